What follows belongs to an exercise in optimizing a design on an open flow for small area; a production flow would make more cautious choices. At most, simulation tests tie the RTL to the original design; equivalence was not proved. The runs stand in the order in which they began. Some may have run side by side, so a run need not build on the results above it, and the first need not be the original design. Not every run is shown, and edits may drop behaviour that the tests do not exercise. No functional check of the RTL was part of runs 3 and 6. In runs 7 to 18 the design's own scripts or RTL, not TritonCTS, make the clock network. The clock port is modelled as an ideal driver, which makes a skipped or thinned clock tree look cheaper than it is; a real chip needs a root buffer or a tree. Power and IR drop assume default switching activity.

`flow/run.sh`:
```
#!/bin/bash
# synth_recipe.tcl (not shown) runs the flow's synth.tcl, then flattens the netlist and writes it again
# the make line also repeats each setting of config.mk as NAME=value (left out here)
make -C /OpenROAD-flow-scripts/flow DESIGN_CONFIG=/design/flow/config.mk WORK_HOME=/design/flow/orfs CLKGATE_MAP_FILE= SYNTH_SCRIPT=/design/flow/synth_recipe.tcl finish
```
`flow/design.v`:
```
module com_ser(
	input [55:0] data_in,
	input clk,
	input rst,
	input n_det, 
	output end_trs,
	output tx_on,
	output Tx
    );
	 reg [2:0] state;
	 reg [11:0] count;
	 reg reg_Tx;
	 reg [7:0] d_shift;
	 reg [3:0] nr_bit;
	 wire [271:0] afis = 272'h4d617375726120756e676869756c756920657374652064653a202E67726164650a0d;
	 reg [271:0] text;
	 reg [55:0] same_d;
	 reg ok;
	 reg reg_end_trs;
	 reg reg_tx_on;
	 reg [5:0] nr_pachet;
	 reg [15:0] delay;
	 parameter stop_begin = 3'b0; 
	 parameter idle = 3'b01;
	 parameter start = 3'b010;
	 parameter trs_state = 3'b011;
	 parameter final_st = 3'b100;
	 assign Tx = reg_Tx;
	 assign end_trs = reg_end_trs;
	 assign tx_on = reg_tx_on;
	 always @(posedge clk) begin
			if (rst) begin
				state <= stop_begin;
				reg_Tx <= 1'b1;
				reg_end_trs <= 1'b0;
				reg_tx_on <= 1'b0;
			end else
			case (state)
				stop_begin: begin
					reg_Tx<=1'b1;
					count <=12'b0;
					nr_pachet<=0;
					delay<=0;
					text <= afis;
					d_shift <=0;
					nr_bit <=0;
					same_d <= data_in;
					reg_end_trs <= 1'b0;
					reg_tx_on <=1'b0;
					if (rst)
						state <=stop_begin;
					else if ((~rst) && (n_det))
						state <= idle;		
				end
				idle: begin
					reg_tx_on <=1'b1;
					state <= start;
					if ((nr_pachet == 6'b11010) || (nr_pachet == 6'b11011) || (nr_pachet == 6'b11100) || (nr_pachet == 6'd30) || (nr_pachet == 6'd31)|| (nr_pachet == 6'd32) || (nr_pachet == 6'd33))  begin
						if (nr_pachet == 6'b11010) begin
							d_shift <= data_in[55:48];
							nr_pachet <= nr_pachet+1'b1;
						end else if (nr_pachet == 6'b11011) begin
							d_shift <= data_in[47:40];
							nr_pachet <= nr_pachet+1'b1;
						end else if (nr_pachet == 6'b11100) begin
							d_shift <= data_in[39:32];
							nr_pachet <= nr_pachet+1'b1;
						end else if (nr_pachet == 6'd30) begin
							d_shift <= data_in[31:24];
							nr_pachet <= nr_pachet+1'b1;
						end else if (nr_pachet == 6'd31) begin
							d_shift <= data_in[23:16];
							nr_pachet <= nr_pachet+1'b1;
						end else if (nr_pachet == 6'd32) begin
							d_shift <= data_in[15:8];
							nr_pachet <= nr_pachet+1'b1;
						end else if (nr_pachet == 6'd33) begin
							d_shift <= data_in[7:0];
							nr_pachet <= nr_pachet+1'b1;
						end
					end else begin
						text <= {text[263:0],8'b0};
						d_shift <= text[271:264];
						nr_pachet <= nr_pachet+1'b1;
					end
				end
				start: begin
					if (count == 12'h363) begin	
						state <= trs_state;
						count <= 12'b0;
						reg_Tx <= d_shift[0] ;
						d_shift <= {1'b0,d_shift[7:1]};
						nr_bit <= nr_bit + 1'b1;
					end else begin
						state <= start;
						count <= count + 1'b1;
						reg_Tx <= 1'b0;
					end
				end
				trs_state: begin
					if(count == 12'h363)
						if ( nr_bit > 4'd7) begin
							state <= final_st;
							count <= 12'b0;
							nr_bit <= 4'b0;
						end else begin
							count <= 12'b0;
							reg_Tx <= d_shift[0] ;
							d_shift <= {1'b0,d_shift[7:1]};
							nr_bit <= nr_bit + 1'b1;
							state <= trs_state;
						end
					else
						count <= count + 1'b1;
				end
				final_st : begin
					reg_Tx <= 1'b1;
					if(nr_pachet > 6'd40) begin
						if(delay==16'h1)
							reg_end_trs <= 1'b1;
						else
							reg_end_trs <= 1'b0;
						if ( delay == 16'hf) begin
							delay <= 16'b0;
							state <= stop_begin;
							text <= afis;
						end else
							delay <= delay+1'b1;					
					end else if ( nr_pachet <= 6'd40) begin
						if ( delay == 16'hffff)
							delay <= 16'b0;
						else
							delay <= delay+1'b1;
						state <= (delay == 16'hffff) ? idle : final_st;	
					end
				end
			endcase
	 end
endmodule
module no_signal(
	input clk,
	input rst,
	input n_det, 
	output end_trs,
	output Tx
    );
	 reg [2:0] state;
	 reg [11:0] count;
	 reg reg_Tx;
	 reg [7:0] d_shift;
	 reg [3:0] nr_bit;
	 wire [151:0] nedetectat = 152'h53656d6e616c206e6564657465637461740a0d;
	 reg [151:0] ned_text;
	 reg ok;
	 reg reg_end_trs;
	 reg [5:0] nr_pachet;
	 reg [15:0] delay;
	 parameter stop_begin = 3'b0; 
	 parameter idle = 3'b01;
	 parameter start = 3'b010;
	 parameter trs_state = 3'b011;
	 parameter final_st = 3'b100;
	 assign Tx = reg_Tx;
	 assign end_trs = reg_end_trs;
	 always @(posedge clk) begin
			if (rst) begin
				state <= stop_begin;
				reg_Tx <= 1'b1;
				reg_end_trs <= 1'b0;
			end else
			case (state)
				stop_begin: begin
					reg_Tx<=1'b1;
					count <=12'b0;
					nr_pachet<=0;
					delay<=0;
					ned_text <= nedetectat;
					d_shift <=0;
					nr_bit <=0;
					reg_end_trs <= 1'b0;
					if(rst)
						state<=stop_begin;
					else if((~rst) && (n_det))
						state <= idle;		
				end
				idle: begin
					state <= start;
					ned_text <= {ned_text[143:0],8'b0};
					d_shift <= ned_text[151:144];
					nr_pachet <= nr_pachet+1'b1;	
				end
				start: begin
					if (count == 12'h363) begin	
						state <= trs_state;
						count <= 12'b0;
						reg_Tx <= d_shift[0] ;
						d_shift <= {1'b0,d_shift[7:1]};
						nr_bit <= nr_bit + 1'b1;
					end else begin
						state <= start;
						count <= count + 1'b1;
						reg_Tx <= 1'b0;
					end
				end
				trs_state: begin
					if(count == 12'h363)
						if ( nr_bit > 4'd7) begin
							state <= final_st;
							count <= 12'b0;
							nr_bit <= 4'b0;
						end else begin
							count <= 12'b0;
							reg_Tx <= d_shift[0] ;
							d_shift <= {1'b0,d_shift[7:1]};
							nr_bit <= nr_bit + 1'b1;
							state <= trs_state;
						end
					else
						count <= count + 1'b1;
				end
				final_st : begin
					reg_Tx <= 1'b1;
					if (nr_pachet > 6'd19) begin
						reg_end_trs <= 1'b1;
						state <=stop_begin;
					end
					if (nr_pachet <= 6'd19) begin
						if ( delay == 16'hffff)
							delay <= 16'b0;
						else
							delay <= delay+1'b1;
						state <= (delay == 16'hffff) ? idle : final_st;	
					end
				end	
			endcase
	 end
endmodule
module report_tx(
	input clk,
	input rst,
	input [55:0] frame,
	input send_frame,
	input send_nosig,
	output tx,
	output frame_done,
	output nosig_done
    );
	 wire Tx_on, Tx_off;
	 wire tx_on;
	 assign tx = (tx_on) ? Tx_on : Tx_off;
	 com_ser EMISIE(.clk(clk),.rst(rst),.data_in(frame),.n_det(send_frame),.Tx(Tx_on),.end_trs(frame_done),.tx_on(tx_on));
	 no_signal No_signal(.clk(clk),.rst(rst),.n_det(send_nosig),.Tx(Tx_off),.end_trs(nosig_done));
endmodule
```
`flow/constraint.sdc`:
```
create_clock -name core_clock -period 10.0 [get_ports {clk}]
set_input_delay 2.0000 -clock core_clock [delete_from_list [all_inputs] [get_ports {clk}]]
set_output_delay 2.0000 -clock core_clock [all_outputs]
set_load 0.01 [all_outputs]
```
`flow/config.mk`:
```
export PLATFORM = sky130hd
export DESIGN_NAME = report_tx
export DESIGN_NICKNAME = report_tx
export VERILOG_FILES = /design/flow/design.v
export SDC_FILE = /design/flow/constraint.sdc
export NUM_CORES = 8
export LEC_CHECK = 0
export CAP_MARGIN = 20
export CORE_MARGIN = 2
export CORE_UTILIZATION = 40
export SLEW_MARGIN = 20
```
==> results of run 1 <==
worst max-delay path, cell delays in order:
cell and delay (ns):
clkdlybuf4s50_1 0.42, buf_4 0.23, nor3_4 0.13, buf_4 0.38
buf_4 0.89
synthesized netlist by cell type (all sizes together), types with 2 or more instances:
| cell | number |
|---|---|
| and3 | 70 |
| or3b | 2 |
| o211a | 7 |
| nand2 | 53 |
| a22o | 6 |
| o22ai | 8 |
| nand4 | 10 |
| nand2b | 61 |
| edfxtp | 414 |
| a41oi | 3 |
| a31oi | 3 |
| a221oi | 8 |
| a22oi | 7 |
| inv | 19 |
| mux2 | 3 |
| nand3 | 34 |
| or3 | 115 |
| o211ai | 3 |
| nor4 | 7 |
| xor2 | 31 |
| xnor2 | 27 |
| mux2i | 7 |
| o21ai | 25 |
| a311o | 8 |
| or4b | 2 |
| dfxtp | 11 |
| a211o | 2 |
| a21oi | 11 |
| clkbuf | 68 |
| a211oi | 6 |
| nor2b | 3 |
| or2 | 3 |
| nor2 | 91 |
| buf | 12 |
| nand3b | 5 |
| and2 | 108 |
| ha | 12 |
| a2111oi | 3 |
| nor3 | 17 |
routing by layer:
metal | wire length [um] | vias to the layer above | global-route usage
met4 | 673 | 0 | 0.0439
li1 | - | 4874 | -
met1 | 14800 | 4960 | 0.187
met2 | 13200 | 164 | 0.192
met3 | 1210 | 44 | 0.0237
met5 | 0 | - | 0
through the flow:
stage                     cell area (um2)  utilization  worst slack, ns  hold slack, ns  total power [mW]
final                               20600        0.466             6.04           0.490              4.69
after global placement              19100        0.433             5.51           0.472              3.10
after global routing                20600        0.466             5.91           0.506              4.93
after floorplan                     17900            -            0.214           0.431              2.95
after detailed placement            19100        0.433             5.49           0.478              3.13
after CTS                           20600        0.465             6.05           0.486              4.76
cells by family (layout without fill, tap and decap cells):
family / count (synthesis) / in the layout / synth area share
fa+ha+maj: 12 / 12 / 0.00838
xor+xnor: 58 / 58 / 0.0284
buf+inv: 100 / 182 / 0.0223
mux: 10 / 10 / 0.00601
compound gates: 106 / 106 / 0.0433
simple gates: 586 / 586 / 0.185
flops: 425 / 425 / 0.706
final timing paths:
path | cells past startpoint | end | slack (ns)
setup / recovery | 5 | No_signal.ned_text[91] | 6.04
hold / removal | 2 | EMISIE.reg_tx_on | 0.49
setup reg to reg | 8 | EMISIE.text[89] | 6.22
hold reg to reg | 2 | EMISIE.reg_tx_on | 0.49
registers in the layout, summed over array words and instances (netlist names), 3 cells and up:
register / cells
No_signal.nr_bit: 4
EMISIE.delay: 16
EMISIE.d_shift: 8
EMISIE.nr_bit: 4
EMISIE.count: 12
No_signal.nr_pachet: 6
No_signal.d_shift: 7
No_signal.state: 3
No_signal.delay: 16
EMISIE.state: 3
EMISIE.text: 213
No_signal.count: 12
No_signal.ned_text: 110
EMISIE.nr_pachet: 6
final cells by class:
type	count	area share
inverter	20	0.00364
tap	592	0.0359
clock inverter	35	0.0145
multi-input combinational	772	0.239
clock buffer	49	0.0554
sequential	425	0.614
timing repair buffer	78	0.0375
where the power goes:
part           total, mW  leakage [nW]  internal [mW]  switching (mW)
combinational      0.664          2.20          0.238           0.425
sequential          2.42          3.77           2.31           0.109
clock               1.61         0.701          0.934           0.680
==> metrics.yaml, run 1 <==
setup_violations: 0
hpwl_um: 15900
grt_util_all_layers: 0.128
insertion_delay_ns: 0.55
power_density_nw_per_um2: 228
clk_pin_slew_ns: 0.06
routedWlPerCell_um: 15.2
die_w_um: 216
max_freq_mhz: 252
rsz0062_at_grt: "false"
synth.area.top_cells: "edfxtp_1 (69%), or3_1 (4.0%), and2_1 (3.8%)"
areaGrowthSynthToFinish_pct: 15.0
die_area_um2: 46500
drt_iter0_drc: 867
fin_crit_ns: 3.96
status: "complete, no violations"
finalMaxSlewViolations: 0
startpoint: "rst"
post-cts-setup-buffers: 0
cts_num_sinks: 425
syn_inst: 1297
synth_area_um2: 17900
synth_largest_area_cell: "edfxtp_1"
tightestPinTransition_ns: 1.08
tritoncts: "built"
antenna_found_initial: 0
fin_skew_ns: 0.0156
wirelength_um: 29900
drive_gt1_frac: 0.0776
placed_cells: 1886
dr.pass1.iters: 5
core_um2: 44200
grt_max_degree: 214
synth_top_flop_cell: "edfxtp_1"
synth_edf_count: 414
hold_start: "EMISIE.reg_tx_on"
ant_nets: 0
rr_startpoint: "EMISIE.nr_pachet[0]"
numPortBuffers: 62
gp_congestion: 0.810
grt_pass1_wl_um: 49900
startpoint_type: "primary input"
ys_ff_latch: 425
stdcell_count: 1971
die_h_um: 216
fill_cells: 3869
num_vias: 10000
crit_arrival_ns: 4.12
mostFrequentLayoutCells: "edfxtp_1 (414), or3_1 (115), and2_1 (107), nor2_1 (90), and3_1 (70)"
htree_num_levels: 2
start_util: 0.405
peakVddDrop_v: 0.000125
power_leakage_nw: 6.67
fin_crit_sh: 0.396
final.setup.tns_ns: 0
path_class: "in2reg"
viasPerCell: 5.09
multi_input_area_um2: 4920
yosysUniqueCellTypes: 64
avgSynthCellArea_um2: 13.8
n_antenna_cell: 0
async_reset_ff_frac: 0
end_kind: "flop"
synth_fp_nets: 1369
overflow: 0
hold_viol: 0
hold_buffers: 0
grt_pass1_vias: 9737
drc: 0
clk_root_buffer_cell: "clkbuf_16"
critical_path_peak_fanout: 87
min_path_type: "reg2reg"
num_rows: 77
layout_commonest_cell: "edfxtp_1"
maxCapViolations: 0
synth_top_area_frac: 0.694
clockBufferDepth: 3
ys_seq_area_frac: 0.706
regArea_um2: 12700
nets: 1414
ios: 63
cts_resized: 0
required_ns: 10.16
cts_made_buffers: 45
ys_warn_count: 2
slew_headroom: 0.279
==> run 2: changes to the inputs <==
==> flow/design.v (replaced) <==
module report_tx(
	input clk,
	input rst,
	input [55:0] frame,
	input send_frame,
	input send_nosig,
	output tx,
	output frame_done,
	output nosig_done
    );
	reg act;
	reg [5:0] b;
	reg [6:0] s;
	reg [9:0] p;
	wire gap = s[6] | s[5] | s[4];
	wire pre = (s == 7'd6);
	wire st  = (s == 7'd7);
	wire dat = (s[6:3] == 4'b0001);
	wire d7  = (s == 7'd15);
	wire h   = p[9] & p[8] & p[6] & p[5];
	wire wrap = pre | (st & h & p[1]) | (dat & ~d7 & h & p[1] & p[0]) |
	            (d7 & h & p[2]) | (gap & (&p));
	reg [7:0] t;
	always @(*) begin
		case (b)
		6'd0: t = 8'h74;
		6'd1: t = 8'h0a;
		6'd2: t = 8'h0d;
		6'd3: t = 8'h00;
		6'd6: t = 8'h4d;
		6'd7: t = 8'h61;
		6'd8: t = 8'h73;
		6'd9: t = 8'h75;
		6'd10: t = 8'h72;
		6'd11: t = 8'h61;
		6'd12: t = 8'h20;
		6'd13: t = 8'h75;
		6'd14: t = 8'h6e;
		6'd15: t = 8'h67;
		6'd16: t = 8'h68;
		6'd17: t = 8'h69;
		6'd18: t = 8'h75;
		6'd19: t = 8'h6c;
		6'd20: t = 8'h75;
		6'd21: t = 8'h69;
		6'd22: t = 8'h20;
		6'd23: t = 8'h65;
		6'd24: t = 8'h73;
		6'd25: t = 8'h74;
		6'd26: t = 8'h65;
		6'd27: t = 8'h20;
		6'd28: t = 8'h64;
		6'd29: t = 8'h65;
		6'd30: t = 8'h3a;
		6'd31: t = 8'h20;
		6'd32: t = 8'h00;
		6'd33: t = 8'h00;
		6'd34: t = 8'h00;
		6'd35: t = 8'h2e;
		6'd36: t = 8'h00;
		6'd37: t = 8'h00;
		6'd38: t = 8'h00;
		6'd39: t = 8'h00;
		6'd40: t = 8'h67;
		6'd41: t = 8'h72;
		6'd42: t = 8'h61;
		6'd43: t = 8'h64;
		6'd44: t = 8'h65;
		6'd45: t = 8'h0a;
		6'd46: t = 8'h0d;
		6'd48: t = 8'h53;
		6'd49: t = 8'h65;
		6'd50: t = 8'h6d;
		6'd51: t = 8'h6e;
		6'd52: t = 8'h61;
		6'd53: t = 8'h6c;
		6'd54: t = 8'h20;
		6'd55: t = 8'h6e;
		6'd56: t = 8'h65;
		6'd57: t = 8'h64;
		6'd58: t = 8'h65;
		6'd59: t = 8'h74;
		6'd60: t = 8'h65;
		6'd61: t = 8'h63;
		6'd62: t = 8'h74;
		6'd63: t = 8'h61;
		default: t = 8'h00;
		endcase
	end
	reg [7:0] fbyte;
	always @(*) begin
		case (b[2:0])
		3'd0: fbyte = frame[55:48];
		3'd1: fbyte = frame[47:40];
		3'd2: fbyte = frame[39:32];
		3'd3: fbyte = 8'h2e;
		3'd4: fbyte = frame[31:24];
		3'd5: fbyte = frame[23:16];
		3'd6: fbyte = frame[15:8];
		default: fbyte = frame[7:0];
		endcase
	end
	wire [7:0] byte_v = (b[5:3] == 3'b100) ? fbyte : t;
	wire bitv = byte_v[s[2:0]];
	assign frame_done = act & (b == 6'd47) & p[0];
	assign nosig_done = act & (b == 6'd4);
	assign tx = ~act | pre | gap | (dat & bitv);
	always @(posedge clk) begin
		if (rst)
			act <= 1'b0;
		else if (act)
			act <= ~(frame_done | nosig_done);
		else
			act <= send_frame | send_nosig;
		if (~act) begin
			s <= 7'd79;
			p <= 10'd1023;
			b <= send_frame ? 6'd6 : 6'd48;
		end else begin
			if (wrap) begin
				p <= 10'd0;
				s <= (s == 7'd79) ? 7'd6 : s + 1'b1;
			end else
				p <= p + 1'b1;
			if (wrap & d7)
				b <= b + 1'b1;
		end
	end
endmodule
==> run 2 against run 1 <==
Core utilization is 4.3 points higher. Synthesized area is 83% lower. First-iteration DRC count is 70% lower. Largest power group is now combinational logic. Global-route usage is 8.9 points higher. Critical path type is now in2out. Die area is 82% lower. Critical path depth is 3 higher. Hold slack better by 0.081 ns. Still clean. Setup slack worse by 2.2 ns. Critical endpoint is now tx. Fmax is 36% lower.
==> metrics.yaml, run 2 <==
synth_fp_nets: 448  # -67%
start_util: 0.413  # +0.00757
nets: 490  # -65%
synth-adder-area-share: 0.0627  # +0.0543
synthSimpleGateAreaFrac: 0.237  # +0.0513
hpwl_um: 6480  # -59%
path_class: "in2out"
power_leakage_nw: 1.37  # -80%
startpoint_type: "primary input"
fill_cells: 698  # -82%
synth_compound_area_frac: 0.297  # +0.254
rrSetupSlack_ns: 6.10  # -0.12 ns
n_antenna_cell: 0  # unchanged
setup_violations: 0  # unchanged
gp_congestion: 0.906  # +12%
min_path_type: "reg2reg"
grt_pass1_wl_um: 14700  # -71%
max_freq_mhz: 161  # -36%
synth_top_area_frac: 0.167  # -0.527
async_reset_ff_frac: 0  # unchanged
wirelength_um: 8950  # -70%
drive_gt1_frac: 0.0817  # +0.00414
required_ns: 8.00  # -2.16 ns
routedWlPerCell_um: 17.4  # +15%
grt_util_all_layers: 0.217  # +0.0890
crit_end: "tx"
dr.pass1.iters: 5  # unchanged
ys_warn_count: 1  # -1
clk_root_buffer_cell: "clkbuf_8"
grt_pass1_vias: 2862  # -71%
rr_startpoint: "s[0]"
num_rows: 31  # -60%
core_um2: 7250  # -84%
peakVddDrop_v: 0.0000956  # -24%
clockBufferDepth: 2  # -1
die_h_um: 90.5  # -58%
num_vias: 3142  # -69%
die_w_um: 90.5  # -58%
rr_endpoint: "t[4]"
tritoncts: "built"
intPower_mw: 0.459  # -87%
areaGrowthSynthToFinish_pct: 23.2
synth_top_family_by_area: "compound AO/OA/AOI/OAI gates"
r2r_cells: 10  # +2
power_density_nw_per_um2: 235  # +3.0%
hold_buffers: 0  # unchanged
die_area_um2: 8190  # -82%
top_register: "p"
post-route-util: 0.509  # +0.0425
slew_headroom: 0.497  # +0.217
antenna_found_initial: 0  # unchanged
crit_arrival_ns: 4.20  # +0.08 ns
ios: 63  # unchanged
startpoint: "frame[14]"
fin_crit_sh: 0.620  # +0.223
cts_resized: 0  # unchanged
avgSynthCellArea_um2: 8.02  # -42%
clockPowerShare: 0.130  # -0.214
end_kind: "output port"
ys_ff_latch: 31  # -93%
status: "complete, no violations"
synth_top_flop_cell: "dfxtp_1"
switching_share: 0.470  # +0.211
viasPerCell: 6.10  # +20%
overflow: 0  # unchanged
layout_commonest_cell: "clkdlybuf4s50_1"
drc: 0  # unchanged
stdcell_count: 515  # -74%
numPortBuffers: 62  # unchanged
synthMostInstantiatedCell: "nand2_1"
power_frac_comb: 0.595  # +0.454
fin_crit_ns: 6.20  # +2.23 ns
post-cts-setup-buffers: 0  # unchanged
final.setup.tns_ns: 0  # unchanged
p_sw_mw: 0.407  # -67%
rsz0062_at_grt: "false"
maxCapViolations: 0  # unchanged
clk_pin_slew_ns: 0.07  # about the same
synth.area.top_cells: "dfxtp_1 (17%), ha_1 (6.3%), edfxtp_1 (6.0%)"
synth.mux.area_fraction: 0.0690  # +0.0630
synth_area_um2: 2990  # -83%
p_seq_frac: 0.276  # -0.239
synth_largest_area_cell: "dfxtp_1"
tightestPinTransition_ns: 0.755  # -0.326 ns
synthXorXnorAreaFrac: 0.0351  # +0.00676
cts_num_sinks: 31  # -93%
syn_inst: 373  # -71%
finalMaxSlewViolations: 0  # unchanged
placed_cells: 507  # -73%
hold_viol: 0  # unchanged
yosysUniqueCellTypes: 68  # +6.3%
critical_path_peak_fanout: 1  # -99%
cts_made_buffers: 5  # -89%
synthTopCellsByCount: "nand2_1 (38), dfxtp_1 (25), nor2_1 (25), o21ai_0 (21), clkbuf_1 (19)"
largest_reg_flops: 10  # -95%
hold_depth: 2  # unchanged
mostFrequentLayoutCells: "clkdlybuf4s50_1 (62), nand2_1 (38), nor2_1 (25), dfxtp_1 (25), o21ai_0 (21)"
fin_skew_ns: 0.00616  # -0.00945 ns
grt_max_degree: 38  # -82%
insertion_delay_ns: 0.28  # -0.27 ns
drt_iter0_drc: 264  # -70%
synth_edf_count: 6  # -99%
ant_nets: 0  # unchanged
htree_num_levels: 2  # unchanged
ys_seq_area_frac: 0.227  # -0.479
[run 2: cell count changes after synthesis, sizes merged, moves of 22 or more]
cell    delta
and2     -100
nand2b    -55
xor2      -24
xnor2     -22
nor2      -66
clkbuf    -49
or3      -108
edfxtp   -408
and3      -66
[run 2: final cells by class]
class,instances,area [um2],share of cell area
Inverter,13,48.8,0.0132
Sequential cell,31,681,0.185
Tap cell,99,124,0.0336
Clock buffer,7,96.3,0.0261
Multi-Input combinational cell,300,2100,0.569
Timing Repair Buffer,64,636,0.172
Clock inverter,1,6.26,0.00170
[run 2: per-layer routing]
layer,track usage,up-vias,share of wire
met4,0.0731,0,0.015
met3,0.0476,14,0.090
met1,0.301,1468,0.46
li1,-,1518,-
met2,0.333,142,0.44
met5,0,-,0
[run 2: cells by family (layout without fill, tap and decap cells)]
group	after synthesis	after routing
mux	15	15
fa+ha+maj	15	15
compound gates	119	119
buf+inv	42	85
flops	31	31
xor+xnor	12	12
simple gates	139	139
[run 2: how the worst min path moves through the flow]
stage | startpoint | end | slack [ns]
floorplan | p[0] | p[0] | 0.50
global placement | p[4] | p[4] | 0.54
detailed placement | s[4] | s[4] | 0.56
CTS | s[4] | s[4] | 0.57
global route | p[0] | p[0] | 0.62
finish | s[4] | s[4] | 0.57
[run 2: power by group through the flow]
| stage | logic, mW | registers [mW] | clock network [mW] |
|---|---|---|---|
| 3_3_place_gp | 0.507 | 0.240 | 0 |
| 5_1_grt | 0.572 | 0.250 | 0.120 |
| 3_5_place_dp | 0.508 | 0.242 | 0 |
| 4_1_cts | 0.512 | 0.239 | 0.115 |
| 2_1_floorplan | 0.438 | 0.204 | 0 |
| 6_report | 0.515 | 0.239 | 0.112 |
[run 2: worst max-delay path, stage by stage]
cell	delay (ns)
clkdlybuf4s50_1	0.47
a222oi_1	0.09
mux4_2	0.52
nand2_1	0.08
o21ai_0	0.10
a221o_1	0.32
nand3_1	0.09
clkdlybuf4s50_1	0.54
[run 2: through the flow]
step / hold WS [ns] / worst slack [ns] / total power [mW] / area, um2
3_5_place_dp: 0.558 / 3.81 / 0.750 / 3590
2_1_floorplan: 0.504 / 4.91 / 0.643 / 2990
5_1_grt: 0.622 / 3.74 / 0.943 / 3690
6_report: 0.571 / 3.80 / 0.866 / 3690
3_3_place_gp: 0.544 / 3.86 / 0.747 / 3590
4_1_cts: 0.568 / 3.81 / 0.865 / 3690
==> run 3: changes to the inputs <==
==> flow/design.v (replaced) <==
module report_tx(
	input clk,
	input rst,
	input [55:0] frame,
	input send_frame,
	input send_nosig,
	output tx,
	output frame_done,
	output nosig_done
    );
	reg act;
	reg [5:0] b;
	reg [6:0] s;
	reg [9:0] p;
	wire gap = s[6] | s[5] | s[4];
	wire pre = (s == 7'd6);
	wire st  = (s == 7'd7);
	wire dat = (s[6:3] == 4'b0001);
	wire d7  = (s == 7'd15);
	wire h   = p[9] & p[8] & p[6] & p[5];
	wire wrap = pre | (st & h & p[1]) | (dat & ~d7 & h & p[1] & p[0]) |
	            (d7 & h & p[2]) | (gap & (&p));
	wire [511:0] text = 512'h61746365746564656e206c616e6d6553000d0a6564617267000000002e000000203a656420657473652069756c756968676e752061727573614d0000000d0a74;
	wire [7:0] t = text[{b, 3'd0} +: 8];
	reg [7:0] fbyte;
	always @(*) begin
		case (b[2:0])
		3'd0: fbyte = frame[55:48];
		3'd1: fbyte = frame[47:40];
		3'd2: fbyte = frame[39:32];
		3'd3: fbyte = 8'h2e;
		3'd4: fbyte = frame[31:24];
		3'd5: fbyte = frame[23:16];
		3'd6: fbyte = frame[15:8];
		default: fbyte = frame[7:0];
		endcase
	end
	wire [7:0] byte_v = (b[5:3] == 3'b100) ? fbyte : t;
	wire bitv = byte_v[s[2:0]];
	assign frame_done = act & (b == 6'd47) & p[0];
	assign nosig_done = act & (b == 6'd4);
	assign tx = ~act | pre | gap | (dat & bitv);
	always @(posedge clk) begin
		if (rst)
			act <= 1'b0;
		else if (act)
			act <= ~(frame_done | nosig_done);
		else
			act <= send_frame | send_nosig;
		if (~act) begin
			s <= 7'd79;
			p <= 10'd1023;
			b <= send_frame ? 6'd6 : 6'd48;
		end else begin
			if (wrap) begin
				p <= 10'd0;
				s <= (s == 7'd79) ? 7'd6 : s + 1'b1;
			end else
				p <= p + 1'b1;
			if (wrap & d7)
				b <= b + 1'b1;
		end
	end
endmodule
==> flow/flow/run.sh (new file) <==
#!/bin/bash
# Layout flow: the standard flow (standard.sh), with two changes:
#  - synthesis maps the logic with an area-oriented ABC script (flow/abc.script)
#  - port buffers are the smallest buffer cell (buf_1)
set -euo pipefail
W=$PWD
rm -rf "$W/scripts"
cp -r "$FLOW_HOME/scripts" "$W/scripts"
cp "$W/flow/abc.script" "$W/scripts/abc_speed.script"
cp "$W/flow/abc.script" "$W/scripts/abc_area.script"
bash standard.sh synth SCRIPTS_DIR="$W/scripts" > "$W/synth.log" 2>&1
bash standard.sh finish SCRIPTS_DIR="$W/scripts" \
  BUFFER_PORTS_ARGS="-buffer_cell sky130_fd_sc_hd__buf_1" > "$W/layout.log" 2>&1
==> flow/flow/abc.script (new file) <==
strash
balance -l
resub -K 6 -l
rewrite -l
resub -K 6 -N 2 -l
refactor -l
resub -K 8 -l
balance -l
resub -K 8 -N 2 -l
rewrite -l
resub -K 10 -l
rewrite -z -l
resub -K 10 -N 2 -l
balance -l
resub -K 12 -l
refactor -z -l
resub -K 12 -N 2 -l
rewrite -z -l
balance -l
dch -f
amap
topo
==> flow/standard.sh (new file) <==
#!/bin/bash
# synth_recipe.tcl (not shown) runs the flow's synth.tcl, then flattens the netlist and writes it again
# the make line also repeats each setting of config.mk as NAME=value (left out here)
make -C /OpenROAD-flow-scripts/flow DESIGN_CONFIG=/design/flow/config.mk WORK_HOME=/design/flow/orfs CLKGATE_MAP_FILE= SYNTH_SCRIPT=/design/flow/synth_recipe.tcl "${@:-finish}"
removed: flow/run.sh
==> run 3 against run 2 <==
Still clean. Final cell count shrank 13%. Synthesized area shrank 29%. Core utilization shrank 1.8 points. Global-route usage grew 0.20 points. Synthesized cell count shrank 16%. Largest power group unchanged.
==> metrics.yaml, run 3 <==
numPortBuffers: 62  # unchanged
die_w_um: 76.7  # -15%
setup_violations: 0  # unchanged
maxCapViolations: 0  # unchanged
drive_gt1_frac: 0.0106  # -0.0711
synthTopCellsByCount: "nor2_1 (56), clkinv_1 (43), o21ai_0 (37), nand2_1 (30), dfxtp_1 (18)"
post-route-util: 0.491  # -0.0178
htree_num_levels: 1  # -1
areaGrowthSynthToFinish_pct: 18.5
required_ns: 8.00  # about the same
synth_area_um2: 2110  # -29%
hpwl_um: 5200  # -20%
synth.area.top_cells: "dfxtp_1 (17%), nor2_1 (9.9%), o21ai_0 (8.8%)"
slew_headroom: 0.462  # -0.0342
status: "complete, no violations"
tritoncts: "built"
peakVddDrop_v: 0.000166  # +73%
cts_num_sinks: 24  # -23%
min_path_type: "reg2reg"
fin_skew_ns: 0.00159  # -0.00457 ns
ys_ff_latch: 24  # -23%
wirelength_um: 6710  # -25%
hold_start: "s[5]"
critical_path_peak_fanout: 11  # +10
top_register: "p"
n_antenna_cell: 0  # unchanged
mostFrequentLayoutCells: "buf_1 (62), nor2_1 (56), clkinv_1 (43), o21ai_0 (37), nand2_1 (30)"
die_area_um2: 5880  # -28%
grt_pass1_vias: 2340  # -18%
ys_warn_count: 1  # unchanged
critPathSlowestCell: "nor2_1"
path_class: "reg2out"
power_density_nw_per_um2: 209  # -11%
hold_viol: 0  # unchanged
avgSynthCellArea_um2: 6.78  # -16%
end_kind: "output port"
insertion_delay_ns: 0.27  # about the same
rsz0062_at_grt: "false"
start_util: 0.414  # +0.00139
pre_cts_slack_ns: 4.04  # +0.225 ns
slowest_delay_ns: 0.64  # +0.10 ns
power_leakage_nw: 0.856  # -37%
largest_reg_flops: 10  # unchanged
design_area_um2: 2510  # -32%
antenna_found_initial: 0  # unchanged
cts_made_buffers: 3  # -2
num_vias: 2611  # -17%
syn_inst: 312  # -16%
fin_crit_sh: 0.612  # -0.00734
crit_path_frequent_cell: "nor2_1"
hold_buffers: 0  # unchanged
die_h_um: 76.7  # -15%
grt_util_all_layers: 0.219  # +0.00196
startpoint_type: "flop"
stdcell_count: 448  # -13%
clk_root_buffer_cell: "clkbuf_8"
hold_depth: 1  # -1
drc: 0  # unchanged
rr_startpoint: "p[0]"
synth_top_flop_cell: "dfxtp_1"
nets: 450  # -8.2%
layout_commonest_cell: "buf_1"
grt_max_degree: 21  # -45%
final.setup.tns_ns: 0  # unchanged
path_cells: "clkinv_1 -> ha_1 -> clkinv_1 -> nor2_1 -> nor2_1 -> nand2_1 -> clkinv_1 -> o22ai_1 -> nand2_1 -> a31oi_1 -> nor4_1 -> nor2_1 -> nor2_1 -> nor2_1 -> o21a_1 -> nor3_1 -> nor2b_1 -> or3_1 -> buf_1"
ant_nets: 0  # unchanged
dr.pass1.iters: 5  # unchanged
cts_resized: 0  # unchanged
startpoint: "b[0]"
viasPerCell: 5.83  # -4.5%
finalMaxSlewViolations: 0  # unchanged
routedWlPerCell_um: 15.0  # -14%
post-cts-setup-buffers: 0  # unchanged
clockBufferDepth: 2  # unchanged
yosysUniqueCellTypes: 36  # -47%
grt_pass1_wl_um: 10700  # -27%
r2r_cells: 12  # +2
synth_largest_area_cell: "dfxtp_1"
fin_ws_ns: 3.88  # +0.0734 ns
core_um2: 5110  # -30%
num_rows: 26  # -16%
ios: 63  # unchanged
placed_cells: 444  # -12%
synthMostInstantiatedCell: "nor2_1"
crit_arrival_ns: 4.12  # -0.08 ns
synth_edf_count: 6  # unchanged
tightestPinTransition_ns: 0.798  # +0.0429 ns
drt_iter0_drc: 325  # +23%
dpl_cell_area_um2: 2430  # -32%
async_reset_ff_frac: 0  # unchanged
ys_seq_area_frac: 0.256  # +0.0282
fin_crit_ns: 6.12  # -0.0734 ns
synth_top_area_frac: 0.170  # +0.00319
max_freq_mhz: 163  # +1.2%
overflow: 0  # unchanged
clk_pin_slew_ns: 0.08  # about the same
synth_fp_nets: 383  # -15%
gp_congestion: 0.948  # +4.7%
## run 3: cell type report
type | instances | area (um2)
Clock inverter | 1 | 30.0
Tap cell | 70 | 87.6
Multi-Input combinational cell | 245 | 1410
Inverter | 43 | 161
Clock buffer | 3 | 41.3
Sequential cell | 24 | 541
Timing Repair Buffer | 62 | 233
Fill cell | 551 | 2600
## run 3: through the flow
| step | power [mW] | hold WS [ns] |
|---|---|---|
| floorplan | 0.363 | 0.452 |
| global placement | 0.438 | 0.473 |
| detailed placement | 0.437 | 0.484 |
| CTS | 0.523 | 0.507 |
| global route | 0.575 | 0.535 |
| finish | 0.523 | 0.500 |
## run 3: metal layers
| layer | GRT usage | part of all wire |
|---|---|---|
| met2 | 0.375 | 0.45 |
| met4 | 0.0927 | 0.034 |
| met3 | 0.0247 | 0.086 |
| met1 | 0.278 | 0.43 |
| met5 | 0 | 0 |
## run 3: worst paths after layout
| path | slack, ns | end |
|---|---|---|
| min reg2reg | 0.50 | s[5] |
| max | 3.88 | tx |
| max reg2reg | 6.84 | b[0] |
| min | 0.50 | s[5] |
## run 3: report_power, final
group / switching, mW / internal [mW]
registers: 0.0325 / 0.129
clock network: 0.0313 / 0.0535
logic: 0.175 / 0.102
total: 0.239 / 0.284
## run 3: cells by family (layout without fill, tap and decap cells)
group | count (synthesis) | count (layout) | share of synthesized area
AND/OR/NAND/NOR | 127 | 127 | 0.262
AO/OA/AOI/OAI | 107 | 107 | 0.341
buffers and inverters | 43 | 109 | 0.0763
flip-flops | 24 | 24 | 0.256
adder cells (fa/ha/maj) | 11 | 11 | 0.0651
## run 3: critical path: cells and delay by family, from the launching register on
family	cells	cell delay, ns
adders and majority gates	1	0.17
and+or+nand+nor	11	1.91
AOI/OAI and AO/OA	3	0.52
buffers and inverters	4	0.72
DFF	1	0.52
==> run 4: changes to the inputs <==
--- a/flow/design.v
+++ b/flow/design.v
@@ -10,2 +10,7 @@
     );
+	localparam [9:0] P_END   = 10'd358;   
+	localparam [9:0] P_START = 10'd1;     
+	localparam [9:0] P_LAST  = 10'd512;   
+	localparam [9:0] P_PRE   = 10'd928;   
+	localparam [9:0] P_IDLE  = 10'd691;   
 	reg act;
@@ -16,8 +21,4 @@
 	wire pre = (s == 7'd6);
-	wire st  = (s == 7'd7);
 	wire dat = (s[6:3] == 4'b0001);
-	wire d7  = (s == 7'd15);
-	wire h   = p[9] & p[8] & p[6] & p[5];
-	wire wrap = pre | (st & h & p[1]) | (dat & ~d7 & h & p[1] & p[0]) |
-	            (d7 & h & p[2]) | (gap & (&p));
+	wire wrap = (p == P_END);
 	wire [511:0] text = 512'h61746365746564656e206c616e6d6553000d0a6564617267000000002e000000203a656420657473652069756c756968676e752061727573614d0000000d0a74;
@@ -50,14 +51,13 @@
 		if (~act) begin
-			s <= 7'd79;
-			p <= 10'd1023;
+			s <= 7'd6;
+			p <= P_IDLE;
 			b <= send_frame ? 6'd6 : 6'd48;
-		end else begin
-			if (wrap) begin
-				p <= 10'd0;
-				s <= (s == 7'd79) ? 7'd6 : s + 1'b1;
-			end else
-				p <= p + 1'b1;
-			if (wrap & d7)
+		end else if (wrap) begin
+			s <= (s == 7'd90) ? 7'd6 : s + 1'b1;
+			p <= (s == 7'd6) ? P_START : (s == 7'd14) ? P_LAST :
+			     (s == 7'd90) ? P_PRE : 10'd0;
+			if (s == 7'd15)
 				b <= b + 1'b1;
-		end
+		end else
+			p <= {p[8:0], ~(p[9] ^ p[6])};
 	end
==> flow/flow/run.sh (replaced) <==
#!/bin/bash
# Layout flow: the standard flow (standard.sh), with these changes:
#  - synthesis maps the logic with an area-oriented ABC script (flow/abc.script)
#    and leaves adders to ABC (no ADDER_MAP_FILE); registers are unchanged
#  - port buffers are the smallest buffer cell (buf_1)
# Each step's full output goes to a log file in this folder.
set -euo pipefail
W=$PWD
rm -rf "$W/scripts"
cp -r "$FLOW_HOME/scripts" "$W/scripts"
cp "$W/flow/abc.script" "$W/scripts/abc_speed.script"
cp "$W/flow/abc.script" "$W/scripts/abc_area.script"
bash standard.sh synth SCRIPTS_DIR="$W/scripts" ADDER_MAP_FILE= > "$W/synth.log" 2>&1
bash standard.sh finish SCRIPTS_DIR="$W/scripts" ADDER_MAP_FILE= \
  BUFFER_PORTS_ARGS="-buffer_cell sky130_fd_sc_hd__buf_1" > "$W/layout.log" 2>&1
--- a/flow/flow/abc.script
+++ b/flow/flow/abc.script
@@ -20,3 +20,3 @@
 dch -f
-amap
+map -a
 topo
==> run 4 against run 3 <==
Sequential cell count is the same. Count of clock-buffer cells in the layout grew 1. Routed wire length shrank 8.9%. Global-route usage grew 2.3 points. Synthesized cell count shrank 11%. Largest cell class unchanged.
==> metrics.yaml, run 4 <==
synth_top_family_by_area: "compound AO/OA/AOI/OAI gates"
grt_pass1_wl_um: 9990  # -6.7%
max_freq_mhz: 179  # +9.9%
peakVddDrop_v: 0.0000682  # -59%
drive_gt1_frac: 0.0262  # +0.0157
rr_startpoint: "b[2]"
synth_area_um2: 1820  # -14%
drc: 0  # unchanged
grt_pass1_vias: 2132  # -8.9%
die_area_um2: 5110  # -13%
ant_nets: 0  # unchanged
grt_max_degree: 17  # -19%
synthTopCellsByCount: "nor2_1 (54), clkinv_1 (41), o21ai_0 (26), nand2_1 (24), a21oi_1 (23)"
rrSetupSlack_ns: 7.13  # +0.29 ns
status: "complete, no violations"
avgSynthCellArea_um2: 6.58  # -2.9%
die_h_um: 71.5  # -6.8%
ys_ff_latch: 24  # unchanged
setup_violations: 0  # unchanged
finalMaxSlewViolations: 0  # unchanged
synth.mux.area_fraction: 0  # unchanged
top_register: "p"
antenna_found_initial: 0  # unchanged
wirelength_um: 6110  # -8.9%
synthXorXnorAreaFrac: 0.00480  # +0.00480
die_w_um: 71.5  # -6.8%
drt_iter0_drc: 255  # -22%
htree_num_levels: 1  # unchanged
hold_viol: 0  # unchanged
rsz0062_at_grt: "false"
num_vias: 2325  # -11%
overflow: 0  # unchanged
synth_fp_nets: 337  # -12%
synthSimpleGateAreaFrac: 0.266  # +0.00476
hpwl_um: 4760  # -8.3%
power_leakage_nw: 0.705  # -18%
fin_skew_ns: 0.00352  # +0.00192 ns
end_kind: "output port"
clk_pin_slew_ns: 0.08  # about the same
placed_cells: 391  # -12%
post-cts-setup-buffers: 0  # unchanged
required_ns: 8.00  # about the same
synth.area.top_cells: "dfxtp_1 (20%), nor2_1 (11%), edfxtp_1 (9.9%)"
rr_endpoint: "act"
numPortBuffers: 62  # unchanged
fin_ws_ns: 4.43  # +0.551 ns
grt_util_all_layers: 0.242  # +0.0232
pre_cts_slack_ns: 4.54  # +0.507 ns
power_density_nw_per_um2: 135  # -35%
async_reset_ff_frac: 0  # unchanged
fill_cells: 462  # -16%
maxCapViolations: 0  # unchanged
viasPerCell: 5.89  # +0.99%
synth_top_flop_cell: "dfxtp_1"
nets: 404  # -10%
gp_congestion: 0.975  # +2.9%
insertion_delay_ns: 0.26  # about the same
clk_root_buffer_cell: "clkbuf_8"
tightestPinTransition_ns: 0.982  # +0.184 ns
yosysUniqueCellTypes: 31  # -14%
synth-adder-area-share: 0  # -0.0651
clockBufferDepth: 2  # unchanged
whs_endpoint: "p[3]"
areaGrowthSynthToFinish_pct: 18.8
startpoint_type: "flop"
hold_buffers: 0  # unchanged
tritoncts: "built"
start_util: 0.416  # +0.00180
syn_inst: 277  # -11%
n_antenna_cell: 0  # unchanged
dr.pass1.iters: 5  # unchanged
core_um2: 4380  # -14%
ys_seq_area_frac: 0.296  # +0.0409
hold_depth: 2  # +1
ios: 63  # unchanged
mostFrequentLayoutCells: "buf_1 (62), nor2_1 (54), clkinv_1 (41), o21ai_0 (26), nand2_1 (24)"
synth_compound_area_frac: 0.348  # +0.00656
fin_crit_sh: 0.557  # -0.0551
final.setup.tns_ns: 0  # unchanged
stdcell_count: 395  # -12%
r2r_cells: 9  # -3
num_rows: 24  # -7.7%
layout_commonest_cell: "buf_1"
total_power_mw: 0.292  # -44%
largest_reg_flops: 10  # unchanged
cts_resized: 0  # unchanged
fin_crit_ns: 5.57  # -0.551 ns
cts_num_sinks: 24  # unchanged
synth_largest_area_cell: "dfxtp_1"
cts_made_buffers: 3  # unchanged
synthMostInstantiatedCell: "nor2_1"
ys_warn_count: 1  # unchanged
min_path_type: "reg2reg"
slew_headroom: 0.340  # -0.123
hold_start: "p[2]"
path_class: "reg2out"
synth_edf_count: 6  # unchanged
critical_path_peak_fanout: 11  # unchanged
routedWlPerCell_um: 15.5  # +3.3%
synth_top_area_frac: 0.198  # +0.0273
crit_arrival_ns: 3.57  # -0.55 ns
==> run 4: worst max path at each step <==
stage | start | end | depth (start not counted)
4_1_cts | b[2] | tx | 15
3_3_place_gp | frame[25] | tx | 10
5_1_grt | b[2] | tx | 15
2_1_floorplan | frame[25] | tx | 8
6_report | b[0] | tx | 14
3_5_place_dp | frame[25] | tx | 10
==> run 4: layer usage <==
metal,routed length [um],global-route usage
met2,2730,0.385
met4,153,0.0650
met1,2860,0.343
met5,0,0
met3,369,0.0380
==> run 4: power by group <==
| part | internal [mW] | leakage, nW | switching, mW |
|---|---|---|---|
| Combinational | 0.0401 | 0.474 | 0.0722 |
| Sequential | 0.109 | 0.208 | 0.0128 |
| Clock | 0.0284 | 0.0228 | 0.0295 |
| Total | 0.177 | 0.705 | 0.115 |
==> run 4: cell type report <==
cell class | count | area (um2) | share of cell area
inverters | 41 | 154 | 0.0711
well taps | 52 | 65.1 | 0.0300
multi-input cells | 212 | 1130 | 0.521
flip-flops and latches | 24 | 541 | 0.250
clock buffers | 4 | 45.0 | 0.0208
repair buffers | 62 | 233 | 0.107
==> run 4: cell families (layout without fill, tap and decap cells) <==
| group | count (synthesis) | after routing |
|---|---|---|
| buffers and inverters | 41 | 107 |
| DFF | 24 | 24 |
| xor gates and xnor gates | 1 | 1 |
| and+or+nand+nor | 112 | 112 |
| AOI/OAI and AO/OA | 99 | 99 |
==> run 4: per-stage QoR <==
step                 util  hold WS [ns]  cell area, um2
global route        0.494         0.447            2170
floorplan               -         0.403            1820
finish              0.494         0.432            2170
global placement    0.484         0.412            2120
detailed placement  0.484         0.417            2120
CTS                 0.494         0.428            2170
==> run 4: critical path, stage by stage (launching register included) <==
cell and delay (ns):
edfxtp_1 0.60, clkinv_1 0.23, nor2_1 0.55, o21ai_0 0.29
a21oi_1 0.31, o21ai_0 0.23, clkinv_1 0.08, o211ai_1 0.09
a22oi_1 0.26, nor2_1 0.07, nor2_1 0.09, a21oi_1 0.07
o21ai_0 0.17, nand4_1 0.11, buf_1 0.16
==> run 5: changes to the inputs <==
--- a/flow/config.mk
+++ b/flow/config.mk
@@ -10,2 +10,3 @@
 export CORE_UTILIZATION = 40
+export CTS_BUF_LIST = sky130_fd_sc_hd__clkbuf_4 sky130_fd_sc_hd__clkbuf_8
 export SLEW_MARGIN = 20
==> run 5 against run 4 <==
Still clean on timing, DRC and antenna. Synthesized area is the same. Global-route usage is the same. Power grew 0.87%. Sequential share of layout area is essentially flat. Hold slack gained 0.0033 ns. Core utilization grew 0.086 points. Sequential cell count is the same. Critical path type unchanged. Critical endpoint unchanged.
==> metrics.yaml, run 5 <==
mostFrequentLayoutCells: "buf_1 (62), nor2_1 (54), clkinv_1 (41), o21ai_0 (26), nand2_1 (24)"
end_kind: "output port"
gp_congestion: 0.975  # unchanged
synthMostInstantiatedCell: "nor2_1"
wirelength_um: 6110  # about the same
intPower_mw: 0.180  # +1.5%
core_um2: 4380  # unchanged
grt_pass1_wl_um: 9990  # unchanged
dr.pass1.iters: 6  # +1
tritoncts: "built"
die_h_um: 71.5  # unchanged
post-route-util: 0.495  # +0.000856
grt_max_degree: 17  # unchanged
hold_start: "p[2]"
required_ns: 8.00  # about the same
drc: 0  # unchanged
async_reset_ff_frac: 0  # unchanged
num_rows: 24  # unchanged
rr_endpoint: "act"
crit_arrival_ns: 3.55  # -0.02 ns
ys_warn_count: 1  # unchanged
overflow: 0  # unchanged
slew_headroom: 0.336  # -0.00372
die_area_um2: 5110  # unchanged
largest_reg_flops: 10  # unchanged
crit_family: "compound AO/OA/AOI/OAI gates"
fill_cells: 462  # unchanged
antenna_found_initial: 0  # unchanged
rr_startpoint: "b[2]"
n_antenna_cell: 0  # unchanged
slowest_delay_ns: 0.60  # about the same
clk_root_buffer_cell: "clkbuf_8"
viasPerCell: 5.84  # -0.82%
maxCapViolations: 0  # unchanged
routedWlPerCell_um: 15.5  # about the same
clk_pin_slew_ns: 0.08  # about the same
min_path_type: "reg2reg"
top_register: "p"
setup_violations: 0  # unchanged
ios: 63  # unchanged
finalMaxSlewViolations: 0  # unchanged
hold_viol: 0  # unchanged
ys_seq_area_frac: 0.296  # unchanged
avgSynthCellArea_um2: 6.58  # unchanged
drive_gt1_frac: 0.0292  # +0.00292
layout_commonest_cell: "buf_1"
cts_resized: 0  # unchanged
synth_largest_area_cell: "dfxtp_1"
power_leakage_nw: 0.709  # +0.48%
status: "complete, no violations"
synth_top_flop_cell: "dfxtp_1"
synth_area_um2: 1820  # unchanged
fin_skew_ns: 0.00254  # -0.000979 ns
synthTopCellsByCount: "nor2_1 (54), clkinv_1 (41), o21ai_0 (26), nand2_1 (24), a21oi_1 (23)"
max_freq_mhz: 180  # +0.48%
numPortBuffers: 62  # unchanged
path_class: "reg2out"
path_buf_inv: 3  # unchanged
htree_num_levels: 1  # unchanged
cts_num_sinks: 24  # unchanged
p_seq_frac: 0.413  # -0.004
rrSetupSlack_ns: 7.15  # +0.02 ns
grt_util_all_layers: 0.242  # unchanged
fin_ws_ns: 4.45  # +0.0267 ns
fin_crit_sh: 0.555  # -0.00267
synth_edf_count: 6  # unchanged
start_util: 0.416  # unchanged
areaGrowthSynthToFinish_pct: 19.0
whs_endpoint: "p[3]"
r2r_cells: 9  # unchanged
synth_fp_nets: 337  # unchanged
nets: 404  # unchanged
power_frac_comb: 0.379  # -0.006
startpoint_type: "flop"
post-cts-setup-buffers: 0  # unchanged
yosysUniqueCellTypes: 31  # unchanged
die_w_um: 71.5  # unchanged
p_sw_mw: 0.114  # -0.17%
insertion_delay_ns: 0.26  # about the same
cts_made_buffers: 3  # unchanged
grt_pass1_vias: 2132  # unchanged
pre_cts_slack_ns: 4.54  # unchanged
power_density_nw_per_um2: 136  # +0.69%
synth_top_area_frac: 0.198  # unchanged
syn_inst: 277  # unchanged
switching_share: 0.389  # -0.00403
tightestPinTransition_ns: 0.987  # +0.00554 ns
clockBufferDepth: 2  # unchanged
hpwl_um: 4760  # unchanged
ys_ff_latch: 24  # unchanged
clockPowerShare: 0.207  # +0.008
rsz0062_at_grt: "false"
path_cells: "clkinv_1 -> nor2_1 -> o21ai_0 -> a21oi_1 -> o21ai_0 -> clkinv_1 -> o211ai_1 -> a22oi_1 -> nor2_1 -> nor2_1 -> a21oi_1 -> o21ai_0 -> nand4_1 -> buf_1"
synth.area.top_cells: "dfxtp_1 (20%), nor2_1 (11%), edfxtp_1 (9.9%)"
critPathSlowestCell: "edfxtp_1"
drt_iter0_drc: 255  # unchanged
ant_nets: 0  # unchanged
num_vias: 2306  # -0.82%
critical_path_peak_fanout: 11  # unchanged
hold_depth: 2  # unchanged
fin_crit_ns: 5.55  # -0.0267 ns
hold_buffers: 0  # unchanged
peakVddDrop_v: 0.0000698  # +2.4%
final.setup.tns_ns: 0  # unchanged
## run 5: changes by cell type in the layout (fill, tap and decap cells not counted)
cell,delta
clkbuf_1,-1
clkbuf_4,+1
## run 5: worst reg2reg max path, stage by stage (launching register included)
cell and delay (ns):
edfxtp_1 0.50, clkinv_1 0.24, nor2_1 0.29, clkinv_1 0.21, nor2_1 0.31, clkinv_1 0.34
nor2_1 0.27, o21ai_0 0.15, nor4_1 0.32, nor4_1 0.10
## run 5: area by class of cell
type,count,area [um2],share of cell area
clock buffer,4,48.8,0.0225
inverter,41,154,0.0709
multi-input combinational,212,1130,0.520
sequential,24,541,0.249
tap,52,65.1,0.0300
timing repair buffer,62,233,0.107
## run 5: metal layers
metal	track usage	vias to the layer above	part of all wire
li1	-	1151	-
met1	0.343	1040	0.46
met2	0.385	99	0.45
met3	0.0380	16	0.067
met4	0.0650	0	0.015
met5	0	-	0
## run 5: worst max path at each step
| stage | startpoint | to | slack [ns] | cells after the start |
|---|---|---|---|---|
| final | b[0] | tx | 4.45 | 14 |
| after global routing | b[2] | tx | 4.07 | 15 |
| after CTS | b[2] | tx | 4.50 | 15 |
| after detailed placement | frame[25] | tx | 4.54 | 10 |
| after global placement | frame[25] | tx | 4.56 | 10 |
| after floorplan | frame[25] | tx | 4.89 | 8 |
## run 5: kinds of logic (layout without fill, tap and decap cells)
group / Yosys count / in the layout / share of synthesized area
simple gates: 112 / 112 / 0.266
flops: 24 / 24 / 0.297
compound gates: 99 / 99 / 0.348
buf+inv: 41 / 107 / 0.0844
xor+xnor: 1 / 1 / 0.00481
## run 5: per-stage QoR
step	total power, mW	cells	hold slack, ns	area (um2)
final	0.294	395	0.435	2170
after detailed placement	0.232	391	0.417	2120
after global placement	0.235	391	0.412	2120
after global routing	0.313	395	0.447	2170
after floorplan	0.195	277	0.403	1820
after CTS	0.292	395	0.428	2170
## run 5: power by group through the flow
stage / Sequential, mW / Combinational, mW / Clock [mW]
2_1_floorplan: 0.119 / 0.0763 / 0
3_3_place_gp: 0.124 / 0.111 / 0
3_5_place_dp: 0.124 / 0.109 / 0
4_1_cts: 0.121 / 0.109 / 0.0614
5_1_grt: 0.123 / 0.125 / 0.0658
6_report: 0.122 / 0.112 / 0.0611
==> run 6: changes to the inputs <==
==> flow/design.v (replaced) <==
module report_tx_logic(input rst, input [55:0] frame, input send_frame, input send_nosig, input act, input [5:0] b, input [6:0] s, input [9:0] p, output act_d, output [5:0] b_d, output [6:0] s_d, output [9:0] p_d, output tx, output frame_done, output nosig_done);
  wire new_n111, new_n112, new_n113, new_n114, new_n115, new_n116, new_n117,
    new_n118, new_n119, new_n120, new_n121, new_n122, new_n123, new_n124,
    new_n125, new_n126, new_n127, new_n128, new_n129, new_n130, new_n131,
    new_n132, new_n133, new_n134, new_n135, new_n136, new_n137, new_n138,
    new_n139, new_n140, new_n141, new_n142, new_n144, new_n145, new_n146,
    new_n147, new_n149, new_n150, new_n151, new_n152, new_n154, new_n155,
    new_n156, new_n157, new_n158, new_n159, new_n160, new_n161, new_n162,
    new_n163, new_n164, new_n165, new_n166, new_n167, new_n168, new_n169,
    new_n170, new_n171, new_n172, new_n174, new_n175, new_n176, new_n177,
    new_n179, new_n180, new_n181, new_n182, new_n183, new_n185, new_n186,
    new_n187, new_n189, new_n190, new_n191, new_n192, new_n194, new_n195,
    new_n196, new_n197, new_n199, new_n200, new_n201, new_n202, new_n203,
    new_n204, new_n205, new_n206, new_n207, new_n208, new_n210, new_n211,
    new_n213, new_n214, new_n216, new_n217, new_n219, new_n220, new_n221,
    new_n223, new_n224, new_n225, new_n227, new_n228, new_n229, new_n231,
    new_n232, new_n233, new_n234, new_n235, new_n236, new_n237, new_n238,
    new_n246, new_n248, new_n250, new_n251, new_n252, new_n253, new_n255,
    new_n256, new_n257, new_n258, new_n259, new_n260, new_n261, new_n262,
    new_n263, new_n264, new_n265, new_n266, new_n267, new_n268, new_n269,
    new_n270, new_n271, new_n272, new_n273, new_n274, new_n275, new_n276,
    new_n277, new_n278, new_n279, new_n280, new_n281, new_n282, new_n283,
    new_n284, new_n285, new_n286, new_n287, new_n288, new_n289, new_n290,
    new_n291, new_n292, new_n293, new_n294, new_n295, new_n296, new_n297,
    new_n298, new_n299, new_n300, new_n301, new_n302, new_n303, new_n304,
    new_n305, new_n306, new_n307, new_n308, new_n309, new_n310, new_n311,
    new_n312, new_n313, new_n314, new_n315, new_n316, new_n317, new_n318,
    new_n319, new_n320, new_n321, new_n322, new_n323, new_n324, new_n325,
    new_n326, new_n327, new_n328, new_n329, new_n330, new_n331, new_n332,
    new_n333, new_n334, new_n335, new_n336, new_n337, new_n338, new_n339,
    new_n340, new_n341, new_n342, new_n343, new_n344, new_n345, new_n346,
    new_n347, new_n348, new_n349, new_n350, new_n351, new_n352, new_n353,
    new_n354, new_n355, new_n356, new_n357, new_n358, new_n359, new_n360,
    new_n361, new_n362, new_n363, new_n364, new_n365, new_n366, new_n367,
    new_n368, new_n369, new_n370, new_n371, new_n372, new_n373, new_n374,
    new_n375, new_n376, new_n377, new_n378, new_n379, new_n380, new_n381,
    new_n382, new_n383, new_n384, new_n385, new_n386, new_n387, new_n388,
    new_n389, new_n390, new_n391, new_n392, new_n393, new_n394, new_n395,
    new_n396, new_n397, new_n398, new_n399, new_n400, new_n401, new_n402,
    new_n403, new_n404, new_n405, new_n406, new_n407, new_n408, new_n409,
    new_n410, new_n411, new_n412, new_n413, new_n414, new_n415, new_n416,
    new_n417, new_n418, new_n419, new_n420, new_n421, new_n422, new_n423,
    new_n424, new_n425, new_n426, new_n427, new_n428, new_n429, new_n430,
    new_n431, new_n432, new_n433, new_n434, new_n435, new_n436, new_n437,
    new_n438, new_n439, new_n440, new_n441, new_n442, new_n443, new_n444,
    new_n445, new_n446, new_n447, new_n448, new_n449, new_n450, new_n451,
    new_n452, new_n453, new_n454, new_n455, new_n456, new_n457, new_n458,
    new_n459, new_n460, new_n461, new_n462, new_n463, new_n464, new_n465,
    new_n466, new_n467, new_n468, new_n469, new_n470, new_n471, new_n472,
    new_n473, new_n474, new_n475, new_n476, new_n477, new_n478, new_n479,
    new_n480, new_n481, new_n482, new_n483, new_n484, new_n485, new_n486,
    new_n487, new_n488, new_n489, new_n490;
  assign new_n111 = b[0] & b[2];
  assign new_n112 = b[3] & new_n111;
  assign new_n113 = ~b[0] & ~b[3];
  assign new_n114 = b[5] & ~new_n113;
  assign new_n115 = ~new_n112 & new_n114;
  assign new_n116 = ~b[3] & ~b[4];
  assign new_n117 = b[5] & new_n116;
  assign new_n118 = b[0] & b[1];
  assign new_n119 = ~b[3] & b[4];
  assign new_n120 = new_n118 & new_n119;
  assign new_n121 = b[0] & ~b[1];
  assign new_n122 = b[3] & ~b[5];
  assign new_n123 = new_n121 & new_n122;
  assign new_n124 = ~new_n120 & ~new_n123;
  assign new_n125 = ~new_n117 & new_n124;
  assign new_n126 = ~new_n115 & new_n125;
  assign new_n127 = ~b[1] & b[2];
  assign new_n128 = ~b[0] & new_n116;
  assign new_n129 = b[3] & ~b[4];
  assign new_n130 = b[2] & ~b[5];
  assign new_n131 = new_n129 & new_n130;
  assign new_n132 = ~new_n128 & ~new_n131;
  assign new_n133 = ~new_n127 & ~new_n132;
  assign new_n134 = ~b[0] & b[1];
  assign new_n135 = ~b[2] & new_n134;
  assign new_n136 = ~b[0] & ~b[1];
  assign new_n137 = new_n130 & new_n136;
  assign new_n138 = ~new_n135 & ~new_n137;
  assign new_n139 = b[4] & ~new_n138;
  assign new_n140 = ~new_n133 & ~new_n139;
  assign new_n141 = new_n126 & new_n140;
  assign new_n142 = act & new_n128;
  assign nosig_done = new_n141 & new_n142;
  assign new_n144 = b[2] & b[5];
  assign new_n145 = new_n129 & new_n144;
  assign new_n146 = act & p[0];
  assign new_n147 = new_n118 & new_n146;
  assign frame_done = new_n145 & new_n147;
  assign new_n149 = ~send_frame & ~act;
  assign new_n150 = ~send_nosig & new_n149;
  assign new_n151 = ~rst & ~new_n150;
  assign new_n152 = ~frame_done & new_n151;
  assign act_d = ~nosig_done & new_n152;
  assign new_n154 = ~s[4] & ~s[5];
  assign new_n155 = ~s[6] & new_n154;
  assign new_n156 = ~p[4] & p[5];
  assign new_n157 = ~p[7] & p[8];
  assign new_n158 = new_n156 & new_n157;
  assign new_n159 = p[6] & ~p[9];
  assign new_n160 = ~p[0] & p[1];
  assign new_n161 = p[2] & ~p[3];
  assign new_n162 = new_n160 & new_n161;
  assign new_n163 = new_n159 & new_n162;
  assign new_n164 = new_n158 & new_n163;
  assign new_n165 = s[0] & new_n164;
  assign new_n166 = s[1] & new_n165;
  assign new_n167 = s[2] & new_n166;
  assign new_n168 = s[3] & new_n167;
  assign new_n169 = new_n155 & new_n168;
  assign new_n170 = ~b[0] & ~new_n169;
  assign new_n171 = b[0] & new_n169;
  assign new_n172 = act & ~new_n171;
  assign b_d[0] = ~new_n170 & new_n172;
  assign new_n174 = ~b[1] & ~new_n171;
  assign new_n175 = new_n118 & new_n169;
  assign new_n176 = ~new_n174 & ~new_n175;
  assign new_n177 = act & ~new_n176;
  assign b_d[1] = ~new_n149 & ~new_n177;
  assign new_n179 = ~b[2] & ~new_n175;
  assign new_n180 = b[2] & new_n118;
  assign new_n181 = new_n169 & new_n180;
  assign new_n182 = ~new_n179 & ~new_n181;
  assign new_n183 = act & ~new_n182;
  assign b_d[2] = ~new_n149 & ~new_n183;
  assign new_n185 = ~b[3] & ~new_n181;
  assign new_n186 = b[3] & new_n181;
  assign new_n187 = act & ~new_n186;
  assign b_d[3] = ~new_n185 & new_n187;
  assign new_n189 = ~b[4] & ~new_n186;
  assign new_n190 = b[4] & new_n186;
  assign new_n191 = act & ~new_n190;
  assign new_n192 = ~new_n189 & new_n191;
  assign b_d[4] = new_n149 | new_n192;
  assign new_n194 = ~b[5] & ~new_n190;
  assign new_n195 = b[5] & new_n190;
  assign new_n196 = act & ~new_n195;
  assign new_n197 = ~new_n194 & new_n196;
  assign b_d[5] = new_n149 | new_n197;
  assign new_n199 = s[4] & ~s[5];
  assign new_n200 = s[6] & new_n199;
  assign new_n201 = ~s[2] & s[3];
  assign new_n202 = ~s[0] & s[1];
  assign new_n203 = new_n201 & new_n202;
  assign new_n204 = new_n200 & new_n203;
  assign new_n205 = new_n164 & new_n204;
  assign new_n206 = act & ~new_n205;
  assign new_n207 = ~s[0] & ~new_n164;
  assign new_n208 = ~new_n165 & ~new_n207;
  assign s_d[0] = new_n206 & new_n208;
  assign new_n210 = ~s[1] & ~new_n165;
  assign new_n211 = ~new_n166 & ~new_n210;
  assign s_d[1] = ~act | new_n211;
  assign new_n213 = ~s[2] & ~new_n166;
  assign new_n214 = ~new_n167 & ~new_n213;
  assign s_d[2] = ~new_n206 | new_n214;
  assign new_n216 = ~s[3] & ~new_n167;
  assign new_n217 = ~new_n168 & new_n206;
  assign s_d[3] = ~new_n216 & new_n217;
  assign new_n219 = ~s[4] & ~new_n168;
  assign new_n220 = s[4] & new_n168;
  assign new_n221 = new_n206 & ~new_n220;
  assign s_d[4] = ~new_n219 & new_n221;
  assign new_n223 = ~s[5] & ~new_n220;
  assign new_n224 = s[5] & new_n220;
  assign new_n225 = act & ~new_n224;
  assign s_d[5] = ~new_n223 & new_n225;
  assign new_n227 = s[6] & new_n224;
  assign new_n228 = ~s[6] & ~new_n224;
  assign new_n229 = new_n206 & ~new_n228;
  assign s_d[6] = ~new_n227 & new_n229;
  assign new_n231 = act & ~new_n164;
  assign new_n232 = new_n155 & new_n202;
  assign new_n233 = s[2] & ~s[3];
  assign new_n234 = new_n232 & new_n233;
  assign new_n235 = act & ~new_n234;
  assign new_n236 = ~new_n231 & ~new_n235;
  assign new_n237 = ~p[6] & p[9];
  assign new_n238 = ~new_n159 & ~new_n237;
  assign p_d[0] = new_n236 | new_n238;
  assign p_d[1] = ~act | p[0];
  assign p_d[2] = p[1] & new_n231;
  assign p_d[3] = p[2] & new_n231;
  assign p_d[4] = ~act | p[3];
  assign p_d[5] = p[4] | ~new_n206;
  assign p_d[6] = p[5] & new_n231;
  assign new_n246 = p[6] & ~new_n164;
  assign p_d[7] = ~new_n206 | new_n246;
  assign new_n248 = ~p[7] & ~new_n205;
  assign p_d[8] = act & ~new_n248;
  assign new_n250 = s[2] & s[3];
  assign new_n251 = new_n232 & new_n250;
  assign new_n252 = new_n164 & ~new_n251;
  assign new_n253 = p[8] & ~new_n252;
  assign p_d[9] = ~new_n206 | new_n253;
  assign new_n255 = ~b[5] & new_n116;
  assign new_n256 = ~new_n145 & ~new_n255;
  assign new_n257 = ~new_n130 & ~new_n256;
  assign new_n258 = ~new_n136 & new_n257;
  assign new_n259 = ~b[1] & ~b[2];
  assign new_n260 = b[5] & new_n259;
  assign new_n261 = new_n126 & new_n260;
  assign new_n262 = ~s[1] & ~new_n261;
  assign new_n263 = b[1] & b[2];
  assign new_n264 = ~frame[13] & new_n263;
  assign new_n265 = ~b[0] & ~new_n264;
  assign new_n266 = ~frame[29] & new_n127;
  assign new_n267 = b[1] & ~b[2];
  assign new_n268 = ~frame[37] & new_n267;
  assign new_n269 = ~frame[53] & new_n259;
  assign new_n270 = ~new_n268 & ~new_n269;
  assign new_n271 = ~new_n266 & new_n270;
  assign new_n272 = new_n265 & new_n271;
  assign new_n273 = ~frame[21] & new_n127;
  assign new_n274 = b[0] & ~new_n273;
  assign new_n275 = ~frame[5] & new_n263;
  assign new_n276 = ~frame[45] & new_n259;
  assign new_n277 = ~new_n275 & ~new_n276;
  assign new_n278 = new_n274 & new_n277;
  assign new_n279 = new_n117 & ~new_n278;
  assign new_n280 = ~new_n272 & new_n279;
  assign new_n281 = b[2] & ~new_n118;
  assign new_n282 = new_n255 & new_n281;
  assign new_n283 = ~new_n280 & ~new_n282;
  assign new_n284 = new_n262 & new_n283;
  assign new_n285 = ~b[1] & b[4];
  assign new_n286 = new_n281 & ~new_n285;
  assign new_n287 = new_n141 & new_n286;
  assign new_n288 = ~frame[30] & new_n136;
  assign new_n289 = b[2] & ~new_n288;
  assign new_n290 = ~frame[22] & new_n121;
  assign new_n291 = ~frame[6] & new_n118;
  assign new_n292 = ~frame[14] & new_n134;
  assign new_n293 = ~new_n291 & ~new_n292;
  assign new_n294 = ~new_n290 & new_n293;
  assign new_n295 = new_n289 & new_n294;
  assign new_n296 = frame[54] & new_n136;
  assign new_n297 = frame[38] & new_n134;
  assign new_n298 = frame[46] & new_n121;
  assign new_n299 = ~new_n297 & ~new_n298;
  assign new_n300 = ~new_n296 & new_n299;
  assign new_n301 = ~b[2] & ~new_n300;
  assign new_n302 = new_n117 & ~new_n301;
  assign new_n303 = ~new_n295 & new_n302;
  assign new_n304 = b[3] & b[4];
  assign new_n305 = new_n118 & new_n304;
  assign new_n306 = ~b[5] & new_n305;
  assign new_n307 = ~s[0] & ~new_n306;
  assign new_n308 = ~new_n303 & new_n307;
  assign new_n309 = ~new_n287 & new_n308;
  assign new_n310 = ~new_n284 & ~new_n309;
  assign new_n311 = ~new_n258 & ~new_n310;
  assign new_n312 = ~s[0] & ~s[1];
  assign new_n313 = frame[15] & new_n134;
  assign new_n314 = b[2] & ~new_n313;
  assign new_n315 = frame[31] & new_n136;
  assign new_n316 = frame[23] & new_n121;
  assign new_n317 = frame[7] & new_n118;
  assign new_n318 = ~new_n316 & ~new_n317;
  assign new_n319 = ~new_n315 & new_n318;
  assign new_n320 = new_n314 & new_n319;
  assign new_n321 = frame[55] & new_n136;
  assign new_n322 = ~b[2] & ~new_n321;
  assign new_n323 = frame[39] & new_n134;
  assign new_n324 = frame[47] & new_n121;
  assign new_n325 = ~new_n323 & ~new_n324;
  assign new_n326 = new_n322 & new_n325;
  assign new_n327 = s[0] & s[1];
  assign new_n328 = new_n117 & new_n327;
  assign new_n329 = ~new_n326 & new_n328;
  assign new_n330 = ~new_n320 & new_n329;
  assign new_n331 = ~new_n312 & ~new_n330;
  assign new_n332 = ~new_n311 & new_n331;
  assign new_n333 = b[2] & new_n134;
  assign new_n334 = frame[12] & new_n333;
  assign new_n335 = b[0] & new_n259;
  assign new_n336 = frame[44] & new_n335;
  assign new_n337 = ~new_n334 & ~new_n336;
  assign new_n338 = frame[36] & new_n135;
  assign new_n339 = frame[4] & new_n180;
  assign new_n340 = ~new_n338 & ~new_n339;
  assign new_n341 = b[2] & new_n121;
  assign new_n342 = frame[20] & new_n341;
  assign new_n343 = ~b[0] & new_n127;
  assign new_n344 = frame[28] & new_n343;
  assign new_n345 = ~new_n342 & ~new_n344;
  assign new_n346 = new_n340 & new_n345;
  assign new_n347 = new_n337 & new_n346;
  assign new_n348 = new_n117 & ~new_n347;
  assign new_n349 = ~b[1] & b[3];
  assign new_n350 = ~b[0] & ~new_n285;
  assign new_n351 = ~new_n349 & ~new_n350;
  assign new_n352 = ~new_n119 & ~new_n129;
  assign new_n353 = b[1] & new_n352;
  assign new_n354 = ~new_n351 & ~new_n353;
  assign new_n355 = ~b[5] & ~new_n354;
  assign new_n356 = ~frame[52] & ~b[4];
  assign new_n357 = ~b[1] & new_n113;
  assign new_n358 = ~new_n356 & new_n357;
  assign new_n359 = b[5] & ~new_n305;
  assign new_n360 = ~new_n358 & new_n359;
  assign new_n361 = ~b[2] & ~new_n360;
  assign new_n362 = ~new_n355 & new_n361;
  assign new_n363 = new_n304 & new_n333;
  assign new_n364 = new_n312 & ~new_n363;
  assign new_n365 = new_n119 & new_n137;
  assign new_n366 = new_n129 & ~new_n144;
  assign new_n367 = new_n121 & new_n366;
  assign new_n368 = ~new_n365 & ~new_n367;
  assign new_n369 = new_n364 & new_n368;
  assign new_n370 = ~new_n362 & new_n369;
  assign new_n371 = ~new_n348 & new_n370;
  assign new_n372 = new_n250 & ~new_n371;
  assign new_n373 = ~new_n332 & new_n372;
  assign new_n374 = frame[17] & new_n121;
  assign new_n375 = b[2] & ~new_n374;
  assign new_n376 = frame[9] & new_n134;
  assign new_n377 = frame[25] & new_n136;
  assign new_n378 = frame[1] & new_n118;
  assign new_n379 = ~new_n377 & ~new_n378;
  assign new_n380 = ~new_n376 & new_n379;
  assign new_n381 = new_n375 & new_n380;
  assign new_n382 = ~frame[33] & new_n135;
  assign new_n383 = new_n117 & ~new_n382;
  assign new_n384 = ~b[0] & new_n259;
  assign new_n385 = ~frame[49] & new_n384;
  assign new_n386 = ~frame[41] & new_n335;
  assign new_n387 = ~new_n385 & ~new_n386;
  assign new_n388 = new_n383 & new_n387;
  assign new_n389 = ~new_n381 & new_n388;
  assign new_n390 = ~b[1] & new_n112;
  assign new_n391 = ~new_n120 & ~new_n390;
  assign new_n392 = b[5] & ~new_n391;
  assign new_n393 = b[3] & new_n384;
  assign new_n394 = ~b[5] & new_n393;
  assign new_n395 = ~new_n134 & ~new_n263;
  assign new_n396 = ~b[5] & ~new_n395;
  assign new_n397 = ~new_n260 & ~new_n396;
  assign new_n398 = new_n129 & ~new_n397;
  assign new_n399 = ~new_n394 & ~new_n398;
  assign new_n400 = ~new_n392 & new_n399;
  assign new_n401 = ~new_n389 & new_n400;
  assign new_n402 = new_n262 & new_n401;
  assign new_n403 = new_n134 & ~new_n256;
  assign new_n404 = ~frame[35] & new_n135;
  assign new_n405 = new_n117 & ~new_n404;
  assign new_n406 = ~frame[11] & new_n333;
  assign new_n407 = ~frame[3] & new_n180;
  assign new_n408 = ~new_n406 & ~new_n407;
  assign new_n409 = new_n405 & new_n408;
  assign new_n410 = ~new_n403 & ~new_n409;
  assign new_n411 = ~frame[27] & new_n343;
  assign new_n412 = ~frame[43] & new_n335;
  assign new_n413 = ~new_n411 & ~new_n412;
  assign new_n414 = ~frame[51] & new_n384;
  assign new_n415 = ~frame[19] & new_n341;
  assign new_n416 = ~new_n414 & ~new_n415;
  assign new_n417 = new_n413 & new_n416;
  assign new_n418 = ~new_n410 & new_n417;
  assign new_n419 = ~b[0] & b[2];
  assign new_n420 = new_n119 & ~new_n419;
  assign new_n421 = new_n397 & new_n420;
  assign new_n422 = s[1] & ~new_n421;
  assign new_n423 = ~new_n418 & new_n422;
  assign new_n424 = ~new_n402 & ~new_n423;
  assign new_n425 = new_n121 & new_n257;
  assign new_n426 = new_n122 & new_n333;
  assign new_n427 = s[0] & ~new_n426;
  assign new_n428 = ~new_n425 & new_n427;
  assign new_n429 = ~new_n424 & new_n428;
  assign new_n430 = ~frame[0] & new_n118;
  assign new_n431 = new_n116 & ~new_n430;
  assign new_n432 = ~frame[24] & new_n136;
  assign new_n433 = ~frame[16] & new_n121;
  assign new_n434 = ~frame[8] & new_n134;
  assign new_n435 = ~new_n433 & ~new_n434;
  assign new_n436 = ~new_n432 & new_n435;
  assign new_n437 = new_n431 & new_n436;
  assign new_n438 = ~new_n305 & ~new_n437;
  assign new_n439 = b[2] & ~new_n438;
  assign new_n440 = frame[48] & new_n259;
  assign new_n441 = frame[32] & new_n267;
  assign new_n442 = ~new_n129 & ~new_n285;
  assign new_n443 = ~new_n441 & new_n442;
  assign new_n444 = ~new_n440 & new_n443;
  assign new_n445 = ~b[0] & ~new_n444;
  assign new_n446 = frame[40] & new_n335;
  assign new_n447 = new_n443 & new_n446;
  assign new_n448 = ~new_n445 & ~new_n447;
  assign new_n449 = ~new_n439 & new_n448;
  assign new_n450 = b[5] & ~new_n449;
  assign new_n451 = ~new_n135 & ~new_n390;
  assign new_n452 = b[4] & ~new_n451;
  assign new_n453 = new_n116 & new_n396;
  assign new_n454 = new_n312 & ~new_n393;
  assign new_n455 = ~new_n453 & new_n454;
  assign new_n456 = ~new_n335 & ~new_n343;
  assign new_n457 = new_n119 & ~new_n456;
  assign new_n458 = ~new_n122 & ~new_n130;
  assign new_n459 = b[0] & ~new_n352;
  assign new_n460 = ~new_n458 & new_n459;
  assign new_n461 = ~new_n457 & ~new_n460;
  assign new_n462 = new_n455 & new_n461;
  assign new_n463 = ~new_n452 & new_n462;
  assign new_n464 = ~new_n450 & new_n463;
  assign new_n465 = frame[50] & new_n259;
  assign new_n466 = new_n113 & ~new_n465;
  assign new_n467 = frame[26] & new_n127;
  assign new_n468 = frame[10] & new_n263;
  assign new_n469 = frame[34] & new_n267;
  assign new_n470 = ~new_n468 & ~new_n469;
  assign new_n471 = ~new_n467 & new_n470;
  assign new_n472 = new_n466 & new_n471;
  assign new_n473 = ~new_n121 & ~new_n135;
  assign new_n474 = b[3] & ~new_n473;
  assign new_n475 = ~frame[42] & new_n335;
  assign new_n476 = ~frame[18] & new_n341;
  assign new_n477 = ~frame[2] & new_n180;
  assign new_n478 = ~new_n476 & ~new_n477;
  assign new_n479 = ~new_n475 & new_n478;
  assign new_n480 = ~new_n474 & new_n479;
  assign new_n481 = ~new_n472 & new_n480;
  assign new_n482 = ~b[4] & b[5];
  assign new_n483 = ~new_n481 & new_n482;
  assign new_n484 = ~new_n141 & ~new_n483;
  assign new_n485 = new_n202 & ~new_n484;
  assign new_n486 = new_n201 & ~new_n485;
  assign new_n487 = ~new_n464 & new_n486;
  assign new_n488 = ~new_n429 & new_n487;
  assign new_n489 = new_n155 & new_n235;
  assign new_n490 = ~new_n488 & new_n489;
  assign tx = new_n373 | ~new_n490;
endmodule
module report_tx(
	input clk,
	input rst,
	input [55:0] frame,
	input send_frame,
	input send_nosig,
	output tx,
	output frame_done,
	output nosig_done
    );
	reg act;
	reg [5:0] b;
	reg [6:0] s;
	reg [9:0] p;
	wire act_d;
	wire [5:0] b_d;
	wire [6:0] s_d;
	wire [9:0] p_d;
	report_tx_logic L(.rst(rst), .frame(frame), .send_frame(send_frame),
		.send_nosig(send_nosig), .act(act), .b(b), .s(s), .p(p),
		.act_d(act_d), .b_d(b_d), .s_d(s_d), .p_d(p_d),
		.tx(tx), .frame_done(frame_done), .nosig_done(nosig_done));
	always @(posedge clk) begin
		act <= act_d;
		b <= b_d;
		s <= s_d;
		p <= p_d;
	end
endmodule
==> flow/flow/run.sh (replaced) <==
#!/bin/bash
# Layout flow: the standard flow (standard.sh) with these changes:
#  - synthesis is run once per ABC mapping script in flow/abc_*.script
#    (area-oriented scripts; adders are left to ABC: no ADDER_MAP_FILE),
#    and the run with the smallest cell area is kept.  Only the mapping of
#    the combinational logic differs between runs; the registers are the
#    standard synthesis's.
#  - port buffers are the smallest buffer cell (buf_1)
# Each run's full output goes to a log file in this folder.
set -euo pipefail
W=$PWD
rm -rf "$W/scripts"
cp -r "$FLOW_HOME/scripts" "$W/scripts"
best=""
bestarea=""
for sc in "$W"/flow/abc_*.script; do
  n=$(basename "$sc" .script)
  cp "$sc" "$W/scripts/abc_speed.script"
  cp "$sc" "$W/scripts/abc_area.script"
  rm -rf "$W/orfs"
  if bash standard.sh synth SCRIPTS_DIR="$W/scripts" ADDER_MAP_FILE= > "$W/synth_$n.log" 2>&1; then
    a=$(grep -h "Chip area for module" "$W"/orfs/reports/*/*/*/synth_stat.txt | awk '{print $NF}')
    echo "$n $a" >> "$W/synth_areas.log"
    if [[ -z "$best" ]] || awk -v a="$a" -v b="$bestarea" 'BEGIN{exit !(a<b)}'; then
      best=$n; bestarea=$a
    fi
    rm -rf "$W/orfs_$n"; mv "$W/orfs" "$W/orfs_$n"
  fi
done
echo "best $best $bestarea" >> "$W/synth_areas.log"
rm -rf "$W/orfs"
mv "$W/orfs_$best" "$W/orfs"
cp "$W/flow/$best.script" "$W/scripts/abc_speed.script"
cp "$W/flow/$best.script" "$W/scripts/abc_area.script"
for d in "$W"/orfs_abc_*; do rm -rf "$d"; done
bash standard.sh finish SCRIPTS_DIR="$W/scripts" ADDER_MAP_FILE= \
  BUFFER_PORTS_ARGS="-buffer_cell sky130_fd_sc_hd__buf_1" > "$W/layout.log" 2>&1
==> flow/flow/abc_1.script (new file) <==
strash
dch -f
map -a
topo
==> flow/flow/abc_2.script (new file) <==
strash
&get -n
&dch -f
&nf -a -R 1000 -p -C 32
&put
topo
==> flow/flow/abc_3.script (new file) <==
strash
dc2
&get -n
&dch -f
&nf -a -R 1000 -p
&put
topo
==> flow/flow/abc_4.script (new file) <==
strash
balance -l
resub -K 6 -l
rewrite -l
resub -K 6 -N 2 -l
refactor -l
resub -K 8 -l
balance -l
resub -K 8 -N 2 -l
rewrite -l
resub -K 10 -l
rewrite -z -l
resub -K 10 -N 2 -l
balance -l
resub -K 12 -l
refactor -z -l
resub -K 12 -N 2 -l
rewrite -z -l
balance -l
dch -f
map -a
topo
==> flow/flow/abc_5.script (new file) <==
strash
balance -l
resub -K 6 -l
rewrite -l
resub -K 6 -N 2 -l
refactor -l
resub -K 8 -l
balance -l
resub -K 8 -N 2 -l
rewrite -l
resub -K 10 -l
rewrite -z -l
resub -K 10 -N 2 -l
balance -l
resub -K 12 -l
refactor -z -l
resub -K 12 -N 2 -l
rewrite -z -l
balance -l
balance -l
resub -K 6 -l
rewrite -l
resub -K 6 -N 2 -l
refactor -l
resub -K 8 -l
balance -l
resub -K 8 -N 2 -l
rewrite -l
resub -K 10 -l
rewrite -z -l
resub -K 10 -N 2 -l
balance -l
resub -K 12 -l
refactor -z -l
resub -K 12 -N 2 -l
rewrite -z -l
balance -l
dch -f
map -a
topo
==> flow/flow/abc_6.script (new file) <==
strash
dch -f
amap -m
topo
--- a/flow/config.mk
+++ b/flow/config.mk
@@ -10,3 +10,2 @@
 export CORE_UTILIZATION = 40
-export CTS_BUF_LIST = sky130_fd_sc_hd__clkbuf_4 sky130_fd_sc_hd__clkbuf_8
 export SLEW_MARGIN = 20
removed: flow/flow/abc.script
==> run 6 against run 5 <==
Via count decreased by 2.5%. Largest cell class unchanged. Critical path depth decreased by 5. Clock skew increased by 0.0012 ns. Sequential cell count unchanged. Count of clock-buffer cells in the layout unchanged. Final cell count decreased by 6.8%. Design area decreased by 3.9%. Routed wire length decreased by 4.4%. First-iteration DRC count decreased by 40%. Combinational power decreased by 31%. Non-clock buffer count increased by 2. Critical path type is now in2out.
==> metrics.yaml, run 6 <==
tritoncts: "built"
fin_skew_ns: 0.00377  # +0.00123 ns
startpoint_type: "primary input"
rr_endpoint: "b[5]"
hold_viol: 0  # unchanged
largest_reg_flops: 10  # unchanged
dpl_cell_area_um2: 2030  # -4.2%
rr_startpoint: "p[0]"
fin_crit_sh: 0.539  # -0.0155
critical_path_peak_fanout: 1  # -10
whs_endpoint: "p[4]"
grt_pass1_vias: 2135  # +0.14%
yosysUniqueCellTypes: 39  # +26%
power_density_nw_per_um2: 125  # -7.8%
post-cts-setup-buffers: 0  # unchanged
path_class: "in2out"
wirelength_um: 5840  # -4.4%
status: "complete, no violations"
num_rows: 23  # -4.2%
ys_warn_count: 1  # unchanged
overflow: 0  # unchanged
top_register: "p"
insertion_delay_ns: 0.27  # about the same
finalMaxSlewViolations: 0  # unchanged
maxCapViolations: 0  # unchanged
power_leakage_nw: 0.680  # -4.1%
cts_made_buffers: 3  # unchanged
mostFrequentLayoutCells: "buf_1 (62), nand2_1 (30), nor2_1 (30), a21oi_1 (24), dfxtp_1 (24)"
fin_crit_ns: 5.39  # -0.155 ns
gp_congestion: 0.947  # -2.9%
layout_commonest_cell: "buf_1"
viasPerCell: 6.11  # +4.6%
min_path_type: "reg2reg"
end_kind: "output port"
routedWlPerCell_um: 15.9  # +2.6%
cts_num_sinks: 24  # unchanged
drt_iter0_drc: 154  # -40%
r2r_cells: 9  # unchanged
ys_ff_latch: 24  # unchanged
rsz0062_at_grt: "false"
drive_gt1_frac: 0.0189  # -0.0103
drc: 0  # unchanged
synth_edf_count: 0  # -6
avgSynthCellArea_um2: 6.88  # +4.6%
synthTopCellsByCount: "nand2_1 (30), nor2_1 (30), a21oi_1 (24), dfxtp_1 (24)"
die_area_um2: 4840  # -5.3%
slew_headroom: 0.432  # +0.0959
dr.pass1.iters: 5  # -1
die_w_um: 69.6  # -2.7%
ant_nets: 0  # unchanged
clk_root_buffer_cell: "clkbuf_8"
peakVddDrop_v: 0.0000722  # +3.4%
grt_pass1_wl_um: 9870  # -1.2%
top_layer: "met4"
areaGrowthSynthToFinish_pct: 21.2
clockBufferDepth: 2  # unchanged
met2WireLength_um: 2570  # -7.2%
nets: 379  # -6.2%
drt-met1-wl_um: 2780  # -1.8%
hold_start: "p[3]"
fin_hold_ws_ns: 0.443  # +0.00828 ns
grt_util_all_layers: 0.246  # +0.00422
tightestPinTransition_ns: 0.846  # -0.142 ns
hold_depth: 1  # -1
setup_violations: 0  # unchanged
numPortBuffers: 62  # unchanged
n_antenna_cell: 0  # unchanged
hpwl_um: 4270  # -10%
rrSetupSlack_ns: 6.87  # -0.28 ns
synth.area.top_cells: "dfxtp_1 (28%), a21oi_1 (7.0%), nand2_1 (6.5%)"
synth_top_flop_cell: "dfxtp_1"
hold_buffers: 0  # unchanged
syn_inst: 250  # -9.7%
synth_area_um2: 1720  # -5.6%
synth_fp_nets: 310  # -8.0%
clk_pin_slew_ns: 0.09  # about the same
max_freq_mhz: 186  # +2.9%
wl_met3_um: 428  # +3.9%
grt_max_degree: 30  # +13
ys_seq_area_frac: 0.279  # -0.0172
ios: 63  # unchanged
required_ns: 8.00  # about the same
synth_top_area_frac: 0.279  # +0.0816
crit_arrival_ns: 3.39  # -0.16 ns
cts_resized: 0  # unchanged
die_h_um: 69.6  # -2.7%
async_reset_ff_frac: 0  # unchanged
num_vias: 2248  # -2.5%
final.setup.tns_ns: 0  # unchanged
start_util: 0.424  # +0.00818
core_um2: 4060  # -7.4%
design_area_um2: 2090  # -3.9%
antenna_found_initial: 0  # unchanged
htree_num_levels: 1  # unchanged
synth_largest_area_cell: "dfxtp_1"
[run 6: cells by family (layout without fill, tap and decap cells)]
kind of cell           Yosys count  count (layout)  share of synthesized area
AND/OR/NAND/NOR                129             129                      0.365
XOR/XNOR                         3               3                     0.0153
flip-flops                      24              24                      0.279
AO/OA/AOI/OAI                   89              89                      0.329
buffers and inverters            5              73                     0.0109
[run 6: worst max-delay path: stages]
cell	delay [ns]
buf_1	0.06
o22ai_1	0.08
nor3_1	0.24
nor3_1	0.10
nor4_1	0.24
o22ai_1	0.14
a211o_1	0.29
nand3_1	0.09
buf_1	0.15
[run 6: power breakdown]
part | switching [mW] | total [mW] | internal (mW)
Combinational | 0.0467 | 0.0778 | 0.0311
Clock | 0.0309 | 0.0661 | 0.0352
Sequential | 0.0139 | 0.117 | 0.103
[run 6: per-stage QoR]
stage / util / instances / power [mW] / setup WS (ns)
floorplan: - / 250 / 0.166 / 5.01
global placement: 0.500 / 364 / 0.195 / 4.62
detailed placement: 0.500 / 364 / 0.195 / 4.65
CTS: 0.514 / 368 / 0.260 / 4.65
global route: 0.514 / 368 / 0.277 / 4.46
finish: 0.514 / 368 / 0.261 / 4.61
[run 6: cell type report]
class	instances	area (um2)
Clock buffer	4	55.1
Fill cell	461	1970
Inverter	5	18.8
Multi-Input combinational cell	221	1220
Sequential cell	24	480
Tap cell	50	62.6
Timing Repair Buffer	64	248
[run 6: worst max path at each step]
stage | end | slack [ns] | start
4_1_cts | tx | 4.65 | frame[53]
3_3_place_gp | tx | 4.62 | frame[6]
2_1_floorplan | tx | 5.01 | frame[6]
6_report | tx | 4.61 | frame[6]
3_5_place_dp | tx | 4.65 | frame[6]
5_1_grt | tx | 4.46 | b[1]
[run 6: per-layer routing]
layer	GRT usage	vias to the layer above
met5	0	-
met3	0.0436	11
li1	-	1109
met4	0.0458	0
met1	0.351	1017
met2	0.392	111
==> run 7: changes to the inputs <==
==> flow/design.v (replaced) <==
module report_tx_logic(input rst, input [55:0] frame, input send_frame, input send_nosig, input act_q, input [5:0] b_q, input [6:0] s_q, input [9:0] p_q, output act_d, output [5:0] b_d, output [6:0] s_d, output [9:0] p_d, output tx, output frame_done, output nosig_done);
  wire new_n111, new_n112, new_n113, new_n114, new_n115, new_n116, new_n117,
    new_n118, new_n119, new_n120, new_n121, new_n122, new_n123, new_n125,
    new_n126, new_n127, new_n128, new_n129, new_n131, new_n132, new_n133,
    new_n134, new_n136, new_n137, new_n138, new_n139, new_n140, new_n141,
    new_n142, new_n143, new_n144, new_n145, new_n146, new_n147, new_n148,
    new_n149, new_n150, new_n151, new_n152, new_n153, new_n154, new_n156,
    new_n157, new_n158, new_n159, new_n161, new_n162, new_n163, new_n164,
    new_n166, new_n167, new_n168, new_n170, new_n171, new_n172, new_n173,
    new_n175, new_n176, new_n177, new_n178, new_n180, new_n181, new_n183,
    new_n184, new_n185, new_n186, new_n187, new_n188, new_n189, new_n190,
    new_n191, new_n192, new_n193, new_n194, new_n195, new_n197, new_n198,
    new_n200, new_n201, new_n202, new_n204, new_n205, new_n206, new_n208,
    new_n209, new_n212, new_n213, new_n215, new_n216, new_n217, new_n218,
    new_n220, new_n222, new_n224, new_n226, new_n228, new_n230, new_n232,
    new_n234, new_n236, new_n237, new_n238, new_n239, new_n240, new_n241,
    new_n242, new_n243, new_n244, new_n245, new_n246, new_n247, new_n248,
    new_n249, new_n250, new_n251, new_n252, new_n253, new_n254, new_n255,
    new_n256, new_n257, new_n258, new_n259, new_n260, new_n261, new_n262,
    new_n263, new_n264, new_n265, new_n266, new_n267, new_n268, new_n269,
    new_n270, new_n271, new_n272, new_n273, new_n274, new_n275, new_n276,
    new_n277, new_n278, new_n279, new_n280, new_n281, new_n282, new_n283,
    new_n284, new_n285, new_n286, new_n287, new_n288, new_n289, new_n290,
    new_n291, new_n292, new_n293, new_n294, new_n295, new_n296, new_n297,
    new_n298, new_n299, new_n300, new_n301, new_n302, new_n303, new_n304,
    new_n305, new_n306, new_n307, new_n308, new_n309, new_n310, new_n311,
    new_n312, new_n313, new_n314, new_n315, new_n316, new_n317, new_n318,
    new_n319, new_n320, new_n321, new_n322, new_n323, new_n324, new_n325,
    new_n326, new_n327, new_n328, new_n329, new_n330, new_n331, new_n332,
    new_n333, new_n334, new_n335, new_n336, new_n337, new_n338, new_n339,
    new_n340, new_n341, new_n342, new_n343, new_n344, new_n345, new_n346,
    new_n347, new_n348, new_n349, new_n350, new_n351, new_n352, new_n353,
    new_n354, new_n355, new_n356, new_n357, new_n358, new_n359, new_n360,
    new_n361, new_n362, new_n363, new_n364, new_n365, new_n366, new_n367,
    new_n368, new_n369, new_n370, new_n371, new_n372, new_n373, new_n374,
    new_n375, new_n376, new_n377, new_n378, new_n379, new_n380, new_n381,
    new_n382, new_n383, new_n384, new_n385, new_n386, new_n387, new_n388,
    new_n389, new_n390, new_n391, new_n392, new_n393, new_n394, new_n395,
    new_n396, new_n397, new_n398, new_n399, new_n400, new_n401, new_n402,
    new_n403, new_n404, new_n405, new_n406, new_n407, new_n408, new_n409,
    new_n410, new_n411, new_n412, new_n413, new_n414, new_n415, new_n416,
    new_n417, new_n418, new_n419, new_n420, new_n421, new_n422, new_n423,
    new_n424, new_n425, new_n426, new_n427, new_n428, new_n429, new_n430,
    new_n431, new_n432, new_n433, new_n434, new_n435, new_n436, new_n437,
    new_n438, new_n439, new_n440, new_n441, new_n442, new_n443, new_n444,
    new_n445, new_n446, new_n447, new_n448, new_n449, new_n450, new_n451,
    new_n452, new_n453, new_n454, new_n455, new_n456, new_n457, new_n458,
    new_n459, new_n460, new_n461, new_n462, new_n463, new_n464, new_n465,
    new_n466, new_n467, new_n468, new_n469, new_n470, new_n471, new_n472,
    new_n473, new_n474, new_n475, new_n476, new_n477, new_n478, new_n479,
    new_n480, new_n481, new_n482, new_n483, new_n484, new_n485, new_n486,
    new_n487, new_n488, new_n489;
  assign new_n111 = ~b_q[1] & ~b_q[2];
  assign new_n112 = ~b_q[0] & new_n111;
  assign new_n113 = ~b_q[3] & ~b_q[5];
  assign new_n114 = ~b_q[1] & b_q[2];
  assign new_n115 = ~b_q[0] & new_n114;
  assign new_n116 = b_q[3] & b_q[5];
  assign new_n117 = b_q[2] & new_n116;
  assign new_n118 = ~new_n115 & new_n117;
  assign new_n119 = ~new_n113 & ~new_n118;
  assign new_n120 = ~new_n112 & ~new_n119;
  assign new_n121 = ~b_q[0] & new_n120;
  assign new_n122 = ~b_q[1] & ~b_q[4];
  assign new_n123 = act_q & new_n122;
  assign nosig_done = new_n121 & new_n123;
  assign new_n125 = b_q[0] & new_n116;
  assign new_n126 = ~b_q[4] & new_n125;
  assign new_n127 = b_q[1] & b_q[2];
  assign new_n128 = act_q & p_q[1];
  assign new_n129 = new_n127 & new_n128;
  assign frame_done = new_n126 & new_n129;
  assign new_n131 = ~send_frame & ~act_q;
  assign new_n132 = ~send_nosig & new_n131;
  assign new_n133 = ~rst & ~new_n132;
  assign new_n134 = ~frame_done & new_n133;
  assign act_d = ~nosig_done & new_n134;
  assign new_n136 = s_q[4] & s_q[5];
  assign new_n137 = s_q[3] & new_n136;
  assign new_n138 = ~p_q[4] & ~p_q[5];
  assign new_n139 = ~p_q[7] & ~p_q[8];
  assign new_n140 = new_n138 & new_n139;
  assign new_n141 = ~p_q[6] & ~p_q[9];
  assign new_n142 = ~p_q[0] & ~p_q[1];
  assign new_n143 = ~p_q[2] & ~p_q[3];
  assign new_n144 = new_n142 & new_n143;
  assign new_n145 = new_n141 & new_n144;
  assign new_n146 = new_n140 & new_n145;
  assign new_n147 = s_q[0] & new_n146;
  assign new_n148 = s_q[1] & s_q[2];
  assign new_n149 = new_n147 & new_n148;
  assign new_n150 = new_n137 & new_n149;
  assign new_n151 = ~s_q[6] & new_n150;
  assign new_n152 = ~b_q[0] & ~new_n151;
  assign new_n153 = b_q[0] & new_n151;
  assign new_n154 = act_q & ~new_n153;
  assign b_d[0] = ~new_n152 & new_n154;
  assign new_n156 = b_q[1] & new_n153;
  assign new_n157 = ~b_q[1] & ~new_n153;
  assign new_n158 = ~new_n156 & ~new_n157;
  assign new_n159 = act_q & ~new_n158;
  assign b_d[1] = ~new_n131 & ~new_n159;
  assign new_n161 = ~b_q[2] & ~new_n156;
  assign new_n162 = new_n127 & new_n153;
  assign new_n163 = ~new_n161 & ~new_n162;
  assign new_n164 = act_q & ~new_n163;
  assign b_d[2] = ~new_n131 & ~new_n164;
  assign new_n166 = ~b_q[3] & ~new_n162;
  assign new_n167 = b_q[3] & new_n162;
  assign new_n168 = act_q & ~new_n167;
  assign b_d[3] = ~new_n166 & new_n168;
  assign new_n170 = ~b_q[4] & ~new_n167;
  assign new_n171 = b_q[4] & new_n167;
  assign new_n172 = act_q & ~new_n171;
  assign new_n173 = ~new_n170 & new_n172;
  assign b_d[4] = new_n131 | new_n173;
  assign new_n175 = ~b_q[5] & ~new_n171;
  assign new_n176 = b_q[5] & new_n171;
  assign new_n177 = act_q & ~new_n176;
  assign new_n178 = ~new_n175 & new_n177;
  assign b_d[5] = new_n131 | new_n178;
  assign new_n180 = ~s_q[0] & ~new_n146;
  assign new_n181 = act_q & ~new_n147;
  assign s_d[0] = ~new_n180 & new_n181;
  assign new_n183 = ~s_q[6] & ~new_n150;
  assign new_n184 = new_n146 & new_n183;
  assign new_n185 = s_q[6] & new_n150;
  assign new_n186 = ~new_n184 & ~new_n185;
  assign new_n187 = ~s_q[0] & new_n136;
  assign new_n188 = new_n148 & new_n187;
  assign new_n189 = ~s_q[3] & new_n188;
  assign new_n190 = ~s_q[6] & ~new_n189;
  assign new_n191 = ~new_n186 & ~new_n190;
  assign new_n192 = act_q & ~new_n191;
  assign new_n193 = s_q[1] & new_n147;
  assign new_n194 = ~s_q[1] & ~new_n147;
  assign new_n195 = ~new_n193 & ~new_n194;
  assign s_d[1] = ~new_n192 | new_n195;
  assign new_n197 = ~s_q[2] & ~new_n193;
  assign new_n198 = ~new_n149 & ~new_n197;
  assign s_d[2] = ~new_n192 | new_n198;
  assign new_n200 = ~s_q[3] & ~new_n149;
  assign new_n201 = s_q[3] & new_n149;
  assign new_n202 = act_q & ~new_n201;
  assign s_d[3] = ~new_n200 & new_n202;
  assign new_n204 = ~s_q[4] & ~new_n201;
  assign new_n205 = s_q[4] & new_n201;
  assign new_n206 = ~new_n204 & ~new_n205;
  assign s_d[4] = ~new_n192 | new_n206;
  assign new_n208 = ~s_q[5] & ~new_n205;
  assign new_n209 = ~new_n151 & ~new_n208;
  assign s_d[5] = ~act_q | new_n209;
  assign s_d[6] = ~new_n183 & new_n192;
  assign new_n212 = p_q[6] & p_q[9];
  assign new_n213 = ~new_n141 & ~new_n212;
  assign p_d[0] = act_q & ~new_n213;
  assign new_n215 = ~new_n186 & ~new_n189;
  assign new_n216 = new_n188 & new_n215;
  assign new_n217 = ~p_q[0] & new_n186;
  assign new_n218 = act_q & ~new_n217;
  assign p_d[1] = ~new_n216 & new_n218;
  assign new_n220 = ~p_q[1] & ~new_n191;
  assign p_d[2] = act_q & ~new_n220;
  assign new_n222 = ~p_q[2] & ~new_n216;
  assign p_d[3] = act_q & ~new_n222;
  assign new_n224 = ~p_q[3] & ~new_n215;
  assign p_d[4] = act_q & ~new_n224;
  assign new_n226 = ~p_q[4] & ~new_n184;
  assign p_d[5] = act_q & ~new_n226;
  assign new_n228 = ~p_q[5] & ~new_n184;
  assign p_d[6] = act_q & ~new_n228;
  assign new_n230 = ~p_q[6] & ~new_n184;
  assign p_d[7] = act_q & ~new_n230;
  assign new_n232 = ~p_q[7] & ~new_n184;
  assign p_d[8] = act_q & ~new_n232;
  assign new_n234 = act_q & ~p_q[8];
  assign p_d[9] = new_n184 | ~new_n234;
  assign new_n236 = ~b_q[0] & new_n127;
  assign new_n237 = b_q[4] & new_n236;
  assign new_n238 = ~b_q[3] & new_n237;
  assign new_n239 = b_q[2] & b_q[4];
  assign new_n240 = b_q[0] & b_q[4];
  assign new_n241 = ~new_n239 & ~new_n240;
  assign new_n242 = b_q[3] & ~b_q[5];
  assign new_n243 = b_q[1] & new_n242;
  assign new_n244 = ~new_n241 & new_n243;
  assign new_n245 = ~s_q[0] & ~new_n244;
  assign new_n246 = ~new_n238 & new_n245;
  assign new_n247 = new_n120 & new_n122;
  assign new_n248 = s_q[1] & ~new_n247;
  assign new_n249 = b_q[1] & ~b_q[2];
  assign new_n250 = frame[34] & new_n249;
  assign new_n251 = frame[26] & new_n114;
  assign new_n252 = frame[50] & new_n111;
  assign new_n253 = b_q[5] & ~new_n252;
  assign new_n254 = ~new_n251 & new_n253;
  assign new_n255 = ~b_q[4] & ~new_n254;
  assign new_n256 = ~new_n250 & ~new_n255;
  assign new_n257 = ~b_q[3] & ~new_n256;
  assign new_n258 = ~frame[10] & ~b_q[3];
  assign new_n259 = ~new_n249 & ~new_n258;
  assign new_n260 = ~b_q[4] & ~new_n259;
  assign new_n261 = ~b_q[5] & new_n239;
  assign new_n262 = ~b_q[1] & ~new_n116;
  assign new_n263 = ~new_n261 & new_n262;
  assign new_n264 = ~new_n260 & ~new_n263;
  assign new_n265 = ~new_n257 & ~new_n264;
  assign new_n266 = ~b_q[0] & ~new_n265;
  assign new_n267 = ~frame[18] & new_n114;
  assign new_n268 = b_q[5] & ~new_n267;
  assign new_n269 = frame[42] & ~b_q[3];
  assign new_n270 = new_n111 & ~new_n269;
  assign new_n271 = ~frame[2] & new_n127;
  assign new_n272 = ~new_n270 & ~new_n271;
  assign new_n273 = new_n268 & new_n272;
  assign new_n274 = new_n242 & ~new_n249;
  assign new_n275 = ~b_q[4] & ~new_n274;
  assign new_n276 = ~new_n273 & new_n275;
  assign new_n277 = b_q[1] & ~b_q[5];
  assign new_n278 = ~new_n119 & ~new_n277;
  assign new_n279 = b_q[0] & ~new_n278;
  assign new_n280 = ~new_n276 & new_n279;
  assign new_n281 = ~new_n266 & ~new_n280;
  assign new_n282 = new_n248 & ~new_n281;
  assign new_n283 = ~b_q[0] & ~b_q[4];
  assign new_n284 = new_n114 & new_n283;
  assign new_n285 = ~frame[24] & new_n284;
  assign new_n286 = ~frame[48] & new_n111;
  assign new_n287 = ~b_q[0] & ~new_n286;
  assign new_n288 = ~new_n285 & new_n287;
  assign new_n289 = ~frame[16] & new_n114;
  assign new_n290 = ~frame[0] & new_n127;
  assign new_n291 = ~new_n239 & ~new_n290;
  assign new_n292 = ~new_n289 & new_n291;
  assign new_n293 = b_q[5] & ~new_n292;
  assign new_n294 = ~b_q[2] & ~b_q[4];
  assign new_n295 = ~frame[40] & new_n294;
  assign new_n296 = ~new_n249 & ~new_n283;
  assign new_n297 = ~new_n295 & new_n296;
  assign new_n298 = ~new_n293 & new_n297;
  assign new_n299 = ~new_n288 & ~new_n298;
  assign new_n300 = b_q[4] & ~new_n112;
  assign new_n301 = ~new_n249 & new_n300;
  assign new_n302 = ~b_q[4] & new_n249;
  assign new_n303 = b_q[0] & new_n302;
  assign new_n304 = ~new_n277 & ~new_n303;
  assign new_n305 = ~new_n301 & new_n304;
  assign new_n306 = ~frame[8] & new_n236;
  assign new_n307 = ~frame[32] & new_n302;
  assign new_n308 = b_q[5] & ~new_n307;
  assign new_n309 = ~new_n306 & new_n308;
  assign new_n310 = new_n305 & ~new_n309;
  assign new_n311 = ~b_q[3] & ~new_n310;
  assign new_n312 = ~new_n299 & new_n311;
  assign new_n313 = b_q[1] & new_n283;
  assign new_n314 = ~new_n115 & ~new_n313;
  assign new_n315 = ~b_q[5] & ~new_n314;
  assign new_n316 = ~b_q[2] & new_n240;
  assign new_n317 = b_q[3] & ~new_n316;
  assign new_n318 = ~new_n315 & new_n317;
  assign new_n319 = ~new_n312 & ~new_n318;
  assign new_n320 = ~s_q[1] & ~new_n126;
  assign new_n321 = ~new_n237 & new_n320;
  assign new_n322 = ~new_n319 & new_n321;
  assign new_n323 = ~new_n282 & ~new_n322;
  assign new_n324 = new_n246 & ~new_n323;
  assign new_n325 = ~b_q[3] & b_q[5];
  assign new_n326 = ~new_n112 & ~new_n127;
  assign new_n327 = ~new_n313 & new_n326;
  assign new_n328 = ~new_n240 & ~new_n327;
  assign new_n329 = ~frame[1] & new_n328;
  assign new_n330 = ~frame[41] & new_n111;
  assign new_n331 = ~frame[17] & new_n114;
  assign new_n332 = ~b_q[1] & b_q[4];
  assign new_n333 = b_q[0] & ~new_n332;
  assign new_n334 = ~new_n331 & new_n333;
  assign new_n335 = ~new_n330 & new_n334;
  assign new_n336 = ~new_n329 & new_n335;
  assign new_n337 = ~frame[49] & ~b_q[4];
  assign new_n338 = new_n112 & ~new_n337;
  assign new_n339 = frame[25] & new_n284;
  assign new_n340 = ~new_n338 & ~new_n339;
  assign new_n341 = frame[33] & new_n302;
  assign new_n342 = frame[9] & new_n127;
  assign new_n343 = new_n283 & new_n342;
  assign new_n344 = ~new_n341 & ~new_n343;
  assign new_n345 = new_n340 & new_n344;
  assign new_n346 = ~new_n336 & new_n345;
  assign new_n347 = new_n325 & ~new_n346;
  assign new_n348 = ~b_q[4] & new_n111;
  assign new_n349 = ~new_n116 & ~new_n120;
  assign new_n350 = new_n348 & ~new_n349;
  assign new_n351 = new_n242 & new_n328;
  assign new_n352 = new_n114 & new_n125;
  assign new_n353 = b_q[4] & new_n127;
  assign new_n354 = ~b_q[5] & new_n122;
  assign new_n355 = s_q[1] & ~new_n354;
  assign new_n356 = ~new_n353 & new_n355;
  assign new_n357 = ~new_n352 & ~new_n356;
  assign new_n358 = ~new_n351 & new_n357;
  assign new_n359 = ~new_n350 & new_n358;
  assign new_n360 = ~new_n347 & new_n359;
  assign new_n361 = b_q[3] & ~new_n127;
  assign new_n362 = ~new_n283 & new_n325;
  assign new_n363 = ~new_n332 & new_n362;
  assign new_n364 = ~frame[19] & new_n114;
  assign new_n365 = ~frame[3] & new_n127;
  assign new_n366 = ~frame[43] & new_n111;
  assign new_n367 = ~new_n365 & ~new_n366;
  assign new_n368 = ~new_n364 & new_n367;
  assign new_n369 = new_n363 & new_n368;
  assign new_n370 = frame[27] & new_n114;
  assign new_n371 = frame[35] & new_n249;
  assign new_n372 = b_q[5] & ~new_n371;
  assign new_n373 = ~new_n370 & new_n372;
  assign new_n374 = new_n283 & ~new_n373;
  assign new_n375 = frame[51] & new_n283;
  assign new_n376 = b_q[5] & ~new_n375;
  assign new_n377 = new_n111 & ~new_n376;
  assign new_n378 = ~new_n111 & new_n240;
  assign new_n379 = ~frame[11] & ~b_q[3];
  assign new_n380 = new_n236 & ~new_n379;
  assign new_n381 = ~new_n378 & ~new_n380;
  assign new_n382 = ~new_n377 & new_n381;
  assign new_n383 = ~new_n374 & new_n382;
  assign new_n384 = ~new_n369 & new_n383;
  assign new_n385 = ~new_n361 & ~new_n384;
  assign new_n386 = new_n248 & ~new_n385;
  assign new_n387 = s_q[0] & ~new_n386;
  assign new_n388 = ~new_n360 & new_n387;
  assign new_n389 = ~s_q[2] & ~new_n388;
  assign new_n390 = ~new_n324 & new_n389;
  assign new_n391 = ~frame[21] & new_n114;
  assign new_n392 = b_q[0] & ~new_n391;
  assign new_n393 = ~frame[5] & new_n127;
  assign new_n394 = ~frame[45] & new_n111;
  assign new_n395 = ~new_n393 & ~new_n394;
  assign new_n396 = new_n392 & new_n395;
  assign new_n397 = frame[29] & new_n115;
  assign new_n398 = frame[13] & new_n236;
  assign new_n399 = frame[37] & new_n249;
  assign new_n400 = s_q[0] & new_n325;
  assign new_n401 = ~new_n399 & new_n400;
  assign new_n402 = ~new_n398 & new_n401;
  assign new_n403 = ~new_n397 & new_n402;
  assign new_n404 = ~new_n396 & new_n403;
  assign new_n405 = ~b_q[5] & new_n127;
  assign new_n406 = new_n120 & ~new_n405;
  assign new_n407 = ~new_n121 & ~new_n406;
  assign new_n408 = ~new_n404 & new_n407;
  assign new_n409 = frame[53] & ~b_q[4];
  assign new_n410 = new_n112 & new_n409;
  assign new_n411 = ~new_n300 & ~new_n410;
  assign new_n412 = ~new_n408 & new_n411;
  assign new_n413 = frame[12] & b_q[2];
  assign new_n414 = b_q[1] & ~new_n413;
  assign new_n415 = ~frame[28] & new_n114;
  assign new_n416 = ~new_n414 & ~new_n415;
  assign new_n417 = frame[36] & new_n294;
  assign new_n418 = ~new_n416 & ~new_n417;
  assign new_n419 = ~frame[52] & new_n348;
  assign new_n420 = new_n325 & ~new_n419;
  assign new_n421 = ~new_n418 & new_n420;
  assign new_n422 = ~b_q[0] & ~new_n421;
  assign new_n423 = frame[44] & new_n111;
  assign new_n424 = b_q[0] & ~b_q[3];
  assign new_n425 = ~new_n423 & new_n424;
  assign new_n426 = frame[20] & new_n114;
  assign new_n427 = frame[4] & new_n127;
  assign new_n428 = ~new_n426 & ~new_n427;
  assign new_n429 = new_n425 & new_n428;
  assign new_n430 = new_n305 & ~new_n429;
  assign new_n431 = ~new_n422 & new_n430;
  assign new_n432 = ~b_q[2] & ~b_q[5];
  assign new_n433 = new_n283 & new_n432;
  assign new_n434 = ~s_q[0] & ~new_n433;
  assign new_n435 = ~new_n431 & new_n434;
  assign new_n436 = ~new_n412 & ~new_n435;
  assign new_n437 = b_q[4] & ~new_n127;
  assign new_n438 = new_n121 & new_n437;
  assign new_n439 = ~b_q[5] & new_n111;
  assign new_n440 = ~new_n237 & ~new_n439;
  assign new_n441 = b_q[3] & ~new_n440;
  assign new_n442 = ~s_q[1] & s_q[2];
  assign new_n443 = ~new_n441 & new_n442;
  assign new_n444 = ~new_n438 & new_n443;
  assign new_n445 = ~new_n436 & new_n444;
  assign new_n446 = frame[23] & new_n114;
  assign new_n447 = b_q[0] & ~new_n446;
  assign new_n448 = frame[7] & new_n127;
  assign new_n449 = frame[47] & new_n111;
  assign new_n450 = ~new_n448 & ~new_n449;
  assign new_n451 = new_n447 & new_n450;
  assign new_n452 = ~frame[31] & new_n115;
  assign new_n453 = ~frame[39] & new_n249;
  assign new_n454 = ~b_q[4] & new_n325;
  assign new_n455 = ~new_n453 & new_n454;
  assign new_n456 = ~new_n452 & new_n455;
  assign new_n457 = ~frame[55] & new_n112;
  assign new_n458 = ~frame[15] & new_n236;
  assign new_n459 = ~new_n457 & ~new_n458;
  assign new_n460 = new_n456 & new_n459;
  assign new_n461 = ~new_n451 & new_n460;
  assign new_n462 = ~new_n246 & ~new_n461;
  assign new_n463 = frame[22] & new_n114;
  assign new_n464 = b_q[0] & ~new_n463;
  assign new_n465 = frame[6] & new_n127;
  assign new_n466 = frame[46] & new_n111;
  assign new_n467 = ~new_n465 & ~new_n466;
  assign new_n468 = new_n464 & new_n467;
  assign new_n469 = ~frame[14] & new_n236;
  assign new_n470 = ~frame[54] & new_n112;
  assign new_n471 = ~frame[38] & new_n249;
  assign new_n472 = ~new_n470 & ~new_n471;
  assign new_n473 = ~new_n469 & new_n472;
  assign new_n474 = ~new_n468 & new_n473;
  assign new_n475 = new_n246 & new_n325;
  assign new_n476 = ~new_n474 & new_n475;
  assign new_n477 = ~frame[30] & ~b_q[3];
  assign new_n478 = ~s_q[0] & new_n477;
  assign new_n479 = b_q[5] & ~new_n478;
  assign new_n480 = new_n115 & ~new_n479;
  assign new_n481 = ~new_n406 & ~new_n480;
  assign new_n482 = ~new_n476 & new_n481;
  assign new_n483 = ~b_q[4] & ~new_n482;
  assign new_n484 = ~new_n462 & ~new_n483;
  assign new_n485 = new_n148 & ~new_n484;
  assign new_n486 = new_n137 & ~new_n485;
  assign new_n487 = ~new_n445 & new_n486;
  assign new_n488 = ~new_n390 & new_n487;
  assign new_n489 = act_q & new_n190;
  assign tx = new_n488 | ~new_n489;
endmodule
module report_tx(
	input clk,
	input rst,
	input [55:0] frame,
	input send_frame,
	input send_nosig,
	output tx,
	output frame_done,
	output nosig_done
    );
	reg act_q;
	reg [5:0] b_q;
	reg [6:0] s_q;
	reg [9:0] p_q;
	wire act_d;
	wire [5:0] b_d;
	wire [6:0] s_d;
	wire [9:0] p_d;
	report_tx_logic L(.rst(rst), .frame(frame), .send_frame(send_frame),
		.send_nosig(send_nosig), .act_q(act_q), .b_q(b_q), .s_q(s_q), .p_q(p_q),
		.act_d(act_d), .b_d(b_d), .s_d(s_d), .p_d(p_d),
		.tx(tx), .frame_done(frame_done), .nosig_done(nosig_done));
	always @(posedge clk) begin
		act_q <= act_d;
		b_q <= b_d;
		s_q <= s_d;
		p_q <= p_d;
	end
endmodule
--- a/flow/flow/run.sh
+++ b/flow/flow/run.sh
@@ -8,2 +8,6 @@
 #  - port buffers are the smallest buffer cell (buf_1)
+#  - the clock tree is a single clock buffer (flow/my_clkbuf.tcl) placed
+#    at the centre of the registers, in place of clock_tree_synthesis; the
+#    clock port drives only this buffer, and every register gets the clock
+#    from it
 # Each run's full output goes to a log file in this folder.
@@ -13,2 +17,6 @@
 cp -r "$FLOW_HOME/scripts" "$W/scripts"
+cp "$W/flow/my_clkbuf.tcl" "$W/scripts/my_clkbuf.tcl"
+grep -q '^log_cmd clock_tree_synthesis {\*}$cts_args$' "$W/scripts/cts.tcl"
+sed -i 's|^log_cmd clock_tree_synthesis {\*}$cts_args$|source $::env(SCRIPTS_DIR)/my_clkbuf.tcl\nbench_single_clock_buffer sky130_fd_sc_hd__clkbuf_16|' "$W/scripts/cts.tcl"
+grep -q '^my_single_clock_buffer' "$W/scripts/cts.tcl"
 best=""
==> flow/flow/my_clkbuf.tcl (new file) <==
# Single clock buffer instead of a clock tree: the design has few registers,
# so one buffer drives all of them (the clock port drives only this buffer).
proc my_single_clock_buffer { cell } {
  set block [ord::get_db_block]
  set net [$block findNet clk]
  set sx 0; set sy 0; set n 0
  foreach iterm [$net getITerms] {
    set loc [[$iterm getInst] getLocation]
    set sx [expr {$sx + [lindex $loc 0]}]
    set sy [expr {$sy + [lindex $loc 1]}]
    incr n
  }
  set dbu [$block getDbUnitsPerMicron]
  set x [expr {double($sx) / $n / $dbu}]
  set y [expr {double($sy) / $n / $dbu}]
  set r [insert_buffer -buffer_cell $cell -net clk -location [list $x $y] \
    -buffer_name clkbuf_root -net_name clk_root]
  set buf [sta::sta_to_db_inst $r]
  if { $buf == "NULL" } { error "clock buffer not inserted" }
  [[$buf findITerm X] getNet] setSigType CLOCK
  $net setSigType CLOCK
}
==> run 7 against run 6 <==
Still clean on timing, DRC and antenna. Clock power down 36%. Via count decreased by 3.6%. Routed wire length decreased by 5.7%. Global-route usage is 1.7 points lower. Critical path type unchanged. Largest power group is now combinational logic.
==> metrics.yaml, run 7 <==
finalMaxSlewViolations: 0  # unchanged
required_ns: 8.00  # about the same
path_cells: "buf_1 -> o221ai_1 -> a2111oi_0 -> o22ai_1 -> o21a_1 -> o32ai_1 -> a211oi_1 -> o311ai_0 -> buf_1"
end_kind: "output port"
async_reset_ff_frac: 0  # unchanged
stdcell_count: 356  # -3.3%
max_freq_mhz: 173  # -6.6%
min_path_type: "reg2reg"
maxCapViolations: 0  # unchanged
intPower_mw: 0.198  # +17%
switching_share: 0.416  # +0.0654
synthTopCellsByCount: "nor2_1 (37), nand2_1 (30), o21ai_0 (25), dfxtp_1 (24), a21oi_1 (19)"
grt_max_degree: 28  # -6.7%
slew_headroom: 0.514  # +0.0821
largest_reg_flops: 10  # unchanged
setup_violations: 0  # unchanged
overflow: 0  # unchanged
viasPerCell: 6.09  # -0.31%
start_util: 0.416  # -0.00784
tightestPinTransition_ns: 0.728  # -0.118 ns
crit_path_frequent_cell: "buf_1"
n_antenna_cell: 0  # unchanged
die_area_um2: 4730  # -2.4%
die_h_um: 68.7  # -1.2%
synth.area.top_cells: "dfxtp_1 (29%), nor2_1 (8.3%), o21ai_0 (7.5%)"
synth_largest_area_cell: "dfxtp_1"
fin_crit_ns: 5.77  # +0.383 ns
routedWlPerCell_um: 15.5  # -2.5%
path_class: "in2out"
drc: 0  # unchanged
antenna_found_initial: 0  # unchanged
cts_resized: 0  # unchanged
ios: 63  # unchanged
power_density_nw_per_um2: 169  # +35%
ys_ff_latch: 24  # unchanged
p_sw_mw: 0.142  # +55%
synth_area_um2: 1680  # -2.5%
top_register: "p_q"
drt_iter0_drc: 216  # +40%
hold_depth: 1  # unchanged
hold_viol: 0  # unchanged
nets: 368  # -2.9%
slowest_delay_ns: 0.40  # +0.11 ns
synthMostInstantiatedCell: "nor2_1"
syn_inst: 241  # -3.6%
drive_gt1_frac: 0.00980  # -0.00906
core_um2: 4030  # -0.71%
grt_util_all_layers: 0.229  # -0.0175
status: "complete, no violations"
peakVddDrop_v: 0.000114  # +58%
r2r_cells: 11  # +2
startpoint_type: "primary input"
synth_fp_nets: 301  # -2.9%
avgSynthCellArea_um2: 6.96  # +1.1%
die_w_um: 68.7  # -1.2%
areaGrowthSynthToFinish_pct: 20.0
insertion_delay_ns: 0.15  # -0.12 ns
gp_congestion: 0.897  # -5.2%
path_buf_inv: 2  # unchanged
num_vias: 2168  # -3.6%
crit_arrival_ns: 3.77  # +0.38 ns
fin_skew_ns: 0.00172  # -0.00205 ns
dr.pass1.iters: 8  # +3
critical_path_peak_fanout: 1  # unchanged
layout_commonest_cell: "buf_1"
ys_seq_area_frac: 0.287  # +0.00729
ant_nets: 0  # unchanged
final.setup.tns_ns: 0  # unchanged
fill_cells: 442  # -4.1%
grt_pass1_wl_um: 8530  # -14%
num_rows: 23  # unchanged
power_frac_comb: 0.449  # +0.151
yosysUniqueCellTypes: 38  # -2.6%
mostFrequentLayoutCells: "buf_1 (62), nor2_1 (37), nand2_1 (30), o21ai_0 (25), dfxtp_1 (24)"
clk_pin_slew_ns: 0.09  # about the same
critPathSlowestCell: "a2111oi_0"
hpwl_um: 4020  # -6.0%
path_depth: 9  # unchanged
fin_hold_ws_ns: 0.452  # +0.00828 ns
grt_pass1_vias: 1827  # -14%
post-cts-setup-buffers: 0  # unchanged
crit_family: "compound AO/OA/AOI/OAI gates"
synth_top_area_frac: 0.287  # +0.00729
p_seq_frac: 0.427  # -0.022
wirelength_um: 5510  # -5.7%
placed_cells: 355  # -2.5%
fin_crit_sh: 0.577  # +0.0383
ys_warn_count: 1  # unchanged
synth_edf_count: 0  # unchanged
rsz0062_at_grt: "false"
clockPowerShare: 0.124  # -0.129
synth_top_flop_cell: "dfxtp_1"
power_leakage_nw: 0.670  # -1.4%
hold_buffers: 0  # unchanged
numPortBuffers: 62  # unchanged
## run 7: changes by cell type in the layout (fill, tap and decap cells not counted), moves of 4 or more
| cell | change |
|---|---|
| a21oi_1 | -5 |
| and3_1 | -6 |
| clkbuf_8 | -4 |
| clkinv_1 | -4 |
| nand2b_1 | -7 |
| nand3_1 | -6 |
| nor2_1 | +7 |
| nor3_1 | -7 |
| o21ai_0 | +8 |
## run 7: power groups by stage
stage / registers [mW] / logic, mW / clock network [mW]
floorplan: 0.141 / 0.109 / 0
global placement: 0.147 / 0.151 / 0
detailed placement: 0.147 / 0.150 / 0
CTS: 0.147 / 0.150 / 0.0325
global route: 0.149 / 0.170 / 0.0465
finish: 0.145 / 0.153 / 0.0421
## run 7: cell families after synthesis
family	Yosys count	share of synthesized area
flops	24	0.287
compound gates	96	0.364
simple gates	115	0.321
buf+inv	1	0.00224
xor+xnor	5	0.0261
## run 7: worst paths after layout
check	from	endpoint	slack, ns
worst max register to register	p_q[5]	b_q[5]	6.76
worst max-delay path	frame[0]	tx	4.23
worst min-delay path	p_q[8]	p_q[9]	0.45
worst min register to register	p_q[8]	p_q[9]	0.45
## run 7: through the flow
| step | total power, mW | area [um2] | utilization | setup slack [ns] |
|---|---|---|---|---|
| after floorplan | 0.250 | 1680 | - | 4.35 |
| after global placement | 0.298 | 1990 | 0.493 | 4.14 |
| after detailed placement | 0.297 | 1990 | 0.493 | 4.19 |
| after CTS | 0.330 | 2010 | 0.499 | 4.20 |
| after global routing | 0.365 | 2010 | 0.499 | 3.92 |
| final | 0.340 | 2010 | 0.499 | 4.23 |
## run 7: layout make-up, clock buffers not listed
class	instances	area (um2)	share of cell area
multi-input combinational	216	1190	0.593
sequential	24	480	0.239
timing repair buffer	64	248	0.123
tap	50	62.6	0.0311
inverter	1	3.75	0.00187
## run 7: worst reg2reg max path, stage by stage, from the launching register on
cell and delay (ns):
dfxtp_1 0.32, nor4_1 0.40, nand3_1 0.16, nor2b_1 0.32
nor2b_1 0.36, and3b_1 0.29, nor2b_1 0.35, nand2_1 0.14
nor2_1 0.27, nand3_1 0.16, xnor2_1 0.18, a21o_1 0.19
## run 7: layer usage
metal / part of all wire / global-route usage / vias to the layer above
met5: 0 / 0 / -
li1: - / - / 1061
met4: 0.010 / 0.0221 / 0
met1: 0.47 / 0.354 / 981
met3: 0.098 / 0.00974 / 8
met2: 0.42 / 0.362 / 118
==> run 8: changes to the inputs <==
--- a/flow/config.mk
+++ b/flow/config.mk
@@ -10,2 +10,3 @@
 export CORE_UTILIZATION = 40
+export GPL_TIMING_DRIVEN = 0
 export SLEW_MARGIN = 20
==> run 8 against run 7 <==
Still clean. Setup slack got worse by 0.11 ns. Global-route usage shrank 0.13 points. Sequential cell count unchanged. Routed wire length down 2.7%. Die area unchanged. Critical path depth did not move. Clock skew increased by 0.0014 ns. Sequential power rose by 3%. Sequential share of layout area increased by 0.18 points.
==> metrics.yaml, run 8 <==
insertion_delay_ns: 0.15  # about the same
grt_pass1_wl_um: 8410  # -1.4%
numPortBuffers: 62  # unchanged
ys_ff_latch: 24  # unchanged
crit_path_frequent_cell: "buf_1"
synth.area.top_cells: "dfxtp_1 (29%), nor2_1 (8.3%), o21ai_0 (7.5%)"
min_path_type: "reg2reg"
r2r_cells: 11  # unchanged
startpoint_type: "primary input"
fin_crit_sh: 0.588  # +0.0105
mostFrequentLayoutCells: "buf_1 (62), nor2_1 (37), nand2_1 (30), o21ai_0 (25), dfxtp_1 (24)"
drt_iter0_drc: 245  # +13%
overflow: 0  # unchanged
grt_util_all_layers: 0.227  # -0.00128
ant_nets: 0  # unchanged
end_kind: "output port"
hold_viol: 0  # unchanged
num_rows: 23  # unchanged
status: "complete, no violations"
slowest_delay_ns: 0.44  # +0.04 ns
areaGrowthSynthToFinish_pct: 19.1
synth_area_um2: 1680  # unchanged
antenna_found_initial: 0  # unchanged
routedWlPerCell_um: 15.1  # -2.1%
n_antenna_cell: 0  # unchanged
clk_pin_slew_ns: 0.09  # about the same
nets: 366  # -0.54%
hold_buffers: 0  # unchanged
syn_inst: 241  # unchanged
power_density_nw_per_um2: 170  # +0.43%
core_um2: 4030  # unchanged
ios: 63  # unchanged
die_w_um: 68.7  # unchanged
wirelength_um: 5360  # -2.7%
synth_top_area_frac: 0.287  # unchanged
final.setup.tns_ns: 0  # unchanged
drive_gt1_frac: 0.00329  # -0.00651
synth_top_flop_cell: "dfxtp_1"
fin_hold_ws_ns: 0.448  # -0.00400 ns
hpwl_um: 3880  # -3.3%
post-cts-setup-buffers: 0  # unchanged
rsz0062_at_grt: "false"
path_class: "in2out"
grtUsageMet2: 0.347  # -0.0144
gp_congestion: 0.857  # -4.5%
crit_arrival_ns: 3.88  # +0.11 ns
path_depth: 9  # unchanged
die_area_um2: 4730  # unchanged
layout_commonest_cell: "buf_1"
critical_path_peak_fanout: 1  # unchanged
synth_largest_area_cell: "dfxtp_1"
synth_edf_count: 0  # unchanged
start_util: 0.416  # unchanged
largest_reg_flops: 10  # unchanged
top_register: "p_q"
total_power_mw: 0.339  # -0.31%
fin_crit_ns: 5.88  # +0.105 ns
path_buf_inv: 2  # unchanged
maxCapViolations: 0  # unchanged
crit_family: "compound AO/OA/AOI/OAI gates"
cts_resized: 0  # unchanged
grt_max_degree: 29  # +3.6%
use_met1: 0.371  # +0.0172
async_reset_ff_frac: 0  # unchanged
hold_depth: 1  # unchanged
tightestPinTransition_ns: 0.937  # +0.209 ns
synth_fp_nets: 301  # unchanged
fin_skew_ns: 0.00316  # +0.00144 ns
fill_cells: 450  # +1.8%
peakVddDrop_v: 0.0000829  # -27%
dr.pass1.iters: 5  # -3
synthMostInstantiatedCell: "nor2_1"
critPathSlowestCell: "a2111oi_0"
num_vias: 2113  # -2.5%
drc: 0  # unchanged
avgSynthCellArea_um2: 6.96  # unchanged
ys_warn_count: 1  # unchanged
max_freq_mhz: 170  # -1.8%
synthTopCellsByCount: "nor2_1 (37), nand2_1 (30), o21ai_0 (25), dfxtp_1 (24), a21oi_1 (19)"
power_leakage_nw: 0.660  # -1.5%
path_cells: "buf_1 -> o221ai_1 -> a2111oi_0 -> o22ai_1 -> o21a_1 -> o32ai_1 -> a211oi_1 -> o311ai_0 -> buf_1"
ys_seq_area_frac: 0.287  # unchanged
yosysUniqueCellTypes: 38  # unchanged
slew_headroom: 0.374  # -0.140
rrSetupSlack_ns: 6.72  # -0.04 ns
required_ns: 8.00  # about the same
viasPerCell: 5.97  # -2.0%
grt_pass1_vias: 1739  # -4.8%
die_h_um: 68.7  # unchanged
grt_busiest_layer: "met1"
setup_violations: 0  # unchanged
gr-usage-met3: 0.00649  # -0.00325
finalMaxSlewViolations: 0  # unchanged
## run 8: cell types whose count changed in the layout (fill, tap and decap cells not counted)
cell / previous run / this run
buf_4: 2 / 0
## run 8: metal layers
| metal | routed length, um | vias to the layer above |
|---|---|---|
| li1 | - | 1057 |
| met1 | 2600 | 961 |
| met2 | 2300 | 93 |
| met3 | 437 | 2 |
| met4 | 19 | 0 |
| met5 | 0 | - |
## run 8: area by class of cell, clock buffers not listed
cell class	instances	area [um2]	area share
Sequential cell	24	480	0.241
Timing Repair Buffer	62	233	0.117
Tap cell	50	62.6	0.0313
Multi-Input combinational cell	216	1190	0.597
Inverter	1	3.75	0.00188
## run 8: where the power goes
group	switching (mW)	leakage (nW)	internal (mW)	total [mW]
logic	0.0873	0.451	0.0611	0.148
clock network	0.0235	0.0123	0.0183	0.0419
registers	0.0303	0.197	0.118	0.149
total	0.141	0.660	0.198	0.339
## run 8: final timing paths
| path | startpoint | end |
|---|---|---|
| max | frame[0] | tx |
| min | p_q[8] | p_q[9] |
| max reg2reg | p_q[5] | b_q[5] |
| min reg2reg | p_q[8] | p_q[9] |
## run 8: metrics by stage
step                      worst slack, ns  std cells   util  instance area, um2
final                                4.12        354  0.496                2000
after global routing                 4.00        354  0.496                2000
after CTS                            4.10        354  0.496                2000
after detailed placement             4.10        353  0.489                1970
after global placement               4.09        353  0.489                1970
after floorplan                      4.35        241      -                1680
## run 8: logic make-up (layout without fill, tap and decap cells)
family / after synthesis / after routing / synth area share
flops: 24 / 24 / 0.287
buf+inv: 1 / 64 / 0.00224
compound gates: 96 / 96 / 0.364
simple gates: 115 / 115 / 0.321
xor+xnor: 5 / 5 / 0.0261
## run 8: worst register-to-register path, delay by kind of cell, from the launching register on
kind / cells / cell delay, ns
and+or+nand+nor: 9 / 2.48
DFF: 1 / 0.32
AOI/OAI and AO/OA: 1 / 0.20
xor gates and xnor gates: 1 / 0.18
==> run 9: changes to the inputs <==
--- a/flow/config.mk
+++ b/flow/config.mk
@@ -7,6 +7,5 @@
 export LEC_CHECK = 0
-export CAP_MARGIN = 20
+export CAP_MARGIN = 0
 export CORE_MARGIN = 2
 export CORE_UTILIZATION = 40
-export GPL_TIMING_DRIVEN = 0
-export SLEW_MARGIN = 20
+export SLEW_MARGIN = 0
==> run 9 against run 8 <==
Still clean. Critical endpoint unchanged. Synthesized cell count unchanged. Fmax increased by 1.8%. Setup slack improved by 0.11 ns. Routed wire length increased by 2.7%. Sequential share of layout area decreased by 0.18 points. Highest routed layer unchanged.
==> metrics.yaml, run 9 <==
core_um2: 4030  # unchanged
async_reset_ff_frac: 0  # unchanged
p_seq_frac: 0.427  # -0.012
switching_share: 0.416  # about the same
dpl_cell_area_um2: 1990  # +0.76%
grt_util_all_layers: 0.229  # +0.00128
synth_fp_nets: 301  # unchanged
insertion_delay_ns: 0.15  # about the same
required_ns: 8.00  # about the same
avgSynthCellArea_um2: 6.96  # unchanged
viasPerCell: 6.09  # +2.0%
yosysUniqueCellTypes: 38  # unchanged
p_sw_mw: 0.142  # +0.33%
tightestPinTransition_ns: 0.728  # -0.209 ns
n_antenna_cell: 0  # unchanged
fin_ws_ns: 4.23  # +0.105 ns
start_util: 0.416  # unchanged
fin_skew_ns: 0.00172  # -0.00144 ns
finalMaxSlewViolations: 0  # unchanged
cts_resized: 0  # unchanged
gr-usage-met3: 0.00974  # +0.00325
power_leakage_nw: 0.670  # +1.6%
hold_viol: 0  # unchanged
routedWlPerCell_um: 15.5  # +2.2%
layout_commonest_cell: "buf_1"
hold_depth: 1  # unchanged
synth_top_flop_cell: "dfxtp_1"
num_vias: 2168  # +2.6%
die_area_um2: 4730  # unchanged
max_freq_mhz: 173  # +1.8%
grt_max_degree: 28  # -3.4%
overflow: 0  # unchanged
synth_area_um2: 1680  # unchanged
largest_reg_flops: 10  # unchanged
maxCapViolations: 0  # unchanged
use_met1: 0.354  # -0.0172
grt_pass1_vias: 1827  # +5.1%
wirelength_um: 5510  # +2.7%
die_h_um: 68.7  # unchanged
ant_nets: 0  # unchanged
min_path_type: "reg2reg"
ys_seq_area_frac: 0.287  # unchanged
synthTopCellsByCount: "nor2_1 (37), nand2_1 (30), o21ai_0 (25), dfxtp_1 (24), a21oi_1 (19)"
r2r_cells: 11  # unchanged
slew_headroom: 0.514  # +0.140
die_w_um: 68.7  # unchanged
fin_crit_sh: 0.577  # -0.0105
intPower_mw: 0.198  # +0.31%
rsz0062_at_grt: "false"
grt_busiest_layer: "met2"
ios: 63  # unchanged
gp_congestion: 0.897  # +4.8%
numPortBuffers: 62  # unchanged
drc: 0  # unchanged
peakVddDrop_v: 0.000114  # +37%
synthMostInstantiatedCell: "nor2_1"
top_register: "p_q"
hpwl_um: 4020  # +3.4%
hold_buffers: 0  # unchanged
synth_top_area_frac: 0.287  # unchanged
antenna_found_initial: 0  # unchanged
critical_path_peak_fanout: 1  # unchanged
num_rows: 23  # unchanged
final.setup.tns_ns: 0  # unchanged
synth_edf_count: 0  # unchanged
clk_pin_slew_ns: 0.09  # about the same
path_class: "in2out"
syn_inst: 241  # unchanged
power_frac_comb: 0.449  # +0.011
ys_warn_count: 1  # unchanged
nets: 368  # +0.55%
grt_pass1_wl_um: 8530  # +1.4%
areaGrowthSynthToFinish_pct: 20.0
end_kind: "output port"
mostFrequentLayoutCells: "buf_1 (62), nor2_1 (37), nand2_1 (30), o21ai_0 (25), dfxtp_1 (24)"
synth_largest_area_cell: "dfxtp_1"
fill_cells: 442  # -1.8%
drt_iter0_drc: 216  # -12%
fin_crit_ns: 5.77  # -0.105 ns
clockPowerShare: 0.124  # about the same
synth.area.top_cells: "dfxtp_1 (29%), nor2_1 (8.3%), o21ai_0 (7.5%)"
status: "complete, no violations"
power_density_nw_per_um2: 169  # -0.43%
crit_arrival_ns: 3.77  # -0.11 ns
setup_violations: 0  # unchanged
grtUsageMet2: 0.362  # +0.0144
design_area_um2: 2010  # +0.75%
startpoint_type: "primary input"
drive_gt1_frac: 0.00980  # +0.00651
dr.pass1.iters: 8  # +3
post-cts-setup-buffers: 0  # unchanged
pre_cts_slack_ns: 4.19  # +0.0863 ns
ys_ff_latch: 24  # unchanged
[run 9: changes by cell type in the layout (fill, tap and decap cells not counted), sizes merged]
cell,delta
buf,+2
[run 9: worst paths after layout]
check / from / end / slack (ns)
setup reg to reg: p_q[5] / b_q[5] / 6.76
setup / recovery: frame[0] / tx / 4.23
hold reg to reg: p_q[8] / p_q[9] / 0.45
hold / removal: p_q[8] / p_q[9] / 0.45
[run 9: area by class of cell, clock buffers not listed]
class                           count  area [um2]  area share
Sequential cell                    24         480       0.239
Tap cell                           50        62.6      0.0311
Timing Repair Buffer               64         248       0.123
Multi-Input combinational cell    216        1190       0.593
Inverter                            1        3.75     0.00187
[run 9: cells by family after synthesis]
| kind of cell | count (synthesis) | share of synthesized area |
|---|---|---|
| buf+inv | 1 | 0.00224 |
| xor+xnor | 5 | 0.0261 |
| flops | 24 | 0.287 |
| compound gates | 96 | 0.364 |
| simple gates | 115 | 0.321 |
[run 9: power groups by stage]
| stage | Clock, mW | Sequential, mW | Combinational [mW] |
|---|---|---|---|
| after detailed placement | 0 | 0.147 | 0.150 |
| after CTS | 0.0325 | 0.147 | 0.150 |
| final | 0.0421 | 0.145 | 0.153 |
| after floorplan | 0 | 0.141 | 0.109 |
| after global routing | 0.0465 | 0.149 | 0.170 |
| after global placement | 0 | 0.147 | 0.151 |
[run 9: critical path, stage by stage]
cell       delay [ns]
buf_1            0.07
o221ai_1         0.11
a2111oi_0        0.40
o22ai_1          0.14
o21a_1           0.19
o32ai_1          0.21
a211oi_1         0.10
o311ai_0         0.34
buf_1            0.19
[run 9: metal layers]
| metal | routed length, um | vias up |
|---|---|---|
| li1 | - | 1061 |
| met1 | 2590 | 981 |
| met2 | 2320 | 118 |
| met3 | 541 | 8 |
| met4 | 57 | 0 |
| met5 | 0 | - |
[run 9: through the flow]
stage	total power, mW	utilization	hold WS, ns	std cells
floorplan	0.250	-	0.417	241
detailed placement	0.297	0.493	0.427	355
global route	0.365	0.499	0.460	356
global placement	0.298	0.493	0.428	355
finish	0.340	0.499	0.452	356
CTS	0.330	0.499	0.427	356
==> run 10: changes to the inputs <==
--- a/flow/flow/run.sh
+++ b/flow/flow/run.sh
@@ -8,3 +8,3 @@
 #  - port buffers are the smallest buffer cell (buf_1)
-#  - the clock tree is a single clock buffer (flow/my_clkbuf.tcl) placed
+#  - the clock tree is a single buffer (buf_12) (flow/my_clkbuf.tcl) placed
 #    at the centre of the registers, in place of clock_tree_synthesis; the
@@ -19,3 +19,3 @@
 grep -q '^log_cmd clock_tree_synthesis {\*}$cts_args$' "$W/scripts/cts.tcl"
-sed -i 's|^log_cmd clock_tree_synthesis {\*}$cts_args$|source $::env(SCRIPTS_DIR)/my_clkbuf.tcl\nbench_single_clock_buffer sky130_fd_sc_hd__clkbuf_16|' "$W/scripts/cts.tcl"
+sed -i 's|^log_cmd clock_tree_synthesis {\*}$cts_args$|source $::env(SCRIPTS_DIR)/my_clkbuf.tcl\nbench_single_clock_buffer sky130_fd_sc_hd__buf_12|' "$W/scripts/cts.tcl"
 grep -q '^my_single_clock_buffer' "$W/scripts/cts.tcl"
--- a/flow/config.mk
+++ b/flow/config.mk
@@ -7,5 +7,6 @@
 export LEC_CHECK = 0
-export CAP_MARGIN = 0
+export CAP_MARGIN = 20
 export CORE_MARGIN = 2
 export CORE_UTILIZATION = 40
-export SLEW_MARGIN = 0
+export GPL_TIMING_DRIVEN = 0
+export SLEW_MARGIN = 20
==> run 10 against run 9 <==
Design area fell by 1.0%. Clock power is 5% lower. Combinational power fell by 3%. Die area is the same. Critical path depth did not move. Via count is 2.4% lower. Sequential share of layout area up 0.24 points. Synthesized area did not move. Setup slack got worse by 0.096 ns. Sequential power up 3%. Sequential cell count is the same. Final cell count shrank 0.56%.
==> metrics.yaml, run 10 <==
status: "complete, no violations"
synth.area.top_cells: "dfxtp_1 (29%), nor2_1 (8.3%), o21ai_0 (7.5%)"
maxCapViolations: 0  # unchanged
multi_input_area_um2: 1190  # unchanged
startpoint_type: "primary input"
rsz0062_at_grt: "false"
synthMostInstantiatedCell: "nor2_1"
ys_seq_area_frac: 0.287  # unchanged
overflow: 0  # unchanged
power_density_nw_per_um2: 169  # +0.10%
max_freq_mhz: 170  # -1.6%
top_register: "p_q"
power_leakage_nw: 0.657  # -2.0%
synth_edf_count: 0  # unchanged
critical_path_peak_fanout: 1  # unchanged
drt_iter0_drc: 258  # +19%
yosysUniqueCellTypes: 38  # unchanged
slowest_delay_ns: 0.44  # +0.04 ns
drc: 0  # unchanged
areaGrowthSynthToFinish_pct: 18.8
critPathSlowestCell: "a2111oi_0"
crit_family: "compound AO/OA/AOI/OAI gates"
numPortBuffers: 62  # unchanged
post-cts-setup-buffers: 0  # unchanged
hpwl_um: 3880  # -3.3%
grt_max_degree: 29  # +3.6%
setup_violations: 0  # unchanged
ant_nets: 0  # unchanged
start_util: 0.416  # unchanged
tightestPinTransition_ns: 0.931  # +0.203 ns
die_w_um: 68.7  # unchanged
async_reset_ff_frac: 0  # unchanged
crit_arrival_ns: 3.87  # +0.10 ns
dr.pass1.iters: 5  # -3
grt_pass1_wl_um: 8380  # -1.8%
die_area_um2: 4730  # unchanged
wirelength_um: 5340  # -3.0%
gp_congestion: 0.857  # -4.5%
n_antenna_cell: 0  # unchanged
layout_commonest_cell: "buf_1"
fin_skew_ns: 0.00213  # +0.000415 ns
synth_largest_area_cell: "dfxtp_1"
peakVddDrop_v: 0.000125  # +9.4%
ys_ff_latch: 24  # unchanged
synth_area_um2: 1680  # unchanged
crit_path_frequent_cell: "buf_1"
ios: 63  # unchanged
routedWlPerCell_um: 15.1  # -2.4%
regArea_um2: 480  # unchanged
dpl_cell_area_um2: 1970  # -0.76%
num_vias: 2117  # -2.4%
design_area_um2: 1990  # -1.0%
grt_pass1_vias: 1733  # -5.1%
synth_top_area_frac: 0.287  # unchanged
end_kind: "output port"
insertion_delay_ns: 0.13  # -0.02 ns
antenna_found_initial: 0  # unchanged
num_rows: 23  # unchanged
syn_inst: 241  # unchanged
hold_buffers: 0  # unchanged
synthTopCellsByCount: "nor2_1 (37), nand2_1 (30), o21ai_0 (25), dfxtp_1 (24), a21oi_1 (19)"
ys_warn_count: 1  # unchanged
core_um2: 4030  # unchanged
path_class: "in2out"
finalMaxSlewViolations: 0  # unchanged
final.setup.tns_ns: 0  # unchanged
clk_pin_slew_ns: 0.09  # about the same
slew_headroom: 0.378  # -0.136
hold_viol: 0  # unchanged
min_path_type: "reg2reg"
drive_gt1_frac: 0.00329  # -0.00651
die_h_um: 68.7  # unchanged
mostFrequentLayoutCells: "buf_1 (62), nor2_1 (37), nand2_1 (30), o21ai_0 (25), dfxtp_1 (24)"
required_ns: 8.00  # about the same
largest_reg_flops: 10  # unchanged
fill_cells: 451  # +2.0%
path_buf_inv: 2  # unchanged
avgSynthCellArea_um2: 6.96  # unchanged
grt_util_all_layers: 0.226  # -0.00264
path_cells: "buf_1 -> o221ai_1 -> a2111oi_0 -> o22ai_1 -> o21a_1 -> o32ai_1 -> a211oi_1 -> o311ai_0 -> buf_1"
fin_crit_ns: 5.87  # +0.0960 ns
nets: 366  # -0.54%
cts_resized: 0  # unchanged
synth_fp_nets: 301  # unchanged
viasPerCell: 5.98  # -1.8%
fin_crit_sh: 0.587  # +0.00960
synth_top_flop_cell: "dfxtp_1"
## run 10: logic make-up (layout without fill, tap and decap cells)
group | count (synthesis) | in the layout | share of synthesized area
DFF | 24 | 24 | 0.287
AOI/OAI and AO/OA | 96 | 96 | 0.364
buffers and inverters | 1 | 64 | 0.00224
and+or+nand+nor | 115 | 115 | 0.321
xor gates and xnor gates | 5 | 5 | 0.0261
## run 10: report_power, final
group	total [mW]	internal, mW	switching [mW]
registers	0.149	0.118	0.0305
logic	0.148	0.0611	0.0867
clock network	0.0402	0.0163	0.0239
total	0.337	0.196	0.141
## run 10: cell type report, clock buffers not listed
| class | instances | share of cell area |
|---|---|---|
| well taps | 50 | 0.0314 |
| inverters | 1 | 0.00188 |
| repair buffers | 62 | 0.117 |
| multi-input cells | 216 | 0.599 |
| flip-flops and latches | 24 | 0.241 |
## run 10: worst paths after layout
path | from | endpoint | slack (ns) | cells after the start
hold / removal | p_q[8] | p_q[9] | 0.45 | 1
hold reg to reg | p_q[8] | p_q[9] | 0.45 | 1
setup / recovery | frame[0] | tx | 4.13 | 9
setup reg to reg | p_q[5] | b_q[5] | 6.72 | 11
## run 10: routing by layer
metal	global-route usage	wire length (um)	share of wire
met1	0.371	2560	0.48
met2	0.346	2320	0.43
met3	0.00487	456	0.085
met4	0	0	0
met5	0	0	0
## run 10: per-stage QoR
stage	total power, mW	std cells	util	worst slack [ns]	hold WS [ns]
after floorplan	0.250	241	-	4.35	0.417
after global placement	0.297	353	0.489	4.09	0.431
after detailed placement	0.296	353	0.489	4.10	0.429
after CTS	0.328	354	0.494	4.10	0.429
after global routing	0.364	354	0.494	4.00	0.478
final	0.337	354	0.494	4.13	0.447
==> run 11: changes to the inputs <==
==> flow/design.v (replaced) <==
module report_tx_logic(input rst, input [55:0] frame, input send_frame, input send_nosig, input act_q, input [5:0] b_q, input [6:0] s_q, input [9:0] p_q, output act_d, output [5:0] b_d, output [6:0] s_d, output [9:0] p_d, output tx, output frame_done, output nosig_done);
  wire new_n111, new_n112, new_n113, new_n114, new_n115, new_n116, new_n117,
    new_n118, new_n119, new_n120, new_n121, new_n122, new_n123, new_n124,
    new_n125, new_n126, new_n128, new_n129, new_n130, new_n131, new_n132,
    new_n133, new_n135, new_n136, new_n137, new_n138, new_n140, new_n141,
    new_n142, new_n143, new_n144, new_n145, new_n146, new_n147, new_n148,
    new_n149, new_n150, new_n151, new_n152, new_n153, new_n154, new_n155,
    new_n156, new_n157, new_n158, new_n159, new_n160, new_n162, new_n163,
    new_n164, new_n166, new_n167, new_n168, new_n169, new_n170, new_n172,
    new_n173, new_n174, new_n176, new_n177, new_n178, new_n179, new_n180,
    new_n181, new_n183, new_n184, new_n185, new_n187, new_n188, new_n189,
    new_n191, new_n192, new_n193, new_n194, new_n195, new_n197, new_n198,
    new_n200, new_n201, new_n203, new_n204, new_n205, new_n207, new_n208,
    new_n210, new_n212, new_n213, new_n215, new_n216, new_n217, new_n218,
    new_n219, new_n220, new_n221, new_n222, new_n223, new_n225, new_n226,
    new_n227, new_n228, new_n230, new_n232, new_n233, new_n234, new_n236,
    new_n238, new_n240, new_n242, new_n244, new_n246, new_n247, new_n248,
    new_n249, new_n250, new_n251, new_n252, new_n253, new_n254, new_n255,
    new_n256, new_n257, new_n258, new_n259, new_n260, new_n261, new_n262,
    new_n263, new_n264, new_n265, new_n266, new_n267, new_n268, new_n269,
    new_n270, new_n271, new_n272, new_n273, new_n274, new_n275, new_n276,
    new_n277, new_n278, new_n279, new_n280, new_n281, new_n282, new_n283,
    new_n284, new_n285, new_n286, new_n287, new_n288, new_n289, new_n290,
    new_n291, new_n292, new_n293, new_n294, new_n295, new_n296, new_n297,
    new_n298, new_n299, new_n300, new_n301, new_n302, new_n303, new_n304,
    new_n305, new_n306, new_n307, new_n308, new_n309, new_n310, new_n311,
    new_n312, new_n313, new_n314, new_n315, new_n316, new_n317, new_n318,
    new_n319, new_n320, new_n321, new_n322, new_n323, new_n324, new_n325,
    new_n326, new_n327, new_n328, new_n329, new_n330, new_n331, new_n332,
    new_n333, new_n334, new_n335, new_n336, new_n337, new_n338, new_n339,
    new_n340, new_n341, new_n342, new_n343, new_n344, new_n345, new_n346,
    new_n347, new_n348, new_n349, new_n350, new_n351, new_n352, new_n353,
    new_n354, new_n355, new_n356, new_n357, new_n358, new_n359, new_n360,
    new_n361, new_n362, new_n363, new_n364, new_n365, new_n366, new_n367,
    new_n368, new_n369, new_n370, new_n371, new_n372, new_n373, new_n374,
    new_n375, new_n376, new_n377, new_n378, new_n379, new_n380, new_n381,
    new_n382, new_n383, new_n384, new_n385, new_n386, new_n387, new_n388,
    new_n389, new_n390, new_n391, new_n392, new_n393, new_n394, new_n395,
    new_n396, new_n397, new_n398, new_n399, new_n400, new_n401, new_n402,
    new_n403, new_n404, new_n405, new_n406, new_n407, new_n408, new_n409,
    new_n410, new_n411, new_n412, new_n413, new_n414, new_n415, new_n416,
    new_n417, new_n418, new_n419, new_n420, new_n421, new_n422, new_n423,
    new_n424, new_n425, new_n426, new_n427, new_n428, new_n429, new_n430,
    new_n431, new_n432, new_n433, new_n434, new_n435, new_n436, new_n437,
    new_n438, new_n439, new_n440, new_n441, new_n442, new_n443, new_n444,
    new_n445, new_n446, new_n447, new_n448, new_n449, new_n450, new_n451,
    new_n452, new_n453, new_n454, new_n455, new_n456, new_n457, new_n458,
    new_n459, new_n460, new_n461, new_n462, new_n463, new_n464, new_n465,
    new_n466, new_n467, new_n468, new_n469, new_n470, new_n471, new_n472,
    new_n473, new_n474, new_n475, new_n476, new_n477, new_n478, new_n479,
    new_n480, new_n481, new_n482, new_n483, new_n484, new_n485, new_n486,
    new_n487, new_n488, new_n489, new_n490, new_n491, new_n492, new_n493,
    new_n494;
  assign new_n111 = b_q[1] & b_q[2];
  assign new_n112 = b_q[3] & ~new_n111;
  assign new_n113 = ~b_q[1] & ~b_q[2];
  assign new_n114 = ~b_q[0] & new_n113;
  assign new_n115 = b_q[4] & ~b_q[5];
  assign new_n116 = ~new_n114 & new_n115;
  assign new_n117 = new_n112 & new_n116;
  assign new_n118 = b_q[1] & ~b_q[2];
  assign new_n119 = b_q[0] & new_n118;
  assign new_n120 = ~b_q[3] & ~new_n119;
  assign new_n121 = b_q[0] & b_q[2];
  assign new_n122 = ~b_q[1] & new_n121;
  assign new_n123 = b_q[3] & ~new_n122;
  assign new_n124 = ~new_n120 & ~new_n123;
  assign new_n125 = new_n117 & ~new_n124;
  assign new_n126 = act_q & b_q[2];
  assign nosig_done = new_n125 & new_n126;
  assign new_n128 = ~b_q[4] & ~b_q[5];
  assign new_n129 = ~b_q[0] & b_q[1];
  assign new_n130 = b_q[2] & new_n129;
  assign new_n131 = new_n128 & new_n130;
  assign new_n132 = act_q & ~b_q[3];
  assign new_n133 = p_q[1] & new_n132;
  assign frame_done = new_n131 & new_n133;
  assign new_n135 = ~send_frame & ~send_nosig;
  assign new_n136 = ~act_q & new_n135;
  assign new_n137 = ~rst & ~new_n136;
  assign new_n138 = ~frame_done & new_n137;
  assign act_d = ~nosig_done & new_n138;
  assign new_n140 = send_frame & ~act_q;
  assign new_n141 = s_q[0] & s_q[1];
  assign new_n142 = ~p_q[4] & ~p_q[5];
  assign new_n143 = ~p_q[7] & ~p_q[8];
  assign new_n144 = new_n142 & new_n143;
  assign new_n145 = ~p_q[6] & ~p_q[9];
  assign new_n146 = ~p_q[0] & ~p_q[1];
  assign new_n147 = ~p_q[2] & ~p_q[3];
  assign new_n148 = new_n146 & new_n147;
  assign new_n149 = new_n145 & new_n148;
  assign new_n150 = new_n144 & new_n149;
  assign new_n151 = new_n141 & new_n150;
  assign new_n152 = s_q[2] & new_n151;
  assign new_n153 = s_q[3] & new_n152;
  assign new_n154 = s_q[4] & s_q[5];
  assign new_n155 = ~s_q[6] & new_n154;
  assign new_n156 = new_n153 & new_n155;
  assign new_n157 = b_q[0] & new_n156;
  assign new_n158 = ~b_q[0] & ~new_n156;
  assign new_n159 = act_q & ~new_n158;
  assign new_n160 = ~new_n157 & new_n159;
  assign b_d[0] = new_n140 | new_n160;
  assign new_n162 = b_q[1] & new_n157;
  assign new_n163 = ~b_q[1] & ~new_n157;
  assign new_n164 = act_q & ~new_n163;
  assign b_d[1] = ~new_n162 & new_n164;
  assign new_n166 = ~b_q[2] & ~new_n162;
  assign new_n167 = b_q[1] & new_n121;
  assign new_n168 = new_n156 & new_n167;
  assign new_n169 = act_q & ~new_n168;
  assign new_n170 = ~new_n166 & new_n169;
  assign b_d[2] = new_n140 | new_n170;
  assign new_n172 = ~b_q[3] & new_n168;
  assign new_n173 = b_q[3] & ~new_n168;
  assign new_n174 = act_q & ~new_n173;
  assign b_d[3] = new_n172 | ~new_n174;
  assign new_n176 = b_q[3] & new_n111;
  assign new_n177 = new_n157 & new_n176;
  assign new_n178 = ~b_q[4] & ~new_n177;
  assign new_n179 = b_q[4] & new_n177;
  assign new_n180 = act_q & ~new_n179;
  assign new_n181 = ~new_n178 & new_n180;
  assign b_d[4] = new_n140 | new_n181;
  assign new_n183 = b_q[5] & new_n179;
  assign new_n184 = ~b_q[5] & ~new_n179;
  assign new_n185 = act_q & ~new_n184;
  assign b_d[5] = ~new_n183 & new_n185;
  assign new_n187 = ~s_q[0] & ~new_n150;
  assign new_n188 = s_q[0] & new_n150;
  assign new_n189 = act_q & ~new_n188;
  assign s_d[0] = ~new_n187 & new_n189;
  assign new_n191 = new_n153 & new_n154;
  assign new_n192 = s_q[6] & new_n191;
  assign new_n193 = act_q & ~new_n192;
  assign new_n194 = ~s_q[1] & ~new_n188;
  assign new_n195 = ~new_n151 & ~new_n194;
  assign s_d[1] = ~new_n193 | new_n195;
  assign new_n197 = ~s_q[2] & ~new_n151;
  assign new_n198 = ~new_n152 & ~new_n197;
  assign s_d[2] = ~new_n193 | new_n198;
  assign new_n200 = ~s_q[3] & ~new_n152;
  assign new_n201 = act_q & ~new_n153;
  assign s_d[3] = ~new_n200 & new_n201;
  assign new_n203 = s_q[4] & new_n153;
  assign new_n204 = ~s_q[4] & ~new_n153;
  assign new_n205 = ~new_n203 & ~new_n204;
  assign s_d[4] = ~new_n193 | new_n205;
  assign new_n207 = ~s_q[5] & ~new_n203;
  assign new_n208 = ~new_n156 & ~new_n207;
  assign s_d[5] = ~act_q | new_n208;
  assign new_n210 = ~s_q[6] & ~new_n191;
  assign s_d[6] = new_n193 & ~new_n210;
  assign new_n212 = p_q[6] & p_q[9];
  assign new_n213 = ~new_n145 & ~new_n212;
  assign p_d[0] = act_q & ~new_n213;
  assign new_n215 = new_n150 & new_n210;
  assign new_n216 = ~p_q[0] & ~new_n192;
  assign new_n217 = ~new_n215 & new_n216;
  assign new_n218 = ~s_q[0] & s_q[1];
  assign new_n219 = s_q[2] & new_n218;
  assign new_n220 = new_n155 & new_n219;
  assign new_n221 = s_q[3] & new_n220;
  assign new_n222 = new_n150 & new_n221;
  assign new_n223 = act_q & ~new_n222;
  assign p_d[1] = ~new_n217 & new_n223;
  assign new_n225 = ~s_q[3] & new_n220;
  assign new_n226 = new_n150 & new_n225;
  assign new_n227 = ~p_q[1] & ~new_n226;
  assign new_n228 = ~new_n192 & new_n227;
  assign p_d[2] = act_q & ~new_n228;
  assign new_n230 = ~p_q[2] & ~new_n222;
  assign p_d[3] = act_q & ~new_n230;
  assign new_n232 = new_n215 & ~new_n225;
  assign new_n233 = ~p_q[3] & ~new_n192;
  assign new_n234 = ~new_n232 & new_n233;
  assign p_d[4] = act_q & ~new_n234;
  assign new_n236 = ~p_q[4] & ~new_n215;
  assign p_d[5] = act_q & ~new_n236;
  assign new_n238 = ~p_q[5] & ~new_n215;
  assign p_d[6] = act_q & ~new_n238;
  assign new_n240 = ~p_q[6] & ~new_n215;
  assign p_d[7] = act_q & ~new_n240;
  assign new_n242 = ~p_q[7] & ~new_n215;
  assign p_d[8] = act_q & ~new_n242;
  assign new_n244 = act_q & ~p_q[8];
  assign p_d[9] = new_n215 | ~new_n244;
  assign new_n246 = b_q[4] & b_q[5];
  assign new_n247 = ~b_q[3] & b_q[4];
  assign new_n248 = ~new_n114 & ~new_n122;
  assign new_n249 = new_n247 & ~new_n248;
  assign new_n250 = b_q[1] & ~b_q[3];
  assign new_n251 = ~new_n249 & ~new_n250;
  assign new_n252 = new_n246 & ~new_n251;
  assign new_n253 = ~b_q[3] & new_n121;
  assign new_n254 = ~new_n112 & ~new_n129;
  assign new_n255 = ~new_n253 & new_n254;
  assign new_n256 = new_n246 & ~new_n255;
  assign new_n257 = ~b_q[0] & ~b_q[3];
  assign new_n258 = ~new_n249 & ~new_n257;
  assign new_n259 = new_n256 & new_n258;
  assign new_n260 = ~b_q[0] & new_n118;
  assign new_n261 = new_n123 & ~new_n260;
  assign new_n262 = ~b_q[4] & b_q[5];
  assign new_n263 = ~new_n257 & new_n262;
  assign new_n264 = ~new_n261 & new_n263;
  assign new_n265 = b_q[0] & b_q[3];
  assign new_n266 = ~new_n113 & new_n265;
  assign new_n267 = ~new_n111 & ~new_n257;
  assign new_n268 = ~new_n266 & new_n267;
  assign new_n269 = new_n128 & ~new_n268;
  assign new_n270 = b_q[3] & new_n129;
  assign new_n271 = ~new_n111 & new_n257;
  assign new_n272 = new_n115 & ~new_n121;
  assign new_n273 = ~new_n271 & new_n272;
  assign new_n274 = ~new_n270 & new_n273;
  assign new_n275 = ~new_n269 & ~new_n274;
  assign new_n276 = ~new_n264 & new_n275;
  assign new_n277 = ~new_n259 & new_n276;
  assign new_n278 = ~new_n252 & new_n277;
  assign new_n279 = frame[8] & new_n122;
  assign new_n280 = b_q[0] & new_n113;
  assign new_n281 = frame[32] & new_n280;
  assign new_n282 = ~b_q[0] & ~b_q[1];
  assign new_n283 = b_q[2] & new_n282;
  assign new_n284 = frame[16] & new_n283;
  assign new_n285 = ~new_n281 & ~new_n284;
  assign new_n286 = ~new_n279 & new_n285;
  assign new_n287 = frame[40] & new_n114;
  assign new_n288 = frame[48] & new_n167;
  assign new_n289 = ~new_n287 & ~new_n288;
  assign new_n290 = frame[0] & new_n130;
  assign new_n291 = frame[24] & new_n119;
  assign new_n292 = ~new_n290 & ~new_n291;
  assign new_n293 = new_n289 & new_n292;
  assign new_n294 = new_n286 & new_n293;
  assign new_n295 = new_n259 & ~new_n294;
  assign new_n296 = ~s_q[0] & ~new_n295;
  assign new_n297 = ~new_n278 & new_n296;
  assign new_n298 = frame[1] & new_n130;
  assign new_n299 = frame[25] & new_n119;
  assign new_n300 = frame[9] & new_n122;
  assign new_n301 = ~new_n299 & ~new_n300;
  assign new_n302 = ~new_n298 & new_n301;
  assign new_n303 = ~new_n167 & ~new_n260;
  assign new_n304 = frame[41] & new_n114;
  assign new_n305 = new_n303 & ~new_n304;
  assign new_n306 = frame[17] & new_n283;
  assign new_n307 = frame[33] & new_n280;
  assign new_n308 = ~new_n306 & ~new_n307;
  assign new_n309 = new_n305 & new_n308;
  assign new_n310 = new_n302 & new_n309;
  assign new_n311 = ~frame[49] & new_n167;
  assign new_n312 = new_n259 & ~new_n311;
  assign new_n313 = ~new_n310 & new_n312;
  assign new_n314 = b_q[3] & ~new_n167;
  assign new_n315 = b_q[4] & ~new_n280;
  assign new_n316 = ~b_q[5] & ~new_n315;
  assign new_n317 = new_n314 & ~new_n316;
  assign new_n318 = b_q[0] & b_q[1];
  assign new_n319 = ~new_n282 & ~new_n318;
  assign new_n320 = ~b_q[0] & b_q[3];
  assign new_n321 = b_q[2] & new_n320;
  assign new_n322 = ~new_n250 & ~new_n321;
  assign new_n323 = ~new_n319 & new_n322;
  assign new_n324 = new_n128 & ~new_n323;
  assign new_n325 = ~new_n122 & new_n247;
  assign new_n326 = ~new_n118 & new_n319;
  assign new_n327 = ~b_q[3] & new_n262;
  assign new_n328 = ~new_n326 & new_n327;
  assign new_n329 = ~new_n325 & ~new_n328;
  assign new_n330 = ~new_n324 & new_n329;
  assign new_n331 = ~new_n317 & new_n330;
  assign new_n332 = s_q[0] & ~new_n331;
  assign new_n333 = ~new_n313 & new_n332;
  assign new_n334 = ~new_n297 & ~new_n333;
  assign new_n335 = ~s_q[1] & ~new_n334;
  assign new_n336 = ~new_n253 & ~new_n261;
  assign new_n337 = new_n116 & ~new_n336;
  assign new_n338 = b_q[2] & ~b_q[3];
  assign new_n339 = ~new_n257 & ~new_n338;
  assign new_n340 = new_n303 & ~new_n339;
  assign new_n341 = b_q[3] & ~new_n121;
  assign new_n342 = ~new_n282 & new_n341;
  assign new_n343 = new_n262 & ~new_n342;
  assign new_n344 = ~new_n340 & new_n343;
  assign new_n345 = ~new_n118 & new_n128;
  assign new_n346 = ~new_n265 & new_n345;
  assign new_n347 = ~new_n122 & new_n346;
  assign new_n348 = ~new_n256 & ~new_n347;
  assign new_n349 = ~new_n344 & new_n348;
  assign new_n350 = ~new_n337 & new_n349;
  assign new_n351 = frame[18] & new_n283;
  assign new_n352 = frame[10] & new_n122;
  assign new_n353 = frame[26] & new_n119;
  assign new_n354 = ~new_n352 & ~new_n353;
  assign new_n355 = ~new_n351 & new_n354;
  assign new_n356 = frame[42] & new_n114;
  assign new_n357 = new_n303 & ~new_n356;
  assign new_n358 = frame[34] & new_n280;
  assign new_n359 = frame[2] & new_n130;
  assign new_n360 = ~new_n358 & ~new_n359;
  assign new_n361 = new_n357 & new_n360;
  assign new_n362 = new_n355 & new_n361;
  assign new_n363 = ~frame[50] & new_n167;
  assign new_n364 = new_n259 & ~new_n363;
  assign new_n365 = ~new_n362 & new_n364;
  assign new_n366 = new_n218 & ~new_n365;
  assign new_n367 = ~new_n350 & new_n366;
  assign new_n368 = ~frame[51] & new_n167;
  assign new_n369 = frame[11] & new_n122;
  assign new_n370 = frame[3] & new_n130;
  assign new_n371 = new_n303 & ~new_n370;
  assign new_n372 = ~new_n369 & new_n371;
  assign new_n373 = frame[43] & new_n114;
  assign new_n374 = frame[35] & new_n280;
  assign new_n375 = ~new_n373 & ~new_n374;
  assign new_n376 = frame[27] & new_n119;
  assign new_n377 = frame[19] & new_n283;
  assign new_n378 = ~new_n376 & ~new_n377;
  assign new_n379 = new_n375 & new_n378;
  assign new_n380 = new_n372 & new_n379;
  assign new_n381 = ~new_n368 & ~new_n380;
  assign new_n382 = new_n259 & new_n381;
  assign new_n383 = ~new_n113 & new_n322;
  assign new_n384 = new_n128 & ~new_n383;
  assign new_n385 = new_n112 & new_n319;
  assign new_n386 = new_n115 & ~new_n385;
  assign new_n387 = ~new_n111 & new_n320;
  assign new_n388 = b_q[5] & ~new_n253;
  assign new_n389 = ~new_n387 & new_n388;
  assign new_n390 = ~new_n386 & ~new_n389;
  assign new_n391 = ~new_n384 & new_n390;
  assign new_n392 = ~new_n259 & new_n391;
  assign new_n393 = new_n141 & ~new_n392;
  assign new_n394 = ~new_n382 & new_n393;
  assign new_n395 = ~s_q[2] & ~new_n394;
  assign new_n396 = ~new_n367 & new_n395;
  assign new_n397 = ~new_n335 & new_n396;
  assign new_n398 = new_n320 & new_n331;
  assign new_n399 = ~frame[53] & new_n167;
  assign new_n400 = frame[29] & new_n119;
  assign new_n401 = frame[13] & new_n122;
  assign new_n402 = frame[5] & new_n130;
  assign new_n403 = ~new_n401 & ~new_n402;
  assign new_n404 = ~new_n400 & new_n403;
  assign new_n405 = frame[45] & new_n114;
  assign new_n406 = new_n303 & ~new_n405;
  assign new_n407 = frame[37] & new_n280;
  assign new_n408 = frame[21] & new_n283;
  assign new_n409 = ~new_n407 & ~new_n408;
  assign new_n410 = new_n406 & new_n409;
  assign new_n411 = new_n404 & new_n410;
  assign new_n412 = ~new_n399 & ~new_n411;
  assign new_n413 = new_n259 & ~new_n412;
  assign new_n414 = new_n128 & new_n338;
  assign new_n415 = s_q[0] & ~new_n414;
  assign new_n416 = ~new_n117 & new_n415;
  assign new_n417 = ~new_n413 & new_n416;
  assign new_n418 = ~new_n398 & new_n417;
  assign new_n419 = ~b_q[4] & ~new_n320;
  assign new_n420 = ~new_n250 & new_n419;
  assign new_n421 = ~new_n122 & new_n420;
  assign new_n422 = b_q[5] & ~new_n249;
  assign new_n423 = ~new_n421 & new_n422;
  assign new_n424 = new_n115 & ~new_n130;
  assign new_n425 = new_n120 & new_n424;
  assign new_n426 = b_q[4] & ~new_n314;
  assign new_n427 = ~b_q[5] & ~new_n114;
  assign new_n428 = ~new_n426 & new_n427;
  assign new_n429 = ~new_n425 & ~new_n428;
  assign new_n430 = ~new_n423 & new_n429;
  assign new_n431 = ~frame[4] & ~b_q[0];
  assign new_n432 = new_n111 & ~new_n431;
  assign new_n433 = frame[12] & new_n122;
  assign new_n434 = ~new_n432 & ~new_n433;
  assign new_n435 = frame[28] & new_n119;
  assign new_n436 = frame[20] & new_n283;
  assign new_n437 = ~new_n435 & ~new_n436;
  assign new_n438 = frame[44] & new_n114;
  assign new_n439 = frame[36] & new_n280;
  assign new_n440 = ~new_n438 & ~new_n439;
  assign new_n441 = new_n437 & new_n440;
  assign new_n442 = new_n434 & new_n441;
  assign new_n443 = ~frame[52] & new_n167;
  assign new_n444 = new_n259 & ~new_n443;
  assign new_n445 = ~new_n442 & new_n444;
  assign new_n446 = ~new_n430 & ~new_n445;
  assign new_n447 = ~s_q[0] & ~new_n446;
  assign new_n448 = ~s_q[1] & ~new_n447;
  assign new_n449 = ~new_n418 & new_n448;
  assign new_n450 = frame[46] & new_n114;
  assign new_n451 = ~frame[6] & ~b_q[0];
  assign new_n452 = new_n111 & ~new_n451;
  assign new_n453 = ~new_n450 & ~new_n452;
  assign new_n454 = frame[22] & new_n283;
  assign new_n455 = frame[30] & new_n119;
  assign new_n456 = ~new_n454 & ~new_n455;
  assign new_n457 = frame[14] & new_n122;
  assign new_n458 = frame[38] & new_n280;
  assign new_n459 = ~new_n457 & ~new_n458;
  assign new_n460 = new_n456 & new_n459;
  assign new_n461 = new_n453 & new_n460;
  assign new_n462 = ~frame[54] & new_n167;
  assign new_n463 = new_n259 & ~new_n462;
  assign new_n464 = ~new_n461 & new_n463;
  assign new_n465 = ~new_n131 & ~new_n414;
  assign new_n466 = ~new_n125 & new_n465;
  assign new_n467 = new_n124 & new_n262;
  assign new_n468 = ~new_n256 & ~new_n467;
  assign new_n469 = new_n466 & new_n468;
  assign new_n470 = new_n218 & ~new_n469;
  assign new_n471 = ~new_n464 & new_n470;
  assign new_n472 = frame[7] & new_n130;
  assign new_n473 = frame[23] & new_n283;
  assign new_n474 = frame[31] & new_n119;
  assign new_n475 = ~new_n473 & ~new_n474;
  assign new_n476 = ~new_n472 & new_n475;
  assign new_n477 = frame[15] & new_n122;
  assign new_n478 = frame[47] & new_n114;
  assign new_n479 = ~new_n477 & ~new_n478;
  assign new_n480 = frame[55] & new_n167;
  assign new_n481 = frame[39] & new_n280;
  assign new_n482 = ~new_n480 & ~new_n481;
  assign new_n483 = new_n479 & new_n482;
  assign new_n484 = new_n476 & new_n483;
  assign new_n485 = new_n259 & ~new_n484;
  assign new_n486 = new_n141 & ~new_n485;
  assign new_n487 = s_q[2] & ~new_n486;
  assign new_n488 = ~new_n471 & new_n487;
  assign new_n489 = ~new_n449 & new_n488;
  assign new_n490 = ~new_n397 & ~new_n489;
  assign new_n491 = s_q[3] & new_n155;
  assign new_n492 = ~new_n490 & new_n491;
  assign new_n493 = act_q & ~s_q[6];
  assign new_n494 = ~new_n225 & new_n493;
  assign tx = new_n492 | ~new_n494;
endmodule
module report_tx(
	input clk,
	input rst,
	input [55:0] frame,
	input send_frame,
	input send_nosig,
	output tx,
	output frame_done,
	output nosig_done
    );
	reg act_q;
	reg [5:0] b_q;
	reg [6:0] s_q;
	reg [9:0] p_q;
	wire act_d;
	wire [5:0] b_d;
	wire [6:0] s_d;
	wire [9:0] p_d;
	report_tx_logic L(.rst(rst), .frame(frame), .send_frame(send_frame),
		.send_nosig(send_nosig), .act_q(act_q), .b_q(b_q), .s_q(s_q), .p_q(p_q),
		.act_d(act_d), .b_d(b_d), .s_d(s_d), .p_d(p_d),
		.tx(tx), .frame_done(frame_done), .nosig_done(nosig_done));
	always @(posedge clk) begin
		act_q <= act_d;
		b_q <= b_d;
		s_q <= s_d;
		p_q <= p_d;
	end
endmodule
==> run 11 against run 10 <==
Still clean on timing, DRC and antenna. Sequential power fell by 6%. Largest cell class unchanged. Setup slack improved by 0.29 ns. Clock power grew 1%.
==> metrics.yaml, run 11 <==
num_vias: 2096  # -0.99%
drt-met1-wl_um: 2400  # -6.5%
top_register: "p_q"
final.setup.tns_ns: 0  # unchanged
start_util: 0.417  # +0.000491
path_class: "in2out"
tightestPinTransition_ns: 0.888  # -0.0437 ns
drive_gt1_frac: 0.0100  # +0.00674
routedWlPerCell_um: 15.2  # +1.1%
antenna_found_initial: 0  # unchanged
fin_skew_ns: 0.00207  # -0.0000637 ns
avgSynthCellArea_um2: 7.06  # +1.5%
gp_congestion: 0.900  # +5.1%
drt_iter0_drc: 162  # -37%
hpwl_um: 3960  # +2.0%
pre_cts_slack_ns: 4.47  # +0.365 ns
ant_nets: 0  # unchanged
drc: 0  # unchanged
ys_ff_latch: 24  # unchanged
hold_viol: 0  # unchanged
grt_pass1_vias: 1764  # +1.8%
min_path_type: "reg2reg"
slew_headroom: 0.406  # +0.0278
core_um2: 4000  # -0.71%
nets: 361  # -1.4%
maxCapViolations: 0  # unchanged
synth_area_um2: 1670  # -0.60%
grt_max_degree: 25  # -14%
hold_depth: 1  # unchanged
dpl_cell_area_um2: 1970  # unchanged
n_antenna_cell: 0  # unchanged
synthMostInstantiatedCell: "nand2_1"
numPortBuffers: 62  # unchanged
grt_pass1_wl_um: 8050  # -3.9%
num_rows: 23  # unchanged
max_freq_mhz: 179  # +5.1%
yosysUniqueCellTypes: 39  # +2.6%
slowest_delay_ns: 0.30  # -0.14 ns
largest_reg_flops: 10  # unchanged
layout_commonest_cell: "buf_1"
synthTopCellsByCount: "nand2_1 (34), nor2_1 (33), dfxtp_1 (24), a21oi_1 (20), o21ai_0 (16)"
path_cells: "buf_1 -> a222oi_1 -> nand3_1 -> o21ai_0 -> nand2_1 -> nand4_1 -> a31oi_1 -> nor3_1 -> o31ai_1 -> o2111ai_1 -> nand3_1 -> buf_1"
ios: 63  # unchanged
rsz0062_at_grt: "false"
hold_buffers: 0  # unchanged
mostFrequentLayoutCells: "buf_1 (62), nand2_1 (34), nor2_1 (33), dfxtp_1 (24), a21oi_1 (20)"
met2WireLength_um: 2540  # +9.5%
syn_inst: 236  # -2.1%
end_kind: "output port"
wl_met3_um: 284  # -38%
required_ns: 8.00  # about the same
overflow: 0  # unchanged
viasPerCell: 6.01  # +0.43%
synth_top_area_frac: 0.288  # +0.00172
finalMaxSlewViolations: 0  # unchanged
async_reset_ff_frac: 0  # unchanged
r2r_cells: 10  # -1
fin_ws_ns: 4.42  # +0.287 ns
synth_largest_area_cell: "dfxtp_1"
peakVddDrop_v: 0.000149  # +20%
top_layer: "met4"
insertion_delay_ns: 0.13  # about the same
ys_seq_area_frac: 0.288  # +0.00172
critical_path_peak_fanout: 1  # unchanged
die_w_um: 68.6  # -0.28%
ys_warn_count: 1  # unchanged
synth.area.top_cells: "dfxtp_1 (29%), nand2_1 (7.7%), nor2_1 (7.4%)"
cts_resized: 0  # unchanged
post-cts-setup-buffers: 0  # unchanged
critPathSlowestCell: "a222oi_1"
startpoint_type: "primary input"
design_area_um2: 1990  # unchanged
crit_arrival_ns: 3.58  # -0.29 ns
dr.pass1.iters: 5  # unchanged
fin_crit_sh: 0.558  # -0.0287
synth_top_flop_cell: "dfxtp_1"
areaGrowthSynthToFinish_pct: 19.5
power_leakage_nw: 0.703  # +7.0%
wirelength_um: 5320  # -0.37%
die_area_um2: 4700  # -0.55%
setup_violations: 0  # unchanged
die_h_um: 68.6  # -0.28%
grt_util_all_layers: 0.217  # -0.00915
power_density_nw_per_um2: 152  # -10%
status: "complete, no violations"
fin_crit_ns: 5.58  # -0.287 ns
clk_pin_slew_ns: 0.10  # about the same
synth_fp_nets: 296  # -1.7%
synth_edf_count: 0  # unchanged
run 11: cells by family after synthesis:
group,after synthesis,synth area share
AOI/OAI and AO/OA,83,0.335
xor gates and xnor gates,5,0.0263
buffers and inverters,4,0.00901
DFF,24,0.288
and+or+nand+nor,120,0.342
run 11: worst paths after layout:
kind              startpoint     end  slack [ns]
setup / recovery   frame[45]      tx        4.42
hold / removal        p_q[8]  p_q[9]        0.45
setup reg to reg      p_q[1]  p_q[4]        7.18
hold reg to reg       p_q[8]  p_q[9]        0.45
run 11: layout make-up, clock buffers not listed:
class | instances | area, um2
tap | 50 | 62.6
sequential | 24 | 480
multi-input combinational | 208 | 1180
fill | 442 | 2010
timing repair buffer | 62 | 233
inverter | 4 | 15.0
run 11: power by group:
group          switching [mW]  internal, mW  leakage, nW  total, mW
clock network          0.0244        0.0163      0.00940     0.0407
logic                  0.0694        0.0527        0.497      0.122
registers              0.0229         0.117        0.196      0.140
total                   0.117         0.186        0.703      0.303
run 11: worst max-delay path: cells and delay by family:
kind / cells / cell delay [ns]
and+or+nand+nor: 5 / 0.69
AOI/OAI and AO/OA: 5 / 0.68
buffers and inverters: 2 / 0.22
run 11: metal layers:
layer	track usage	vias to the layer above
met2	0.377	90
li1	-	1035
met1	0.299	959
met5	0	-
met4	0.0500	0
met3	0.00325	12
run 11: metrics by stage:
| step | util | instances | power, mW | hold slack [ns] |
|---|---|---|---|---|
| after floorplan | - | 236 | 0.225 | 0.417 |
| after global placement | 0.490 | 348 | 0.263 | 0.435 |
| after detailed placement | 0.493 | 348 | 0.262 | 0.435 |
| after CTS | 0.498 | 349 | 0.294 | 0.435 |
| after global routing | 0.498 | 349 | 0.330 | 0.473 |
| final | 0.498 | 349 | 0.303 | 0.453 |
==> run 12: changes to the inputs <==
==> flow/design.v (replaced) <==
module report_tx_logic(input rst, input [55:0] frame, input send_frame, input send_nosig, input act_q, input [5:0] b_q, input [6:0] s_q, input [9:0] p_q, output act_d, output [5:0] b_d, output [6:0] s_d, output [9:0] p_d, output tx, output frame_done, output nosig_done);
  wire new_n111, new_n112, new_n113, new_n114, new_n115, new_n116, new_n117,
    new_n118, new_n119, new_n120, new_n121, new_n122, new_n123, new_n124,
    new_n125, new_n126, new_n128, new_n129, new_n130, new_n131, new_n132,
    new_n134, new_n135, new_n136, new_n137, new_n139, new_n140, new_n141,
    new_n142, new_n143, new_n144, new_n145, new_n146, new_n147, new_n148,
    new_n149, new_n150, new_n151, new_n152, new_n153, new_n154, new_n155,
    new_n157, new_n158, new_n159, new_n160, new_n162, new_n163, new_n164,
    new_n165, new_n167, new_n168, new_n169, new_n170, new_n172, new_n173,
    new_n174, new_n176, new_n177, new_n178, new_n179, new_n181, new_n182,
    new_n184, new_n185, new_n186, new_n187, new_n188, new_n189, new_n191,
    new_n192, new_n194, new_n195, new_n197, new_n198, new_n200, new_n201,
    new_n202, new_n203, new_n205, new_n207, new_n208, new_n210, new_n211,
    new_n212, new_n213, new_n214, new_n215, new_n216, new_n217, new_n218,
    new_n219, new_n221, new_n222, new_n224, new_n226, new_n227, new_n229,
    new_n231, new_n233, new_n235, new_n237, new_n239, new_n240, new_n241,
    new_n242, new_n243, new_n244, new_n245, new_n246, new_n247, new_n248,
    new_n249, new_n250, new_n251, new_n252, new_n253, new_n254, new_n255,
    new_n256, new_n257, new_n258, new_n259, new_n260, new_n261, new_n262,
    new_n263, new_n264, new_n265, new_n266, new_n267, new_n268, new_n269,
    new_n270, new_n271, new_n272, new_n273, new_n274, new_n275, new_n276,
    new_n277, new_n278, new_n279, new_n280, new_n281, new_n282, new_n283,
    new_n284, new_n285, new_n286, new_n287, new_n288, new_n289, new_n290,
    new_n291, new_n292, new_n293, new_n294, new_n295, new_n296, new_n297,
    new_n298, new_n299, new_n300, new_n301, new_n302, new_n303, new_n304,
    new_n305, new_n306, new_n307, new_n308, new_n309, new_n310, new_n311,
    new_n312, new_n313, new_n314, new_n315, new_n316, new_n317, new_n318,
    new_n319, new_n320, new_n321, new_n322, new_n323, new_n324, new_n325,
    new_n326, new_n327, new_n328, new_n329, new_n330, new_n331, new_n332,
    new_n333, new_n334, new_n335, new_n336, new_n337, new_n338, new_n339,
    new_n340, new_n341, new_n342, new_n343, new_n344, new_n345, new_n346,
    new_n347, new_n348, new_n349, new_n350, new_n351, new_n352, new_n353,
    new_n354, new_n355, new_n356, new_n357, new_n358, new_n359, new_n360,
    new_n361, new_n362, new_n363, new_n364, new_n365, new_n366, new_n367,
    new_n368, new_n369, new_n370, new_n371, new_n372, new_n373, new_n374,
    new_n375, new_n376, new_n377, new_n378, new_n379, new_n380, new_n381,
    new_n382, new_n383, new_n384, new_n385, new_n386, new_n387, new_n388,
    new_n389, new_n390, new_n391, new_n392, new_n393, new_n394, new_n395,
    new_n396, new_n397, new_n398, new_n399, new_n400, new_n401, new_n402,
    new_n403, new_n404, new_n405, new_n406, new_n407, new_n408, new_n409,
    new_n410, new_n411, new_n412, new_n413, new_n414, new_n415, new_n416,
    new_n417, new_n418, new_n419, new_n420, new_n421, new_n422, new_n423,
    new_n424, new_n425, new_n426, new_n427, new_n428, new_n429, new_n430,
    new_n431, new_n432, new_n433, new_n434, new_n435, new_n436, new_n437,
    new_n438, new_n439, new_n440, new_n441, new_n442, new_n443, new_n444,
    new_n445, new_n446, new_n447, new_n448, new_n449, new_n450, new_n451,
    new_n452, new_n453, new_n454, new_n455, new_n456, new_n457, new_n458,
    new_n459, new_n460, new_n461, new_n462, new_n463, new_n464, new_n465,
    new_n466, new_n467, new_n468, new_n469, new_n470, new_n471, new_n472,
    new_n473, new_n474, new_n475, new_n476, new_n477, new_n478, new_n479,
    new_n480, new_n481;
  assign new_n111 = ~b_q[0] & b_q[3];
  assign new_n112 = b_q[4] & b_q[5];
  assign new_n113 = b_q[2] & ~b_q[5];
  assign new_n114 = ~new_n112 & ~new_n113;
  assign new_n115 = ~new_n111 & ~new_n114;
  assign new_n116 = ~b_q[2] & ~b_q[3];
  assign new_n117 = b_q[1] & ~b_q[2];
  assign new_n118 = b_q[3] & ~new_n117;
  assign new_n119 = ~new_n116 & ~new_n118;
  assign new_n120 = ~b_q[5] & ~new_n116;
  assign new_n121 = ~b_q[0] & ~new_n120;
  assign new_n122 = ~new_n119 & new_n121;
  assign new_n123 = ~new_n115 & new_n122;
  assign new_n124 = ~b_q[1] & b_q[2];
  assign new_n125 = act_q & b_q[4];
  assign new_n126 = new_n124 & new_n125;
  assign nosig_done = new_n123 & new_n126;
  assign new_n128 = b_q[0] & new_n116;
  assign new_n129 = ~b_q[5] & new_n128;
  assign new_n130 = ~b_q[1] & b_q[4];
  assign new_n131 = act_q & p_q[1];
  assign new_n132 = new_n130 & new_n131;
  assign frame_done = new_n129 & new_n132;
  assign new_n134 = ~send_frame & ~act_q;
  assign new_n135 = ~send_nosig & new_n134;
  assign new_n136 = ~rst & ~new_n135;
  assign new_n137 = ~frame_done & new_n136;
  assign act_d = ~nosig_done & new_n137;
  assign new_n139 = ~p_q[4] & ~p_q[5];
  assign new_n140 = ~p_q[7] & ~p_q[8];
  assign new_n141 = new_n139 & new_n140;
  assign new_n142 = ~p_q[6] & ~p_q[9];
  assign new_n143 = ~p_q[0] & ~p_q[1];
  assign new_n144 = ~p_q[2] & ~p_q[3];
  assign new_n145 = new_n143 & new_n144;
  assign new_n146 = new_n142 & new_n145;
  assign new_n147 = new_n141 & new_n146;
  assign new_n148 = s_q[0] & new_n147;
  assign new_n149 = s_q[1] & new_n148;
  assign new_n150 = s_q[2] & new_n149;
  assign new_n151 = s_q[3] & new_n150;
  assign new_n152 = ~s_q[6] & new_n151;
  assign new_n153 = b_q[0] & ~new_n152;
  assign new_n154 = ~b_q[0] & new_n152;
  assign new_n155 = ~new_n153 & ~new_n154;
  assign b_d[0] = act_q & ~new_n155;
  assign new_n157 = b_q[1] & ~new_n154;
  assign new_n158 = ~b_q[1] & new_n154;
  assign new_n159 = act_q & ~new_n158;
  assign new_n160 = ~new_n157 & new_n159;
  assign b_d[1] = ~new_n134 & ~new_n160;
  assign new_n162 = b_q[2] & ~new_n158;
  assign new_n163 = ~b_q[1] & ~b_q[2];
  assign new_n164 = new_n154 & new_n163;
  assign new_n165 = ~new_n162 & ~new_n164;
  assign b_d[2] = act_q & ~new_n165;
  assign new_n167 = new_n116 & new_n158;
  assign new_n168 = b_q[3] & ~new_n164;
  assign new_n169 = act_q & ~new_n168;
  assign new_n170 = ~new_n167 & new_n169;
  assign b_d[3] = ~new_n134 & ~new_n170;
  assign new_n172 = b_q[4] & ~new_n167;
  assign new_n173 = ~b_q[4] & new_n167;
  assign new_n174 = act_q & ~new_n173;
  assign b_d[4] = new_n172 | ~new_n174;
  assign new_n176 = b_q[5] & ~new_n173;
  assign new_n177 = ~b_q[5] & new_n173;
  assign new_n178 = act_q & ~new_n177;
  assign new_n179 = ~new_n176 & new_n178;
  assign b_d[5] = ~new_n134 & ~new_n179;
  assign new_n181 = ~s_q[0] & ~new_n147;
  assign new_n182 = act_q & ~new_n148;
  assign s_d[0] = ~new_n181 & new_n182;
  assign new_n184 = s_q[4] & new_n151;
  assign new_n185 = s_q[5] & new_n184;
  assign new_n186 = s_q[6] & new_n185;
  assign new_n187 = act_q & ~new_n186;
  assign new_n188 = ~s_q[1] & ~new_n148;
  assign new_n189 = ~new_n149 & ~new_n188;
  assign s_d[1] = ~new_n187 | new_n189;
  assign new_n191 = ~s_q[2] & ~new_n149;
  assign new_n192 = ~new_n150 & ~new_n191;
  assign s_d[2] = ~new_n187 | new_n192;
  assign new_n194 = ~s_q[3] & ~new_n150;
  assign new_n195 = act_q & ~new_n151;
  assign s_d[3] = ~new_n194 & new_n195;
  assign new_n197 = ~s_q[4] & ~new_n151;
  assign new_n198 = ~new_n184 & ~new_n197;
  assign s_d[4] = ~new_n187 | new_n198;
  assign new_n200 = act_q & ~s_q[6];
  assign new_n201 = new_n185 & new_n200;
  assign new_n202 = act_q & ~s_q[5];
  assign new_n203 = ~new_n184 & new_n202;
  assign s_d[5] = ~new_n201 & ~new_n203;
  assign new_n205 = ~s_q[6] & ~new_n185;
  assign s_d[6] = new_n187 & ~new_n205;
  assign new_n207 = p_q[6] & p_q[9];
  assign new_n208 = ~new_n142 & ~new_n207;
  assign p_d[0] = act_q & ~new_n208;
  assign new_n210 = ~s_q[6] & new_n147;
  assign new_n211 = ~new_n151 & new_n210;
  assign new_n212 = ~new_n186 & ~new_n211;
  assign new_n213 = ~p_q[0] & new_n212;
  assign new_n214 = ~s_q[0] & ~s_q[3];
  assign new_n215 = new_n211 & ~new_n214;
  assign new_n216 = ~s_q[0] & s_q[1];
  assign new_n217 = s_q[2] & new_n216;
  assign new_n218 = new_n215 & new_n217;
  assign new_n219 = act_q & ~new_n218;
  assign p_d[1] = ~new_n213 & new_n219;
  assign new_n221 = ~new_n212 & ~new_n215;
  assign new_n222 = ~p_q[1] & ~new_n221;
  assign p_d[2] = act_q & ~new_n222;
  assign new_n224 = ~p_q[2] & ~new_n218;
  assign p_d[3] = act_q & ~new_n224;
  assign new_n226 = ~p_q[3] & ~new_n215;
  assign new_n227 = ~new_n186 & new_n226;
  assign p_d[4] = act_q & ~new_n227;
  assign new_n229 = ~p_q[4] & ~new_n211;
  assign p_d[5] = act_q & ~new_n229;
  assign new_n231 = ~p_q[5] & ~new_n211;
  assign p_d[6] = act_q & ~new_n231;
  assign new_n233 = ~p_q[6] & ~new_n211;
  assign p_d[7] = act_q & ~new_n233;
  assign new_n235 = ~p_q[7] & ~new_n211;
  assign p_d[8] = act_q & ~new_n235;
  assign new_n237 = act_q & ~p_q[8];
  assign p_d[9] = new_n211 | ~new_n237;
  assign new_n239 = ~frame[2] & s_q[1];
  assign new_n240 = ~frame[1] & s_q[0];
  assign new_n241 = ~new_n239 & ~new_n240;
  assign new_n242 = new_n163 & ~new_n241;
  assign new_n243 = ~s_q[0] & ~s_q[1];
  assign new_n244 = frame[16] & new_n117;
  assign new_n245 = b_q[1] & b_q[2];
  assign new_n246 = frame[40] & new_n245;
  assign new_n247 = frame[0] & new_n163;
  assign new_n248 = ~new_n246 & ~new_n247;
  assign new_n249 = ~new_n244 & new_n248;
  assign new_n250 = new_n243 & ~new_n249;
  assign new_n251 = ~frame[41] & new_n245;
  assign new_n252 = s_q[0] & ~s_q[1];
  assign new_n253 = ~frame[17] & new_n117;
  assign new_n254 = new_n252 & ~new_n253;
  assign new_n255 = ~new_n251 & new_n254;
  assign new_n256 = ~frame[42] & new_n245;
  assign new_n257 = ~frame[18] & new_n117;
  assign new_n258 = new_n216 & ~new_n257;
  assign new_n259 = ~new_n256 & new_n258;
  assign new_n260 = ~new_n255 & ~new_n259;
  assign new_n261 = ~new_n250 & new_n260;
  assign new_n262 = ~new_n242 & ~new_n261;
  assign new_n263 = s_q[0] & s_q[1];
  assign new_n264 = ~frame[19] & new_n117;
  assign new_n265 = new_n263 & ~new_n264;
  assign new_n266 = ~frame[43] & new_n245;
  assign new_n267 = ~frame[3] & new_n163;
  assign new_n268 = ~new_n266 & ~new_n267;
  assign new_n269 = new_n265 & new_n268;
  assign new_n270 = b_q[0] & ~new_n269;
  assign new_n271 = ~new_n262 & new_n270;
  assign new_n272 = frame[51] & new_n163;
  assign new_n273 = new_n263 & ~new_n272;
  assign new_n274 = frame[27] & new_n124;
  assign new_n275 = frame[11] & new_n117;
  assign new_n276 = frame[35] & new_n245;
  assign new_n277 = ~new_n275 & ~new_n276;
  assign new_n278 = ~new_n274 & new_n277;
  assign new_n279 = new_n273 & new_n278;
  assign new_n280 = frame[33] & new_n245;
  assign new_n281 = new_n252 & ~new_n280;
  assign new_n282 = frame[9] & new_n117;
  assign new_n283 = frame[49] & new_n163;
  assign new_n284 = frame[25] & new_n124;
  assign new_n285 = ~new_n283 & ~new_n284;
  assign new_n286 = ~new_n282 & new_n285;
  assign new_n287 = new_n281 & new_n286;
  assign new_n288 = ~new_n279 & ~new_n287;
  assign new_n289 = frame[8] & new_n117;
  assign new_n290 = new_n243 & ~new_n289;
  assign new_n291 = frame[32] & new_n245;
  assign new_n292 = frame[24] & new_n124;
  assign new_n293 = frame[48] & new_n163;
  assign new_n294 = ~new_n292 & ~new_n293;
  assign new_n295 = ~new_n291 & new_n294;
  assign new_n296 = new_n290 & new_n295;
  assign new_n297 = frame[10] & new_n117;
  assign new_n298 = new_n216 & ~new_n297;
  assign new_n299 = frame[34] & new_n245;
  assign new_n300 = frame[26] & new_n124;
  assign new_n301 = frame[50] & new_n163;
  assign new_n302 = ~new_n300 & ~new_n301;
  assign new_n303 = ~new_n299 & new_n302;
  assign new_n304 = new_n298 & new_n303;
  assign new_n305 = ~new_n296 & ~new_n304;
  assign new_n306 = new_n288 & new_n305;
  assign new_n307 = ~b_q[0] & ~new_n306;
  assign new_n308 = ~s_q[2] & ~new_n307;
  assign new_n309 = ~new_n271 & new_n308;
  assign new_n310 = ~frame[5] & new_n163;
  assign new_n311 = ~frame[21] & new_n117;
  assign new_n312 = ~frame[45] & new_n245;
  assign new_n313 = ~new_n311 & ~new_n312;
  assign new_n314 = ~new_n310 & new_n313;
  assign new_n315 = new_n252 & ~new_n314;
  assign new_n316 = frame[23] & new_n117;
  assign new_n317 = new_n263 & ~new_n316;
  assign new_n318 = frame[47] & new_n245;
  assign new_n319 = frame[7] & new_n163;
  assign new_n320 = ~new_n318 & ~new_n319;
  assign new_n321 = new_n317 & new_n320;
  assign new_n322 = b_q[0] & ~new_n321;
  assign new_n323 = frame[4] & new_n163;
  assign new_n324 = new_n243 & ~new_n323;
  assign new_n325 = frame[20] & new_n117;
  assign new_n326 = frame[44] & new_n245;
  assign new_n327 = ~new_n325 & ~new_n326;
  assign new_n328 = new_n324 & new_n327;
  assign new_n329 = frame[6] & new_n163;
  assign new_n330 = new_n216 & ~new_n329;
  assign new_n331 = frame[46] & new_n245;
  assign new_n332 = frame[22] & new_n117;
  assign new_n333 = ~new_n331 & ~new_n332;
  assign new_n334 = new_n330 & new_n333;
  assign new_n335 = ~new_n328 & ~new_n334;
  assign new_n336 = new_n322 & new_n335;
  assign new_n337 = ~new_n315 & new_n336;
  assign new_n338 = frame[15] & new_n117;
  assign new_n339 = new_n263 & ~new_n338;
  assign new_n340 = frame[39] & new_n245;
  assign new_n341 = frame[31] & new_n124;
  assign new_n342 = frame[55] & new_n163;
  assign new_n343 = ~new_n341 & ~new_n342;
  assign new_n344 = ~new_n340 & new_n343;
  assign new_n345 = new_n339 & new_n344;
  assign new_n346 = ~b_q[0] & ~new_n345;
  assign new_n347 = frame[13] & new_n117;
  assign new_n348 = new_n252 & ~new_n347;
  assign new_n349 = frame[37] & new_n245;
  assign new_n350 = frame[29] & new_n124;
  assign new_n351 = frame[53] & new_n163;
  assign new_n352 = ~new_n350 & ~new_n351;
  assign new_n353 = ~new_n349 & new_n352;
  assign new_n354 = new_n348 & new_n353;
  assign new_n355 = frame[30] & new_n124;
  assign new_n356 = new_n216 & ~new_n355;
  assign new_n357 = frame[38] & new_n245;
  assign new_n358 = frame[14] & new_n117;
  assign new_n359 = frame[54] & new_n163;
  assign new_n360 = ~new_n358 & ~new_n359;
  assign new_n361 = ~new_n357 & new_n360;
  assign new_n362 = new_n356 & new_n361;
  assign new_n363 = frame[36] & new_n245;
  assign new_n364 = new_n243 & ~new_n363;
  assign new_n365 = frame[52] & new_n163;
  assign new_n366 = frame[12] & new_n117;
  assign new_n367 = frame[28] & new_n124;
  assign new_n368 = ~new_n366 & ~new_n367;
  assign new_n369 = ~new_n365 & new_n368;
  assign new_n370 = new_n364 & new_n369;
  assign new_n371 = ~new_n362 & ~new_n370;
  assign new_n372 = ~new_n354 & new_n371;
  assign new_n373 = new_n346 & new_n372;
  assign new_n374 = ~new_n337 & ~new_n373;
  assign new_n375 = s_q[2] & ~new_n374;
  assign new_n376 = ~b_q[1] & ~b_q[4];
  assign new_n377 = b_q[5] & new_n376;
  assign new_n378 = ~b_q[0] & b_q[5];
  assign new_n379 = ~b_q[3] & new_n378;
  assign new_n380 = ~b_q[2] & new_n379;
  assign new_n381 = new_n377 & new_n380;
  assign new_n382 = b_q[0] & b_q[3];
  assign new_n383 = b_q[5] & ~new_n382;
  assign new_n384 = b_q[4] & ~b_q[5];
  assign new_n385 = ~new_n113 & ~new_n384;
  assign new_n386 = ~b_q[0] & ~new_n385;
  assign new_n387 = ~new_n383 & ~new_n386;
  assign new_n388 = new_n163 & ~new_n387;
  assign new_n389 = b_q[3] & new_n384;
  assign new_n390 = ~new_n388 & new_n389;
  assign new_n391 = ~new_n381 & ~new_n390;
  assign new_n392 = ~new_n375 & ~new_n391;
  assign new_n393 = ~new_n309 & new_n392;
  assign new_n394 = ~b_q[4] & ~new_n113;
  assign new_n395 = ~new_n382 & new_n394;
  assign new_n396 = b_q[1] & ~new_n115;
  assign new_n397 = ~new_n395 & new_n396;
  assign new_n398 = s_q[1] & ~new_n397;
  assign new_n399 = b_q[0] & ~b_q[3];
  assign new_n400 = b_q[1] & ~new_n383;
  assign new_n401 = new_n399 & new_n400;
  assign new_n402 = new_n252 & ~new_n379;
  assign new_n403 = ~new_n401 & new_n402;
  assign new_n404 = ~new_n388 & new_n403;
  assign new_n405 = ~new_n398 & ~new_n404;
  assign new_n406 = new_n377 & new_n399;
  assign new_n407 = ~s_q[0] & ~new_n406;
  assign new_n408 = b_q[2] & ~b_q[4];
  assign new_n409 = new_n111 & new_n408;
  assign new_n410 = ~new_n378 & ~new_n409;
  assign new_n411 = b_q[5] & new_n408;
  assign new_n412 = ~new_n410 & ~new_n411;
  assign new_n413 = new_n407 & ~new_n412;
  assign new_n414 = ~new_n130 & new_n382;
  assign new_n415 = ~b_q[2] & b_q[5];
  assign new_n416 = b_q[1] & ~b_q[4];
  assign new_n417 = ~new_n415 & ~new_n416;
  assign new_n418 = new_n414 & new_n417;
  assign new_n419 = ~new_n380 & ~new_n418;
  assign new_n420 = ~new_n413 & new_n419;
  assign new_n421 = ~new_n405 & new_n420;
  assign new_n422 = ~new_n128 & new_n130;
  assign new_n423 = ~new_n120 & new_n422;
  assign new_n424 = b_q[2] & b_q[4];
  assign new_n425 = ~b_q[5] & ~new_n424;
  assign new_n426 = new_n400 & ~new_n425;
  assign new_n427 = ~new_n129 & ~new_n426;
  assign new_n428 = ~new_n423 & new_n427;
  assign new_n429 = new_n216 & ~new_n428;
  assign new_n430 = ~b_q[4] & new_n245;
  assign new_n431 = ~b_q[1] & b_q[5];
  assign new_n432 = ~new_n430 & ~new_n431;
  assign new_n433 = ~b_q[5] & ~new_n128;
  assign new_n434 = ~b_q[4] & ~new_n433;
  assign new_n435 = ~s_q[0] & ~new_n434;
  assign new_n436 = new_n432 & ~new_n435;
  assign new_n437 = new_n112 & new_n399;
  assign new_n438 = ~s_q[1] & ~new_n111;
  assign new_n439 = ~new_n437 & new_n438;
  assign new_n440 = ~new_n386 & new_n439;
  assign new_n441 = ~s_q[0] & ~new_n399;
  assign new_n442 = new_n430 & new_n441;
  assign new_n443 = new_n118 & new_n415;
  assign new_n444 = ~new_n442 & ~new_n443;
  assign new_n445 = new_n440 & new_n444;
  assign new_n446 = ~new_n436 & new_n445;
  assign new_n447 = ~b_q[0] & ~s_q[0];
  assign new_n448 = b_q[1] & b_q[4];
  assign new_n449 = new_n447 & ~new_n448;
  assign new_n450 = ~b_q[3] & ~b_q[5];
  assign new_n451 = ~new_n163 & ~new_n408;
  assign new_n452 = ~new_n450 & new_n451;
  assign new_n453 = new_n449 & new_n452;
  assign new_n454 = ~s_q[2] & ~new_n453;
  assign new_n455 = ~new_n446 & new_n454;
  assign new_n456 = ~new_n429 & new_n455;
  assign new_n457 = ~new_n421 & new_n456;
  assign new_n458 = new_n399 & new_n408;
  assign new_n459 = new_n432 & new_n458;
  assign new_n460 = b_q[5] & new_n245;
  assign new_n461 = ~new_n442 & new_n460;
  assign new_n462 = ~new_n447 & new_n448;
  assign new_n463 = new_n243 & ~new_n462;
  assign new_n464 = ~new_n461 & new_n463;
  assign new_n465 = ~new_n459 & new_n464;
  assign new_n466 = ~new_n123 & new_n465;
  assign new_n467 = new_n407 & ~new_n453;
  assign new_n468 = s_q[1] & ~new_n467;
  assign new_n469 = ~new_n424 & ~new_n462;
  assign new_n470 = b_q[3] & ~new_n469;
  assign new_n471 = new_n116 & new_n384;
  assign new_n472 = ~new_n449 & new_n471;
  assign new_n473 = s_q[2] & ~new_n472;
  assign new_n474 = ~new_n470 & new_n473;
  assign new_n475 = ~new_n468 & new_n474;
  assign new_n476 = ~new_n466 & new_n475;
  assign new_n477 = new_n391 & ~new_n476;
  assign new_n478 = ~new_n457 & new_n477;
  assign new_n479 = s_q[3] & ~new_n478;
  assign new_n480 = ~new_n393 & new_n479;
  assign new_n481 = new_n200 & ~new_n214;
  assign tx = new_n480 | ~new_n481;
endmodule
module report_tx(
	input clk,
	input rst,
	input [55:0] frame,
	input send_frame,
	input send_nosig,
	output tx,
	output frame_done,
	output nosig_done
    );
	reg act_q;
	reg [5:0] b_q;
	reg [6:0] s_q;
	reg [9:0] p_q;
	wire act_d;
	wire [5:0] b_d;
	wire [6:0] s_d;
	wire [9:0] p_d;
	report_tx_logic L(.rst(rst), .frame(frame), .send_frame(send_frame),
		.send_nosig(send_nosig), .act_q(act_q), .b_q(b_q), .s_q(s_q), .p_q(p_q),
		.act_d(act_d), .b_d(b_d), .s_d(s_d), .p_d(p_d),
		.tx(tx), .frame_done(frame_done), .nosig_done(nosig_done));
	always @(posedge clk) begin
		act_q <= act_d;
		b_q <= b_d;
		s_q <= s_d;
		p_q <= p_d;
	end
endmodule
==> flow/flow/abc_10.script (new file) <==
strash
&get -n
&dch -f
&nf -a -R 1000 -p -C 32
&put
mfs3 -ae
topo
==> flow/flow/abc_11.script (new file) <==
strash
dch -f
map -a
mfs3 -ae -R 4
topo
==> flow/flow/abc_7.script (new file) <==
strash
&get -n
&dch -f
&nf -a -R 1000 -p -C 32
&put
mfs3 -ae -R 4
topo
==> flow/flow/abc_8.script (new file) <==
strash
dc2
&get -n
&dch -f
&nf -a -R 1000 -p
&put
mfs3 -ae -R 4
topo
==> flow/flow/abc_9.script (new file) <==
strash
&get -n
&dch -f
&nf -a -R 1000 -p -C 32
&put
mfs3 -ae -R 4 -K 8 -H 6
topo
==> run 12 against run 11 <==
Critical path depth stayed put. Routed wire length fell by 9.2%. Sequential cell count unchanged. Clock power decreased by 2%. Critical path type is now reg2out. Highest routed layer unchanged. Largest cell class unchanged. Fmax is 0.88% lower. Combinational power increased by 11%. Synthesized cell count down 5.5%. First-iteration DRC count rose by 30%. Still clean on timing, DRC and antenna.
==> metrics.yaml, run 12 <==
status: "complete, no violations"
p_sw_mw: 0.127  # +8.6%
rsz0062_at_grt: "false"
slowest_delay_ns: 0.80  # +0.50 ns
dpl_cell_area_um2: 1900  # -3.5%
hold_viol: 0  # unchanged
n_antenna_cell: 0  # unchanged
placed_cells: 335  # -3.7%
avgSynthCellArea_um2: 7.21  # +2.1%
rrSetupSlack_ns: 7.00  # -0.18 ns
synth.mux.area_fraction: 0  # unchanged
fin_skew_ns: 0.00146  # -0.000608 ns
stdcell_count: 336  # -3.7%
synth_compound_area_frac: 0.377  # +0.0418
synth.area.top_cells: "dfxtp_1 (30%), a21oi_1 (7.2%), nand2_1 (6.5%)"
yosysUniqueCellTypes: 40  # +2.6%
final.setup.tns_ns: 0  # unchanged
synth_edf_count: 0  # unchanged
min_path_type: "reg2reg"
synthSimpleGateAreaFrac: 0.287  # -0.0544
grt_pass1_vias: 1827  # +3.6%
async_reset_ff_frac: 0  # unchanged
switching_share: 0.396  # +0.0101
insertion_delay_ns: 0.13  # about the same
synth_top_family_by_area: "compound AO/OA/AOI/OAI gates"
finalMaxSlewViolations: 0  # unchanged
startpoint_type: "flop"
crit_arrival_ns: 3.63  # +0.05 ns
hold_buffers: 0  # unchanged
fill_cells: 415  # -6.1%
fin_crit_sh: 0.563  # +0.00498
critical_path_peak_fanout: 14  # +13
core_um2: 3940  # -1.4%
synth_area_um2: 1610  # -3.5%
synth_largest_area_cell: "dfxtp_1"
num_rows: 23  # unchanged
end_kind: "output port"
largest_reg_flops: 10  # unchanged
synth-adder-area-share: 0  # unchanged
required_ns: 8.00  # about the same
areaGrowthSynthToFinish_pct: 19.8
cts_resized: 0  # unchanged
start_util: 0.408  # -0.00883
layout_commonest_cell: "buf_1"
synthXorXnorAreaFrac: 0.0163  # -0.00993
grt_util_all_layers: 0.224  # +0.00702
intPower_mw: 0.194  # +4.0%
tightestPinTransition_ns: 0.991  # +0.104 ns
critPathSlowestCell: "nor2_1"
dr.pass1.iters: 5  # unchanged
max_freq_mhz: 178  # -0.88%
top_register: "p_q"
mostFrequentLayoutCells: "buf_1 (62), nand2_1 (28), dfxtp_1 (24), a21oi_1 (23), o21ai_0 (18)"
wirelength_um: 4830  # -9.2%
design_area_um2: 1930  # -3.3%
power_frac_comb: 0.426  # +0.023
ant_nets: 0  # unchanged
grt_max_degree: 25  # unchanged
grt_pass1_wl_um: 8200  # +1.9%
numPortBuffers: 62  # unchanged
routedWlPerCell_um: 14.4  # -5.7%
gp_congestion: 0.868  # -3.6%
setup_violations: 0  # unchanged
clk_pin_slew_ns: 0.09  # about the same
power_leakage_nw: 0.634  # -9.8%
synth_top_flop_cell: "dfxtp_1"
syn_inst: 223  # -5.5%
p_seq_frac: 0.450  # -0.013
slew_headroom: 0.334  # -0.0720
synth_fp_nets: 283  # -4.4%
antenna_found_initial: 0  # unchanged
crit_family: "simple AND/OR/NAND/NOR gates"
peakVddDrop_v: 0.000102  # -32%
path_buf_inv: 2  # unchanged
drive_gt1_frac: 0.00699  # -0.00304
drt_iter0_drc: 211  # +30%
ios: 63  # unchanged
die_area_um2: 4540  # -3.3%
hpwl_um: 3580  # -9.5%
ys_seq_area_frac: 0.299  # +0.0105
power_density_nw_per_um2: 166  # +9.4%
die_w_um: 67.4  # -1.7%
synthTopCellsByCount: "nand2_1 (28), dfxtp_1 (24), a21oi_1 (23), nor2_1 (18), o21ai_0 (18)"
synth_top_area_frac: 0.299  # +0.0105
drc: 0  # unchanged
num_vias: 1956  # -6.7%
total_power_mw: 0.320  # +5.8%
maxCapViolations: 0  # unchanged
clockPowerShare: 0.124  # -0.010
ys_warn_count: 1  # unchanged
path_class: "reg2out"
fin_crit_ns: 5.63  # +0.0498 ns
path_cells: "clkinv_1 -> nor2_1 -> nor3_1 -> a222oi_1 -> nand2_1 -> nand4_1 -> a21oi_1 -> nor3_1 -> a31oi_1 -> o211ai_1 -> o211ai_1 -> buf_1"
synthMostInstantiatedCell: "nand2_1"
overflow: 0  # unchanged
viasPerCell: 5.82  # -3.1%
die_h_um: 67.4  # -1.7%
nets: 348  # -3.6%
ys_ff_latch: 24  # unchanged
post-cts-setup-buffers: 0  # unchanged
==> run 12: cell count changes in the layout (fill, tap and decap cells not counted), moves of 5 or more <==
cell,before,now
nor2b_1,9,3
nor3_1,6,12
clkinv_1,4,9
nand2_1,34,28
nor2_1,33,17
a22oi_1,10,4
o21a_1,0,7
a222oi_1,3,8
==> run 12: stage by stage <==
step	hold slack [ns]	utilization	worst slack, ns
2_1_floorplan	0.413	-	4.96
3_3_place_gp	0.432	0.483	4.52
3_5_place_dp	0.430	0.483	4.51
4_1_cts	0.430	0.488	4.52
5_1_grt	0.483	0.488	3.96
6_report	0.450	0.488	4.37
==> run 12: final timing paths <==
check / start / to / cells past startpoint
worst max-delay path: b_q[1] / tx / 12
worst max register to register: b_q[1] / act_q / 8
worst min register to register: p_q[8] / p_q[9] / 2
worst min-delay path: p_q[8] / p_q[9] / 2
==> run 12: routing by layer <==
layer | wire [um] | global-route usage | up-vias
met5 | 0 | 0 | -
met4 | 13 | 0.0383 | 0
met3 | 195 | 0.0117 | 2
met2 | 2340 | 0.381 | 51
met1 | 2280 | 0.317 | 898
li1 | - | - | 1005
==> run 12: logic make-up (layout without fill, tap and decap cells) <==
group           Yosys count  in the layout
compound gates           91             91
xor+xnor                  3              3
buf+inv                   9             72
flops                    24             24
simple gates             96             96
==> run 12: tightest hold or removal path, stage by stage (launching register included) <==
cell and delay (ns):
dfxtp_1 0.34, nor2_1 0.05, nand2_1 0.04
==> run 12: power groups by stage <==
stage / combinational, mW / sequential [mW] / clock, mW
6_report: 0.136 / 0.144 / 0.0398
5_1_grt: 0.156 / 0.148 / 0.0443
3_5_place_dp: 0.135 / 0.146 / 0
2_1_floorplan: 0.103 / 0.138 / 0
3_3_place_gp: 0.135 / 0.146 / 0
4_1_cts: 0.136 / 0.146 / 0.0307
==> run 12: final cells by class, clock buffers not listed <==
cell class / instances / area (um2) / share of cell area
Multi-Input combinational cell: 190 / 1100 / 0.569
Timing Repair Buffer: 62 / 233 / 0.121
Sequential cell: 24 / 480 / 0.250
Inverter: 9 / 33.8 / 0.0175
Tap cell: 50 / 62.6 / 0.0325
==> run 13: changes to the inputs <==
==> flow/design.v (replaced) <==
module report_tx_logic(input rst, input [55:0] frame, input send_frame, input send_nosig, input act_q, input [5:0] b_q, input [6:0] s_q, input [9:0] p_q, output act_d, output [5:0] b_d, output [6:0] s_d, output [9:0] p_d, output tx, output frame_done, output nosig_done);
  wire new_n111, new_n112, new_n113, new_n114, new_n115, new_n116, new_n117,
    new_n118, new_n119, new_n120, new_n121, new_n122, new_n124, new_n126,
    new_n127, new_n128, new_n129, new_n131, new_n132, new_n133, new_n134,
    new_n135, new_n136, new_n137, new_n138, new_n139, new_n140, new_n141,
    new_n142, new_n143, new_n144, new_n145, new_n146, new_n147, new_n149,
    new_n150, new_n151, new_n152, new_n154, new_n155, new_n156, new_n158,
    new_n159, new_n160, new_n161, new_n163, new_n164, new_n165, new_n166,
    new_n168, new_n169, new_n170, new_n171, new_n173, new_n174, new_n176,
    new_n177, new_n178, new_n179, new_n180, new_n181, new_n183, new_n184,
    new_n186, new_n187, new_n189, new_n190, new_n192, new_n193, new_n194,
    new_n196, new_n198, new_n199, new_n201, new_n202, new_n203, new_n204,
    new_n205, new_n206, new_n207, new_n208, new_n210, new_n211, new_n212,
    new_n213, new_n215, new_n217, new_n218, new_n220, new_n222, new_n224,
    new_n226, new_n228, new_n230, new_n231, new_n232, new_n233, new_n234,
    new_n235, new_n236, new_n237, new_n238, new_n239, new_n240, new_n241,
    new_n242, new_n243, new_n244, new_n245, new_n246, new_n247, new_n248,
    new_n249, new_n250, new_n251, new_n252, new_n253, new_n254, new_n255,
    new_n256, new_n257, new_n258, new_n259, new_n260, new_n261, new_n262,
    new_n263, new_n264, new_n265, new_n266, new_n267, new_n268, new_n269,
    new_n270, new_n271, new_n272, new_n273, new_n274, new_n275, new_n276,
    new_n277, new_n278, new_n279, new_n280, new_n281, new_n282, new_n283,
    new_n284, new_n285, new_n286, new_n287, new_n288, new_n289, new_n290,
    new_n291, new_n292, new_n293, new_n294, new_n295, new_n296, new_n297,
    new_n298, new_n299, new_n300, new_n301, new_n302, new_n303, new_n304,
    new_n305, new_n306, new_n307, new_n308, new_n309, new_n310, new_n311,
    new_n312, new_n313, new_n314, new_n315, new_n316, new_n317, new_n318,
    new_n319, new_n320, new_n321, new_n322, new_n323, new_n324, new_n325,
    new_n326, new_n327, new_n328, new_n329, new_n330, new_n331, new_n332,
    new_n333, new_n334, new_n335, new_n336, new_n337, new_n338, new_n339,
    new_n340, new_n341, new_n342, new_n343, new_n344, new_n345, new_n346,
    new_n347, new_n348, new_n349, new_n350, new_n351, new_n352, new_n353,
    new_n354, new_n355, new_n356, new_n357, new_n358, new_n359, new_n360,
    new_n361, new_n362, new_n363, new_n364, new_n365, new_n366, new_n367,
    new_n368, new_n369, new_n370, new_n371, new_n372, new_n373, new_n374,
    new_n375, new_n376, new_n377, new_n378, new_n379, new_n380, new_n381,
    new_n382, new_n383, new_n384, new_n385, new_n386, new_n387, new_n388,
    new_n389, new_n390, new_n391, new_n392, new_n393, new_n394, new_n395,
    new_n396, new_n397, new_n398, new_n399, new_n400, new_n401, new_n402,
    new_n403, new_n404, new_n405, new_n406, new_n407, new_n408, new_n409,
    new_n410, new_n411, new_n412, new_n413, new_n414, new_n415, new_n416,
    new_n417, new_n418, new_n419, new_n420, new_n421, new_n422, new_n423,
    new_n424, new_n425, new_n426, new_n427, new_n428, new_n429, new_n430,
    new_n431, new_n432, new_n433, new_n434, new_n435, new_n436, new_n437,
    new_n438, new_n439, new_n440, new_n441, new_n442, new_n443, new_n444,
    new_n445, new_n446, new_n447, new_n448, new_n449, new_n450, new_n451,
    new_n452, new_n453, new_n454, new_n455, new_n456, new_n457, new_n458,
    new_n459, new_n460, new_n461, new_n462, new_n463, new_n464, new_n465,
    new_n466, new_n467, new_n468, new_n469, new_n470, new_n471, new_n472,
    new_n473, new_n474;
  assign new_n111 = ~b_q[2] & ~b_q[5];
  assign new_n112 = ~b_q[0] & ~b_q[1];
  assign new_n113 = new_n111 & ~new_n112;
  assign new_n114 = ~b_q[0] & ~b_q[2];
  assign new_n115 = ~b_q[1] & ~b_q[2];
  assign new_n116 = b_q[3] & ~new_n115;
  assign new_n117 = ~new_n114 & new_n116;
  assign new_n118 = ~new_n113 & ~new_n117;
  assign new_n119 = b_q[4] & ~new_n118;
  assign new_n120 = act_q & ~b_q[1];
  assign new_n121 = new_n119 & new_n120;
  assign new_n122 = ~b_q[0] & b_q[5];
  assign nosig_done = new_n121 & new_n122;
  assign new_n124 = ~b_q[3] & p_q[1];
  assign frame_done = new_n121 & new_n124;
  assign new_n126 = ~send_frame & ~act_q;
  assign new_n127 = ~send_nosig & new_n126;
  assign new_n128 = ~rst & ~new_n127;
  assign new_n129 = ~frame_done & new_n128;
  assign act_d = ~nosig_done & new_n129;
  assign new_n131 = ~p_q[4] & ~p_q[5];
  assign new_n132 = ~p_q[7] & ~p_q[8];
  assign new_n133 = new_n131 & new_n132;
  assign new_n134 = ~p_q[6] & ~p_q[9];
  assign new_n135 = ~p_q[0] & ~p_q[1];
  assign new_n136 = ~p_q[2] & ~p_q[3];
  assign new_n137 = new_n135 & new_n136;
  assign new_n138 = new_n134 & new_n137;
  assign new_n139 = new_n133 & new_n138;
  assign new_n140 = s_q[0] & new_n139;
  assign new_n141 = s_q[1] & new_n140;
  assign new_n142 = s_q[2] & new_n141;
  assign new_n143 = s_q[3] & new_n142;
  assign new_n144 = ~s_q[6] & new_n143;
  assign new_n145 = b_q[0] & ~new_n144;
  assign new_n146 = ~b_q[0] & new_n144;
  assign new_n147 = ~new_n145 & ~new_n146;
  assign b_d[0] = act_q & ~new_n147;
  assign new_n149 = b_q[1] & ~new_n146;
  assign new_n150 = ~b_q[1] & new_n146;
  assign new_n151 = act_q & ~new_n150;
  assign new_n152 = ~new_n149 & new_n151;
  assign b_d[1] = ~new_n126 & ~new_n152;
  assign new_n154 = b_q[2] & ~new_n150;
  assign new_n155 = new_n115 & new_n146;
  assign new_n156 = ~new_n154 & ~new_n155;
  assign b_d[2] = act_q & ~new_n156;
  assign new_n158 = b_q[3] & ~new_n155;
  assign new_n159 = ~b_q[3] & new_n155;
  assign new_n160 = act_q & ~new_n159;
  assign new_n161 = ~new_n158 & new_n160;
  assign b_d[3] = ~new_n126 & ~new_n161;
  assign new_n163 = b_q[4] & ~new_n159;
  assign new_n164 = ~b_q[3] & ~b_q[4];
  assign new_n165 = new_n155 & new_n164;
  assign new_n166 = act_q & ~new_n165;
  assign b_d[4] = new_n163 | ~new_n166;
  assign new_n168 = b_q[5] & ~new_n165;
  assign new_n169 = ~b_q[5] & new_n165;
  assign new_n170 = act_q & ~new_n169;
  assign new_n171 = ~new_n168 & new_n170;
  assign b_d[5] = ~new_n126 & ~new_n171;
  assign new_n173 = ~s_q[0] & ~new_n139;
  assign new_n174 = act_q & ~new_n140;
  assign s_d[0] = ~new_n173 & new_n174;
  assign new_n176 = s_q[4] & new_n143;
  assign new_n177 = s_q[5] & new_n176;
  assign new_n178 = s_q[6] & new_n177;
  assign new_n179 = act_q & ~new_n178;
  assign new_n180 = ~s_q[1] & ~new_n140;
  assign new_n181 = ~new_n141 & ~new_n180;
  assign s_d[1] = ~new_n179 | new_n181;
  assign new_n183 = ~s_q[2] & ~new_n141;
  assign new_n184 = ~new_n142 & ~new_n183;
  assign s_d[2] = ~new_n179 | new_n184;
  assign new_n186 = ~s_q[3] & ~new_n142;
  assign new_n187 = act_q & ~new_n143;
  assign s_d[3] = ~new_n186 & new_n187;
  assign new_n189 = ~s_q[4] & ~new_n143;
  assign new_n190 = ~new_n176 & ~new_n189;
  assign s_d[4] = ~new_n179 | new_n190;
  assign new_n192 = ~s_q[5] & ~new_n176;
  assign new_n193 = ~s_q[6] & new_n177;
  assign new_n194 = ~new_n192 & ~new_n193;
  assign s_d[5] = ~act_q | new_n194;
  assign new_n196 = ~s_q[6] & ~new_n177;
  assign s_d[6] = new_n179 & ~new_n196;
  assign new_n198 = p_q[6] & p_q[9];
  assign new_n199 = ~new_n134 & ~new_n198;
  assign p_d[0] = act_q & ~new_n199;
  assign new_n201 = ~s_q[6] & new_n139;
  assign new_n202 = ~new_n143 & new_n201;
  assign new_n203 = ~new_n178 & ~new_n202;
  assign new_n204 = ~p_q[0] & new_n203;
  assign new_n205 = s_q[1] & s_q[2];
  assign new_n206 = s_q[3] & new_n205;
  assign new_n207 = new_n202 & new_n206;
  assign new_n208 = act_q & ~new_n207;
  assign p_d[1] = ~new_n204 & new_n208;
  assign new_n210 = ~s_q[0] & ~s_q[3];
  assign new_n211 = ~s_q[6] & ~new_n210;
  assign new_n212 = ~new_n203 & ~new_n211;
  assign new_n213 = ~p_q[1] & ~new_n212;
  assign p_d[2] = act_q & ~new_n213;
  assign new_n215 = ~p_q[2] & ~new_n207;
  assign p_d[3] = act_q & ~new_n215;
  assign new_n217 = ~new_n203 & ~new_n210;
  assign new_n218 = ~p_q[3] & ~new_n217;
  assign p_d[4] = act_q & ~new_n218;
  assign new_n220 = ~p_q[4] & ~new_n202;
  assign p_d[5] = act_q & ~new_n220;
  assign new_n222 = ~p_q[5] & ~new_n202;
  assign p_d[6] = act_q & ~new_n222;
  assign new_n224 = ~p_q[6] & ~new_n202;
  assign p_d[7] = act_q & ~new_n224;
  assign new_n226 = ~p_q[7] & ~new_n202;
  assign p_d[8] = act_q & ~new_n226;
  assign new_n228 = act_q & ~p_q[8];
  assign p_d[9] = new_n202 | ~new_n228;
  assign new_n230 = b_q[0] & b_q[5];
  assign new_n231 = ~b_q[1] & new_n230;
  assign new_n232 = b_q[4] & new_n231;
  assign new_n233 = ~b_q[0] & ~b_q[5];
  assign new_n234 = ~b_q[3] & ~new_n233;
  assign new_n235 = b_q[1] & ~new_n230;
  assign new_n236 = new_n234 & ~new_n235;
  assign new_n237 = s_q[0] & ~new_n236;
  assign new_n238 = ~new_n232 & ~new_n237;
  assign new_n239 = b_q[1] & b_q[4];
  assign new_n240 = b_q[2] & ~new_n239;
  assign new_n241 = b_q[0] & b_q[2];
  assign new_n242 = ~new_n234 & ~new_n241;
  assign new_n243 = ~new_n240 & ~new_n242;
  assign new_n244 = ~b_q[4] & ~b_q[5];
  assign new_n245 = ~b_q[2] & ~new_n244;
  assign new_n246 = ~b_q[0] & ~new_n245;
  assign new_n247 = ~b_q[1] & ~new_n230;
  assign new_n248 = ~new_n246 & new_n247;
  assign new_n249 = ~new_n243 & ~new_n248;
  assign new_n250 = ~new_n238 & ~new_n249;
  assign new_n251 = b_q[0] & ~new_n250;
  assign new_n252 = b_q[2] & ~b_q[3];
  assign new_n253 = new_n239 & ~new_n252;
  assign new_n254 = ~new_n251 & new_n253;
  assign new_n255 = ~b_q[3] & new_n114;
  assign new_n256 = b_q[0] & b_q[3];
  assign new_n257 = ~b_q[4] & ~new_n115;
  assign new_n258 = new_n256 & new_n257;
  assign new_n259 = ~new_n255 & ~new_n258;
  assign new_n260 = b_q[5] & s_q[0];
  assign new_n261 = ~new_n259 & new_n260;
  assign new_n262 = ~b_q[1] & b_q[2];
  assign new_n263 = ~new_n114 & ~new_n241;
  assign new_n264 = ~new_n262 & ~new_n263;
  assign new_n265 = b_q[3] & ~b_q[5];
  assign new_n266 = ~new_n112 & new_n265;
  assign new_n267 = ~new_n264 & new_n266;
  assign new_n268 = s_q[1] & ~new_n267;
  assign new_n269 = ~new_n261 & new_n268;
  assign new_n270 = ~new_n254 & new_n269;
  assign new_n271 = ~s_q[2] & ~new_n270;
  assign new_n272 = new_n164 & ~new_n263;
  assign new_n273 = b_q[1] & ~b_q[2];
  assign new_n274 = ~b_q[4] & ~new_n273;
  assign new_n275 = ~new_n231 & ~new_n235;
  assign new_n276 = new_n274 & ~new_n275;
  assign new_n277 = new_n272 & ~new_n276;
  assign new_n278 = ~s_q[2] & ~new_n276;
  assign new_n279 = ~b_q[3] & new_n230;
  assign new_n280 = ~new_n265 & ~new_n279;
  assign new_n281 = new_n262 & new_n280;
  assign new_n282 = ~new_n262 & ~new_n280;
  assign new_n283 = ~new_n281 & ~new_n282;
  assign new_n284 = new_n278 & new_n283;
  assign new_n285 = ~b_q[0] & b_q[3];
  assign new_n286 = ~new_n239 & ~new_n285;
  assign new_n287 = ~new_n233 & ~new_n286;
  assign new_n288 = ~s_q[1] & ~new_n287;
  assign new_n289 = ~b_q[1] & new_n279;
  assign new_n290 = ~b_q[0] & new_n273;
  assign new_n291 = ~new_n289 & ~new_n290;
  assign new_n292 = ~new_n288 & new_n291;
  assign new_n293 = ~b_q[3] & b_q[4];
  assign new_n294 = new_n111 & new_n293;
  assign new_n295 = ~s_q[1] & ~new_n294;
  assign new_n296 = b_q[4] & ~new_n295;
  assign new_n297 = ~s_q[0] & ~new_n296;
  assign new_n298 = ~new_n292 & new_n297;
  assign new_n299 = ~new_n284 & ~new_n298;
  assign new_n300 = ~new_n277 & ~new_n299;
  assign new_n301 = b_q[4] & ~new_n262;
  assign new_n302 = new_n122 & ~new_n301;
  assign new_n303 = ~new_n274 & new_n302;
  assign new_n304 = ~s_q[0] & ~new_n303;
  assign new_n305 = b_q[4] & new_n116;
  assign new_n306 = new_n295 & ~new_n305;
  assign new_n307 = ~new_n304 & ~new_n306;
  assign new_n308 = ~new_n119 & ~new_n307;
  assign new_n309 = ~new_n300 & new_n308;
  assign new_n310 = ~new_n271 & ~new_n309;
  assign new_n311 = b_q[0] & new_n305;
  assign new_n312 = b_q[3] & new_n113;
  assign new_n313 = ~b_q[1] & b_q[5];
  assign new_n314 = new_n164 & new_n313;
  assign new_n315 = new_n256 & new_n262;
  assign new_n316 = ~new_n314 & ~new_n315;
  assign new_n317 = ~new_n312 & new_n316;
  assign new_n318 = b_q[4] & ~new_n230;
  assign new_n319 = new_n234 & new_n318;
  assign new_n320 = ~new_n272 & ~new_n319;
  assign new_n321 = new_n317 & new_n320;
  assign new_n322 = ~new_n311 & new_n321;
  assign new_n323 = new_n304 & new_n322;
  assign new_n324 = ~s_q[1] & ~s_q[2];
  assign new_n325 = ~new_n250 & new_n324;
  assign new_n326 = ~new_n323 & new_n325;
  assign new_n327 = new_n119 & new_n265;
  assign new_n328 = new_n114 & new_n314;
  assign new_n329 = ~new_n327 & ~new_n328;
  assign new_n330 = ~new_n326 & new_n329;
  assign new_n331 = ~new_n310 & new_n330;
  assign new_n332 = frame[0] & new_n115;
  assign new_n333 = frame[16] & new_n273;
  assign new_n334 = b_q[1] & b_q[2];
  assign new_n335 = frame[40] & new_n334;
  assign new_n336 = ~new_n333 & ~new_n335;
  assign new_n337 = ~new_n332 & new_n336;
  assign new_n338 = ~s_q[1] & ~new_n337;
  assign new_n339 = ~s_q[2] & ~new_n338;
  assign new_n340 = frame[44] & new_n334;
  assign new_n341 = ~s_q[1] & s_q[2];
  assign new_n342 = ~new_n340 & new_n341;
  assign new_n343 = frame[20] & new_n273;
  assign new_n344 = frame[4] & new_n115;
  assign new_n345 = ~new_n343 & ~new_n344;
  assign new_n346 = new_n342 & new_n345;
  assign new_n347 = frame[6] & new_n115;
  assign new_n348 = s_q[1] & ~new_n347;
  assign new_n349 = frame[22] & new_n273;
  assign new_n350 = frame[46] & new_n334;
  assign new_n351 = ~new_n349 & ~new_n350;
  assign new_n352 = new_n348 & new_n351;
  assign new_n353 = ~new_n346 & ~new_n352;
  assign new_n354 = ~new_n339 & new_n353;
  assign new_n355 = ~frame[42] & new_n334;
  assign new_n356 = s_q[1] & ~s_q[2];
  assign new_n357 = ~new_n355 & new_n356;
  assign new_n358 = ~frame[18] & new_n273;
  assign new_n359 = ~frame[2] & new_n115;
  assign new_n360 = ~new_n358 & ~new_n359;
  assign new_n361 = new_n357 & new_n360;
  assign new_n362 = ~new_n354 & ~new_n361;
  assign new_n363 = b_q[0] & ~new_n362;
  assign new_n364 = frame[48] & new_n115;
  assign new_n365 = new_n324 & ~new_n364;
  assign new_n366 = frame[24] & new_n262;
  assign new_n367 = frame[32] & new_n334;
  assign new_n368 = frame[8] & new_n273;
  assign new_n369 = ~new_n367 & ~new_n368;
  assign new_n370 = ~new_n366 & new_n369;
  assign new_n371 = new_n365 & new_n370;
  assign new_n372 = ~b_q[0] & ~new_n371;
  assign new_n373 = frame[30] & new_n262;
  assign new_n374 = new_n205 & ~new_n373;
  assign new_n375 = frame[54] & new_n115;
  assign new_n376 = frame[14] & new_n273;
  assign new_n377 = frame[38] & new_n334;
  assign new_n378 = ~new_n376 & ~new_n377;
  assign new_n379 = ~new_n375 & new_n378;
  assign new_n380 = new_n374 & new_n379;
  assign new_n381 = frame[26] & new_n262;
  assign new_n382 = new_n356 & ~new_n381;
  assign new_n383 = frame[34] & new_n334;
  assign new_n384 = frame[10] & new_n273;
  assign new_n385 = frame[50] & new_n115;
  assign new_n386 = ~new_n384 & ~new_n385;
  assign new_n387 = ~new_n383 & new_n386;
  assign new_n388 = new_n382 & new_n387;
  assign new_n389 = frame[12] & new_n273;
  assign new_n390 = new_n341 & ~new_n389;
  assign new_n391 = frame[52] & new_n115;
  assign new_n392 = frame[36] & new_n334;
  assign new_n393 = frame[28] & new_n262;
  assign new_n394 = ~new_n392 & ~new_n393;
  assign new_n395 = ~new_n391 & new_n394;
  assign new_n396 = new_n390 & new_n395;
  assign new_n397 = ~new_n388 & ~new_n396;
  assign new_n398 = ~new_n380 & new_n397;
  assign new_n399 = new_n372 & new_n398;
  assign new_n400 = ~s_q[0] & ~new_n399;
  assign new_n401 = ~new_n363 & new_n400;
  assign new_n402 = ~frame[45] & new_n334;
  assign new_n403 = b_q[0] & ~new_n402;
  assign new_n404 = ~frame[21] & new_n273;
  assign new_n405 = ~frame[5] & new_n115;
  assign new_n406 = ~new_n404 & ~new_n405;
  assign new_n407 = new_n403 & new_n406;
  assign new_n408 = ~frame[13] & new_n273;
  assign new_n409 = ~b_q[0] & ~new_n408;
  assign new_n410 = ~frame[37] & new_n334;
  assign new_n411 = ~frame[29] & new_n262;
  assign new_n412 = ~frame[53] & new_n115;
  assign new_n413 = ~new_n411 & ~new_n412;
  assign new_n414 = ~new_n410 & new_n413;
  assign new_n415 = new_n409 & new_n414;
  assign new_n416 = ~new_n407 & ~new_n415;
  assign new_n417 = new_n341 & ~new_n416;
  assign new_n418 = frame[31] & new_n262;
  assign new_n419 = ~b_q[0] & ~new_n418;
  assign new_n420 = frame[15] & new_n273;
  assign new_n421 = frame[39] & new_n334;
  assign new_n422 = frame[55] & new_n115;
  assign new_n423 = ~new_n421 & ~new_n422;
  assign new_n424 = ~new_n420 & new_n423;
  assign new_n425 = new_n419 & new_n424;
  assign new_n426 = frame[7] & new_n115;
  assign new_n427 = b_q[0] & ~new_n426;
  assign new_n428 = frame[23] & new_n273;
  assign new_n429 = frame[47] & new_n334;
  assign new_n430 = ~new_n428 & ~new_n429;
  assign new_n431 = new_n427 & new_n430;
  assign new_n432 = new_n205 & ~new_n431;
  assign new_n433 = ~new_n425 & new_n432;
  assign new_n434 = s_q[0] & ~new_n433;
  assign new_n435 = ~new_n417 & new_n434;
  assign new_n436 = ~frame[33] & new_n334;
  assign new_n437 = ~b_q[0] & ~new_n436;
  assign new_n438 = ~frame[49] & new_n115;
  assign new_n439 = ~frame[25] & new_n262;
  assign new_n440 = ~frame[9] & new_n273;
  assign new_n441 = ~new_n439 & ~new_n440;
  assign new_n442 = ~new_n438 & new_n441;
  assign new_n443 = new_n437 & new_n442;
  assign new_n444 = ~frame[41] & new_n334;
  assign new_n445 = b_q[0] & ~new_n444;
  assign new_n446 = ~frame[17] & new_n273;
  assign new_n447 = ~frame[1] & new_n115;
  assign new_n448 = ~new_n446 & ~new_n447;
  assign new_n449 = new_n445 & new_n448;
  assign new_n450 = ~new_n443 & ~new_n449;
  assign new_n451 = new_n324 & ~new_n450;
  assign new_n452 = ~frame[11] & new_n273;
  assign new_n453 = ~b_q[0] & ~new_n452;
  assign new_n454 = ~frame[35] & new_n334;
  assign new_n455 = ~frame[51] & new_n115;
  assign new_n456 = ~frame[27] & new_n262;
  assign new_n457 = ~new_n455 & ~new_n456;
  assign new_n458 = ~new_n454 & new_n457;
  assign new_n459 = new_n453 & new_n458;
  assign new_n460 = ~frame[19] & new_n273;
  assign new_n461 = b_q[0] & ~new_n460;
  assign new_n462 = ~frame[43] & new_n334;
  assign new_n463 = ~frame[3] & new_n115;
  assign new_n464 = ~new_n462 & ~new_n463;
  assign new_n465 = new_n461 & new_n464;
  assign new_n466 = ~new_n459 & ~new_n465;
  assign new_n467 = new_n356 & ~new_n466;
  assign new_n468 = ~new_n451 & ~new_n467;
  assign new_n469 = new_n435 & new_n468;
  assign new_n470 = ~new_n329 & ~new_n469;
  assign new_n471 = ~new_n401 & new_n470;
  assign new_n472 = ~new_n331 & ~new_n471;
  assign new_n473 = s_q[3] & ~new_n472;
  assign new_n474 = act_q & new_n211;
  assign tx = new_n473 | ~new_n474;
endmodule
module report_tx(
	input clk,
	input rst,
	input [55:0] frame,
	input send_frame,
	input send_nosig,
	output tx,
	output frame_done,
	output nosig_done
    );
	reg act_q;
	reg [5:0] b_q;
	reg [6:0] s_q;
	reg [9:0] p_q;
	wire act_d;
	wire [5:0] b_d;
	wire [6:0] s_d;
	wire [9:0] p_d;
	report_tx_logic L(.rst(rst), .frame(frame), .send_frame(send_frame),
		.send_nosig(send_nosig), .act_q(act_q), .b_q(b_q), .s_q(s_q), .p_q(p_q),
		.act_d(act_d), .b_d(b_d), .s_d(s_d), .p_d(p_d),
		.tx(tx), .frame_done(frame_done), .nosig_done(nosig_done));
	always @(posedge clk) begin
		act_q <= act_d;
		b_q <= b_d;
		s_q <= s_d;
		p_q <= p_d;
	end
endmodule
==> run 13 against run 12 <==
Core utilization increased by 2.0 points. Final cell count decreased by 0.60%. Power decreased by 8.7%. Critical endpoint unchanged. Global-route usage decreased by 2.2 points. Sequential cell count unchanged. Critical path type is now in2out. Via count decreased by 1.1%. Synthesized area decreased by 1.1%. Sequential share of layout area increased by 0.30 points. Setup slack got worse by 0.099 ns. Design area decreased by 1.2%. Die area decreased by 1.0%. Largest cell class unchanged.
==> metrics.yaml, run 13 <==
numPortBuffers: 62  # unchanged
num_vias: 1935  # -1.1%
layout_commonest_cell: "buf_1"
hold_start: "p_q[8]"
path_class: "in2out"
crit_family: "compound AO/OA/AOI/OAI gates"
clk_pin_slew_ns: 0.09  # about the same
slew_headroom: 0.432  # +0.0978
switching_share: 0.371  # -0.0243
startpoint_type: "primary input"
post-cts-setup-buffers: 0  # unchanged
viasPerCell: 5.79  # -0.48%
crit_arrival_ns: 3.73  # +0.10 ns
largest_reg_flops: 10  # unchanged
dr.pass1.iters: 5  # unchanged
rsz0062_at_grt: "false"
synth_top_flop_cell: "dfxtp_1"
yosysUniqueCellTypes: 36  # -10%
dpl_cell_area_um2: 1880  # -1.1%
grt_pass1_vias: 1570  # -14%
nets: 348  # unchanged
hold_depth: 2  # unchanged
finalMaxSlewViolations: 0  # unchanged
num_rows: 22  # -4.3%
r2r_cells: 8  # unchanged
final.setup.tns_ns: 0  # unchanged
fin_crit_ns: 5.73  # +0.0994 ns
die_w_um: 67.1  # -0.51%
top_register: "p_q"
clockPowerShare: 0.132  # +0.008
end_kind: "output port"
routedWlPerCell_um: 14.3  # -0.80%
grt_util_all_layers: 0.202  # -0.0222
required_ns: 8.00  # about the same
rr_endpoint: "act_q"
synth_top_area_frac: 0.302  # +0.00329
critPathSlowestCell: "a222oi_1"
die_area_um2: 4500  # -1.0%
synth_edf_count: 0  # unchanged
fin_crit_sh: 0.573  # +0.00994
areaGrowthSynthToFinish_pct: 19.7  # about the same
synth_area_um2: 1590  # -1.1%
intPower_mw: 0.184  # -5.0%
drc: 0  # unchanged
ys_warn_count: 1  # unchanged
grt_max_degree: 25  # unchanged
synth_fp_nets: 283  # unchanged
ys_ff_latch: 24  # unchanged
start_util: 0.425  # +0.0170
overflow: 0  # unchanged
power_density_nw_per_um2: 154  # -7.6%
ys_seq_area_frac: 0.302  # +0.00329
wirelength_um: 4760  # -1.4%
mostFrequentLayoutCells: "buf_1 (62), nor2_1 (29), nand2_1 (29), dfxtp_1 (24), a21oi_1 (22)"
p_seq_frac: 0.481  # +0.031
status: "complete, no violations"
power_frac_comb: 0.387  # -0.039
hold_viol: 0  # unchanged
drive_gt1_frac: 0.00350  # -0.00350
power_leakage_nw: 0.622  # -1.8%
rr_startpoint: "b_q[2]"
path_cells: "buf_1 -> a222oi_1 -> nor2_1 -> o21ai_0 -> o31ai_1 -> a32o_1 -> o221a_1 -> o21ai_0 -> nand3_1 -> buf_1"
ios: 63  # unchanged
synthTopCellsByCount: "nand2_1 (29), nor2_1 (29), dfxtp_1 (24), a21oi_1 (22), o21ai_0 (14)"
slowest_delay_ns: 0.31  # -0.49 ns
hpwl_um: 3620  # +1.1%
peakVddDrop_v: 0.000152  # +49%
grt_pass1_wl_um: 7330  # -11%
avgSynthCellArea_um2: 7.13  # -1.1%
die_h_um: 67.1  # -0.51%
drt_iter0_drc: 222  # +5.2%
cts_resized: 0  # unchanged
path_buf_inv: 2  # unchanged
syn_inst: 223  # unchanged
fin_skew_ns: 0.00318  # +0.00172 ns
critical_path_peak_fanout: 1  # -13
rrSetupSlack_ns: 7.26  # +0.26 ns
core_um2: 3740  # -5.0%
whs_endpoint: "p_q[9]"
max_freq_mhz: 174  # -1.7%
synth_largest_area_cell: "dfxtp_1"
n_antenna_cell: 0  # unchanged
design_area_um2: 1900  # -1.2%
setup_violations: 0  # unchanged
gp_congestion: 0.931  # +7.2%
synth.area.top_cells: "dfxtp_1 (30%), a21oi_1 (6.9%), nand2_1 (6.8%)"
tightestPinTransition_ns: 0.849  # -0.142 ns
async_reset_ff_frac: 0  # unchanged
antenna_found_initial: 0  # unchanged
maxCapViolations: 0  # unchanged
p_sw_mw: 0.109  # -14%
insertion_delay_ns: 0.12  # about the same
ant_nets: 0  # unchanged
min_path_type: "reg2reg"
hold_buffers: 0  # unchanged
run 13: per-stage QoR:
stage	util	instances	setup slack (ns)	hold WS (ns)	power, mW
2_1_floorplan	-	223	4.76	0.414	0.220
3_3_place_gp	0.503	333	4.27	0.443	0.255
3_5_place_dp	0.503	333	4.32	0.443	0.255
4_1_cts	0.508	334	4.29	0.445	0.286
5_1_grt	0.508	334	4.13	0.494	0.317
6_report	0.508	334	4.27	0.458	0.293
run 13: worst register-to-register path, delay by kind of cell, from the launching register on:
kind / cells / cell delay (ns)
simple gates: 6 / 1.52
compound gates: 1 / 0.23
flops: 1 / 0.45
buf+inv: 1 / 0.46
run 13: cells by family after synthesis:
logic type | Yosys count | synth area share
buffers and inverters | 10 | 0.0236
xor gates and xnor gates | 5 | 0.0275
DFF | 24 | 0.302
and+or+nand+nor | 97 | 0.281
AOI/OAI and AO/OA | 87 | 0.366
run 13: power by group through the flow:
stage / clock network, mW / registers, mW / logic (mW)
detailed placement: 0 / 0.143 / 0.112
global placement: 0 / 0.143 / 0.112
floorplan: 0 / 0.135 / 0.0854
finish: 0.0386 / 0.141 / 0.113
CTS: 0.0307 / 0.143 / 0.112
global route: 0.0453 / 0.144 / 0.128
run 13: layer usage:
metal	global-route usage	wire, um	share of wire
met1	0.289	2170	0.46
met2	0.345	2310	0.48
met3	0.00676	252	0.053
met4	0.0204	32	0.0067
met5	0	0	0
run 13: worst max path at each step:
stage / startpoint / to / slack, ns / cells after the start
finish: frame[0] / tx / 4.27 / 10
global route: frame[0] / tx / 4.13 / 10
CTS: frame[0] / tx / 4.29 / 10
detailed placement: frame[0] / tx / 4.32 / 10
global placement: frame[0] / tx / 4.27 / 10
floorplan: frame[0] / tx / 4.76 / 8
run 13: area by class of cell, clock buffers not listed:
| class | instances | area [um2] |
|---|---|---|
| fillers | 424 | 1840 |
| multi-input cells | 189 | 1070 |
| flip-flops and latches | 24 | 480 |
| repair buffers | 62 | 233 |
| well taps | 48 | 60.1 |
| inverters | 10 | 37.5 |
==> run 14: changes to the inputs <==
--- a/flow/flow/run.sh
+++ b/flow/flow/run.sh
@@ -4,3 +4,4 @@
 #    (area-oriented scripts; adders are left to ABC: no ADDER_MAP_FILE),
-#    and the run with the smallest cell area is kept.  Only the mapping of
+#    each with and without yosys's own "abc -fast" step inside synth
+#    (SYNTH_ARGS=-noabc), and the run with the smallest cell area is kept.  Only the mapping of
 #    the combinational logic differs between runs; the registers are the
@@ -23,15 +24,21 @@
 bestarea=""
+bestsc=""
+bestextra=()
 for sc in "$W"/flow/abc_*.script; do
-  n=$(basename "$sc" .script)
-  cp "$sc" "$W/scripts/abc_speed.script"
-  cp "$sc" "$W/scripts/abc_area.script"
-  rm -rf "$W/orfs"
-  if bash standard.sh synth SCRIPTS_DIR="$W/scripts" ADDER_MAP_FILE= > "$W/synth_$n.log" 2>&1; then
-    a=$(grep -h "Chip area for module" "$W"/orfs/reports/*/*/*/synth_stat.txt | awk '{print $NF}')
-    echo "$n $a" >> "$W/synth_areas.log"
-    if [[ -z "$best" ]] || awk -v a="$a" -v b="$bestarea" 'BEGIN{exit !(a<b)}'; then
-      best=$n; bestarea=$a
+  for mode in std noabc; do
+    n=$(basename "$sc" .script)_$mode
+    extra=()
+    [[ $mode == noabc ]] && extra=(SYNTH_ARGS=-noabc)
+    cp "$sc" "$W/scripts/abc_speed.script"
+    cp "$sc" "$W/scripts/abc_area.script"
+    rm -rf "$W/orfs"
+    if bash standard.sh synth SCRIPTS_DIR="$W/scripts" ADDER_MAP_FILE= "${extra[@]}" > "$W/synth_$n.log" 2>&1; then
+      a=$(grep -h "Chip area for module" "$W"/orfs/reports/*/*/*/synth_stat.txt | awk '{print $NF}')
+      echo "$n $a" >> "$W/synth_areas.log"
+      if [[ -z "$best" ]] || awk -v a="$a" -v b="$bestarea" 'BEGIN{exit !(a<b)}'; then
+        best=$n; bestarea=$a; bestsc=$sc; bestextra=("${extra[@]}")
+      fi
+      rm -rf "$W/orfs_$n"; mv "$W/orfs" "$W/orfs_$n"
     fi
-    rm -rf "$W/orfs_$n"; mv "$W/orfs" "$W/orfs_$n"
-  fi
+  done
 done
@@ -40,6 +47,6 @@
 mv "$W/orfs_$best" "$W/orfs"
-cp "$W/flow/$best.script" "$W/scripts/abc_speed.script"
-cp "$W/flow/$best.script" "$W/scripts/abc_area.script"
+cp "$bestsc" "$W/scripts/abc_speed.script"
+cp "$bestsc" "$W/scripts/abc_area.script"
 for d in "$W"/orfs_abc_*; do rm -rf "$d"; done
-bash standard.sh finish SCRIPTS_DIR="$W/scripts" ADDER_MAP_FILE= \
+bash standard.sh finish SCRIPTS_DIR="$W/scripts" ADDER_MAP_FILE= "${bestextra[@]}" \
   BUFFER_PORTS_ARGS="-buffer_cell sky130_fd_sc_hd__buf_1" > "$W/layout.log" 2>&1
==> flow/flow/abc_12.script (new file) <==
strash
&get -n
&nf -a -R 1000 -p -C 32
&put
mfs3 -ae -R 4
topo
==> flow/flow/abc_13.script (new file) <==
strash
&get -n
&nf -a -R 1000 -p -C 32 -F 8 -A 8
&put
mfs3 -ae -R 4
topo
==> flow/flow/abc_14.script (new file) <==
strash
balance
&get -n
&nf -a -R 1000 -p -C 32
&put
mfs3 -ae -R 4
topo
==> flow/flow/abc_15.script (new file) <==
strash
&get -n
&nf -a -R 1000 -p -C 32
&put
topo
==> run 14 against run 13 <==
Setup slack better by 0.11 ns. Sequential cell count unchanged. Design area shrank 0.53%. Hold slack got worse by 0.019 ns.
==> metrics.yaml, run 14 <==
switching_share: 0.378  # +0.00622
path_class: "in2out"
start_util: 0.425  # +0.000453
power_leakage_nw: 0.639  # +2.7%
fin_skew_ns: 0.00511  # +0.00193 ns
nets: 352  # +1.1%
num_vias: 1941  # +0.31%
numPortBuffers: 62  # unchanged
gr-usage-met3: 0.00676  # unchanged
ios: 63  # unchanged
viasPerCell: 5.74  # -0.88%
synth_fp_nets: 287  # +1.4%
avgSynthCellArea_um2: 6.96  # -2.4%
startpoint_type: "primary input"
areaGrowthSynthToFinish_pct: 19.8
total_power_mw: 0.296  # +1.1%
die_h_um: 66.9  # -0.30%
grt_busiest_layer: "met1"
synthTopCellsByCount: "nor2_1 (47), dfxtp_1 (24), o21ai_0 (22), nand2_1 (21), a21oi_1 (20)"
end_kind: "output port"
synth_top_area_frac: 0.304  # +0.00191
die_area_um2: 4470  # -0.60%
maxCapViolations: 0  # unchanged
crit_arrival_ns: 3.63  # -0.10 ns
p_seq_frac: 0.477  # -0.004
synth_area_um2: 1580  # -0.63%
wirelength_um: 4510  # -5.4%
status: "complete, no violations"
required_ns: 8.00  # about the same
clockPowerShare: 0.138  # +0.006
max_freq_mhz: 178  # +1.9%
die_w_um: 66.9  # -0.30%
use_met1: 0.318  # +0.0290
async_reset_ff_frac: 0  # unchanged
fin_crit_ns: 5.63  # -0.105 ns
mostFrequentLayoutCells: "buf_1 (62), nor2_1 (47), dfxtp_1 (24), o21ai_0 (22), nand2_1 (21)"
grt_pass1_vias: 1516  # -3.4%
cts_resized: 0  # unchanged
min_path_type: "reg2reg"
synth_largest_area_cell: "dfxtp_1"
grt_util_all_layers: 0.197  # -0.00516
gp_congestion: 0.903  # -3.0%
peakVddDrop_v: 0.0000848  # -44%
rsz0062_at_grt: "false"
grtUsageMet2: 0.295  # -0.0503
stdcell_count: 338  # +1.2%
hold_depth: 2  # unchanged
top_register: "p_q"
finalMaxSlewViolations: 0  # unchanged
n_antenna_cell: 0  # unchanged
syn_inst: 227  # +1.8%
synth.area.top_cells: "dfxtp_1 (30%), nor2_1 (11%), o21ai_0 (7.0%)"
num_rows: 22  # unchanged
ys_ff_latch: 24  # unchanged
r2r_cells: 9  # +1
drc: 0  # unchanged
insertion_delay_ns: 0.13  # about the same
design_area_um2: 1890  # -0.53%
largest_reg_flops: 10  # unchanged
clk_pin_slew_ns: 0.10  # about the same
antenna_found_initial: 0  # unchanged
routedWlPerCell_um: 13.3  # -6.6%
yosysUniqueCellTypes: 37  # +2.8%
fin_hold_ws_ns: 0.439  # -0.0185 ns
hold_viol: 0  # unchanged
post-cts-setup-buffers: 0  # unchanged
ys_seq_area_frac: 0.304  # +0.00191
slew_headroom: 0.440  # +0.00830
drive_gt1_frac: 0.00345  # -0.0000482
synthMostInstantiatedCell: "nor2_1"
layout_commonest_cell: "buf_1"
core_um2: 3720  # -0.74%
dr.pass1.iters: 5  # unchanged
overflow: 0  # unchanged
fin_ws_ns: 4.37  # +0.105 ns
synth_edf_count: 0  # unchanged
setup_violations: 0  # unchanged
power_frac_comb: 0.385  # -0.002
fin_crit_sh: 0.563  # -0.0105
intPower_mw: 0.184  # about the same
power_density_nw_per_um2: 156  # +1.6%
grt_pass1_wl_um: 7110  # -3.0%
drt_iter0_drc: 216  # -2.7%
pre_cts_slack_ns: 4.43  # +0.116 ns
grt_max_degree: 25  # unchanged
ys_warn_count: 1  # unchanged
tightestPinTransition_ns: 0.837  # -0.0124 ns
hold_buffers: 0  # unchanged
synth_top_flop_cell: "dfxtp_1"
placed_cells: 337  # +1.2%
dpl_cell_area_um2: 1870  # -0.53%
p_sw_mw: 0.112  # +2.8%
critical_path_peak_fanout: 1  # unchanged
post-route-util: 0.509  # +0.00107
final.setup.tns_ns: 0  # unchanged
ant_nets: 0  # unchanged
hpwl_um: 3430  # -5.5%
## run 14: logic make-up (layout without fill, tap and decap cells)
group	after synthesis	count (layout)	share of synthesized area
compound gates	85	85	0.349
xor+xnor	4	4	0.0222
buf+inv	9	72	0.0214
flops	24	24	0.304
simple gates	105	105	0.303
## run 14: cell type report, clock buffers not listed
| class | instances | area (um2) |
|---|---|---|
| fillers | 401 | 1820 |
| multi-input cells | 194 | 1070 |
| flip-flops and latches | 24 | 480 |
| repair buffers | 62 | 233 |
| well taps | 48 | 60.1 |
| inverters | 9 | 33.8 |
## run 14: power by group through the flow
stage                     clock network, mW  logic [mW]  registers [mW]
final                                0.0408       0.114           0.141
after global routing                 0.0458       0.132           0.146
after CTS                            0.0307       0.114           0.144
after detailed placement                  0       0.113           0.143
after global placement                    0       0.113           0.144
after floorplan                           0      0.0861           0.136
## run 14: routing by layer
metal	vias up	routed length, um
li1	1000	-
met1	879	2230
met2	60	2030
met3	2	219
met4	0	21
met5	-	0
## run 14: worst max-delay path: stages
cell      delay, ns
buf_1          0.07
a222oi_1       0.31
nor2_1         0.07
o21ai_0        0.19
o21ai_0        0.12
a221oi_1       0.32
nor3_1         0.08
o21ai_0        0.19
nand3_1        0.12
buf_1          0.16
## run 14: worst paths after layout
kind	start	end	slack (ns)
worst max-delay path	frame[0]	tx	4.37
worst min-delay path	p_q[2]	p_q[3]	0.44
worst max register to register	p_q[8]	b_q[5]	6.61
worst min register to register	p_q[2]	p_q[3]	0.44
==> run 15: changes to the inputs <==
==> flow/flow/abc_16.script (new file) <==
strash
balance
&get -n
&nf -a -R 1000 -p -C 32
&put
mfs3 -ae -R 4
strash
&get -n
&nf -a -R 1000 -p -C 32
&put
mfs3 -ae -R 4
topo
==> flow/flow/abc_17.script (new file) <==
strash
balance
&get -n
&nf -a -R 1000 -p -C 32
&put
mfs3 -ae -R 4
strash
&get -n
&nf -a -R 1000 -p -C 32
&put
mfs3 -ae -R 4
strash
&get -n
&nf -a -R 1000 -p -C 32
&put
mfs3 -ae -R 4
topo
==> flow/flow/abc_18.script (new file) <==
strash
balance
&get -n
&nf -a -R 1000 -p -C 32
&put
mfs3 -ae -R 4
strash
&get -n
&nf -a -R 1000 -p -C 32
&put
mfs3 -ae -R 4
strash
&get -n
&nf -a -R 1000 -p -C 32
&put
mfs3 -ae -R 4
strash
&get -n
&nf -a -R 1000 -p -C 32
&put
mfs3 -ae -R 4
topo
==> flow/flow/abc_19.script (new file) <==
strash
balance
&get -n
&nf -a -R 1000 -p -C 32
&put
mfs3 -ae -R 4
strash
&get -n
&nf -a -R 1000 -p -C 32
&put
mfs3 -ae -R 4
strash
&get -n
&nf -a -R 1000 -p -C 32
&put
mfs3 -ae -R 4
strash
&get -n
&nf -a -R 1000 -p -C 32
&put
mfs3 -ae -R 4
strash
&get -n
&nf -a -R 1000 -p -C 32
&put
mfs3 -ae -R 4
topo
==> flow/flow/abc_20.script (new file) <==
strash
balance
&get -n
&nf -a -R 1000 -p -C 32
&put
mfs3 -ae -R 4
strash
&get -n
&nf -a -R 1000 -p -C 32
&put
mfs3 -ae -R 4
strash
&get -n
&nf -a -R 1000 -p -C 32
&put
mfs3 -ae -R 4
strash
&get -n
&nf -a -R 1000 -p -C 32
&put
mfs3 -ae -R 4
strash
&get -n
&nf -a -R 1000 -p -C 32
&put
mfs3 -ae -R 4
strash
&get -n
&nf -a -R 1000 -p -C 32
&put
mfs3 -ae -R 4
topo
==> flow/flow/abc_21.script (new file) <==
strash
&get -n
&nf -a -R 1000 -p -C 32
&put
mfs3 -ae -R 4
strash
&get -n
&nf -a -R 1000 -p -C 32
&put
mfs3 -ae -R 4
strash
&get -n
&nf -a -R 1000 -p -C 32
&put
mfs3 -ae -R 4
topo
==> flow/flow/abc_22.script (new file) <==
strash
&get -n
&nf -a -R 1000 -p -C 32
&put
mfs3 -ae -R 4
strash
&get -n
&nf -a -R 1000 -p -C 32
&put
mfs3 -ae -R 4
strash
&get -n
&nf -a -R 1000 -p -C 32
&put
mfs3 -ae -R 4
strash
&get -n
&nf -a -R 1000 -p -C 32
&put
mfs3 -ae -R 4
strash
&get -n
&nf -a -R 1000 -p -C 32
&put
mfs3 -ae -R 4
topo
==> flow/flow/abc_23.script (new file) <==
strash
balance
&get -n
&nf -a -R 1000 -p -C 32
&put
mfs3 -ae -R 4
strash
&get -n
&nf -a -R 1000 -p -C 32
&put
mfs3 -ae -R 4
strash
&get -n
&nf -a -R 1000 -p -C 32
&put
mfs3 -ae -R 4
strash
&get -n
&nf -a -R 1000 -p -C 32
&put
mfs3 -ae -R 4
strash
&get -n
&nf -a -R 1000 -p -C 32
&put
mfs3 -ae -R 4
strash
&get -n
&nf -a -R 1000 -p -C 32
&put
mfs3 -ae -R 4
strash
&get -n
&nf -a -R 1000 -p -C 32
&put
mfs3 -ae -R 4
topo
==> flow/flow/abc_24.script (new file) <==
strash
balance
&get -n
&nf -a -R 1000 -p -C 32
&put
mfs3 -ae -R 4
strash
&get -n
&nf -a -R 1000 -p -C 32
&put
mfs3 -ae -R 4
strash
&get -n
&nf -a -R 1000 -p -C 32
&put
mfs3 -ae -R 4
strash
&get -n
&nf -a -R 1000 -p -C 32
&put
mfs3 -ae -R 4
strash
&get -n
&nf -a -R 1000 -p -C 32
&put
mfs3 -ae -R 4
strash
&get -n
&nf -a -R 1000 -p -C 32
&put
mfs3 -ae -R 4
strash
&get -n
&nf -a -R 1000 -p -C 32
&put
mfs3 -ae -R 4
strash
&get -n
&nf -a -R 1000 -p -C 32
&put
mfs3 -ae -R 4
topo
==> flow/flow/abc_25.script (new file) <==
strash
balance
&get -n
&nf -a -R 1000 -p -C 32
&put
mfs3 -ae -R 4
strash
&get -n
&dch -f
&nf -a -R 1000 -p -C 32
&put
mfs3 -ae -R 4
strash
&get -n
&nf -a -R 1000 -p -C 32
&put
mfs3 -ae -R 4
strash
&get -n
&dch -f
&nf -a -R 1000 -p -C 32
&put
mfs3 -ae -R 4
strash
&get -n
&nf -a -R 1000 -p -C 32
&put
mfs3 -ae -R 4
strash
&get -n
&dch -f
&nf -a -R 1000 -p -C 32
&put
mfs3 -ae -R 4
topo
==> flow/flow/abc_26.script (new file) <==
strash
balance
&get -n
&nf -a -R 1000 -p -C 32
&put
mfs3 -ae -R 4
strash
&get -n
&nf -a -R 1000 -p -C 32
&put
mfs3 -ae -R 4
strash
&get -n
&dch -f
&nf -a -R 1000 -p -C 32
&put
mfs3 -ae -R 4
strash
&get -n
&nf -a -R 1000 -p -C 32
&put
mfs3 -ae -R 4
strash
&get -n
&dch -f
&nf -a -R 1000 -p -C 32
&put
mfs3 -ae -R 4
strash
&get -n
&nf -a -R 1000 -p -C 32
&put
mfs3 -ae -R 4
topo
==> run 15 against run 14 <==
Critical path depth rose by 7. Sequential power is essentially flat. Clock power hardly changed. First-iteration DRC count up 7.9%.
==> metrics.yaml, run 15 <==
multi_input_area_um2: 1030  # -3.1%
min_path_type: "reg2reg"
overflow: 0  # unchanged
num_rows: 22  # unchanged
synth.area.top_cells: "dfxtp_1 (31%), nor2_1 (10%), a21oi_1 (7.4%)"
hold_buffers: 0  # unchanged
slowest_delay_ns: 0.63  # +0.31 ns
fill_cells: 404  # +0.75%
synth_edf_count: 0  # unchanged
core_um2: 3690  # -0.74%
drt_iter0_drc: 233  # +7.9%
synthSimpleGateAreaFrac: 0.267  # -0.0365
fin_skew_ns: 0.00166  # -0.00344 ns
startpoint_type: "flop"
viasPerCell: 5.83  # +1.4%
slew_headroom: 0.429  # -0.0116
synth.mux.area_fraction: 0.00647  # +0.00647
grt_util_all_layers: 0.192  # -0.00491
antenna_found_initial: 0  # unchanged
peakVddDrop_v: 0.0000933  # +10%
top_register: "p_q"
numPortBuffers: 62  # unchanged
nets: 341  # -3.1%
path_buf_inv: 1  # -1
cts_resized: 0  # unchanged
ios: 63  # unchanged
synth_area_um2: 1550  # -2.1%
die_w_um: 66.2  # -0.97%
synth_compound_area_frac: 0.355  # +0.00572
layout_commonest_cell: "buf_1"
synth_top_flop_cell: "dfxtp_1"
areaGrowthSynthToFinish_pct: 20.2
finalMaxSlewViolations: 0  # unchanged
fin_crit_sh: 0.597  # +0.0344
tightestPinTransition_ns: 0.855  # +0.0188 ns
synthMostInstantiatedCell: "nor2_1"
power_density_nw_per_um2: 159  # +1.7%
critPathSlowestCell: "dfxtp_1"
hold_viol: 0  # unchanged
fin_crit_ns: 5.97  # +0.344 ns
grt_pass1_wl_um: 7050  # -0.79%
largest_reg_flops: 10  # unchanged
ys_seq_area_frac: 0.310  # +0.00639
wirelength_um: 4490  # -0.27%
max_freq_mhz: 167  # -5.8%
regArea_um2: 480  # unchanged
synth_fp_nets: 276  # -3.8%
hpwl_um: 3450  # +0.61%
start_util: 0.420  # -0.00565
ys_ff_latch: 24  # unchanged
synth_top_family_by_area: "compound AO/OA/AOI/OAI gates"
async_reset_ff_frac: 0  # unchanged
insertion_delay_ns: 0.13  # about the same
maxCapViolations: 0  # unchanged
critical_path_peak_fanout: 14  # +13
synth-adder-area-share: 0  # unchanged
gp_congestion: 0.968  # +7.2%
yosysUniqueCellTypes: 34  # -8.1%
fin_ws_ns: 4.03  # -0.344 ns
syn_inst: 216  # -4.8%
grt_pass1_vias: 1565  # +3.2%
avgSynthCellArea_um2: 7.17  # +2.9%
path_cells: "or2_0 -> and3_1 -> nand3_1 -> o211a_1 -> a2111oi_0 -> a32oi_1 -> a21oi_1 -> o211ai_1 -> nor2_1 -> nor3_1 -> o21ai_0 -> a21oi_1 -> o21ai_0 -> a21oi_1 -> o21ai_0 -> nand3_1 -> buf_1"
power_leakage_nw: 0.617  # -3.6%
rsz0062_at_grt: "false"
synth_largest_area_cell: "dfxtp_1"
ys_warn_count: 1  # unchanged
crit_arrival_ns: 3.97  # +0.34 ns
pre_cts_slack_ns: 4.32  # -0.110 ns
end_kind: "output port"
synth_top_area_frac: 0.310  # +0.00639
dr.pass1.iters: 5  # unchanged
die_h_um: 66.2  # -0.97%
status: "complete, no violations"
crit_family: "compound AO/OA/AOI/OAI gates"
path_class: "reg2out"
routedWlPerCell_um: 13.7  # +3.1%
num_vias: 1905  # -1.9%
ant_nets: 0  # unchanged
clk_pin_slew_ns: 0.10  # about the same
setup_violations: 0  # unchanged
die_area_um2: 4380  # -1.9%
post-cts-setup-buffers: 0  # unchanged
synthXorXnorAreaFrac: 0.0396  # +0.0174
drive_gt1_frac: 0.00358  # +0.000136
mostFrequentLayoutCells: "buf_1 (62), nor2_1 (43), dfxtp_1 (24), a21oi_1 (23), o21ai_0 (18)"
n_antenna_cell: 0  # unchanged
grt_max_degree: 25  # unchanged
synthTopCellsByCount: "nor2_1 (43), dfxtp_1 (24), a21oi_1 (23), o21ai_0 (18), nand2_1 (13)"
final.setup.tns_ns: 0  # unchanged
required_ns: 8.00  # about the same
drc: 0  # unchanged
[run 15: area by class of cell, clock buffers not listed]
| type | instances | area share |
|---|---|---|
| multi-input combinational | 183 | 0.555 |
| sequential | 24 | 0.258 |
| tap | 48 | 0.0323 |
| timing repair buffer | 62 | 0.125 |
| inverter | 9 | 0.0182 |
[run 15: metal layers]
metal,vias up,track usage,share of wire
li1,967,-,-
met5,-,0,0
met1,887,0.290,0.48
met4,0,0.0128,0.0024
met2,49,0.306,0.48
met3,2,0.0170,0.043
[run 15: tightest hold or removal path, stage by stage, from the launching register on]
cell and delay [ns]:
dfxtp_1 0.33, clkinv_1 0.04, a21oi_1 0.05
[run 15: cell families (layout without fill, tap and decap cells)]
| group | count (synthesis) | in the layout |
|---|---|---|
| flip-flops | 24 | 24 |
| AO/OA/AOI/OAI | 84 | 84 |
| multiplexers | 1 | 1 |
| buffers and inverters | 9 | 72 |
| XOR/XNOR | 7 | 7 |
| AND/OR/NAND/NOR | 91 | 91 |
[run 15: power by group]
group / switching, mW / internal, mW
Combinational: 0.0632 / 0.0504
Sequential: 0.0244 / 0.117
Clock: 0.0244 / 0.0163
Total: 0.112 / 0.184
[run 15: worst paths after layout]
kind / startpoint / to / slack [ns] / cells past startpoint
worst max register to register: p_q[1] / b_q[5] / 7.45 / 10
worst min-delay path: p_q[0] / p_q[1] / 0.46 / 2
worst min register to register: p_q[0] / p_q[1] / 0.46 / 2
worst max-delay path: b_q[1] / tx / 4.03 / 17
[run 15: metrics by stage]
stage          area (um2)  hold WS (ns)  total power, mW   util  instances
5_1_grt              1860         0.471            0.322  0.504        327
4_1_cts              1860         0.436            0.287  0.504        327
3_3_place_gp         1840         0.428            0.257  0.499        326
6_report             1860         0.457            0.296  0.504        327
3_5_place_dp         1840         0.433            0.256  0.499        326
2_1_floorplan        1550         0.415            0.223      -        216
==> run 16: changes to the inputs <==
--- a/flow/flow/run.sh
+++ b/flow/flow/run.sh
@@ -16,2 +16,6 @@
 W=$PWD
+# keep every temporary file of the tools inside this folder, and no core dumps
+mkdir -p "$W/tmp" "$W/home"
+export TMPDIR="$W/tmp" HOME="$W/home"
+ulimit -c 0
 rm -rf "$W/scripts"
@@ -50,2 +54,3 @@
 for d in "$W"/orfs_abc_*; do rm -rf "$d"; done
+rm -rf "$W/tmp"/* 
 bash standard.sh finish SCRIPTS_DIR="$W/scripts" ADDER_MAP_FILE= "${bestextra[@]}" \
removed: flow/flow/abc_11.script
==> run 16 against run 15 <==
Largest cell class unchanged. Power unchanged. First-iteration DRC count unchanged. Fmax stayed put.
==> metrics.yaml, run 16 <==
status: "complete, no violations"
antenna_found_initial: 0  # unchanged
numPortBuffers: 62  # unchanged
grt_util_all_layers: 0.192  # unchanged
grt_busiest_layer: "met2"
min_path_type: "reg2reg"
ys_ff_latch: 24  # unchanged
nets: 341  # unchanged
hpwl_um: 3450  # unchanged
tightestPinTransition_ns: 0.855  # unchanged
end_kind: "output port"
avgSynthCellArea_um2: 7.17  # unchanged
die_h_um: 66.2  # unchanged
maxCapViolations: 0  # unchanged
ys_seq_area_frac: 0.310  # unchanged
finalMaxSlewViolations: 0  # unchanged
dr.pass1.iters: 5  # unchanged
largest_reg_flops: 10  # unchanged
ios: 63  # unchanged
clk_pin_slew_ns: 0.10  # about the same
setup_violations: 0  # unchanged
grt_pass1_wl_um: 7050  # unchanged
gp_congestion: 0.968  # unchanged
synth_fp_nets: 276  # unchanged
path_class: "reg2out"
synth_top_flop_cell: "dfxtp_1"
num_rows: 22  # unchanged
synthMostInstantiatedCell: "nor2_1"
synth_top_area_frac: 0.310  # unchanged
start_util: 0.420  # unchanged
dpl_cell_area_um2: 1840  # unchanged
rr_startpoint: "p_q[1]"
power_leakage_nw: 0.617  # unchanged
r2r_cells: 10  # unchanged
required_ns: 8.00  # about the same
synth_largest_area_cell: "dfxtp_1"
startpoint_type: "flop"
fin_crit_ns: 5.97  # unchanged
synth.area.top_cells: "dfxtp_1 (31%), nor2_1 (10%), a21oi_1 (7.4%)"
hold_depth: 2  # unchanged
synthTopCellsByCount: "nor2_1 (43), dfxtp_1 (24), a21oi_1 (23), o21ai_0 (18), nand2_1 (13)"
num_vias: 1905  # unchanged
overflow: 0  # unchanged
hold_buffers: 0  # unchanged
design_area_um2: 1860  # unchanged
post-cts-setup-buffers: 0  # unchanged
core_um2: 3690  # unchanged
yosysUniqueCellTypes: 34  # unchanged
drt_iter0_drc: 233  # unchanged
whs_endpoint: "p_q[1]"
pre_cts_slack_ns: 4.32  # unchanged
grtUsageMet2: 0.306  # unchanged
final.setup.tns_ns: 0  # unchanged
mostFrequentLayoutCells: "buf_1 (62), nor2_1 (43), dfxtp_1 (24), a21oi_1 (23), o21ai_0 (18)"
hold_start: "p_q[0]"
fin_ws_ns: 4.03  # unchanged
ys_warn_count: 1  # unchanged
hold_viol: 0  # unchanged
slew_headroom: 0.429  # unchanged
syn_inst: 216  # unchanged
routedWlPerCell_um: 13.7  # unchanged
insertion_delay_ns: 0.13  # about the same
cts_resized: 0  # unchanged
synth_area_um2: 1550  # unchanged
peakVddDrop_v: 0.0000933  # unchanged
top_register: "p_q"
grt_pass1_vias: 1565  # unchanged
use_met1: 0.290  # unchanged
die_w_um: 66.2  # unchanged
drive_gt1_frac: 0.00358  # unchanged
rsz0062_at_grt: "false"
layout_commonest_cell: "buf_1"
drc: 0  # unchanged
fin_crit_sh: 0.597  # unchanged
die_area_um2: 4380  # unchanged
max_freq_mhz: 167  # unchanged
ant_nets: 0  # unchanged
rr_endpoint: "b_q[5]"
grt_max_degree: 25  # unchanged
wirelength_um: 4490  # unchanged
rrSetupSlack_ns: 7.45  # about the same
fin_skew_ns: 0.00166  # unchanged
power_density_nw_per_um2: 159  # unchanged
critical_path_peak_fanout: 14  # unchanged
async_reset_ff_frac: 0  # unchanged
gr-usage-met3: 0.0170  # unchanged
n_antenna_cell: 0  # unchanged
fin_hold_ws_ns: 0.457  # unchanged
areaGrowthSynthToFinish_pct: 20.2  # unchanged
viasPerCell: 5.83  # unchanged
synth_edf_count: 0  # unchanged
crit_arrival_ns: 3.97  # about the same
run 16: kinds of logic (layout without fill, tap and decap cells):
logic type / Yosys count / count (layout) / share of synthesized area
compound gates: 84 / 84 / 0.355
xor+xnor: 7 / 7 / 0.0396
buf+inv: 9 / 72 / 0.0218
flops: 24 / 24 / 0.310
mux: 1 / 1 / 0.00647
simple gates: 91 / 91 / 0.267
run 16: final cells by class, clock buffers not listed:
cell class	instances	area (um2)
Inverter	9	33.8
Multi-Input combinational cell	183	1030
Fill cell	404	1830
Timing Repair Buffer	62	233
Sequential cell	24	480
Tap cell	48	60.1
run 16: worst max-delay path by stage:
stage          slack (ns)  end  startpoint
2_1_floorplan        4.82   tx    frame[6]
3_3_place_gp         4.21   tx      b_q[1]
3_5_place_dp         4.32   tx      b_q[1]
4_1_cts              4.29   tx      b_q[1]
5_1_grt              3.73   tx      b_q[1]
6_report             4.03   tx      b_q[1]
run 16: critical path, stage by stage, from the launching register on:
cell,delay (ns)
dfxtp_1,0.63
or2_0,0.55
and3_1,0.29
nand3_1,0.12
o211a_1,0.20
a2111oi_0,0.42
a32oi_1,0.20
a21oi_1,0.17
o211ai_1,0.11
nor2_1,0.12
nor3_1,0.06
o21ai_0,0.21
a21oi_1,0.06
o21ai_0,0.17
a21oi_1,0.06
o21ai_0,0.21
nand3_1,0.11
buf_1,0.15
run 16: layer usage:
layer / share of wire / wire (um)
met2: 0.48 / 2140
met4: 0.0024 / 11
met1: 0.48 / 2150
met3: 0.043 / 193
met5: 0 / 0
run 16: power by group:
part	internal, mW	leakage, nW	switching [mW]
clock network	0.0163	0.00940	0.0244
registers	0.117	0.196	0.0244
logic	0.0504	0.411	0.0632
run 16: through the flow:
step,std cells,power (mW),util
3_3_place_gp,326,0.257,0.499
4_1_cts,327,0.287,0.504
2_1_floorplan,216,0.223,-
6_report,327,0.296,0.504
5_1_grt,327,0.322,0.504
3_5_place_dp,326,0.256,0.499
==> run 17: changes to the inputs <==
==> flow/design.v (replaced) <==
module report_tx_logic(input rst, input [55:0] frame, input send_frame, input send_nosig, input act_q, input [5:0] b_q, input [6:0] s_q, input [9:0] p_q, output act_d, output [5:0] b_d, output [6:0] s_d, output [9:0] p_d, output tx, output frame_done, output nosig_done);
  wire new_n111, new_n112, new_n113, new_n114, new_n115, new_n116, new_n117,
    new_n118, new_n119, new_n120, new_n121, new_n122, new_n123, new_n124,
    new_n125, new_n126, new_n127, new_n128, new_n129, new_n130, new_n131,
    new_n132, new_n133, new_n134, new_n135, new_n136, new_n137, new_n138,
    new_n139, new_n140, new_n141, new_n142, new_n143, new_n144, new_n145,
    new_n146, new_n148, new_n149, new_n151, new_n152, new_n153, new_n154,
    new_n156, new_n157, new_n158, new_n159, new_n160, new_n161, new_n162,
    new_n163, new_n164, new_n165, new_n166, new_n167, new_n168, new_n169,
    new_n170, new_n171, new_n172, new_n174, new_n175, new_n176, new_n177,
    new_n178, new_n180, new_n181, new_n182, new_n184, new_n185, new_n186,
    new_n187, new_n188, new_n190, new_n191, new_n192, new_n194, new_n195,
    new_n196, new_n197, new_n199, new_n200, new_n201, new_n203, new_n204,
    new_n205, new_n206, new_n207, new_n208, new_n210, new_n211, new_n213,
    new_n214, new_n216, new_n217, new_n219, new_n220, new_n221, new_n222,
    new_n224, new_n226, new_n227, new_n229, new_n230, new_n231, new_n232,
    new_n233, new_n234, new_n235, new_n236, new_n237, new_n238, new_n240,
    new_n241, new_n243, new_n245, new_n246, new_n248, new_n250, new_n252,
    new_n254, new_n256, new_n258, new_n259, new_n260, new_n261, new_n262,
    new_n263, new_n264, new_n265, new_n266, new_n267, new_n268, new_n269,
    new_n270, new_n271, new_n272, new_n273, new_n274, new_n275, new_n276,
    new_n277, new_n278, new_n279, new_n280, new_n281, new_n282, new_n283,
    new_n284, new_n285, new_n286, new_n287, new_n288, new_n289, new_n290,
    new_n291, new_n292, new_n293, new_n294, new_n295, new_n296, new_n297,
    new_n298, new_n299, new_n300, new_n301, new_n302, new_n303, new_n304,
    new_n305, new_n306, new_n307, new_n308, new_n309, new_n310, new_n311,
    new_n312, new_n313, new_n314, new_n315, new_n316, new_n317, new_n318,
    new_n319, new_n320, new_n321, new_n322, new_n323, new_n324, new_n325,
    new_n326, new_n327, new_n328, new_n329, new_n330, new_n331, new_n332,
    new_n333, new_n334, new_n335, new_n336, new_n337, new_n338, new_n339,
    new_n340, new_n341, new_n342, new_n343, new_n344, new_n345, new_n346,
    new_n347, new_n348, new_n349, new_n350, new_n351, new_n352, new_n353,
    new_n354, new_n355, new_n356, new_n357, new_n358, new_n359, new_n360,
    new_n361, new_n362, new_n363, new_n364, new_n365, new_n366, new_n367,
    new_n368, new_n369, new_n370, new_n371, new_n372, new_n373, new_n374,
    new_n375, new_n376, new_n377, new_n378, new_n379, new_n380, new_n381,
    new_n382, new_n383, new_n384, new_n385, new_n386, new_n387, new_n388,
    new_n389, new_n390, new_n391, new_n392, new_n393, new_n394, new_n395,
    new_n396, new_n397, new_n398, new_n399, new_n400, new_n401, new_n402,
    new_n403, new_n404, new_n405, new_n406, new_n407, new_n408, new_n409,
    new_n410, new_n411, new_n412, new_n413, new_n414, new_n415, new_n416,
    new_n417, new_n418, new_n419, new_n420, new_n421, new_n422, new_n423,
    new_n424, new_n425, new_n426, new_n427, new_n428, new_n429, new_n430,
    new_n431, new_n432, new_n433, new_n434, new_n435, new_n436, new_n437,
    new_n438, new_n439, new_n440, new_n441, new_n442, new_n443, new_n444,
    new_n445, new_n446, new_n447, new_n448, new_n449, new_n450, new_n451,
    new_n452, new_n453, new_n454, new_n455, new_n456, new_n457, new_n458,
    new_n459, new_n460, new_n461, new_n462, new_n463, new_n464, new_n465,
    new_n466, new_n467, new_n468, new_n469, new_n470, new_n471, new_n472,
    new_n473, new_n474;
  assign new_n111 = b_q[1] & b_q[4];
  assign new_n112 = ~b_q[3] & ~b_q[5];
  assign new_n113 = ~b_q[1] & b_q[2];
  assign new_n114 = new_n112 & new_n113;
  assign new_n115 = b_q[0] & b_q[5];
  assign new_n116 = ~b_q[1] & ~b_q[2];
  assign new_n117 = ~b_q[0] & b_q[3];
  assign new_n118 = ~new_n111 & ~new_n117;
  assign new_n119 = b_q[5] & ~new_n118;
  assign new_n120 = ~b_q[0] & ~b_q[5];
  assign new_n121 = ~new_n115 & ~new_n120;
  assign new_n122 = b_q[0] & b_q[3];
  assign new_n123 = b_q[4] & ~new_n122;
  assign new_n124 = ~new_n121 & new_n123;
  assign new_n125 = ~new_n119 & ~new_n124;
  assign new_n126 = new_n116 & ~new_n125;
  assign new_n127 = b_q[1] & ~b_q[3];
  assign new_n128 = ~new_n126 & ~new_n127;
  assign new_n129 = new_n115 & ~new_n128;
  assign new_n130 = ~new_n114 & ~new_n129;
  assign new_n131 = ~new_n111 & new_n130;
  assign new_n132 = b_q[2] & ~b_q[4];
  assign new_n133 = ~new_n111 & ~new_n132;
  assign new_n134 = b_q[0] & ~new_n133;
  assign new_n135 = ~new_n131 & new_n134;
  assign new_n136 = ~b_q[3] & b_q[4];
  assign new_n137 = ~b_q[2] & ~b_q[5];
  assign new_n138 = new_n136 & new_n137;
  assign new_n139 = b_q[1] & ~b_q[2];
  assign new_n140 = new_n119 & ~new_n139;
  assign new_n141 = ~new_n138 & ~new_n140;
  assign new_n142 = ~new_n135 & new_n141;
  assign new_n143 = ~b_q[0] & ~new_n116;
  assign new_n144 = ~new_n112 & new_n143;
  assign new_n145 = new_n133 & new_n144;
  assign new_n146 = act_q & new_n145;
  assign nosig_done = ~new_n142 & new_n146;
  assign new_n148 = act_q & p_q[1];
  assign new_n149 = new_n138 & new_n148;
  assign frame_done = new_n128 & new_n149;
  assign new_n151 = ~send_frame & ~send_nosig;
  assign new_n152 = ~act_q & new_n151;
  assign new_n153 = ~rst & ~new_n152;
  assign new_n154 = ~frame_done & new_n153;
  assign act_d = ~nosig_done & new_n154;
  assign new_n156 = s_q[0] & s_q[1];
  assign new_n157 = ~p_q[4] & ~p_q[5];
  assign new_n158 = ~p_q[7] & ~p_q[8];
  assign new_n159 = new_n157 & new_n158;
  assign new_n160 = ~p_q[6] & ~p_q[9];
  assign new_n161 = ~p_q[0] & ~p_q[1];
  assign new_n162 = ~p_q[2] & ~p_q[3];
  assign new_n163 = new_n161 & new_n162;
  assign new_n164 = new_n160 & new_n163;
  assign new_n165 = new_n159 & new_n164;
  assign new_n166 = new_n156 & new_n165;
  assign new_n167 = s_q[2] & new_n166;
  assign new_n168 = s_q[3] & new_n167;
  assign new_n169 = ~s_q[6] & new_n168;
  assign new_n170 = b_q[0] & ~new_n169;
  assign new_n171 = ~b_q[0] & new_n169;
  assign new_n172 = ~new_n170 & ~new_n171;
  assign b_d[0] = act_q & ~new_n172;
  assign new_n174 = send_frame & ~act_q;
  assign new_n175 = b_q[1] & ~new_n171;
  assign new_n176 = ~b_q[1] & new_n171;
  assign new_n177 = ~new_n175 & ~new_n176;
  assign new_n178 = act_q & ~new_n177;
  assign b_d[1] = new_n174 | new_n178;
  assign new_n180 = b_q[2] & ~new_n176;
  assign new_n181 = ~b_q[2] & new_n176;
  assign new_n182 = ~new_n180 & ~new_n181;
  assign b_d[2] = act_q & ~new_n182;
  assign new_n184 = b_q[3] & ~new_n181;
  assign new_n185 = ~b_q[2] & ~b_q[3];
  assign new_n186 = new_n176 & new_n185;
  assign new_n187 = ~new_n184 & ~new_n186;
  assign new_n188 = act_q & ~new_n187;
  assign b_d[3] = new_n174 | new_n188;
  assign new_n190 = ~b_q[4] & new_n186;
  assign new_n191 = b_q[4] & ~new_n186;
  assign new_n192 = act_q & ~new_n191;
  assign b_d[4] = new_n190 | ~new_n192;
  assign new_n194 = ~b_q[5] & ~new_n190;
  assign new_n195 = b_q[5] & new_n190;
  assign new_n196 = act_q & ~new_n195;
  assign new_n197 = ~new_n194 & new_n196;
  assign b_d[5] = new_n174 | new_n197;
  assign new_n199 = ~s_q[0] & ~new_n165;
  assign new_n200 = s_q[0] & new_n165;
  assign new_n201 = act_q & ~new_n200;
  assign s_d[0] = ~new_n199 & new_n201;
  assign new_n203 = s_q[4] & new_n168;
  assign new_n204 = s_q[5] & new_n203;
  assign new_n205 = s_q[6] & new_n204;
  assign new_n206 = act_q & ~new_n205;
  assign new_n207 = ~s_q[1] & ~new_n200;
  assign new_n208 = ~new_n166 & ~new_n207;
  assign s_d[1] = ~new_n206 | new_n208;
  assign new_n210 = ~s_q[2] & ~new_n166;
  assign new_n211 = ~new_n167 & ~new_n210;
  assign s_d[2] = ~new_n206 | new_n211;
  assign new_n213 = ~s_q[3] & ~new_n167;
  assign new_n214 = act_q & ~new_n168;
  assign s_d[3] = ~new_n213 & new_n214;
  assign new_n216 = ~s_q[4] & ~new_n168;
  assign new_n217 = ~new_n203 & ~new_n216;
  assign s_d[4] = ~new_n206 | new_n217;
  assign new_n219 = act_q & ~s_q[6];
  assign new_n220 = new_n204 & new_n219;
  assign new_n221 = act_q & ~s_q[5];
  assign new_n222 = ~new_n203 & new_n221;
  assign s_d[5] = ~new_n220 & ~new_n222;
  assign new_n224 = ~s_q[6] & ~new_n204;
  assign s_d[6] = new_n206 & ~new_n224;
  assign new_n226 = p_q[6] & p_q[9];
  assign new_n227 = ~new_n160 & ~new_n226;
  assign p_d[0] = act_q & ~new_n227;
  assign new_n229 = ~s_q[6] & new_n165;
  assign new_n230 = ~new_n168 & new_n229;
  assign new_n231 = ~new_n205 & ~new_n230;
  assign new_n232 = ~p_q[0] & new_n231;
  assign new_n233 = ~s_q[0] & ~s_q[3];
  assign new_n234 = new_n230 & ~new_n233;
  assign new_n235 = ~s_q[0] & s_q[1];
  assign new_n236 = s_q[2] & new_n235;
  assign new_n237 = new_n234 & new_n236;
  assign new_n238 = act_q & ~new_n237;
  assign p_d[1] = ~new_n232 & new_n238;
  assign new_n240 = act_q & ~new_n234;
  assign new_n241 = ~new_n231 & new_n240;
  assign p_d[2] = new_n148 | new_n241;
  assign new_n243 = ~p_q[2] & ~new_n237;
  assign p_d[3] = act_q & ~new_n243;
  assign new_n245 = ~p_q[3] & ~new_n234;
  assign new_n246 = ~new_n205 & new_n245;
  assign p_d[4] = act_q & ~new_n246;
  assign new_n248 = ~p_q[4] & ~new_n230;
  assign p_d[5] = act_q & ~new_n248;
  assign new_n250 = ~p_q[5] & ~new_n230;
  assign p_d[6] = act_q & ~new_n250;
  assign new_n252 = ~p_q[6] & ~new_n230;
  assign p_d[7] = act_q & ~new_n252;
  assign new_n254 = ~p_q[7] & ~new_n230;
  assign p_d[8] = act_q & ~new_n254;
  assign new_n256 = act_q & ~p_q[8];
  assign p_d[9] = new_n230 | ~new_n256;
  assign new_n258 = ~s_q[0] & ~s_q[1];
  assign new_n259 = ~b_q[0] & ~b_q[4];
  assign new_n260 = new_n185 & new_n259;
  assign new_n261 = new_n258 & ~new_n260;
  assign new_n262 = new_n142 & new_n261;
  assign new_n263 = ~s_q[0] & ~new_n145;
  assign new_n264 = ~b_q[0] & new_n263;
  assign new_n265 = ~b_q[1] & ~b_q[4];
  assign new_n266 = ~b_q[3] & b_q[5];
  assign new_n267 = new_n265 & new_n266;
  assign new_n268 = new_n263 & ~new_n267;
  assign new_n269 = s_q[1] & ~new_n268;
  assign new_n270 = b_q[3] & new_n111;
  assign new_n271 = ~new_n138 & ~new_n270;
  assign new_n272 = ~new_n269 & new_n271;
  assign new_n273 = ~new_n264 & ~new_n272;
  assign new_n274 = b_q[2] & b_q[3];
  assign new_n275 = b_q[4] & new_n274;
  assign new_n276 = new_n111 & new_n137;
  assign new_n277 = s_q[2] & ~new_n276;
  assign new_n278 = ~new_n275 & new_n277;
  assign new_n279 = ~new_n273 & new_n278;
  assign new_n280 = ~new_n262 & new_n279;
  assign new_n281 = ~b_q[0] & new_n185;
  assign new_n282 = b_q[1] & b_q[2];
  assign new_n283 = b_q[4] & ~new_n282;
  assign new_n284 = ~new_n116 & new_n122;
  assign new_n285 = ~new_n283 & new_n284;
  assign new_n286 = ~new_n281 & ~new_n285;
  assign new_n287 = new_n267 & ~new_n286;
  assign new_n288 = b_q[3] & ~b_q[5];
  assign new_n289 = b_q[4] & new_n288;
  assign new_n290 = ~new_n126 & new_n289;
  assign new_n291 = ~new_n287 & ~new_n290;
  assign new_n292 = new_n121 & new_n132;
  assign new_n293 = new_n112 & new_n259;
  assign new_n294 = new_n235 & ~new_n293;
  assign new_n295 = new_n122 & new_n265;
  assign new_n296 = new_n116 & new_n288;
  assign new_n297 = ~new_n295 & ~new_n296;
  assign new_n298 = new_n294 & new_n297;
  assign new_n299 = ~new_n292 & new_n298;
  assign new_n300 = new_n130 & new_n299;
  assign new_n301 = b_q[5] & ~new_n286;
  assign new_n302 = new_n156 & ~new_n276;
  assign new_n303 = ~new_n301 & new_n302;
  assign new_n304 = ~new_n300 & ~new_n303;
  assign new_n305 = ~b_q[0] & ~new_n282;
  assign new_n306 = ~new_n117 & ~new_n305;
  assign new_n307 = new_n111 & ~new_n306;
  assign new_n308 = b_q[0] & new_n282;
  assign new_n309 = new_n288 & ~new_n305;
  assign new_n310 = ~new_n308 & new_n309;
  assign new_n311 = ~new_n307 & ~new_n310;
  assign new_n312 = ~new_n304 & new_n311;
  assign new_n313 = b_q[0] & ~new_n185;
  assign new_n314 = ~new_n136 & ~new_n281;
  assign new_n315 = ~new_n313 & new_n314;
  assign new_n316 = b_q[3] & ~new_n111;
  assign new_n317 = ~new_n113 & ~new_n137;
  assign new_n318 = new_n316 & new_n317;
  assign new_n319 = ~new_n124 & ~new_n318;
  assign new_n320 = ~new_n315 & new_n319;
  assign new_n321 = new_n268 & ~new_n320;
  assign new_n322 = ~b_q[1] & ~b_q[5];
  assign new_n323 = b_q[2] & new_n111;
  assign new_n324 = ~new_n322 & ~new_n323;
  assign new_n325 = new_n122 & ~new_n324;
  assign new_n326 = new_n127 & ~new_n132;
  assign new_n327 = new_n121 & new_n326;
  assign new_n328 = ~new_n325 & ~new_n327;
  assign new_n329 = s_q[0] & ~new_n328;
  assign new_n330 = ~s_q[1] & ~new_n126;
  assign new_n331 = ~new_n329 & new_n330;
  assign new_n332 = ~new_n321 & new_n331;
  assign new_n333 = ~s_q[2] & ~new_n332;
  assign new_n334 = ~new_n312 & new_n333;
  assign new_n335 = new_n291 & ~new_n334;
  assign new_n336 = ~new_n280 & new_n335;
  assign new_n337 = ~frame[15] & new_n139;
  assign new_n338 = new_n156 & ~new_n337;
  assign new_n339 = ~frame[55] & new_n116;
  assign new_n340 = ~frame[39] & new_n282;
  assign new_n341 = ~frame[31] & new_n113;
  assign new_n342 = ~new_n340 & ~new_n341;
  assign new_n343 = ~new_n339 & new_n342;
  assign new_n344 = new_n338 & new_n343;
  assign new_n345 = s_q[2] & ~new_n344;
  assign new_n346 = s_q[0] & ~s_q[1];
  assign new_n347 = ~frame[29] & new_n113;
  assign new_n348 = new_n346 & ~new_n347;
  assign new_n349 = ~frame[53] & new_n116;
  assign new_n350 = ~frame[13] & new_n139;
  assign new_n351 = ~frame[37] & new_n282;
  assign new_n352 = ~new_n350 & ~new_n351;
  assign new_n353 = ~new_n349 & new_n352;
  assign new_n354 = new_n348 & new_n353;
  assign new_n355 = ~frame[12] & new_n139;
  assign new_n356 = new_n258 & ~new_n355;
  assign new_n357 = ~frame[52] & new_n116;
  assign new_n358 = ~frame[36] & new_n282;
  assign new_n359 = ~frame[28] & new_n113;
  assign new_n360 = ~new_n358 & ~new_n359;
  assign new_n361 = ~new_n357 & new_n360;
  assign new_n362 = new_n356 & new_n361;
  assign new_n363 = ~frame[14] & new_n139;
  assign new_n364 = new_n235 & ~new_n363;
  assign new_n365 = ~frame[54] & new_n116;
  assign new_n366 = ~frame[38] & new_n282;
  assign new_n367 = ~frame[30] & new_n113;
  assign new_n368 = ~new_n366 & ~new_n367;
  assign new_n369 = ~new_n365 & new_n368;
  assign new_n370 = new_n364 & new_n369;
  assign new_n371 = ~new_n362 & ~new_n370;
  assign new_n372 = ~new_n354 & new_n371;
  assign new_n373 = new_n345 & new_n372;
  assign new_n374 = frame[50] & new_n116;
  assign new_n375 = new_n235 & ~new_n374;
  assign new_n376 = frame[34] & new_n282;
  assign new_n377 = frame[26] & new_n113;
  assign new_n378 = frame[10] & new_n139;
  assign new_n379 = ~new_n377 & ~new_n378;
  assign new_n380 = ~new_n376 & new_n379;
  assign new_n381 = new_n375 & new_n380;
  assign new_n382 = frame[32] & new_n282;
  assign new_n383 = new_n258 & ~new_n382;
  assign new_n384 = frame[48] & new_n116;
  assign new_n385 = frame[8] & new_n139;
  assign new_n386 = frame[24] & new_n113;
  assign new_n387 = ~new_n385 & ~new_n386;
  assign new_n388 = ~new_n384 & new_n387;
  assign new_n389 = new_n383 & new_n388;
  assign new_n390 = ~new_n381 & ~new_n389;
  assign new_n391 = frame[51] & new_n116;
  assign new_n392 = new_n156 & ~new_n391;
  assign new_n393 = frame[27] & new_n113;
  assign new_n394 = frame[11] & new_n139;
  assign new_n395 = frame[35] & new_n282;
  assign new_n396 = ~new_n394 & ~new_n395;
  assign new_n397 = ~new_n393 & new_n396;
  assign new_n398 = new_n392 & new_n397;
  assign new_n399 = frame[9] & new_n139;
  assign new_n400 = new_n346 & ~new_n399;
  assign new_n401 = frame[33] & new_n282;
  assign new_n402 = frame[49] & new_n116;
  assign new_n403 = frame[25] & new_n113;
  assign new_n404 = ~new_n402 & ~new_n403;
  assign new_n405 = ~new_n401 & new_n404;
  assign new_n406 = new_n400 & new_n405;
  assign new_n407 = ~new_n398 & ~new_n406;
  assign new_n408 = new_n390 & new_n407;
  assign new_n409 = ~s_q[2] & ~new_n408;
  assign new_n410 = ~b_q[0] & ~new_n409;
  assign new_n411 = ~new_n373 & new_n410;
  assign new_n412 = ~frame[1] & new_n116;
  assign new_n413 = ~frame[41] & new_n282;
  assign new_n414 = ~frame[17] & new_n139;
  assign new_n415 = ~new_n413 & ~new_n414;
  assign new_n416 = ~new_n412 & new_n415;
  assign new_n417 = new_n346 & ~new_n416;
  assign new_n418 = frame[16] & new_n139;
  assign new_n419 = new_n258 & ~new_n418;
  assign new_n420 = frame[0] & new_n116;
  assign new_n421 = frame[40] & new_n282;
  assign new_n422 = ~new_n420 & ~new_n421;
  assign new_n423 = new_n419 & new_n422;
  assign new_n424 = ~s_q[2] & ~new_n423;
  assign new_n425 = ~new_n417 & new_n424;
  assign new_n426 = ~frame[3] & new_n116;
  assign new_n427 = ~frame[43] & new_n282;
  assign new_n428 = ~frame[19] & new_n139;
  assign new_n429 = ~new_n427 & ~new_n428;
  assign new_n430 = ~new_n426 & new_n429;
  assign new_n431 = new_n156 & ~new_n430;
  assign new_n432 = ~frame[2] & new_n116;
  assign new_n433 = ~frame[42] & new_n282;
  assign new_n434 = ~frame[18] & new_n139;
  assign new_n435 = ~new_n433 & ~new_n434;
  assign new_n436 = ~new_n432 & new_n435;
  assign new_n437 = new_n235 & ~new_n436;
  assign new_n438 = ~new_n431 & ~new_n437;
  assign new_n439 = new_n425 & new_n438;
  assign new_n440 = ~frame[5] & new_n116;
  assign new_n441 = ~frame[45] & new_n282;
  assign new_n442 = ~frame[21] & new_n139;
  assign new_n443 = ~new_n441 & ~new_n442;
  assign new_n444 = ~new_n440 & new_n443;
  assign new_n445 = new_n346 & ~new_n444;
  assign new_n446 = frame[23] & new_n139;
  assign new_n447 = new_n156 & ~new_n446;
  assign new_n448 = frame[47] & new_n282;
  assign new_n449 = frame[7] & new_n116;
  assign new_n450 = ~new_n448 & ~new_n449;
  assign new_n451 = new_n447 & new_n450;
  assign new_n452 = s_q[2] & ~new_n451;
  assign new_n453 = frame[20] & new_n139;
  assign new_n454 = new_n258 & ~new_n453;
  assign new_n455 = frame[44] & new_n282;
  assign new_n456 = frame[4] & new_n116;
  assign new_n457 = ~new_n455 & ~new_n456;
  assign new_n458 = new_n454 & new_n457;
  assign new_n459 = frame[22] & new_n139;
  assign new_n460 = new_n235 & ~new_n459;
  assign new_n461 = frame[6] & new_n116;
  assign new_n462 = frame[46] & new_n282;
  assign new_n463 = ~new_n461 & ~new_n462;
  assign new_n464 = new_n460 & new_n463;
  assign new_n465 = ~new_n458 & ~new_n464;
  assign new_n466 = new_n452 & new_n465;
  assign new_n467 = ~new_n445 & new_n466;
  assign new_n468 = ~new_n439 & ~new_n467;
  assign new_n469 = b_q[0] & ~new_n468;
  assign new_n470 = ~new_n291 & ~new_n469;
  assign new_n471 = ~new_n411 & new_n470;
  assign new_n472 = s_q[3] & ~new_n471;
  assign new_n473 = ~new_n336 & new_n472;
  assign new_n474 = new_n219 & ~new_n233;
  assign tx = new_n473 | ~new_n474;
endmodule
module report_tx(
	input clk,
	input rst,
	input [55:0] frame,
	input send_frame,
	input send_nosig,
	output tx,
	output frame_done,
	output nosig_done
    );
	reg act_q;
	reg [5:0] b_q;
	reg [6:0] s_q;
	reg [9:0] p_q;
	wire act_d;
	wire [5:0] b_d;
	wire [6:0] s_d;
	wire [9:0] p_d;
	report_tx_logic L(.rst(rst), .frame(frame), .send_frame(send_frame),
		.send_nosig(send_nosig), .act_q(act_q), .b_q(b_q), .s_q(s_q), .p_q(p_q),
		.act_d(act_d), .b_d(b_d), .s_d(s_d), .p_d(p_d),
		.tx(tx), .frame_done(frame_done), .nosig_done(nosig_done));
	always @(posedge clk) begin
		act_q <= act_d;
		b_q <= b_d;
		s_q <= s_d;
		p_q <= p_d;
	end
endmodule
==> run 17 against run 16 <==
Fmax grew 10%. Routed wire length rose by 5.8%. Critical path type is now in2out. Power rose by 6.5%. Synthesized area is 0.89% lower. Global-route usage up 2.6 points. Sequential power is essentially flat. Largest power group unchanged. Highest routed layer unchanged. Final cell count down 0.61%.
==> metrics.yaml, run 17 <==
maxCapViolations: 0  # unchanged
syn_inst: 214  # -0.93%
grt_util_all_layers: 0.218  # +0.0262
routedWlPerCell_um: 14.6  # +6.4%
top_register: "p_q"
startpoint_type: "primary input"
final.setup.tns_ns: 0  # unchanged
switching_share: 0.397  # +0.0179
overflow: 0  # unchanged
p_seq_frac: 0.447  # -0.031
synth_fp_nets: 274  # -0.72%
die_area_um2: 4350  # -0.84%
end_kind: "output port"
post-route-util: 0.504  # about the same
largest_reg_flops: 10  # unchanged
intPower_mw: 0.190  # +3.4%
start_util: 0.419  # -0.000604
ys_seq_area_frac: 0.313  # +0.00279
cts_resized: 0  # unchanged
wirelength_um: 4750  # +5.8%
drc: 0  # unchanged
synth_edf_count: 0  # unchanged
hold_buffers: 0  # unchanged
num_vias: 1915  # +0.52%
synth_largest_area_cell: "dfxtp_1"
die_w_um: 65.9  # -0.42%
antenna_found_initial: 0  # unchanged
fin_ws_ns: 4.57  # +0.544 ns
dr.pass1.iters: 5  # unchanged
path_buf_inv: 2  # +1
status: "complete, no violations"
async_reset_ff_frac: 0  # unchanged
avgSynthCellArea_um2: 7.17  # about the same
drive_gt1_frac: 0.00361  # +0.0000259
gp_congestion: 0.925  # -4.4%
grt_max_degree: 25  # unchanged
viasPerCell: 5.89  # +1.1%
power_frac_comb: 0.429  # +0.045
rr_startpoint: "p_q[1]"
critPathSlowestCell: "o311ai_0"
setup_violations: 0  # unchanged
critical_path_peak_fanout: 1  # -13
crit_arrival_ns: 3.43  # -0.54 ns
synthMostInstantiatedCell: "nor2_1"
hold_start: "p_q[8]"
fin_skew_ns: 0.00241  # +0.000750 ns
rsz0062_at_grt: "false"
p_sw_mw: 0.125  # +12%
min_path_type: "reg2reg"
power_leakage_nw: 0.606  # -1.8%
num_rows: 22  # unchanged
yosysUniqueCellTypes: 37  # +8.8%
layout_commonest_cell: "buf_1"
synth.area.top_cells: "dfxtp_1 (31%), nor2_1 (7.3%), nand2_1 (6.9%)"
fin_crit_ns: 5.43  # -0.544 ns
whs_endpoint: "p_q[9]"
path_cells: "buf_1 -> a221o_1 -> a21oi_1 -> a21oi_1 -> nand4_1 -> a21boi_0 -> o311ai_0 -> o211ai_1 -> buf_1"
grt_pass1_vias: 1733  # +11%
numPortBuffers: 62  # unchanged
drt_iter0_drc: 114  # -51%
slew_headroom: 0.410  # -0.0182
pre_cts_slack_ns: 4.54  # +0.214 ns
clk_pin_slew_ns: 0.09  # about the same
hpwl_um: 3690  # +7.0%
grt_pass1_wl_um: 7770  # +10%
synth_top_area_frac: 0.313  # +0.00279
fin_crit_sh: 0.543  # -0.0544
required_ns: 8.00  # about the same
clockPowerShare: 0.124  # -0.014
core_um2: 3660  # -0.75%
tightestPinTransition_ns: 0.881  # +0.0259 ns
ys_ff_latch: 24  # unchanged
fin_hold_ws_ns: 0.457  # +0.000326 ns
slowest_delay_ns: 0.33  # -0.30 ns
path_class: "in2out"
post-cts-setup-buffers: 0  # unchanged
n_antenna_cell: 0  # unchanged
ys_warn_count: 1  # unchanged
mostFrequentLayoutCells: "buf_1 (62), nor2_1 (30), nand2_1 (28), dfxtp_1 (24), o21ai_0 (21)"
synth_top_flop_cell: "dfxtp_1"
insertion_delay_ns: 0.13  # about the same
peakVddDrop_v: 0.000151  # +61%
r2r_cells: 10  # unchanged
ant_nets: 0  # unchanged
rr_endpoint: "b_q[5]"
ios: 63  # unchanged
hold_depth: 1  # -1
nets: 339  # -0.59%
synthTopCellsByCount: "nor2_1 (30), nand2_1 (28), dfxtp_1 (24), o21ai_0 (21), a21oi_1 (18)"
die_h_um: 65.9  # -0.42%
max_freq_mhz: 184  # +10%
hold_viol: 0  # unchanged
crit_family: "compound AO/OA/AOI/OAI gates"
rrSetupSlack_ns: 6.74  # -0.71 ns
synth_area_um2: 1530  # -0.89%
areaGrowthSynthToFinish_pct: 20.4
power_density_nw_per_um2: 170  # +7.3%
finalMaxSlewViolations: 0  # unchanged
==> run 17: final cells by class, clock buffers not listed <==
cell class              instances  area, um2
multi-input cells             182       1020
well taps                      48       60.1
inverters                       8       30.0
repair buffers                 62        233
flip-flops and latches         24        480
fillers                       408       1810
==> run 17: worst reg2reg max path, cell delays in order, from the launching register on <==
cell      delay [ns]
dfxtp_1         0.32
or4_1           0.52
nor4_1          0.63
nor2b_1         0.27
and2_0          0.20
nand2_1         0.12
nor3_1          0.46
nand2b_1        0.14
nor4_1          0.25
xnor2_1         0.16
o21ai_0         0.08
==> run 17: worst max path at each step <==
stage / startpoint / to / slack [ns] / cells past startpoint
2_1_floorplan: frame[34] / tx / 4.94 / 6
3_3_place_gp: frame[34] / tx / 4.55 / 8
3_5_place_dp: frame[23] / tx / 4.54 / 9
4_1_cts: frame[23] / tx / 4.52 / 9
5_1_grt: b_q[1] / tx / 4.37 / 12
6_report: frame[23] / tx / 4.57 / 9
==> run 17: power groups by stage <==
stage	Combinational, mW	Sequential [mW]	Clock (mW)
5_1_grt	0.152	0.145	0.0444
6_report	0.135	0.141	0.0390
2_1_floorplan	0.0991	0.136	0
3_3_place_gp	0.134	0.143	0
3_5_place_dp	0.133	0.143	0
4_1_cts	0.134	0.143	0.0307
==> run 17: kinds of logic (layout without fill, tap and decap cells) <==
| logic type | count (synthesis) | after routing | share of synthesized area |
|---|---|---|---|
| AO/OA/AOI/OAI | 86 | 86 | 0.370 |
| XOR/XNOR | 6 | 6 | 0.0343 |
| AND/OR/NAND/NOR | 90 | 90 | 0.263 |
| buffers and inverters | 8 | 71 | 0.0196 |
| flip-flops | 24 | 24 | 0.313 |
==> run 17: layer usage <==
metal  track usage  up-vias  wire, um
li1              -      973         -
met1         0.304      842      2230
met2         0.390       94      2110
met3       0.00852        6       360
met4        0.0104        0        55
met5             0        -         0
==> run 17: through the flow <==
step,area [um2],instances,total power [mW]
global placement,1830,324,0.277
detailed placement,1830,324,0.276
global route,1850,325,0.341
finish,1850,325,0.315
floorplan,1530,214,0.235
CTS,1850,325,0.308
==> run 18: changes to the inputs <==
==> flow/design.v (replaced) <==
module report_tx_logic(input rst, input [55:0] frame, input send_frame, input send_nosig, input act_q, input [5:0] b_q, input [6:0] s_q, input [9:0] p_q, output act_d, output [5:0] b_d, output [6:0] s_d, output [9:0] p_d, output tx, output frame_done, output nosig_done);
  wire new_n111, new_n112, new_n113, new_n114, new_n115, new_n116, new_n117,
    new_n118, new_n119, new_n120, new_n121, new_n122, new_n123, new_n124,
    new_n125, new_n126, new_n127, new_n128, new_n129, new_n130, new_n131,
    new_n133, new_n134, new_n135, new_n136, new_n137, new_n139, new_n140,
    new_n141, new_n142, new_n144, new_n145, new_n146, new_n147, new_n148,
    new_n149, new_n150, new_n151, new_n152, new_n153, new_n154, new_n155,
    new_n156, new_n157, new_n158, new_n159, new_n160, new_n162, new_n163,
    new_n164, new_n165, new_n167, new_n168, new_n169, new_n171, new_n172,
    new_n173, new_n174, new_n176, new_n177, new_n178, new_n180, new_n181,
    new_n182, new_n183, new_n185, new_n186, new_n187, new_n189, new_n190,
    new_n191, new_n192, new_n193, new_n194, new_n196, new_n197, new_n199,
    new_n200, new_n202, new_n203, new_n205, new_n206, new_n207, new_n208,
    new_n210, new_n212, new_n213, new_n215, new_n216, new_n217, new_n218,
    new_n219, new_n220, new_n221, new_n222, new_n223, new_n224, new_n226,
    new_n227, new_n229, new_n231, new_n232, new_n234, new_n236, new_n238,
    new_n240, new_n242, new_n244, new_n245, new_n246, new_n247, new_n248,
    new_n249, new_n250, new_n251, new_n252, new_n253, new_n254, new_n255,
    new_n256, new_n257, new_n258, new_n259, new_n260, new_n261, new_n262,
    new_n263, new_n264, new_n265, new_n266, new_n267, new_n268, new_n269,
    new_n270, new_n271, new_n272, new_n273, new_n274, new_n275, new_n276,
    new_n277, new_n278, new_n279, new_n280, new_n281, new_n282, new_n283,
    new_n284, new_n285, new_n286, new_n287, new_n288, new_n289, new_n290,
    new_n291, new_n292, new_n293, new_n294, new_n295, new_n296, new_n297,
    new_n298, new_n299, new_n300, new_n301, new_n302, new_n303, new_n304,
    new_n305, new_n306, new_n307, new_n308, new_n309, new_n310, new_n311,
    new_n312, new_n313, new_n314, new_n315, new_n316, new_n317, new_n318,
    new_n319, new_n320, new_n321, new_n322, new_n323, new_n324, new_n325,
    new_n326, new_n327, new_n328, new_n329, new_n330, new_n331, new_n332,
    new_n333, new_n334, new_n335, new_n336, new_n337, new_n338, new_n339,
    new_n340, new_n341, new_n342, new_n343, new_n344, new_n345, new_n346,
    new_n347, new_n348, new_n349, new_n350, new_n351, new_n352, new_n353,
    new_n354, new_n355, new_n356, new_n357, new_n358, new_n359, new_n360,
    new_n361, new_n362, new_n363, new_n364, new_n365, new_n366, new_n367,
    new_n368, new_n369, new_n370, new_n371, new_n372, new_n373, new_n374,
    new_n375, new_n376, new_n377, new_n378, new_n379, new_n380, new_n381,
    new_n382, new_n383, new_n384, new_n385, new_n386, new_n387, new_n388,
    new_n389, new_n390, new_n391, new_n392, new_n393, new_n394, new_n395,
    new_n396, new_n397, new_n398, new_n399, new_n400, new_n401, new_n402,
    new_n403, new_n404, new_n405, new_n406, new_n407, new_n408, new_n409,
    new_n410, new_n411, new_n412, new_n413, new_n414, new_n415, new_n416,
    new_n417, new_n418, new_n419, new_n420, new_n421, new_n422, new_n423,
    new_n424, new_n425, new_n426, new_n427, new_n428, new_n429, new_n430,
    new_n431, new_n432, new_n433, new_n434, new_n435, new_n436, new_n437,
    new_n438, new_n439, new_n440, new_n441, new_n442, new_n443, new_n444,
    new_n445, new_n446, new_n447, new_n448, new_n449, new_n450, new_n451,
    new_n452, new_n453, new_n454, new_n455, new_n456, new_n457, new_n458,
    new_n459, new_n460, new_n461, new_n462, new_n463, new_n464, new_n465,
    new_n466, new_n467, new_n468, new_n469;
  assign new_n111 = b_q[0] & b_q[5];
  assign new_n112 = ~b_q[0] & ~b_q[5];
  assign new_n113 = ~new_n111 & ~new_n112;
  assign new_n114 = b_q[1] & b_q[4];
  assign new_n115 = ~b_q[0] & b_q[3];
  assign new_n116 = ~new_n114 & ~new_n115;
  assign new_n117 = new_n113 & ~new_n116;
  assign new_n118 = b_q[1] & ~b_q[2];
  assign new_n119 = new_n117 & ~new_n118;
  assign new_n120 = ~b_q[2] & ~b_q[5];
  assign new_n121 = ~b_q[3] & b_q[4];
  assign new_n122 = new_n120 & new_n121;
  assign new_n123 = ~new_n119 & ~new_n122;
  assign new_n124 = act_q & ~new_n123;
  assign new_n125 = ~b_q[3] & new_n112;
  assign new_n126 = b_q[2] & ~b_q[4];
  assign new_n127 = ~new_n114 & ~new_n126;
  assign new_n128 = ~b_q[1] & ~b_q[2];
  assign new_n129 = ~b_q[0] & ~new_n128;
  assign new_n130 = new_n127 & new_n129;
  assign new_n131 = ~new_n125 & new_n130;
  assign nosig_done = new_n124 & new_n131;
  assign new_n133 = b_q[0] & b_q[3];
  assign new_n134 = b_q[4] & ~new_n133;
  assign new_n135 = ~new_n113 & new_n134;
  assign new_n136 = ~new_n117 & ~new_n135;
  assign new_n137 = p_q[1] & new_n136;
  assign frame_done = new_n124 & new_n137;
  assign new_n139 = ~send_frame & ~act_q;
  assign new_n140 = ~send_nosig & new_n139;
  assign new_n141 = ~rst & ~new_n140;
  assign new_n142 = ~frame_done & new_n141;
  assign act_d = ~nosig_done & new_n142;
  assign new_n144 = s_q[0] & s_q[1];
  assign new_n145 = ~p_q[4] & ~p_q[5];
  assign new_n146 = ~p_q[7] & ~p_q[8];
  assign new_n147 = new_n145 & new_n146;
  assign new_n148 = ~p_q[6] & ~p_q[9];
  assign new_n149 = ~p_q[0] & ~p_q[1];
  assign new_n150 = ~p_q[2] & ~p_q[3];
  assign new_n151 = new_n149 & new_n150;
  assign new_n152 = new_n148 & new_n151;
  assign new_n153 = new_n147 & new_n152;
  assign new_n154 = new_n144 & new_n153;
  assign new_n155 = s_q[2] & new_n154;
  assign new_n156 = s_q[3] & new_n155;
  assign new_n157 = ~s_q[6] & new_n156;
  assign new_n158 = ~b_q[0] & new_n157;
  assign new_n159 = b_q[0] & ~new_n157;
  assign new_n160 = ~new_n158 & ~new_n159;
  assign b_d[0] = act_q & ~new_n160;
  assign new_n162 = b_q[1] & ~new_n158;
  assign new_n163 = ~b_q[1] & new_n158;
  assign new_n164 = act_q & ~new_n163;
  assign new_n165 = ~new_n162 & new_n164;
  assign b_d[1] = ~new_n139 & ~new_n165;
  assign new_n167 = b_q[2] & ~new_n163;
  assign new_n168 = new_n128 & new_n158;
  assign new_n169 = ~new_n167 & ~new_n168;
  assign b_d[2] = act_q & ~new_n169;
  assign new_n171 = b_q[3] & ~new_n168;
  assign new_n172 = ~b_q[3] & new_n168;
  assign new_n173 = act_q & ~new_n172;
  assign new_n174 = ~new_n171 & new_n173;
  assign b_d[3] = ~new_n139 & ~new_n174;
  assign new_n176 = ~b_q[4] & new_n172;
  assign new_n177 = b_q[4] & ~new_n172;
  assign new_n178 = act_q & ~new_n177;
  assign b_d[4] = new_n176 | ~new_n178;
  assign new_n180 = b_q[5] & ~new_n176;
  assign new_n181 = ~b_q[5] & new_n176;
  assign new_n182 = act_q & ~new_n181;
  assign new_n183 = ~new_n180 & new_n182;
  assign b_d[5] = ~new_n139 & ~new_n183;
  assign new_n185 = ~s_q[0] & ~new_n153;
  assign new_n186 = s_q[0] & new_n153;
  assign new_n187 = act_q & ~new_n186;
  assign s_d[0] = ~new_n185 & new_n187;
  assign new_n189 = s_q[4] & new_n156;
  assign new_n190 = s_q[5] & new_n189;
  assign new_n191 = s_q[6] & new_n190;
  assign new_n192 = act_q & ~new_n191;
  assign new_n193 = ~s_q[1] & ~new_n186;
  assign new_n194 = ~new_n154 & ~new_n193;
  assign s_d[1] = ~new_n192 | new_n194;
  assign new_n196 = ~s_q[2] & ~new_n154;
  assign new_n197 = ~new_n155 & ~new_n196;
  assign s_d[2] = ~new_n192 | new_n197;
  assign new_n199 = ~s_q[3] & ~new_n155;
  assign new_n200 = act_q & ~new_n156;
  assign s_d[3] = ~new_n199 & new_n200;
  assign new_n202 = ~s_q[4] & ~new_n156;
  assign new_n203 = ~new_n189 & ~new_n202;
  assign s_d[4] = ~new_n192 | new_n203;
  assign new_n205 = act_q & ~s_q[6];
  assign new_n206 = new_n190 & new_n205;
  assign new_n207 = act_q & ~s_q[5];
  assign new_n208 = ~new_n189 & new_n207;
  assign s_d[5] = ~new_n206 & ~new_n208;
  assign new_n210 = ~s_q[6] & ~new_n190;
  assign s_d[6] = new_n192 & ~new_n210;
  assign new_n212 = p_q[6] & p_q[9];
  assign new_n213 = ~new_n148 & ~new_n212;
  assign p_d[0] = act_q & ~new_n213;
  assign new_n215 = ~s_q[6] & new_n153;
  assign new_n216 = ~new_n156 & new_n215;
  assign new_n217 = ~new_n191 & ~new_n216;
  assign new_n218 = ~p_q[0] & new_n217;
  assign new_n219 = ~s_q[0] & ~s_q[3];
  assign new_n220 = new_n216 & ~new_n219;
  assign new_n221 = ~s_q[0] & s_q[1];
  assign new_n222 = s_q[2] & new_n221;
  assign new_n223 = new_n220 & new_n222;
  assign new_n224 = act_q & ~new_n223;
  assign p_d[1] = ~new_n218 & new_n224;
  assign new_n226 = ~p_q[1] & new_n217;
  assign new_n227 = act_q & ~new_n220;
  assign p_d[2] = ~new_n226 & new_n227;
  assign new_n229 = ~p_q[2] & ~new_n223;
  assign p_d[3] = act_q & ~new_n229;
  assign new_n231 = ~p_q[3] & ~new_n220;
  assign new_n232 = ~new_n191 & new_n231;
  assign p_d[4] = act_q & ~new_n232;
  assign new_n234 = ~p_q[4] & ~new_n216;
  assign p_d[5] = act_q & ~new_n234;
  assign new_n236 = ~p_q[5] & ~new_n216;
  assign p_d[6] = act_q & ~new_n236;
  assign new_n238 = ~p_q[6] & ~new_n216;
  assign p_d[7] = act_q & ~new_n238;
  assign new_n240 = ~p_q[7] & ~new_n216;
  assign p_d[8] = act_q & ~new_n240;
  assign new_n242 = act_q & ~p_q[8];
  assign p_d[9] = new_n216 | ~new_n242;
  assign new_n244 = ~s_q[0] & ~new_n131;
  assign new_n245 = ~b_q[0] & new_n244;
  assign new_n246 = ~b_q[3] & ~b_q[4];
  assign new_n247 = ~b_q[1] & b_q[5];
  assign new_n248 = new_n246 & new_n247;
  assign new_n249 = new_n244 & ~new_n248;
  assign new_n250 = s_q[1] & ~new_n249;
  assign new_n251 = b_q[3] & new_n114;
  assign new_n252 = ~new_n122 & ~new_n251;
  assign new_n253 = ~new_n250 & new_n252;
  assign new_n254 = ~new_n245 & ~new_n253;
  assign new_n255 = ~b_q[1] & b_q[2];
  assign new_n256 = ~b_q[5] & new_n255;
  assign new_n257 = new_n111 & ~new_n255;
  assign new_n258 = ~new_n248 & new_n257;
  assign new_n259 = ~new_n256 & ~new_n258;
  assign new_n260 = ~b_q[3] & ~new_n259;
  assign new_n261 = b_q[0] & ~new_n127;
  assign new_n262 = new_n260 & new_n261;
  assign new_n263 = ~s_q[0] & ~s_q[1];
  assign new_n264 = ~b_q[0] & ~b_q[2];
  assign new_n265 = ~b_q[3] & new_n264;
  assign new_n266 = ~b_q[4] & new_n265;
  assign new_n267 = new_n263 & ~new_n266;
  assign new_n268 = new_n123 & new_n267;
  assign new_n269 = ~new_n262 & new_n268;
  assign new_n270 = b_q[2] & b_q[3];
  assign new_n271 = b_q[4] & new_n270;
  assign new_n272 = new_n114 & new_n120;
  assign new_n273 = s_q[2] & ~new_n272;
  assign new_n274 = ~new_n271 & new_n273;
  assign new_n275 = ~new_n269 & new_n274;
  assign new_n276 = ~new_n254 & new_n275;
  assign new_n277 = new_n248 & new_n265;
  assign new_n278 = new_n128 & ~new_n136;
  assign new_n279 = b_q[3] & ~b_q[5];
  assign new_n280 = b_q[4] & new_n279;
  assign new_n281 = ~new_n278 & new_n280;
  assign new_n282 = ~new_n277 & ~new_n281;
  assign new_n283 = ~new_n115 & ~new_n135;
  assign new_n284 = b_q[0] & b_q[2];
  assign new_n285 = new_n246 & ~new_n264;
  assign new_n286 = ~new_n284 & new_n285;
  assign new_n287 = ~new_n114 & new_n133;
  assign new_n288 = ~new_n120 & ~new_n255;
  assign new_n289 = new_n287 & new_n288;
  assign new_n290 = ~new_n286 & ~new_n289;
  assign new_n291 = new_n283 & new_n290;
  assign new_n292 = new_n249 & ~new_n291;
  assign new_n293 = ~b_q[1] & new_n133;
  assign new_n294 = b_q[1] & ~b_q[3];
  assign new_n295 = ~new_n126 & new_n294;
  assign new_n296 = ~new_n293 & ~new_n295;
  assign new_n297 = new_n113 & ~new_n296;
  assign new_n298 = b_q[1] & b_q[2];
  assign new_n299 = b_q[4] & ~new_n298;
  assign new_n300 = ~new_n128 & new_n133;
  assign new_n301 = ~new_n299 & new_n300;
  assign new_n302 = b_q[4] & new_n301;
  assign new_n303 = ~new_n297 & ~new_n302;
  assign new_n304 = s_q[0] & ~new_n303;
  assign new_n305 = ~s_q[1] & ~new_n278;
  assign new_n306 = ~new_n304 & new_n305;
  assign new_n307 = ~new_n292 & new_n306;
  assign new_n308 = ~new_n133 & ~new_n298;
  assign new_n309 = ~b_q[5] & ~new_n308;
  assign new_n310 = ~b_q[0] & new_n114;
  assign new_n311 = ~new_n309 & ~new_n310;
  assign new_n312 = ~new_n115 & new_n298;
  assign new_n313 = ~new_n311 & ~new_n312;
  assign new_n314 = ~new_n125 & ~new_n293;
  assign new_n315 = ~b_q[4] & ~new_n314;
  assign new_n316 = new_n113 & new_n126;
  assign new_n317 = new_n128 & new_n279;
  assign new_n318 = new_n221 & ~new_n317;
  assign new_n319 = ~new_n316 & new_n318;
  assign new_n320 = ~new_n315 & new_n319;
  assign new_n321 = ~new_n260 & new_n320;
  assign new_n322 = ~new_n265 & ~new_n301;
  assign new_n323 = b_q[5] & ~new_n322;
  assign new_n324 = new_n144 & ~new_n272;
  assign new_n325 = ~new_n323 & new_n324;
  assign new_n326 = ~new_n321 & ~new_n325;
  assign new_n327 = ~new_n313 & ~new_n326;
  assign new_n328 = ~s_q[2] & ~new_n327;
  assign new_n329 = ~new_n307 & new_n328;
  assign new_n330 = new_n282 & ~new_n329;
  assign new_n331 = ~new_n276 & new_n330;
  assign new_n332 = ~frame[14] & new_n118;
  assign new_n333 = new_n221 & ~new_n332;
  assign new_n334 = ~frame[38] & new_n298;
  assign new_n335 = ~frame[30] & new_n255;
  assign new_n336 = ~frame[54] & new_n128;
  assign new_n337 = ~new_n335 & ~new_n336;
  assign new_n338 = ~new_n334 & new_n337;
  assign new_n339 = new_n333 & new_n338;
  assign new_n340 = ~b_q[0] & ~new_n339;
  assign new_n341 = s_q[0] & ~s_q[1];
  assign new_n342 = ~frame[29] & new_n255;
  assign new_n343 = new_n341 & ~new_n342;
  assign new_n344 = ~frame[53] & new_n128;
  assign new_n345 = ~frame[13] & new_n118;
  assign new_n346 = ~frame[37] & new_n298;
  assign new_n347 = ~new_n345 & ~new_n346;
  assign new_n348 = ~new_n344 & new_n347;
  assign new_n349 = new_n343 & new_n348;
  assign new_n350 = ~frame[52] & new_n128;
  assign new_n351 = new_n263 & ~new_n350;
  assign new_n352 = ~frame[36] & new_n298;
  assign new_n353 = ~frame[28] & new_n255;
  assign new_n354 = ~frame[12] & new_n118;
  assign new_n355 = ~new_n353 & ~new_n354;
  assign new_n356 = ~new_n352 & new_n355;
  assign new_n357 = new_n351 & new_n356;
  assign new_n358 = ~frame[39] & new_n298;
  assign new_n359 = new_n144 & ~new_n358;
  assign new_n360 = ~frame[15] & new_n118;
  assign new_n361 = ~frame[55] & new_n128;
  assign new_n362 = ~frame[31] & new_n255;
  assign new_n363 = ~new_n361 & ~new_n362;
  assign new_n364 = ~new_n360 & new_n363;
  assign new_n365 = new_n359 & new_n364;
  assign new_n366 = ~new_n357 & ~new_n365;
  assign new_n367 = ~new_n349 & new_n366;
  assign new_n368 = new_n340 & new_n367;
  assign new_n369 = ~frame[45] & new_n298;
  assign new_n370 = ~frame[5] & new_n128;
  assign new_n371 = ~frame[21] & new_n118;
  assign new_n372 = ~new_n370 & ~new_n371;
  assign new_n373 = ~new_n369 & new_n372;
  assign new_n374 = new_n341 & ~new_n373;
  assign new_n375 = frame[20] & new_n118;
  assign new_n376 = new_n263 & ~new_n375;
  assign new_n377 = frame[4] & new_n128;
  assign new_n378 = frame[44] & new_n298;
  assign new_n379 = ~new_n377 & ~new_n378;
  assign new_n380 = new_n376 & new_n379;
  assign new_n381 = frame[7] & new_n128;
  assign new_n382 = new_n144 & ~new_n381;
  assign new_n383 = frame[47] & new_n298;
  assign new_n384 = frame[23] & new_n118;
  assign new_n385 = ~new_n383 & ~new_n384;
  assign new_n386 = new_n382 & new_n385;
  assign new_n387 = frame[6] & new_n128;
  assign new_n388 = new_n221 & ~new_n387;
  assign new_n389 = frame[22] & new_n118;
  assign new_n390 = frame[46] & new_n298;
  assign new_n391 = ~new_n389 & ~new_n390;
  assign new_n392 = new_n388 & new_n391;
  assign new_n393 = ~new_n386 & ~new_n392;
  assign new_n394 = ~new_n380 & new_n393;
  assign new_n395 = ~new_n374 & new_n394;
  assign new_n396 = b_q[0] & ~new_n395;
  assign new_n397 = s_q[2] & ~new_n396;
  assign new_n398 = ~new_n368 & new_n397;
  assign new_n399 = frame[35] & new_n298;
  assign new_n400 = new_n144 & ~new_n399;
  assign new_n401 = frame[27] & new_n255;
  assign new_n402 = frame[11] & new_n118;
  assign new_n403 = frame[51] & new_n128;
  assign new_n404 = ~new_n402 & ~new_n403;
  assign new_n405 = ~new_n401 & new_n404;
  assign new_n406 = new_n400 & new_n405;
  assign new_n407 = ~b_q[0] & ~new_n406;
  assign new_n408 = frame[48] & new_n128;
  assign new_n409 = new_n263 & ~new_n408;
  assign new_n410 = frame[8] & new_n118;
  assign new_n411 = frame[24] & new_n255;
  assign new_n412 = frame[32] & new_n298;
  assign new_n413 = ~new_n411 & ~new_n412;
  assign new_n414 = ~new_n410 & new_n413;
  assign new_n415 = new_n409 & new_n414;
  assign new_n416 = frame[50] & new_n128;
  assign new_n417 = new_n221 & ~new_n416;
  assign new_n418 = frame[10] & new_n118;
  assign new_n419 = frame[34] & new_n298;
  assign new_n420 = frame[26] & new_n255;
  assign new_n421 = ~new_n419 & ~new_n420;
  assign new_n422 = ~new_n418 & new_n421;
  assign new_n423 = new_n417 & new_n422;
  assign new_n424 = frame[49] & new_n128;
  assign new_n425 = new_n341 & ~new_n424;
  assign new_n426 = frame[25] & new_n255;
  assign new_n427 = frame[33] & new_n298;
  assign new_n428 = frame[9] & new_n118;
  assign new_n429 = ~new_n427 & ~new_n428;
  assign new_n430 = ~new_n426 & new_n429;
  assign new_n431 = new_n425 & new_n430;
  assign new_n432 = ~new_n423 & ~new_n431;
  assign new_n433 = ~new_n415 & new_n432;
  assign new_n434 = new_n407 & new_n433;
  assign new_n435 = ~frame[42] & new_n298;
  assign new_n436 = ~frame[2] & new_n128;
  assign new_n437 = ~frame[18] & new_n118;
  assign new_n438 = ~new_n436 & ~new_n437;
  assign new_n439 = ~new_n435 & new_n438;
  assign new_n440 = new_n221 & ~new_n439;
  assign new_n441 = frame[40] & new_n298;
  assign new_n442 = new_n263 & ~new_n441;
  assign new_n443 = frame[16] & new_n118;
  assign new_n444 = frame[0] & new_n128;
  assign new_n445 = ~new_n443 & ~new_n444;
  assign new_n446 = new_n442 & new_n445;
  assign new_n447 = b_q[0] & ~new_n446;
  assign new_n448 = ~new_n440 & new_n447;
  assign new_n449 = ~frame[17] & new_n118;
  assign new_n450 = ~frame[1] & new_n128;
  assign new_n451 = ~frame[41] & new_n298;
  assign new_n452 = ~new_n450 & ~new_n451;
  assign new_n453 = ~new_n449 & new_n452;
  assign new_n454 = new_n341 & ~new_n453;
  assign new_n455 = ~frame[43] & new_n298;
  assign new_n456 = ~frame[3] & new_n128;
  assign new_n457 = ~frame[19] & new_n118;
  assign new_n458 = ~new_n456 & ~new_n457;
  assign new_n459 = ~new_n455 & new_n458;
  assign new_n460 = new_n144 & ~new_n459;
  assign new_n461 = ~new_n454 & ~new_n460;
  assign new_n462 = new_n448 & new_n461;
  assign new_n463 = ~new_n434 & ~new_n462;
  assign new_n464 = ~s_q[2] & ~new_n463;
  assign new_n465 = ~new_n282 & ~new_n464;
  assign new_n466 = ~new_n398 & new_n465;
  assign new_n467 = s_q[3] & ~new_n466;
  assign new_n468 = ~new_n331 & new_n467;
  assign new_n469 = new_n205 & ~new_n219;
  assign tx = new_n468 | ~new_n469;
endmodule
module report_tx(
	input clk,
	input rst,
	input [55:0] frame,
	input send_frame,
	input send_nosig,
	output tx,
	output frame_done,
	output nosig_done
    );
	reg act_q;
	reg [5:0] b_q;
	reg [6:0] s_q;
	reg [9:0] p_q;
	wire act_d;
	wire [5:0] b_d;
	wire [6:0] s_d;
	wire [9:0] p_d;
	report_tx_logic L(.rst(rst), .frame(frame), .send_frame(send_frame),
		.send_nosig(send_nosig), .act_q(act_q), .b_q(b_q), .s_q(s_q), .p_q(p_q),
		.act_d(act_d), .b_d(b_d), .s_d(s_d), .p_d(p_d),
		.tx(tx), .frame_done(frame_done), .nosig_done(nosig_done));
	always @(posedge clk) begin
		act_q <= act_d;
		b_q <= b_d;
		s_q <= s_d;
		p_q <= p_d;
	end
endmodule
==> run 18 against run 17 <==
Still clean on timing, DRC and antenna. Routed wire length is 0.61% higher. Critical path depth is 1 higher. Sequential cell count unchanged. Core utilization decreased by 0.24 points. Fmax is 0.35% lower. Register-to-register slack better by 0.54 ns. Combinational power about the same. Sequential power hardly changed. Via count shrank 1.1%.
==> metrics.yaml, run 18 <==
status: "complete, no violations"
required_ns: 8.00  # about the same
tightestPinTransition_ns: 0.927  # +0.0461 ns
numPortBuffers: 62  # unchanged
viasPerCell: 5.99  # +1.7%
synthMostInstantiatedCell: "dfxtp_1"
start_util: 0.417  # -0.00239
ys_seq_area_frac: 0.315  # +0.00180
nets: 330  # -2.7%
async_reset_ff_frac: 0  # unchanged
fin_hold_ws_ns: 0.470  # +0.0128 ns
hpwl_um: 3500  # -5.2%
power_density_nw_per_um2: 172  # +0.89%
startpoint_type: "primary input"
synth_area_um2: 1530  # -0.57%
synth.area.top_cells: "dfxtp_1 (32%), nand2_1 (5.7%), a222oi_1 (5.3%)"
n_antenna_cell: 0  # unchanged
grt_pass1_vias: 1648  # -4.9%
synth_top_flop_cell: "dfxtp_1"
fill_cells: 403  # -1.2%
cts_resized: 0  # unchanged
maxCapViolations: 0  # unchanged
yosysUniqueCellTypes: 36  # -2.7%
max_freq_mhz: 184  # -0.35%
syn_inst: 205  # -4.2%
top_register: "p_q"
core_um2: 3660  # unchanged
die_area_um2: 4320  # -0.53%
synth_edf_count: 0  # unchanged
die_h_um: 65.8  # -0.27%
crit_arrival_ns: 3.45  # +0.02 ns
die_w_um: 65.8  # -0.27%
insertion_delay_ns: 0.13  # about the same
min_path_type: "reg2reg"
stdcell_count: 316  # -2.8%
setup_violations: 0  # unchanged
drive_gt1_frac: 0.00373  # +0.000121
pre_cts_slack_ns: 4.54  # +0.00686 ns
areaGrowthSynthToFinish_pct: 20.5  # about the same
end_kind: "output port"
grt_max_degree: 26  # +4.0%
gp_congestion: 0.899  # -2.8%
largest_reg_flops: 10  # unchanged
placed_cells: 315  # -2.8%
synthTopCellsByCount: "dfxtp_1 (24), nand2_1 (23), nor2_1 (20), o21ai_0 (16), a21oi_1 (15)"
finalMaxSlewViolations: 0  # unchanged
avgSynthCellArea_um2: 7.44  # +3.8%
drt_iter0_drc: 124  # +8.8%
hold_buffers: 0  # unchanged
num_vias: 1893  # -1.1%
overflow: 0  # unchanged
hold_viol: 0  # unchanged
peakVddDrop_v: 0.000195  # +30%
wirelength_um: 4780  # +0.61%
slew_headroom: 0.380  # -0.0308
fin_skew_ns: 0.00246  # +0.0000489 ns
num_rows: 22  # unchanged
path_class: "in2out"
ios: 63  # unchanged
ys_ff_latch: 24  # unchanged
mostFrequentLayoutCells: "buf_1 (62), dfxtp_1 (24), nand2_1 (23), nor2_1 (20), o21ai_0 (16)"
routedWlPerCell_um: 15.1  # +3.5%
synth_fp_nets: 265  # -3.3%
clk_pin_slew_ns: 0.09  # about the same
final.setup.tns_ns: 0  # unchanged
synth_largest_area_cell: "dfxtp_1"
post-cts-setup-buffers: 0  # unchanged
synth_top_area_frac: 0.315  # +0.00180
power_leakage_nw: 0.604  # -0.31%
drc: 0  # unchanged
fin_crit_sh: 0.545  # +0.00193
fin_crit_ns: 5.45  # +0.0193 ns
critical_path_peak_fanout: 1  # unchanged
dr.pass1.iters: 5  # unchanged
antenna_found_initial: 0  # unchanged
ant_nets: 0  # unchanged
fin_ws_ns: 4.55  # -0.0193 ns
grt_pass1_wl_um: 7370  # -5.1%
layout_commonest_cell: "buf_1"
ys_warn_count: 1  # unchanged
rsz0062_at_grt: "false"
grt_util_all_layers: 0.209  # -0.00903
==> run 18: cell count changes after synthesis, sizes merged, moves of 3 or more <==
cell / change
a211oi: +3
a21oi: -3
a31oi: +6
a32oi: -3
nand2: -5
nor2: -10
nor2b: +3
o21a: +3
o21ai: -5
==> run 18: through the flow <==
stage               instance area (um2)  power (mW)  utilization
finish                             1840       0.316        0.502
CTS                                1840       0.310        0.502
floorplan                          1530       0.237            -
global route                       1840       0.342        0.502
detailed placement                 1820       0.278        0.497
global placement                   1820       0.278        0.497
==> run 18: cell families after synthesis <==
kind of cell / after synthesis / share of synthesized area
flops: 24 / 0.315
simple gates: 79 / 0.241
xor+xnor: 4 / 0.0230
buf+inv: 7 / 0.0172
compound gates: 91 / 0.404
==> run 18: critical path, cell delays in order <==
cell and delay [ns]:
buf_1 0.07, a222oi_1 0.30, nand2_1 0.09, a21oi_1 0.14, a31oi_1 0.06, a31oi_1 0.23, o21ai_0 0.10, o221ai_1 0.20
o211ai_1 0.12, buf_1 0.14
==> run 18: final timing paths <==
check	startpoint	to	slack (ns)	cells after the start
max	frame[33]	tx	4.55	10
min reg2reg	p_q[8]	p_q[9]	0.47	2
max reg2reg	p_q[1]	b_q[5]	7.28	10
min	p_q[8]	p_q[9]	0.47	2
==> run 18: layout make-up, clock buffers not listed <==
cell class                      count  area [um2]  share of cell area
Tap cell                           48        60.1              0.0327
Multi-Input combinational cell    174        1020               0.554
Sequential cell                    24         480               0.261
Timing Repair Buffer               62         233               0.127
Inverter                            7        26.3              0.0143
==> run 18: where the power goes <==
group	internal [mW]	switching (mW)	leakage (nW)
Combinational	0.0572	0.0765	0.398
Sequential	0.118	0.0249	0.196
Clock	0.0163	0.0231	0.00940
==> run 18: metal layers <==
layer  GRT usage  up-vias  routed length [um]  part of all wire
met2       0.386      104                2270              0.48
met5           0        -                   0                 0
met4      0.0313        0                  33            0.0069
li1            -      947                   -                 -
met3      0.0120        6                 403             0.084
met1       0.269      836                2070              0.43

[re-timing with driven ports]
How much do the figures lean on ideal ports? The routed layouts below were timed once more, with nothing changed but the port constraints.
Step 1, drivers: a clkbuf_16 drives clk and a buf_2 each remaining input, both assumed.
Step 2 moves the port delays by t, midway between the first and last clock arrival at a register: inputs arrive t later, outputs are due t later. That takes back most of the time a late clock gives input paths.
a / b / c = no drivers / after step 1 / after step 2; a / b = the first two.
run | t, ns | setup slack, ns | worst setup path at the end | latest minus earliest clock arrival (ns) | pins driven straight from the clock port
run 1 | 0.598 | 6.037 / 6.059 / 5.461 | input to register | 0.018 / 0.018 | 1
run 2 | 0.310 | 3.804 / 3.771 / 3.771 | input to output | 0.006 / 0.007 | 1
run 3 | 0.290 | 3.877 / 3.853 / 3.988 | input to output | 0.002 / 0.002 | 1
run 4 | 0.284 | 4.428 / 4.403 / 4.469 | input to output | 0.003 / 0.003 | 1
run 5 | 0.285 | 4.454 / 4.429 / 4.485 | input to output | 0.002 / 0.002 | 1
run 6 | 0.289 | 4.609 / 4.581 / 4.581 | input to output | 0.004 / 0.004 | 1
run 7 | 0.177 | 4.226 / 4.203 / 4.203 | input to output | 0.002 / 0.002 | 1
run 8 | 0.182 | 4.120 / 4.099 / 4.099 | input to output | 0.003 / 0.004 | 1
run 9 | 0.177 | 4.226 / 4.203 / 4.203 | input to output | 0.002 / 0.002 | 1
run 10 | 0.154 | 4.130 / 4.108 / 4.108 | input to output | 0.002 / 0.002 | 1
run 11 | 0.158 | 4.417 / 4.391 / 4.391 | input to output | 0.002 / 0.002 | 1
run 12 | 0.155 | 4.367 / 4.338 / 4.493 | register to output | 0.001 / 0.001 | 1
run 13 | 0.152 | 4.268 / 4.244 / 4.244 | input to output | 0.003 / 0.003 | 1
run 14 | 0.158 | 4.373 / 4.354 / 4.354 | input to output | 0.005 / 0.006 | 1
run 15 | 0.158 | 4.029 / 3.999 / 4.157 | register to output | 0.001 / 0.002 | 1
run 16 | 0.158 | 4.029 / 3.999 / 4.157 | register to output | 0.001 / 0.002 | 1
run 17 | 0.151 | 4.573 / 4.553 / 4.553 | input to output | 0.002 / 0.002 | 1
run 18 | 0.154 | 4.554 / 4.534 / 4.534 | input to output | 0.002 / 0.003 | 1
After both steps every run listed still meets setup and hold. The setup slack of run 1, which loses most, moves by +0.022 ns with the drivers and by -0.576 ns with both steps.
